This is an optimization exercise on Yosys and OpenROAD, whose aim is small area and a short achievable clock period, not a production implementation. RTL that was checked went through simulation tests only; none was proved equivalent to the original. Order is by start time. A run may have started before the one above it ended, and the first run may already hold edits. The series may have gaps, and a smaller design here may also do less where the tests do not look. Only the layout flow was run in runs 2, 5 to 8, 11, 13 to 15 and 17; the RTL was not checked for function there. Power and IR drop assume default switching activity.

File: run.sh
#!/bin/bash
# synth_recipe.tcl (not shown) runs the flow's synth.tcl, then flattens the netlist and writes it again
# the make line also repeats each setting of config.mk as NAME=value (left out here)
make -C /OpenROAD-flow-scripts/flow DESIGN_CONFIG=/design/flow/config.mk WORK_HOME=/design/flow/orfs CLKGATE_MAP_FILE= SYNTH_SCRIPT=/design/flow/synth_recipe.tcl finish
File: config.mk
export PLATFORM = sky130hd
export DESIGN_NAME = ks_add
export DESIGN_NICKNAME = ks_add
export VERILOG_FILES = /design/flow/design.v
export SDC_FILE = /design/flow/constraint.sdc
export NUM_CORES = 4
export LEC_CHECK = 0
export CAP_MARGIN = 20
export CORE_MARGIN = 2
export CORE_UTILIZATION = 40
export SLEW_MARGIN = 20
File: constraint.sdc
create_clock -name core_clock -period 2.0 [get_ports {clk}]
set_input_delay 0.4000 -clock core_clock [delete_from_list [all_inputs] [get_ports {clk}]]
set_output_delay 0.4000 -clock core_clock [all_outputs]
set_load 0.01 [all_outputs]
File: design.v
module pg_0 (
    input logic a,
    input logic b,
    output logic p,
    output logic g
);
assign p = a ^ b;
assign g = a & b;
endmodule
module pg_1plus (
    input logic pi_cur,
    input logic gi_cur,
    input logic pi_prev,
    input logic gi_prev,
    output logic pout,
    output logic gout
);
assign pout = pi_cur & pi_prev;
assign gout = gi_cur | (pi_cur & gi_prev);
endmodule
module ks_add #(
    parameter N = 64
)
(
    input  logic         clk,
    input  logic         rstn_,
    input  logic         en,
    input  logic [N-1:0] a,
    input  logic [N-1:0] b,
    output logic [N-1:0] out
);
    localparam int K = 7;                  
    localparam int W = N / K;              
    localparam int R = N - W * K;          
    function automatic int lo_bit(input int k);
        lo_bit = k * W + ((k < R) ? k : R);
    endfunction
    logic [K-2:0] c_reg;                   
    logic [K-2:0] c_nxt;
    logic [N-1:0] s_nxt;
    genvar k;
    generate
        for (k = 0; k < K; k++) begin : chunk
            localparam int LO = lo_bit(k);
            localparam int HI = lo_bit(k + 1) - 1;
            logic [HI-LO+1:0] s;
            if (k == 0) begin : first
                assign s = a[HI:LO] + b[HI:LO];
            end else begin : rest
                assign s = a[HI:LO] + b[HI:LO] + c_reg[k-1];
            end
            assign s_nxt[HI:LO] = s[HI-LO:0];
            if (k < K - 1) begin : carry
                assign c_nxt[k] = s[HI-LO+1];
            end
        end
    endgenerate
    always_ff @(posedge clk) begin
        if (!rstn_) begin
            out <= '0;
        end else if (en) begin
            out <= s_nxt;
        end
    end
    always_ff @(posedge clk) begin
        if (en) begin
            c_reg <= c_nxt;
        end
    end
endmodule
==> results of run 1 <==
per-stage QoR:
stage / instances / worst slack [ns] / setup TNS [ns]
5_1_grt: 1115 / -0.217 / -0.984
6_report: 1115 / -0.129 / -0.315
4_1_cts: 1114 / -0.118 / -0.248
3_5_place_dp: 1089 / -0.703 / -21.55
2_1_floorplan: 655 / -0.0411 / -0.0411
3_3_place_gp: 1089 / -0.612 / -19.85
synth_stat cells (all sizes together), types with 3 or more instances:
library cell and n:
o31ai 4, or3 6, nor3 24, dfxtp 64
a31o 6, nor2b 30, nand3 18, o31a 11
a31oi 15, o2111a 4, and3 10, o21bai 6
a21oi 18, mux2i 3, nand4b 14, nand2 26
o21ai 36, fa 13, o21a 41, nor2 80
a211oi 32, buf 16, a21o 10, ha 57
clkbuf 15, edfxtp 6, and2 4, o211ai 20
inv 32, o2111ai 17
path summary, 6_finish.rpt:
path,cells past startpoint,startpoint,slack [ns],endpoint
min,3,rstn_,0.41,out[63]
min reg2reg,2,out[1],0.47,out[1]
max,6,c_reg[5],-0.13,out[61]
max reg2reg,6,c_reg[5],-0.13,out[61]
critical path, delay by kind of cell, from the launching register on:
family                   cells  cell delay [ns]
adder cells (fa/ha/maj)      2             0.79
AND/OR/NAND/NOR              1             0.07
flip-flops                   1             0.42
AO/OA/AOI/OAI                3             0.80
layer usage:
layer  track usage  up-vias
li1              -     3030
met1         0.337     2877
met3        0.0531       15
met4        0.0647        0
met5             0        -
met2         0.390      196
what timing repair did:
item                                    in CTS  in global routing
endpoints found under the setup margin      25                 29
cloned                                       0                  0
pin swaps                                   36                 32
buffers inserted                             9                  1
resized for setup                           43                 24
logic make-up after synthesis:
| family | count (synthesis) |
|---|---|
| DFF | 70 |
| and+or+nand+nor | 217 |
| xor gates and xnor gates | 2 |
| muxes | 3 |
| adders and majority gates | 70 |
| AOI/OAI and AO/OA | 230 |
| buffers and inverters | 63 |
where the power goes:
part / leakage (uW) / internal, uW / switching (uW)
Combinational: 0.00293 / 1110 / 902
Clock: 0.000155 / 1120 / 621
Sequential: 0.000588 / 1570 / 80.5
layout make-up:
class,count,area (sq um)
Fill cell,1153,4570
Sequential cell,70,1460
Multi-Input combinational cell,522,3920
Clock buffer,11,243
Inverter,32,120
Clock inverter,5,72.6
Timing Repair Buffer,299,2750
Tap cell,176,220
==> reports/metrics.cfg, run 1 <==
[run_status]
status = failed layout checks
check.faults = negative setup slack

[pwr]
leakage_uw = 0.00367
overall_power_uw = 5400
powerDensity_mw_per_mm2 = 615
irDropWorstVdd_v = 0.000449

[yosys]
number_of_enable_type_register_cells_in_the_synthesized_netlist = 6
synth_cells = 655
synth_cell_type_count = 50
synth_largest_area_cell = sky130_fd_sc_hd__dfxtp_1
mux_cell_area_share_after_synthesis = 0.00547
yosys.area_share.xor_xnor = 0.00319
adder_cell_share_of_the_synthesized_area = 0.177
synth.top_cell.area_share = 0.233
postSynthNetCount = 856
synth_async_sr_flop_share = 0
combinational_family_with_the_most_area_after_synthesis = compound AO/OA/AOI/OAI gates
share_of_synthesized_area_occupied_by_flip_flops_and_latches = 0.266
synth_top_flop_cell = sky130_fd_sc_hd__dfxtp_1
cell_types_with_the_largest_area_share_after_synthesis = sky130_fd_sc_hd__dfxtp_1 (23%), sky130_fd_sc_hd__ha_1 (13%), sky130_fd_sc_hd__nor2_1 (5.5%)
yosys_register_bits = 70
warnings_from_yosys = 1
synth-compound-area-share = 0.304
syn_area_per_cell_sq_um = 8.39
synth_area_sq_mm = 0.00549
yosys.area_share.simple = 0.197

[routing]
met2_wirelength_um = 8280
post_route_met1_wirelength_um = 8180
drt_wl_total_um = 17900
detail_route.drc_violations = 0
detail_route.wl_per_cell_um = 16.0
wl_met3_um = 1250
drtAntennaViolNets = 0
routed_via_density = 5.49
top_layer_used = met4
drtIter0Drc = 384
drt-pass1-iter-count = 4
routed-via-count = 6118

[setup_path]
critPathKind = flop to flop
critical_path.most_common_cell = sky130_fd_sc_hd__fa_2
slowest_cell_on_crit_path = sky130_fd_sc_hd__edfxtp_1
cp_data_arrival_time_ns = 2.41
ordered_list_of_cells_on_the_worst_path = fa_2 > fa_2 > a211oi_4 > o21bai_1 > a2111o_1 > nand3_1
setup.worst_path.start_class = flop
path_max_fanout = 3
critical_path_required_ns = 2.29
timing.critical_path.to_type = flop
max_stage_delay_on_crit_path_ns = 0.42

[timing]
period_minus_slack_ns = 2.13
final.setup.worst_slack_ns = -0.129
report.final.hold_viol_count = 0
timing.max_slew.rel_slack = 0.717
timing_worst_slew_pin_value_ns = 0.419
rsz0062_at_grt = yes
hold_ws_ns = 0.409
finalSetupViolCount = 4
drv_slew = 0
max_freq_ghz = 0.470
period_share = 1.06
final_worst_clock_skew_ns = 0.00447

[place]
port_buffer_count = 194
detailedPlacementHpwl_um = 13700
placedInstanceArea_sq_mm = 0.00827
routability_driven_placement_congestion_ratio = 0.852

[layout]
layout.core_utilization = 0.658
layout_cell_share_with_drive_strength_beyond_1 = 0.191
layout_common_cells = sky130_fd_sc_hd__clkdlybuf4s50_1 (174), sky130_fd_sc_hd__buf_4 (101), sky130_fd_sc_hd__nor2_1 (80)
areaGrowthSynthToFinish_pct = 59.8
design_area_sq_mm = 0.00878
antenna-diode-count = 0
layout_commonest_cell = sky130_fd_sc_hd__clkdlybuf4s50_1
largest_register_ffs = 64
final_nets = 1135

[die]
die-height_um = 121
fp.coreArea_sq_mm = 0.0133
num_io_pins = 195
fp.dieW_um = 121
num_rows = 42
dieArea_sq_mm = 0.0147
initial_utilization = 0.412

[clock_network]
cts_sinks = 70
ctsRootBufferMaster = sky130_fd_sc_hd__clkbuf_16
clk_latency_ns = 0.34
cts_inserted_buffers = 9
cts_hold_buf = 0
cts.reportedPaths.clkPinSlew_ns = 0.06
htree_depth = 3
clock_tree.buffer_depth = 2
tritoncts = built

[grt]
global_route.overflow_total = 0
grt_pass1_wl_um = 29000
global_route.usage.total = 0.245
first_global_vias = 5963
grt_start_max_net_pins = 85
number_of_antenna_violations_at_the_first_check_in_global_routing = 0

[hold_path]
timing.hold.worst.class = primary input to flop

[flow_run]
cap_viol_max_count = 0

==> inputs of run 2 (changes only) <==
--- a/design.v
+++ b/design.v
@@ -32,26 +32,51 @@
     localparam int K = 7;                  
     localparam int W = N / K;              
     localparam int R = N - W * K;          
+    localparam int L = 4;                  
     function automatic int lo_bit(input int k);
         lo_bit = k * W + ((k < R) ? k : R);
     endfunction
     logic [K-2:0] c_reg;                   
     logic [K-2:0] c_nxt;
     logic [N-1:0] s_nxt;
-    genvar k;
+    genvar k, l, i;
     generate
         for (k = 0; k < K; k++) begin : chunk
             localparam int LO = lo_bit(k);
-            localparam int HI = lo_bit(k + 1) - 1;
-            logic [HI-LO+1:0] s;
+            localparam int M = lo_bit(k + 1) - LO;    
+            logic [M-1:0] p, g;
+            logic [M-1:0] gp [0:L];                    
+            logic [M-1:0] pp [0:L];                    
+            logic [M-1:0] c;                           
+            logic         cin;
+            assign p = a[LO+M-1:LO] ^ b[LO+M-1:LO];
+            assign g = a[LO+M-1:LO] & b[LO+M-1:LO];
+            assign gp[0] = g;
+            assign pp[0] = p;
+            for (l = 0; l < L; l++) begin : lvl
+                for (i = 0; i < M; i++) begin : bit_
+                    if ((i >> l) & 1) begin : comb
+                        localparam int J = ((i >> l) << l) - 1;    
+                        assign gp[l+1][i] = gp[l][i] | (pp[l][i] & gp[l][J]);
+                        assign pp[l+1][i] = pp[l][i] & pp[l][J];
+                    end else begin : pass
+                        assign gp[l+1][i] = gp[l][i];
+                        assign pp[l+1][i] = pp[l][i];
+                    end
+                end
+            end
             if (k == 0) begin : first
-                assign s = a[HI:LO] + b[HI:LO];
+                assign cin = 1'b0;
             end else begin : rest
-                assign s = a[HI:LO] + b[HI:LO] + c_reg[k-1];
+                assign cin = c_reg[k-1];
             end
-            assign s_nxt[HI:LO] = s[HI-LO:0];
-            if (k < K - 1) begin : carry
-                assign c_nxt[k] = s[HI-LO+1];
+            assign c[0] = cin;
+            for (i = 1; i < M; i++) begin : carry
+                assign c[i] = gp[L][i-1] | (pp[L][i-1] & cin);
+            end
+            assign s_nxt[LO+M-1:LO] = p ^ c;
+            if (k < K - 1) begin : cout
+                assign c_nxt[k] = gp[L][M-1] | (pp[L][M-1] & cin);
             end
         end
     endgenerate
==> run 2 against run 1 <==
Compared with the run above: the layout still fails its checks (negative setup slack); power fell by 4.6%; cell area decreased by 11%; critical path depth increased by 6; synthesized cell count is 23% lower; routed wire length is 21% lower; non-clock buffer count is 18 lower; sequential cell count did not move; first-iteration DRC count shrank 61%.
==> reports/metrics.cfg, run 2 <==
[layout]
layout_cell_share_with_drive_strength_beyond_1 = 0.176  ; -0.0142
multiInputGateArea_sq_mm = 0.00320  ; -18%
largest_register_ffs = 64  ; unchanged
final-seq-area_sq_mm = 0.00146  ; unchanged
final_nets = 986  ; -13%
layout_commonest_cell = sky130_fd_sc_hd__clkdlybuf4s50_1
antenna-diode-count = 0  ; unchanged
filler_cell_count = 947  ; -18%
areaGrowthSynthToFinish_pct = 68.4
layout_common_cells = sky130_fd_sc_hd__clkdlybuf4s50_1 (181), sky130_fd_sc_hd__buf_4 (87), sky130_fd_sc_hd__dfxtp_1 (64)

[setup_path]
path_max_fanout = 2  ; -1
cp_data_arrival_time_ns = 2.40  ; about the same
timing.critical_path.to_type = flop
critical_path_required_ns = 2.27  ; -0.02 ns
timing.critical_path.max_delay_family = adder cells
critPathKind = primary input to flop
setup.worst_path.start_class = primary input
max_stage_delay_on_crit_path_ns = 0.52  ; +0.10 ns
cp.buffers_inverters = 1  ; +1
slowest_cell_on_crit_path = sky130_fd_sc_hd__fa_2
ordered_list_of_cells_on_the_worst_path = buf_6 > ha_4 > fa_2 > a21o_1 > a21o_1 > a21oi_2 > a21oi_2 > nand2_1 > nand2b_1 > fa_2 > mux2i_1 > nor2_1

[routing]
drtAntennaViolNets = 0  ; unchanged
routed-via-count = 4697  ; -23%
drtIter0Drc = 148  ; -61%
drt-pass1-iter-count = 4  ; unchanged
routed_via_density = 5.05  ; -8.1%
drt_wl_total_um = 14100  ; -21%
detail_route.drc_violations = 0  ; unchanged
detail_route.wl_per_cell_um = 15.1  ; -5.6%

[timing]
timing_worst_slew_pin_value_ns = 0.520  ; +0.101 ns
final_worst_clock_skew_ns = 0.00412  ; -0.000347 ns
rsz0062_at_grt = yes
max_freq_ghz = 0.470  ; about the same
period_share = 1.06  ; about the same
report.final.hold_viol_count = 0  ; unchanged
finalSetupViolCount = 2  ; -2
timing.max_slew.rel_slack = 0.653  ; -0.0643
period_minus_slack_ns = 2.13  ; +0.000740 ns
final.setup.worst_slack_ns = -0.130  ; -0.000740 ns
hold_ws_ns = 0.380  ; -0.0292 ns
drv_slew = 0  ; unchanged

[yosys]
synth_cell_type_count = 34  ; -32%
postSynthNetCount = 710  ; -17%
share_of_synthesized_area_occupied_by_flip_flops_and_latches = 0.315  ; +0.0486
warnings_from_yosys = 15  ; +14
synth_most_common_cell = sky130_fd_sc_hd__dfxtp_1
number_of_enable_type_register_cells_in_the_synthesized_netlist = 6  ; unchanged
synth_async_sr_flop_share = 0  ; unchanged
syn_area_per_cell_sq_um = 9.16  ; +9.2%
synth_common_cells = sky130_fd_sc_hd__dfxtp_1 (64), sky130_fd_sc_hd__nor2_1 (63), sky130_fd_sc_hd__ha_1 (62), sky130_fd_sc_hd__a21oi_1 (30), sky130_fd_sc_hd__nand2_1 (29)
synth_largest_area_cell = sky130_fd_sc_hd__dfxtp_1
synth_top_flop_cell = sky130_fd_sc_hd__dfxtp_1
synth_area_sq_mm = 0.00465  ; -15%
synth_cells = 507  ; -23%
yosys_register_bits = 70  ; unchanged
synth.top_cell.area_share = 0.276  ; +0.0426
cell_types_with_the_largest_area_share_after_synthesis = sky130_fd_sc_hd__dfxtp_1 (28%), sky130_fd_sc_hd__ha_1 (17%), sky130_fd_sc_hd__xnor2_1 (5.3%)

[clock_network]
cts_hold_buf = 0  ; unchanged
htree_depth = 3  ; unchanged
clk_latency_ns = 0.34  ; about the same
ctsRootBufferMaster = sky130_fd_sc_hd__clkbuf_16
cts.reportedPaths.clkPinSlew_ns = 0.06  ; about the same
clock_tree.buffer_depth = 2  ; unchanged
cts_sinks = 70  ; unchanged
tritoncts = built
cts_inserted_buffers = 9  ; unchanged

[die]
fp.dieW_um = 112  ; -7.8%
num_rows = 39  ; -7.1%
die-height_um = 112  ; -7.8%
fp.coreArea_sq_mm = 0.0114  ; -15%
initial_utilization = 0.409  ; -0.00300
num_io_pins = 195  ; unchanged
dieArea_sq_mm = 0.0125  ; -15%

[pwr]
overall_power_uw = 5150  ; -4.6%
irDropWorstVdd_v = 0.000478  ; +6.4%
powerDensity_mw_per_mm2 = 659  ; +7.1%
leakage_uw = 0.00348  ; -5.1%

[flow_run]
cap_viol_max_count = 0  ; unchanged

[grt]
global_route.overflow_total = 0  ; unchanged
first_global_vias = 4812  ; -19%
grt_start_max_net_pins = 38  ; -55%
number_of_antenna_violations_at_the_first_check_in_global_routing = 0  ; unchanged
grt_pass1_wl_um = 22200  ; -24%
global_route.usage.total = 0.220  ; -0.0254

[place]
detailedPlacementHpwl_um = 10900  ; -20%
routability_driven_placement_congestion_ratio = 0.837  ; -1.7%
port_buffer_count = 194  ; unchanged

[hold_path]
timing.hold.worst.class = primary input to flop

[run_status]
check.faults = negative setup slack
status = failed layout checks

run 2: logic make-up (layout without fill, tap and decap cells):
family / count (synthesis) / in the layout / synth area share
AO/OA/AOI/OAI: 148 / 148 / 0.213
XOR/XNOR: 41 / 41 / 0.0773
adder cells (fa/ha/maj): 72 / 72 / 0.210
buffers and inverters: 40 / 321 / 0.0337
flip-flops: 70 / 70 / 0.315
multiplexers: 24 / 24 / 0.0517
AND/OR/NAND/NOR: 112 / 112 / 0.0997
run 2: per-stage QoR:
stage               instance area (sq um)  TNS [ns]  cells   util  worst slack, ns
floorplan                            4670    -0.688    507      -           -0.340
global placement                     7310    -13.97    905  0.643           -0.904
detailed placement                   7310    -16.12    905  0.643           -0.955
CTS                                  7650    -0.306    927  0.673           -0.168
global route                         7820    -0.646    931  0.688           -0.260
finish                               7820    -0.237    931  0.688           -0.130
run 2: layout make-up:
| class | count | area share |
|---|---|---|
| timing repair buffer | 281 | 0.333 |
| multi-input combinational | 397 | 0.408 |
| clock buffer | 9 | 0.0288 |
| inverter | 24 | 0.0115 |
| tap | 143 | 0.0229 |
| clock inverter | 7 | 0.00832 |
| sequential | 70 | 0.187 |
run 2: repair_timing:
item                                    CTS  global route
pin swaps                                13            22
resized for setup                        22            32
endpoints found under the hold margin     0             0
endpoints found under the setup margin   13            34
setup buffers                             7             5
run 2: worst paths after layout:
path	slack, ns	cells after the start	from	endpoint
max	-0.13	12	b[0]	out[8]
min	0.38	2	en	out[19]
max reg2reg	0.39	6	c_reg[5]	out[62]
min reg2reg	0.45	2	out[17]	out[17]
run 2: layer usage:
| layer | track usage | up-vias | share of wire |
|---|---|---|---|
| li1 | - | 2351 | - |
| met1 | 0.247 | 2167 | 0.40 |
| met2 | 0.392 | 157 | 0.50 |
| met3 | 0.0659 | 22 | 0.078 |
| met4 | 0.0840 | 0 | 0.019 |
| met5 | 0 | - | 0 |
run 2: power by group:
group          switching, uW  leakage (uW)  internal (uW)
Clock                    623      0.000133            954
Sequential              90.4      0.000588           1570
Combinational            797       0.00276           1110
Total                   1510       0.00348           3640
==> inputs of run 3 (changes only) <==
==> design.v (replaced) <==
module pg_0 (
    input logic a,
    input logic b,
    output logic p,
    output logic g
);
assign p = a ^ b;
assign g = a & b;
endmodule
module pg_1plus (
    input logic pi_cur,
    input logic gi_cur,
    input logic pi_prev,
    input logic gi_prev,
    output logic pout,
    output logic gout
);
assign pout = pi_cur & pi_prev;
assign gout = gi_cur | (pi_cur & gi_prev);
endmodule
module ks_add #(
    parameter N = 64
)
(
    input  logic         clk,
    input  logic         rstn_,
    input  logic         en,
    input  logic [N-1:0] a,
    input  logic [N-1:0] b,
    output logic [N-1:0] out
);
    localparam int K = 7;                  
    localparam int W = N / K;              
    localparam int R = N - W * K;          
    function automatic int lo_bit(input int k);
        lo_bit = k * W + ((k < R) ? k : R);
    endfunction
    logic [K-2:0] c_reg;                   
    logic [K-2:0] c_nxt;
    logic [N-1:0] s_nxt;
    genvar k;
    generate
        for (k = 0; k < K; k++) begin : chunk
            localparam int LO = lo_bit(k);
            localparam int HI = lo_bit(k + 1) - 1;
            logic [HI-LO+1:0] s;
            logic cin;
            logic [HI-LO+2:0] t;
            if (k == 0) begin : first
                assign cin = 1'b0;
            end else begin : rest
                assign cin = c_reg[k-1];
            end
            assign t = {1'b0, a[HI:LO], 1'b1} + {1'b0, b[HI:LO], cin};
            assign s = t[HI-LO+2:1];
            assign s_nxt[HI:LO] = s[HI-LO:0];
            if (k < K - 1) begin : carry
                assign c_nxt[k] = s[HI-LO+1];
            end
        end
    endgenerate
    always_ff @(posedge clk) begin
        if (!rstn_) begin
            out <= '0;
        end else if (en) begin
            out <= s_nxt;
        end
    end
    always_ff @(posedge clk) begin
        if (en) begin
            c_reg <= c_nxt;
        end
    end
endmodule
--- a/config.mk
+++ b/config.mk
@@ -5,7 +5,9 @@
 export SDC_FILE = /design/flow/constraint.sdc
 export NUM_CORES = 4
 export LEC_CHECK = 0
+export ABC_CLOCK_PERIOD_IN_PS = 1400
 export CAP_MARGIN = 20
 export CORE_MARGIN = 2
 export CORE_UTILIZATION = 40
+export SETUP_SLACK_MARGIN = 0.5
 export SLEW_MARGIN = 20
==> run 3 against run 2 <==
Compared with the run above: first-iteration DRC count grew 39%; global-route usage up 1.8 points; sequential cell count stayed put; critical endpoint is now out[15]; sequential power is essentially flat; sequential share of layout area decreased by 2.7 points; utilization rose by 7.0 points; now clean on timing, DRC and antenna; critical path depth fell by 4; synthesized cell count increased by 14%; cell area up 17%; power rose by 15%; largest power group unchanged; largest cell class unchanged; via count is 13% higher; hold slack better by 0.058 ns.
==> reports/metrics.cfg, run 3 <==
[yosys]
synth_area_sq_mm = 0.00497  ; +6.9%
number_of_enable_type_register_cells_in_the_synthesized_netlist = 6  ; unchanged
share_of_synthesized_area_occupied_by_flip_flops_and_latches = 0.294  ; -0.0204
warnings_from_yosys = 1  ; -14
yosys.area_share.xor_xnor = 0.0864  ; +0.00908
synth_async_sr_flop_share = 0  ; unchanged
cell_types_with_the_largest_area_share_after_synthesis = sky130_fd_sc_hd__dfxtp_1 (26%), sky130_fd_sc_hd__ha_1 (16%), sky130_fd_sc_hd__o21ai_0 (7.3%)
synth_common_cells = sky130_fd_sc_hd__o21ai_0 (72), sky130_fd_sc_hd__dfxtp_1 (64), sky130_fd_sc_hd__ha_1 (63), sky130_fd_sc_hd__nor2_1 (63), sky130_fd_sc_hd__a21oi_1 (34)
yosys.area_share.simple = 0.158  ; +0.0582
synth.top_cell.area_share = 0.258  ; -0.0179
adder_cell_share_of_the_synthesized_area = 0.187  ; -0.0232
combinational_family_with_the_most_area_after_synthesis = compound AO/OA/AOI/OAI gates
postSynthNetCount = 778  ; +9.6%
synth_top_flop_cell = sky130_fd_sc_hd__dfxtp_1
synth_cells = 577  ; +14%
synth_largest_area_cell = sky130_fd_sc_hd__dfxtp_1
yosys_register_bits = 70  ; unchanged
synth_most_common_cell = sky130_fd_sc_hd__o21ai_0
synth_cell_type_count = 37  ; +8.8%
syn_area_per_cell_sq_um = 8.61  ; -6.0%
mux_cell_area_share_after_synthesis = 0.0504  ; -0.00135
synth-compound-area-share = 0.192  ; -0.0206

[routing]
drt-pass1-iter-count = 4  ; unchanged
post_route_met1_wirelength_um = 6780  ; +19%
routed-via-count = 5306  ; +13%
wl_met3_um = 883  ; -19%
met2_wirelength_um = 8150  ; +16%
detail_route.wl_per_cell_um = 15.8  ; +4.2%
top_layer_used = met4
routed_via_density = 5.10  ; +1.0%
detail_route.drc_violations = 0  ; unchanged
drtAntennaViolNets = 0  ; unchanged
drtIter0Drc = 206  ; +39%
drt_wl_total_um = 16400  ; +17%

[timing]
finalSetupTns_ns = 0  ; +0.237 ns
final_worst_clock_skew_ns = 0.00822  ; +0.00410 ns
timing_worst_slew_pin_value_ns = 0.400  ; -0.121 ns
drv_slew = 0  ; unchanged
period_share = 0.905  ; -0.159
timing.max_slew.rel_slack = 0.732  ; +0.0789
finalSetupViolCount = 0  ; -2
rsz0062_at_grt = yes
max_freq_ghz = 0.552  ; +18%
period_minus_slack_ns = 1.81  ; -0.319 ns
report.final.hold_viol_count = 0  ; unchanged

[clock_network]
htree_depth = 3  ; unchanged
cts.reportedPaths.clkPinSlew_ns = 0.06  ; about the same
cts_inserted_buffers = 9  ; unchanged
clk_latency_ns = 0.34  ; about the same
cts_sinks = 70  ; unchanged
tritoncts = built
clock_tree.buffer_depth = 2  ; unchanged
cts_hold_buf = 0  ; unchanged
ctsRootBufferMaster = sky130_fd_sc_hd__clkbuf_16

[setup_path]
critPathCapture = out[15]
startpoint = c_reg[0]
critical_path.reg2reg.startpoint = c_reg[0]
worstReg2RegEnd = out[15]
worst-r2r-cell-count = 8  ; +2
critPathKind = flop to flop
cp_data_arrival_time_ns = 2.09  ; -0.31 ns
critical_path_required_ns = 2.27  ; about the same
path_max_fanout = 3  ; +1
setup.worst_path.start_class = flop
timing.critical_path.to_type = flop
slack_of_the_worst_reg_to_reg_path_ns = 0.19  ; -0.20 ns

[layout]
areaGrowthSynthToFinish_pct = 84.2
multiInputGateArea_sq_mm = 0.00437  ; +37%
filler_cell_count = 899  ; -5.1%
design_area_sq_mm = 0.00915  ; +17%
final-seq-area_sq_mm = 0.00146  ; unchanged
layout_commonest_cell = sky130_fd_sc_hd__dlygate4sd2_1
layout_common_cells = sky130_fd_sc_hd__dlygate4sd2_1 (124), sky130_fd_sc_hd__buf_4 (83), sky130_fd_sc_hd__dfxtp_1 (64)
final_nets = 1066  ; +8.1%
layout_cell_share_with_drive_strength_beyond_1 = 0.331  ; +0.155
largest_register_ffs = 64  ; unchanged
final-instance-count-excl-fill = 1041  ; +12%

[grt]
grt_pass1_wl_um = 24900  ; +13%
number_of_antenna_violations_at_the_first_check_in_global_routing = 2  ; +2
grt_start_max_net_pins = 35  ; -7.9%
first_global_vias = 5340  ; +11%
global_route.overflow_total = 0  ; unchanged
global_route.usage.total = 0.238  ; +0.0175

[place]
detailedPlacementHpwl_um = 12000  ; +9.5%
placedInstanceArea_sq_mm = 0.00788  ; +7.7%
port_buffer_count = 194  ; unchanged
routability_driven_placement_congestion_ratio = 0.895  ; +6.9%
dp_cells = 993  ; +9.7%

[die]
fp.coreArea_sq_mm = 0.0121  ; +6.1%
initial_utilization = 0.412  ; +0.00332
fp.dieW_um = 115  ; +3.3%
dieArea_sq_mm = 0.0133  ; +6.7%
die-height_um = 115  ; +3.3%
num_rows = 40  ; +2.6%
num_io_pins = 195  ; unchanged

[pwr]
leakage_uw = 0.00410  ; +18%
irDropWorstVdd_v = 0.000330  ; -31%
overall_power_uw = 5920  ; +15%
powerDensity_mw_per_mm2 = 647  ; -1.7%

[hold_path]
min_path_cells = 4  ; +2
timing.hold.worst.class = primary input to flop

[run_status]
status = complete, no violations

[flow_run]
cap_viol_max_count = 0  ; unchanged

-- run 3: logic make-up after synthesis --
logic type,after synthesis
AOI/OAI and AO/OA,161
xor gates and xnor gates,49
adders and majority gates,70
buffers and inverters,41
DFF,70
muxes,25
and+or+nand+nor,161
-- run 3: worst min path at each step --
stage	endpoint	slack, ns	from
3_5_place_dp	out[54]	0.45	out[54]
4_1_cts	out[0]	0.44	a[0]
3_3_place_gp	out[18]	0.44	out[18]
6_report	out[0]	0.44	a[0]
5_1_grt	out[0]	0.46	a[0]
2_1_floorplan	out[8]	0.47	out[8]
-- run 3: where the power goes --
| part | leakage, uW | internal (uW) | switching, uW |
|---|---|---|---|
| Clock | 0.000179 | 1380 | 609 |
| Combinational | 0.00333 | 1230 | 1040 |
| Sequential | 0.000588 | 1580 | 84.3 |
| Total | 0.00410 | 4180 | 1740 |
-- run 3: cell type report --
class,instances,share of cell area
antenna,3,0.000820
clock buffer,10,0.0261
clock inverter,6,0.0145
inverter,24,0.0103
multi-input combinational,466,0.477
sequential,70,0.160
tap,168,0.0230
timing repair buffer,294,0.288
-- run 3: repair_timing --
action,in CTS,in global routing
gates resized for setup,293,81
endpoints found under the setup margin,127,49
pin swaps,127,84
setup buffers,20,9
-- run 3: metrics by stage --
stage	hold slack, ns	setup WS, ns	util
finish	0.437	0.189	0.759
global route	0.460	0.0938	0.758
CTS	0.437	0.173	0.726
detailed placement	0.446	-0.373	0.653
global placement	0.437	-0.306	0.653
floorplan	0.472	0.303	-
-- run 3: critical path: stages (launching register included) --
cell,delay [ns]
sky130_fd_sc_hd__edfxtp_1,0.45
sky130_fd_sc_hd__inv_2,0.09
sky130_fd_sc_hd__fa_2,0.19
sky130_fd_sc_hd__nor2b_1,0.05
sky130_fd_sc_hd__o21a_1,0.18
sky130_fd_sc_hd__o21ai_2,0.21
sky130_fd_sc_hd__nand2b_1,0.12
sky130_fd_sc_hd__a2111oi_2,0.30
sky130_fd_sc_hd__nand4b_1,0.15
-- run 3: metal layers --
layer | vias up | GRT usage
met3 | 40 | 0.0418
met2 | 156 | 0.419
met5 | - | 0
li1 | 2630 | -
met4 | 0 | 0.119
met1 | 2480 | 0.277
==> inputs of run 4 (changes only) <==
==> flow/run.sh (new file) <==
#!/bin/bash
# The standard layout, except that the input and output ports get the
# smallest buffer cell instead of the one buffer_ports picks by itself.
set -euo pipefail
export BUFFER_PORTS_ARGS="-buffer_cell sky130_fd_sc_hd__buf_1"
bash standard.sh finish > standard_flow.log 2>&1
==> standard.sh (new file) <==
#!/bin/bash
# synth_recipe.tcl (not shown) runs the flow's synth.tcl, then flattens the netlist and writes it again
# the make line also repeats each setting of config.mk as NAME=value (left out here)
make -C /OpenROAD-flow-scripts/flow DESIGN_CONFIG=/design/flow/config.mk WORK_HOME=/design/flow/orfs CLKGATE_MAP_FILE= SYNTH_SCRIPT=/design/flow/synth_recipe.tcl "${@:-finish}"
--- a/config.mk
+++ b/config.mk
@@ -5,9 +5,7 @@
 export SDC_FILE = /design/flow/constraint.sdc
 export NUM_CORES = 4
 export LEC_CHECK = 0
-export ABC_CLOCK_PERIOD_IN_PS = 1400
 export CAP_MARGIN = 20
 export CORE_MARGIN = 2
 export CORE_UTILIZATION = 40
-export SETUP_SLACK_MARGIN = 0.5
 export SLEW_MARGIN = 20
removed: run.sh
==> run 4 against run 3 <==
Compared with the run above: via count fell by 10%; synthesized cell count is the same; register-to-register slack lost 0.04 ns; still clean; critical endpoint is now out[17]; first-iteration DRC count up 13%; utilization decreased by 24 points; sequential cell count unchanged; clock-buffer cell count grew 4.
==> reports/metrics.cfg, run 4 <==
[routing]
detail_route.drc_violations = 0  ; unchanged
drtIter0Drc = 233  ; +13%
drt-pass1-iter-count = 4  ; unchanged
drtAntennaViolNets = 0  ; unchanged
routed-via-count = 4771  ; -10%
routed_via_density = 5.01  ; -1.7%
drt_wl_total_um = 12900  ; -21%
detail_route.wl_per_cell_um = 13.6  ; -14%

[place]
place_worst_setup_slack_ns = -0.112  ; +0.261 ns
placedInstanceArea_sq_mm = 0.00595  ; -24%
routability_driven_placement_congestion_ratio = 0.880  ; -1.6%
port_buffer_count = 194  ; unchanged
detailedPlacementHpwl_um = 9890  ; -17%
dp_cells = 935  ; -5.8%

[yosys]
cell_types_with_the_largest_area_share_after_synthesis = sky130_fd_sc_hd__dfxtp_1 (26%), sky130_fd_sc_hd__ha_1 (16%), sky130_fd_sc_hd__o21ai_0 (7.3%)
postSynthNetCount = 778  ; unchanged
synth_cell_type_count = 37  ; unchanged
number_of_enable_type_register_cells_in_the_synthesized_netlist = 6  ; unchanged
warnings_from_yosys = 1  ; unchanged
share_of_synthesized_area_occupied_by_flip_flops_and_latches = 0.294  ; unchanged
syn_area_per_cell_sq_um = 8.61  ; unchanged
synth_top_flop_cell = sky130_fd_sc_hd__dfxtp_1
synth_most_common_cell = sky130_fd_sc_hd__o21ai_0
synth.top_cell.area_share = 0.258  ; unchanged
synth_async_sr_flop_share = 0  ; unchanged
synth_area_sq_mm = 0.00497  ; unchanged
synth_cells = 577  ; unchanged
synth_largest_area_cell = sky130_fd_sc_hd__dfxtp_1
yosys_register_bits = 70  ; unchanged
synth_common_cells = sky130_fd_sc_hd__o21ai_0 (72), sky130_fd_sc_hd__dfxtp_1 (64), sky130_fd_sc_hd__ha_1 (63), sky130_fd_sc_hd__nor2_1 (63), sky130_fd_sc_hd__a21oi_1 (34)

[clock_network]
htree_depth = 3  ; unchanged
clock_tree.buffer_depth = 2  ; unchanged
ctsRootBufferMaster = sky130_fd_sc_hd__clkbuf_16
cts_inserted_buffers = 9  ; unchanged
clk_latency_ns = 0.33  ; about the same
tritoncts = built
cts.reportedPaths.clkPinSlew_ns = 0.05  ; about the same
cts_sinks = 70  ; unchanged

[setup_path]
timing.critical_path.to_type = flop
slack_of_the_worst_reg_to_reg_path_ns = 0.15  ; -0.04 ns
setup.worst_path.start_class = flop
critPathKind = flop to flop
path_max_fanout = 3  ; unchanged
cp_data_arrival_time_ns = 2.10  ; about the same
critical_path_required_ns = 2.25  ; -0.02 ns
startpoint = c_reg[0]
critical_path.reg2reg.startpoint = c_reg[0]
critPathCapture = out[17]
worstReg2RegEnd = out[17]
worst-r2r-cell-count = 8  ; unchanged

[timing]
period_share = 0.924  ; +0.0186
timing_worst_slew_pin_value_ns = 0.643  ; +0.243 ns
period_minus_slack_ns = 1.85  ; +0.0372 ns
drv_slew = 0  ; unchanged
timing.max_slew.rel_slack = 0.571  ; -0.161
report.final.hold_viol_count = 0  ; unchanged
rsz0062_at_grt = no
final_worst_clock_skew_ns = 0.00509  ; -0.00313 ns
final.setup.worst_slack_ns = 0.152  ; -0.0372 ns
max_freq_ghz = 0.541  ; -2.0%
finalSetupViolCount = 0  ; unchanged

[layout]
layout_cell_share_with_drive_strength_beyond_1 = 0.0446  ; -0.286
layout_commonest_cell = sky130_fd_sc_hd__buf_1
antenna-diode-count = 0  ; -3
final_nets = 980  ; -8.1%
filler_cell_count = 1210  ; +35%
final-instance-count-excl-fill = 952  ; -8.5%
areaGrowthSynthToFinish_pct = 25.5
layout_common_cells = sky130_fd_sc_hd__buf_1 (193), sky130_fd_sc_hd__o21ai_0 (69), sky130_fd_sc_hd__dfxtp_1 (64)
largest_register_ffs = 64  ; unchanged
design_area_sq_mm = 0.00624  ; -32%

[die]
initial_utilization = 0.412  ; unchanged
num_rows = 40  ; unchanged
fp.coreArea_sq_mm = 0.0121  ; unchanged
num_io_pins = 195  ; unchanged
fp.dieW_um = 115  ; unchanged
dieArea_sq_mm = 0.0133  ; unchanged
die-height_um = 115  ; unchanged

[grt]
first_global_vias = 4492  ; -16%
global_route.usage.total = 0.196  ; -0.0414
grt_pass1_wl_um = 20700  ; -17%
grt_start_max_net_pins = 80  ; +130%
global_route.overflow_total = 0  ; unchanged
number_of_antenna_violations_at_the_first_check_in_global_routing = 0  ; -2

[hold_path]
timing.hold.worst.class = primary input to flop
timing.hold.worst.start = b[0]

[flow_run]
cap_viol_max_count = 0  ; unchanged

[pwr]
leakage_uw = 0.00257  ; -37%
powerDensity_mw_per_mm2 = 720  ; +11%
overall_power_uw = 4490  ; -24%
irDropWorstVdd_v = 0.000329  ; -0.44%

[run_status]
status = complete, no violations

## run 4: cell families (layout without fill, tap and decap cells)
group | Yosys count | count (layout) | share of synthesized area
AO/OA/AOI/OAI | 161 | 161 | 0.192
XOR/XNOR | 49 | 49 | 0.0864
adder cells (fa/ha/maj) | 70 | 70 | 0.187
buffers and inverters | 41 | 248 | 0.0320
flip-flops | 70 | 70 | 0.294
multiplexers | 25 | 25 | 0.0504
AND/OR/NAND/NOR | 161 | 161 | 0.158
## run 4: critical path, cell delays in order (launching register included)
cell	delay (ns)
sky130_fd_sc_hd__edfxtp_1	0.45
sky130_fd_sc_hd__inv_2	0.06
sky130_fd_sc_hd__fa_1	0.38
sky130_fd_sc_hd__nor2b_1	0.13
sky130_fd_sc_hd__o21a_1	0.15
sky130_fd_sc_hd__o21ai_2	0.09
sky130_fd_sc_hd__a21oi_1	0.22
sky130_fd_sc_hd__xnor2_1	0.09
sky130_fd_sc_hd__a211oi_1	0.21
## run 4: worst min-delay path by stage
stage,end,slack [ns],cells after the start
3_5_place_dp,out[18],0.44,2
4_1_cts,out[0],0.41,4
5_1_grt,out[0],0.42,4
2_1_floorplan,out[18],0.48,2
6_report,out[0],0.41,4
3_3_place_gp,out[26],0.44,2
## run 4: through the flow
step / TNS (ns) / hold WS, ns / utilization
CTS: 0 / 0.411 / 0.515
global placement: -0.0605 / 0.441 / 0.493
finish: 0 / 0.413 / 0.517
detailed placement: -0.270 / 0.444 / 0.493
global route: 0 / 0.422 / 0.517
floorplan: 0 / 0.483 / -
## run 4: area by class of cell
cell class,count,area [sq um],share of cell area
Multi-Input combinational cell,466,3360,0.539
Sequential cell,70,1460,0.234
Timing Repair Buffer,208,850,0.136
Clock buffer,14,254,0.0407
Tap cell,168,210,0.0337
Inverter,24,90.1,0.0144
Clock inverter,2,10.0,0.00161
## run 4: what timing repair did
action | CTS | global route
gates resized for setup | 0 | 7
hold buffers | 0 | 0
buffers inserted | 0 | 1
setup endpoints to repair | 0 | 6
endpoints found under the hold margin | 0 | 0
## run 4: where the power goes
part,switching [uW],internal (uW)
sequential,86.4,1580
clock,575,870
combinational,757,623
## run 4: routing by layer
metal / track usage / wire [um] / up-vias
met5: 0 / 0 / -
met4: 0.0562 / 180 / 0
met3: 0.0481 / 726 / 10
met2: 0.327 / 6140 / 131
met1: 0.252 / 5880 / 2171
li1: - / - / 2459
==> inputs of run 5 (changes only) <==
==> design.v: back to that of run 2 <==
==> run 5 against run 4 <==
Compared with the run above: sequential cell count stayed put; combinational power hardly changed; first-iteration DRC count is 17% lower; sequential power hardly changed; now fails the layout checks on negative setup slack; critical endpoint is now out[9]; cell count is 7.4% lower; die area is 6.3% lower; critical path depth is 4 higher; largest cell class unchanged; synthesized cell count is 12% lower; clock-buffer cell count is 4 lower; clock power is 7% higher.
==> reports/metrics.cfg, run 5 <==
[run_status]
status = failed layout checks
check.faults = negative setup slack

[grt]
number_of_antenna_violations_at_the_first_check_in_global_routing = 0  ; unchanged
use_met3 = 0.0566  ; +0.00850
global_route.overflow_total = 0  ; unchanged
grt-busiest-layer = met2
grt_start_max_net_pins = 25  ; -69%
first_global_vias = 4370  ; -2.7%
grtUsageMet2 = 0.332  ; +0.00423
grt_pass1_wl_um = 19900  ; -3.8%
global_route.usage.total = 0.197  ; +0.000900
gr-usage-met1 = 0.240  ; -0.0122

[yosys]
share_of_synthesized_area_occupied_by_flip_flops_and_latches = 0.315  ; +0.0204
synth_area_sq_mm = 0.00465  ; -6.5%
warnings_from_yosys = 15  ; +14
synth_async_sr_flop_share = 0  ; unchanged
number_of_enable_type_register_cells_in_the_synthesized_netlist = 6  ; unchanged
synth.top_cell.area_share = 0.276  ; +0.0179
synth_largest_area_cell = sky130_fd_sc_hd__dfxtp_1
synth_most_common_cell = sky130_fd_sc_hd__dfxtp_1
yosys_register_bits = 70  ; unchanged
syn_area_per_cell_sq_um = 9.16  ; +6.4%
synth_top_flop_cell = sky130_fd_sc_hd__dfxtp_1
synth_cell_type_count = 34  ; -8.1%
postSynthNetCount = 710  ; -8.7%
synth_cells = 507  ; -12%
synth_common_cells = sky130_fd_sc_hd__dfxtp_1 (64), sky130_fd_sc_hd__nor2_1 (63), sky130_fd_sc_hd__ha_1 (62), sky130_fd_sc_hd__a21oi_1 (30), sky130_fd_sc_hd__nand2_1 (29)
cell_types_with_the_largest_area_share_after_synthesis = sky130_fd_sc_hd__dfxtp_1 (28%), sky130_fd_sc_hd__ha_1 (17%), sky130_fd_sc_hd__xnor2_1 (5.3%)

[clock_network]
ctsRootBufferMaster = sky130_fd_sc_hd__clkbuf_16
cts_sinks = 70  ; unchanged
cts.reportedPaths.clkPinSlew_ns = 0.05  ; about the same
cts_inserted_buffers = 9  ; unchanged
htree_depth = 3  ; unchanged
cts_hold_buf = 0  ; unchanged
clk_latency_ns = 0.33  ; about the same
clock_tree.buffer_depth = 2  ; unchanged
tritoncts = built

[routing]
drt_wl_total_um = 12200  ; -5.6%
drt-pass1-iter-count = 4  ; unchanged
drtIter0Drc = 194  ; -17%
drtAntennaViolNets = 0  ; unchanged
routed-via-count = 4430  ; -7.1%
detail_route.drc_violations = 0  ; unchanged
routed_via_density = 5.02  ; +0.22%
detail_route.wl_per_cell_um = 13.8  ; +1.9%

[hold_path]
hold-path-endpoint = out[0]
min_path_cells = 4  ; unchanged
timing.hold.worst.class = primary input to flop
timing.hold.worst.start = a[0]

[layout]
design_area_sq_mm = 0.00612  ; -1.9%
filler_cell_count = 1113  ; -8.0%
layout_common_cells = sky130_fd_sc_hd__buf_1 (191), sky130_fd_sc_hd__dfxtp_1 (64), sky130_fd_sc_hd__nor2_1 (63)
layout_commonest_cell = sky130_fd_sc_hd__buf_1
areaGrowthSynthToFinish_pct = 31.6
final_nets = 937  ; -4.4%
final-instance-count-excl-fill = 882  ; -7.4%
layout_cell_share_with_drive_strength_beyond_1 = 0.0920  ; +0.0474
final-seq-area_sq_mm = 0.00146  ; unchanged
antenna-diode-count = 0  ; unchanged
multiInputGateArea_sq_mm = 0.00306  ; -9.0%
largest_register_ffs = 64  ; unchanged

[timing]
report.final.hold_viol_count = 0  ; unchanged
period_share = 1.07  ; +0.146
finalSetupViolCount = 3  ; +3
final.setup.worst_slack_ns = -0.141  ; -0.293 ns
max_freq_ghz = 0.467  ; -14%
period_minus_slack_ns = 2.14  ; +0.293 ns
hold_ws_ns = 0.413  ; +0.000422 ns
rsz0062_at_grt = yes
timing.max_slew.rel_slack = 0.684  ; +0.113
timing_worst_slew_pin_value_ns = 0.473  ; -0.170 ns
final_worst_clock_skew_ns = 0.00705  ; +0.00196 ns
drv_slew = 0  ; unchanged
finalSetupTns_ns = -0.307  ; -0.307 ns

[die]
fp.dieW_um = 112  ; -3.2%
fp.coreArea_sq_mm = 0.0114  ; -5.7%
die-height_um = 112  ; -3.2%
dieArea_sq_mm = 0.0125  ; -6.3%
num_io_pins = 195  ; unchanged
num_rows = 39  ; -2.5%
initial_utilization = 0.409  ; -0.00332

[setup_path]
path_max_fanout = 2  ; -1
critical_path.reg2reg.startpoint = c_reg[5]
setup.worst_path.start_class = primary input
worstReg2RegEnd = out[62]
slack_of_the_worst_reg_to_reg_path_ns = 0.34  ; +0.19 ns
critical_path_required_ns = 2.24  ; about the same
max_stage_delay_on_crit_path_ns = 0.34  ; -0.11 ns
ordered_list_of_cells_on_the_worst_path = buf_6 > ha_4 > fa_2 > a21o_1 > a21o_1 > a21oi_2 > a21oi_2 > nand2_1 > nand2b_1 > fa_2 > xnor2_1 > a211oi_1
worst-r2r-cell-count = 6  ; -2
timing.critical_path.to_type = flop
critPathKind = primary input to flop
slowest_cell_on_crit_path = sky130_fd_sc_hd__fa_2
cp_data_arrival_time_ns = 2.38  ; +0.28 ns

[place]
port_buffer_count = 194  ; unchanged
routability_driven_placement_congestion_ratio = 0.787  ; -11%
dp_cells = 860  ; -8.0%
detailedPlacementHpwl_um = 9720  ; -1.8%
placedInstanceArea_sq_mm = 0.00576  ; -3.3%
place_worst_setup_slack_ns = -0.593  ; -0.481 ns

[pwr]
leakage_uw = 0.00270  ; +5.1%
powerDensity_mw_per_mm2 = 748  ; +3.8%
irDropWorstVdd_v = 0.000439  ; +34%

[flow_run]
cap_viol_max_count = 0  ; unchanged

## run 5: final cells by class
type                    instances  share of cell area
inverters                      24              0.0147
well taps                     143              0.0293
clock buffers                  10              0.0374
clock inverters                 6             0.00859
flip-flops and latches         70               0.239
repair buffers                232               0.171
multi-input cells             397               0.500
## run 5: timing repair
action,in CTS,in global routing
setup endpoints to repair,2,4
buffers inserted,5,1
pin swaps,10,5
gates resized for setup,9,0
## run 5: layer usage
layer | part of all wire | vias to the layer above
met4 | 0.015 | 0
met3 | 0.075 | 13
met2 | 0.46 | 136
met1 | 0.45 | 2015
li1 | - | 2266
met5 | 0 | -
## run 5: worst max-delay path by stage
stage               from  endpoint  slack (ns)
CTS                 b[0]    out[9]       -0.18
detailed placement  a[0]    out[8]       -0.59
finish              b[0]    out[9]       -0.14
floorplan           a[0]    out[9]       -0.34
global route        b[0]    out[9]       -0.26
global placement    a[0]    out[9]       -0.53
## run 5: report_power, final
part           switching (uW)  internal, uW
Sequential               84.5          1570
Combinational             720           650
Clock                     596           950
Total                    1400          3170
## run 5: cells by family (layout without fill, tap and decap cells)
kind of cell    Yosys count  count (layout)  synth area share
xor+xnor                 41              41            0.0773
mux                      24              24            0.0517
compound gates          148             148             0.213
buf+inv                  40             272            0.0337
fa+ha+maj                72              72             0.210
flops                    70              70             0.315
simple gates            112             112            0.0997
## run 5: metrics by stage
step                 util  total power (uW)
floorplan               -              2560
global placement    0.506              2990
finish              0.538              4570
detailed placement  0.506              3020
global route        0.538              4870
CTS                 0.537              4620
## run 5: worst max-delay path: cells and delay by family
| family | cells | cell delay (ns) |
|---|---|---|
| and+or+nand+nor | 2 | 0.16 |
| AOI/OAI and AO/OA | 5 | 0.78 |
| adders and majority gates | 3 | 0.82 |
| buffers and inverters | 1 | 0.10 |
| xor gates and xnor gates | 1 | 0.13 |
==> inputs of run 6 (changes only) <==
--- a/config.mk
+++ b/config.mk
@@ -5,6 +5,7 @@
 export SDC_FILE = /design/flow/constraint.sdc
 export NUM_CORES = 4
 export LEC_CHECK = 0
+export ABC_CLOCK_PERIOD_IN_PS = 1000
 export CAP_MARGIN = 20
 export CORE_MARGIN = 2
 export CORE_UTILIZATION = 40
==> run 6 against run 5 <==
Compared with the run above: the layout still fails its checks (negative setup slack); synthesized area unchanged; maximum frequency unchanged; clock power about the same; register-to-register slack about the same; die area unchanged; setup slack unchanged.
==> reports/metrics.cfg, run 6 <==
[run_status]
status = failed layout checks
check.faults = negative setup slack

[clock_network]
clk_latency_ns = 0.33  ; about the same
cts_inserted_buffers = 9  ; unchanged
ctsRootBufferMaster = sky130_fd_sc_hd__clkbuf_16
htree_depth = 3  ; unchanged
cts_hold_buf = 0  ; unchanged
cts_sinks = 70  ; unchanged
clock_tree.buffer_depth = 2  ; unchanged
tritoncts = built
cts.reportedPaths.clkPinSlew_ns = 0.05  ; about the same

[timing]
final_worst_clock_skew_ns = 0.00705  ; unchanged
period_minus_slack_ns = 2.14  ; unchanged
max_freq_ghz = 0.467  ; unchanged
timing_worst_slew_pin_value_ns = 0.473  ; unchanged
drv_slew = 0  ; unchanged
final.setup.worst_slack_ns = -0.141  ; unchanged
report.final.hold_viol_count = 0  ; unchanged
timing.max_slew.rel_slack = 0.684  ; unchanged
finalSetupViolCount = 3  ; unchanged
finalSetupTns_ns = -0.307  ; unchanged
period_share = 1.07  ; unchanged
rsz0062_at_grt = yes

[yosys]
synth_common_cells = sky130_fd_sc_hd__dfxtp_1 (64), sky130_fd_sc_hd__nor2_1 (63), sky130_fd_sc_hd__ha_1 (62), sky130_fd_sc_hd__a21oi_1 (30), sky130_fd_sc_hd__nand2_1 (29)
synth_area_sq_mm = 0.00465  ; unchanged
synth_largest_area_cell = sky130_fd_sc_hd__dfxtp_1
cell_types_with_the_largest_area_share_after_synthesis = sky130_fd_sc_hd__dfxtp_1 (28%), sky130_fd_sc_hd__ha_1 (17%), sky130_fd_sc_hd__xnor2_1 (5.3%)
warnings_from_yosys = 15  ; unchanged
synth_cell_type_count = 34  ; unchanged
synth_async_sr_flop_share = 0  ; unchanged
synth_most_common_cell = sky130_fd_sc_hd__dfxtp_1
number_of_enable_type_register_cells_in_the_synthesized_netlist = 6  ; unchanged
yosys_register_bits = 70  ; unchanged
synth_cells = 507  ; unchanged
share_of_synthesized_area_occupied_by_flip_flops_and_latches = 0.315  ; unchanged
synth_top_flop_cell = sky130_fd_sc_hd__dfxtp_1
synth.top_cell.area_share = 0.276  ; unchanged
postSynthNetCount = 710  ; unchanged
syn_area_per_cell_sq_um = 9.16  ; unchanged

[die]
num_io_pins = 195  ; unchanged
num_rows = 39  ; unchanged
initial_utilization = 0.409  ; unchanged
dieArea_sq_mm = 0.0125  ; unchanged
fp.coreArea_sq_mm = 0.0114  ; unchanged
fp.dieW_um = 112  ; unchanged
die-height_um = 112  ; unchanged

[place]
routability_driven_placement_congestion_ratio = 0.787  ; unchanged
detailedPlacementHpwl_um = 9720  ; unchanged
placedInstanceArea_sq_mm = 0.00576  ; unchanged
place_worst_setup_slack_ns = -0.593  ; unchanged
port_buffer_count = 194  ; unchanged

[grt]
grt_start_max_net_pins = 25  ; unchanged
grt_pass1_wl_um = 19900  ; unchanged
number_of_antenna_violations_at_the_first_check_in_global_routing = 0  ; unchanged
first_global_vias = 4370  ; unchanged
global_route.usage.total = 0.197  ; unchanged
global_route.overflow_total = 0  ; unchanged

[pwr]
powerDensity_mw_per_mm2 = 748  ; unchanged
leakage_uw = 0.00270  ; unchanged
irDropWorstVdd_v = 0.000439  ; unchanged
overall_power_uw = 4570  ; unchanged

[setup_path]
cp_data_arrival_time_ns = 2.38  ; about the same
setup.worst_path.start_class = primary input
critical_path.reg2reg.startpoint = c_reg[5]
critPathKind = primary input to flop
worst-r2r-cell-count = 6  ; unchanged
path_max_fanout = 2  ; unchanged
critical_path_required_ns = 2.24  ; about the same
worstReg2RegEnd = out[62]
startpoint = b[0]
slack_of_the_worst_reg_to_reg_path_ns = 0.34  ; about the same
timing.critical_path.to_type = flop

[hold_path]
hold-path-endpoint = out[0]
timing.hold.worst.class = primary input to flop
timing.hold.worst.start = a[0]
min_path_cells = 4  ; unchanged

[layout]
areaGrowthSynthToFinish_pct = 31.6  ; unchanged
layout_commonest_cell = sky130_fd_sc_hd__buf_1
layout_common_cells = sky130_fd_sc_hd__buf_1 (191), sky130_fd_sc_hd__dfxtp_1 (64), sky130_fd_sc_hd__nor2_1 (63)
layout_cell_share_with_drive_strength_beyond_1 = 0.0920  ; unchanged
filler_cell_count = 1113  ; unchanged
final_nets = 937  ; unchanged
antenna-diode-count = 0  ; unchanged
layout.core_utilization = 0.538  ; unchanged
design_area_sq_mm = 0.00612  ; unchanged
largest_register_ffs = 64  ; unchanged

[routing]
routed-via-count = 4430  ; unchanged
detail_route.drc_violations = 0  ; unchanged
drtIter0Drc = 194  ; unchanged
drt-pass1-iter-count = 4  ; unchanged
detail_route.wl_per_cell_um = 13.8  ; unchanged
routed_via_density = 5.02  ; unchanged
drtAntennaViolNets = 0  ; unchanged
drt_wl_total_um = 12200  ; unchanged

[flow_run]
cap_viol_max_count = 0  ; unchanged

## run 6: cell counts after synthesis
Identical to the previous run, type by type.
## run 6: worst max-delay path, cell delays in order
cell	delay, ns
sky130_fd_sc_hd__buf_6	0.10
sky130_fd_sc_hd__ha_4	0.15
sky130_fd_sc_hd__fa_2	0.33
sky130_fd_sc_hd__a21o_1	0.16
sky130_fd_sc_hd__a21o_1	0.17
sky130_fd_sc_hd__a21oi_2	0.17
sky130_fd_sc_hd__a21oi_2	0.08
sky130_fd_sc_hd__nand2_1	0.08
sky130_fd_sc_hd__nand2b_1	0.08
sky130_fd_sc_hd__fa_2	0.34
sky130_fd_sc_hd__xnor2_1	0.13
sky130_fd_sc_hd__a211oi_1	0.20
## run 6: routing by layer
layer,vias up,part of all wire,track usage
li1,2266,-,-
met1,2015,0.45,0.240
met2,136,0.46,0.332
met3,13,0.075,0.0566
met4,0,0.015,0.0716
met5,-,0,0
## run 6: worst max-delay path by stage
stage	endpoint	slack, ns	cells after the start
3_3_place_gp	out[9]	-0.53	12
5_1_grt	out[9]	-0.26	12
3_5_place_dp	out[8]	-0.59	12
2_1_floorplan	out[9]	-0.34	11
4_1_cts	out[9]	-0.18	12
6_report	out[9]	-0.14	12
## run 6: through the flow
| step | cells | hold WS (ns) |
|---|---|---|
| 2_1_floorplan | 507 | 0.483 |
| 6_report | 882 | 0.413 |
| 3_5_place_dp | 860 | 0.440 |
| 5_1_grt | 882 | 0.428 |
| 3_3_place_gp | 860 | 0.439 |
| 4_1_cts | 881 | 0.398 |
## run 6: kinds of logic (layout without fill, tap and decap cells)
group,after synthesis,after routing,share of synthesized area
adders and majority gates,72,72,0.210
muxes,24,24,0.0517
and+or+nand+nor,112,112,0.0997
DFF,70,70,0.315
buffers and inverters,40,272,0.0337
xor gates and xnor gates,41,41,0.0773
AOI/OAI and AO/OA,148,148,0.213
## run 6: timing repair
action,4_1_cts,5_1_grt
buffers inserted,5,1
setup endpoints to repair,2,4
gates resized for setup,9,0
pin swaps,10,5
## run 6: power by group
part	internal [uW]	switching [uW]
registers	1570	84.5
logic	650	720
clock network	950	596
total	3170	1400
## run 6: area by class of cell
type	instances	area, sq um	share of cell area
multi-input cells	397	3060	0.500
flip-flops and latches	70	1460	0.239
repair buffers	232	1050	0.171
clock buffers	10	229	0.0374
well taps	143	179	0.0293
inverters	24	90.1	0.0147
clock inverters	6	52.6	0.00859
==> inputs of run 7 (changes only) <==
--- a/config.mk
+++ b/config.mk
@@ -5,7 +5,7 @@
 export SDC_FILE = /design/flow/constraint.sdc
 export NUM_CORES = 4
 export LEC_CHECK = 0
-export ABC_CLOCK_PERIOD_IN_PS = 1000
+export ABC_CLOCK_PERIOD_IN_PS = 700
 export CAP_MARGIN = 20
 export CORE_MARGIN = 2
 export CORE_UTILIZATION = 40
==> run 7 against run 6 <==
Compared with the run above: still fails the layout checks on negative setup slack; synthesized area unchanged; largest cell class unchanged; sequential share of layout area unchanged; die area unchanged; first-iteration DRC count unchanged; utilization unchanged; maximum frequency unchanged.
==> reports/metrics.cfg, run 7 <==
[clock_network]
tritoncts = built
htree_depth = 3  ; unchanged
cts_inserted_buffers = 9  ; unchanged
cts_hold_buf = 0  ; unchanged
cts.reportedPaths.clkPinSlew_ns = 0.05  ; about the same
cts_sinks = 70  ; unchanged
clock_tree.buffer_depth = 2  ; unchanged
clk_latency_ns = 0.33  ; about the same
ctsRootBufferMaster = sky130_fd_sc_hd__clkbuf_16

[timing]
drv_slew = 0  ; unchanged
finalSetupViolCount = 3  ; unchanged
hold_ws_ns = 0.413  ; unchanged
report.final.hold_viol_count = 0  ; unchanged
period_minus_slack_ns = 2.14  ; unchanged
max_freq_ghz = 0.467  ; unchanged
rsz0062_at_grt = yes
timing_worst_slew_pin_value_ns = 0.473  ; unchanged
final_worst_clock_skew_ns = 0.00705  ; unchanged
final.setup.worst_slack_ns = -0.141  ; unchanged
period_share = 1.07  ; unchanged
timing.max_slew.rel_slack = 0.684  ; unchanged

[setup_path]
setup.worst_path.start_class = primary input
worst-r2r-cell-count = 6  ; unchanged
critical_path_required_ns = 2.24  ; about the same
timing.critical_path.to_type = flop
ordered_list_of_cells_on_the_worst_path = buf_6 > ha_4 > fa_2 > a21o_1 > a21o_1 > a21oi_2 > a21oi_2 > nand2_1 > nand2b_1 > fa_2 > xnor2_1 > a211oi_1
slowest_cell_on_crit_path = sky130_fd_sc_hd__fa_2
max_stage_delay_on_crit_path_ns = 0.34  ; about the same
path_max_fanout = 2  ; unchanged
critPathKind = primary input to flop
cp_data_arrival_time_ns = 2.38  ; about the same

[yosys]
yosys_register_bits = 70  ; unchanged
synth.top_cell.area_share = 0.276  ; unchanged
synth_area_sq_mm = 0.00465  ; unchanged
cell_types_with_the_largest_area_share_after_synthesis = sky130_fd_sc_hd__dfxtp_1 (28%), sky130_fd_sc_hd__ha_1 (17%), sky130_fd_sc_hd__xnor2_1 (5.3%)
number_of_enable_type_register_cells_in_the_synthesized_netlist = 6  ; unchanged
synth_async_sr_flop_share = 0  ; unchanged
synth_largest_area_cell = sky130_fd_sc_hd__dfxtp_1
synth_cells = 507  ; unchanged
synth_top_flop_cell = sky130_fd_sc_hd__dfxtp_1
synth_common_cells = sky130_fd_sc_hd__dfxtp_1 (64), sky130_fd_sc_hd__nor2_1 (63), sky130_fd_sc_hd__ha_1 (62), sky130_fd_sc_hd__a21oi_1 (30), sky130_fd_sc_hd__nand2_1 (29)
synth_most_common_cell = sky130_fd_sc_hd__dfxtp_1
syn_area_per_cell_sq_um = 9.16  ; unchanged
share_of_synthesized_area_occupied_by_flip_flops_and_latches = 0.315  ; unchanged
warnings_from_yosys = 15  ; unchanged
synth_cell_type_count = 34  ; unchanged
postSynthNetCount = 710  ; unchanged

[die]
dieArea_sq_mm = 0.0125  ; unchanged
num_rows = 39  ; unchanged
initial_utilization = 0.409  ; unchanged
die-height_um = 112  ; unchanged
num_io_pins = 195  ; unchanged
fp.coreArea_sq_mm = 0.0114  ; unchanged
fp.dieW_um = 112  ; unchanged

[grt]
grt_pass1_wl_um = 19900  ; unchanged
first_global_vias = 4370  ; unchanged
global_route.usage.total = 0.197  ; unchanged
global_route.overflow_total = 0  ; unchanged
number_of_antenna_violations_at_the_first_check_in_global_routing = 0  ; unchanged
grt_start_max_net_pins = 25  ; unchanged

[place]
dp_cells = 860  ; unchanged
placedInstanceArea_sq_mm = 0.00576  ; unchanged
port_buffer_count = 194  ; unchanged
detailedPlacementHpwl_um = 9720  ; unchanged
routability_driven_placement_congestion_ratio = 0.787  ; unchanged

[routing]
detail_route.wl_per_cell_um = 13.8  ; unchanged
drt_wl_total_um = 12200  ; unchanged
drtIter0Drc = 194  ; unchanged
detail_route.drc_violations = 0  ; unchanged
drt-pass1-iter-count = 4  ; unchanged
drtAntennaViolNets = 0  ; unchanged
routed-via-count = 4430  ; unchanged
routed_via_density = 5.02  ; unchanged

[layout]
layout.core_utilization = 0.538  ; unchanged
design_area_sq_mm = 0.00612  ; unchanged
areaGrowthSynthToFinish_pct = 31.6  ; unchanged
final-instance-count-excl-fill = 882  ; unchanged
layout_cell_share_with_drive_strength_beyond_1 = 0.0920  ; unchanged
largest_register_ffs = 64  ; unchanged
layout_commonest_cell = sky130_fd_sc_hd__buf_1
antenna-diode-count = 0  ; unchanged
layout_common_cells = sky130_fd_sc_hd__buf_1 (191), sky130_fd_sc_hd__dfxtp_1 (64), sky130_fd_sc_hd__nor2_1 (63)
final_nets = 937  ; unchanged
filler_cell_count = 1113  ; unchanged

[hold_path]
timing.hold.worst.class = primary input to flop
min_path_cells = 4  ; unchanged

[run_status]
check.faults = negative setup slack
status = failed layout checks

[pwr]
powerDensity_mw_per_mm2 = 748  ; unchanged
irDropWorstVdd_v = 0.000439  ; unchanged
overall_power_uw = 4570  ; unchanged
leakage_uw = 0.00270  ; unchanged

[flow_run]
cap_viol_max_count = 0  ; unchanged

[run 7: cell counts after synthesis]
Identical to the previous run, type by type.
[run 7: power breakdown]
part           total, uW  internal, uW  leakage (uW)  switching, uW
logic               1370           650       0.00197            720
registers           1660          1570      0.000588           84.5
clock network       1550           950      0.000141            596
total               4570          3170       0.00270           1400
[run 7: worst paths after layout]
path,from,slack [ns],end
max,b[0],-0.14,out[9]
min reg2reg,out[18],0.45,out[18]
max reg2reg,c_reg[5],0.34,out[62]
min,a[0],0.41,out[0]
[run 7: through the flow]
| stage | TNS, ns | setup slack [ns] |
|---|---|---|
| global placement | -1.54 | -0.532 |
| floorplan | -0.688 | -0.340 |
| global route | -0.591 | -0.257 |
| CTS | -0.381 | -0.184 |
| detailed placement | -1.90 | -0.593 |
| finish | -0.307 | -0.141 |
[run 7: repair_timing]
item / in CTS / in global routing
setup buffers: 5 / 1
pin swaps: 10 / 5
resized for setup: 9 / 0
endpoints found under the setup margin: 2 / 4
[run 7: cell families after synthesis]
kind of cell / count (synthesis) / share of synthesized area
flops: 70 / 0.315
fa+ha+maj: 72 / 0.210
compound gates: 148 / 0.213
xor+xnor: 41 / 0.0773
buf+inv: 40 / 0.0337
simple gates: 112 / 0.0997
mux: 24 / 0.0517
[run 7: layout make-up]
cell class / instances / area, sq um / share of cell area
clock buffer: 10 / 229 / 0.0374
clock inverter: 6 / 52.6 / 0.00859
inverter: 24 / 90.1 / 0.0147
multi-input combinational: 397 / 3060 / 0.500
sequential: 70 / 1460 / 0.239
tap: 143 / 179 / 0.0293
timing repair buffer: 232 / 1050 / 0.171
[run 7: worst max-delay path: cells and delay by family]
kind | cells | cell delay (ns)
compound gates | 5 | 0.78
xor+xnor | 1 | 0.13
simple gates | 2 | 0.16
fa+ha+maj | 3 | 0.82
buf+inv | 1 | 0.10
[run 7: metal layers]
layer  routed length, um  GRT usage  up-vias
met1                5450      0.240     2015
li1                    -          -     2266
met4                 186     0.0716        0
met2                5650      0.332      136
met5                   0          0        -
met3                 919     0.0566       13
==> inputs of run 8 (changes only) <==
==> design.v (replaced) <==
module pg_0 (
    input logic a,
    input logic b,
    output logic p,
    output logic g
);
assign p = a ^ b;
assign g = a & b;
endmodule
module pg_1plus (
    input logic pi_cur,
    input logic gi_cur,
    input logic pi_prev,
    input logic gi_prev,
    output logic pout,
    output logic gout
);
assign pout = pi_cur & pi_prev;
assign gout = gi_cur | (pi_cur & gi_prev);
endmodule
module ks_add #(
    parameter N = 64
)
(
    input  logic         clk,
    input  logic         rstn_,
    input  logic         en,
    input  logic [N-1:0] a,
    input  logic [N-1:0] b,
    output logic [N-1:0] out
);
    localparam int K = 7;                  
    localparam int W = N / K;              
    localparam int R = N - W * K;          
    function automatic int lo_bit(input int k);
        lo_bit = k * W + ((k < R) ? k : R);
    endfunction
    logic [K-2:0] c_reg;                   
    logic [K-1:0] c_nxt;
    logic [N-1:0] s_nxt;
    logic [N-1:0] p;
    ks_xor #(.W(N)) u_p (.a(a), .b(b), .p(p));
    genvar k;
    generate
        for (k = 0; k < K; k++) begin : chunk
            localparam int LO = lo_bit(k);
            localparam int M = lo_bit(k + 1) - LO;
            ks_chunk #(.W(M), .CIN(k > 0)) u_chunk (
                .a   (a[LO+M-1:LO]),
                .b   (b[LO+M-1:LO]),
                .p   (p[LO+M-1:LO]),
                .cin ((k > 0) ? c_reg[(k > 0) ? k-1 : 0] : 1'b0),
                .s   (s_nxt[LO+M-1:LO]),
                .cout(c_nxt[k])
            );
        end
    endgenerate
    always_ff @(posedge clk) begin
        if (!rstn_) begin
            out <= '0;
        end else if (en) begin
            out <= s_nxt;
        end
    end
    always_ff @(posedge clk) begin
        if (en) begin
            c_reg <= c_nxt[K-2:0];
        end
    end
endmodule
module ks_xor #(
    parameter W = 64
)
(
    input  logic [W-1:0] a,
    input  logic [W-1:0] b,
    output logic [W-1:0] p
);
    assign p = a ^ b;
endmodule
module ks_chunk #(
    parameter W   = 9,
    parameter CIN = 1
)
(
    input  logic [W-1:0] a,
    input  logic [W-1:0] b,
    input  logic [W-1:0] p,                
    input  logic         cin,
    output logic [W-1:0] s,
    output logic         cout
);
    localparam int L = $clog2(W);
    logic [W-1:0] gp [0:L];                
    logic [W-1:0] pp [0:L];                
    logic [W:0]   c;                       
    assign gp[0] = a & b;
    assign pp[0] = p;
    genvar l, i;
    generate
        for (l = 0; l < L; l++) begin : lvl
            for (i = 0; i < W; i++) begin : bit_
                if ((i >> l) & 1) begin : comb
                    localparam int J = ((i >> l) << l) - 1;    
                    assign gp[l+1][i] = gp[l][i] | (pp[l][i] & gp[l][J]);
                    assign pp[l+1][i] = pp[l][i] & pp[l][J];
                end else begin : pass
                    assign gp[l+1][i] = gp[l][i];
                    assign pp[l+1][i] = pp[l][i];
                end
            end
        end
        if (CIN) begin : with_cin
            assign c[0] = cin;
            for (i = 1; i <= W; i++) begin : carry
                assign c[i] = gp[L][i-1] | (pp[L][i-1] & cin);
            end
        end else begin : no_cin
            assign c[0] = 1'b0;
            for (i = 1; i <= W; i++) begin : carry
                assign c[i] = gp[L][i-1];
            end
        end
    endgenerate
    assign s    = p ^ c[W-1:0];
    assign cout = c[W];
endmodule
--- a/config.mk
+++ b/config.mk
@@ -5,8 +5,9 @@
 export SDC_FILE = /design/flow/constraint.sdc
 export NUM_CORES = 4
 export LEC_CHECK = 0
-export ABC_CLOCK_PERIOD_IN_PS = 700
 export CAP_MARGIN = 20
 export CORE_MARGIN = 2
 export CORE_UTILIZATION = 40
 export SLEW_MARGIN = 20
+export SYNTH_HIERARCHICAL = 1
+export SYNTH_MINIMUM_KEEP_SIZE = 0
==> run 8 against run 7 <==
Compared with the run above: the run now finishes clean; synthesized area grew 9.3%; routed wire length increased by 1.5%; via count grew 8.1%; critical path depth did not move; utilization is 0.86 points lower; cell area is 8.3% higher; first-iteration DRC count fell by 32%; critical path type unchanged; cell count increased by 9.9%; sequential power about the same; register-to-register slack worse by 0.09 ns; power increased by 6.0%; non-clock buffer count up 15.
==> reports/metrics.cfg, run 8 <==
[run_status]
status = complete, no violations

[layout]
layout.core_utilization = 0.529  ; -0.00862
areaGrowthSynthToFinish_pct = 30.4
final_nets = 931  ; -0.64%
final-seq-area_sq_mm = 0.00146  ; unchanged
filler_cell_count = 1258  ; +13%
layout_common_cells = sky130_fd_sc_hd__buf_1 (192), sky130_fd_sc_hd__xor2_1 (88), sky130_fd_sc_hd__mux2i_1 (64), sky130_fd_sc_hd__nor2b_1 (64), sky130_fd_sc_hd__dfxtp_1 (64)
multiInputGateArea_sq_mm = 0.00344  ; +12%
largest_register_ffs = 64  ; unchanged
layout_commonest_cell = sky130_fd_sc_hd__buf_1
layout_cell_share_with_drive_strength_beyond_1 = 0.108  ; +0.0162

[yosys]
postSynthNetCount = 688  ; -3.1%
synth_area_sq_mm = 0.00508  ; +9.3%
warnings_from_yosys = 13  ; -2
syn_area_per_cell_sq_um = 9.29  ; +1.3%
synth_cells = 547  ; +7.9%

[clock_network]
htree_depth = 3  ; unchanged
cts_inserted_buffers = 9  ; unchanged
cts_hold_buf = 0  ; unchanged
cts_sinks = 70  ; unchanged
clk_latency_ns = 0.33  ; about the same
ctsRootBufferMaster = sky130_fd_sc_hd__clkbuf_16
cts.reportedPaths.clkPinSlew_ns = 0.06  ; about the same
clock_tree.buffer_depth = 2  ; unchanged
tritoncts = built

[setup_path]
timing.critical_path.to_type = flop
worst-r2r-cell-count = 7  ; +1
critPathKind = primary input to flop
critical_path_required_ns = 2.27  ; +0.03 ns
setup.worst_path.start_class = primary input
cp_data_arrival_time_ns = 2.11  ; -0.27 ns
path_max_fanout = 2  ; unchanged

[grt]
first_global_vias = 4636  ; +6.1%
grt_start_max_net_pins = 71  ; +180%
number_of_antenna_violations_at_the_first_check_in_global_routing = 2  ; +2
grt-busiest-layer = met2
global_route.usage.total = 0.183  ; -0.0142
global_route.overflow_total = 0  ; unchanged
use_met3 = 0.0638  ; +0.00722
grt_pass1_wl_um = 20000  ; +0.45%
grtUsageMet2 = 0.326  ; -0.00609
gr-usage-met1 = 0.199  ; -0.0408

[pwr]
irDropWorstVdd_v = 0.000363  ; -17%
internal_pwr_total_uw = 3350  ; +5.6%
swShare = 0.309  ; +0.00280
power_frac_clock = 0.332  ; -0.006
powerDensity_mw_per_mm2 = 732  ; -2.1%
leakage_uw = 0.00282  ; +4.5%
combinationalPowerShare = 0.322  ; +0.023
power.share.sequential = 0.345  ; -0.018
overall_power_uw = 4850  ; +6.0%
p_sw_uw = 1500  ; +7.0%

[hold_path]
timing.hold.worst.class = primary input to flop
min_path_cells = 2  ; -2

[die]
dieArea_sq_mm = 0.0136  ; +9.0%
initial_utilization = 0.406  ; -0.00277
fp.dieW_um = 117  ; +4.4%
num_rows = 41  ; +5.1%
die-height_um = 117  ; +4.4%
num_io_pins = 195  ; unchanged
fp.coreArea_sq_mm = 0.0125  ; +10%

[routing]
routed-via-count = 4787  ; +8.1%
drtIter0Drc = 131  ; -32%
routed_via_density = 4.94  ; -1.6%
detail_route.wl_per_cell_um = 12.8  ; -7.6%
drtAntennaViolNets = 0  ; unchanged
drt-pass1-iter-count = 4  ; unchanged
detail_route.drc_violations = 0  ; unchanged
drt_wl_total_um = 12400  ; +1.5%

[place]
routability_driven_placement_congestion_ratio = 0.819  ; +4.1%
port_buffer_count = 194  ; unchanged
detailedPlacementHpwl_um = 9700  ; -0.21%

[timing]
report.final.hold_viol_count = 0  ; unchanged
timing_worst_slew_pin_value_ns = 0.529  ; +0.0560 ns
final_worst_clock_skew_ns = 0.00783  ; +0.000780 ns
drv_slew = 0  ; unchanged
period_minus_slack_ns = 1.84  ; -0.297 ns
rsz0062_at_grt = no
timing.max_slew.rel_slack = 0.647  ; -0.0366
period_share = 0.922  ; -0.149
finalSetupViolCount = 0  ; -3
max_freq_ghz = 0.543  ; +16%

[flow_run]
cap_viol_max_count = 0  ; unchanged

run 8: final timing paths:
path / startpoint / endpoint / slack (ns)
setup reg to reg: c_reg[3] / out[45] / 0.25
hold / removal: b[27] / c_reg[2] / 0.42
hold reg to reg: out[20] / out[20] / 0.51
setup / recovery: b[1] / out[9] / 0.16
run 8: metal layers:
layer	routed length (um)	part of all wire	up-vias
met4	198	0.016	0
met3	1110	0.090	18
met1	5130	0.41	2181
met2	5950	0.48	147
li1	-	-	2441
met5	0	0	-
run 8: final cells by class:
cell class                      instances  share of cell area
Antenna cell                            2            0.000755
Clock buffer                           12              0.0387
Clock inverter                          4             0.00680
Inverter                               13             0.00737
Multi-Input combinational cell        449               0.519
Sequential cell                        70               0.221
Tap cell                              172              0.0325
Timing Repair Buffer                  247               0.175
run 8: power groups by stage:
stage	clock network (uW)	logic [uW]	registers [uW]
floorplan	0	930	1760
global placement	0	1530	1700
detailed placement	0	1570	1700
CTS	1680	1580	1680
global route	1730	1750	1690
finish	1610	1560	1670
run 8: metrics by stage:
stage	std cells	setup TNS (ns)	setup slack [ns]	hold slack, ns	instance area [sq um]
after floorplan	547	0	0.00280	0.512	5080
after global placement	951	-0.250	-0.152	0.497	6310
after detailed placement	951	-0.584	-0.211	0.502	6310
after CTS	967	0	0.151	0.406	6620
after global routing	967	0	0.00632	0.437	6620
final	969	0	0.157	0.425	6630
run 8: timing repair:
item	in CTS	in global routing
setup buffers	0	0
gates resized for setup	0	1
endpoints found under the setup margin	0	1
run 8: critical path, cell delays in order:
cell and delay (ns):
sky130_fd_sc_hd__buf_1 0.09, sky130_fd_sc_hd__xor2_1 0.16, sky130_fd_sc_hd__ha_1 0.19, sky130_fd_sc_hd__a21o_1 0.18
sky130_fd_sc_hd__a31o_4 0.25, sky130_fd_sc_hd__a21oi_2 0.14, sky130_fd_sc_hd__inv_1 0.06, sky130_fd_sc_hd__ha_1 0.17
sky130_fd_sc_hd__a21oi_1 0.14, sky130_fd_sc_hd__xnor2_1 0.13, sky130_fd_sc_hd__mux2i_1 0.08, sky130_fd_sc_hd__nor2b_1 0.11
==> inputs of run 9 (changes only) <==
==> design.v (replaced) <==
module pg_0 (
    input logic a,
    input logic b,
    output logic p,
    output logic g
);
assign p = a ^ b;
assign g = a & b;
endmodule
module pg_1plus (
    input logic pi_cur,
    input logic gi_cur,
    input logic pi_prev,
    input logic gi_prev,
    output logic pout,
    output logic gout
);
assign pout = pi_cur & pi_prev;
assign gout = gi_cur | (pi_cur & gi_prev);
endmodule
module ks_add #(
    parameter N = 64
)
(
    input  logic         clk,
    input  logic         rstn_,
    input  logic         en,
    input  logic [N-1:0] a,
    input  logic [N-1:0] b,
    output logic [N-1:0] out
);
    localparam int K = 7;                  
    localparam int W = N / K;              
    localparam int R = N - W * K;          
    function automatic int lo_bit(input int k);
        lo_bit = k * W + ((k < R) ? k : R);
    endfunction
    logic [K-2:0] c_reg;                   
    logic [K-2:0] c_nxt;
    logic [N-1:0] s_nxt;
    genvar k;
    generate
        for (k = 0; k < K; k++) begin : chunk
            localparam int LO = lo_bit(k);
            localparam int HI = lo_bit(k + 1) - 1;
            logic [HI-LO+1:0] s;
            logic cin;
            logic [HI-LO+2:0] t;
            if (k == 0) begin : first
                assign cin = 1'b0;
            end else begin : rest
                assign cin = c_reg[k-1];
            end
            assign t = {1'b0, a[HI:LO], 1'b1} + {1'b0, b[HI:LO], cin};
            assign s = t[HI-LO+2:1];
            assign s_nxt[HI:LO] = s[HI-LO:0];
            if (k < K - 1) begin : carry
                assign c_nxt[k] = s[HI-LO+1];
            end
        end
    endgenerate
    always_ff @(posedge clk) begin
        if (!rstn_) begin
            out <= '0;
        end else if (en) begin
            out <= s_nxt;
        end
    end
    always_ff @(posedge clk) begin
        if (en) begin
            c_reg <= c_nxt;
        end
    end
endmodule
--- a/config.mk
+++ b/config.mk
@@ -7,7 +7,6 @@
 export LEC_CHECK = 0
 export CAP_MARGIN = 20
 export CORE_MARGIN = 2
-export CORE_UTILIZATION = 40
+export CORE_UTILIZATION = 65
+export CTS_BUF_LIST = sky130_fd_sc_hd__clkbuf_4 sky130_fd_sc_hd__clkbuf_8
 export SLEW_MARGIN = 20
-export SYNTH_HIERARCHICAL = 1
-export SYNTH_MINIMUM_KEEP_SIZE = 0
==> run 9 against run 8 <==
Compared with the run above: clock power decreased by 11%; global-route usage is 12 points higher; synthesized area fell by 2.2%; routed wire length is 2.6% higher; power fell by 7.7%; critical path type is now flop to flop; critical endpoint is now out[51]; largest power group unchanged.
==> reports/metrics.cfg, run 9 <==
[yosys]
warnings_from_yosys = 1  ; -12
synth_top_flop_cell = sky130_fd_sc_hd__dfxtp_1
synth_area_sq_mm = 0.00497  ; -2.2%
cell_types_with_the_largest_area_share_after_synthesis = sky130_fd_sc_hd__dfxtp_1 (26%), sky130_fd_sc_hd__ha_1 (16%), sky130_fd_sc_hd__o21ai_0 (7.3%)
synth_most_common_cell = sky130_fd_sc_hd__o21ai_0
synth_cell_type_count = 37
synth.top_cell.area_share = 0.258
syn_area_per_cell_sq_um = 8.61  ; -7.3%
synth_common_cells = sky130_fd_sc_hd__o21ai_0 (72), sky130_fd_sc_hd__dfxtp_1 (64), sky130_fd_sc_hd__ha_1 (63), sky130_fd_sc_hd__nor2_1 (63), sky130_fd_sc_hd__a21oi_1 (34)
synth_cells = 577  ; +5.5%
yosys_register_bits = 70
share_of_synthesized_area_occupied_by_flip_flops_and_latches = 0.294
postSynthNetCount = 778  ; +13%
synth_largest_area_cell = sky130_fd_sc_hd__dfxtp_1
synth_async_sr_flop_share = 0
number_of_enable_type_register_cells_in_the_synthesized_netlist = 6

[setup_path]
max_stage_delay_on_crit_path_ns = 0.39  ; +0.14 ns
critical_path.reg2reg.startpoint = c_reg[4]
ordered_list_of_cells_on_the_worst_path = inv_1 > fa_1 > nor2b_1 > o21a_1 > o21ai_2 > a21oi_1 > nor2_1 > a311o_1
cp_data_arrival_time_ns = 2.10  ; about the same
critical_path_required_ns = 2.22  ; -0.05 ns
worstReg2RegEnd = out[51]
cp.depth = 8  ; -4
critPathCapture = out[51]
timing.critical_path.to_type = flop
setup.worst_path.start_class = flop
cp.buffers_inverters = 1  ; -1
slowest_cell_on_crit_path = sky130_fd_sc_hd__edfxtp_1
startpoint = c_reg[4]
path_max_fanout = 3  ; +1
critPathKind = flop to flop
worst-r2r-cell-count = 8  ; +1
slack_of_the_worst_reg_to_reg_path_ns = 0.12  ; -0.13 ns
timing.critical_path.max_delay_family = compound AO/OA/AOI/OAI gates

[routing]
drt_wl_total_um = 12700  ; +2.6%
drt-pass1-iter-count = 5  ; +1
detail_route.drc_violations = 0  ; unchanged
drtIter0Drc = 272  ; +110%
routed_via_density = 5.68  ; +15%
detail_route.wl_per_cell_um = 14.5  ; +13%
routed-via-count = 4984  ; +4.1%
drtAntennaViolNets = 0  ; unchanged

[timing]
period_minus_slack_ns = 1.88  ; +0.0369 ns
drv_slew = 0  ; unchanged
timing_worst_slew_pin_value_ns = 0.993  ; +0.464 ns
max_freq_ghz = 0.532  ; -2.0%
report.final.hold_viol_count = 0  ; unchanged
timing.max_slew.rel_slack = 0.336  ; -0.312
period_share = 0.940  ; +0.0185
finalSetupViolCount = 0  ; unchanged
rsz0062_at_grt = yes
final_worst_clock_skew_ns = 0.00729  ; -0.000540 ns
hold_ws_ns = 0.423  ; -0.00208 ns

[layout]
layout_cell_share_with_drive_strength_beyond_1 = 0.0386  ; -0.0696
largest_register_ffs = 64  ; unchanged
filler_cell_count = 517  ; -59%
final_nets = 974  ; +4.6%
layout_common_cells = sky130_fd_sc_hd__buf_1 (193), sky130_fd_sc_hd__o21ai_0 (68), sky130_fd_sc_hd__dfxtp_1 (64)
areaGrowthSynthToFinish_pct = 22.3
layout_commonest_cell = sky130_fd_sc_hd__buf_1
final-seq-area_sq_mm = 0.00146  ; unchanged
multiInputGateArea_sq_mm = 0.00335  ; -2.4%
antenna-diode-count = 0  ; -2

[pwr]
leakage_uw = 0.00253  ; -10%
overall_power_uw = 4480  ; -7.7%
irDropWorstVdd_v = 0.000402  ; +11%
powerDensity_mw_per_mm2 = 736  ; +0.59%

[clock_network]
cts_sinks = 70  ; unchanged
clk_latency_ns = 0.33  ; about the same
ctsRootBufferMaster = sky130_fd_sc_hd__clkbuf_8
tritoncts = built
cts.reportedPaths.clkPinSlew_ns = 0.07  ; about the same
htree_depth = 3  ; unchanged
cts_hold_buf = 0  ; unchanged
cts_resized = 0  ; unchanged
clock_tree.buffer_depth = 2  ; unchanged
cts_inserted_buffers = 9  ; unchanged
postCtsSetupRepairBufs = 0  ; unchanged

[die]
num_rows = 31  ; -24%
fp.dieW_um = 91.4  ; -22%
die-height_um = 91.4  ; -22%
initial_utilization = 0.678  ; +0.272
fp.coreArea_sq_mm = 0.00733  ; -41%
num_io_pins = 195  ; unchanged
dieArea_sq_mm = 0.00836  ; -39%

[flow_run]
cap_viol_max_count = 0  ; unchanged

[grt]
global_route.usage.total = 0.299  ; +0.116
grt_start_max_net_pins = 39  ; -45%
global_route.overflow_total = 0  ; unchanged
grt_pass1_wl_um = 20500  ; +2.5%
first_global_vias = 4718  ; +1.8%
number_of_antenna_violations_at_the_first_check_in_global_routing = 0  ; -2

[place]
routability_driven_placement_congestion_ratio = 0.889  ; +8.5%
detailedPlacementHpwl_um = 9870  ; +1.8%
port_buffer_count = 194  ; unchanged

[run_status]
status = complete, no violations

[hold_path]
timing.hold.worst.class = primary input to flop

[run 9: worst min path at each step]
stage                 start       to  slack [ns]  cells after the start
floorplan           out[18]  out[18]        0.48                      2
global placement    out[54]  out[54]        0.44                      2
detailed placement  out[27]  out[27]        0.45                      2
CTS                    b[0]   out[0]        0.42                      4
global route           b[0]   out[0]        0.45                      4
finish                 b[0]   out[0]        0.42                      4
[run 9: layout make-up]
cell class / count / share of cell area
multi-input cells: 466 / 0.552
flip-flops and latches: 70 / 0.240
repair buffers: 202 / 0.130
clock buffers: 13 / 0.0274
well taps: 99 / 0.0204
clock inverters: 3 / 0.0148
inverters: 24 / 0.0148
[run 9: stage by stage]
stage                     std cells  cell area [sq um]  setup WS (ns)  setup TNS [ns]   util
after floorplan                 577               4970          0.190               0      -
after global routing            877               6080        -0.0203         -0.0267  0.829
after detailed placement        861               5820         -0.100          -0.333  0.793
after CTS                       877               6070         0.0600               0  0.828
final                           877               6080          0.120               0  0.829
after global placement          861               5820         0.0311               0  0.793
[run 9: routing by layer]
metal	track usage	vias to the layer above	wire length (um)
li1	-	2444	-
met1	0.353	2326	5170
met2	0.525	186	6280
met3	0.0614	28	949
met4	0.125	0	310
met5	0	-	0
[run 9: kinds of logic after synthesis]
kind of cell,share of synthesized area
AND/OR/NAND/NOR,0.158
multiplexers,0.0504
XOR/XNOR,0.0864
adder cells (fa/ha/maj),0.187
flip-flops,0.294
AO/OA/AOI/OAI,0.192
buffers and inverters,0.0320
[run 9: worst min-delay path, cell delays in order]
cell and delay, ns:
sky130_fd_sc_hd__buf_1 0.07, sky130_fd_sc_hd__ha_1 0.12, sky130_fd_sc_hd__mux2i_1 0.06, sky130_fd_sc_hd__nor2_1 0.07
[run 9: power by group]
group | switching, uW | total, uW | internal (uW)
clock | 505 | 1430 | 926
combinational | 770 | 1380 | 605
sequential | 92.4 | 1670 | 1580
==> inputs of run 10 (changes only) <==
==> design.v (replaced) <==
module pg_0 (
    input logic a,
    input logic b,
    output logic p,
    output logic g
);
assign p = a ^ b;
assign g = a & b;
endmodule
module pg_1plus (
    input logic pi_cur,
    input logic gi_cur,
    input logic pi_prev,
    input logic gi_prev,
    output logic pout,
    output logic gout
);
assign pout = pi_cur & pi_prev;
assign gout = gi_cur | (pi_cur & gi_prev);
endmodule
module ks_add #(
    parameter N = 64
)
(
    input  logic         clk,
    input  logic         rstn_,
    input  logic         en,
    input  logic [N-1:0] a,
    input  logic [N-1:0] b,
    output logic [N-1:0] out
);
    localparam int K = 7;                  
    localparam int W = N / K;              
    localparam int R = N - W * K;          
    function automatic int lo_bit(input int k);
        lo_bit = k * W + ((k < R) ? k : R);
    endfunction
    logic [K-2:0] c_reg;                   
    logic [K-1:0] c_nxt;
    logic [N-1:0] d;                       
    logic [N-1:0] p;
    ks_xor #(.W(N)) u_p (.a(a), .b(b), .p(p));
    genvar k;
    generate
        for (k = 0; k < K; k++) begin : chunk
            localparam int LO = lo_bit(k);
            localparam int M = lo_bit(k + 1) - LO;
            ks_chunk #(.W(M), .CIN(k > 0)) u_chunk (
                .a    (a[LO+M-1:LO]),
                .b    (b[LO+M-1:LO]),
                .p    (p[LO+M-1:LO]),
                .cin  ((k > 0) ? c_reg[(k > 0) ? k-1 : 0] : 1'b0),
                .q    (out[LO+M-1:LO]),
                .en   (en),
                .rstn (rstn_),
                .d    (d[LO+M-1:LO]),
                .cout (c_nxt[k])
            );
        end
    endgenerate
    always_ff @(posedge clk) begin
        out <= d;
    end
    always_ff @(posedge clk) begin
        if (en) begin
            c_reg <= c_nxt[K-2:0];
        end
    end
endmodule
module ks_xor #(
    parameter W = 64
)
(
    input  logic [W-1:0] a,
    input  logic [W-1:0] b,
    output logic [W-1:0] p
);
    assign p = a ^ b;
endmodule
module ks_chunk #(
    parameter W   = 9,
    parameter CIN = 1
)
(
    input  logic [W-1:0] a,
    input  logic [W-1:0] b,
    input  logic [W-1:0] p,                
    input  logic         cin,
    input  logic [W-1:0] q,
    input  logic         en,
    input  logic         rstn,
    output logic [W-1:0] d,
    output logic         cout
);
    localparam int L = $clog2(W);
    logic [W-1:0] gp [0:L];                
    logic [W-1:0] tp [0:L];                
    logic [W:0]   c;                       
    logic [W-1:0] s;
    assign gp[0] = a & b;
    assign tp[0] = a | b;
    genvar l, i;
    generate
        for (l = 0; l < L; l++) begin : lvl
            for (i = 0; i < W; i++) begin : bit_
                if ((i >> l) & 1) begin : comb
                    localparam int J = ((i >> l) << l) - 1;    
                    assign gp[l+1][i] = gp[l][i] | (tp[l][i] & gp[l][J]);
                    assign tp[l+1][i] = tp[l][i] & tp[l][J];
                end else begin : pass
                    assign gp[l+1][i] = gp[l][i];
                    assign tp[l+1][i] = tp[l][i];
                end
            end
        end
        if (CIN) begin : with_cin
            assign c[0] = cin;
            for (i = 1; i <= W; i++) begin : carry
                assign c[i] = gp[L][i-1] | (tp[L][i-1] & cin);
            end
        end else begin : no_cin
            assign c[0] = 1'b0;
            for (i = 1; i <= W; i++) begin : carry
                assign c[i] = gp[L][i-1];
            end
        end
    endgenerate
    assign s    = p ^ c[W-1:0];
    assign cout = c[W];
    assign d    = !rstn ? '0 : (en ? s : q);
endmodule
--- a/config.mk
+++ b/config.mk
@@ -7,6 +7,7 @@
 export LEC_CHECK = 0
 export CAP_MARGIN = 20
 export CORE_MARGIN = 2
-export CORE_UTILIZATION = 65
-export CTS_BUF_LIST = sky130_fd_sc_hd__clkbuf_4 sky130_fd_sc_hd__clkbuf_8
+export CORE_UTILIZATION = 40
 export SLEW_MARGIN = 20
+export SYNTH_HIERARCHICAL = 1
+export SYNTH_MINIMUM_KEEP_SIZE = 0
==> run 10 against run 9 <==
Compared with the run above: setup slack lost 0.076 ns; first-iteration DRC count shrank 14%; combinational power is essentially flat; via count grew 5.7%; hold slack gained 0.020 ns; utilization shrank 29 points; sequential power is essentially flat; synthesized area grew 2.6%; critical path type unchanged; critical endpoint is now out[51]; highest routed layer unchanged.
==> reports/metrics.cfg, run 10 <==
[routing]
drt_wl_total_um = 14000  ; +10%
drt-pass1-iter-count = 4  ; -1
routed-via-count = 5267  ; +5.7%
detail_route.wl_per_cell_um = 14.0  ; -3.4%
routed_via_density = 5.27  ; -7.3%
detail_route.drc_violations = 0  ; unchanged
drtIter0Drc = 235  ; -14%
drtAntennaViolNets = 0  ; unchanged

[setup_path]
cp_data_arrival_time_ns = 2.18  ; +0.08 ns
timing.critical_path.to_type = flop
setup.worst_path.start_class = flop
cp.buffers_inverters = 1  ; unchanged
slowest_cell_on_crit_path = sky130_fd_sc_hd__edfxtp_1
max_stage_delay_on_crit_path_ns = 0.43  ; +0.04 ns
critical_path_required_ns = 2.23  ; about the same
timing.critical_path.max_delay_family = compound AO/OA/AOI/OAI gates
ordered_list_of_cells_on_the_worst_path = maj3_2 > o221a_4 > buf_4 > or3_1 > o221ai_1 > nor3_2
critPathKind = flop to flop
path_max_fanout = 5  ; +2

[die]
num_io_pins = 195  ; unchanged
initial_utilization = 0.407  ; -0.270
fp.coreArea_sq_mm = 0.0125  ; +71%
die-height_um = 117  ; +28%
num_rows = 41  ; +32%
dieArea_sq_mm = 0.0137  ; +64%
fp.dieW_um = 117  ; +28%

[timing]
period_minus_slack_ns = 1.96  ; +0.0757 ns
max_freq_ghz = 0.511  ; -3.9%
report.final.hold_viol_count = 0  ; unchanged
period_share = 0.978  ; +0.0378
final_worst_clock_skew_ns = 0.00522  ; -0.00207 ns
finalSetupViolCount = 0  ; unchanged
hold_ws_ns = 0.443  ; +0.0203 ns
timing_worst_slew_pin_value_ns = 0.483  ; -0.510 ns
timing.max_slew.rel_slack = 0.678  ; +0.342
drv_slew = 0  ; unchanged
rsz0062_at_grt = yes

[clock_network]
htree_depth = 3  ; unchanged
ctsRootBufferMaster = sky130_fd_sc_hd__clkbuf_16
cts_inserted_buffers = 9  ; unchanged
tritoncts = built
cts.reportedPaths.clkPinSlew_ns = 0.05  ; -0.02 ns
cts_sinks = 70  ; unchanged
clk_latency_ns = 0.34  ; about the same
clock_tree.buffer_depth = 2  ; unchanged

[layout]
layout_cell_share_with_drive_strength_beyond_1 = 0.141  ; +0.103
final_nets = 954  ; -2.1%
design_area_sq_mm = 0.00669  ; +10%
areaGrowthSynthToFinish_pct = 31.1
layout_common_cells = sky130_fd_sc_hd__buf_1 (192), sky130_fd_sc_hd__xor2_1 (66), sky130_fd_sc_hd__dfxtp_1 (64)
antenna-diode-count = 0  ; unchanged
filler_cell_count = 1270  ; +150%
largest_register_ffs = 64  ; unchanged
layout_commonest_cell = sky130_fd_sc_hd__buf_1

[pwr]
irDropWorstVdd_v = 0.000301  ; -25%
powerDensity_mw_per_mm2 = 690  ; -6.3%
internal_pwr_total_uw = 3170  ; +2.1%
power_frac_clock = 0.342  ; +0.022
combinationalPowerShare = 0.301  ; -0.006
p_sw_uw = 1440  ; +5.3%
leakage_uw = 0.00255  ; +0.82%
power.share.sequential = 0.357  ; -0.016
swShare = 0.312  ; +0.00657

[grt]
grt_start_max_net_pins = 38  ; -2.6%
first_global_vias = 4895  ; +3.8%
global_route.overflow_total = 0  ; unchanged
number_of_antenna_violations_at_the_first_check_in_global_routing = 0  ; unchanged
grt_pass1_wl_um = 21900  ; +6.8%
global_route.usage.total = 0.200  ; -0.0989

[yosys]
synth_cells = 586  ; +1.6%
warnings_from_yosys = 13  ; +12
syn_area_per_cell_sq_um = 8.70  ; +1.1%
postSynthNetCount = 717  ; -7.8%
synth_area_sq_mm = 0.00510  ; +2.6%

[place]
detailedPlacementHpwl_um = 11200  ; +14%
placedInstanceArea_sq_mm = 0.00632  ; +8.7%
routability_driven_placement_congestion_ratio = 0.847  ; -4.7%
port_buffer_count = 194  ; unchanged

[flow_run]
cap_viol_max_count = 0  ; unchanged

[hold_path]
timing.hold.worst.class = flop to flop

[run_status]
status = complete, no violations

## run 10: changes by cell type in the layout (fill, tap and decap cells not counted), moves of 22 or more
cell / delta
sky130_fd_sc_hd__buf_4: +30
sky130_fd_sc_hd__nor2_1: -29
sky130_fd_sc_hd__o21ai_0: -51
sky130_fd_sc_hd__ha_1: -63
sky130_fd_sc_hd__mux2i_1: -22
sky130_fd_sc_hd__nand2_1: +27
sky130_fd_sc_hd__maj3_2: +23
sky130_fd_sc_hd__xor2_1: +47
## run 10: power by group through the flow
stage | Sequential, uW | Clock [uW] | Combinational, uW
after global routing | 1660 | 1670 | 1540
after global placement | 1670 | 0 | 1320
after detailed placement | 1680 | 0 | 1360
final | 1650 | 1580 | 1390
after CTS | 1650 | 1620 | 1360
after floorplan | 1730 | 0 | 758
## run 10: path summary, 6_finish.rpt
| path | start | end | slack [ns] | depth (start not counted) |
|---|---|---|---|---|
| setup / recovery | c_reg[4] | out[51] | 0.04 | 6 |
| hold / removal | out[40] | out[40] | 0.44 | 2 |
| setup reg to reg | c_reg[4] | out[51] | 0.04 | 6 |
| hold reg to reg | out[40] | out[40] | 0.44 | 2 |
## run 10: metal layers
metal	wire length, um	GRT usage	up-vias
met2	6490	0.341	156
li1	-	-	2671
met4	368	0.0925	0
met3	978	0.0505	20
met1	6170	0.238	2420
met5	0	0	-
## run 10: cell type report
type	count	area, sq um	area share
Clock buffer	16	292	0.0436
Inverter	8	30.0	0.00449
Multi-Input combinational cell	500	3630	0.543
Sequential cell	70	1460	0.219
Tap cell	172	215	0.0322
Timing Repair Buffer	234	1060	0.158
## run 10: tightest hold or removal path: cells and delay by family (launching register included)
| kind | cells | cell delay [ns] |
|---|---|---|
| flops | 1 | 0.31 |
| compound gates | 1 | 0.05 |
| simple gates | 1 | 0.05 |
## run 10: timing repair
| action | in CTS | in global routing |
|---|---|---|
| hold buffers | 0 | 0 |
| buffers inserted | 0 | 3 |
| resized for setup | 0 | 5 |
| endpoints found under the setup margin | 0 | 5 |
## run 10: stage by stage
| stage | setup WS, ns | util | power (uW) | TNS (ns) | std cells |
|---|---|---|---|---|---|
| finish | 0.0441 | 0.534 | 4610 | 0 | 1000 |
| global placement | -0.0152 | 0.505 | 2990 | -0.0152 | 981 |
| CTS | 0.0148 | 0.528 | 4630 | 0 | 997 |
| global route | -0.00543 | 0.534 | 4870 | -0.0117 | 1000 |
| floorplan | 0.125 | - | 2490 | 0 | 586 |
| detailed placement | -0.0150 | 0.505 | 3030 | -0.0305 | 981 |
==> inputs of run 11 (changes only) <==
--- a/design.v
+++ b/design.v
@@ -38,17 +38,25 @@
     logic [K-2:0] c_reg;                   
     logic [K-1:0] c_nxt;
     logic [N-1:0] d;                       
-    logic [N-1:0] p;
+    logic [N-1:0] p;                       
+    logic [N-1:0] gg;                      
+    logic [N-1:0] tt;                      
     ks_xor #(.W(N)) u_p (.a(a), .b(b), .p(p));
     genvar k;
     generate
         for (k = 0; k < K; k++) begin : chunk
             localparam int LO = lo_bit(k);
             localparam int M = lo_bit(k + 1) - LO;
-            ks_chunk #(.W(M), .CIN(k > 0)) u_chunk (
-                .a    (a[LO+M-1:LO]),
-                .b    (b[LO+M-1:LO]),
+            ks_prefix #(.W(M)) u_prefix (
+                .a (a[LO+M-1:LO]),
+                .b (b[LO+M-1:LO]),
+                .g (gg[LO+M-1:LO]),
+                .t (tt[LO+M-1:LO])
+            );
+            ks_sum #(.W(M), .CIN(k > 0)) u_sum (
                 .p    (p[LO+M-1:LO]),
+                .g    (gg[LO+M-1:LO]),
+                .t    (tt[LO+M-1:LO]),
                 .cin  ((k > 0) ? c_reg[(k > 0) ? k-1 : 0] : 1'b0),
                 .q    (out[LO+M-1:LO]),
                 .en   (en),
@@ -77,26 +85,18 @@
 );
     assign p = a ^ b;
 endmodule
-module ks_chunk #(
-    parameter W   = 9,
-    parameter CIN = 1
+module ks_prefix #(
+    parameter W = 9
 )
 (
     input  logic [W-1:0] a,
     input  logic [W-1:0] b,
-    input  logic [W-1:0] p,                
-    input  logic         cin,
-    input  logic [W-1:0] q,
-    input  logic         en,
-    input  logic         rstn,
-    output logic [W-1:0] d,
-    output logic         cout
+    output logic [W-1:0] g,
+    output logic [W-1:0] t
 );
     localparam int L = $clog2(W);
-    logic [W-1:0] gp [0:L];                
-    logic [W-1:0] tp [0:L];                
-    logic [W:0]   c;                       
-    logic [W-1:0] s;
+    logic [W-1:0] gp [0:L];
+    logic [W-1:0] tp [0:L];
     assign gp[0] = a & b;
     assign tp[0] = a | b;
     genvar l, i;
@@ -113,18 +113,29 @@
                 end
             end
         end
-        if (CIN) begin : with_cin
-            assign c[0] = cin;
-            for (i = 1; i <= W; i++) begin : carry
-                assign c[i] = gp[L][i-1] | (tp[L][i-1] & cin);
-            end
-        end else begin : no_cin
-            assign c[0] = 1'b0;
-            for (i = 1; i <= W; i++) begin : carry
-                assign c[i] = gp[L][i-1];
-            end
-        end
     endgenerate
+    assign g = gp[L];
+    assign t = tp[L];
+endmodule
+module ks_sum #(
+    parameter W   = 9,
+    parameter CIN = 1
+)
+(
+    input  logic [W-1:0] p,
+    input  logic [W-1:0] g,
+    input  logic [W-1:0] t,
+    input  logic         cin,
+    input  logic [W-1:0] q,
+    input  logic         en,
+    input  logic         rstn,
+    output logic [W-1:0] d,
+    output logic         cout
+);
+    logic [W:0]   c;                       
+    logic [W-1:0] s;
+    assign c[0] = CIN ? cin : 1'b0;
+    assign c[W:1] = CIN ? (g | (t & {W{cin}})) : g;
     assign s    = p ^ c[W-1:0];
     assign cout = c[W];
     assign d    = !rstn ? '0 : (en ? s : q);
--- a/config.mk
+++ b/config.mk
@@ -5,6 +5,7 @@
 export SDC_FILE = /design/flow/constraint.sdc
 export NUM_CORES = 4
 export LEC_CHECK = 0
+export ABC_AREA = 1
 export CAP_MARGIN = 20
 export CORE_MARGIN = 2
 export CORE_UTILIZATION = 40
==> run 11 against run 10 <==
Compared with the run above: utilization is 6.5 points lower; non-clock buffer count is 37 lower; cell area is 32% higher; sequential power hardly changed; clock-buffer cell count is 3 lower; clock skew is 0.0020 ns higher; sequential cell count stayed put; power is 8.2% higher; critical path depth is 5 lower; cell count is 90% higher; register-to-register slack better by 0.82 ns; via count is 54% higher; critical path type is now flop to output port; highest routed layer unchanged.
==> reports/metrics.cfg, run 11 <==
[setup_path]
worstReg2RegEnd = out[53]
path_max_fanout = 2  ; -3
timing.critical_path.max_delay_family = flip-flops
ordered_list_of_cells_on_the_worst_path = buf_1
critical_path_required_ns = 1.60  ; -0.63 ns
startpoint = out[35]
cp_data_arrival_time_ns = 0.93  ; -1.25 ns
timing.critical_path.to_type = output port
worst-r2r-cell-count = 6  ; unchanged
slowest_cell_on_crit_path = sky130_fd_sc_hd__dfxtp_1
critical_path.reg2reg.startpoint = c_reg[4]
setup.worst_path.start_class = flop
cp.buffers_inverters = 1  ; unchanged
max_stage_delay_on_crit_path_ns = 0.42  ; about the same
slack_of_the_worst_reg_to_reg_path_ns = 0.86  ; +0.82 ns
critPathKind = flop to output port

[die]
die-height_um = 143  ; +22%
num_io_pins = 195  ; unchanged
fp.coreArea_sq_mm = 0.0188  ; +50%
dieArea_sq_mm = 0.0204  ; +49%
initial_utilization = 0.409  ; +0.00187
fp.dieW_um = 143  ; +22%
num_rows = 50  ; +22%

[clock_network]
ctsRootBufferMaster = sky130_fd_sc_hd__clkbuf_16
tritoncts = built
clock_tree.buffer_depth = 2  ; unchanged
clk_latency_ns = 0.34  ; about the same
cts_resized = 0  ; unchanged
htree_depth = 3  ; unchanged
cts_sinks = 70  ; unchanged
cts_hold_buf = 0  ; unchanged
postCtsSetupRepairBufs = 0  ; unchanged
cts_inserted_buffers = 9  ; unchanged
cts.reportedPaths.clkPinSlew_ns = 0.06  ; about the same

[routing]
detail_route.wl_per_cell_um = 9.45  ; -33%
post_route_met1_wirelength_um = 8640  ; +40%
met2_wirelength_um = 8020  ; +24%
drt_wl_total_um = 18000  ; +28%
wl_met3_um = 1130  ; +15%
drtIter0Drc = 287  ; +22%
drtAntennaViolNets = 0  ; unchanged
routed-via-count = 8103  ; +54%
routed_via_density = 4.26  ; -19%
drt-pass1-iter-count = 5  ; +1
top_layer_used = met4
detail_route.drc_violations = 0  ; unchanged

[pwr]
leakage_uw = 0.00544  ; +110%
irDropWorstVdd_v = 0.000387  ; +29%
overall_power_uw = 4990  ; +8.2%
powerDensity_mw_per_mm2 = 565  ; -18%

[layout]
antenna-diode-count = 0  ; unchanged
layout_commonest_cell = sky130_fd_sc_hd__nand2_1
layout_common_cells = sky130_fd_sc_hd__nand2_1 (516), sky130_fd_sc_hd__inv_1 (351), sky130_fd_sc_hd__buf_1 (193)
final_nets = 1769  ; +85%
areaGrowthSynthToFinish_pct = 14.6
layout_cell_share_with_drive_strength_beyond_1 = 0.0931  ; -0.0482
layout.core_utilization = 0.469  ; -0.0651
largest_register_ffs = 64  ; unchanged
filler_cell_count = 2145  ; +69%

[hold_path]
timing.hold.worst.start = a[0]
hold-path-endpoint = out[0]
timing.hold.worst.class = primary input to flop
min_path_cells = 5  ; +3

[timing]
drv_slew = 0  ; unchanged
period_minus_slack_ns = 1.33  ; -0.625 ns
timing_worst_slew_pin_value_ns = 0.436  ; -0.0475 ns
period_share = 0.665  ; -0.313
finalSetupTns_ns = 0  ; unchanged
report.final.hold_viol_count = 0  ; unchanged
final_worst_clock_skew_ns = 0.00718  ; +0.00196 ns
rsz0062_at_grt = no
max_freq_ghz = 0.751  ; +47%
finalSetupViolCount = 0  ; unchanged
timing.max_slew.rel_slack = 0.710  ; +0.0317

[yosys]
syn_area_per_cell_sq_um = 5.31  ; -39%
warnings_from_yosys = 13  ; unchanged
synth_area_sq_mm = 0.00771  ; +51%
postSynthNetCount = 1582  ; +120%
synth_cells = 1451  ; +150%

[run_status]
status = complete, no violations

[grt]
global_route.overflow_total = 0  ; unchanged
first_global_vias = 6742  ; +38%
grt_pass1_wl_um = 29400  ; +34%
global_route.usage.total = 0.175  ; -0.0253
number_of_antenna_violations_at_the_first_check_in_global_routing = 0  ; unchanged
grt_start_max_net_pins = 84  ; +120%

[place]
routability_driven_placement_congestion_ratio = 0.778  ; -8.2%
port_buffer_count = 194  ; unchanged
detailedPlacementHpwl_um = 14300  ; +27%

[flow_run]
cap_viol_max_count = 0  ; unchanged

run 11: cell types whose count changed in the layout (fill, tap and decap cells not counted), moves of 23 or more:
cell	delta
sky130_fd_sc_hd__buf_4	-37
sky130_fd_sc_hd__nor2_2	+41
sky130_fd_sc_hd__inv_1	+343
sky130_fd_sc_hd__nand3_1	+106
sky130_fd_sc_hd__nand2_2	+31
sky130_fd_sc_hd__xor2_1	-66
sky130_fd_sc_hd__maj3_2	-23
sky130_fd_sc_hd__nor2_1	+134
sky130_fd_sc_hd__nand2_1	+460
run 11: worst max path at each step:
stage               depth (start not counted)  slack (ns)       end
floorplan                                   8        0.63  c_reg[1]
global placement                            8        0.37  c_reg[4]
detailed placement                         12        0.35   out[18]
CTS                                         1        0.66   out[35]
global route                               12        0.51   out[27]
finish                                      1        0.67   out[35]
run 11: final cells by class:
class	instances	area, sq um	area share
multi-input cells	1002	4630	0.524
well taps	260	325	0.0368
clock inverters	3	15.0	0.00170
inverters	358	1340	0.152
clock buffers	13	282	0.0319
flip-flops and latches	70	1460	0.165
repair buffers	197	779	0.0882
run 11: per-stage QoR:
step	instances	setup slack (ns)	instance area [sq um]	hold slack, ns
finish	1903	0.669	8830	0.421
global route	1903	0.512	8830	0.449
CTS	1903	0.656	8830	0.411
detailed placement	1887	0.347	8540	0.526
global placement	1887	0.373	8540	0.514
floorplan	1451	0.634	7710	0.512
run 11: per-layer routing:
metal  up-vias  GRT usage
met5         -          0
li1       4589          -
met2       137      0.305
met3        12     0.0469
met1      3365      0.217
met4         0     0.0344
run 11: where the power goes:
part	internal (uW)	total (uW)	switching (uW)	leakage, uW
logic	642	1700	1060	0.00470
registers	1550	1650	106	0.000590
clock network	979	1640	661	0.000151
==> inputs of run 12 (changes only) <==
==> design.v: back to that of run 10 <==
==> run 12 against run 11 <==
Compared with the run above: still clean; sequential power barely moved; sequential share of layout area up 3.1 points; utilization rose by 2.1 points; register-to-register slack worse by 0.23 ns; power fell by 6.8%; hold slack improved by 0.0031 ns; non-clock buffer count increased by 1; critical path type is now flop to flop; clock-buffer cell count is 1 lower; highest routed layer unchanged; sequential cell count unchanged; cell area down 16%.
==> reports/metrics.cfg, run 12 <==
[timing]
max_freq_ghz = 0.731  ; -2.7%
timing.max_slew.rel_slack = 0.786  ; +0.0760
rsz0062_at_grt = no
final_worst_clock_skew_ns = 0.00470  ; -0.00247 ns
report.final.hold_viol_count = 0  ; unchanged
finalSetupTns_ns = 0  ; unchanged
timing_worst_slew_pin_value_ns = 0.322  ; -0.114 ns
drv_slew = 0  ; unchanged
finalSetupViolCount = 0  ; unchanged
period_minus_slack_ns = 1.37  ; +0.0371 ns
period_share = 0.684  ; +0.0185

[layout]
multiInputGateArea_sq_mm = 0.00368  ; -20%
final-seq-area_sq_mm = 0.00146  ; unchanged
layout_cell_share_with_drive_strength_beyond_1 = 0.0590  ; -0.0341
antenna-diode-count = 0  ; unchanged
layout_common_cells = sky130_fd_sc_hd__nand2_1 (398), sky130_fd_sc_hd__inv_1 (260), sky130_fd_sc_hd__buf_1 (193)
design_area_sq_mm = 0.00745  ; -16%
layout_commonest_cell = sky130_fd_sc_hd__nand2_1
filler_cell_count = 1682  ; -22%
final_nets = 1498  ; -15%
largest_register_ffs = 64  ; unchanged
areaGrowthSynthToFinish_pct = 20.0

[yosys]
synth_cells = 1166  ; -20%
syn_area_per_cell_sq_um = 5.33  ; +0.30%
warnings_from_yosys = 13  ; unchanged
postSynthNetCount = 1297  ; -18%
synth_area_sq_mm = 0.00621  ; -19%

[die]
die-height_um = 129  ; -9.9%
num_io_pins = 195  ; unchanged
initial_utilization = 0.409  ; -0.000660
num_rows = 45  ; -10%
fp.coreArea_sq_mm = 0.0152  ; -19%
dieArea_sq_mm = 0.0165  ; -19%
fp.dieW_um = 129  ; -9.9%

[routing]
drt_wl_total_um = 14500  ; -19%
drtAntennaViolNets = 0  ; unchanged
drtIter0Drc = 262  ; -8.7%
detail_route.drc_violations = 0  ; unchanged
routed-via-count = 6669  ; -18%
routed_via_density = 4.28  ; +0.40%
drt-pass1-iter-count = 4  ; -1
detail_route.wl_per_cell_um = 9.31  ; -1.4%

[place]
routability_driven_placement_congestion_ratio = 0.854  ; +9.8%
placedInstanceArea_sq_mm = 0.00714  ; -16%
detailedPlacementHpwl_um = 11800  ; -17%
port_buffer_count = 194  ; unchanged

[clock_network]
cts_sinks = 70  ; unchanged
ctsRootBufferMaster = sky130_fd_sc_hd__clkbuf_16
cts.reportedPaths.clkPinSlew_ns = 0.06  ; about the same
clk_latency_ns = 0.34  ; about the same
clock_tree.buffer_depth = 2  ; unchanged
cts_resized = 0  ; unchanged
postCtsSetupRepairBufs = 0  ; unchanged
htree_depth = 3  ; unchanged
cts_hold_buf = 0  ; unchanged
tritoncts = built
cts_inserted_buffers = 9  ; unchanged

[setup_path]
slack_of_the_worst_reg_to_reg_path_ns = 0.63  ; -0.23 ns
timing.critical_path.to_type = flop
path_max_fanout = 4  ; +2
critical_path_required_ns = 2.10  ; +0.50 ns
setup.worst_path.start_class = flop
critPathKind = flop to flop
cp_data_arrival_time_ns = 1.47  ; +0.54 ns

[grt]
gr-usage-met1 = 0.211  ; -0.00601
global_route.usage.total = 0.179  ; +0.00397
number_of_antenna_violations_at_the_first_check_in_global_routing = 0  ; unchanged
grtUsageMet2 = 0.314  ; +0.00835
grt-busiest-layer = met2
global_route.overflow_total = 0  ; unchanged
grt_start_max_net_pins = 49  ; -42%
grt_pass1_wl_um = 24200  ; -18%
use_met3 = 0.0578  ; +0.0108
first_global_vias = 5712  ; -15%

[pwr]
leakage_uw = 0.00447  ; -18%
internal_pwr_total_uw = 3120  ; -1.7%
p_sw_uw = 1540  ; -16%
combinationalPowerShare = 0.296  ; -0.044
power_frac_clock = 0.356  ; +0.027
power.share.sequential = 0.348  ; +0.017
swShare = 0.330  ; -0.0350
powerDensity_mw_per_mm2 = 624  ; +10%
irDropWorstVdd_v = 0.000379  ; -2.2%

[hold_path]
timing.hold.worst.class = primary input to flop

[flow_run]
cap_viol_max_count = 0  ; unchanged

[run_status]
status = complete, no violations

run 12: critical path: stages (launching register included):
cell,delay [ns]
sky130_fd_sc_hd__edfxtp_1,0.43
sky130_fd_sc_hd__o21ai_1,0.16
sky130_fd_sc_hd__nand2_2,0.10
sky130_fd_sc_hd__nand3_2,0.09
sky130_fd_sc_hd__nand2_2,0.09
sky130_fd_sc_hd__nand2_2,0.08
sky130_fd_sc_hd__nand2_2,0.05
sky130_fd_sc_hd__o21ai_1,0.07
sky130_fd_sc_hd__nand2_1,0.06
run 12: path summary, 6_finish.rpt:
path | start | to | depth (start not counted)
setup / recovery | c_reg[2] | c_reg[3] | 8
hold / removal | b[54] | c_reg[5] | 3
setup reg to reg | c_reg[2] | c_reg[3] | 8
hold reg to reg | out[23] | out[23] | 2
run 12: power by group through the flow:
stage	Sequential [uW]	Combinational [uW]	Clock, uW
final	1620	1380	1660
after global routing	1640	1610	1770
after CTS	1620	1390	1720
after detailed placement	1650	1390	0
after global placement	1650	1370	0
after floorplan	1690	894	0
run 12: layout make-up:
| class | count | area share |
|---|---|---|
| inverter | 261 | 0.131 |
| tap | 188 | 0.0316 |
| clock inverter | 4 | 0.00588 |
| clock buffer | 12 | 0.0358 |
| sequential | 70 | 0.196 |
| timing repair buffer | 198 | 0.106 |
| multi-input combinational | 827 | 0.494 |
run 12: stage by stage:
step                 util  power, uW  hold WS (ns)  setup WS (ns)  std cells
global placement    0.470       3020         0.460          0.468       1544
finish              0.490       4650         0.424          0.632       1560
floorplan               -       2590         0.512          0.705       1166
detailed placement  0.470       3040         0.464          0.467       1544
global route        0.490       5020         0.430          0.524       1560
CTS                 0.490       4730         0.410          0.627       1560
run 12: layer usage:
metal,vias up,part of all wire
li1,3852,-
met1,2680,0.48
met2,126,0.44
met3,11,0.069
met4,0,0.011
met5,-,0
==> inputs of run 13 (changes only) <==
==> design.v (replaced) <==
module pg_0 (
    input logic a,
    input logic b,
    output logic p,
    output logic g
);
assign p = a ^ b;
assign g = a & b;
endmodule
module pg_1plus (
    input logic pi_cur,
    input logic gi_cur,
    input logic pi_prev,
    input logic gi_prev,
    output logic pout,
    output logic gout
);
assign pout = pi_cur & pi_prev;
assign gout = gi_cur | (pi_cur & gi_prev);
endmodule
module ks_add #(
    parameter N = 64
)
(
    input  logic         clk,
    input  logic         rstn_,
    input  logic         en,
    input  logic [N-1:0] a,
    input  logic [N-1:0] b,
    output logic [N-1:0] out
);
    logic [5:0] c_reg;                   
    logic [5:0] c_nxt;                   
    logic [N-1:0] d;                       
    logic [N-1:0] p;                       
    logic [N-1:0] gx, tx;                  
    ks_xor #(.W(N)) u_p (.a(a), .b(b), .p(p));
    ks_gt #(.W(N)) u_gt (.a(a), .b(b), .g(gx), .t(tx));
    ks_chunk10_first u_chunk0 (
        .g(gx[9:0]),
        .t(tx[9:0]),
        .p(p[9:0]),
        .q(out[9:0]),
        .en(en),
        .rstn(rstn_),
        .d(d[9:0]),
        .cd(c_nxt[0])
    );
    ks_chunk9 u_chunk1 (
        .g(gx[18:10]),
        .t(tx[18:10]),
        .p(p[18:10]),
        .cin(c_reg[0]),
        .q(out[18:10]),
        .en(en),
        .rstn(rstn_),
        .d(d[18:10]),
        .cd(c_nxt[1])
    );
    ks_chunk9 u_chunk2 (
        .g(gx[27:19]),
        .t(tx[27:19]),
        .p(p[27:19]),
        .cin(c_reg[1]),
        .q(out[27:19]),
        .en(en),
        .rstn(rstn_),
        .d(d[27:19]),
        .cd(c_nxt[2])
    );
    ks_chunk9 u_chunk3 (
        .g(gx[36:28]),
        .t(tx[36:28]),
        .p(p[36:28]),
        .cin(c_reg[2]),
        .q(out[36:28]),
        .en(en),
        .rstn(rstn_),
        .d(d[36:28]),
        .cd(c_nxt[3])
    );
    ks_chunk9 u_chunk4 (
        .g(gx[45:37]),
        .t(tx[45:37]),
        .p(p[45:37]),
        .cin(c_reg[3]),
        .q(out[45:37]),
        .en(en),
        .rstn(rstn_),
        .d(d[45:37]),
        .cd(c_nxt[4])
    );
    ks_chunk9 u_chunk5 (
        .g(gx[54:46]),
        .t(tx[54:46]),
        .p(p[54:46]),
        .cin(c_reg[4]),
        .q(out[54:46]),
        .en(en),
        .rstn(rstn_),
        .d(d[54:46]),
        .cd(c_nxt[5])
    );
    ks_chunk9_last u_chunk6 (
        .g(gx[63:55]),
        .t(tx[63:55]),
        .p(p[63:55]),
        .cin(c_reg[5]),
        .q(out[63:55]),
        .en(en),
        .rstn(rstn_),
        .d(d[63:55])
    );
    always_ff @(posedge clk) begin
        out <= d;
    end
    always_ff @(posedge clk) begin
        if (en) begin
            c_reg <= c_nxt;
        end
    end
endmodule
module ks_xor #(
    parameter W = 64
)
(
    input  logic [W-1:0] a,
    input  logic [W-1:0] b,
    output logic [W-1:0] p
);
    assign p = a ^ b;
endmodule
module ks_gt #(
    parameter W = 64
)
(
    input  logic [W-1:0] a,
    input  logic [W-1:0] b,
    output logic [W-1:0] g,
    output logic [W-1:0] t
);
    assign g = ~(a & b);
    assign t = ~(a | b);
endmodule
module ks_chunk10_first #(
    parameter W = 10
)
(
    input  logic [W-1:0] g,  
    input  logic [W-1:0] t,  
    input  logic [W-1:0] p,  
    input  logic [W-1:0] q,  
    input  logic         en,
    input  logic         rstn,
    output logic [W-1:0] d,  
    output logic         cd  
);
    logic [W-1:0] g0, t0;
    assign g0 = ~g;
    assign t0 = ~t;
    logic [W-1:0] g1, t1;
    assign g1[0] = g0[0];
    assign t1[0] = t0[0];
    assign g1[1] = g0[1] | (t0[1] & g0[0]);
    assign t1[1] = t0[1] & t0[0];
    assign g1[2] = g0[2];
    assign t1[2] = t0[2];
    assign g1[3] = g0[3] | (t0[3] & g0[2]);
    assign t1[3] = t0[3] & t0[2];
    assign g1[4] = g0[4];
    assign t1[4] = t0[4];
    assign g1[5] = g0[5] | (t0[5] & g0[4]);
    assign t1[5] = t0[5] & t0[4];
    assign g1[6] = g0[6];
    assign t1[6] = t0[6];
    assign g1[7] = g0[7] | (t0[7] & g0[6]);
    assign t1[7] = t0[7] & t0[6];
    assign g1[8] = g0[8];
    assign t1[8] = t0[8];
    assign g1[9] = g0[9] | (t0[9] & g0[8]);
    assign t1[9] = t0[9] & t0[8];
    logic [W-1:0] g2, t2;
    assign g2[0] = g1[0];
    assign t2[0] = t1[0];
    assign g2[1] = g1[1];
    assign t2[1] = t1[1];
    assign g2[2] = g1[2] | (t1[2] & g1[1]);
    assign t2[2] = t1[2] & t1[1];
    assign g2[3] = g1[3] | (t1[3] & g1[1]);
    assign t2[3] = t1[3] & t1[1];
    assign g2[4] = g1[4];
    assign t2[4] = t1[4];
    assign g2[5] = g1[5];
    assign t2[5] = t1[5];
    assign g2[6] = g1[6] | (t1[6] & g1[5]);
    assign t2[6] = t1[6] & t1[5];
    assign g2[7] = g1[7] | (t1[7] & g1[5]);
    assign t2[7] = t1[7] & t1[5];
    assign g2[8] = g1[8];
    assign t2[8] = t1[8];
    assign g2[9] = g1[9];
    assign t2[9] = t1[9];
    logic [W-1:0] g3, t3;
    assign g3[0] = g2[0];
    assign t3[0] = t2[0];
    assign g3[1] = g2[1];
    assign t3[1] = t2[1];
    assign g3[2] = g2[2];
    assign t3[2] = t2[2];
    assign g3[3] = g2[3];
    assign t3[3] = t2[3];
    assign g3[4] = g2[4] | (t2[4] & g2[3]);
    assign t3[4] = t2[4] & t2[3];
    assign g3[5] = g2[5] | (t2[5] & g2[3]);
    assign t3[5] = t2[5] & t2[3];
    assign g3[6] = g2[6] | (t2[6] & g2[3]);
    assign t3[6] = t2[6] & t2[3];
    assign g3[7] = g2[7] | (t2[7] & g2[3]);
    assign t3[7] = t2[7] & t2[3];
    assign g3[8] = g2[8];
    assign t3[8] = t2[8];
    assign g3[9] = g2[9];
    assign t3[9] = t2[9];
    logic [W-1:0] g4, t4;
    assign g4[0] = g3[0];
    assign t4[0] = t3[0];
    assign g4[1] = g3[1];
    assign t4[1] = t3[1];
    assign g4[2] = g3[2];
    assign t4[2] = t3[2];
    assign g4[3] = g3[3];
    assign t4[3] = t3[3];
    assign g4[4] = g3[4];
    assign t4[4] = t3[4];
    assign g4[5] = g3[5];
    assign t4[5] = t3[5];
    assign g4[6] = g3[6];
    assign t4[6] = t3[6];
    assign g4[7] = g3[7];
    assign t4[7] = t3[7];
    assign g4[8] = g3[8] | (t3[8] & g3[7]);
    assign t4[8] = t3[8] & t3[7];
    assign g4[9] = g3[9] | (t3[9] & g3[7]);
    assign t4[9] = t3[9] & t3[7];
    logic [W:0]   c;                       
    logic [W-1:0] s;
    assign c[0] = 1'b0;
    assign c[W:1] = g4;
    assign s = p ^ c[W-1:0];
    assign d = !rstn ? '0 : (en ? s : q);
    assign cd = c[W];
endmodule
module ks_chunk9 #(
    parameter W = 9
)
(
    input  logic [W-1:0] g,  
    input  logic [W-1:0] t,  
    input  logic [W-1:0] p,  
    input  logic         cin,  
    input  logic [W-1:0] q,  
    input  logic         en,
    input  logic         rstn,
    output logic [W-1:0] d,  
    output logic         cd  
);
    logic [W-1:0] g0, t0;
    assign g0 = ~g;
    assign t0 = ~t;
    logic [W-1:0] g1, t1;
    assign g1[0] = g0[0];
    assign t1[0] = t0[0];
    assign g1[1] = g0[1] | (t0[1] & g0[0]);
    assign t1[1] = t0[1] & t0[0];
    assign g1[2] = g0[2];
    assign t1[2] = t0[2];
    assign g1[3] = g0[3] | (t0[3] & g0[2]);
    assign t1[3] = t0[3] & t0[2];
    assign g1[4] = g0[4];
    assign t1[4] = t0[4];
    assign g1[5] = g0[5] | (t0[5] & g0[4]);
    assign t1[5] = t0[5] & t0[4];
    assign g1[6] = g0[6];
    assign t1[6] = t0[6];
    assign g1[7] = g0[7] | (t0[7] & g0[6]);
    assign t1[7] = t0[7] & t0[6];
    assign g1[8] = g0[8];
    assign t1[8] = t0[8];
    logic [W-1:0] g2, t2;
    assign g2[0] = g1[0];
    assign t2[0] = t1[0];
    assign g2[1] = g1[1];
    assign t2[1] = t1[1];
    assign g2[2] = g1[2] | (t1[2] & g1[1]);
    assign t2[2] = t1[2] & t1[1];
    assign g2[3] = g1[3] | (t1[3] & g1[1]);
    assign t2[3] = t1[3] & t1[1];
    assign g2[4] = g1[4];
    assign t2[4] = t1[4];
    assign g2[5] = g1[5];
    assign t2[5] = t1[5];
    assign g2[6] = g1[6] | (t1[6] & g1[5]);
    assign t2[6] = t1[6] & t1[5];
    assign g2[7] = g1[7] | (t1[7] & g1[5]);
    assign t2[7] = t1[7] & t1[5];
    assign g2[8] = g1[8];
    assign t2[8] = t1[8];
    logic [W-1:0] g3, t3;
    assign g3[0] = g2[0];
    assign t3[0] = t2[0];
    assign g3[1] = g2[1];
    assign t3[1] = t2[1];
    assign g3[2] = g2[2];
    assign t3[2] = t2[2];
    assign g3[3] = g2[3];
    assign t3[3] = t2[3];
    assign g3[4] = g2[4] | (t2[4] & g2[3]);
    assign t3[4] = t2[4] & t2[3];
    assign g3[5] = g2[5] | (t2[5] & g2[3]);
    assign t3[5] = t2[5] & t2[3];
    assign g3[6] = g2[6] | (t2[6] & g2[3]);
    assign t3[6] = t2[6] & t2[3];
    assign g3[7] = g2[7] | (t2[7] & g2[3]);
    assign t3[7] = t2[7] & t2[3];
    assign g3[8] = g2[8];
    assign t3[8] = t2[8];
    logic [W-1:0] g4, t4;
    assign g4[0] = g3[0];
    assign t4[0] = t3[0];
    assign g4[1] = g3[1];
    assign t4[1] = t3[1];
    assign g4[2] = g3[2];
    assign t4[2] = t3[2];
    assign g4[3] = g3[3];
    assign t4[3] = t3[3];
    assign g4[4] = g3[4];
    assign t4[4] = t3[4];
    assign g4[5] = g3[5];
    assign t4[5] = t3[5];
    assign g4[6] = g3[6];
    assign t4[6] = t3[6];
    assign g4[7] = g3[7];
    assign t4[7] = t3[7];
    assign g4[8] = g3[8] | (t3[8] & g3[7]);
    assign t4[8] = t3[8] & t3[7];
    logic [W:0]   c;                       
    logic [W-1:0] s;
    assign c[0] = cin;
    assign c[W:1] = g4 | (t4 & {W{cin}});
    assign s = p ^ c[W-1:0];
    assign d = !rstn ? '0 : (en ? s : q);
    assign cd = c[W];
endmodule
module ks_chunk9_last #(
    parameter W = 9
)
(
    input  logic [W-1:0] g,  
    input  logic [W-1:0] t,  
    input  logic [W-1:0] p,  
    input  logic         cin,  
    input  logic [W-1:0] q,  
    input  logic         en,
    input  logic         rstn,
    output logic [W-1:0] d  
);
    logic [W-1:0] g0, t0;
    assign g0 = ~g;
    assign t0 = ~t;
    logic [W-1:0] g1, t1;
    assign g1[0] = g0[0];
    assign t1[0] = t0[0];
    assign g1[1] = g0[1] | (t0[1] & g0[0]);
    assign t1[1] = t0[1] & t0[0];
    assign g1[2] = g0[2];
    assign t1[2] = t0[2];
    assign g1[3] = g0[3] | (t0[3] & g0[2]);
    assign t1[3] = t0[3] & t0[2];
    assign g1[4] = g0[4];
    assign t1[4] = t0[4];
    assign g1[5] = g0[5] | (t0[5] & g0[4]);
    assign t1[5] = t0[5] & t0[4];
    assign g1[6] = g0[6];
    assign t1[6] = t0[6];
    assign g1[7] = g0[7] | (t0[7] & g0[6]);
    assign t1[7] = t0[7] & t0[6];
    assign g1[8] = g0[8];
    assign t1[8] = t0[8];
    logic [W-1:0] g2, t2;
    assign g2[0] = g1[0];
    assign t2[0] = t1[0];
    assign g2[1] = g1[1];
    assign t2[1] = t1[1];
    assign g2[2] = g1[2] | (t1[2] & g1[1]);
    assign t2[2] = t1[2] & t1[1];
    assign g2[3] = g1[3] | (t1[3] & g1[1]);
    assign t2[3] = t1[3] & t1[1];
    assign g2[4] = g1[4];
    assign t2[4] = t1[4];
    assign g2[5] = g1[5];
    assign t2[5] = t1[5];
    assign g2[6] = g1[6] | (t1[6] & g1[5]);
    assign t2[6] = t1[6] & t1[5];
    assign g2[7] = g1[7] | (t1[7] & g1[5]);
    assign t2[7] = t1[7] & t1[5];
    assign g2[8] = g1[8];
    assign t2[8] = t1[8];
    logic [W-1:0] g3, t3;
    assign g3[0] = g2[0];
    assign t3[0] = t2[0];
    assign g3[1] = g2[1];
    assign t3[1] = t2[1];
    assign g3[2] = g2[2];
    assign t3[2] = t2[2];
    assign g3[3] = g2[3];
    assign t3[3] = t2[3];
    assign g3[4] = g2[4] | (t2[4] & g2[3]);
    assign t3[4] = t2[4] & t2[3];
    assign g3[5] = g2[5] | (t2[5] & g2[3]);
    assign t3[5] = t2[5] & t2[3];
    assign g3[6] = g2[6] | (t2[6] & g2[3]);
    assign t3[6] = t2[6] & t2[3];
    assign g3[7] = g2[7] | (t2[7] & g2[3]);
    assign t3[7] = t2[7] & t2[3];
    assign g3[8] = g2[8];
    assign t3[8] = t2[8];
    logic [W-1:0] g4, t4;
    assign g4[0] = g3[0];
    assign t4[0] = t3[0];
    assign g4[1] = g3[1];
    assign t4[1] = t3[1];
    assign g4[2] = g3[2];
    assign t4[2] = t3[2];
    assign g4[3] = g3[3];
    assign t4[3] = t3[3];
    assign g4[4] = g3[4];
    assign t4[4] = t3[4];
    assign g4[5] = g3[5];
    assign t4[5] = t3[5];
    assign g4[6] = g3[6];
    assign t4[6] = t3[6];
    assign g4[7] = g3[7];
    assign t4[7] = t3[7];
    assign g4[8] = g3[8] | (t3[8] & g3[7]);
    assign t4[8] = t3[8] & t3[7];
    logic [W:0]   c;                       
    logic [W-1:0] s;
    assign c[0] = cin;
    assign c[W:1] = g4 | (t4 & {W{cin}});
    assign s = p ^ c[W-1:0];
    assign d = !rstn ? '0 : (en ? s : q);
endmodule
==> run 13 against run 12 <==
Compared with the run above: still clean on timing, DRC and antenna; sequential cell count stayed put; clock skew hardly changed; sequential power hardly changed; first-iteration DRC count is 6.9% lower; power is 1.5% higher; register-to-register slack better by 0.12 ns; combinational power hardly changed; via count is 1.2% higher; hold slack better by 0.0014 ns; non-clock buffer count is 6 higher; maximum frequency is 7.5% higher; highest routed layer unchanged.
==> reports/metrics.cfg, run 13 <==
[run_status]
status = complete, no violations

[die]
num_io_pins = 195  ; unchanged
num_rows = 45  ; unchanged
die-height_um = 128  ; -0.45%
fp.dieW_um = 128  ; -0.45%
initial_utilization = 0.406  ; -0.00228
fp.coreArea_sq_mm = 0.0151  ; -0.37%
dieArea_sq_mm = 0.0164  ; -0.90%

[place]
port_buffer_count = 194  ; unchanged
dp_cells = 1560  ; +1.0%
routability_driven_placement_congestion_ratio = 0.833  ; -2.4%
detailedPlacementHpwl_um = 12400  ; +5.0%
placedInstanceArea_sq_mm = 0.00718  ; +0.58%

[timing]
rsz0062_at_grt = no
period_minus_slack_ns = 1.27  ; -0.0957 ns
final_worst_clock_skew_ns = 0.00445  ; -0.000249 ns
report.final.hold_viol_count = 0  ; unchanged
period_share = 0.636  ; -0.0478
finalSetupViolCount = 0  ; unchanged
timing.max_slew.rel_slack = 0.827  ; +0.0409
max_freq_ghz = 0.786  ; +7.5%
timing_worst_slew_pin_value_ns = 0.260  ; -0.0617 ns
finalSetupTns_ns = 0  ; unchanged
drv_slew = 0  ; unchanged
hold_ws_ns = 0.426  ; +0.00140 ns

[layout]
layout.core_utilization = 0.496  ; +0.00571
layout_common_cells = sky130_fd_sc_hd__nand2_1 (393), sky130_fd_sc_hd__inv_1 (267), sky130_fd_sc_hd__nor2_1 (211)
filler_cell_count = 1709  ; +1.6%
final-instance-count-excl-fill = 1576  ; +1.0%
antenna-diode-count = 0  ; unchanged
layout_commonest_cell = sky130_fd_sc_hd__nand2_1
final_nets = 1514  ; +1.1%
areaGrowthSynthToFinish_pct = 22.1
final-seq-area_sq_mm = 0.00146  ; unchanged
layout_cell_share_with_drive_strength_beyond_1 = 0.0483  ; -0.0108
design_area_sq_mm = 0.00751  ; +0.79%
largest_register_ffs = 64  ; unchanged
multiInputGateArea_sq_mm = 0.00364  ; -1.0%

[grt]
grt_pass1_wl_um = 25100  ; +3.9%
number_of_antenna_violations_at_the_first_check_in_global_routing = 0  ; unchanged
grt_start_max_net_pins = 34  ; -31%
global_route.overflow_total = 0  ; unchanged
global_route.usage.total = 0.186  ; +0.00704
first_global_vias = 5833  ; +2.1%

[yosys]
synth_area_sq_mm = 0.00615  ; -0.93%
synth_cells = 1175  ; +0.77%
warnings_from_yosys = 7  ; -6
postSynthNetCount = 1306  ; +0.69%
syn_area_per_cell_sq_um = 5.24  ; -1.7%

[setup_path]
slowest_cell_on_crit_path = sky130_fd_sc_hd__dfxtp_1
cp.buffers_inverters = 1  ; +1
path_max_fanout = 2  ; -2
cp_data_arrival_time_ns = 0.87  ; -0.60 ns
timing.critical_path.max_delay_family = flip-flops
ordered_list_of_cells_on_the_worst_path = buf_1
setup.worst_path.start_class = flop
critical_path_required_ns = 1.60  ; -0.50 ns
max_stage_delay_on_crit_path_ns = 0.33  ; -0.10 ns
timing.critical_path.to_type = output port
critPathKind = flop to output port

[pwr]
leakage_uw = 0.00453  ; +1.2%
internal_pwr_total_uw = 3170  ; +1.8%
combinationalPowerShare = 0.288  ; -0.008
irDropWorstVdd_v = 0.000339  ; -10%
power.share.sequential = 0.345  ; -0.003
power_frac_clock = 0.367  ; +0.011
swShare = 0.329  ; -0.00183
p_sw_uw = 1550  ; +0.93%
powerDensity_mw_per_mm2 = 629  ; +0.70%

[clock_network]
clk_latency_ns = 0.33  ; about the same
htree_depth = 3  ; unchanged
cts_sinks = 70  ; unchanged
ctsRootBufferMaster = sky130_fd_sc_hd__clkbuf_16
clock_tree.buffer_depth = 2  ; unchanged
cts_inserted_buffers = 9  ; unchanged
cts_hold_buf = 0  ; unchanged
postCtsSetupRepairBufs = 0  ; unchanged
cts_resized = 0  ; unchanged
tritoncts = built
cts.reportedPaths.clkPinSlew_ns = 0.06  ; about the same

[hold_path]
timing.hold.worst.class = primary input to flop

[flow_run]
cap_viol_max_count = 0  ; unchanged

[routing]
drt-pass1-iter-count = 5  ; +1
drtAntennaViolNets = 0  ; unchanged
detail_route.wl_per_cell_um = 9.51  ; +2.1%
routed-via-count = 6752  ; +1.2%
routed_via_density = 4.28  ; +0.22%
detail_route.drc_violations = 0  ; unchanged
drtIter0Drc = 244  ; -6.9%
drt_wl_total_um = 15000  ; +3.2%

run 13: per-stage QoR:
step           setup WS, ns  power [uW]
6_report              0.728        4720
4_1_cts               0.685        4810
3_5_place_dp          0.380        3030
5_1_grt               0.594        5100
3_3_place_gp          0.397        3010
2_1_floorplan         0.672        2570
run 13: worst paths after layout:
check           start  endpoint  slack (ns)  depth (start not counted)
max reg2reg  c_reg[1]  c_reg[2]        0.75                          6
min             b[45]  c_reg[4]        0.43                          3
max           out[32]   out[32]        0.73                          1
min reg2reg    out[0]    out[0]        0.49                          2
run 13: final cells by class:
class	count	share of cell area
inverters	270	0.135
well taps	188	0.0313
multi-input cells	828	0.485
repair buffers	204	0.111
clock inverters	4	0.00666
clock buffers	12	0.0370
flip-flops and latches	70	0.195
run 13: power groups by stage:
stage	Sequential (uW)	Combinational, uW	Clock [uW]
global placement	1660	1360	0
floorplan	1700	867	0
global route	1640	1600	1860
CTS	1630	1380	1800
detailed placement	1660	1370	0
finish	1630	1360	1740
run 13: layer usage:
layer  global-route usage  vias up  share of wire
met5                    0        -              0
met4               0.0485        0          0.014
met3               0.0526       13          0.061
met2                0.321      123           0.45
met1                0.228     2733           0.47
li1                     -     3883              -
==> inputs of run 14 (changes only) <==
--- a/design.v
+++ b/design.v
@@ -184,16 +184,16 @@
     assign t2[0] = t1[0];
     assign g2[1] = g1[1];
     assign t2[1] = t1[1];
-    assign g2[2] = g1[2] | (t1[2] & g1[1]);
-    assign t2[2] = t1[2] & t1[1];
+    assign g2[2] = g1[2];
+    assign t2[2] = t1[2];
     assign g2[3] = g1[3] | (t1[3] & g1[1]);
     assign t2[3] = t1[3] & t1[1];
     assign g2[4] = g1[4];
     assign t2[4] = t1[4];
     assign g2[5] = g1[5];
     assign t2[5] = t1[5];
-    assign g2[6] = g1[6] | (t1[6] & g1[5]);
-    assign t2[6] = t1[6] & t1[5];
+    assign g2[6] = g1[6];
+    assign t2[6] = t1[6];
     assign g2[7] = g1[7] | (t1[7] & g1[5]);
     assign t2[7] = t1[7] & t1[5];
     assign g2[8] = g1[8];
@@ -209,12 +209,12 @@
     assign t3[2] = t2[2];
     assign g3[3] = g2[3];
     assign t3[3] = t2[3];
-    assign g3[4] = g2[4] | (t2[4] & g2[3]);
-    assign t3[4] = t2[4] & t2[3];
-    assign g3[5] = g2[5] | (t2[5] & g2[3]);
-    assign t3[5] = t2[5] & t2[3];
-    assign g3[6] = g2[6] | (t2[6] & g2[3]);
-    assign t3[6] = t2[6] & t2[3];
+    assign g3[4] = g2[4];
+    assign t3[4] = t2[4];
+    assign g3[5] = g2[5];
+    assign t3[5] = t2[5];
+    assign g3[6] = g2[6];
+    assign t3[6] = t2[6];
     assign g3[7] = g2[7] | (t2[7] & g2[3]);
     assign t3[7] = t2[7] & t2[3];
     assign g3[8] = g2[8];
@@ -232,20 +232,41 @@
     assign t4[3] = t3[3];
     assign g4[4] = g3[4];
     assign t4[4] = t3[4];
-    assign g4[5] = g3[5];
-    assign t4[5] = t3[5];
+    assign g4[5] = g3[5] | (t3[5] & g3[3]);
+    assign t4[5] = t3[5] & t3[3];
     assign g4[6] = g3[6];
     assign t4[6] = t3[6];
     assign g4[7] = g3[7];
     assign t4[7] = t3[7];
-    assign g4[8] = g3[8] | (t3[8] & g3[7]);
-    assign t4[8] = t3[8] & t3[7];
+    assign g4[8] = g3[8];
+    assign t4[8] = t3[8];
     assign g4[9] = g3[9] | (t3[9] & g3[7]);
     assign t4[9] = t3[9] & t3[7];
+    logic [W-1:0] g5, t5;
+    assign g5[0] = g4[0];
+    assign t5[0] = t4[0];
+    assign g5[1] = g4[1];
+    assign t5[1] = t4[1];
+    assign g5[2] = g4[2] | (t4[2] & g4[1]);
+    assign t5[2] = t4[2] & t4[1];
+    assign g5[3] = g4[3];
+    assign t5[3] = t4[3];
+    assign g5[4] = g4[4] | (t4[4] & g4[3]);
+    assign t5[4] = t4[4] & t4[3];
+    assign g5[5] = g4[5];
+    assign t5[5] = t4[5];
+    assign g5[6] = g4[6] | (t4[6] & g4[5]);
+    assign t5[6] = t4[6] & t4[5];
+    assign g5[7] = g4[7];
+    assign t5[7] = t4[7];
+    assign g5[8] = g4[8] | (t4[8] & g4[7]);
+    assign t5[8] = t4[8] & t4[7];
+    assign g5[9] = g4[9];
+    assign t5[9] = t4[9];
     logic [W:0]   c;                       
     logic [W-1:0] s;
     assign c[0] = 1'b0;
-    assign c[W:1] = g4;
+    assign c[W:1] = g5;
     assign s = p ^ c[W-1:0];
     assign d = !rstn ? '0 : (en ? s : q);
     assign cd = c[W];
@@ -291,16 +312,16 @@
     assign t2[0] = t1[0];
     assign g2[1] = g1[1];
     assign t2[1] = t1[1];
-    assign g2[2] = g1[2] | (t1[2] & g1[1]);
-    assign t2[2] = t1[2] & t1[1];
+    assign g2[2] = g1[2];
+    assign t2[2] = t1[2];
     assign g2[3] = g1[3] | (t1[3] & g1[1]);
     assign t2[3] = t1[3] & t1[1];
     assign g2[4] = g1[4];
     assign t2[4] = t1[4];
     assign g2[5] = g1[5];
     assign t2[5] = t1[5];
-    assign g2[6] = g1[6] | (t1[6] & g1[5]);
-    assign t2[6] = t1[6] & t1[5];
+    assign g2[6] = g1[6];
+    assign t2[6] = t1[6];
     assign g2[7] = g1[7] | (t1[7] & g1[5]);
     assign t2[7] = t1[7] & t1[5];
     assign g2[8] = g1[8];
@@ -314,12 +335,12 @@
     assign t3[2] = t2[2];
     assign g3[3] = g2[3];
     assign t3[3] = t2[3];
-    assign g3[4] = g2[4] | (t2[4] & g2[3]);
-    assign t3[4] = t2[4] & t2[3];
-    assign g3[5] = g2[5] | (t2[5] & g2[3]);
-    assign t3[5] = t2[5] & t2[3];
-    assign g3[6] = g2[6] | (t2[6] & g2[3]);
-    assign t3[6] = t2[6] & t2[3];
+    assign g3[4] = g2[4];
+    assign t3[4] = t2[4];
+    assign g3[5] = g2[5];
+    assign t3[5] = t2[5];
+    assign g3[6] = g2[6];
+    assign t3[6] = t2[6];
     assign g3[7] = g2[7] | (t2[7] & g2[3]);
     assign t3[7] = t2[7] & t2[3];
     assign g3[8] = g2[8];
@@ -335,18 +356,37 @@
     assign t4[3] = t3[3];
     assign g4[4] = g3[4];
     assign t4[4] = t3[4];
-    assign g4[5] = g3[5];
-    assign t4[5] = t3[5];
+    assign g4[5] = g3[5] | (t3[5] & g3[3]);
+    assign t4[5] = t3[5] & t3[3];
     assign g4[6] = g3[6];
     assign t4[6] = t3[6];
     assign g4[7] = g3[7];
     assign t4[7] = t3[7];
-    assign g4[8] = g3[8] | (t3[8] & g3[7]);
-    assign t4[8] = t3[8] & t3[7];
+    assign g4[8] = g3[8];
+    assign t4[8] = t3[8];
+    logic [W-1:0] g5, t5;
+    assign g5[0] = g4[0];
+    assign t5[0] = t4[0];
+    assign g5[1] = g4[1];
+    assign t5[1] = t4[1];
+    assign g5[2] = g4[2] | (t4[2] & g4[1]);
+    assign t5[2] = t4[2] & t4[1];
+    assign g5[3] = g4[3];
+    assign t5[3] = t4[3];
+    assign g5[4] = g4[4] | (t4[4] & g4[3]);
+    assign t5[4] = t4[4] & t4[3];
+    assign g5[5] = g4[5];
+    assign t5[5] = t4[5];
+    assign g5[6] = g4[6] | (t4[6] & g4[5]);
+    assign t5[6] = t4[6] & t4[5];
+    assign g5[7] = g4[7];
+    assign t5[7] = t4[7];
+    assign g5[8] = g4[8] | (t4[8] & g4[7]);
+    assign t5[8] = t4[8] & t4[7];
     logic [W:0]   c;                       
     logic [W-1:0] s;
     assign c[0] = cin;
-    assign c[W:1] = g4 | (t4 & {W{cin}});
+    assign c[W:1] = g5 | (t5 & {W{cin}});
     assign s = p ^ c[W-1:0];
     assign d = !rstn ? '0 : (en ? s : q);
     assign cd = c[W];
@@ -391,16 +431,16 @@
     assign t2[0] = t1[0];
     assign g2[1] = g1[1];
     assign t2[1] = t1[1];
-    assign g2[2] = g1[2] | (t1[2] & g1[1]);
-    assign t2[2] = t1[2] & t1[1];
+    assign g2[2] = g1[2];
+    assign t2[2] = t1[2];
     assign g2[3] = g1[3] | (t1[3] & g1[1]);
     assign t2[3] = t1[3] & t1[1];
     assign g2[4] = g1[4];
     assign t2[4] = t1[4];
     assign g2[5] = g1[5];
     assign t2[5] = t1[5];
-    assign g2[6] = g1[6] | (t1[6] & g1[5]);
-    assign t2[6] = t1[6] & t1[5];
+    assign g2[6] = g1[6];
+    assign t2[6] = t1[6];
     assign g2[7] = g1[7] | (t1[7] & g1[5]);
     assign t2[7] = t1[7] & t1[5];
     assign g2[8] = g1[8];
@@ -414,12 +454,12 @@
     assign t3[2] = t2[2];
     assign g3[3] = g2[3];
     assign t3[3] = t2[3];
-    assign g3[4] = g2[4] | (t2[4] & g2[3]);
-    assign t3[4] = t2[4] & t2[3];
-    assign g3[5] = g2[5] | (t2[5] & g2[3]);
-    assign t3[5] = t2[5] & t2[3];
-    assign g3[6] = g2[6] | (t2[6] & g2[3]);
-    assign t3[6] = t2[6] & t2[3];
+    assign g3[4] = g2[4];
+    assign t3[4] = t2[4];
+    assign g3[5] = g2[5];
+    assign t3[5] = t2[5];
+    assign g3[6] = g2[6];
+    assign t3[6] = t2[6];
     assign g3[7] = g2[7] | (t2[7] & g2[3]);
     assign t3[7] = t2[7] & t2[3];
     assign g3[8] = g2[8];
@@ -435,18 +475,37 @@
     assign t4[3] = t3[3];
     assign g4[4] = g3[4];
     assign t4[4] = t3[4];
-    assign g4[5] = g3[5];
-    assign t4[5] = t3[5];
+    assign g4[5] = g3[5] | (t3[5] & g3[3]);
+    assign t4[5] = t3[5] & t3[3];
     assign g4[6] = g3[6];
     assign t4[6] = t3[6];
     assign g4[7] = g3[7];
     assign t4[7] = t3[7];
-    assign g4[8] = g3[8] | (t3[8] & g3[7]);
-    assign t4[8] = t3[8] & t3[7];
+    assign g4[8] = g3[8];
+    assign t4[8] = t3[8];
+    logic [W-1:0] g5, t5;
+    assign g5[0] = g4[0];
+    assign t5[0] = t4[0];
+    assign g5[1] = g4[1];
+    assign t5[1] = t4[1];
+    assign g5[2] = g4[2] | (t4[2] & g4[1]);
+    assign t5[2] = t4[2] & t4[1];
+    assign g5[3] = g4[3];
+    assign t5[3] = t4[3];
+    assign g5[4] = g4[4] | (t4[4] & g4[3]);
+    assign t5[4] = t4[4] & t4[3];
+    assign g5[5] = g4[5];
+    assign t5[5] = t4[5];
+    assign g5[6] = g4[6] | (t4[6] & g4[5]);
+    assign t5[6] = t4[6] & t4[5];
+    assign g5[7] = g4[7];
+    assign t5[7] = t4[7];
+    assign g5[8] = g4[8] | (t4[8] & g4[7]);
+    assign t5[8] = t4[8] & t4[7];
     logic [W:0]   c;                       
     logic [W-1:0] s;
     assign c[0] = cin;
-    assign c[W:1] = g4 | (t4 & {W{cin}});
+    assign c[W:1] = g5 | (t5 & {W{cin}});
     assign s = p ^ c[W-1:0];
     assign d = !rstn ? '0 : (en ? s : q);
 endmodule
--- a/config.mk
+++ b/config.mk
@@ -5,7 +5,7 @@
 export SDC_FILE = /design/flow/constraint.sdc
 export NUM_CORES = 4
 export LEC_CHECK = 0
-export ABC_AREA = 1
+export ABC_AREA = 0
 export CAP_MARGIN = 20
 export CORE_MARGIN = 2
 export CORE_UTILIZATION = 40
==> run 14 against run 13 <==
Compared with the run above: largest cell class unchanged; still clean; clock power fell by 7%; setup slack got worse by 0.20 ns; first-iteration DRC count rose by 12%; critical endpoint is now out[63].
==> reports/metrics.cfg, run 14 <==
[pwr]
combinationalPowerShare = 0.294  ; +0.006
p_sw_uw = 1450  ; -6.6%
swShare = 0.312  ; -0.0167
powerDensity_mw_per_mm2 = 708  ; +13%
internal_pwr_total_uw = 3200  ; +0.81%
power_frac_clock = 0.347  ; -0.020
power.share.sequential = 0.359  ; +0.014
leakage_uw = 0.00271  ; -40%
irDropWorstVdd_v = 0.000374  ; +10%

[yosys]
warnings_from_yosys = 7  ; unchanged
synth_area_sq_mm = 0.00529  ; -14%
syn_area_per_cell_sq_um = 7.52  ; +44%
synth_cells = 703  ; -40%
postSynthNetCount = 834  ; -36%

[setup_path]
setup.worst_path.start_class = primary input
timing.critical_path.to_type = flop
critical_path.reg2reg.startpoint = c_reg[5]
slack_of_the_worst_reg_to_reg_path_ns = 0.53  ; -0.22 ns
cp_data_arrival_time_ns = 1.69  ; +0.82 ns
path_max_fanout = 4  ; +2
critical_path_required_ns = 2.22  ; +0.62 ns
worstReg2RegEnd = out[62]
critPathKind = primary input to flop
worst-r2r-cell-count = 5  ; -1

[layout]
areaGrowthSynthToFinish_pct = 24.0
largest_register_ffs = 64  ; unchanged
final-instance-count-excl-fill = 1085  ; -31%
layout_cell_share_with_drive_strength_beyond_1 = 0.0583  ; +0.0100
final-seq-area_sq_mm = 0.00146  ; unchanged
layout_commonest_cell = sky130_fd_sc_hd__buf_1
final_nets = 1035  ; -32%
layout_common_cells = sky130_fd_sc_hd__buf_1 (192), sky130_fd_sc_hd__nand2_1 (134), sky130_fd_sc_hd__nor2_1 (95)
multiInputGateArea_sq_mm = 0.00373  ; +2.3%
filler_cell_count = 1385  ; -19%
antenna-diode-count = 0  ; unchanged

[die]
num_io_pins = 195  ; unchanged
num_rows = 42  ; -6.7%
initial_utilization = 0.404  ; -0.00217
fp.coreArea_sq_mm = 0.0131  ; -14%
dieArea_sq_mm = 0.0142  ; -14%
die-height_um = 119  ; -7.1%
fp.dieW_um = 119  ; -7.1%

[routing]
drt_wl_total_um = 12900  ; -14%
post_route_met1_wirelength_um = 6320  ; -10%
wl_met3_um = 669  ; -27%
top_layer_used = met4
routed-via-count = 5209  ; -23%
drtIter0Drc = 274  ; +12%
routed_via_density = 4.80  ; +12%
drt-pass1-iter-count = 4  ; -1
detail_route.drc_violations = 0  ; unchanged
detail_route.wl_per_cell_um = 11.9  ; +25%
drtAntennaViolNets = 0  ; unchanged
met2_wirelength_um = 5760  ; -15%

[clock_network]
cts_sinks = 70  ; unchanged
htree_depth = 3  ; unchanged
ctsRootBufferMaster = sky130_fd_sc_hd__clkbuf_16
clk_latency_ns = 0.33  ; about the same
tritoncts = built
cts_hold_buf = 0  ; unchanged
cts_inserted_buffers = 9  ; unchanged
clock_tree.buffer_depth = 2  ; unchanged
postCtsSetupRepairBufs = 0  ; unchanged
cts.reportedPaths.clkPinSlew_ns = 0.06  ; about the same
cts_resized = 0  ; unchanged

[timing]
finalSetupViolCount = 0  ; unchanged
finalSetupTns_ns = 0  ; unchanged
drv_slew = 0  ; unchanged
period_minus_slack_ns = 1.47  ; +0.200 ns
max_freq_ghz = 0.679  ; -14%
rsz0062_at_grt = no
timing_worst_slew_pin_value_ns = 0.484  ; +0.224 ns
timing.max_slew.rel_slack = 0.677  ; -0.150
period_share = 0.736  ; +0.0999
report.final.hold_viol_count = 0  ; unchanged
final_worst_clock_skew_ns = 0.00507  ; +0.000616 ns

[place]
port_buffer_count = 194  ; unchanged
dp_cells = 1069  ; -31%
routability_driven_placement_congestion_ratio = 0.845  ; +1.5%
detailedPlacementHpwl_um = 10400  ; -16%

[hold_path]
min_path_cells = 3  ; unchanged
timing.hold.worst.class = primary input to flop
hold-path-endpoint = c_reg[4]
timing.hold.worst.start = b[45]

[flow_run]
cap_viol_max_count = 0  ; unchanged

[grt]
grt_start_max_net_pins = 57  ; +68%
number_of_antenna_violations_at_the_first_check_in_global_routing = 0  ; unchanged
grt_pass1_wl_um = 21900  ; -13%
first_global_vias = 4843  ; -17%
global_route.usage.total = 0.185  ; -0.000581
global_route.overflow_total = 0  ; unchanged

[run_status]
status = complete, no violations

[run 14: how the worst max path moves through the flow]
stage          depth (start not counted)       to  slack, ns      from
3_3_place_gp                           7  out[63]       0.22     a[58]
4_1_cts                                5  out[62]       0.51  c_reg[5]
6_report                               7  out[63]       0.53     b[58]
3_5_place_dp                           7  out[63]       0.20     a[58]
2_1_floorplan                          6  out[63]       0.44     a[58]
5_1_grt                                5  out[62]       0.41  c_reg[5]
[run 14: power by group through the flow]
stage               clock, uW  combinational [uW]  sequential, uW
floorplan                   0                 861            1750
CTS                      1680                1380            1670
detailed placement          0                1370            1700
finish                   1610                1360            1670
global route             1720                1540            1690
global placement            0                1360            1700
[run 14: final cells by class]
cell class,count,area share
Clock buffer,15,0.0408
Tap cell,176,0.0336
Timing Repair Buffer,199,0.121
Sequential cell,70,0.223
Inverter,16,0.00916
Clock inverter,1,0.00458
Multi-Input combinational cell,608,0.568
[run 14: critical path: stages]
cell and delay [ns]:
sky130_fd_sc_hd__buf_1 0.13, sky130_fd_sc_hd__nand2_1 0.12, sky130_fd_sc_hd__a21o_1 0.23, sky130_fd_sc_hd__a2111o_1 0.40, sky130_fd_sc_hd__a21oi_1 0.15, sky130_fd_sc_hd__mux2i_1 0.20
sky130_fd_sc_hd__nand2_1 0.06
[run 14: metrics by stage]
| stage | hold slack, ns | cell area (sq um) | setup WS (ns) | power [uW] | utilization |
|---|---|---|---|---|---|
| 5_1_grt | 0.450 | 6560 | 0.412 | 4940 | 0.501 |
| 3_5_place_dp | 0.436 | 6260 | 0.201 | 3070 | 0.478 |
| 4_1_cts | 0.420 | 6560 | 0.514 | 4720 | 0.501 |
| 3_3_place_gp | 0.432 | 6260 | 0.220 | 3060 | 0.478 |
| 6_report | 0.434 | 6560 | 0.528 | 4640 | 0.501 |
| 2_1_floorplan | 0.470 | 5290 | 0.440 | 2610 | - |
[run 14: layer usage]
| layer | track usage | up-vias |
|---|---|---|
| met5 | 0 | - |
| met1 | 0.246 | 2249 |
| met3 | 0.0354 | 11 |
| met4 | 0.0558 | 0 |
| met2 | 0.305 | 131 |
| li1 | - | 2818 |
==> inputs of run 15 (changes only) <==
--- a/design.v
+++ b/design.v
@@ -32,14 +32,11 @@
     logic [5:0] c_reg;                   
     logic [5:0] c_nxt;                   
     logic [N-1:0] d;                       
-    logic [N-1:0] p;                       
     logic [N-1:0] gx, tx;                  
-    ks_xor #(.W(N)) u_p (.a(a), .b(b), .p(p));
     ks_gt #(.W(N)) u_gt (.a(a), .b(b), .g(gx), .t(tx));
     ks_chunk10_first u_chunk0 (
         .g(gx[9:0]),
         .t(tx[9:0]),
-        .p(p[9:0]),
         .q(out[9:0]),
         .en(en),
         .rstn(rstn_),
@@ -49,7 +46,6 @@
     ks_chunk9 u_chunk1 (
         .g(gx[18:10]),
         .t(tx[18:10]),
-        .p(p[18:10]),
         .cin(c_reg[0]),
         .q(out[18:10]),
         .en(en),
@@ -60,7 +56,6 @@
     ks_chunk9 u_chunk2 (
         .g(gx[27:19]),
         .t(tx[27:19]),
-        .p(p[27:19]),
         .cin(c_reg[1]),
         .q(out[27:19]),
         .en(en),
@@ -71,7 +66,6 @@
     ks_chunk9 u_chunk3 (
         .g(gx[36:28]),
         .t(tx[36:28]),
-        .p(p[36:28]),
         .cin(c_reg[2]),
         .q(out[36:28]),
         .en(en),
@@ -82,7 +76,6 @@
     ks_chunk9 u_chunk4 (
         .g(gx[45:37]),
         .t(tx[45:37]),
-        .p(p[45:37]),
         .cin(c_reg[3]),
         .q(out[45:37]),
         .en(en),
@@ -93,7 +86,6 @@
     ks_chunk9 u_chunk5 (
         .g(gx[54:46]),
         .t(tx[54:46]),
-        .p(p[54:46]),
         .cin(c_reg[4]),
         .q(out[54:46]),
         .en(en),
@@ -104,7 +96,6 @@
     ks_chunk9_last u_chunk6 (
         .g(gx[63:55]),
         .t(tx[63:55]),
-        .p(p[63:55]),
         .cin(c_reg[5]),
         .q(out[63:55]),
         .en(en),
@@ -120,16 +111,6 @@
         end
     end
 endmodule
-module ks_xor #(
-    parameter W = 64
-)
-(
-    input  logic [W-1:0] a,
-    input  logic [W-1:0] b,
-    output logic [W-1:0] p
-);
-    assign p = a ^ b;
-endmodule
 module ks_gt #(
     parameter W = 64
 )
@@ -148,7 +129,6 @@
 (
     input  logic [W-1:0] g,  
     input  logic [W-1:0] t,  
-    input  logic [W-1:0] p,  
     input  logic [W-1:0] q,  
     input  logic         en,
     input  logic         rstn,
@@ -184,16 +164,16 @@
     assign t2[0] = t1[0];
     assign g2[1] = g1[1];
     assign t2[1] = t1[1];
-    assign g2[2] = g1[2];
-    assign t2[2] = t1[2];
+    assign g2[2] = g1[2] | (t1[2] & g1[1]);
+    assign t2[2] = t1[2] & t1[1];
     assign g2[3] = g1[3] | (t1[3] & g1[1]);
     assign t2[3] = t1[3] & t1[1];
     assign g2[4] = g1[4];
     assign t2[4] = t1[4];
     assign g2[5] = g1[5];
     assign t2[5] = t1[5];
-    assign g2[6] = g1[6];
-    assign t2[6] = t1[6];
+    assign g2[6] = g1[6] | (t1[6] & g1[5]);
+    assign t2[6] = t1[6] & t1[5];
     assign g2[7] = g1[7] | (t1[7] & g1[5]);
     assign t2[7] = t1[7] & t1[5];
     assign g2[8] = g1[8];
@@ -209,12 +189,12 @@
     assign t3[2] = t2[2];
     assign g3[3] = g2[3];
     assign t3[3] = t2[3];
-    assign g3[4] = g2[4];
-    assign t3[4] = t2[4];
-    assign g3[5] = g2[5];
-    assign t3[5] = t2[5];
-    assign g3[6] = g2[6];
-    assign t3[6] = t2[6];
+    assign g3[4] = g2[4] | (t2[4] & g2[3]);
+    assign t3[4] = t2[4] & t2[3];
+    assign g3[5] = g2[5] | (t2[5] & g2[3]);
+    assign t3[5] = t2[5] & t2[3];
+    assign g3[6] = g2[6] | (t2[6] & g2[3]);
+    assign t3[6] = t2[6] & t2[3];
     assign g3[7] = g2[7] | (t2[7] & g2[3]);
     assign t3[7] = t2[7] & t2[3];
     assign g3[8] = g2[8];
@@ -232,41 +212,22 @@
     assign t4[3] = t3[3];
     assign g4[4] = g3[4];
     assign t4[4] = t3[4];
-    assign g4[5] = g3[5] | (t3[5] & g3[3]);
-    assign t4[5] = t3[5] & t3[3];
+    assign g4[5] = g3[5];
+    assign t4[5] = t3[5];
     assign g4[6] = g3[6];
     assign t4[6] = t3[6];
     assign g4[7] = g3[7];
     assign t4[7] = t3[7];
-    assign g4[8] = g3[8];
-    assign t4[8] = t3[8];
+    assign g4[8] = g3[8] | (t3[8] & g3[7]);
+    assign t4[8] = t3[8] & t3[7];
     assign g4[9] = g3[9] | (t3[9] & g3[7]);
     assign t4[9] = t3[9] & t3[7];
-    logic [W-1:0] g5, t5;
-    assign g5[0] = g4[0];
-    assign t5[0] = t4[0];
-    assign g5[1] = g4[1];
-    assign t5[1] = t4[1];
-    assign g5[2] = g4[2] | (t4[2] & g4[1]);
-    assign t5[2] = t4[2] & t4[1];
-    assign g5[3] = g4[3];
-    assign t5[3] = t4[3];
-    assign g5[4] = g4[4] | (t4[4] & g4[3]);
-    assign t5[4] = t4[4] & t4[3];
-    assign g5[5] = g4[5];
-    assign t5[5] = t4[5];
-    assign g5[6] = g4[6] | (t4[6] & g4[5]);
-    assign t5[6] = t4[6] & t4[5];
-    assign g5[7] = g4[7];
-    assign t5[7] = t4[7];
-    assign g5[8] = g4[8] | (t4[8] & g4[7]);
-    assign t5[8] = t4[8] & t4[7];
-    assign g5[9] = g4[9];
-    assign t5[9] = t4[9];
+    logic [W-1:0] p;                       
+    assign p = t0 & ~g0;
     logic [W:0]   c;                       
     logic [W-1:0] s;
     assign c[0] = 1'b0;
-    assign c[W:1] = g5;
+    assign c[W:1] = g4;
     assign s = p ^ c[W-1:0];
     assign d = !rstn ? '0 : (en ? s : q);
     assign cd = c[W];
@@ -277,7 +238,6 @@
 (
     input  logic [W-1:0] g,  
     input  logic [W-1:0] t,  
-    input  logic [W-1:0] p,  
     input  logic         cin,  
     input  logic [W-1:0] q,  
     input  logic         en,
@@ -312,16 +272,16 @@
     assign t2[0] = t1[0];
     assign g2[1] = g1[1];
     assign t2[1] = t1[1];
-    assign g2[2] = g1[2];
-    assign t2[2] = t1[2];
+    assign g2[2] = g1[2] | (t1[2] & g1[1]);
+    assign t2[2] = t1[2] & t1[1];
     assign g2[3] = g1[3] | (t1[3] & g1[1]);
     assign t2[3] = t1[3] & t1[1];
     assign g2[4] = g1[4];
     assign t2[4] = t1[4];
     assign g2[5] = g1[5];
     assign t2[5] = t1[5];
-    assign g2[6] = g1[6];
-    assign t2[6] = t1[6];
+    assign g2[6] = g1[6] | (t1[6] & g1[5]);
+    assign t2[6] = t1[6] & t1[5];
     assign g2[7] = g1[7] | (t1[7] & g1[5]);
     assign t2[7] = t1[7] & t1[5];
     assign g2[8] = g1[8];
@@ -335,12 +295,12 @@
     assign t3[2] = t2[2];
     assign g3[3] = g2[3];
     assign t3[3] = t2[3];
-    assign g3[4] = g2[4];
-    assign t3[4] = t2[4];
-    assign g3[5] = g2[5];
-    assign t3[5] = t2[5];
-    assign g3[6] = g2[6];
-    assign t3[6] = t2[6];
+    assign g3[4] = g2[4] | (t2[4] & g2[3]);
+    assign t3[4] = t2[4] & t2[3];
+    assign g3[5] = g2[5] | (t2[5] & g2[3]);
+    assign t3[5] = t2[5] & t2[3];
+    assign g3[6] = g2[6] | (t2[6] & g2[3]);
+    assign t3[6] = t2[6] & t2[3];
     assign g3[7] = g2[7] | (t2[7] & g2[3]);
     assign t3[7] = t2[7] & t2[3];
     assign g3[8] = g2[8];
@@ -356,37 +316,20 @@
     assign t4[3] = t3[3];
     assign g4[4] = g3[4];
     assign t4[4] = t3[4];
-    assign g4[5] = g3[5] | (t3[5] & g3[3]);
-    assign t4[5] = t3[5] & t3[3];
+    assign g4[5] = g3[5];
+    assign t4[5] = t3[5];
     assign g4[6] = g3[6];
     assign t4[6] = t3[6];
     assign g4[7] = g3[7];
     assign t4[7] = t3[7];
-    assign g4[8] = g3[8];
-    assign t4[8] = t3[8];
-    logic [W-1:0] g5, t5;
-    assign g5[0] = g4[0];
-    assign t5[0] = t4[0];
-    assign g5[1] = g4[1];
-    assign t5[1] = t4[1];
-    assign g5[2] = g4[2] | (t4[2] & g4[1]);
-    assign t5[2] = t4[2] & t4[1];
-    assign g5[3] = g4[3];
-    assign t5[3] = t4[3];
-    assign g5[4] = g4[4] | (t4[4] & g4[3]);
-    assign t5[4] = t4[4] & t4[3];
-    assign g5[5] = g4[5];
-    assign t5[5] = t4[5];
-    assign g5[6] = g4[6] | (t4[6] & g4[5]);
-    assign t5[6] = t4[6] & t4[5];
-    assign g5[7] = g4[7];
-    assign t5[7] = t4[7];
-    assign g5[8] = g4[8] | (t4[8] & g4[7]);
-    assign t5[8] = t4[8] & t4[7];
+    assign g4[8] = g3[8] | (t3[8] & g3[7]);
+    assign t4[8] = t3[8] & t3[7];
+    logic [W-1:0] p;                       
+    assign p = t0 & ~g0;
     logic [W:0]   c;                       
     logic [W-1:0] s;
     assign c[0] = cin;
-    assign c[W:1] = g5 | (t5 & {W{cin}});
+    assign c[W:1] = g4 | (t4 & {W{cin}});
     assign s = p ^ c[W-1:0];
     assign d = !rstn ? '0 : (en ? s : q);
     assign cd = c[W];
@@ -397,7 +340,6 @@
 (
     input  logic [W-1:0] g,  
     input  logic [W-1:0] t,  
-    input  logic [W-1:0] p,  
     input  logic         cin,  
     input  logic [W-1:0] q,  
     input  logic         en,
@@ -431,16 +373,16 @@
     assign t2[0] = t1[0];
     assign g2[1] = g1[1];
     assign t2[1] = t1[1];
-    assign g2[2] = g1[2];
-    assign t2[2] = t1[2];
+    assign g2[2] = g1[2] | (t1[2] & g1[1]);
+    assign t2[2] = t1[2] & t1[1];
     assign g2[3] = g1[3] | (t1[3] & g1[1]);
     assign t2[3] = t1[3] & t1[1];
     assign g2[4] = g1[4];
     assign t2[4] = t1[4];
     assign g2[5] = g1[5];
     assign t2[5] = t1[5];
-    assign g2[6] = g1[6];
-    assign t2[6] = t1[6];
+    assign g2[6] = g1[6] | (t1[6] & g1[5]);
+    assign t2[6] = t1[6] & t1[5];
     assign g2[7] = g1[7] | (t1[7] & g1[5]);
     assign t2[7] = t1[7] & t1[5];
     assign g2[8] = g1[8];
@@ -454,12 +396,12 @@
     assign t3[2] = t2[2];
     assign g3[3] = g2[3];
     assign t3[3] = t2[3];
-    assign g3[4] = g2[4];
-    assign t3[4] = t2[4];
-    assign g3[5] = g2[5];
-    assign t3[5] = t2[5];
-    assign g3[6] = g2[6];
-    assign t3[6] = t2[6];
+    assign g3[4] = g2[4] | (t2[4] & g2[3]);
+    assign t3[4] = t2[4] & t2[3];
+    assign g3[5] = g2[5] | (t2[5] & g2[3]);
+    assign t3[5] = t2[5] & t2[3];
+    assign g3[6] = g2[6] | (t2[6] & g2[3]);
+    assign t3[6] = t2[6] & t2[3];
     assign g3[7] = g2[7] | (t2[7] & g2[3]);
     assign t3[7] = t2[7] & t2[3];
     assign g3[8] = g2[8];
@@ -475,37 +417,20 @@
     assign t4[3] = t3[3];
     assign g4[4] = g3[4];
     assign t4[4] = t3[4];
-    assign g4[5] = g3[5] | (t3[5] & g3[3]);
-    assign t4[5] = t3[5] & t3[3];
+    assign g4[5] = g3[5];
+    assign t4[5] = t3[5];
     assign g4[6] = g3[6];
     assign t4[6] = t3[6];
     assign g4[7] = g3[7];
     assign t4[7] = t3[7];
-    assign g4[8] = g3[8];
-    assign t4[8] = t3[8];
-    logic [W-1:0] g5, t5;
-    assign g5[0] = g4[0];
-    assign t5[0] = t4[0];
-    assign g5[1] = g4[1];
-    assign t5[1] = t4[1];
-    assign g5[2] = g4[2] | (t4[2] & g4[1]);
-    assign t5[2] = t4[2] & t4[1];
-    assign g5[3] = g4[3];
-    assign t5[3] = t4[3];
-    assign g5[4] = g4[4] | (t4[4] & g4[3]);
-    assign t5[4] = t4[4] & t4[3];
-    assign g5[5] = g4[5];
-    assign t5[5] = t4[5];
-    assign g5[6] = g4[6] | (t4[6] & g4[5]);
-    assign t5[6] = t4[6] & t4[5];
-    assign g5[7] = g4[7];
-    assign t5[7] = t4[7];
-    assign g5[8] = g4[8] | (t4[8] & g4[7]);
-    assign t5[8] = t4[8] & t4[7];
+    assign g4[8] = g3[8] | (t3[8] & g3[7]);
+    assign t4[8] = t3[8] & t3[7];
+    logic [W-1:0] p;                       
+    assign p = t0 & ~g0;
     logic [W:0]   c;                       
     logic [W-1:0] s;
     assign c[0] = cin;
-    assign c[W:1] = g5 | (t5 & {W{cin}});
+    assign c[W:1] = g4 | (t4 & {W{cin}});
     assign s = p ^ c[W-1:0];
     assign d = !rstn ? '0 : (en ? s : q);
 endmodule
--- a/config.mk
+++ b/config.mk
@@ -5,7 +5,7 @@
 export SDC_FILE = /design/flow/constraint.sdc
 export NUM_CORES = 4
 export LEC_CHECK = 0
-export ABC_AREA = 0
+export ABC_AREA = 1
 export CAP_MARGIN = 20
 export CORE_MARGIN = 2
 export CORE_UTILIZATION = 40
==> run 15 against run 14 <==
Compared with the run above: still clean; synthesized area increased by 2.6%; clock-buffer cell count fell by 1; utilization grew 0.69 points; clock skew fell by 0.0027 ns; power down 0.25%; sequential cell count is the same; die area is 2.6% higher; clock power grew 7%; setup slack better by 0.082 ns; via count grew 14%; largest power group is now clock.
==> reports/metrics.cfg, run 15 <==
[layout]
layout_common_cells = sky130_fd_sc_hd__nor2_1 (247), sky130_fd_sc_hd__nand2_1 (217), sky130_fd_sc_hd__buf_1 (192)
layout_cell_share_with_drive_strength_beyond_1 = 0.0709  ; +0.0126
layout.core_utilization = 0.508  ; +0.00688
areaGrowthSynthToFinish_pct = 23.9  ; about the same
filler_cell_count = 1468  ; +6.0%
largest_register_ffs = 64  ; unchanged
layout_commonest_cell = sky130_fd_sc_hd__nor2_1
final_nets = 1282  ; +24%
antenna-diode-count = 0  ; unchanged
final-instance-count-excl-fill = 1332  ; +23%

[die]
num_rows = 42  ; unchanged
initial_utilization = 0.410  ; +0.00577
dieArea_sq_mm = 0.0145  ; +2.6%
fp.coreArea_sq_mm = 0.0132  ; +1.2%
die-height_um = 121  ; +1.3%
num_io_pins = 195  ; unchanged
fp.dieW_um = 121  ; +1.3%

[pwr]
leakage_uw = 0.00362  ; +34%
powerDensity_mw_per_mm2 = 689  ; -2.8%
irDropWorstVdd_v = 0.000328  ; -12%

[timing]
timing_worst_slew_pin_value_ns = 0.590  ; +0.106 ns
hold_ws_ns = 0.408  ; -0.0258 ns
finalSetupTns_ns = 0  ; unchanged
report.final.hold_viol_count = 0  ; unchanged
timing.max_slew.rel_slack = 0.607  ; -0.0701
period_share = 0.695  ; -0.0408
finalSetupViolCount = 0  ; unchanged
period_minus_slack_ns = 1.39  ; -0.0816 ns
final_worst_clock_skew_ns = 0.00237  ; -0.00271 ns
drv_slew = 0  ; unchanged
rsz0062_at_grt = no
max_freq_ghz = 0.719  ; +5.9%

[clock_network]
clock_tree.buffer_depth = 2  ; unchanged
tritoncts = built
cts_sinks = 70  ; unchanged
htree_depth = 3  ; unchanged
cts_inserted_buffers = 9  ; unchanged
postCtsSetupRepairBufs = 0  ; unchanged
clk_latency_ns = 0.33  ; about the same
cts.reportedPaths.clkPinSlew_ns = 0.06  ; about the same
cts_resized = 0  ; unchanged
cts_hold_buf = 0  ; unchanged
ctsRootBufferMaster = sky130_fd_sc_hd__clkbuf_16

[setup_path]
setup.worst_path.start_class = primary input
critPathKind = primary input to flop
slack_of_the_worst_reg_to_reg_path_ns = 0.66  ; +0.13 ns
critical_path.reg2reg.startpoint = c_reg[3]
timing.critical_path.to_type = flop
worst-r2r-cell-count = 5  ; unchanged
path_max_fanout = 5  ; +1
cp_data_arrival_time_ns = 1.47  ; -0.22 ns
critical_path_required_ns = 2.08  ; -0.14 ns
worstReg2RegEnd = c_reg[4]

[routing]
drt_wl_total_um = 13600  ; +5.1%
drtAntennaViolNets = 0  ; unchanged
detail_route.drc_violations = 0  ; unchanged
drtIter0Drc = 249  ; -9.1%
routed_via_density = 4.47  ; -6.9%
detail_route.wl_per_cell_um = 10.2  ; -14%
drt-pass1-iter-count = 4  ; unchanged
routed-via-count = 5954  ; +14%

[yosys]
synth_cells = 952  ; +35%
syn_area_per_cell_sq_um = 5.70  ; -24%
warnings_from_yosys = 7  ; unchanged
number_of_enable_type_register_cells_in_the_synthesized_netlist = 6
share_of_synthesized_area_occupied_by_flip_flops_and_latches = 0.269
mux_cell_area_share_after_synthesis = 0
synth_area_sq_mm = 0.00543  ; +2.6%
yosys_register_bits = 70
yosys.area_share.simple = 0.437
yosys.area_share.xor_xnor = 0.0274
combinational_family_with_the_most_area_after_synthesis = simple AND/OR/NAND/NOR gates
synth_cell_type_count = 28
synth_largest_area_cell = sky130_fd_sc_hd__dfxtp_1
cell_types_with_the_largest_area_share_after_synthesis = sky130_fd_sc_hd__dfxtp_1 (24%), sky130_fd_sc_hd__nor2_1 (17%), sky130_fd_sc_hd__nand2_1 (15%)
synth_most_common_cell = sky130_fd_sc_hd__nor2_1
synth_common_cells = sky130_fd_sc_hd__nor2_1 (247), sky130_fd_sc_hd__nand2_1 (217), sky130_fd_sc_hd__inv_1 (164), sky130_fd_sc_hd__dfxtp_1 (64), sky130_fd_sc_hd__nand3_1 (60)
postSynthNetCount = 1083  ; +30%
synth-compound-area-share = 0.140
synth_async_sr_flop_share = 0
synth_top_flop_cell = sky130_fd_sc_hd__dfxtp_1
synth.top_cell.area_share = 0.236
adder_cell_share_of_the_synthesized_area = 0

[grt]
use_met3 = 0.0406  ; +0.00513
global_route.usage.total = 0.186  ; +0.000550
number_of_antenna_violations_at_the_first_check_in_global_routing = 0  ; unchanged
grt_pass1_wl_um = 22100  ; +0.95%
grt-busiest-layer = met2
grt_start_max_net_pins = 37  ; -35%
grtUsageMet2 = 0.300  ; -0.00482
first_global_vias = 5068  ; +4.6%
global_route.overflow_total = 0  ; unchanged
gr-usage-met1 = 0.243  ; -0.00338

[hold_path]
timing.hold.worst.start = b[9]
min_path_cells = 3  ; unchanged
hold-path-endpoint = c_reg[0]
timing.hold.worst.class = primary input to flop

[place]
routability_driven_placement_congestion_ratio = 0.917  ; +8.4%
dp_cells = 1316  ; +23%
detailedPlacementHpwl_um = 10900  ; +5.0%
port_buffer_count = 194  ; unchanged

[run_status]
status = complete, no violations

[flow_run]
cap_viol_max_count = 0  ; unchanged

run 15: through the flow:
| stage | area (sq um) | total power, uW | setup slack, ns |
|---|---|---|---|
| after CTS | 6730 | 4710 | 0.620 |
| after detailed placement | 6400 | 2940 | 0.264 |
| final | 6730 | 4630 | 0.610 |
| after global routing | 6730 | 4950 | 0.475 |
| after global placement | 6400 | 2930 | 0.280 |
| after floorplan | 5430 | 2550 | 0.510 |
run 15: worst max path at each step:
stage               startpoint       end  slack, ns  depth (start not counted)
detailed placement       b[20]  c_reg[2]       0.26                          8
finish                   b[20]  c_reg[2]       0.61                          8
floorplan                b[11]  c_reg[1]       0.51                          7
global placement         b[47]  c_reg[5]       0.28                          8
global route             b[11]  c_reg[1]       0.47                          8
CTS                      b[20]  c_reg[2]       0.62                          8
run 15: cell type report:
type,count,area [sq um],share of cell area
sequential,70,1460,0.217
clock buffer,14,295,0.0439
timing repair buffer,202,818,0.122
clock inverter,2,35.0,0.00521
inverter,165,619,0.0920
tap,176,220,0.0327
multi-input combinational,703,3280,0.487
run 15: power by group:
group / internal [uW] / switching [uW]
registers: 1550 / 72.8
logic: 484 / 801
clock network: 1140 / 587
total: 3170 / 1460
run 15: layer usage:
layer / vias up / share of wire
li1: 3326 / -
met1: 2470 / 0.49
met2: 141 / 0.43
met4: 0 / 0.019
met5: - / 0
met3: 17 / 0.060
run 15: modules after synthesis, one instance, submodules excluded, excerpt:
module | times used | flip-flops and latches | cells inside | cell area (sq um)
ks_chunk9_last | 1 | 0 | 107 | 482
ks_chunk9 | 5 | 0 | 109 | 504
ks_chunk10_first | 1 | 0 | 102 | 484
ks_add | 1 | 70 | 70 | 1460
run 15: logic make-up after synthesis:
kind of cell    Yosys count
compound gates          117
xor+xnor                 17
buf+inv                 179
flops                    70
simple gates            569
run 15: worst max-delay path, stage by stage:
cell                      delay [ns]
sky130_fd_sc_hd__buf_1          0.08
sky130_fd_sc_hd__nor2_1         0.28
sky130_fd_sc_hd__nor2_1         0.11
sky130_fd_sc_hd__nand3_2        0.09
sky130_fd_sc_hd__nand3_2        0.14
sky130_fd_sc_hd__nand2_2        0.11
sky130_fd_sc_hd__a21oi_1        0.06
sky130_fd_sc_hd__or2_1          0.20
==> inputs of run 16 (changes only) <==
--- a/design.v
+++ b/design.v
@@ -164,16 +164,16 @@
     assign t2[0] = t1[0];
     assign g2[1] = g1[1];
     assign t2[1] = t1[1];
-    assign g2[2] = g1[2] | (t1[2] & g1[1]);
-    assign t2[2] = t1[2] & t1[1];
+    assign g2[2] = g1[2];
+    assign t2[2] = t1[2];
     assign g2[3] = g1[3] | (t1[3] & g1[1]);
     assign t2[3] = t1[3] & t1[1];
     assign g2[4] = g1[4];
     assign t2[4] = t1[4];
     assign g2[5] = g1[5];
     assign t2[5] = t1[5];
-    assign g2[6] = g1[6] | (t1[6] & g1[5]);
-    assign t2[6] = t1[6] & t1[5];
+    assign g2[6] = g1[6];
+    assign t2[6] = t1[6];
     assign g2[7] = g1[7] | (t1[7] & g1[5]);
     assign t2[7] = t1[7] & t1[5];
     assign g2[8] = g1[8];
@@ -189,12 +189,12 @@
     assign t3[2] = t2[2];
     assign g3[3] = g2[3];
     assign t3[3] = t2[3];
-    assign g3[4] = g2[4] | (t2[4] & g2[3]);
-    assign t3[4] = t2[4] & t2[3];
-    assign g3[5] = g2[5] | (t2[5] & g2[3]);
-    assign t3[5] = t2[5] & t2[3];
-    assign g3[6] = g2[6] | (t2[6] & g2[3]);
-    assign t3[6] = t2[6] & t2[3];
+    assign g3[4] = g2[4];
+    assign t3[4] = t2[4];
+    assign g3[5] = g2[5];
+    assign t3[5] = t2[5];
+    assign g3[6] = g2[6];
+    assign t3[6] = t2[6];
     assign g3[7] = g2[7] | (t2[7] & g2[3]);
     assign t3[7] = t2[7] & t2[3];
     assign g3[8] = g2[8];
@@ -212,22 +212,43 @@
     assign t4[3] = t3[3];
     assign g4[4] = g3[4];
     assign t4[4] = t3[4];
-    assign g4[5] = g3[5];
-    assign t4[5] = t3[5];
+    assign g4[5] = g3[5] | (t3[5] & g3[3]);
+    assign t4[5] = t3[5] & t3[3];
     assign g4[6] = g3[6];
     assign t4[6] = t3[6];
     assign g4[7] = g3[7];
     assign t4[7] = t3[7];
-    assign g4[8] = g3[8] | (t3[8] & g3[7]);
-    assign t4[8] = t3[8] & t3[7];
+    assign g4[8] = g3[8];
+    assign t4[8] = t3[8];
     assign g4[9] = g3[9] | (t3[9] & g3[7]);
     assign t4[9] = t3[9] & t3[7];
+    logic [W-1:0] g5, t5;
+    assign g5[0] = g4[0];
+    assign t5[0] = t4[0];
+    assign g5[1] = g4[1];
+    assign t5[1] = t4[1];
+    assign g5[2] = g4[2] | (t4[2] & g4[1]);
+    assign t5[2] = t4[2] & t4[1];
+    assign g5[3] = g4[3];
+    assign t5[3] = t4[3];
+    assign g5[4] = g4[4] | (t4[4] & g4[3]);
+    assign t5[4] = t4[4] & t4[3];
+    assign g5[5] = g4[5];
+    assign t5[5] = t4[5];
+    assign g5[6] = g4[6] | (t4[6] & g4[5]);
+    assign t5[6] = t4[6] & t4[5];
+    assign g5[7] = g4[7];
+    assign t5[7] = t4[7];
+    assign g5[8] = g4[8] | (t4[8] & g4[7]);
+    assign t5[8] = t4[8] & t4[7];
+    assign g5[9] = g4[9];
+    assign t5[9] = t4[9];
     logic [W-1:0] p;                       
     assign p = t0 & ~g0;
     logic [W:0]   c;                       
     logic [W-1:0] s;
     assign c[0] = 1'b0;
-    assign c[W:1] = g4;
+    assign c[W:1] = g5;
     assign s = p ^ c[W-1:0];
     assign d = !rstn ? '0 : (en ? s : q);
     assign cd = c[W];
@@ -272,16 +293,16 @@
     assign t2[0] = t1[0];
     assign g2[1] = g1[1];
     assign t2[1] = t1[1];
-    assign g2[2] = g1[2] | (t1[2] & g1[1]);
-    assign t2[2] = t1[2] & t1[1];
+    assign g2[2] = g1[2];
+    assign t2[2] = t1[2];
     assign g2[3] = g1[3] | (t1[3] & g1[1]);
     assign t2[3] = t1[3] & t1[1];
     assign g2[4] = g1[4];
     assign t2[4] = t1[4];
     assign g2[5] = g1[5];
     assign t2[5] = t1[5];
-    assign g2[6] = g1[6] | (t1[6] & g1[5]);
-    assign t2[6] = t1[6] & t1[5];
+    assign g2[6] = g1[6];
+    assign t2[6] = t1[6];
     assign g2[7] = g1[7] | (t1[7] & g1[5]);
     assign t2[7] = t1[7] & t1[5];
     assign g2[8] = g1[8];
@@ -295,12 +316,12 @@
     assign t3[2] = t2[2];
     assign g3[3] = g2[3];
     assign t3[3] = t2[3];
-    assign g3[4] = g2[4] | (t2[4] & g2[3]);
-    assign t3[4] = t2[4] & t2[3];
-    assign g3[5] = g2[5] | (t2[5] & g2[3]);
-    assign t3[5] = t2[5] & t2[3];
-    assign g3[6] = g2[6] | (t2[6] & g2[3]);
-    assign t3[6] = t2[6] & t2[3];
+    assign g3[4] = g2[4];
+    assign t3[4] = t2[4];
+    assign g3[5] = g2[5];
+    assign t3[5] = t2[5];
+    assign g3[6] = g2[6];
+    assign t3[6] = t2[6];
     assign g3[7] = g2[7] | (t2[7] & g2[3]);
     assign t3[7] = t2[7] & t2[3];
     assign g3[8] = g2[8];
@@ -316,20 +337,39 @@
     assign t4[3] = t3[3];
     assign g4[4] = g3[4];
     assign t4[4] = t3[4];
-    assign g4[5] = g3[5];
-    assign t4[5] = t3[5];
+    assign g4[5] = g3[5] | (t3[5] & g3[3]);
+    assign t4[5] = t3[5] & t3[3];
     assign g4[6] = g3[6];
     assign t4[6] = t3[6];
     assign g4[7] = g3[7];
     assign t4[7] = t3[7];
-    assign g4[8] = g3[8] | (t3[8] & g3[7]);
-    assign t4[8] = t3[8] & t3[7];
+    assign g4[8] = g3[8];
+    assign t4[8] = t3[8];
+    logic [W-1:0] g5, t5;
+    assign g5[0] = g4[0];
+    assign t5[0] = t4[0];
+    assign g5[1] = g4[1];
+    assign t5[1] = t4[1];
+    assign g5[2] = g4[2] | (t4[2] & g4[1]);
+    assign t5[2] = t4[2] & t4[1];
+    assign g5[3] = g4[3];
+    assign t5[3] = t4[3];
+    assign g5[4] = g4[4] | (t4[4] & g4[3]);
+    assign t5[4] = t4[4] & t4[3];
+    assign g5[5] = g4[5];
+    assign t5[5] = t4[5];
+    assign g5[6] = g4[6] | (t4[6] & g4[5]);
+    assign t5[6] = t4[6] & t4[5];
+    assign g5[7] = g4[7];
+    assign t5[7] = t4[7];
+    assign g5[8] = g4[8] | (t4[8] & g4[7]);
+    assign t5[8] = t4[8] & t4[7];
     logic [W-1:0] p;                       
     assign p = t0 & ~g0;
     logic [W:0]   c;                       
     logic [W-1:0] s;
     assign c[0] = cin;
-    assign c[W:1] = g4 | (t4 & {W{cin}});
+    assign c[W:1] = g5 | (t5 & {W{cin}});
     assign s = p ^ c[W-1:0];
     assign d = !rstn ? '0 : (en ? s : q);
     assign cd = c[W];
@@ -373,16 +413,16 @@
     assign t2[0] = t1[0];
     assign g2[1] = g1[1];
     assign t2[1] = t1[1];
-    assign g2[2] = g1[2] | (t1[2] & g1[1]);
-    assign t2[2] = t1[2] & t1[1];
+    assign g2[2] = g1[2];
+    assign t2[2] = t1[2];
     assign g2[3] = g1[3] | (t1[3] & g1[1]);
     assign t2[3] = t1[3] & t1[1];
     assign g2[4] = g1[4];
     assign t2[4] = t1[4];
     assign g2[5] = g1[5];
     assign t2[5] = t1[5];
-    assign g2[6] = g1[6] | (t1[6] & g1[5]);
-    assign t2[6] = t1[6] & t1[5];
+    assign g2[6] = g1[6];
+    assign t2[6] = t1[6];
     assign g2[7] = g1[7] | (t1[7] & g1[5]);
     assign t2[7] = t1[7] & t1[5];
     assign g2[8] = g1[8];
@@ -396,12 +436,12 @@
     assign t3[2] = t2[2];
     assign g3[3] = g2[3];
     assign t3[3] = t2[3];
-    assign g3[4] = g2[4] | (t2[4] & g2[3]);
-    assign t3[4] = t2[4] & t2[3];
-    assign g3[5] = g2[5] | (t2[5] & g2[3]);
-    assign t3[5] = t2[5] & t2[3];
-    assign g3[6] = g2[6] | (t2[6] & g2[3]);
-    assign t3[6] = t2[6] & t2[3];
+    assign g3[4] = g2[4];
+    assign t3[4] = t2[4];
+    assign g3[5] = g2[5];
+    assign t3[5] = t2[5];
+    assign g3[6] = g2[6];
+    assign t3[6] = t2[6];
     assign g3[7] = g2[7] | (t2[7] & g2[3]);
     assign t3[7] = t2[7] & t2[3];
     assign g3[8] = g2[8];
@@ -417,20 +457,39 @@
     assign t4[3] = t3[3];
     assign g4[4] = g3[4];
     assign t4[4] = t3[4];
-    assign g4[5] = g3[5];
-    assign t4[5] = t3[5];
+    assign g4[5] = g3[5] | (t3[5] & g3[3]);
+    assign t4[5] = t3[5] & t3[3];
     assign g4[6] = g3[6];
     assign t4[6] = t3[6];
     assign g4[7] = g3[7];
     assign t4[7] = t3[7];
-    assign g4[8] = g3[8] | (t3[8] & g3[7]);
-    assign t4[8] = t3[8] & t3[7];
+    assign g4[8] = g3[8];
+    assign t4[8] = t3[8];
+    logic [W-1:0] g5, t5;
+    assign g5[0] = g4[0];
+    assign t5[0] = t4[0];
+    assign g5[1] = g4[1];
+    assign t5[1] = t4[1];
+    assign g5[2] = g4[2] | (t4[2] & g4[1]);
+    assign t5[2] = t4[2] & t4[1];
+    assign g5[3] = g4[3];
+    assign t5[3] = t4[3];
+    assign g5[4] = g4[4] | (t4[4] & g4[3]);
+    assign t5[4] = t4[4] & t4[3];
+    assign g5[5] = g4[5];
+    assign t5[5] = t4[5];
+    assign g5[6] = g4[6] | (t4[6] & g4[5]);
+    assign t5[6] = t4[6] & t4[5];
+    assign g5[7] = g4[7];
+    assign t5[7] = t4[7];
+    assign g5[8] = g4[8] | (t4[8] & g4[7]);
+    assign t5[8] = t4[8] & t4[7];
     logic [W-1:0] p;                       
     assign p = t0 & ~g0;
     logic [W:0]   c;                       
     logic [W-1:0] s;
     assign c[0] = cin;
-    assign c[W:1] = g4 | (t4 & {W{cin}});
+    assign c[W:1] = g5 | (t5 & {W{cin}});
     assign s = p ^ c[W-1:0];
     assign d = !rstn ? '0 : (en ? s : q);
 endmodule
==> run 16 against run 15 <==
Compared with the run above: global-route usage down 0.31 points; register-to-register slack better by 0.05 ns; setup slack better by 0.044 ns; still clean on timing, DRC and antenna.
==> reports/metrics.cfg, run 16 <==
[timing]
hold_ws_ns = 0.387  ; -0.0209 ns
max_freq_ghz = 0.743  ; +3.2%
period_share = 0.673  ; -0.0218
timing.max_slew.rel_slack = 0.786  ; +0.179
drv_slew = 0  ; unchanged
rsz0062_at_grt = no
final_worst_clock_skew_ns = 0.00360  ; +0.00124 ns
finalSetupTns_ns = 0  ; unchanged
timing_worst_slew_pin_value_ns = 0.321  ; -0.269 ns
period_minus_slack_ns = 1.35  ; -0.0436 ns
report.final.hold_viol_count = 0  ; unchanged
finalSetupViolCount = 0  ; unchanged

[clock_network]
cts_hold_buf = 0  ; unchanged
tritoncts = built
cts_sinks = 70  ; unchanged
clock_tree.buffer_depth = 2  ; unchanged
htree_depth = 3  ; unchanged
cts_resized = 0  ; unchanged
ctsRootBufferMaster = sky130_fd_sc_hd__clkbuf_16
clk_latency_ns = 0.33  ; about the same
postCtsSetupRepairBufs = 0  ; unchanged
cts.reportedPaths.clkPinSlew_ns = 0.05  ; about the same
cts_inserted_buffers = 9  ; unchanged

[yosys]
combinational_family_with_the_most_area_after_synthesis = simple AND/OR/NAND/NOR gates
synth_area_sq_mm = 0.00508  ; -6.5%
synth-compound-area-share = 0.135  ; -0.00508
adder_cell_share_of_the_synthesized_area = 0  ; unchanged
synth_common_cells = sky130_fd_sc_hd__nor2_1 (219), sky130_fd_sc_hd__nand2_1 (189), sky130_fd_sc_hd__inv_1 (154), sky130_fd_sc_hd__dfxtp_1 (64), sky130_fd_sc_hd__o21ai_0 (40)
share_of_synthesized_area_occupied_by_flip_flops_and_latches = 0.288  ; +0.0186
synth_largest_area_cell = sky130_fd_sc_hd__dfxtp_1
synth_async_sr_flop_share = 0  ; unchanged
synth_cells = 879  ; -7.7%
number_of_enable_type_register_cells_in_the_synthesized_netlist = 6  ; unchanged
yosys_register_bits = 70  ; unchanged
cell_types_with_the_largest_area_share_after_synthesis = sky130_fd_sc_hd__dfxtp_1 (25%), sky130_fd_sc_hd__nor2_1 (16%), sky130_fd_sc_hd__nand2_1 (14%)
warnings_from_yosys = 7  ; unchanged
synth_most_common_cell = sky130_fd_sc_hd__nor2_1
syn_area_per_cell_sq_um = 5.78  ; +1.3%
synth_top_flop_cell = sky130_fd_sc_hd__dfxtp_1
mux_cell_area_share_after_synthesis = 0  ; unchanged
yosys.area_share.xor_xnor = 0.0586  ; +0.0312
postSynthNetCount = 1010  ; -6.7%
synth.top_cell.area_share = 0.252  ; +0.0163
yosys.area_share.simple = 0.392  ; -0.0447
synth_cell_type_count = 22  ; -21%

[routing]
met2_wirelength_um = 4910  ; -16%
detail_route.wl_per_cell_um = 9.75  ; -4.2%
drt_wl_total_um = 12200  ; -10%
post_route_met1_wirelength_um = 6090  ; -8.0%
routed_via_density = 4.34  ; -3.0%
drtIter0Drc = 272  ; +9.2%
detail_route.drc_violations = 0  ; unchanged
wl_met3_um = 986  ; +20%
routed-via-count = 5430  ; -8.8%
drtAntennaViolNets = 0  ; unchanged
top_layer_used = met4
drt-pass1-iter-count = 6  ; +2

[setup_path]
slack_of_the_worst_reg_to_reg_path_ns = 0.71  ; +0.05 ns
cp_data_arrival_time_ns = 1.58  ; +0.11 ns
path_max_fanout = 4  ; -1
critPathKind = primary input to flop
critical_path_required_ns = 2.23  ; +0.15 ns
setup.worst_path.start_class = primary input
worst-r2r-cell-count = 10  ; +5
timing.critical_path.to_type = flop

[grt]
global_route.usage.total = 0.183  ; -0.00305
global_route.overflow_total = 0  ; unchanged
grt_pass1_wl_um = 19800  ; -10%
grt_start_max_net_pins = 51  ; +38%
number_of_antenna_violations_at_the_first_check_in_global_routing = 0  ; unchanged
first_global_vias = 4649  ; -8.3%

[place]
routability_driven_placement_congestion_ratio = 0.847  ; -7.6%
port_buffer_count = 194  ; unchanged
detailedPlacementHpwl_um = 9670  ; -12%
dp_cells = 1236  ; -6.1%

[layout]
layout_cell_share_with_drive_strength_beyond_1 = 0.0574  ; -0.0135
filler_cell_count = 1410  ; -4.0%
multiInputGateArea_sq_mm = 0.00297  ; -9.3%
antenna-diode-count = 0  ; unchanged
layout_commonest_cell = sky130_fd_sc_hd__nor2_1
final_nets = 1206  ; -5.9%
areaGrowthSynthToFinish_pct = 24.3
final-instance-count-excl-fill = 1252  ; -6.0%
final-seq-area_sq_mm = 0.00146  ; unchanged
largest_register_ffs = 64  ; unchanged
layout_common_cells = sky130_fd_sc_hd__nor2_1 (219), sky130_fd_sc_hd__buf_1 (192), sky130_fd_sc_hd__nand2_1 (189)

[pwr]
internal_pwr_total_uw = 2950  ; -7.0%
p_sw_uw = 1380  ; -5.8%
irDropWorstVdd_v = 0.000354  ; +8.1%
powerDensity_mw_per_mm2 = 686  ; -0.42%
power_frac_clock = 0.351  ; -0.022
power.share.sequential = 0.376  ; +0.026
swShare = 0.318  ; +0.00293
combinationalPowerShare = 0.273  ; -0.004
leakage_uw = 0.00342  ; -5.6%

[die]
fp.dieW_um = 117  ; -3.2%
die-height_um = 117  ; -3.2%
num_rows = 41  ; -2.4%
initial_utilization = 0.406  ; -0.00432
fp.coreArea_sq_mm = 0.0125  ; -5.5%
dieArea_sq_mm = 0.0136  ; -6.3%
num_io_pins = 195  ; unchanged

[hold_path]
timing.hold.worst.class = primary input to flop
min_path_cells = 3  ; unchanged

[flow_run]
cap_viol_max_count = 0  ; unchanged

[run_status]
status = complete, no violations

==> run 16: cell count changes after synthesis, sizes merged, moves of 11 or more <==
cell / before / now
xor2: 8 / 20
nand3: 72 / 37
o21ai: 69 / 81
inv: 165 / 154
nand2: 229 / 215
nor2: 254 / 224
==> run 16: power by group through the flow <==
stage               sequential, uW  clock (uW)  combinational, uW
detailed placement            1660           0               1190
global placement              1660           0               1180
finish                        1630        1520               1180
floorplan                     1700           0                773
global route                  1640        1610               1380
CTS                           1630        1560               1190
==> run 16: layout make-up <==
class	count	area share
Multi-Input combinational cell	642	0.471
Sequential cell	70	0.232
Timing Repair Buffer	198	0.127
Inverter	154	0.0916
Clock buffer	16	0.0446
Tap cell	172	0.0341
==> run 16: layer usage <==
layer / vias to the layer above / track usage
met5: - / 0
met4: 0 / 0.0659
met1: 2196 / 0.237
met2: 141 / 0.286
li1: 3077 / -
met3: 16 / 0.0592
==> run 16: cell families (layout without fill, tap and decap cells) <==
kind of cell / after synthesis / count (layout)
simple gates: 485 / 485
flops: 70 / 70
buf+inv: 167 / 368
compound gates: 123 / 123
xor+xnor: 34 / 34
==> run 16: critical path: stages <==
cell and delay (ns):
sky130_fd_sc_hd__buf_1 0.08, sky130_fd_sc_hd__nor2_1 0.27, sky130_fd_sc_hd__nor2_1 0.11, sky130_fd_sc_hd__nand3_1 0.11
sky130_fd_sc_hd__nand3_2 0.14, sky130_fd_sc_hd__nand2_2 0.09, sky130_fd_sc_hd__nand2_2 0.06, sky130_fd_sc_hd__nand2_2 0.06
sky130_fd_sc_hd__nand2_1 0.05, sky130_fd_sc_hd__nand2_1 0.06, sky130_fd_sc_hd__nand3_1 0.06, sky130_fd_sc_hd__nand2_1 0.06
sky130_fd_sc_hd__inv_1 0.03
==> run 16: Yosys stat by module, one instance, submodules excluded, a selection <==
module	copies in the design	area, sq um	flops+latches	cells
ks_chunk9_last	1	439	0	95
ks_chunk9	5	447	0	97
ks_add	1	1460	70	70
ks_chunk10_first	1	463	0	101
==> run 16: metrics by stage <==
| stage | setup WS (ns) | util | total power (uW) | area (sq um) |
|---|---|---|---|---|
| 6_report | 0.653 | 0.504 | 4330 | 6310 |
| 4_1_cts | 0.665 | 0.504 | 4390 | 6310 |
| 3_5_place_dp | 0.325 | 0.482 | 2850 | 6030 |
| 5_1_grt | 0.440 | 0.504 | 4630 | 6310 |
| 2_1_floorplan | 0.624 | - | 2470 | 5080 |
| 3_3_place_gp | 0.340 | 0.482 | 2840 | 6030 |
==> run 16: worst paths after layout <==
| check | startpoint | end |
|---|---|---|
| hold / removal | b[36] | c_reg[3] |
| setup / recovery | b[29] | out[35] |
| hold reg to reg | out[50] | out[50] |
| setup reg to reg | c_reg[2] | out[35] |
==> inputs of run 17 (changes only) <==
--- a/design.v
+++ b/design.v
@@ -34,73 +34,73 @@
     logic [N-1:0] d;                       
     logic [N-1:0] gx, tx;                  
     ks_gt #(.W(N)) u_gt (.a(a), .b(b), .g(gx), .t(tx));
-    ks_chunk10_first u_chunk0 (
-        .g(gx[9:0]),
-        .t(tx[9:0]),
-        .q(out[9:0]),
+    ks_chunk9_first u_chunk0 (
+        .g(gx[8:0]),
+        .t(tx[8:0]),
+        .q(out[8:0]),
         .en(en),
         .rstn(rstn_),
-        .d(d[9:0]),
+        .d(d[8:0]),
         .cd(c_nxt[0])
     );
     ks_chunk9 u_chunk1 (
-        .g(gx[18:10]),
-        .t(tx[18:10]),
+        .g(gx[17:9]),
+        .t(tx[17:9]),
         .cin(c_reg[0]),
-        .q(out[18:10]),
+        .q(out[17:9]),
         .en(en),
         .rstn(rstn_),
-        .d(d[18:10]),
+        .d(d[17:9]),
         .cd(c_nxt[1])
     );
     ks_chunk9 u_chunk2 (
-        .g(gx[27:19]),
-        .t(tx[27:19]),
+        .g(gx[26:18]),
+        .t(tx[26:18]),
         .cin(c_reg[1]),
-        .q(out[27:19]),
+        .q(out[26:18]),
         .en(en),
         .rstn(rstn_),
-        .d(d[27:19]),
+        .d(d[26:18]),
         .cd(c_nxt[2])
     );
     ks_chunk9 u_chunk3 (
-        .g(gx[36:28]),
-        .t(tx[36:28]),
+        .g(gx[35:27]),
+        .t(tx[35:27]),
         .cin(c_reg[2]),
-        .q(out[36:28]),
+        .q(out[35:27]),
         .en(en),
         .rstn(rstn_),
-        .d(d[36:28]),
+        .d(d[35:27]),
         .cd(c_nxt[3])
     );
     ks_chunk9 u_chunk4 (
-        .g(gx[45:37]),
-        .t(tx[45:37]),
+        .g(gx[44:36]),
+        .t(tx[44:36]),
         .cin(c_reg[3]),
-        .q(out[45:37]),
+        .q(out[44:36]),
         .en(en),
         .rstn(rstn_),
-        .d(d[45:37]),
+        .d(d[44:36]),
         .cd(c_nxt[4])
     );
     ks_chunk9 u_chunk5 (
-        .g(gx[54:46]),
-        .t(tx[54:46]),
+        .g(gx[53:45]),
+        .t(tx[53:45]),
         .cin(c_reg[4]),
-        .q(out[54:46]),
+        .q(out[53:45]),
         .en(en),
         .rstn(rstn_),
-        .d(d[54:46]),
+        .d(d[53:45]),
         .cd(c_nxt[5])
     );
-    ks_chunk9_last u_chunk6 (
-        .g(gx[63:55]),
-        .t(tx[63:55]),
+    ks_chunk10_last u_chunk6 (
+        .g(gx[63:54]),
+        .t(tx[63:54]),
         .cin(c_reg[5]),
-        .q(out[63:55]),
+        .q(out[63:54]),
         .en(en),
         .rstn(rstn_),
-        .d(d[63:55])
+        .d(d[63:54])
     );
     always_ff @(posedge clk) begin
         out <= d;
@@ -123,8 +123,8 @@
     assign g = ~(a & b);
     assign t = ~(a | b);
 endmodule
-module ks_chunk10_first #(
-    parameter W = 10
+module ks_chunk9_first #(
+    parameter W = 9
 )
 (
     input  logic [W-1:0] g,  
@@ -157,8 +157,6 @@
     assign t1[7] = t0[7] & t0[6];
     assign g1[8] = g0[8];
     assign t1[8] = t0[8];
-    assign g1[9] = g0[9] | (t0[9] & g0[8]);
-    assign t1[9] = t0[9] & t0[8];
     logic [W-1:0] g2, t2;
     assign g2[0] = g1[0];
     assign t2[0] = t1[0];
@@ -178,8 +176,6 @@
     assign t2[7] = t1[7] & t1[5];
     assign g2[8] = g1[8];
     assign t2[8] = t1[8];
-    assign g2[9] = g1[9];
-    assign t2[9] = t1[9];
     logic [W-1:0] g3, t3;
     assign g3[0] = g2[0];
     assign t3[0] = t2[0];
@@ -199,8 +195,6 @@
     assign t3[7] = t2[7] & t2[3];
     assign g3[8] = g2[8];
     assign t3[8] = t2[8];
-    assign g3[9] = g2[9];
-    assign t3[9] = t2[9];
     logic [W-1:0] g4, t4;
     assign g4[0] = g3[0];
     assign t4[0] = t3[0];
@@ -220,8 +214,6 @@
     assign t4[7] = t3[7];
     assign g4[8] = g3[8];
     assign t4[8] = t3[8];
-    assign g4[9] = g3[9] | (t3[9] & g3[7]);
-    assign t4[9] = t3[9] & t3[7];
     logic [W-1:0] g5, t5;
     assign g5[0] = g4[0];
     assign t5[0] = t4[0];
@@ -241,8 +233,6 @@
     assign t5[7] = t4[7];
     assign g5[8] = g4[8] | (t4[8] & g4[7]);
     assign t5[8] = t4[8] & t4[7];
-    assign g5[9] = g4[9];
-    assign t5[9] = t4[9];
     logic [W-1:0] p;                       
     assign p = t0 & ~g0;
     logic [W:0]   c;                       
@@ -374,8 +364,8 @@
     assign d = !rstn ? '0 : (en ? s : q);
     assign cd = c[W];
 endmodule
-module ks_chunk9_last #(
-    parameter W = 9
+module ks_chunk10_last #(
+    parameter W = 10
 )
 (
     input  logic [W-1:0] g,  
@@ -408,6 +398,8 @@
     assign t1[7] = t0[7] & t0[6];
     assign g1[8] = g0[8];
     assign t1[8] = t0[8];
+    assign g1[9] = g0[9] | (t0[9] & g0[8]);
+    assign t1[9] = t0[9] & t0[8];
     logic [W-1:0] g2, t2;
     assign g2[0] = g1[0];
     assign t2[0] = t1[0];
@@ -427,6 +419,8 @@
     assign t2[7] = t1[7] & t1[5];
     assign g2[8] = g1[8];
     assign t2[8] = t1[8];
+    assign g2[9] = g1[9];
+    assign t2[9] = t1[9];
     logic [W-1:0] g3, t3;
     assign g3[0] = g2[0];
     assign t3[0] = t2[0];
@@ -446,6 +440,8 @@
     assign t3[7] = t2[7] & t2[3];
     assign g3[8] = g2[8];
     assign t3[8] = t2[8];
+    assign g3[9] = g2[9];
+    assign t3[9] = t2[9];
     logic [W-1:0] g4, t4;
     assign g4[0] = g3[0];
     assign t4[0] = t3[0];
@@ -465,6 +461,8 @@
     assign t4[7] = t3[7];
     assign g4[8] = g3[8];
     assign t4[8] = t3[8];
+    assign g4[9] = g3[9] | (t3[9] & g3[7]);
+    assign t4[9] = t3[9] & t3[7];
     logic [W-1:0] g5, t5;
     assign g5[0] = g4[0];
     assign t5[0] = t4[0];
@@ -484,6 +482,8 @@
     assign t5[7] = t4[7];
     assign g5[8] = g4[8] | (t4[8] & g4[7]);
     assign t5[8] = t4[8] & t4[7];
+    assign g5[9] = g4[9];
+    assign t5[9] = t4[9];
     logic [W-1:0] p;                       
     assign p = t0 & ~g0;
     logic [W:0]   c;                       
==> run 17 against run 16 <==
Compared with the run above: clock skew about the same; routed wire length down 2.0%; sequential cell count unchanged; register-to-register slack worse by 0.02 ns; clock power is 6% lower; synthesized area fell by 0.57%; die area is 0.55% lower; via count increased by 0.48%; cell count down 0.96%; clock-buffer cell count shrank 2; largest power group unchanged.
==> reports/metrics.cfg, run 17 <==
[routing]
routed-via-count = 5456  ; +0.48%
drtAntennaViolNets = 0  ; unchanged
routed_via_density = 4.40  ; +1.5%
drt_wl_total_um = 12000  ; -2.0%
drtIter0Drc = 203  ; -25%
detail_route.wl_per_cell_um = 9.64  ; -1.1%
detail_route.drc_violations = 0  ; unchanged
drt-pass1-iter-count = 5  ; -1

[die]
fp.coreArea_sq_mm = 0.0125  ; -0.41%
num_io_pins = 195  ; unchanged
num_rows = 41  ; unchanged
fp.dieW_um = 116  ; -0.27%
dieArea_sq_mm = 0.0135  ; -0.55%
initial_utilization = 0.405  ; -0.000639
die-height_um = 116  ; -0.27%

[timing]
timing_worst_slew_pin_value_ns = 0.371  ; +0.0499 ns
final_worst_clock_skew_ns = 0.00397  ; +0.000367 ns
period_minus_slack_ns = 1.31  ; -0.0345 ns
timing.max_slew.rel_slack = 0.753  ; -0.0333
finalSetupViolCount = 0  ; unchanged
rsz0062_at_grt = no
period_share = 0.656  ; -0.0173
finalSetupTns_ns = 0  ; unchanged
report.final.hold_viol_count = 0  ; unchanged
hold_ws_ns = 0.400  ; +0.0125 ns
max_freq_ghz = 0.762  ; +2.6%
drv_slew = 0  ; unchanged

[clock_network]
cts_resized = 0  ; unchanged
clock_tree.buffer_depth = 2  ; unchanged
cts_sinks = 70  ; unchanged
cts.reportedPaths.clkPinSlew_ns = 0.05  ; about the same
htree_depth = 3  ; unchanged
clk_latency_ns = 0.33  ; about the same
ctsRootBufferMaster = sky130_fd_sc_hd__clkbuf_16
cts_inserted_buffers = 9  ; unchanged
cts_hold_buf = 0  ; unchanged
postCtsSetupRepairBufs = 0  ; unchanged
tritoncts = built

[layout]
largest_register_ffs = 64  ; unchanged
areaGrowthSynthToFinish_pct = 24.0
filler_cell_count = 1375  ; -2.5%
layout_cell_share_with_drive_strength_beyond_1 = 0.0627  ; +0.00533
layout.core_utilization = 0.502  ; -0.00194
final_nets = 1194  ; -1.0%
design_area_sq_mm = 0.00626  ; -0.79%
layout_common_cells = sky130_fd_sc_hd__nor2_1 (206), sky130_fd_sc_hd__nand2_1 (193), sky130_fd_sc_hd__buf_1 (192)
antenna-diode-count = 0  ; unchanged
layout_commonest_cell = sky130_fd_sc_hd__nor2_1

[grt]
grt_pass1_wl_um = 20000  ; +0.77%
first_global_vias = 4797  ; +3.2%
global_route.overflow_total = 0  ; unchanged
number_of_antenna_violations_at_the_first_check_in_global_routing = 0  ; unchanged
global_route.usage.total = 0.182  ; -0.000631
grt_start_max_net_pins = 48  ; -5.9%

[yosys]
postSynthNetCount = 997  ; -1.3%
synth_async_sr_flop_share = 0  ; unchanged
cell_types_with_the_largest_area_share_after_synthesis = sky130_fd_sc_hd__dfxtp_1 (25%), sky130_fd_sc_hd__nor2_1 (15%), sky130_fd_sc_hd__nand2_1 (14%)
synth_area_sq_mm = 0.00505  ; -0.57%
synth.top_cell.area_share = 0.254  ; +0.00144
synth_cell_type_count = 25  ; +14%
share_of_synthesized_area_occupied_by_flip_flops_and_latches = 0.289  ; +0.00164
synth_top_flop_cell = sky130_fd_sc_hd__dfxtp_1
synth_most_common_cell = sky130_fd_sc_hd__nor2_1
synth_largest_area_cell = sky130_fd_sc_hd__dfxtp_1
yosys_register_bits = 70  ; unchanged
synth_common_cells = sky130_fd_sc_hd__nor2_1 (206), sky130_fd_sc_hd__nand2_1 (193), sky130_fd_sc_hd__inv_1 (146), sky130_fd_sc_hd__dfxtp_1 (64), sky130_fd_sc_hd__o21ai_0 (39)
number_of_enable_type_register_cells_in_the_synthesized_netlist = 6  ; unchanged
warnings_from_yosys = 7  ; unchanged
synth_cells = 866  ; -1.5%
syn_area_per_cell_sq_um = 5.83  ; +0.93%

[setup_path]
slowest_cell_on_crit_path = sky130_fd_sc_hd__edfxtp_1
critical_path_required_ns = 2.23  ; about the same
max_stage_delay_on_crit_path_ns = 0.47  ; +0.20 ns
setup.worst_path.start_class = flop
timing.critical_path.to_type = flop
critPathKind = flop to flop
ordered_list_of_cells_on_the_worst_path = nand3_1 > nand3_2 > nand2_2 > nand2_2 > nand2_2 > nand2_1 > nand2_1 > nand3_1 > nand2_1 > inv_1
worst-r2r-cell-count = 10  ; unchanged
path_max_fanout = 4  ; unchanged
cp_data_arrival_time_ns = 1.55  ; -0.03 ns

[place]
routability_driven_placement_congestion_ratio = 0.798  ; -5.8%
port_buffer_count = 194  ; unchanged
placedInstanceArea_sq_mm = 0.00600  ; -0.54%
detailedPlacementHpwl_um = 9620  ; -0.47%

[run_status]
status = complete, no violations

[hold_path]
min_path_cells = 3  ; unchanged
timing.hold.worst.class = primary input to flop

[pwr]
powerDensity_mw_per_mm2 = 676  ; -1.3%
irDropWorstVdd_v = 0.000350  ; -1.1%
leakage_uw = 0.00335  ; -2.0%

[flow_run]
cap_viol_max_count = 0  ; unchanged

## run 17: cell types whose count changed after synthesis, sizes merged, moves of 3 or more
cell   before  now
nor2      224  213
nand2     215  218
nand3      37   33
a21oi      28   32
xor2       20   24
inv       154  147
## run 17: logic make-up after synthesis
| logic type | synth area share |
|---|---|
| compound gates | 0.138 |
| flops | 0.289 |
| buf+inv | 0.122 |
| xor+xnor | 0.0659 |
| simple gates | 0.384 |
## run 17: worst paths after layout
path                                from       end  slack [ns]
worst max-delay path            c_reg[2]   out[34]        0.69
worst min-delay path               a[26]  c_reg[2]        0.40
worst max register to register  c_reg[2]   out[34]        0.69
worst min register to register    out[0]    out[0]        0.47
## run 17: per-module statistics from Yosys, one instance, submodules excluded, a selection
module,times used,area [sq um],cells,flops+latches
ks_chunk10_last,1,478,98,0
ks_chunk9_first,1,395,85,0
ks_chunk9,5,447,97,0
ks_add,1,1460,70,70
## run 17: critical path: cells and delay by family, from the launching register on
kind,cells,cell delay (ns)
and+or+nand+nor,9,0.71
DFF,1,0.47
buffers and inverters,1,0.03
## run 17: final cells by class
type | count | area (sq um) | area share
multi-input combinational | 636 | 2970 | 0.475
sequential | 70 | 1460 | 0.233
timing repair buffer | 199 | 796 | 0.127
inverter | 147 | 552 | 0.0881
clock buffer | 14 | 254 | 0.0406
tap | 172 | 215 | 0.0344
clock inverter | 2 | 10.0 | 0.00160
## run 17: where the power goes
part / internal (uW) / total, uW / switching [uW] / leakage, uW
clock: 870 / 1430 / 557 / 0.000131
combinational: 454 / 1180 / 722 / 0.00263
sequential: 1550 / 1630 / 79.4 / 0.000590
total: 2880 / 4230 / 1360 / 0.00335
## run 17: metrics by stage
step                setup slack, ns  cells  power (uW)
detailed placement            0.361   1224        2850
global placement              0.380   1224        2840
floorplan                     0.614    866        2470
global route                  0.467   1240        4560
finish                        0.688   1240        4230
CTS                           0.664   1240        4310
## run 17: metal layers
layer,part of all wire,track usage,vias to the layer above
met5,0,0,-
met4,0.024,0.0794,0
met3,0.063,0.0431,20
met2,0.43,0.298,134
met1,0.48,0.229,2250
li1,-,-,3052
==> inputs of run 18 (changes only) <==
==> design.v: back to that of run 16 <==
--- a/config.mk
+++ b/config.mk
@@ -9,6 +9,8 @@
 export CAP_MARGIN = 20
 export CORE_MARGIN = 2
 export CORE_UTILIZATION = 40
+export CTS_CLUSTER_DIAMETER = 200
+export CTS_CLUSTER_SIZE = 50
 export SLEW_MARGIN = 20
 export SYNTH_HIERARCHICAL = 1
 export SYNTH_MINIMUM_KEEP_SIZE = 0
==> run 18 against run 17 <==
Compared with the run above: register-to-register slack better by 0.02 ns; synthesized cell count up 1.5%; critical path type is now primary input to flop; routed wire length up 2.0%; clock skew about the same; critical path depth up 3; first-iteration DRC count up 34%; utilization up 0.19 points; via count down 0.48%; synthesized area up 0.57%; clock power up 6%; setup slack worse by 0.035 ns.
==> reports/metrics.cfg, run 18 <==
[die]
dieArea_sq_mm = 0.0136  ; +0.55%
die-height_um = 117  ; +0.28%
fp.coreArea_sq_mm = 0.0125  ; +0.41%
initial_utilization = 0.406  ; +0.000639
num_rows = 41  ; unchanged
num_io_pins = 195  ; unchanged
fp.dieW_um = 117  ; +0.28%

[yosys]
synth_cells = 879  ; +1.5%
synth_largest_area_cell = sky130_fd_sc_hd__dfxtp_1
adder_cell_share_of_the_synthesized_area = 0  ; unchanged
yosys.area_share.xor_xnor = 0.0586  ; -0.00727
syn_area_per_cell_sq_um = 5.78  ; -0.92%
cell_types_with_the_largest_area_share_after_synthesis = sky130_fd_sc_hd__dfxtp_1 (25%), sky130_fd_sc_hd__nor2_1 (16%), sky130_fd_sc_hd__nand2_1 (14%)
synth_most_common_cell = sky130_fd_sc_hd__nor2_1
combinational_family_with_the_most_area_after_synthesis = simple AND/OR/NAND/NOR gates
warnings_from_yosys = 7  ; unchanged
yosys.area_share.simple = 0.392  ; +0.00743
synth_common_cells = sky130_fd_sc_hd__nor2_1 (219), sky130_fd_sc_hd__nand2_1 (189), sky130_fd_sc_hd__inv_1 (154), sky130_fd_sc_hd__dfxtp_1 (64), sky130_fd_sc_hd__o21ai_0 (40)
synth_area_sq_mm = 0.00508  ; +0.57%
synth.top_cell.area_share = 0.252  ; -0.00144
synth_top_flop_cell = sky130_fd_sc_hd__dfxtp_1
number_of_enable_type_register_cells_in_the_synthesized_netlist = 6  ; unchanged
share_of_synthesized_area_occupied_by_flip_flops_and_latches = 0.288  ; -0.00164
synth_cell_type_count = 22  ; -12%
postSynthNetCount = 1010  ; +1.3%
synth_async_sr_flop_share = 0  ; unchanged
mux_cell_area_share_after_synthesis = 0  ; unchanged
yosys_register_bits = 70  ; unchanged
synth-compound-area-share = 0.135  ; -0.00325

[pwr]
irDropWorstVdd_v = 0.000354  ; +1.1%
leakage_uw = 0.00342  ; +2.0%
powerDensity_mw_per_mm2 = 686  ; +1.4%

[timing]
timing.max_slew.rel_slack = 0.786  ; +0.0333
period_minus_slack_ns = 1.35  ; +0.0345 ns
report.final.hold_viol_count = 0  ; unchanged
final_worst_clock_skew_ns = 0.00360  ; -0.000367 ns
finalSetupViolCount = 0  ; unchanged
rsz0062_at_grt = no
finalSetupTns_ns = 0  ; unchanged
drv_slew = 0  ; unchanged
period_share = 0.673  ; +0.0173
max_freq_ghz = 0.743  ; -2.6%
timing_worst_slew_pin_value_ns = 0.321  ; -0.0499 ns

[place]
routability_driven_placement_congestion_ratio = 0.847  ; +6.2%
port_buffer_count = 194  ; unchanged
detailedPlacementHpwl_um = 9670  ; +0.47%

[setup_path]
cp_data_arrival_time_ns = 1.58  ; +0.03 ns
worst-r2r-cell-count = 10  ; unchanged
timing.critical_path.to_type = flop
slack_of_the_worst_reg_to_reg_path_ns = 0.71  ; +0.02 ns
critical_path_required_ns = 2.23  ; about the same
critPathKind = primary input to flop
max_stage_delay_on_crit_path_ns = 0.27  ; -0.20 ns
path_max_fanout = 4  ; unchanged
cp.buffers_inverters = 2  ; +1
ordered_list_of_cells_on_the_worst_path = buf_1 > nor2_1 > nor2_1 > nand3_1 > nand3_2 > nand2_2 > nand2_2 > nand2_2 > nand2_1 > nand2_1 > nand3_1 > nand2_1 > inv_1
worstReg2RegEnd = out[35]
setup.worst_path.start_class = primary input
critical_path.reg2reg.startpoint = c_reg[2]
slowest_cell_on_crit_path = sky130_fd_sc_hd__nor2_1
timing.critical_path.max_delay_family = simple AND/OR/NAND/NOR gates

[clock_network]
clock_tree.buffer_depth = 2  ; unchanged
cts_inserted_buffers = 9  ; unchanged
postCtsSetupRepairBufs = 0  ; unchanged
clk_latency_ns = 0.33  ; about the same
htree_depth = 3  ; unchanged
cts_hold_buf = 0  ; unchanged
cts_resized = 0  ; unchanged
cts_sinks = 70  ; unchanged
ctsRootBufferMaster = sky130_fd_sc_hd__clkbuf_16
tritoncts = built
cts.reportedPaths.clkPinSlew_ns = 0.05  ; about the same

[routing]
detail_route.wl_per_cell_um = 9.75  ; +1.1%
drtIter0Drc = 272  ; +34%
drt-pass1-iter-count = 6  ; +1
detail_route.drc_violations = 0  ; unchanged
routed_via_density = 4.34  ; -1.4%
drtAntennaViolNets = 0  ; unchanged
routed-via-count = 5430  ; -0.48%
drt_wl_total_um = 12200  ; +2.0%

[layout]
areaGrowthSynthToFinish_pct = 24.3
layout_common_cells = sky130_fd_sc_hd__nor2_1 (219), sky130_fd_sc_hd__buf_1 (192), sky130_fd_sc_hd__nand2_1 (189)
layout_cell_share_with_drive_strength_beyond_1 = 0.0574  ; -0.00533
antenna-diode-count = 0  ; unchanged
layout_commonest_cell = sky130_fd_sc_hd__nor2_1
largest_register_ffs = 64  ; unchanged
layout.core_utilization = 0.504  ; +0.00194
final_nets = 1206  ; +1.0%

[hold_path]
min_path_cells = 3  ; unchanged
hold-path-endpoint = c_reg[3]
timing.hold.worst.class = primary input to flop
timing.hold.worst.start = b[36]

[grt]
first_global_vias = 4649  ; -3.1%
global_route.overflow_total = 0  ; unchanged
grt_pass1_wl_um = 19800  ; -0.76%
number_of_antenna_violations_at_the_first_check_in_global_routing = 0  ; unchanged
grt_start_max_net_pins = 51  ; +6.3%
global_route.usage.total = 0.183  ; +0.000631

[run_status]
status = complete, no violations

[flow_run]
cap_viol_max_count = 0  ; unchanged

==> run 18: cell count changes after synthesis, sizes merged, moves of 3 or more <==
cell,delta
a21oi,-4
inv,+7
nand2,-3
nand3,+4
nor2,+11
xor2,-4
==> run 18: Yosys stat by module, one instance, submodules excluded, a selection <==
module	cells inside	cell area, sq um	copies in the design
ks_chunk9	97	447	5
ks_add	70	1460	1
ks_chunk10_first	101	463	1
ks_chunk9_last	95	439	1
==> run 18: how the worst max path moves through the flow <==
| stage | from | endpoint | slack (ns) | cells past startpoint |
|---|---|---|---|---|
| 4_1_cts | b[29] | out[35] | 0.66 | 13 |
| 6_report | b[29] | out[35] | 0.65 | 13 |
| 3_3_place_gp | b[29] | out[35] | 0.34 | 13 |
| 5_1_grt | b[29] | out[36] | 0.44 | 11 |
| 3_5_place_dp | b[29] | out[35] | 0.32 | 13 |
| 2_1_floorplan | b[13] | out[17] | 0.62 | 12 |
==> run 18: routing by layer <==
metal | vias to the layer above | global-route usage | wire length (um)
met5 | - | 0 | 0
met1 | 2196 | 0.237 | 6090
met3 | 16 | 0.0592 | 986
met2 | 141 | 0.286 | 4910
li1 | 3077 | - | -
met4 | 0 | 0.0659 | 211
==> run 18: per-stage QoR <==
stage	total power (uW)	hold slack [ns]	cell area, sq um	setup WS, ns	std cells
3_3_place_gp	2840	0.464	6030	0.340	1236
2_1_floorplan	2470	0.489	5080	0.624	879
4_1_cts	4390	0.369	6310	0.665	1252
3_5_place_dp	2850	0.465	6030	0.325	1236
5_1_grt	4630	0.405	6310	0.440	1252
6_report	4330	0.387	6310	0.653	1252
==> run 18: kinds of logic (layout without fill, tap and decap cells) <==
| kind of cell | Yosys count | count (layout) |
|---|---|---|
| buffers and inverters | 167 | 368 |
| XOR/XNOR | 34 | 34 |
| AND/OR/NAND/NOR | 485 | 485 |
| AO/OA/AOI/OAI | 123 | 123 |
| flip-flops | 70 | 70 |
==> run 18: final cells by class <==
class / count / area [sq um]
Clock buffer: 16 / 282
Multi-Input combinational cell: 642 / 2970
Inverter: 154 / 578
Tap cell: 172 / 215
Sequential cell: 70 / 1460
Fill cell: 1410 / 6210
Timing Repair Buffer: 198 / 801
==> run 18: power breakdown <==
group          internal, uW  switching, uW
logic                   455            725
registers              1550           77.8
clock network           943            574
total                  2950           1380
==> run 18: worst register-to-register path, cell delays in order, from the launching register on <==
cell and delay [ns]:
sky130_fd_sc_hd__edfxtp_1 0.45, sky130_fd_sc_hd__nand3_1 0.13, sky130_fd_sc_hd__nand3_2 0.14, sky130_fd_sc_hd__nand2_2 0.09
sky130_fd_sc_hd__nand2_2 0.06, sky130_fd_sc_hd__nand2_2 0.06, sky130_fd_sc_hd__nand2_1 0.05, sky130_fd_sc_hd__nand2_1 0.06
sky130_fd_sc_hd__nand3_1 0.06, sky130_fd_sc_hd__nand2_1 0.06, sky130_fd_sc_hd__inv_1 0.03
==> inputs of run 19 (changes only) <==
--- a/config.mk
+++ b/config.mk
@@ -8,9 +8,8 @@
 export ABC_AREA = 1
 export CAP_MARGIN = 20
 export CORE_MARGIN = 2
-export CORE_UTILIZATION = 40
-export CTS_CLUSTER_DIAMETER = 200
-export CTS_CLUSTER_SIZE = 50
+export CORE_UTILIZATION = 60
+export PLACE_DENSITY = 0.75
 export SLEW_MARGIN = 20
 export SYNTH_HIERARCHICAL = 1
 export SYNTH_MINIMUM_KEEP_SIZE = 0
==> run 19 against run 18 <==
Compared with the run above: first-iteration DRC count decreased by 34%; critical endpoint unchanged; synthesized area unchanged; non-clock buffer count increased by 1; critical path type is now flop to flop; via count increased by 4.8%; largest cell class unchanged.
==> reports/metrics.cfg, run 19 <==
[routing]
drtAntennaViolNets = 0  ; unchanged
drt-pass1-iter-count = 6  ; unchanged
routed_via_density = 4.80  ; +11%
routed-via-count = 5689  ; +4.8%
detail_route.wl_per_cell_um = 9.84  ; +0.95%
detail_route.drc_violations = 0  ; unchanged
drtIter0Drc = 180  ; -34%
drt_wl_total_um = 11700  ; -4.4%

[yosys]
synth_cells = 879  ; unchanged
cell_types_with_the_largest_area_share_after_synthesis = sky130_fd_sc_hd__dfxtp_1 (25%), sky130_fd_sc_hd__nor2_1 (16%), sky130_fd_sc_hd__nand2_1 (14%)
synth_most_common_cell = sky130_fd_sc_hd__nor2_1
postSynthNetCount = 1010  ; unchanged
syn_area_per_cell_sq_um = 5.78  ; unchanged
synth_async_sr_flop_share = 0  ; unchanged
synth_largest_area_cell = sky130_fd_sc_hd__dfxtp_1
share_of_synthesized_area_occupied_by_flip_flops_and_latches = 0.288  ; unchanged
yosys_register_bits = 70  ; unchanged
warnings_from_yosys = 7  ; unchanged
synth_area_sq_mm = 0.00508  ; unchanged
synth_cell_type_count = 22  ; unchanged
synth_top_flop_cell = sky130_fd_sc_hd__dfxtp_1
synth_common_cells = sky130_fd_sc_hd__nor2_1 (219), sky130_fd_sc_hd__nand2_1 (189), sky130_fd_sc_hd__inv_1 (154), sky130_fd_sc_hd__dfxtp_1 (64), sky130_fd_sc_hd__o21ai_0 (40)
number_of_enable_type_register_cells_in_the_synthesized_netlist = 6  ; unchanged
synth.top_cell.area_share = 0.252  ; unchanged

[layout]
layout_commonest_cell = sky130_fd_sc_hd__nor2_1
layout_cell_share_with_drive_strength_beyond_1 = 0.0601  ; +0.00272
antenna-diode-count = 0  ; unchanged
layout_common_cells = sky130_fd_sc_hd__nor2_1 (219), sky130_fd_sc_hd__buf_1 (193), sky130_fd_sc_hd__nand2_1 (189)
final_nets = 1207  ; +0.083%
final-instance-count-excl-fill = 1186  ; -5.3%
largest_register_ffs = 64  ; unchanged
areaGrowthSynthToFinish_pct = 21.5

[clock_network]
postCtsSetupRepairBufs = 0  ; unchanged
cts_resized = 0  ; unchanged
cts_hold_buf = 0  ; unchanged
cts_inserted_buffers = 9  ; unchanged
tritoncts = built
cts.reportedPaths.clkPinSlew_ns = 0.08  ; +0.03 ns
ctsRootBufferMaster = sky130_fd_sc_hd__clkbuf_8
clock_tree.buffer_depth = 2  ; unchanged
clk_latency_ns = 0.34  ; about the same
htree_depth = 3  ; unchanged
cts_sinks = 70  ; unchanged

[setup_path]
critical_path_required_ns = 2.24  ; about the same
critPathKind = flop to flop
cp_data_arrival_time_ns = 1.65  ; +0.07 ns
setup.worst_path.start_class = flop
slack_of_the_worst_reg_to_reg_path_ns = 0.60  ; -0.11 ns
timing.critical_path.to_type = flop
path_max_fanout = 4  ; unchanged

[timing]
period_minus_slack_ns = 1.40  ; +0.0570 ns
max_freq_ghz = 0.712  ; -4.1%
drv_slew = 0  ; unchanged
final_worst_clock_skew_ns = 0.00878  ; +0.00518 ns
period_share = 0.702  ; +0.0285
timing.max_slew.rel_slack = 0.818  ; +0.0321
hold_ws_ns = 0.378  ; -0.00959 ns
finalSetupTns_ns = 0  ; unchanged
timing_worst_slew_pin_value_ns = 0.270  ; -0.0509 ns
rsz0062_at_grt = no
report.final.hold_viol_count = 0  ; unchanged
finalSetupViolCount = 0  ; unchanged

[die]
fp.dieW_um = 96.0  ; -18%
num_io_pins = 195  ; unchanged
fp.coreArea_sq_mm = 0.00822  ; -34%
dieArea_sq_mm = 0.00921  ; -32%
num_rows = 33  ; -20%
die-height_um = 96.0  ; -18%
initial_utilization = 0.618  ; +0.212

[hold_path]
timing.hold.worst.class = primary input to flop

[place]
port_buffer_count = 194  ; unchanged
dp_cells = 1170  ; -5.3%
routability_driven_placement_congestion_ratio = 0.907  ; +7.1%
detailedPlacementHpwl_um = 9360  ; -3.2%

[grt]
grt_start_max_net_pins = 55  ; +7.8%
number_of_antenna_violations_at_the_first_check_in_global_routing = 0  ; unchanged
global_route.overflow_total = 0  ; unchanged
global_route.usage.total = 0.252  ; +0.0691
first_global_vias = 4701  ; +1.1%
grt_pass1_wl_um = 18700  ; -5.7%

[pwr]
overall_power_uw = 4130  ; -4.6%
irDropWorstVdd_v = 0.000399  ; +13%
leakage_uw = 0.00339  ; -0.86%
powerDensity_mw_per_mm2 = 669  ; -2.5%

[run_status]
status = complete, no violations

[flow_run]
cap_viol_max_count = 0  ; unchanged

run 19: worst max-delay path: stages, from the launching register on:
cell	delay, ns
sky130_fd_sc_hd__edfxtp_1	0.46
sky130_fd_sc_hd__nand3_1	0.14
sky130_fd_sc_hd__nand3_2	0.16
sky130_fd_sc_hd__nand2_2	0.10
sky130_fd_sc_hd__nand2_2	0.07
sky130_fd_sc_hd__nand2_2	0.07
sky130_fd_sc_hd__nand2_1	0.05
sky130_fd_sc_hd__nand2_1	0.05
sky130_fd_sc_hd__nand3_1	0.06
sky130_fd_sc_hd__nand2_1	0.08
sky130_fd_sc_hd__inv_1	0.05
run 19: report_power, final:
part | switching (uW) | total, uW | internal, uW | leakage (uW)
clock | 541 | 1320 | 776 | 0.000111
sequential | 74.8 | 1620 | 1550 | 0.000590
combinational | 734 | 1190 | 453 | 0.00269
run 19: per-module statistics from Yosys, one instance, submodules excluded, a selection:
module,cell area (sq um),cells
ks_add,1460,70
ks_chunk9_last,439,95
ks_chunk9,447,97
ks_chunk10_first,463,101
run 19: cell type report:
| type | instances | area, sq um |
|---|---|---|
| flip-flops and latches | 70 | 1460 |
| fillers | 765 | 2050 |
| clock buffers | 11 | 153 |
| repair buffers | 199 | 795 |
| inverters | 154 | 578 |
| well taps | 105 | 131 |
| clock inverters | 5 | 80.1 |
| multi-input cells | 642 | 2970 |
run 19: kinds of logic after synthesis:
logic type | share of synthesized area
compound gates | 0.135
xor+xnor | 0.0587
buf+inv | 0.127
flops | 0.288
simple gates | 0.392
run 19: final timing paths:
check	from	endpoint	cells after the start
worst max-delay path	c_reg[2]	out[35]	10
worst min-delay path	b[9]	c_reg[0]	3
worst max register to register	c_reg[2]	out[35]	10
worst min register to register	out[32]	out[32]	2
run 19: per-layer routing:
metal	vias up	wire, um	share of wire	track usage
li1	3081	-	-	-
met1	2425	5170	0.44	0.292
met2	163	5420	0.46	0.444
met3	20	838	0.072	0.0673
met4	0	241	0.021	0.0905
met5	-	0	0	0
run 19: metrics by stage:
step                instance area [sq um]   util  worst slack [ns]
finish                               6170  0.751             0.596
global placement                     5940  0.723             0.406
floorplan                            5080      -             0.624
global route                         6170  0.751             0.491
detailed placement                   5940  0.723             0.338
CTS                                  6170  0.751             0.590
==> inputs of run 20 (changes only) <==
--- a/design.v
+++ b/design.v
@@ -33,13 +33,16 @@
     logic [5:0] c_nxt;                   
     logic [N-1:0] d;                       
     logic [N-1:0] gx, tx;                  
+    logic ld, hd;                          
+    assign ld = rstn_ & en;
+    assign hd = rstn_ & !en;
     ks_gt #(.W(N)) u_gt (.a(a), .b(b), .g(gx), .t(tx));
     ks_chunk10_first u_chunk0 (
         .g(gx[9:0]),
         .t(tx[9:0]),
         .q(out[9:0]),
-        .en(en),
-        .rstn(rstn_),
+        .ld(ld),
+        .hd(hd),
         .d(d[9:0]),
         .cd(c_nxt[0])
     );
@@ -48,8 +51,8 @@
         .t(tx[18:10]),
         .cin(c_reg[0]),
         .q(out[18:10]),
-        .en(en),
-        .rstn(rstn_),
+        .ld(ld),
+        .hd(hd),
         .d(d[18:10]),
         .cd(c_nxt[1])
     );
@@ -58,8 +61,8 @@
         .t(tx[27:19]),
         .cin(c_reg[1]),
         .q(out[27:19]),
-        .en(en),
-        .rstn(rstn_),
+        .ld(ld),
+        .hd(hd),
         .d(d[27:19]),
         .cd(c_nxt[2])
     );
@@ -68,8 +71,8 @@
         .t(tx[36:28]),
         .cin(c_reg[2]),
         .q(out[36:28]),
-        .en(en),
-        .rstn(rstn_),
+        .ld(ld),
+        .hd(hd),
         .d(d[36:28]),
         .cd(c_nxt[3])
     );
@@ -78,8 +81,8 @@
         .t(tx[45:37]),
         .cin(c_reg[3]),
         .q(out[45:37]),
-        .en(en),
-        .rstn(rstn_),
+        .ld(ld),
+        .hd(hd),
         .d(d[45:37]),
         .cd(c_nxt[4])
     );
@@ -88,8 +91,8 @@
         .t(tx[54:46]),
         .cin(c_reg[4]),
         .q(out[54:46]),
-        .en(en),
-        .rstn(rstn_),
+        .ld(ld),
+        .hd(hd),
         .d(d[54:46]),
         .cd(c_nxt[5])
     );
@@ -98,8 +101,8 @@
         .t(tx[63:55]),
         .cin(c_reg[5]),
         .q(out[63:55]),
-        .en(en),
-        .rstn(rstn_),
+        .ld(ld),
+        .hd(hd),
         .d(d[63:55])
     );
     always_ff @(posedge clk) begin
@@ -130,8 +133,8 @@
     input  logic [W-1:0] g,  
     input  logic [W-1:0] t,  
     input  logic [W-1:0] q,  
-    input  logic         en,
-    input  logic         rstn,
+    input  logic         ld,
+    input  logic         hd,
     output logic [W-1:0] d,  
     output logic         cd  
 );
@@ -250,7 +253,7 @@
     assign c[0] = 1'b0;
     assign c[W:1] = g5;
     assign s = p ^ c[W-1:0];
-    assign d = !rstn ? '0 : (en ? s : q);
+    assign d = ({W{ld}} & s) | ({W{hd}} & q);
     assign cd = c[W];
 endmodule
 module ks_chunk9 #(
@@ -261,8 +264,8 @@
     input  logic [W-1:0] t,  
     input  logic         cin,  
     input  logic [W-1:0] q,  
-    input  logic         en,
-    input  logic         rstn,
+    input  logic         ld,
+    input  logic         hd,
     output logic [W-1:0] d,  
     output logic         cd  
 );
@@ -371,7 +374,7 @@
     assign c[0] = cin;
     assign c[W:1] = g5 | (t5 & {W{cin}});
     assign s = p ^ c[W-1:0];
-    assign d = !rstn ? '0 : (en ? s : q);
+    assign d = ({W{ld}} & s) | ({W{hd}} & q);
     assign cd = c[W];
 endmodule
 module ks_chunk9_last #(
@@ -382,8 +385,8 @@
     input  logic [W-1:0] t,  
     input  logic         cin,  
     input  logic [W-1:0] q,  
-    input  logic         en,
-    input  logic         rstn,
+    input  logic         ld,
+    input  logic         hd,
     output logic [W-1:0] d  
 );
     logic [W-1:0] g0, t0;
@@ -491,5 +494,5 @@
     assign c[0] = cin;
     assign c[W:1] = g5 | (t5 & {W{cin}});
     assign s = p ^ c[W-1:0];
-    assign d = !rstn ? '0 : (en ? s : q);
+    assign d = ({W{ld}} & s) | ({W{hd}} & q);
 endmodule
--- a/config.mk
+++ b/config.mk
@@ -8,8 +8,7 @@
 export ABC_AREA = 1
 export CAP_MARGIN = 20
 export CORE_MARGIN = 2
-export CORE_UTILIZATION = 60
-export PLACE_DENSITY = 0.75
+export CORE_UTILIZATION = 35
 export SLEW_MARGIN = 20
 export SYNTH_HIERARCHICAL = 1
 export SYNTH_MINIMUM_KEEP_SIZE = 0
==> run 20 against run 19 <==
Compared with the run above: via count down 4.7%; clock power rose by 19%; routed wire length rose by 7.0%; synthesized area is 6.0% lower; power rose by 3.3%; global-route usage fell by 7.8 points; largest cell class unchanged; largest power group unchanged; highest routed layer unchanged.
==> reports/metrics.cfg, run 20 <==
[clock_network]
clk_latency_ns = 0.33  ; about the same
cts_resized = 0  ; unchanged
ctsRootBufferMaster = sky130_fd_sc_hd__clkbuf_16
cts_sinks = 70  ; unchanged
clock_tree.buffer_depth = 2  ; unchanged
cts_hold_buf = 0  ; unchanged
cts_inserted_buffers = 9  ; unchanged
tritoncts = built
htree_depth = 3  ; unchanged
postCtsSetupRepairBufs = 0  ; unchanged
cts.reportedPaths.clkPinSlew_ns = 0.06  ; -0.02 ns

[layout]
layout_common_cells = sky130_fd_sc_hd__nand2_1 (257), sky130_fd_sc_hd__buf_1 (194), sky130_fd_sc_hd__nor2_1 (101)
layout_commonest_cell = sky130_fd_sc_hd__nand2_1
final_nets = 1127  ; -6.6%
antenna-diode-count = 0  ; unchanged
final-seq-area_sq_mm = 0.00146  ; unchanged
filler_cell_count = 1452  ; +90%
areaGrowthSynthToFinish_pct = 25.6
final-instance-count-excl-fill = 1177  ; -0.76%
largest_register_ffs = 64  ; unchanged
layout_cell_share_with_drive_strength_beyond_1 = 0.0689  ; +0.00880
multiInputGateArea_sq_mm = 0.00290  ; -2.6%

[yosys]
synth_area_sq_mm = 0.00477  ; -6.0%
number_of_enable_type_register_cells_in_the_synthesized_netlist = 6  ; unchanged
synth_most_common_cell = sky130_fd_sc_hd__nand2_1
synth_top_flop_cell = sky130_fd_sc_hd__dfxtp_1
synth_cells = 798  ; -9.2%
share_of_synthesized_area_occupied_by_flip_flops_and_latches = 0.306  ; +0.0185
synth.top_cell.area_share = 0.269  ; +0.0162
cell_types_with_the_largest_area_share_after_synthesis = sky130_fd_sc_hd__dfxtp_1 (27%), sky130_fd_sc_hd__nand2_1 (20%), sky130_fd_sc_hd__nand3_1 (10%)
yosys_register_bits = 70  ; unchanged
postSynthNetCount = 929  ; -8.0%
syn_area_per_cell_sq_um = 5.98  ; +3.5%
synth_largest_area_cell = sky130_fd_sc_hd__dfxtp_1
synth_async_sr_flop_share = 0  ; unchanged
synth_cell_type_count = 28  ; +27%
synth_common_cells = sky130_fd_sc_hd__nand2_1 (257), sky130_fd_sc_hd__nor2_1 (101), sky130_fd_sc_hd__nand3_1 (98), sky130_fd_sc_hd__inv_1 (75), sky130_fd_sc_hd__dfxtp_1 (64)
warnings_from_yosys = 7  ; unchanged

[timing]
period_share = 0.658  ; -0.0442
period_minus_slack_ns = 1.32  ; -0.0884 ns
max_freq_ghz = 0.760  ; +6.7%
rsz0062_at_grt = no
timing.max_slew.rel_slack = 0.790  ; -0.0283
timing_worst_slew_pin_value_ns = 0.315  ; +0.0452 ns
finalSetupViolCount = 0  ; unchanged
drv_slew = 0  ; unchanged
final_worst_clock_skew_ns = 0.00686  ; -0.00191 ns
finalSetupTns_ns = 0  ; unchanged
report.final.hold_viol_count = 0  ; unchanged

[grt]
grt_start_max_net_pins = 38  ; -31%
number_of_antenna_violations_at_the_first_check_in_global_routing = 0  ; unchanged
grt_pass1_wl_um = 20400  ; +9.4%
global_route.usage.total = 0.174  ; -0.0781
global_route.overflow_total = 0  ; unchanged
first_global_vias = 4628  ; -1.6%

[die]
dieArea_sq_mm = 0.0146  ; +58%
fp.coreArea_sq_mm = 0.0133  ; +62%
initial_utilization = 0.359  ; -0.259
num_rows = 42  ; +27%
fp.dieW_um = 121  ; +26%
die-height_um = 121  ; +26%
num_io_pins = 195  ; unchanged

[pwr]
leakage_uw = 0.00276  ; -19%
powerDensity_mw_per_mm2 = 711  ; +6.4%
irDropWorstVdd_v = 0.000365  ; -8.4%
overall_power_uw = 4260  ; +3.3%

[routing]
drt_wl_total_um = 12500  ; +7.0%
routed-via-count = 5422  ; -4.7%
detail_route.drc_violations = 0  ; unchanged
drt-pass1-iter-count = 5  ; -1
detail_route.wl_per_cell_um = 10.6  ; +7.8%
routed_via_density = 4.61  ; -4.0%
drtAntennaViolNets = 0  ; unchanged
drtIter0Drc = 246  ; +37%

[setup_path]
critPathKind = flop to flop
worstReg2RegEnd = c_reg[3]
timing.critical_path.to_type = flop
critical_path.reg2reg.startpoint = c_reg[2]
setup.worst_path.start_class = flop
worst-r2r-cell-count = 6  ; -4
cp_data_arrival_time_ns = 1.40  ; -0.25 ns
slack_of_the_worst_reg_to_reg_path_ns = 0.68  ; +0.09 ns
path_max_fanout = 5  ; +1
critical_path_required_ns = 2.08  ; -0.16 ns

[flow_run]
cap_viol_max_count = 0  ; unchanged

[hold_path]
hold-path-endpoint = out[0]
timing.hold.worst.start = a[0]
timing.hold.worst.class = primary input to flop
min_path_cells = 3  ; unchanged

[place]
routability_driven_placement_congestion_ratio = 0.830  ; -8.5%
detailedPlacementHpwl_um = 9930  ; +6.2%
port_buffer_count = 194  ; unchanged
dp_cells = 1161  ; -0.77%

[run_status]
status = complete, no violations

[run 20: cell types whose count changed after synthesis, sizes merged, moves of 7 or more]
cell	before	now
inv	154	80
o21ai	81	67
o221ai	7	0
nand2	215	284
nor2	224	102
nand3	37	104
xnor2	14	0
o21a	0	7
buf	13	1
xor2	20	0
clkbuf	0	13
a21oi	28	41
a32o	0	7
[run 20: metal layers]
layer  global-route usage  routed length [um]  up-vias
met3               0.0453                 906       13
met1                0.221                5910     2273
met4               0.0654                 182        0
met5                    0                   0        -
met2                0.282                5490      141
li1                     -                   -     2995
[run 20: stage by stage]
step                      setup slack, ns   util  hold slack (ns)  area, sq um
after detailed placement            0.370  0.429            0.437         5700
final                               0.685  0.451            0.349         5990
after floorplan                     0.654      -            0.467         4770
after global routing                0.485  0.451            0.377         5990
after global placement              0.396  0.429            0.431         5700
after CTS                           0.652  0.451            0.335         5990
[run 20: modules after synthesis, one instance, submodules excluded, excerpt]
| module | cells inside | area [sq um] | flops+latches | copies in the design |
|---|---|---|---|---|
| ks_chunk9_last | 83 | 390 | 0 | 1 |
| ks_chunk9 | 85 | 400 | 0 | 5 |
| ks_add | 74 | 1480 | 70 | 1 |
| ks_chunk10_first | 88 | 419 | 0 | 1 |
[run 20: kinds of logic after synthesis]
logic type,Yosys count,share of synthesized area
AOI/OAI and AO/OA,128,0.152
buffers and inverters,95,0.0876
DFF,70,0.306
and+or+nand+nor,505,0.454
[run 20: area by class of cell]
class | count | area share
Clock buffer | 16 | 0.0487
Inverter | 81 | 0.0507
Sequential cell | 70 | 0.244
Multi-Input combinational cell | 633 | 0.483
Timing Repair Buffer | 201 | 0.137
Tap cell | 176 | 0.0368
[run 20: worst max-delay path by stage]
| stage | from | to | depth (start not counted) |
|---|---|---|---|
| floorplan | b[5] | c_reg[0] | 9 |
| global placement | b[38] | c_reg[4] | 9 |
| detailed placement | b[21] | c_reg[2] | 9 |
| CTS | c_reg[2] | c_reg[3] | 6 |
| global route | b[21] | c_reg[2] | 9 |
| finish | c_reg[2] | c_reg[3] | 6 |
[run 20: where the power goes]
group | switching (uW) | internal (uW) | total (uW)
combinational | 668 | 400 | 1070
clock | 590 | 978 | 1570
sequential | 76.1 | 1550 | 1630
[run 20: worst max-delay path, cell delays in order (launching register included)]
cell and delay (ns):
sky130_fd_sc_hd__edfxtp_1 0.48, sky130_fd_sc_hd__nand3_1 0.14, sky130_fd_sc_hd__nand3_2 0.14, sky130_fd_sc_hd__nand3_1 0.12, sky130_fd_sc_hd__nand2_1 0.07, sky130_fd_sc_hd__nand2_1 0.06
sky130_fd_sc_hd__nand2_1 0.05
==> inputs of run 21 (changes only) <==
--- a/config.mk
+++ b/config.mk
@@ -8,7 +8,7 @@
 export ABC_AREA = 1
 export CAP_MARGIN = 20
 export CORE_MARGIN = 2
-export CORE_UTILIZATION = 35
+export CORE_UTILIZATION = 45
 export SLEW_MARGIN = 20
 export SYNTH_HIERARCHICAL = 1
 export SYNTH_MINIMUM_KEEP_SIZE = 0
==> run 21 against run 20 <==
Compared with the run above: cell area fell by 2.5%; hold slack got worse by 0.013 ns; setup slack improved by 0.016 ns; power fell by 6.0%; largest cell class unchanged; via count rose by 3.0%; sequential cell count did not move; die area fell by 22%; non-clock buffer count fell by 1; largest power group unchanged; still clean on timing, DRC and antenna; cell count fell by 3.5%; clock skew rose by 0.0015 ns; combinational power barely moved.
==> reports/metrics.cfg, run 21 <==
[clock_network]
tritoncts = built
cts_resized = 0  ; unchanged
cts_sinks = 70  ; unchanged
clk_latency_ns = 0.35  ; +0.02 ns
clock_tree.buffer_depth = 2  ; unchanged
postCtsSetupRepairBufs = 0  ; unchanged
cts_hold_buf = 0  ; unchanged
ctsRootBufferMaster = sky130_fd_sc_hd__clkbuf_8
htree_depth = 3  ; unchanged
cts.reportedPaths.clkPinSlew_ns = 0.08  ; +0.02 ns
cts_inserted_buffers = 9  ; unchanged

[routing]
drtIter0Drc = 285  ; +16%
detail_route.drc_violations = 0  ; unchanged
drt_wl_total_um = 12300  ; -1.1%
detail_route.wl_per_cell_um = 10.9  ; +2.4%
routed-via-count = 5585  ; +3.0%
drtAntennaViolNets = 0  ; unchanged
routed_via_density = 4.92  ; +6.7%
drt-pass1-iter-count = 6  ; +1

[setup_path]
timing.critical_path.to_type = output port
slowest_cell_on_crit_path = sky130_fd_sc_hd__dfxtp_1
path_max_fanout = 2  ; -3
cp.buffers_inverters = 1  ; +1
critPathKind = flop to output port
ordered_list_of_cells_on_the_worst_path = buf_1
timing.critical_path.max_delay_family = flip-flops
setup.worst_path.start_class = flop
max_stage_delay_on_crit_path_ns = 0.34  ; -0.14 ns
critical_path_required_ns = 1.60  ; -0.48 ns
cp_data_arrival_time_ns = 0.90  ; -0.50 ns

[place]
placedInstanceArea_sq_mm = 0.00562  ; -1.4%
port_buffer_count = 194  ; unchanged
dp_cells = 1120  ; -3.5%
detailedPlacementHpwl_um = 9860  ; -0.71%
routability_driven_placement_congestion_ratio = 0.864  ; +4.0%

[yosys]
cell_types_with_the_largest_area_share_after_synthesis = sky130_fd_sc_hd__dfxtp_1 (27%), sky130_fd_sc_hd__nand2_1 (20%), sky130_fd_sc_hd__nand3_1 (10%)
synth_top_flop_cell = sky130_fd_sc_hd__dfxtp_1
synth_common_cells = sky130_fd_sc_hd__nand2_1 (257), sky130_fd_sc_hd__nor2_1 (101), sky130_fd_sc_hd__nand3_1 (98), sky130_fd_sc_hd__inv_1 (75), sky130_fd_sc_hd__dfxtp_1 (64)
share_of_synthesized_area_occupied_by_flip_flops_and_latches = 0.306  ; unchanged
synth_largest_area_cell = sky130_fd_sc_hd__dfxtp_1
warnings_from_yosys = 7  ; unchanged
postSynthNetCount = 929  ; unchanged
synth_area_sq_mm = 0.00477  ; unchanged
synth.top_cell.area_share = 0.269  ; unchanged
syn_area_per_cell_sq_um = 5.98  ; unchanged
synth_cell_type_count = 28  ; unchanged
synth_async_sr_flop_share = 0  ; unchanged
number_of_enable_type_register_cells_in_the_synthesized_netlist = 6  ; unchanged
synth_cells = 798  ; unchanged
yosys_register_bits = 70  ; unchanged
synth_most_common_cell = sky130_fd_sc_hd__nand2_1

[layout]
layout_cell_share_with_drive_strength_beyond_1 = 0.0690  ; +0.0000689
antenna-diode-count = 0  ; unchanged
layout.core_utilization = 0.566  ; +0.115
filler_cell_count = 1077  ; -26%
final-instance-count-excl-fill = 1136  ; -3.5%
final-seq-area_sq_mm = 0.00146  ; unchanged
multiInputGateArea_sq_mm = 0.00290  ; unchanged
design_area_sq_mm = 0.00584  ; -2.5%
largest_register_ffs = 64  ; unchanged
layout_commonest_cell = sky130_fd_sc_hd__nand2_1
layout_common_cells = sky130_fd_sc_hd__nand2_1 (257), sky130_fd_sc_hd__buf_1 (194), sky130_fd_sc_hd__nor2_1 (101)
areaGrowthSynthToFinish_pct = 22.4
final_nets = 1126  ; -0.089%

[die]
fp.dieW_um = 107  ; -11%
fp.coreArea_sq_mm = 0.0103  ; -22%
die-height_um = 107  ; -11%
num_io_pins = 195  ; unchanged
dieArea_sq_mm = 0.0114  ; -22%
num_rows = 37  ; -12%
initial_utilization = 0.462  ; +0.103

[timing]
finalSetupTns_ns = 0  ; unchanged
report.final.hold_viol_count = 0  ; unchanged
finalSetupViolCount = 0  ; unchanged
timing.max_slew.rel_slack = 0.736  ; -0.0539
hold_ws_ns = 0.336  ; -0.0129 ns
period_share = 0.650  ; -0.00808
drv_slew = 0  ; unchanged
max_freq_ghz = 0.770  ; +1.2%
final_worst_clock_skew_ns = 0.00839  ; +0.00153 ns
timing_worst_slew_pin_value_ns = 0.396  ; +0.0808 ns
rsz0062_at_grt = no
period_minus_slack_ns = 1.30  ; -0.0162 ns

[grt]
number_of_antenna_violations_at_the_first_check_in_global_routing = 0  ; unchanged
first_global_vias = 4885  ; +5.6%
global_route.overflow_total = 0  ; unchanged
global_route.usage.total = 0.220  ; +0.0457
grt_start_max_net_pins = 35  ; -7.9%
grt_pass1_wl_um = 20300  ; -0.61%

[pwr]
irDropWorstVdd_v = 0.000465  ; +27%
leakage_uw = 0.00272  ; -1.5%
powerDensity_mw_per_mm2 = 686  ; -3.6%

[hold_path]
timing.hold.worst.class = primary input to flop

[flow_run]
cap_viol_max_count = 0  ; unchanged

[run_status]
status = complete, no violations

[run 21: Yosys stat by module, one instance, submodules excluded, a selection]
module | flops+latches | area (sq um) | times used | cells
ks_chunk9_last | 0 | 390 | 1 | 83
ks_chunk10_first | 0 | 419 | 1 | 88
ks_add | 70 | 1480 | 1 | 74
ks_chunk9 | 0 | 400 | 5 | 85
[run 21: per-layer routing]
metal,track usage,routed length [um]
met4,0.0900,347
met1,0.250,5140
met3,0.0657,994
met5,0,0
met2,0.383,5870
[run 21: logic make-up (layout without fill, tap and decap cells)]
kind of cell           after synthesis  in the layout  share of synthesized area
buffers and inverters               95            297                     0.0876
AO/OA/AOI/OAI                      128            128                      0.152
AND/OR/NAND/NOR                    505            505                      0.454
flip-flops                          70             70                      0.306
[run 21: power by group]
group          total (uW)  switching [uW]  internal [uW]
Combinational        1060             670            394
Sequential           1620            73.8           1550
Clock                1320             554            766
Total                4010            1300           2710
[run 21: cell type report]
class / count / area share
repair buffers: 200 / 0.135
well taps: 136 / 0.0291
inverters: 81 / 0.0520
clock buffers: 12 / 0.0266
multi-input cells: 633 / 0.496
clock inverters: 4 / 0.0118
flip-flops and latches: 70 / 0.250
[run 21: per-stage QoR]
| step | worst slack (ns) | power (uW) |
|---|---|---|
| floorplan | 0.654 | 2380 |
| global placement | 0.402 | 2690 |
| detailed placement | 0.385 | 2720 |
| CTS | 0.670 | 4060 |
| global route | 0.602 | 4300 |
| finish | 0.701 | 4010 |
[run 21: path summary, 6_finish.rpt]
check	startpoint	end	slack (ns)	cells after the start
worst max-delay path	out[19]	out[19]	0.70	1
worst min-delay path	a[0]	out[0]	0.34	3
worst max register to register	c_reg[3]	c_reg[4]	0.72	6
worst min register to register	out[52]	out[52]	0.44	2
[run 21: worst min-delay path, stage by stage]
cell and delay, ns:
sky130_fd_sc_hd__buf_1 0.08, sky130_fd_sc_hd__nor2_1 0.08, sky130_fd_sc_hd__o21ai_0 0.09
==> inputs of run 22 (changes only) <==
==> flow/run.sh (replaced) <==
#!/bin/bash
# The standard layout, except that the input and output ports get the
# smallest buffer cell instead of the one buffer_ports picks by itself.
set -euo pipefail
export BUFFER_PORTS_ARGS="-buffer_cell sky130_fd_sc_hd__buf_2"
bash standard.sh finish > standard_flow.log 2>&1
==> run 22 against run 21 <==
Compared with the run above: synthesized cell count unchanged; sequential cell count unchanged; synthesized area unchanged; power down 0.79%; sequential power about the same; cell count about the same; critical endpoint is now c_reg[4]; largest power group unchanged.
==> reports/metrics.cfg, run 22 <==
[die]
num_rows = 37  ; unchanged
die-height_um = 107  ; unchanged
fp.dieW_um = 107  ; unchanged
num_io_pins = 195  ; unchanged
fp.coreArea_sq_mm = 0.0103  ; unchanged
dieArea_sq_mm = 0.0114  ; unchanged
initial_utilization = 0.462  ; unchanged

[clock_network]
cts_hold_buf = 0  ; unchanged
ctsRootBufferMaster = sky130_fd_sc_hd__clkbuf_8
tritoncts = built
postCtsSetupRepairBufs = 0  ; unchanged
htree_depth = 3  ; unchanged
cts_resized = 0  ; unchanged
clk_latency_ns = 0.34  ; about the same
clock_tree.buffer_depth = 2  ; unchanged
cts_inserted_buffers = 9  ; unchanged
cts_sinks = 70  ; unchanged
cts.reportedPaths.clkPinSlew_ns = 0.08  ; about the same

[routing]
routed_via_density = 4.86  ; -1.2%
detail_route.drc_violations = 0  ; unchanged
drtIter0Drc = 213  ; -25%
drt_wl_total_um = 12300  ; about the same
met2_wirelength_um = 5780  ; -1.5%
detail_route.wl_per_cell_um = 10.9  ; about the same
wl_met3_um = 885  ; -11%
drtAntennaViolNets = 0  ; unchanged
routed-via-count = 5512  ; -1.3%
drt-pass1-iter-count = 4  ; -2
top_layer_used = met4
post_route_met1_wirelength_um = 5430  ; +5.6%

[timing]
max_freq_ghz = 0.769  ; -0.12%
timing.max_slew.rel_slack = 0.748  ; +0.0120
report.final.hold_viol_count = 0  ; unchanged
finalSetupTns_ns = 0  ; unchanged
final_worst_clock_skew_ns = 0.00455  ; -0.00385 ns
finalSetupViolCount = 0  ; unchanged
period_minus_slack_ns = 1.30  ; +0.00155 ns
drv_slew = 0  ; unchanged
rsz0062_at_grt = no
period_share = 0.650  ; +0.000777
timing_worst_slew_pin_value_ns = 0.377  ; -0.0190 ns

[yosys]
mux_cell_area_share_after_synthesis = 0  ; unchanged
synth.top_cell.area_share = 0.269  ; unchanged
adder_cell_share_of_the_synthesized_area = 0  ; unchanged
synth_top_flop_cell = sky130_fd_sc_hd__dfxtp_1
warnings_from_yosys = 7  ; unchanged
share_of_synthesized_area_occupied_by_flip_flops_and_latches = 0.306  ; unchanged
postSynthNetCount = 929  ; unchanged
yosys.area_share.xor_xnor = 0  ; unchanged
combinational_family_with_the_most_area_after_synthesis = simple AND/OR/NAND/NOR gates
synth_most_common_cell = sky130_fd_sc_hd__nand2_1
yosys_register_bits = 70  ; unchanged
synth_common_cells = sky130_fd_sc_hd__nand2_1 (257), sky130_fd_sc_hd__nor2_1 (101), sky130_fd_sc_hd__nand3_1 (98), sky130_fd_sc_hd__inv_1 (75), sky130_fd_sc_hd__dfxtp_1 (64)
number_of_enable_type_register_cells_in_the_synthesized_netlist = 6  ; unchanged
synth_cell_type_count = 28  ; unchanged
synth_async_sr_flop_share = 0  ; unchanged
syn_area_per_cell_sq_um = 5.98  ; unchanged
synth-compound-area-share = 0.152  ; unchanged
synth_cells = 798  ; unchanged
yosys.area_share.simple = 0.454  ; unchanged
synth_area_sq_mm = 0.00477  ; unchanged
synth_largest_area_cell = sky130_fd_sc_hd__dfxtp_1
cell_types_with_the_largest_area_share_after_synthesis = sky130_fd_sc_hd__dfxtp_1 (27%), sky130_fd_sc_hd__nand2_1 (20%), sky130_fd_sc_hd__nand3_1 (10%)

[layout]
layout.core_utilization = 0.587  ; +0.0210
layout_cell_share_with_drive_strength_beyond_1 = 0.261  ; +0.192
antenna-diode-count = 0  ; unchanged
design_area_sq_mm = 0.00606  ; +3.7%
layout_common_cells = sky130_fd_sc_hd__nand2_1 (257), sky130_fd_sc_hd__buf_2 (194), sky130_fd_sc_hd__nor2_1 (101)
largest_register_ffs = 64  ; unchanged
areaGrowthSynthToFinish_pct = 27.0
final_nets = 1125  ; -0.089%
layout_commonest_cell = sky130_fd_sc_hd__nand2_1

[place]
placedInstanceArea_sq_mm = 0.00585  ; +4.2%
port_buffer_count = 194  ; unchanged
detailedPlacementHpwl_um = 9840  ; -0.28%
routability_driven_placement_congestion_ratio = 0.858  ; -0.59%

[setup_path]
slack_of_the_worst_reg_to_reg_path_ns = 0.70  ; -0.02 ns
startpoint = c_reg[3]
timing.critical_path.to_type = flop
critical_path.reg2reg.startpoint = c_reg[3]
critical_path.most_common_cell = sky130_fd_sc_hd__nand2_1
slowest_cell_on_crit_path = sky130_fd_sc_hd__edfxtp_1
max_stage_delay_on_crit_path_ns = 0.47  ; +0.13 ns
ordered_list_of_cells_on_the_worst_path = nand3_1 > nand3_2 > nand3_1 > nand2_1 > nand2_1 > nand2_1
critPathKind = flop to flop
timing.critical_path.max_delay_family = simple AND/OR/NAND/NOR gates
critical_path_required_ns = 2.10  ; +0.50 ns
path_max_fanout = 5  ; +3
setup.worst_path.start_class = flop
cp_data_arrival_time_ns = 1.40  ; +0.50 ns
cp.buffers_inverters = 0  ; -1

[flow_run]
cap_viol_max_count = 0  ; unchanged

[grt]
global_route.overflow_total = 0  ; unchanged
number_of_antenna_violations_at_the_first_check_in_global_routing = 0  ; unchanged
first_global_vias = 4966  ; +1.7%
grt_start_max_net_pins = 40  ; +14%
grt_pass1_wl_um = 20300  ; -0.14%
global_route.usage.total = 0.215  ; -0.00428

[run_status]
status = complete, no violations

[hold_path]
timing.hold.worst.start = a[0]
timing.hold.worst.class = primary input to flop

[pwr]
leakage_uw = 0.00330  ; +22%
irDropWorstVdd_v = 0.000284  ; -39%
powerDensity_mw_per_mm2 = 656  ; -4.3%

[run 22: cell counts after synthesis]
No cell type changed its count.
[run 22: cell type report]
class	instances	area, sq um
repair buffers	199	1020
multi-input cells	633	2900
flip-flops and latches	70	1460
well taps	136	170
clock inverters	5	73.8
fillers	1050	4270
inverters	81	304
clock buffers	11	131
[run 22: Yosys stat by module (local to each module, per instance), excerpt]
| module | cells | area, sq um | flops+latches |
|---|---|---|---|
| ks_chunk9_last | 83 | 390 | 0 |
| ks_add | 74 | 1480 | 70 |
| ks_chunk9 | 85 | 400 | 0 |
| ks_chunk10_first | 88 | 419 | 0 |
[run 22: final timing paths]
check                                 to  cells after the start
worst min register to register   out[52]                      2
worst min-delay path              out[0]                      3
worst max-delay path            c_reg[4]                      6
worst max register to register  c_reg[4]                      6
[run 22: layer usage]
metal  global-route usage  vias to the layer above
li1                     -                     2981
met1                0.261                     2374
met2                0.371                      141
met3               0.0462                       16
met4               0.0863                        0
met5                    0                        -
[run 22: kinds of logic after synthesis]
logic type | Yosys count
flops | 70
simple gates | 505
buf+inv | 95
compound gates | 128
[run 22: per-stage QoR]
stage | worst slack, ns | total power [uW] | cells | hold slack, ns
2_1_floorplan | 0.654 | 2380 | 798 | 0.467
3_3_place_gp | 0.388 | 2750 | 1119 | 0.429
3_5_place_dp | 0.365 | 2780 | 1119 | 0.430
4_1_cts | 0.698 | 4020 | 1135 | 0.337
5_1_grt | 0.544 | 4250 | 1135 | 0.377
6_report | 0.699 | 3970 | 1135 | 0.351
[run 22: worst register-to-register path, cell delays in order (launching register included)]
cell	delay, ns
sky130_fd_sc_hd__edfxtp_1	0.47
sky130_fd_sc_hd__nand3_1	0.15
sky130_fd_sc_hd__nand3_2	0.14
sky130_fd_sc_hd__nand3_1	0.12
sky130_fd_sc_hd__nand2_1	0.08
sky130_fd_sc_hd__nand2_1	0.06
sky130_fd_sc_hd__nand2_1	0.05
[run 22: report_power, final]
part / internal, uW / leakage [uW] / switching [uW]
sequential: 1550 / 0.000587 / 72.7
combinational: 457 / 0.00261 / 669
clock: 696 / 0.000105 / 530
total: 2700 / 0.00330 / 1270
==> inputs of run 23 (changes only) <==
==> flow/run.sh (replaced) <==
#!/bin/bash
# The standard layout, except that the input and output ports get the
# smallest buffer cell instead of the one buffer_ports picks by itself.
set -euo pipefail
export BUFFER_PORTS_ARGS="-buffer_cell sky130_fd_sc_hd__buf_1"
bash standard.sh finish > standard_flow.log 2>&1
--- a/config.mk
+++ b/config.mk
@@ -9,6 +9,7 @@
 export CAP_MARGIN = 20
 export CORE_MARGIN = 2
 export CORE_UTILIZATION = 45
+export SETUP_SLACK_MARGIN = 0.8
 export SLEW_MARGIN = 20
 export SYNTH_HIERARCHICAL = 1
 export SYNTH_MINIMUM_KEEP_SIZE = 0
==> run 23 against run 22 <==
Compared with the run above: still clean; clock skew grew 0.0023 ns; hold slack improved by 0.038 ns; non-clock buffer count up 23; critical path depth down 2; routed wire length grew 9.0%; clock-buffer cell count up 4; sequential share of layout area fell by 2.7 points; power increased by 6.8%; cell area is 19% higher; sequential cell count stayed put; clock power is 11% lower; maximum frequency grew 5.2%; largest cell class unchanged.
==> reports/metrics.cfg, run 23 <==
[routing]
drt-pass1-iter-count = 6  ; +2
detail_route.drc_violations = 0  ; unchanged
drtIter0Drc = 240  ; +13%
drt_wl_total_um = 13500  ; +9.0%
top_layer_used = met4
met2_wirelength_um = 6590  ; +14%
post_route_met1_wirelength_um = 5780  ; +6.5%
detail_route.wl_per_cell_um = 11.6  ; +6.7%
routed-via-count = 5680  ; +3.0%
routed_via_density = 4.90  ; +0.91%
wl_met3_um = 840  ; -5.1%
drtAntennaViolNets = 0  ; unchanged

[pwr]
swShare = 0.337  ; +0.0169
leakage_uw = 0.00337  ; +2.1%
p_sw_uw = 1430  ; +12%
power.share.sequential = 0.394  ; -0.014
powerDensity_mw_per_mm2 = 588  ; -10%
overall_power_uw = 4240  ; +6.8%
combinationalPowerShare = 0.350  ; +0.066
irDropWorstVdd_v = 0.000318  ; +12%
internal_pwr_total_uw = 2810  ; +4.1%
power_frac_clock = 0.256  ; -0.053

[timing]
timing_worst_slew_pin_value_ns = 0.338  ; -0.0390 ns
timing.max_slew.rel_slack = 0.775  ; +0.0266
finalSetupViolCount = 0  ; unchanged
period_minus_slack_ns = 1.24  ; -0.0639 ns
final.setup.worst_slack_ns = 0.763  ; +0.0639 ns
hold_ws_ns = 0.390  ; +0.0384 ns
period_share = 0.618  ; -0.0319
drv_slew = 0  ; unchanged
final_worst_clock_skew_ns = 0.00688  ; +0.00233 ns
report.final.hold_viol_count = 0  ; unchanged
rsz0062_at_grt = yes
finalSetupTns_ns = 0  ; unchanged
max_freq_ghz = 0.808  ; +5.2%

[yosys]
number_of_enable_type_register_cells_in_the_synthesized_netlist = 6  ; unchanged
syn_area_per_cell_sq_um = 5.98  ; unchanged
synth.top_cell.area_share = 0.269  ; unchanged
synth_cell_type_count = 28  ; unchanged
synth_most_common_cell = sky130_fd_sc_hd__nand2_1
share_of_synthesized_area_occupied_by_flip_flops_and_latches = 0.306  ; unchanged
postSynthNetCount = 929  ; unchanged
yosys_register_bits = 70  ; unchanged
synth_area_sq_mm = 0.00477  ; unchanged
warnings_from_yosys = 7  ; unchanged
cell_types_with_the_largest_area_share_after_synthesis = sky130_fd_sc_hd__dfxtp_1 (27%), sky130_fd_sc_hd__nand2_1 (20%), sky130_fd_sc_hd__nand3_1 (10%)
synth_common_cells = sky130_fd_sc_hd__nand2_1 (257), sky130_fd_sc_hd__nor2_1 (101), sky130_fd_sc_hd__nand3_1 (98), sky130_fd_sc_hd__inv_1 (75), sky130_fd_sc_hd__dfxtp_1 (64)
synth_cells = 798  ; unchanged
synth_largest_area_cell = sky130_fd_sc_hd__dfxtp_1
synth_async_sr_flop_share = 0  ; unchanged
synth_top_flop_cell = sky130_fd_sc_hd__dfxtp_1

[grt]
grt_start_max_net_pins = 41  ; +2.5%
global_route.usage.total = 0.231  ; +0.0155
number_of_antenna_violations_at_the_first_check_in_global_routing = 1  ; +1
first_global_vias = 5327  ; +7.3%
grt_pass1_wl_um = 21700  ; +6.8%
global_route.overflow_total = 0  ; unchanged

[setup_path]
path_max_fanout = 3  ; -2
timing.critical_path.to_type = flop
critical_path_required_ns = 2.23  ; +0.13 ns
cp_data_arrival_time_ns = 1.47  ; +0.07 ns
slack_of_the_worst_reg_to_reg_path_ns = 0.76  ; +0.06 ns
setup.worst_path.start_class = flop
critPathKind = flop to flop

[die]
dieArea_sq_mm = 0.0114  ; unchanged
initial_utilization = 0.462  ; unchanged
num_rows = 37  ; unchanged
die-height_um = 107  ; unchanged
fp.coreArea_sq_mm = 0.0103  ; unchanged
num_io_pins = 195  ; unchanged
fp.dieW_um = 107  ; unchanged

[run_status]
status = complete, no violations

[layout]
layout_common_cells = sky130_fd_sc_hd__nand2_1 (230), sky130_fd_sc_hd__nand3_1 (88), sky130_fd_sc_hd__buf_1 (83)
largest_register_ffs = 64  ; unchanged
filler_cell_count = 901  ; -14%
areaGrowthSynthToFinish_pct = 51.1
layout_cell_share_with_drive_strength_beyond_1 = 0.356  ; +0.0949
final_nets = 1148  ; +2.0%
final-instance-count-excl-fill = 1159  ; +2.1%
layout_commonest_cell = sky130_fd_sc_hd__nand2_1

[clock_network]
clock_tree.buffer_depth = 2  ; unchanged
tritoncts = built
cts_inserted_buffers = 9  ; unchanged
clk_latency_ns = 0.34  ; about the same
cts_sinks = 70  ; unchanged
htree_depth = 3  ; unchanged
cts.reportedPaths.clkPinSlew_ns = 0.07  ; about the same
ctsRootBufferMaster = sky130_fd_sc_hd__clkbuf_8

[place]
detailedPlacementHpwl_um = 10100  ; +2.8%
dp_cells = 1120  ; +0.089%
port_buffer_count = 194  ; unchanged
routability_driven_placement_congestion_ratio = 0.850  ; -0.99%
place_worst_setup_slack_ns = 0.334  ; -0.0308 ns

[hold_path]
timing.hold.worst.class = primary input to flop

[flow_run]
cap_viol_max_count = 0  ; unchanged

==> run 23: kinds of logic (layout without fill, tap and decap cells) <==
group,after synthesis,after routing,share of synthesized area
buffers and inverters,95,319,0.0876
and+or+nand+nor,505,505,0.454
other,0,1,0
DFF,70,70,0.306
AOI/OAI and AO/OA,128,128,0.152
==> run 23: repair_timing <==
action / 4_1_cts / 5_1_grt
hold buffers: 0 / 0
setup buffers: 14 / 8
pin swaps: 2 / 27
setup endpoints to repair: 85 / 102
gates resized for setup: 206 / 102
==> run 23: power by group through the flow <==
stage          Sequential [uW]  Clock [uW]  Combinational, uW
2_1_floorplan             1700           0                721
3_3_place_gp              1650           0               1130
3_5_place_dp              1660           0               1160
4_1_cts                   1670        1120               1370
5_1_grt                   1690        1190               1650
6_report                  1670        1090               1490
==> run 23: routing by layer <==
layer | track usage | vias to the layer above
li1 | - | 3033
met1 | 0.259 | 2485
met2 | 0.423 | 145
met3 | 0.0535 | 17
met4 | 0.0863 | 0
met5 | 0 | -
==> run 23: worst paths after layout <==
| path | endpoint | start | cells past startpoint |
|---|---|---|---|
| setup reg to reg | out[55] | c_reg[5] | 4 |
| setup / recovery | out[55] | c_reg[5] | 4 |
| hold reg to reg | out[16] | out[16] | 2 |
| hold / removal | c_reg[3] | en | 1 |
==> run 23: per-module statistics from Yosys, one instance, submodules excluded, excerpt <==
module | flip-flops and latches | times used | area [sq um] | cells inside
ks_add | 70 | 1 | 1480 | 74
ks_chunk9 | 0 | 5 | 400 | 85
ks_chunk9_last | 0 | 1 | 390 | 83
ks_chunk10_first | 0 | 1 | 419 | 88
==> run 23: cell type report <==
| cell class | instances | area [sq um] | share of cell area |
|---|---|---|---|
| Timing Repair Buffer | 222 | 1530 | 0.212 |
| Clock inverter | 1 | 5.00 | 0.000694 |
| Tap cell | 136 | 170 | 0.0236 |
| Inverter | 81 | 304 | 0.0422 |
| Clock buffer | 15 | 176 | 0.0245 |
| Sequential cell | 70 | 1540 | 0.214 |
| Multi-Input combinational cell | 633 | 3480 | 0.483 |
| Antenna cell | 1 | 2.50 | 0.000347 |
==> run 23: worst max-delay path, stage by stage (launching register included) <==
cell                       delay (ns)
sky130_fd_sc_hd__edfxtp_1        0.45
sky130_fd_sc_hd__buf_4           0.17
sky130_fd_sc_hd__buf_4           0.13
sky130_fd_sc_hd__a21o_2          0.18
sky130_fd_sc_hd__a32o_1          0.21
==> run 23: metrics by stage <==
step                cell area (sq um)  utilization
finish                           7210        0.698
global route                     7210        0.698
CTS                              6850        0.663
detailed placement               5990        0.580
global placement                 5990        0.580
floorplan                        5140            -
==> inputs of run 24 (changes only) <==
--- a/config.mk
+++ b/config.mk
@@ -9,7 +9,7 @@
 export CAP_MARGIN = 20
 export CORE_MARGIN = 2
 export CORE_UTILIZATION = 45
-export SETUP_SLACK_MARGIN = 0.8
+export SETUP_SLACK_MARGIN = 0.6
 export SLEW_MARGIN = 20
 export SYNTH_HIERARCHICAL = 1
 export SYNTH_MINIMUM_KEEP_SIZE = 0
==> run 24 against run 23 <==
Compared with the run above: register-to-register slack got worse by 0.04 ns; sequential cell count did not move; hold slack got worse by 0.054 ns; power fell by 5.6%; sequential share of layout area rose by 3.6 points; cell count fell by 2.0%; die area did not move; via count fell by 1.7%; clock-buffer cell count fell by 3; first-iteration DRC count rose by 19%; non-clock buffer count fell by 22; synthesized area did not move.
==> reports/metrics.cfg, run 24 <==
[pwr]
combinationalPowerShare = 0.266  ; -0.084
powerDensity_mw_per_mm2 = 686  ; +17%
overall_power_uw = 4010  ; -5.6%
irDropWorstVdd_v = 0.000465  ; +46%
leakage_uw = 0.00272  ; -20%
power.share.sequential = 0.405  ; +0.011
internal_pwr_total_uw = 2710  ; -3.7%
power_frac_clock = 0.329  ; +0.073
swShare = 0.324  ; -0.0131
p_sw_uw = 1300  ; -9.3%

[place]
detailedPlacementHpwl_um = 9860  ; -2.5%
routability_driven_placement_congestion_ratio = 0.864  ; +1.6%
port_buffer_count = 194  ; unchanged
place_worst_setup_slack_ns = 0.385  ; +0.0504 ns

[timing]
finalSetupTns_ns = 0  ; unchanged
timing_worst_slew_pin_value_ns = 0.396  ; +0.0580 ns
max_freq_ghz = 0.770  ; -4.8%
final.setup.worst_slack_ns = 0.701  ; -0.0623 ns
hold_ws_ns = 0.336  ; -0.0536 ns
drv_slew = 0  ; unchanged
period_minus_slack_ns = 1.30  ; +0.0623 ns
report.final.hold_viol_count = 0  ; unchanged
final_worst_clock_skew_ns = 0.00839  ; +0.00151 ns
finalSetupViolCount = 0  ; unchanged
period_share = 0.650  ; +0.0311
rsz0062_at_grt = no
timing.max_slew.rel_slack = 0.736  ; -0.0386

[die]
die-height_um = 107  ; unchanged
num_rows = 37  ; unchanged
fp.dieW_um = 107  ; unchanged
fp.coreArea_sq_mm = 0.0103  ; unchanged
initial_utilization = 0.462  ; unchanged
num_io_pins = 195  ; unchanged
dieArea_sq_mm = 0.0114  ; unchanged

[setup_path]
ordered_list_of_cells_on_the_worst_path = buf_1
startpoint = out[19]
critPathKind = flop to output port
cp.buffers_inverters = 1  ; -1
critical_path_required_ns = 1.60  ; -0.63 ns
setup.worst_path.start_class = flop
timing.critical_path.max_delay_family = flip-flops
cp_data_arrival_time_ns = 0.90  ; -0.57 ns
slowest_cell_on_crit_path = sky130_fd_sc_hd__dfxtp_1
timing.critical_path.to_type = output port
path_max_fanout = 2  ; -1
max_stage_delay_on_crit_path_ns = 0.34  ; -0.11 ns
critical_path.reg2reg.startpoint = c_reg[3]

[layout]
final-seq-area_sq_mm = 0.00146  ; -5.2%
layout_cell_share_with_drive_strength_beyond_1 = 0.0690  ; -0.287
filler_cell_count = 1077  ; +20%
multiInputGateArea_sq_mm = 0.00290  ; -17%
antenna-diode-count = 0  ; -1
largest_register_ffs = 64  ; unchanged
final_nets = 1126  ; -1.9%
layout_commonest_cell = sky130_fd_sc_hd__nand2_1
areaGrowthSynthToFinish_pct = 22.4
layout_common_cells = sky130_fd_sc_hd__nand2_1 (257), sky130_fd_sc_hd__buf_1 (194), sky130_fd_sc_hd__nor2_1 (101)

[yosys]
warnings_from_yosys = 7  ; unchanged
synth_cell_type_count = 28  ; unchanged
synth_async_sr_flop_share = 0  ; unchanged
yosys_register_bits = 70  ; unchanged
number_of_enable_type_register_cells_in_the_synthesized_netlist = 6  ; unchanged
cell_types_with_the_largest_area_share_after_synthesis = sky130_fd_sc_hd__dfxtp_1 (27%), sky130_fd_sc_hd__nand2_1 (20%), sky130_fd_sc_hd__nand3_1 (10%)
synth_cells = 798  ; unchanged
synth_top_flop_cell = sky130_fd_sc_hd__dfxtp_1
postSynthNetCount = 929  ; unchanged
synth_largest_area_cell = sky130_fd_sc_hd__dfxtp_1
syn_area_per_cell_sq_um = 5.98  ; unchanged
synth_most_common_cell = sky130_fd_sc_hd__nand2_1
synth_area_sq_mm = 0.00477  ; unchanged
synth.top_cell.area_share = 0.269  ; unchanged
synth_common_cells = sky130_fd_sc_hd__nand2_1 (257), sky130_fd_sc_hd__nor2_1 (101), sky130_fd_sc_hd__nand3_1 (98), sky130_fd_sc_hd__inv_1 (75), sky130_fd_sc_hd__dfxtp_1 (64)
share_of_synthesized_area_occupied_by_flip_flops_and_latches = 0.306  ; unchanged

[hold_path]
timing.hold.worst.class = primary input to flop
timing.hold.worst.start = a[0]

[routing]
drt_wl_total_um = 12300  ; -8.3%
routed_via_density = 4.92  ; +0.32%
drtIter0Drc = 285  ; +19%
routed-via-count = 5585  ; -1.7%
detail_route.drc_violations = 0  ; unchanged
drt-pass1-iter-count = 6  ; unchanged
detail_route.wl_per_cell_um = 10.9  ; -6.4%
drtAntennaViolNets = 0  ; unchanged

[clock_network]
clk_latency_ns = 0.35  ; about the same
cts_sinks = 70  ; unchanged
cts_inserted_buffers = 9  ; unchanged
tritoncts = built
htree_depth = 3  ; unchanged
cts_hold_buf = 0  ; unchanged
clock_tree.buffer_depth = 2  ; unchanged
cts_resized = 0  ; -100%
postCtsSetupRepairBufs = 0  ; -14
ctsRootBufferMaster = sky130_fd_sc_hd__clkbuf_8
cts.reportedPaths.clkPinSlew_ns = 0.08  ; about the same

[grt]
first_global_vias = 4885  ; -8.3%
grt_start_max_net_pins = 35  ; -15%
global_route.usage.total = 0.220  ; -0.0113
number_of_antenna_violations_at_the_first_check_in_global_routing = 0  ; -1
global_route.overflow_total = 0  ; unchanged
grt_pass1_wl_um = 20300  ; -6.3%

[run_status]
status = complete, no violations

[flow_run]
cap_viol_max_count = 0  ; unchanged

==> run 24: cells by family (layout without fill, tap and decap cells) <==
group	Yosys count	after routing	share of synthesized area
compound gates	128	128	0.152
buf+inv	95	297	0.0876
flops	70	70	0.306
simple gates	505	505	0.454
==> run 24: per-module statistics from Yosys, one instance, submodules excluded, a selection <==
module            copies in the design  cell area [sq um]  flip-flops and latches  cells
ks_add                               1               1480                      70     74
ks_chunk10_first                     1                419                       0     88
ks_chunk9_last                       1                390                       0     83
ks_chunk9                            5                400                       0     85
==> run 24: metrics by stage <==
step            util  cell area, sq um  instances
2_1_floorplan      -              4770        798
3_3_place_gp   0.544              5620       1120
3_5_place_dp   0.544              5620       1120
4_1_cts        0.566              5840       1136
5_1_grt        0.566              5840       1136
6_report       0.566              5840       1136
==> run 24: cell type report <==
class                   count  share of cell area
well taps                 136              0.0291
clock inverters             4              0.0118
clock buffers              12              0.0266
repair buffers            200               0.135
inverters                  81              0.0520
flip-flops and latches     70               0.250
multi-input cells         633               0.496
==> run 24: worst paths after layout <==
path / slack, ns / to / cells after the start
worst max register to register: 0.72 / c_reg[4] / 6
worst min register to register: 0.44 / out[52] / 2
worst min-delay path: 0.34 / out[0] / 3
worst max-delay path: 0.70 / out[19] / 1
==> run 24: metal layers <==
metal / wire length [um] / vias to the layer above / track usage
li1: - / 2991 / -
met1: 5140 / 2411 / 0.250
met2: 5870 / 154 / 0.383
met3: 994 / 29 / 0.0657
met4: 347 / 0 / 0.0900
met5: 0 / - / 0
==> run 24: power by group through the flow <==
| stage | logic [uW] | clock network, uW | registers [uW] |
|---|---|---|---|
| global route | 1230 | 1430 | 1640 |
| finish | 1060 | 1320 | 1620 |
| floorplan | 675 | 0 | 1700 |
| global placement | 1040 | 0 | 1650 |
| CTS | 1070 | 1370 | 1620 |
| detailed placement | 1070 | 0 | 1650 |
==> inputs of run 25 (changes only) <==
--- a/config.mk
+++ b/config.mk
@@ -9,7 +9,7 @@
 export CAP_MARGIN = 20
 export CORE_MARGIN = 2
 export CORE_UTILIZATION = 45
-export SETUP_SLACK_MARGIN = 0.6
+export SETUP_SLACK_MARGIN = 0.75
 export SLEW_MARGIN = 20
 export SYNTH_HIERARCHICAL = 1
 export SYNTH_MINIMUM_KEEP_SIZE = 0
==> run 25 against run 24 <==
Compared with the run above: non-clock buffer count grew 14; setup slack improved by 0.066 ns; maximum frequency up 5.4%; via count up 0.84%; critical endpoint is now out[7]; largest cell class unchanged.
==> reports/metrics.cfg, run 25 <==
[flow_run]
cap_viol_max_count = 0  ; unchanged

[die]
die-height_um = 107  ; unchanged
num_io_pins = 195  ; unchanged
fp.coreArea_sq_mm = 0.0103  ; unchanged
num_rows = 37  ; unchanged
fp.dieW_um = 107  ; unchanged
initial_utilization = 0.462  ; unchanged
dieArea_sq_mm = 0.0114  ; unchanged

[run_status]
status = complete, no violations

[clock_network]
cts_inserted_buffers = 9  ; unchanged
ctsRootBufferMaster = sky130_fd_sc_hd__clkbuf_8
cts_hold_buf = 0  ; unchanged
htree_depth = 3  ; unchanged
tritoncts = built
cts.reportedPaths.clkPinSlew_ns = 0.08  ; about the same
cts_sinks = 70  ; unchanged
clock_tree.buffer_depth = 2  ; unchanged
clk_latency_ns = 0.37  ; +0.02 ns

[layout]
design_area_sq_mm = 0.00659  ; +13%
layout_common_cells = sky130_fd_sc_hd__nand2_1 (249), sky130_fd_sc_hd__buf_1 (114), sky130_fd_sc_hd__nand3_1 (91)
final_nets = 1140  ; +1.2%
areaGrowthSynthToFinish_pct = 38.2
layout_commonest_cell = sky130_fd_sc_hd__nand2_1
largest_register_ffs = 64  ; unchanged
layout_cell_share_with_drive_strength_beyond_1 = 0.266  ; +0.197
final-instance-count-excl-fill = 1150  ; +1.2%
antenna-diode-count = 0  ; unchanged

[routing]
drtIter0Drc = 239  ; -16%
routed_via_density = 4.90  ; -0.39%
routed-via-count = 5632  ; +0.84%
drt_wl_total_um = 13100  ; +6.0%
detail_route.wl_per_cell_um = 11.4  ; +4.7%
drt-pass1-iter-count = 4  ; -2
detail_route.drc_violations = 0  ; unchanged
drtAntennaViolNets = 0  ; unchanged

[yosys]
yosys_register_bits = 70  ; unchanged
synth_largest_area_cell = sky130_fd_sc_hd__dfxtp_1
warnings_from_yosys = 7  ; unchanged
synth_cells = 798  ; unchanged
synth_most_common_cell = sky130_fd_sc_hd__nand2_1
cell_types_with_the_largest_area_share_after_synthesis = sky130_fd_sc_hd__dfxtp_1 (27%), sky130_fd_sc_hd__nand2_1 (20%), sky130_fd_sc_hd__nand3_1 (10%)
synth_area_sq_mm = 0.00477  ; unchanged
synth_top_flop_cell = sky130_fd_sc_hd__dfxtp_1
synth.top_cell.area_share = 0.269  ; unchanged
synth_async_sr_flop_share = 0  ; unchanged
postSynthNetCount = 929  ; unchanged
synth_common_cells = sky130_fd_sc_hd__nand2_1 (257), sky130_fd_sc_hd__nor2_1 (101), sky130_fd_sc_hd__nand3_1 (98), sky130_fd_sc_hd__inv_1 (75), sky130_fd_sc_hd__dfxtp_1 (64)
share_of_synthesized_area_occupied_by_flip_flops_and_latches = 0.306  ; unchanged
syn_area_per_cell_sq_um = 5.98  ; unchanged
number_of_enable_type_register_cells_in_the_synthesized_netlist = 6  ; unchanged
synth_cell_type_count = 28  ; unchanged

[timing]
timing.max_slew.rel_slack = 0.739  ; +0.00316
hold_ws_ns = 0.354  ; +0.0176 ns
rsz0062_at_grt = yes
period_share = 0.616  ; -0.0332
timing_worst_slew_pin_value_ns = 0.391  ; -0.00532 ns
final.setup.worst_slack_ns = 0.767  ; +0.0664 ns
final_worst_clock_skew_ns = 0.0106  ; +0.00223 ns
max_freq_ghz = 0.811  ; +5.4%
report.final.hold_viol_count = 0  ; unchanged
drv_slew = 0  ; unchanged
period_minus_slack_ns = 1.23  ; -0.0664 ns
finalSetupTns_ns = 0  ; unchanged
finalSetupViolCount = 0  ; unchanged

[setup_path]
cp_data_arrival_time_ns = 0.83  ; -0.07 ns
timing.critical_path.max_delay_family = flip-flops
max_stage_delay_on_crit_path_ns = 0.34  ; about the same
ordered_list_of_cells_on_the_worst_path = buf_2
critical_path_required_ns = 1.60  ; about the same
timing.critical_path.to_type = output port
slowest_cell_on_crit_path = sky130_fd_sc_hd__dfxtp_1
worstReg2RegEnd = out[14]
critPathKind = flop to output port
path_max_fanout = 2  ; unchanged
setup.worst_path.start_class = flop
cp.buffers_inverters = 1  ; unchanged
slack_of_the_worst_reg_to_reg_path_ns = 0.78  ; +0.06 ns
critical_path.reg2reg.startpoint = c_reg[0]
worst-r2r-cell-count = 6  ; unchanged

[hold_path]
hold-path-endpoint = out[0]
timing.hold.worst.class = primary input to flop
min_path_cells = 3  ; unchanged
timing.hold.worst.start = a[0]

[place]
port_buffer_count = 194  ; unchanged
placedInstanceArea_sq_mm = 0.00595  ; +5.9%
dp_cells = 1120  ; unchanged
routability_driven_placement_congestion_ratio = 0.837  ; -3.0%
place_worst_setup_slack_ns = 0.344  ; -0.0408 ns
detailedPlacementHpwl_um = 10200  ; +3.8%

[pwr]
power_frac_clock = 0.318  ; -0.011
irDropWorstVdd_v = 0.000326  ; -30%
leakage_uw = 0.00317  ; +17%
p_sw_uw = 1410  ; +8.7%
combinationalPowerShare = 0.299  ; +0.033
power.share.sequential = 0.384  ; -0.021
internal_pwr_total_uw = 2870  ; +6.0%
powerDensity_mw_per_mm2 = 649  ; -5.3%
swShare = 0.329  ; +0.00541

[grt]
grt_pass1_wl_um = 21500  ; +5.7%
grt_start_max_net_pins = 35  ; unchanged
global_route.usage.total = 0.230  ; +0.00996
number_of_antenna_violations_at_the_first_check_in_global_routing = 0  ; unchanged
global_route.overflow_total = 0  ; unchanged
first_global_vias = 5171  ; +5.9%

run 25: changes by cell type in the layout (fill, tap and decap cells not counted), moves of 14 or more:
cell,before,now
sky130_fd_sc_hd__dfxtp_1,64,15
sky130_fd_sc_hd__nor2_2,0,14
sky130_fd_sc_hd__buf_2,0,50
sky130_fd_sc_hd__buf_1,194,114
sky130_fd_sc_hd__dfxtp_2,0,49
sky130_fd_sc_hd__nor2_1,101,66
sky130_fd_sc_hd__buf_6,0,17
sky130_fd_sc_hd__nor2_4,1,22
run 25: logic make-up (layout without fill, tap and decap cells):
logic type      after synthesis  after routing  synth area share
compound gates              128            128             0.152
flops                        70             70             0.306
buf+inv                      95            311            0.0876
simple gates                505            505             0.454
run 25: area by class of cell:
type | count | area [sq um]
clock buffers | 11 | 151
clock inverters | 5 | 80.1
fillers | 1025 | 3730
inverters | 81 | 304
multi-input cells | 633 | 3260
flip-flops and latches | 70 | 1520
well taps | 136 | 170
repair buffers | 214 | 1110
run 25: worst max-delay path by stage:
stage,startpoint,endpoint,slack [ns],cells past startpoint
after global routing,c_reg[2],out[35],0.70,9
after floorplan,b[1],c_reg[0],0.73,10
after global placement,a[37],out[44],0.40,12
final,out[7],out[7],0.77,1
after CTS,out[39],out[39],0.73,1
after detailed placement,a[46],out[53],0.34,12
run 25: metal layers:
metal | track usage | up-vias | part of all wire
met5 | 0 | - | 0
met4 | 0.0900 | 0 | 0.024
met2 | 0.417 | 154 | 0.49
met1 | 0.266 | 2443 | 0.42
met3 | 0.0407 | 21 | 0.067
li1 | - | 3014 | -
run 25: modules after synthesis, one instance, submodules excluded, excerpt:
module,flip-flops and latches,cell area (sq um),cells inside
ks_add,70,1480,74
ks_chunk10_first,0,419,88
ks_chunk9,0,400,85
ks_chunk9_last,0,390,83
run 25: power groups by stage:
| stage | logic, uW | registers, uW | clock network, uW |
|---|---|---|---|
| after global placement | 1120 | 1650 | 0 |
| after detailed placement | 1150 | 1660 | 0 |
| after global routing | 1450 | 1660 | 1440 |
| after floorplan | 715 | 1700 | 0 |
| final | 1280 | 1640 | 1360 |
| after CTS | 1200 | 1630 | 1380 |
run 25: timing repair:
item | CTS | global route
setup endpoints to repair | 68 | 69
setup buffers | 2 | 12
pin swaps | 1 | 15
resized for setup | 87 | 75
run 25: through the flow:
step / power, uW / util
after floorplan: 2420 / -
after global placement: 2770 / 0.576
after detailed placement: 2800 / 0.576
after CTS: 4220 / 0.614
after global routing: 4540 / 0.639
final: 4280 / 0.639
==> inputs of run 26 (changes only) <==
--- a/config.mk
+++ b/config.mk
@@ -9,7 +9,7 @@
 export CAP_MARGIN = 20
 export CORE_MARGIN = 2
 export CORE_UTILIZATION = 45
-export SETUP_SLACK_MARGIN = 0.75
+export SETUP_SLACK_MARGIN = 0.7
 export SLEW_MARGIN = 20
 export SYNTH_HIERARCHICAL = 1
 export SYNTH_MINIMUM_KEEP_SIZE = 0
==> run 26 against run 25 <==
Compared with the run above: still clean; power is 13% lower; die area stayed put; critical path depth did not move; clock skew is 0.0020 ns lower.
==> reports/metrics.cfg, run 26 <==
[run_status]
status = complete, no violations

[hold_path]
min_path_cells = 3  ; unchanged
timing.hold.worst.class = primary input to flop
timing.hold.worst.start = a[0]
hold-path-endpoint = out[0]

[setup_path]
ordered_list_of_cells_on_the_worst_path = buf_1
slowest_cell_on_crit_path = sky130_fd_sc_hd__dfxtp_1
cp.buffers_inverters = 1  ; unchanged
critPathKind = flop to output port
worst-r2r-cell-count = 5  ; -1
startpoint = out[54]
timing.critical_path.max_delay_family = flip-flops
cp_data_arrival_time_ns = 0.86  ; +0.03 ns
critical_path.reg2reg.startpoint = c_reg[3]
setup.worst_path.start_class = flop
timing.critical_path.to_type = output port
max_stage_delay_on_crit_path_ns = 0.35  ; about the same
path_max_fanout = 2  ; unchanged
critical_path_required_ns = 1.60  ; about the same
slack_of_the_worst_reg_to_reg_path_ns = 0.76  ; -0.02 ns
worstReg2RegEnd = out[40]

[timing]
period_share = 0.631  ; +0.0143
report.final.hold_viol_count = 0  ; unchanged
drv_slew = 0  ; unchanged
timing.max_slew.rel_slack = 0.782  ; +0.0429
period_minus_slack_ns = 1.26  ; +0.0286 ns
finalSetupTns_ns = 0  ; unchanged
finalSetupViolCount = 0  ; unchanged
timing_worst_slew_pin_value_ns = 0.326  ; -0.0646 ns
final.setup.worst_slack_ns = 0.739  ; -0.0286 ns
final_worst_clock_skew_ns = 0.00863  ; -0.00198 ns
max_freq_ghz = 0.793  ; -2.3%
rsz0062_at_grt = yes
hold_ws_ns = 0.345  ; -0.00912 ns

[yosys]
syn_area_per_cell_sq_um = 5.98  ; unchanged
synth_async_sr_flop_share = 0  ; unchanged
number_of_enable_type_register_cells_in_the_synthesized_netlist = 6  ; unchanged
yosys_register_bits = 70  ; unchanged
synth_largest_area_cell = sky130_fd_sc_hd__dfxtp_1
synth_area_sq_mm = 0.00477  ; unchanged
synth.top_cell.area_share = 0.269  ; unchanged
postSynthNetCount = 929  ; unchanged
share_of_synthesized_area_occupied_by_flip_flops_and_latches = 0.306  ; unchanged
warnings_from_yosys = 7  ; unchanged
synth_cells = 798  ; unchanged
synth_common_cells = sky130_fd_sc_hd__nand2_1 (257), sky130_fd_sc_hd__nor2_1 (101), sky130_fd_sc_hd__nand3_1 (98), sky130_fd_sc_hd__inv_1 (75), sky130_fd_sc_hd__dfxtp_1 (64)
synth_most_common_cell = sky130_fd_sc_hd__nand2_1
synth_cell_type_count = 28  ; unchanged
cell_types_with_the_largest_area_share_after_synthesis = sky130_fd_sc_hd__dfxtp_1 (27%), sky130_fd_sc_hd__nand2_1 (20%), sky130_fd_sc_hd__nand3_1 (10%)
synth_top_flop_cell = sky130_fd_sc_hd__dfxtp_1

[place]
port_buffer_count = 194  ; unchanged
placedInstanceArea_sq_mm = 0.00567  ; -4.7%
place_worst_setup_slack_ns = 0.420  ; +0.0762 ns
routability_driven_placement_congestion_ratio = 0.890  ; +6.3%
detailedPlacementHpwl_um = 10000  ; -2.1%

[routing]
drtAntennaViolNets = 0  ; unchanged
detail_route.wl_per_cell_um = 11.3  ; -1.0%
drt-pass1-iter-count = 5  ; +1
detail_route.drc_violations = 0  ; unchanged
drtIter0Drc = 249  ; +4.2%
drt_wl_total_um = 12900  ; -1.4%
routed_via_density = 4.92  ; +0.53%
routed-via-count = 5642  ; +0.18%

[layout]
areaGrowthSynthToFinish_pct = 25.5
antenna-diode-count = 0  ; unchanged
final_nets = 1137  ; -0.26%
filler_cell_count = 1053  ; +2.7%
layout_commonest_cell = sky130_fd_sc_hd__nand2_1
layout_cell_share_with_drive_strength_beyond_1 = 0.126  ; -0.141
design_area_sq_mm = 0.00599  ; -9.2%
layout_common_cells = sky130_fd_sc_hd__nand2_1 (255), sky130_fd_sc_hd__buf_1 (179), sky130_fd_sc_hd__nand3_1 (93)
largest_register_ffs = 64  ; unchanged

[clock_network]
clk_latency_ns = 0.35  ; -0.02 ns
tritoncts = built
cts_inserted_buffers = 9  ; unchanged
cts.reportedPaths.clkPinSlew_ns = 0.07  ; about the same
clock_tree.buffer_depth = 2  ; unchanged
htree_depth = 3  ; unchanged
ctsRootBufferMaster = sky130_fd_sc_hd__clkbuf_8
cts_sinks = 70  ; unchanged
cts_hold_buf = 0  ; unchanged

[die]
num_io_pins = 195  ; unchanged
dieArea_sq_mm = 0.0114  ; unchanged
fp.coreArea_sq_mm = 0.0103  ; unchanged
die-height_um = 107  ; unchanged
fp.dieW_um = 107  ; unchanged
num_rows = 37  ; unchanged
initial_utilization = 0.462  ; unchanged

[pwr]
irDropWorstVdd_v = 0.000251  ; -23%
overall_power_uw = 3720  ; -13%
leakage_uw = 0.00279  ; -12%
powerDensity_mw_per_mm2 = 621  ; -4.3%

[grt]
grt_pass1_wl_um = 20300  ; -5.3%
grt_start_max_net_pins = 40  ; +14%
global_route.usage.total = 0.219  ; -0.0107
number_of_antenna_violations_at_the_first_check_in_global_routing = 0  ; unchanged
global_route.overflow_total = 0  ; unchanged
first_global_vias = 5017  ; -3.0%

[flow_run]
cap_viol_max_count = 0  ; unchanged

## run 26: changes by cell type in the layout (fill, tap and decap cells not counted), sizes merged
cell | before | now
bufinv | 2 | 0
clkbuf | 24 | 27
inv | 81 | 80
clkinv | 3 | 4
buf | 201 | 196
## run 26: how the worst max path moves through the flow
stage | to | slack [ns] | cells after the start
detailed placement | out[2] | 0.42 | 6
floorplan | c_reg[0] | 0.70 | 9
global route | out[13] | 0.65 | 6
finish | out[54] | 0.74 | 1
CTS | out[19] | 0.70 | 1
global placement | out[2] | 0.45 | 6
## run 26: final cells by class
type	count	area [sq um]	area share
clock buffers	12	135	0.0226
repair buffers	211	887	0.148
flip-flops and latches	70	1460	0.244
clock inverters	3	12.5	0.00209
well taps	136	170	0.0284
multi-input cells	633	3020	0.504
inverters	81	304	0.0508
## run 26: through the flow
| step | instances | util |
|---|---|---|
| final | 1146 | 0.580 |
| after global routing | 1146 | 0.580 |
| after CTS | 1136 | 0.564 |
| after detailed placement | 1120 | 0.549 |
| after global placement | 1120 | 0.549 |
| after floorplan | 798 | - |
## run 26: logic make-up after synthesis
family | Yosys count | synth area share
and+or+nand+nor | 505 | 0.454
buffers and inverters | 95 | 0.0876
DFF | 70 | 0.306
AOI/OAI and AO/OA | 128 | 0.152
## run 26: what timing repair did
action                     4_1_cts  5_1_grt
setup endpoints to repair        1       35
buffers inserted                 1       10
gates resized for setup          0       33
pin swaps                        0        6
## run 26: layer usage
metal	track usage	vias to the layer above	routed length (um)
met5	0	-	0
met4	0.104	0	429
met1	0.249	2447	5520
met3	0.0498	29	912
li1	-	3011	-
met2	0.386	155	6040
## run 26: modules after synthesis (local to each module, per instance), excerpt
module            cells  flip-flops and latches
ks_add               74                      70
ks_chunk10_first     88                       0
ks_chunk9            85                       0
ks_chunk9_last       83                       0
## run 26: report_power, final
part	total [uW]	switching, uW	internal (uW)
Clock	951	517	435
Sequential	1620	73.0	1550
Combinational	1150	709	438
==> inputs of run 27 (changes only) <==
--- a/config.mk
+++ b/config.mk
@@ -8,7 +8,7 @@
 export ABC_AREA = 1
 export CAP_MARGIN = 20
 export CORE_MARGIN = 2
-export CORE_UTILIZATION = 45
+export CORE_UTILIZATION = 50
 export SETUP_SLACK_MARGIN = 0.7
 export SLEW_MARGIN = 20
 export SYNTH_HIERARCHICAL = 1
==> run 27 against run 26 <==
Compared with the run above: cell area is 0.86% higher; utilization is 7.4 points higher; clock power is 24% higher; first-iteration DRC count is 40% lower; setup slack improved by 0.00072 ns; critical endpoint is now out[0]; largest cell class unchanged.
==> reports/metrics.cfg, run 27 <==
[grt]
global_route.usage.total = 0.238  ; +0.0194
grt_start_max_net_pins = 44  ; +10%
global_route.overflow_total = 0  ; unchanged
first_global_vias = 4897  ; -2.4%
number_of_antenna_violations_at_the_first_check_in_global_routing = 1  ; +1
grt_pass1_wl_um = 19900  ; -2.2%

[place]
routability_driven_placement_congestion_ratio = 0.888  ; -0.21%
port_buffer_count = 194  ; unchanged
detailedPlacementHpwl_um = 9710  ; -3.2%

[yosys]
syn_area_per_cell_sq_um = 5.98  ; unchanged
yosys_register_bits = 70  ; unchanged
number_of_enable_type_register_cells_in_the_synthesized_netlist = 6  ; unchanged
synth_most_common_cell = sky130_fd_sc_hd__nand2_1
synth_cells = 798  ; unchanged
postSynthNetCount = 929  ; unchanged
warnings_from_yosys = 7  ; unchanged
synth_async_sr_flop_share = 0  ; unchanged
synth_largest_area_cell = sky130_fd_sc_hd__dfxtp_1
synth_area_sq_mm = 0.00477  ; unchanged
synth_cell_type_count = 28  ; unchanged
synth_common_cells = sky130_fd_sc_hd__nand2_1 (257), sky130_fd_sc_hd__nor2_1 (101), sky130_fd_sc_hd__nand3_1 (98), sky130_fd_sc_hd__inv_1 (75), sky130_fd_sc_hd__dfxtp_1 (64)
share_of_synthesized_area_occupied_by_flip_flops_and_latches = 0.306  ; unchanged
synth.top_cell.area_share = 0.269  ; unchanged
synth_top_flop_cell = sky130_fd_sc_hd__dfxtp_1
cell_types_with_the_largest_area_share_after_synthesis = sky130_fd_sc_hd__dfxtp_1 (27%), sky130_fd_sc_hd__nand2_1 (20%), sky130_fd_sc_hd__nand3_1 (10%)

[layout]
final_nets = 1132  ; -0.44%
filler_cell_count = 893  ; -15%
layout_commonest_cell = sky130_fd_sc_hd__nand2_1
multiInputGateArea_sq_mm = 0.00302  ; +0.17%
layout_common_cells = sky130_fd_sc_hd__nand2_1 (254), sky130_fd_sc_hd__buf_1 (165), sky130_fd_sc_hd__nand3_1 (91)
layout.core_utilization = 0.654  ; +0.0736
largest_register_ffs = 64  ; unchanged
layout_cell_share_with_drive_strength_beyond_1 = 0.143  ; +0.0174
areaGrowthSynthToFinish_pct = 26.6
final-seq-area_sq_mm = 0.00147  ; +0.26%

[setup_path]
worstReg2RegEnd = out[49]
path_max_fanout = 2  ; unchanged
ordered_list_of_cells_on_the_worst_path = clkbuf_2
critical_path_required_ns = 1.60  ; about the same
timing.critical_path.to_type = output port
cp.depth = 1  ; unchanged
cp.buffers_inverters = 1  ; unchanged
slack_of_the_worst_reg_to_reg_path_ns = 0.76  ; about the same
setup.worst_path.start_class = flop
timing.critical_path.max_delay_family = flip-flops
worst-r2r-cell-count = 5  ; unchanged
slowest_cell_on_crit_path = sky130_fd_sc_hd__dfxtp_1
critPathKind = flop to output port
max_stage_delay_on_crit_path_ns = 0.36  ; about the same
cp_data_arrival_time_ns = 0.86  ; about the same
critical_path.reg2reg.startpoint = c_reg[4]

[die]
initial_utilization = 0.516  ; +0.0542
die-height_um = 102  ; -4.9%
num_rows = 35  ; -5.4%
num_io_pins = 195  ; unchanged
dieArea_sq_mm = 0.0103  ; -9.6%
fp.dieW_um = 102  ; -4.9%
fp.coreArea_sq_mm = 0.00924  ; -10%

[clock_network]
htree_depth = 3  ; unchanged
tritoncts = built
ctsRootBufferMaster = sky130_fd_sc_hd__clkbuf_8
cts_inserted_buffers = 9  ; unchanged
cts.reportedPaths.clkPinSlew_ns = 0.08  ; about the same
cts_hold_buf = 0  ; unchanged
clock_tree.buffer_depth = 2  ; unchanged
clk_latency_ns = 0.35  ; about the same
cts_sinks = 70  ; unchanged

[flow_run]
cap_viol_max_count = 0  ; unchanged

[timing]
final_worst_clock_skew_ns = 0.0119  ; +0.00332 ns
finalSetupViolCount = 0  ; unchanged
rsz0062_at_grt = yes
period_share = 0.630  ; about the same
period_minus_slack_ns = 1.26  ; -0.000721 ns
report.final.hold_viol_count = 0  ; unchanged
finalSetupTns_ns = 0  ; unchanged
timing.max_slew.rel_slack = 0.810  ; +0.0275
max_freq_ghz = 0.793  ; about the same
timing_worst_slew_pin_value_ns = 0.285  ; -0.0409 ns
drv_slew = 0  ; unchanged

[hold_path]
hold-path-endpoint = out[0]
timing.hold.worst.class = primary input to flop
min_path_cells = 3  ; unchanged
timing.hold.worst.start = a[0]

[pwr]
irDropWorstVdd_v = 0.000365  ; +46%
leakage_uw = 0.00285  ; +2.0%
powerDensity_mw_per_mm2 = 652  ; +5.0%

[routing]
detail_route.drc_violations = 0  ; unchanged
top_layer_used = met4
drt-pass1-iter-count = 5  ; unchanged
drtIter0Drc = 149  ; -40%
detail_route.wl_per_cell_um = 11.1  ; -1.6%
post_route_met1_wirelength_um = 5270  ; -4.5%
drtAntennaViolNets = 0  ; unchanged
routed-via-count = 5641  ; -0.018%
met2_wirelength_um = 6150  ; +1.8%
drt_wl_total_um = 12600  ; -2.4%
wl_met3_um = 927  ; +1.6%
routed_via_density = 4.97  ; +0.86%

[run_status]
status = complete, no violations

run 27: cell types whose count changed in the layout (fill, tap and decap cells not counted), moves of 2 or more:
cell / previous run / this run
sky130_fd_sc_hd__o21ai_2: 7 / 5
sky130_fd_sc_hd__dfxtp_2: 0 / 3
sky130_fd_sc_hd__dfxtp_1: 64 / 61
sky130_fd_sc_hd__buf_4: 16 / 10
sky130_fd_sc_hd__nand3_1: 93 / 91
sky130_fd_sc_hd__buf_1: 179 / 165
sky130_fd_sc_hd__clkbuf_1: 3 / 1
sky130_fd_sc_hd__clkinv_1: 3 / 1
sky130_fd_sc_hd__clkbuf_16: 0 / 2
sky130_fd_sc_hd__o21ai_1: 35 / 37
sky130_fd_sc_hd__clkbuf_2: 15 / 28
run 27: what timing repair did:
| item | in CTS | in global routing |
|---|---|---|
| pin swaps | 0 | 4 |
| endpoints found under the hold margin | 0 | 0 |
| setup endpoints to repair | 2 | 43 |
| setup buffers | 1 | 5 |
| gates resized for setup | 1 | 49 |
run 27: how the worst max path moves through the flow:
stage               slack, ns  startpoint        to
floorplan                0.70        b[5]  c_reg[0]
global placement         0.48       b[47]  c_reg[5]
detailed placement       0.44       a[10]   out[17]
CTS                      0.71     out[21]   out[21]
global route             0.67    c_reg[1]   out[22]
finish                   0.74      out[0]    out[0]
run 27: routing by layer:
| layer | up-vias | GRT usage |
|---|---|---|
| met5 | - | 0 |
| met4 | 0 | 0.0904 |
| met3 | 22 | 0.0587 |
| met2 | 167 | 0.420 |
| met1 | 2435 | 0.278 |
| li1 | 3017 | - |
run 27: per-stage QoR:
step                      hold slack [ns]  cells  worst slack (ns)  power [uW]  cell area, sq um
after floorplan                     0.467    798             0.695        2380              4820
after global placement              0.430   1113             0.481        2700              5670
after detailed placement            0.436   1113             0.437        2740              5670
after CTS                           0.334   1130             0.709        3920              5880
after global routing                0.339   1135             0.669        4200              6040
final                               0.354   1136             0.739        3940              6040
run 27: cell families after synthesis:
logic type	Yosys count	synth area share
buffers and inverters	95	0.0876
AND/OR/NAND/NOR	505	0.454
AO/OA/AOI/OAI	128	0.152
flip-flops	70	0.306
run 27: power breakdown:
| part | total (uW) | internal [uW] | switching, uW | leakage [uW] |
|---|---|---|---|---|
| sequential | 1620 | 1550 | 75.3 | 0.000588 |
| combinational | 1140 | 435 | 704 | 0.00216 |
| clock | 1180 | 600 | 578 | 0.000103 |
| total | 3940 | 2580 | 1360 | 0.00285 |
run 27: layout make-up:
cell class              instances  share of cell area
clock buffers                  12              0.0294
inverters                      81              0.0503
clock inverters                 4             0.00435
flip-flops and latches         70               0.243
diodes                          1            0.000414
multi-input cells             633               0.501
repair buffers                206               0.146
well taps                     129              0.0267
run 27: Yosys stat by module (local to each module, per instance), excerpt:
module / cell area [sq um] / copies in the design
ks_add: 1480 / 1
ks_chunk10_first: 419 / 1
ks_chunk9: 400 / 5
ks_chunk9_last: 390 / 1
==> inputs of run 28 (changes only) <==
--- a/config.mk
+++ b/config.mk
@@ -8,7 +8,8 @@
 export ABC_AREA = 1
 export CAP_MARGIN = 20
 export CORE_MARGIN = 2
-export CORE_UTILIZATION = 50
+export CORE_UTILIZATION = 45
+export CTS_BUF_LIST = sky130_fd_sc_hd__clkbuf_8
 export SETUP_SLACK_MARGIN = 0.7
 export SLEW_MARGIN = 20
 export SYNTH_HIERARCHICAL = 1
==> run 28 against run 27 <==
Compared with the run above: cell area down 0.85%; synthesized cell count unchanged; hold slack worse by 0.0091 ns; setup slack worse by 0.0016 ns; die area up 11%; maximum frequency down 0.13%; non-clock buffer count up 5; largest cell class unchanged; largest power group unchanged.
==> reports/metrics.cfg, run 28 <==
[pwr]
powerDensity_mw_per_mm2 = 619  ; -5.1%
power_frac_clock = 0.253  ; -0.046
swShare = 0.351  ; +0.00690
internal_pwr_total_uw = 2410  ; -6.9%
irDropWorstVdd_v = 0.000246  ; -33%
combinationalPowerShare = 0.309  ; +0.020
overall_power_uw = 3710  ; -5.9%
power.share.sequential = 0.437  ; +0.025
p_sw_uw = 1300  ; -4.0%
leakage_uw = 0.00281  ; -1.5%

[clock_network]
cts.reportedPaths.clkPinSlew_ns = 0.07  ; about the same
cts_sinks = 70  ; unchanged
cts_inserted_buffers = 9  ; unchanged
clk_latency_ns = 0.35  ; about the same
ctsRootBufferMaster = sky130_fd_sc_hd__clkbuf_8
clock_tree.buffer_depth = 2  ; unchanged
tritoncts = built
htree_depth = 3  ; unchanged

[timing]
period_minus_slack_ns = 1.26  ; +0.00162 ns
timing.max_slew.rel_slack = 0.784  ; -0.0256
rsz0062_at_grt = yes
period_share = 0.631  ; +0.000811
final_worst_clock_skew_ns = 0.00969  ; -0.00226 ns
hold_ws_ns = 0.345  ; -0.00911 ns
drv_slew = 0  ; unchanged
max_freq_ghz = 0.792  ; -0.13%
report.final.hold_viol_count = 0  ; unchanged
timing_worst_slew_pin_value_ns = 0.323  ; +0.0380 ns
finalSetupViolCount = 0  ; unchanged
finalSetupTns_ns = 0  ; unchanged

[flow_run]
cap_viol_max_count = 0  ; unchanged

[die]
die-height_um = 107  ; +5.2%
fp.coreArea_sq_mm = 0.0103  ; +12%
num_io_pins = 195  ; unchanged
dieArea_sq_mm = 0.0114  ; +11%
num_rows = 37  ; +5.7%
fp.dieW_um = 107  ; +5.2%
initial_utilization = 0.462  ; -0.0542

[yosys]
synth_top_flop_cell = sky130_fd_sc_hd__dfxtp_1
synth_common_cells = sky130_fd_sc_hd__nand2_1 (257), sky130_fd_sc_hd__nor2_1 (101), sky130_fd_sc_hd__nand3_1 (98), sky130_fd_sc_hd__inv_1 (75), sky130_fd_sc_hd__dfxtp_1 (64)
postSynthNetCount = 929  ; unchanged
yosys_register_bits = 70  ; unchanged
warnings_from_yosys = 7  ; unchanged
synth_async_sr_flop_share = 0  ; unchanged
share_of_synthesized_area_occupied_by_flip_flops_and_latches = 0.306  ; unchanged
synth_cells = 798  ; unchanged
syn_area_per_cell_sq_um = 5.98  ; unchanged
synth_area_sq_mm = 0.00477  ; unchanged
number_of_enable_type_register_cells_in_the_synthesized_netlist = 6  ; unchanged
synth.top_cell.area_share = 0.269  ; unchanged
cell_types_with_the_largest_area_share_after_synthesis = sky130_fd_sc_hd__dfxtp_1 (27%), sky130_fd_sc_hd__nand2_1 (20%), sky130_fd_sc_hd__nand3_1 (10%)
synth_most_common_cell = sky130_fd_sc_hd__nand2_1
synth_largest_area_cell = sky130_fd_sc_hd__dfxtp_1
synth_cell_type_count = 28  ; unchanged

[layout]
final-instance-count-excl-fill = 1146  ; +0.88%
areaGrowthSynthToFinish_pct = 25.5
largest_register_ffs = 64  ; unchanged
layout_common_cells = sky130_fd_sc_hd__nand2_1 (255), sky130_fd_sc_hd__buf_1 (179), sky130_fd_sc_hd__nand3_1 (93)
layout_commonest_cell = sky130_fd_sc_hd__nand2_1
antenna-diode-count = 0  ; -1
layout_cell_share_with_drive_strength_beyond_1 = 0.126  ; -0.0174
final_nets = 1137  ; +0.44%

[routing]
routed-via-count = 5644  ; +0.053%
drt_wl_total_um = 12900  ; +2.7%
routed_via_density = 4.92  ; -0.82%
detail_route.wl_per_cell_um = 11.3  ; +1.8%
drt-pass1-iter-count = 8  ; +3
detail_route.drc_violations = 0  ; unchanged
drtAntennaViolNets = 0  ; unchanged
drtIter0Drc = 247  ; +66%

[setup_path]
ordered_list_of_cells_on_the_worst_path = buf_1
setup.worst_path.start_class = flop
cp.buffers_inverters = 1  ; unchanged
cp_data_arrival_time_ns = 0.86  ; about the same
path_max_fanout = 2  ; unchanged
max_stage_delay_on_crit_path_ns = 0.35  ; about the same
slowest_cell_on_crit_path = sky130_fd_sc_hd__dfxtp_1
timing.critical_path.max_delay_family = flip-flops
critical_path_required_ns = 1.60  ; about the same
timing.critical_path.to_type = output port
worst-r2r-cell-count = 5  ; unchanged
cp.depth = 1  ; unchanged
critPathKind = flop to output port

[hold_path]
min_path_cells = 3  ; unchanged
timing.hold.worst.class = primary input to flop

[grt]
number_of_antenna_violations_at_the_first_check_in_global_routing = 0  ; -1
first_global_vias = 5017  ; +2.5%
grt_start_max_net_pins = 40  ; -9.1%
grt_pass1_wl_um = 20300  ; +2.3%
global_route.usage.total = 0.219  ; -0.0194
global_route.overflow_total = 0  ; unchanged

[place]
routability_driven_placement_congestion_ratio = 0.890  ; +0.21%
dp_cells = 1120  ; +0.63%
detailedPlacementHpwl_um = 10000  ; +3.3%
port_buffer_count = 194  ; unchanged

[run_status]
status = complete, no violations

run 28: cell counts after synthesis:
No cell type changed its count.
run 28: cell type report:
| class | count | area (sq um) |
|---|---|---|
| clock buffer | 9 | 124 |
| fill | 1053 | 4330 |
| timing repair buffer | 211 | 887 |
| sequential | 70 | 1460 |
| multi-input combinational | 633 | 3020 |
| tap | 136 | 170 |
| clock inverter | 6 | 23.8 |
| inverter | 81 | 304 |
run 28: final timing paths:
| path | slack (ns) | start | endpoint |
|---|---|---|---|
| setup / recovery | 0.74 | out[54] | out[54] |
| hold reg to reg | 0.44 | out[43] | out[43] |
| hold / removal | 0.34 | a[0] | out[0] |
| setup reg to reg | 0.76 | c_reg[0] | out[13] |
run 28: metrics by stage:
stage                     cell area (sq um)  utilization  setup slack (ns)
after global placement                 5670        0.549             0.454
after floorplan                        4820            -             0.695
after detailed placement               5670        0.549             0.420
after global routing                   5990        0.580             0.655
final                                  5990        0.580             0.738
after CTS                              5820        0.564             0.703
run 28: per-module statistics from Yosys (local to each module, per instance), excerpt:
module,flip-flops and latches,cells,area (sq um)
ks_add,70,74,1480
ks_chunk10_first,0,88,419
ks_chunk9,0,85,400
ks_chunk9_last,0,83,390
run 28: per-layer routing:
metal  part of all wire  global-route usage  vias to the layer above
li1                   -                   -                     3012
met2               0.47               0.386                      155
met3              0.071              0.0498                       31
met1               0.43               0.249                     2446
met4              0.033               0.104                        0
met5                  0                   0                        -
run 28: power groups by stage:
stage | logic [uW] | clock network [uW] | registers (uW)
5_1_grt | 1310 | 1010 | 1640
6_report | 1150 | 940 | 1620
3_3_place_gp | 1050 | 0 | 1650
2_1_floorplan | 680 | 0 | 1700
3_5_place_dp | 1080 | 0 | 1660
4_1_cts | 1090 | 970 | 1620
run 28: logic make-up (layout without fill, tap and decap cells):
| logic type | Yosys count | in the layout | synth area share |
|---|---|---|---|
| AND/OR/NAND/NOR | 505 | 505 | 0.454 |
| flip-flops | 70 | 70 | 0.306 |
| buffers and inverters | 95 | 307 | 0.0876 |
| AO/OA/AOI/OAI | 128 | 128 | 0.152 |
run 28: what timing repair did:
item,in CTS,in global routing
hold buffers,0,0
endpoints found under the setup margin,1,35
gates resized for setup,0,33
setup buffers,1,10
pin swaps,0,6
==> inputs of run 29 (changes only) <==
--- a/config.mk
+++ b/config.mk
@@ -9,7 +9,7 @@
 export CAP_MARGIN = 20
 export CORE_MARGIN = 2
 export CORE_UTILIZATION = 45
-export CTS_BUF_LIST = sky130_fd_sc_hd__clkbuf_8
+export CTS_BUF_LIST = sky130_fd_sc_hd__clkbuf_4
 export SETUP_SLACK_MARGIN = 0.7
 export SLEW_MARGIN = 20
 export SYNTH_HIERARCHICAL = 1
==> run 29 against run 28 <==
Compared with the run above: still clean on timing, DRC and antenna; clock power fell by 16%; via count rose by 0.87%; sequential cell count did not move; critical path depth did not move; register-to-register slack improved by 0.02 ns; cell area rose by 9.4%; clock skew rose by 0.0022 ns; clock-buffer cell count rose by 3; non-clock buffer count rose by 8; die area did not move; setup slack got worse by 0.033 ns; power rose by 2.1%; critical path type unchanged.
==> reports/metrics.cfg, run 29 <==
[run_status]
status = complete, no violations

[setup_path]
setup.worst_path.start_class = flop
cp_data_arrival_time_ns = 0.89  ; +0.03 ns
critical_path.reg2reg.startpoint = c_reg[4]
critical_path_required_ns = 1.60  ; about the same
timing.critical_path.max_delay_family = flip-flops
slowest_cell_on_crit_path = sky130_fd_sc_hd__dfxtp_2
cp.buffers_inverters = 1  ; unchanged
ordered_list_of_cells_on_the_worst_path = buf_6
max_stage_delay_on_crit_path_ns = 0.37  ; +0.02 ns
startpoint = out[54]
path_max_fanout = 2  ; unchanged
timing.critical_path.to_type = output port
critPathKind = flop to output port

[timing]
report.final.hold_viol_count = 0  ; unchanged
max_freq_ghz = 0.772  ; -2.5%
period_share = 0.647  ; +0.0163
final_worst_clock_skew_ns = 0.0119  ; +0.00224 ns
rsz0062_at_grt = yes
finalSetupViolCount = 0  ; unchanged
timing.max_slew.rel_slack = 0.751  ; -0.0332
finalSetupTns_ns = 0  ; unchanged
timing_worst_slew_pin_value_ns = 0.374  ; +0.0505 ns
drv_slew = 0  ; unchanged
period_minus_slack_ns = 1.29  ; +0.0326 ns
hold_ws_ns = 0.276  ; -0.0684 ns

[grt]
global_route.overflow_total = 0  ; unchanged
grt_start_max_net_pins = 40  ; unchanged
first_global_vias = 5187  ; +3.4%
number_of_antenna_violations_at_the_first_check_in_global_routing = 0  ; unchanged
global_route.usage.total = 0.228  ; +0.00933
grt_pass1_wl_um = 21200  ; +4.2%

[layout]
layout_commonest_cell = sky130_fd_sc_hd__nand2_1
largest_register_ffs = 64  ; unchanged
layout_common_cells = sky130_fd_sc_hd__nand2_1 (256), sky130_fd_sc_hd__buf_1 (130), sky130_fd_sc_hd__nand3_1 (91)
design_area_sq_mm = 0.00655  ; +9.4%
final_nets = 1145  ; +0.70%
layout.core_utilization = 0.634  ; +0.0543
antenna-diode-count = 0  ; unchanged
layout_cell_share_with_drive_strength_beyond_1 = 0.242  ; +0.116
filler_cell_count = 975  ; -7.4%
areaGrowthSynthToFinish_pct = 37.3

[die]
num_io_pins = 195  ; unchanged
initial_utilization = 0.462  ; unchanged
fp.coreArea_sq_mm = 0.0103  ; unchanged
dieArea_sq_mm = 0.0114  ; unchanged
num_rows = 37  ; unchanged
fp.dieW_um = 107  ; unchanged
die-height_um = 107  ; unchanged

[routing]
drt-pass1-iter-count = 5  ; -3
detail_route.wl_per_cell_um = 11.5  ; +2.4%
wl_met3_um = 874  ; -5.0%
post_route_met1_wirelength_um = 5580  ; +0.76%
top_layer_used = met4
drt_wl_total_um = 13300  ; +3.1%
drtAntennaViolNets = 0  ; unchanged
routed_via_density = 4.93  ; +0.17%
met2_wirelength_um = 6430  ; +6.4%
detail_route.drc_violations = 0  ; unchanged
routed-via-count = 5693  ; +0.87%
drtIter0Drc = 239  ; -3.2%

[pwr]
p_sw_uw = 1320  ; +1.4%
irDropWorstVdd_v = 0.000256  ; +4.0%
power_frac_clock = 0.208  ; -0.045
leakage_uw = 0.00311  ; +11%
internal_pwr_total_uw = 2460  ; +2.4%
swShare = 0.349  ; -0.00214
power.share.sequential = 0.441  ; +0.004
powerDensity_mw_per_mm2 = 578  ; -6.7%
combinationalPowerShare = 0.351  ; +0.042

[clock_network]
cts.reportedPaths.clkPinSlew_ns = 0.12  ; +0.05 ns
cts_inserted_buffers = 9  ; unchanged
clk_latency_ns = 0.42  ; +0.07 ns
clock_tree.buffer_depth = 2  ; unchanged
ctsRootBufferMaster = sky130_fd_sc_hd__clkbuf_4
cts_hold_buf = 0  ; unchanged
tritoncts = built
cts_sinks = 70  ; unchanged
htree_depth = 3  ; unchanged

[hold_path]
timing.hold.worst.class = primary input to flop
timing.hold.worst.start = a[0]

[yosys]
postSynthNetCount = 929  ; unchanged
synth_async_sr_flop_share = 0  ; unchanged
synth_common_cells = sky130_fd_sc_hd__nand2_1 (257), sky130_fd_sc_hd__nor2_1 (101), sky130_fd_sc_hd__nand3_1 (98), sky130_fd_sc_hd__inv_1 (75), sky130_fd_sc_hd__dfxtp_1 (64)
syn_area_per_cell_sq_um = 5.98  ; unchanged
share_of_synthesized_area_occupied_by_flip_flops_and_latches = 0.306  ; unchanged
synth_top_flop_cell = sky130_fd_sc_hd__dfxtp_1
warnings_from_yosys = 7  ; unchanged
synth_area_sq_mm = 0.00477  ; unchanged
yosys_register_bits = 70  ; unchanged
synth_cells = 798  ; unchanged
synth.top_cell.area_share = 0.269  ; unchanged
synth_most_common_cell = sky130_fd_sc_hd__nand2_1
synth_largest_area_cell = sky130_fd_sc_hd__dfxtp_1
number_of_enable_type_register_cells_in_the_synthesized_netlist = 6  ; unchanged
cell_types_with_the_largest_area_share_after_synthesis = sky130_fd_sc_hd__dfxtp_1 (27%), sky130_fd_sc_hd__nand2_1 (20%), sky130_fd_sc_hd__nand3_1 (10%)
synth_cell_type_count = 28  ; unchanged

[place]
port_buffer_count = 194  ; unchanged
placedInstanceArea_sq_mm = 0.00567  ; unchanged
detailedPlacementHpwl_um = 10000  ; unchanged
routability_driven_placement_congestion_ratio = 0.890  ; unchanged

[flow_run]
cap_viol_max_count = 0  ; unchanged

==> run 29: metal layers <==
metal / track usage / vias up
met5: 0 / -
met4: 0.117 / 0
met3: 0.0547 / 30
met2: 0.406 / 149
met1: 0.252 / 2488
li1: - / 3026
==> run 29: modules after synthesis (local to each module, per instance), excerpt <==
module            copies in the design  area (sq um)  cells  flops+latches
ks_chunk9_last                       1           390     83              0
ks_add                               1          1480     74             70
ks_chunk10_first                     1           419     88              0
ks_chunk9                            5           400     85              0
==> run 29: repair_timing <==
| action | 4_1_cts | 5_1_grt |
|---|---|---|
| buffers inserted | 4 | 15 |
| gates resized for setup | 192 | 18 |
| cloned | 0 | 0 |
| pin swaps | 0 | 8 |
| endpoints found under the setup margin | 65 | 81 |
==> run 29: through the flow <==
stage,power (uW),worst slack [ns],instances
after detailed placement,2740,0.420,1120
after global placement,2710,0.454,1120
final,3790,0.705,1154
after global routing,4030,0.659,1154
after CTS,3740,0.676,1139
after floorplan,2380,0.695,798
==> run 29: power groups by stage <==
stage	Sequential [uW]	Clock, uW	Combinational (uW)
global placement	1650	0	1050
detailed placement	1660	0	1080
CTS	1670	814	1250
global route	1680	855	1500
finish	1670	788	1330
floorplan	1700	0	680
==> run 29: cells by family after synthesis <==
kind of cell           synth area share
AOI/OAI and AO/OA                 0.152
buffers and inverters            0.0876
and+or+nand+nor                   0.454
DFF                               0.306
==> run 29: final timing paths <==
kind	endpoint	slack (ns)	cells past startpoint
worst max-delay path	out[54]	0.71	1
worst min register to register	out[43]	0.45	2
worst max register to register	c_reg[5]	0.78	6
worst min-delay path	out[0]	0.28	3
==> run 29: area by class of cell <==
cell class,count,area [sq um],area share
inverter,81,304,0.0464
clock buffer,12,90.1,0.0138
multi-input combinational,633,3020,0.462
timing repair buffer,219,1410,0.215
sequential,70,1540,0.235
clock inverter,3,12.5,0.00191
tap,136,170,0.0260
==> run 29: worst reg2reg max path, stage by stage, from the launching register on <==
cell                       delay (ns)
sky130_fd_sc_hd__edfxtp_1        0.47
sky130_fd_sc_hd__nand3_2         0.13
sky130_fd_sc_hd__nand3_4         0.09
sky130_fd_sc_hd__nand3_1         0.10
sky130_fd_sc_hd__nand2_1         0.08
sky130_fd_sc_hd__nand2_1         0.06
sky130_fd_sc_hd__nand2_1         0.05
==> inputs of run 30 (changes only) <==
--- a/config.mk
+++ b/config.mk
@@ -9,8 +9,7 @@
 export CAP_MARGIN = 20
 export CORE_MARGIN = 2
 export CORE_UTILIZATION = 45
-export CTS_BUF_LIST = sky130_fd_sc_hd__clkbuf_4
-export SETUP_SLACK_MARGIN = 0.7
+export SETUP_SLACK_MARGIN = 0.72
 export SLEW_MARGIN = 20
 export SYNTH_HIERARCHICAL = 1
 export SYNTH_MINIMUM_KEEP_SIZE = 0
==> run 30 against run 29 <==
Compared with the run above: still clean on timing, DRC and antenna; combinational power fell by 11%; sequential share of layout area is 0.26 points higher; non-clock buffer count fell by 3; critical path depth is the same; sequential power decreased by 3%; power increased by 2.4%; clock-buffer cell count rose by 3; maximum frequency up 4.1%; routed wire length down 3.5%; largest cell class unchanged; highest routed layer unchanged.
==> reports/metrics.cfg, run 30 <==
[layout]
layout_common_cells = sky130_fd_sc_hd__nand2_1 (251), sky130_fd_sc_hd__buf_1 (157), sky130_fd_sc_hd__nand3_1 (91)
final_nets = 1142  ; -0.26%
layout_commonest_cell = sky130_fd_sc_hd__nand2_1
multiInputGateArea_sq_mm = 0.00306  ; +1.4%
final-seq-area_sq_mm = 0.00146  ; -5.1%
layout_cell_share_with_drive_strength_beyond_1 = 0.162  ; -0.0792
final-instance-count-excl-fill = 1152  ; -0.17%
filler_cell_count = 1057  ; +8.4%
largest_register_ffs = 64  ; unchanged
design_area_sq_mm = 0.00615  ; -6.2%
antenna-diode-count = 0  ; unchanged
areaGrowthSynthToFinish_pct = 28.8

[grt]
global_route.overflow_total = 0  ; unchanged
first_global_vias = 5022  ; -3.2%
grt_start_max_net_pins = 36  ; -10%
global_route.usage.total = 0.220  ; -0.00780
number_of_antenna_violations_at_the_first_check_in_global_routing = 0  ; unchanged
grt_pass1_wl_um = 20700  ; -2.3%

[routing]
routed-via-count = 5612  ; -1.4%
detail_route.drc_violations = 0  ; unchanged
drt-pass1-iter-count = 7  ; +2
detail_route.wl_per_cell_um = 11.2  ; -3.4%
drtAntennaViolNets = 0  ; unchanged
drt_wl_total_um = 12900  ; -3.5%
drtIter0Drc = 235  ; -1.7%
routed_via_density = 4.87  ; -1.3%

[yosys]
synth_common_cells = sky130_fd_sc_hd__nand2_1 (257), sky130_fd_sc_hd__nor2_1 (101), sky130_fd_sc_hd__nand3_1 (98), sky130_fd_sc_hd__inv_1 (75), sky130_fd_sc_hd__dfxtp_1 (64)
synth_top_flop_cell = sky130_fd_sc_hd__dfxtp_1
warnings_from_yosys = 7  ; unchanged
share_of_synthesized_area_occupied_by_flip_flops_and_latches = 0.306  ; unchanged
number_of_enable_type_register_cells_in_the_synthesized_netlist = 6  ; unchanged
postSynthNetCount = 929  ; unchanged
synth_cells = 798  ; unchanged
synth_area_sq_mm = 0.00477  ; unchanged
yosys_register_bits = 70  ; unchanged
synth_cell_type_count = 28  ; unchanged
cell_types_with_the_largest_area_share_after_synthesis = sky130_fd_sc_hd__dfxtp_1 (27%), sky130_fd_sc_hd__nand2_1 (20%), sky130_fd_sc_hd__nand3_1 (10%)
synth.top_cell.area_share = 0.269  ; unchanged
synth_async_sr_flop_share = 0  ; unchanged
syn_area_per_cell_sq_um = 5.98  ; unchanged
synth_largest_area_cell = sky130_fd_sc_hd__dfxtp_1
synth_most_common_cell = sky130_fd_sc_hd__nand2_1

[timing]
period_minus_slack_ns = 1.24  ; -0.0510 ns
period_share = 0.622  ; -0.0255
final_worst_clock_skew_ns = 0.00764  ; -0.00429 ns
timing_worst_slew_pin_value_ns = 0.400  ; +0.0264 ns
finalSetupViolCount = 0  ; unchanged
drv_slew = 0  ; unchanged
max_freq_ghz = 0.804  ; +4.1%
rsz0062_at_grt = yes
report.final.hold_viol_count = 0  ; unchanged
timing.max_slew.rel_slack = 0.733  ; -0.0176
finalSetupTns_ns = 0  ; unchanged

[die]
die-height_um = 107  ; unchanged
num_io_pins = 195  ; unchanged
num_rows = 37  ; unchanged
dieArea_sq_mm = 0.0114  ; unchanged
fp.coreArea_sq_mm = 0.0103  ; unchanged
initial_utilization = 0.462  ; unchanged
fp.dieW_um = 107  ; unchanged

[clock_network]
cts_sinks = 70  ; unchanged
htree_depth = 3  ; unchanged
cts.reportedPaths.clkPinSlew_ns = 0.08  ; -0.04 ns
ctsRootBufferMaster = sky130_fd_sc_hd__clkbuf_8
clk_latency_ns = 0.34  ; -0.08 ns
cts_inserted_buffers = 9  ; unchanged
tritoncts = built
clock_tree.buffer_depth = 2  ; unchanged

[setup_path]
critPathKind = flop to output port
slowest_cell_on_crit_path = sky130_fd_sc_hd__dfxtp_1
max_stage_delay_on_crit_path_ns = 0.35  ; -0.02 ns
timing.critical_path.to_type = output port
path_max_fanout = 2  ; unchanged
cp_data_arrival_time_ns = 0.84  ; -0.05 ns
critical_path_required_ns = 1.60  ; about the same
setup.worst_path.start_class = flop
cp.buffers_inverters = 1  ; unchanged
ordered_list_of_cells_on_the_worst_path = buf_1
timing.critical_path.max_delay_family = flip-flops

[place]
dp_cells = 1120  ; unchanged
port_buffer_count = 194  ; unchanged
placedInstanceArea_sq_mm = 0.00570  ; +0.53%
detailedPlacementHpwl_um = 9980  ; -0.47%
routability_driven_placement_congestion_ratio = 0.886  ; -0.45%

[pwr]
irDropWorstVdd_v = 0.000305  ; +19%
leakage_uw = 0.00292  ; -6.2%
powerDensity_mw_per_mm2 = 631  ; +9.2%

[hold_path]
timing.hold.worst.class = primary input to flop

[run_status]
status = complete, no violations

[flow_run]
cap_viol_max_count = 0  ; unchanged

## run 30: metal layers
metal,GRT usage,part of all wire
met1,0.259,0.44
met2,0.395,0.48
met3,0.0468,0.062
met4,0.0761,0.015
met5,0,0
## run 30: repair_timing
action	in CTS	in global routing
buffers inserted	1	15
hold buffers	0	0
endpoints found under the setup margin	5	52
gates resized for setup	3	59
pin swaps	0	15
## run 30: layout make-up
cell class / count / share of cell area
multi-input cells: 633 / 0.498
flip-flops and latches: 70 / 0.238
repair buffers: 216 / 0.157
inverters: 81 / 0.0495
clock buffers: 15 / 0.0287
well taps: 136 / 0.0277
clock inverters: 1 / 0.000814
## run 30: kinds of logic after synthesis
kind of cell,Yosys count,synth area share
buf+inv,95,0.0876
compound gates,128,0.152
flops,70,0.306
simple gates,505,0.454
## run 30: per-module statistics from Yosys (local to each module, per instance), a selection
module,cells inside,times used,flops+latches,cell area (sq um)
ks_add,74,1,70,1480
ks_chunk10_first,88,1,0,419
ks_chunk9_last,83,1,0,390
ks_chunk9,85,5,0,400
## run 30: path summary, 6_finish.rpt
check | start | endpoint | slack [ns] | depth (start not counted)
worst max-delay path | out[42] | out[42] | 0.76 | 1
worst min-delay path | a[0] | out[0] | 0.36 | 3
worst max register to register | c_reg[0] | out[13] | 0.77 | 5
worst min register to register | out[52] | out[52] | 0.45 | 2
## run 30: through the flow
| step | utilization | power (uW) | setup slack, ns | hold WS, ns |
|---|---|---|---|---|
| after floorplan | - | 2380 | 0.712 | 0.467 |
| after global placement | 0.552 | 2710 | 0.469 | 0.431 |
| after detailed placement | 0.552 | 2740 | 0.421 | 0.435 |
| after CTS | 0.571 | 3840 | 0.722 | 0.324 |
| after global routing | 0.595 | 4150 | 0.667 | 0.389 |
| final | 0.595 | 3880 | 0.756 | 0.360 |
## run 30: power by group
group | total [uW] | internal (uW) | switching, uW
Combinational | 1180 | 464 | 719
Clock | 1070 | 553 | 521
Sequential | 1620 | 1550 | 71.3
Total | 3880 | 2570 | 1310
==> inputs of run 31 (changes only) <==
--- a/config.mk
+++ b/config.mk
@@ -9,7 +9,8 @@
 export CAP_MARGIN = 20
 export CORE_MARGIN = 2
 export CORE_UTILIZATION = 45
-export SETUP_SLACK_MARGIN = 0.72
+export PLACE_DENSITY = 0.7
+export SETUP_SLACK_MARGIN = 0.7
 export SLEW_MARGIN = 20
 export SYNTH_HIERARCHICAL = 1
 export SYNTH_MINIMUM_KEEP_SIZE = 0
==> run 31 against run 30 <==
Compared with the run above: still clean; clock power about the same; cell count decreased by 0.69%; synthesized cell count unchanged; utilization decreased by 1.5 points; combinational power decreased by 5%; critical path depth unchanged; non-clock buffer count decreased by 8; critical path type unchanged; critical endpoint is now out[9].
==> reports/metrics.cfg, run 31 <==
[layout]
final-seq-area_sq_mm = 0.00146  ; about the same
final_nets = 1134  ; -0.70%
filler_cell_count = 1081  ; +2.3%
layout_commonest_cell = sky130_fd_sc_hd__nand2_1
multiInputGateArea_sq_mm = 0.00299  ; -2.4%
areaGrowthSynthToFinish_pct = 25.6
layout_common_cells = sky130_fd_sc_hd__nand2_1 (255), sky130_fd_sc_hd__buf_1 (181), sky130_fd_sc_hd__nand3_1 (95)
antenna-diode-count = 0  ; unchanged
layout_cell_share_with_drive_strength_beyond_1 = 0.118  ; -0.0443
largest_register_ffs = 64  ; unchanged

[timing]
final_worst_clock_skew_ns = 0.0121  ; +0.00446 ns
finalSetupViolCount = 0  ; unchanged
period_minus_slack_ns = 1.25  ; +0.00790 ns
drv_slew = 0  ; unchanged
report.final.hold_viol_count = 0  ; unchanged
finalSetupTns_ns = 0  ; unchanged
timing.max_slew.rel_slack = 0.794  ; +0.0606
rsz0062_at_grt = yes
period_share = 0.626  ; +0.00395
timing_worst_slew_pin_value_ns = 0.309  ; -0.0909 ns
max_freq_ghz = 0.799  ; -0.63%

[pwr]
powerDensity_mw_per_mm2 = 634  ; +0.55%
power_frac_clock = 0.279  ; +0.002
power.share.sequential = 0.427  ; +0.009
leakage_uw = 0.00279  ; -4.5%
combinationalPowerShare = 0.294  ; -0.011
p_sw_uw = 1300  ; -1.2%
internal_pwr_total_uw = 2500  ; -2.4%
irDropWorstVdd_v = 0.000290  ; -4.8%
overall_power_uw = 3800  ; -2.0%
swShare = 0.341  ; +0.00272

[clock_network]
tritoncts = built
clk_latency_ns = 0.33  ; about the same
cts.reportedPaths.clkPinSlew_ns = 0.09  ; about the same
cts_inserted_buffers = 9  ; unchanged
cts_sinks = 70  ; unchanged
cts_hold_buf = 0  ; unchanged
htree_depth = 3  ; unchanged
ctsRootBufferMaster = sky130_fd_sc_hd__clkbuf_8
clock_tree.buffer_depth = 2  ; unchanged

[routing]
drt_wl_total_um = 11700  ; -9.3%
drt-pass1-iter-count = 4  ; -3
detail_route.wl_per_cell_um = 10.2  ; -8.7%
detail_route.drc_violations = 0  ; unchanged
drtIter0Drc = 223  ; -5.1%
routed_via_density = 4.81  ; -1.3%
drtAntennaViolNets = 0  ; unchanged
routed-via-count = 5499  ; -2.0%

[yosys]
synth_largest_area_cell = sky130_fd_sc_hd__dfxtp_1
synth_common_cells = sky130_fd_sc_hd__nand2_1 (257), sky130_fd_sc_hd__nor2_1 (101), sky130_fd_sc_hd__nand3_1 (98), sky130_fd_sc_hd__inv_1 (75), sky130_fd_sc_hd__dfxtp_1 (64)
yosys_register_bits = 70  ; unchanged
synth_cells = 798  ; unchanged
syn_area_per_cell_sq_um = 5.98  ; unchanged
postSynthNetCount = 929  ; unchanged
number_of_enable_type_register_cells_in_the_synthesized_netlist = 6  ; unchanged
share_of_synthesized_area_occupied_by_flip_flops_and_latches = 0.306  ; unchanged
synth_cell_type_count = 28  ; unchanged
synth_top_flop_cell = sky130_fd_sc_hd__dfxtp_1
cell_types_with_the_largest_area_share_after_synthesis = sky130_fd_sc_hd__dfxtp_1 (27%), sky130_fd_sc_hd__nand2_1 (20%), sky130_fd_sc_hd__nand3_1 (10%)
synth_most_common_cell = sky130_fd_sc_hd__nand2_1
synth_async_sr_flop_share = 0  ; unchanged
synth.top_cell.area_share = 0.269  ; unchanged
warnings_from_yosys = 7  ; unchanged
synth_area_sq_mm = 0.00477  ; unchanged

[place]
detailedPlacementHpwl_um = 9160  ; -8.3%
port_buffer_count = 194  ; unchanged
routability_driven_placement_congestion_ratio = 0.825  ; -6.8%

[setup_path]
timing.critical_path.to_type = output port
cp_data_arrival_time_ns = 0.85  ; about the same
path_max_fanout = 2  ; unchanged
setup.worst_path.start_class = flop
max_stage_delay_on_crit_path_ns = 0.34  ; about the same
ordered_list_of_cells_on_the_worst_path = buf_1
critPathKind = flop to output port
slowest_cell_on_crit_path = sky130_fd_sc_hd__dfxtp_1
timing.critical_path.max_delay_family = flip-flops
critical_path_required_ns = 1.60  ; about the same
cp.buffers_inverters = 1  ; unchanged

[grt]
first_global_vias = 4726  ; -5.9%
grt_pass1_wl_um = 19400  ; -6.1%
global_route.overflow_total = 0  ; unchanged
grt_start_max_net_pins = 37  ; +2.8%
global_route.usage.total = 0.204  ; -0.0163
number_of_antenna_violations_at_the_first_check_in_global_routing = 0  ; unchanged

[die]
fp.dieW_um = 107  ; unchanged
dieArea_sq_mm = 0.0114  ; unchanged
num_io_pins = 195  ; unchanged
num_rows = 37  ; unchanged
initial_utilization = 0.462  ; unchanged
die-height_um = 107  ; unchanged
fp.coreArea_sq_mm = 0.0103  ; unchanged

[hold_path]
timing.hold.worst.class = primary input to flop

[flow_run]
cap_viol_max_count = 0  ; unchanged

[run_status]
status = complete, no violations

run 31: cell counts after synthesis:
Identical to the previous run, type by type.
run 31: area by class of cell:
cell class                 instances  share of cell area
multi-input combinational        633               0.499
sequential                        70               0.244
timing repair buffer             208               0.148
inverter                          81              0.0507
tap                              136              0.0284
clock buffer                      13              0.0267
clock inverter                     3             0.00292
run 31: power groups by stage:
stage	combinational [uW]	clock (uW)	sequential [uW]
after floorplan	680	0	1700
after global placement	1070	0	1660
after detailed placement	1080	0	1660
after CTS	1090	1100	1620
after global routing	1290	1170	1640
final	1120	1060	1620
run 31: logic make-up after synthesis:
family / synth area share
flops: 0.306
compound gates: 0.152
buf+inv: 0.0876
simple gates: 0.454
run 31: per-stage QoR:
| step | utilization | cells | cell area [sq um] | worst slack (ns) | hold WS, ns |
|---|---|---|---|---|---|
| after floorplan | - | 798 | 4820 | 0.695 | 0.467 |
| after global placement | 0.551 | 1120 | 5690 | 0.471 | 0.433 |
| after detailed placement | 0.551 | 1120 | 5690 | 0.455 | 0.435 |
| after CTS | 0.570 | 1138 | 5890 | 0.707 | 0.323 |
| after global routing | 0.580 | 1144 | 5990 | 0.691 | 0.368 |
| final | 0.580 | 1144 | 5990 | 0.748 | 0.335 |
run 31: modules after synthesis, one instance, submodules excluded, excerpt:
module | flops+latches | cell area, sq um | cells | copies in the design
ks_add | 70 | 1480 | 74 | 1
ks_chunk10_first | 0 | 419 | 88 | 1
ks_chunk9 | 0 | 400 | 85 | 5
ks_chunk9_last | 0 | 390 | 83 | 1
run 31: what timing repair did:
item | 4_1_cts | 5_1_grt
endpoints found under the setup margin | 2 | 26
hold endpoints to repair | 0 | 0
gates resized for setup | 0 | 24
pin swaps | 0 | 5
buffers inserted | 2 | 6
run 31: layer usage:
| layer | track usage | wire, um | vias up |
|---|---|---|---|
| li1 | - | - | 3001 |
| met1 | 0.255 | 5340 | 2339 |
| met2 | 0.354 | 5390 | 147 |
| met3 | 0.0486 | 796 | 12 |
| met4 | 0.0519 | 123 | 0 |
| met5 | 0 | 0 | - |
run 31: worst paths after layout:
path | endpoint | cells past startpoint | startpoint | slack (ns)
setup / recovery | out[9] | 1 | out[9] | 0.75
hold / removal | out[0] | 3 | a[0] | 0.34
setup reg to reg | c_reg[5] | 6 | c_reg[4] | 0.77
hold reg to reg | out[52] | 2 | out[52] | 0.44
==> inputs of run 32 (changes only) <==
--- a/config.mk
+++ b/config.mk
@@ -9,7 +9,7 @@
 export CAP_MARGIN = 20
 export CORE_MARGIN = 2
 export CORE_UTILIZATION = 45
-export PLACE_DENSITY = 0.7
+export PLACE_DENSITY = 0.8
 export SETUP_SLACK_MARGIN = 0.7
 export SLEW_MARGIN = 20
 export SYNTH_HIERARCHICAL = 1
==> run 32 against run 31 <==
Compared with the run above: still clean on timing, DRC and antenna; sequential cell count unchanged; sequential power about the same; cell area up 1.2%; critical endpoint is now out[19]; highest routed layer unchanged.
==> reports/metrics.cfg, run 32 <==
[run_status]
status = complete, no violations

[timing]
finalSetupViolCount = 0  ; unchanged
drv_slew = 0  ; unchanged
max_freq_ghz = 0.796  ; -0.39%
finalSetupTns_ns = 0  ; unchanged
period_minus_slack_ns = 1.26  ; +0.00486 ns
report.final.hold_viol_count = 0  ; unchanged
rsz0062_at_grt = yes
timing_worst_slew_pin_value_ns = 0.299  ; -0.00999 ns
period_share = 0.628  ; +0.00243
final_worst_clock_skew_ns = 0.0115  ; -0.000597 ns
timing.max_slew.rel_slack = 0.800  ; +0.00592

[layout]
layout_cell_share_with_drive_strength_beyond_1 = 0.127  ; +0.00880
layout.core_utilization = 0.587  ; +0.00679
layout_commonest_cell = sky130_fd_sc_hd__nand2_1
layout_common_cells = sky130_fd_sc_hd__nand2_1 (254), sky130_fd_sc_hd__buf_1 (181), sky130_fd_sc_hd__nand3_1 (91)
largest_register_ffs = 64  ; unchanged
final_nets = 1135  ; +0.088%
areaGrowthSynthToFinish_pct = 27.1
antenna-diode-count = 0  ; unchanged

[setup_path]
slowest_cell_on_crit_path = sky130_fd_sc_hd__dfxtp_1
ordered_list_of_cells_on_the_worst_path = buf_1
cp_data_arrival_time_ns = 0.86  ; about the same
slack_of_the_worst_reg_to_reg_path_ns = 0.77  ; about the same
path_max_fanout = 2  ; unchanged
critical_path.reg2reg.startpoint = c_reg[1]
worstReg2RegEnd = out[22]
cp.buffers_inverters = 1  ; unchanged
setup.worst_path.start_class = flop
timing.critical_path.to_type = output port
critical_path_required_ns = 1.60  ; about the same
startpoint = out[19]
timing.critical_path.max_delay_family = flip-flops
max_stage_delay_on_crit_path_ns = 0.33  ; about the same
worst-r2r-cell-count = 5  ; -1
critPathKind = flop to output port

[clock_network]
cts_sinks = 70  ; unchanged
cts_inserted_buffers = 9  ; unchanged
cts.reportedPaths.clkPinSlew_ns = 0.08  ; about the same
clock_tree.buffer_depth = 2  ; unchanged
cts_hold_buf = 0  ; unchanged
ctsRootBufferMaster = sky130_fd_sc_hd__clkbuf_8
htree_depth = 3  ; unchanged
clk_latency_ns = 0.34  ; about the same
tritoncts = built

[yosys]
share_of_synthesized_area_occupied_by_flip_flops_and_latches = 0.306  ; unchanged
postSynthNetCount = 929  ; unchanged
synth_cells = 798  ; unchanged
synth_largest_area_cell = sky130_fd_sc_hd__dfxtp_1
synth_most_common_cell = sky130_fd_sc_hd__nand2_1
synth_cell_type_count = 28  ; unchanged
synth_common_cells = sky130_fd_sc_hd__nand2_1 (257), sky130_fd_sc_hd__nor2_1 (101), sky130_fd_sc_hd__nand3_1 (98), sky130_fd_sc_hd__inv_1 (75), sky130_fd_sc_hd__dfxtp_1 (64)
number_of_enable_type_register_cells_in_the_synthesized_netlist = 6  ; unchanged
cell_types_with_the_largest_area_share_after_synthesis = sky130_fd_sc_hd__dfxtp_1 (27%), sky130_fd_sc_hd__nand2_1 (20%), sky130_fd_sc_hd__nand3_1 (10%)
syn_area_per_cell_sq_um = 5.98  ; unchanged
synth_async_sr_flop_share = 0  ; unchanged
synth_area_sq_mm = 0.00477  ; unchanged
yosys_register_bits = 70  ; unchanged
warnings_from_yosys = 7  ; unchanged
synth.top_cell.area_share = 0.269  ; unchanged
synth_top_flop_cell = sky130_fd_sc_hd__dfxtp_1

[die]
num_io_pins = 195  ; unchanged
num_rows = 37  ; unchanged
initial_utilization = 0.462  ; unchanged
fp.coreArea_sq_mm = 0.0103  ; unchanged
fp.dieW_um = 107  ; unchanged
die-height_um = 107  ; unchanged
dieArea_sq_mm = 0.0114  ; unchanged

[routing]
drt-pass1-iter-count = 5  ; +1
drt_wl_total_um = 12100  ; +3.7%
routed-via-count = 5489  ; -0.18%
routed_via_density = 4.79  ; -0.27%
drtAntennaViolNets = 0  ; unchanged
detail_route.wl_per_cell_um = 10.6  ; +3.7%
detail_route.drc_violations = 0  ; unchanged
drtIter0Drc = 241  ; +8.1%

[place]
detailedPlacementHpwl_um = 9480  ; +3.6%
routability_driven_placement_congestion_ratio = 0.832  ; +0.80%
port_buffer_count = 194  ; unchanged

[pwr]
powerDensity_mw_per_mm2 = 662  ; +4.4%
irDropWorstVdd_v = 0.000378  ; +30%
leakage_uw = 0.00282  ; +0.99%

[hold_path]
hold-path-endpoint = out[0]
timing.hold.worst.start = a[0]
min_path_cells = 3  ; unchanged
timing.hold.worst.class = primary input to flop

[grt]
global_route.usage.total = 0.202  ; -0.00185
first_global_vias = 4655  ; -1.5%
global_route.overflow_total = 0  ; unchanged
grt_start_max_net_pins = 46  ; +24%
number_of_antenna_violations_at_the_first_check_in_global_routing = 0  ; unchanged
grt_pass1_wl_um = 19100  ; -1.9%

[flow_run]
cap_viol_max_count = 0  ; unchanged

-- run 32: stage by stage --
step                      power [uW]  area, sq um  hold slack [ns]  setup WS (ns)  cells
after floorplan                 2380         4820            0.467          0.695    798
after global placement          2710         5680            0.433          0.471   1120
after detailed placement        2730         5680            0.435          0.424   1120
after CTS                       4010         5890            0.336          0.702   1136
after global routing            4290         6060            0.399          0.675   1145
final                           4010         6060            0.363          0.743   1145
-- run 32: routing by layer --
metal | global-route usage | routed length (um) | vias up
met5 | 0 | 0 | -
met2 | 0.347 | 5460 | 158
met1 | 0.257 | 5670 | 2323
met4 | 0.0473 | 159 | 0
li1 | - | - | 2994
met3 | 0.0486 | 804 | 14
-- run 32: what timing repair did --
item	CTS	global route
buffers inserted	0	9
endpoints found under the setup margin	1	26
pin swaps	0	8
resized for setup	1	33
-- run 32: per-module statistics from Yosys (local to each module, per instance), excerpt --
module / flip-flops and latches / times used / area (sq um) / cells inside
ks_add: 70 / 1 / 1480 / 74
ks_chunk9_last: 0 / 1 / 390 / 83
ks_chunk10_first: 0 / 1 / 419 / 88
ks_chunk9: 0 / 5 / 400 / 85
-- run 32: layout make-up --
type                            count  area [sq um]
Clock buffer                        9           124
Clock inverter                      7          88.8
Fill cell                        1057          4260
Inverter                           81           304
Multi-Input combinational cell    633          3030
Sequential cell                    70          1460
Tap cell                          136           170
Timing Repair Buffer              209           882
-- run 32: logic make-up (layout without fill, tap and decap cells) --
| family | after synthesis | count (layout) | share of synthesized area |
|---|---|---|---|
| flip-flops | 70 | 70 | 0.306 |
| buffers and inverters | 95 | 306 | 0.0876 |
| AO/OA/AOI/OAI | 128 | 128 | 0.152 |
| AND/OR/NAND/NOR | 505 | 505 | 0.454 |
-- run 32: power breakdown --
group	switching [uW]	internal (uW)
Clock	564	694
Combinational	698	435
Sequential	75.4	1550
Total	1340	2680
-- run 32: worst max path at each step --
| stage | to | depth (start not counted) |
|---|---|---|
| after global placement | c_reg[2] | 9 |
| after CTS | out[44] | 8 |
| after detailed placement | c_reg[2] | 9 |
| after floorplan | c_reg[0] | 9 |
| after global routing | out[22] | 5 |
| final | out[19] | 1 |
==> inputs of run 33 (changes only) <==
--- a/design.v
+++ b/design.v
@@ -44,6 +44,8 @@
         .ld(ld),
         .hd(hd),
         .d(d[9:0]),
+        .en(en),
+        .cq(c_reg[0]),
         .cd(c_nxt[0])
     );
     ks_chunk9 u_chunk1 (
@@ -54,6 +56,8 @@
         .ld(ld),
         .hd(hd),
         .d(d[18:10]),
+        .en(en),
+        .cq(c_reg[1]),
         .cd(c_nxt[1])
     );
     ks_chunk9 u_chunk2 (
@@ -64,6 +68,8 @@
         .ld(ld),
         .hd(hd),
         .d(d[27:19]),
+        .en(en),
+        .cq(c_reg[2]),
         .cd(c_nxt[2])
     );
     ks_chunk9 u_chunk3 (
@@ -74,6 +80,8 @@
         .ld(ld),
         .hd(hd),
         .d(d[36:28]),
+        .en(en),
+        .cq(c_reg[3]),
         .cd(c_nxt[3])
     );
     ks_chunk9 u_chunk4 (
@@ -84,6 +92,8 @@
         .ld(ld),
         .hd(hd),
         .d(d[45:37]),
+        .en(en),
+        .cq(c_reg[4]),
         .cd(c_nxt[4])
     );
     ks_chunk9 u_chunk5 (
@@ -94,6 +104,8 @@
         .ld(ld),
         .hd(hd),
         .d(d[54:46]),
+        .en(en),
+        .cq(c_reg[5]),
         .cd(c_nxt[5])
     );
     ks_chunk9_last u_chunk6 (
@@ -109,9 +121,7 @@
         out <= d;
     end
     always_ff @(posedge clk) begin
-        if (en) begin
-            c_reg <= c_nxt;
-        end
+        c_reg <= c_nxt;
     end
 endmodule
 module ks_gt #(
@@ -135,7 +145,9 @@
     input  logic [W-1:0] q,  
     input  logic         ld,
     input  logic         hd,
+    input  logic         en,
     output logic [W-1:0] d,  
+    input  logic         cq,  
     output logic         cd  
 );
     logic [W-1:0] g0, t0;
@@ -254,7 +266,7 @@
     assign c[W:1] = g5;
     assign s = p ^ c[W-1:0];
     assign d = ({W{ld}} & s) | ({W{hd}} & q);
-    assign cd = c[W];
+    assign cd = en ? c[W] : cq;
 endmodule
 module ks_chunk9 #(
     parameter W = 9
@@ -266,7 +278,9 @@
     input  logic [W-1:0] q,  
     input  logic         ld,
     input  logic         hd,
+    input  logic         en,
     output logic [W-1:0] d,  
+    input  logic         cq,  
     output logic         cd  
 );
     logic [W-1:0] g0, t0;
@@ -375,7 +389,7 @@
     assign c[W:1] = g5 | (t5 & {W{cin}});
     assign s = p ^ c[W-1:0];
     assign d = ({W{ld}} & s) | ({W{hd}} & q);
-    assign cd = c[W];
+    assign cd = en ? c[W] : cq;
 endmodule
 module ks_chunk9_last #(
     parameter W = 9
--- a/config.mk
+++ b/config.mk
@@ -9,7 +9,7 @@
 export CAP_MARGIN = 20
 export CORE_MARGIN = 2
 export CORE_UTILIZATION = 45
-export PLACE_DENSITY = 0.8
+export PLACE_DENSITY = 0.7
 export SETUP_SLACK_MARGIN = 0.7
 export SLEW_MARGIN = 20
 export SYNTH_HIERARCHICAL = 1
==> run 33 against run 32 <==
Compared with the run above: largest power group unchanged; routed wire length down 0.11%; synthesized area up 0.34%; cell count about the same; cell area down 3.1%; synthesized cell count up 1.0%; register-to-register slack better by 0.04 ns; global-route usage up 0.92 points; clock skew up 0.00067 ns; still clean; hold slack worse by 0.026 ns; power down 6.1%; critical path type unchanged; die area up 0.33%; clock-buffer cell count up 5.
==> reports/metrics.cfg, run 33 <==
[run_status]
status = complete, no violations

[layout]
layout_commonest_cell = sky130_fd_sc_hd__nand2_1
multiInputGateArea_sq_mm = 0.00299  ; -1.4%
areaGrowthSynthToFinish_pct = 22.8
final-instance-count-excl-fill = 1144  ; -0.087%
layout_common_cells = sky130_fd_sc_hd__nand2_1 (264), sky130_fd_sc_hd__buf_1 (170), sky130_fd_sc_hd__nor2_1 (89)
final-seq-area_sq_mm = 0.00141  ; -3.8%
layout.core_utilization = 0.569  ; -0.0179
largest_register_ffs = 64  ; unchanged
layout_cell_share_with_drive_strength_beyond_1 = 0.100  ; -0.0267
final_nets = 1135  ; unchanged
filler_cell_count = 1111  ; +5.1%
antenna-diode-count = 0  ; unchanged

[pwr]
p_sw_uw = 1290  ; -3.3%
leakage_uw = 0.00272  ; -3.3%
internal_pwr_total_uw = 2480  ; -7.6%
power_frac_clock = 0.273  ; -0.040
irDropWorstVdd_v = 0.000259  ; -32%
powerDensity_mw_per_mm2 = 641  ; -3.2%
combinationalPowerShare = 0.296  ; +0.014
swShare = 0.343  ; +0.0101
power.share.sequential = 0.431  ; +0.027

[yosys]
postSynthNetCount = 937  ; +0.86%
synth_common_cells = sky130_fd_sc_hd__nand2_1 (266), sky130_fd_sc_hd__nor2_1 (101), sky130_fd_sc_hd__inv_1 (81), sky130_fd_sc_hd__nand3_1 (76), sky130_fd_sc_hd__dfxtp_1 (70)
synth.top_cell.area_share = 0.293  ; +0.0242
yosys_register_bits = 70  ; unchanged
synth_most_common_cell = sky130_fd_sc_hd__nand2_1
synth_largest_area_cell = sky130_fd_sc_hd__dfxtp_1
synth_async_sr_flop_share = 0  ; unchanged
synth_top_flop_cell = sky130_fd_sc_hd__dfxtp_1
share_of_synthesized_area_occupied_by_flip_flops_and_latches = 0.293  ; -0.0136
warnings_from_yosys = 7  ; unchanged
cell_types_with_the_largest_area_share_after_synthesis = sky130_fd_sc_hd__dfxtp_1 (29%), sky130_fd_sc_hd__nand2_1 (21%), sky130_fd_sc_hd__nand3_1 (7.9%)
syn_area_per_cell_sq_um = 5.94  ; -0.66%
number_of_enable_type_register_cells_in_the_synthesized_netlist = 0  ; -6
synth_area_sq_mm = 0.00479  ; +0.34%
synth_cell_type_count = 28  ; unchanged
synth_cells = 806  ; +1.0%

[setup_path]
max_stage_delay_on_crit_path_ns = 0.36  ; +0.03 ns
worst-r2r-cell-count = 9  ; +4
critPathCapture = out[31]
timing.critical_path.to_type = output port
worstReg2RegEnd = out[26]
slowest_cell_on_crit_path = sky130_fd_sc_hd__dfxtp_1
critical_path_required_ns = 1.60  ; about the same
slack_of_the_worst_reg_to_reg_path_ns = 0.81  ; +0.04 ns
ordered_list_of_cells_on_the_worst_path = buf_1
critPathKind = flop to output port
cp_data_arrival_time_ns = 0.85  ; about the same
critical_path.reg2reg.startpoint = c_reg[1]
cp.buffers_inverters = 1  ; unchanged
cp.depth = 1  ; unchanged
setup.worst_path.start_class = flop
startpoint = out[31]
path_max_fanout = 2  ; unchanged
timing.critical_path.max_delay_family = flip-flops

[place]
detailedPlacementHpwl_um = 9450  ; -0.36%
routability_driven_placement_congestion_ratio = 0.869  ; +4.4%
dp_cells = 1127  ; +0.63%
port_buffer_count = 194  ; unchanged
place_worst_setup_slack_ns = 0.398  ; -0.0258 ns

[clock_network]
clock_tree.buffer_depth = 2  ; unchanged
tritoncts = built
clk_latency_ns = 0.34  ; about the same
htree_depth = 3  ; unchanged
cts_sinks = 70  ; unchanged
cts_inserted_buffers = 9  ; unchanged
cts.reportedPaths.clkPinSlew_ns = 0.07  ; about the same
ctsRootBufferMaster = sky130_fd_sc_hd__clkbuf_8

[hold_path]
min_path_cells = 3  ; unchanged
timing.hold.worst.class = primary input to flop

[die]
num_rows = 37  ; unchanged
num_io_pins = 195  ; unchanged
fp.dieW_um = 107  ; +0.16%
dieArea_sq_mm = 0.0115  ; +0.33%
initial_utilization = 0.464  ; +0.00158
die-height_um = 107  ; +0.16%
fp.coreArea_sq_mm = 0.0103  ; unchanged

[grt]
global_route.usage.total = 0.211  ; +0.00920
global_route.overflow_total = 0  ; unchanged
grt_pass1_wl_um = 20000  ; +4.9%
first_global_vias = 4745  ; +1.9%
grt_start_max_net_pins = 45  ; -2.2%
number_of_antenna_violations_at_the_first_check_in_global_routing = 0  ; unchanged

[timing]
final_worst_clock_skew_ns = 0.0122  ; +0.000673 ns
finalSetupTns_ns = 0  ; unchanged
report.final.hold_viol_count = 0  ; unchanged
period_share = 0.626  ; -0.00208
period_minus_slack_ns = 1.25  ; -0.00416 ns
timing_worst_slew_pin_value_ns = 0.295  ; -0.00379 ns
finalSetupViolCount = 0  ; unchanged
final.setup.worst_slack_ns = 0.747  ; +0.00416 ns
rsz0062_at_grt = yes
max_freq_ghz = 0.798  ; +0.33%
timing.max_slew.rel_slack = 0.802  ; +0.00235
drv_slew = 0  ; unchanged

[routing]
detail_route.wl_per_cell_um = 10.6  ; about the same
drt_wl_total_um = 12100  ; -0.11%
routed-via-count = 5508  ; +0.35%
drtIter0Drc = 235  ; -2.5%
routed_via_density = 4.81  ; +0.43%
drt-pass1-iter-count = 4  ; -1
detail_route.drc_violations = 0  ; unchanged
drtAntennaViolNets = 0  ; unchanged

[flow_run]
cap_viol_max_count = 0  ; unchanged

[run 33: cell count changes in the layout (fill, tap and decap cells not counted), sizes merged, moves of 6 or more]
cell,before,now
dfxtp,64,70
nand3,104,82
clkbuf,20,37
a31oi,0,10
a21oi,41,48
buf,198,178
o21ai,67,78
edfxtp,6,0
[run 33: worst register-to-register path, stage by stage, from the launching register on]
cell and delay, ns:
sky130_fd_sc_hd__dfxtp_1 0.44, sky130_fd_sc_hd__nand3_1 0.13, sky130_fd_sc_hd__nand3_2 0.13, sky130_fd_sc_hd__nand2_2 0.07, sky130_fd_sc_hd__nand2_1 0.06, sky130_fd_sc_hd__nand2_1 0.06
sky130_fd_sc_hd__nand2_1 0.06, sky130_fd_sc_hd__nand2_1 0.05, sky130_fd_sc_hd__nand3_1 0.06, sky130_fd_sc_hd__nand2_1 0.05
[run 33: cell families after synthesis]
family                 share of synthesized area
AO/OA/AOI/OAI                              0.187
flip-flops                                 0.293
buffers and inverters                     0.0920
AND/OR/NAND/NOR                            0.428
[run 33: routing by layer]
metal / wire length [um] / track usage
met1: 5780 / 0.270
met2: 5370 / 0.354
met3: 726 / 0.0401
met4: 209 / 0.0761
met5: 0 / 0
[run 33: worst min-delay path by stage]
stage | startpoint | slack [ns] | endpoint
floorplan | out[61] | 0.47 | out[61]
detailed placement | out[62] | 0.44 | out[62]
finish | a[0] | 0.34 | out[0]
global route | b[36] | 0.36 | c_reg[3]
global placement | out[61] | 0.43 | out[61]
CTS | a[0] | 0.32 | out[0]
[run 33: area by class of cell]
type / instances / area share
Inverter: 82 / 0.0524
Timing Repair Buffer: 201 / 0.142
Multi-Input combinational cell: 640 / 0.509
Clock inverter: 1 / 0.000852
Clock buffer: 14 / 0.0277
Tap cell: 136 / 0.0290
Sequential cell: 70 / 0.239
[run 33: power by group through the flow]
stage / Sequential [uW] / Combinational, uW / Clock, uW
6_report: 1630 / 1110 / 1030
5_1_grt: 1640 / 1280 / 1130
4_1_cts: 1620 / 1090 / 1080
3_5_place_dp: 1650 / 1090 / 0
3_3_place_gp: 1650 / 1080 / 0
2_1_floorplan: 1700 / 698 / 0
[run 33: what timing repair did]
action,4_1_cts,5_1_grt
gates resized for setup,1,40
buffers inserted,0,2
hold buffers,0,0
pin swaps,0,5
endpoints found under the setup margin,1,33
hold endpoints to repair,0,0
[run 33: per-stage QoR]
stage / area, sq um / power (uW) / hold slack [ns]
floorplan: 4800 / 2400 / 0.467
detailed placement: 5630 / 2740 / 0.438
global placement: 5630 / 2730 / 0.431
finish: 5880 / 3770 / 0.338
CTS: 5800 / 3790 / 0.324
global route: 5880 / 4060 / 0.355
[run 33: per-module statistics from Yosys (local to each module, per instance), a selection]
module / flip-flops and latches / cells inside / cell area (sq um) / copies in the design
ks_add: 70 / 74 / 1420 / 1
ks_chunk10_first: 0 / 91 / 452 / 1
ks_chunk9: 0 / 86 / 409 / 5
ks_chunk9_last: 0 / 83 / 390 / 1
==> inputs of run 34 (changes only) <==
--- a/config.mk
+++ b/config.mk
@@ -6,11 +6,11 @@
 export NUM_CORES = 4
 export LEC_CHECK = 0
 export ABC_AREA = 1
-export CAP_MARGIN = 20
+export CAP_MARGIN = 5
 export CORE_MARGIN = 2
 export CORE_UTILIZATION = 45
 export PLACE_DENSITY = 0.7
 export SETUP_SLACK_MARGIN = 0.7
-export SLEW_MARGIN = 20
+export SLEW_MARGIN = 5
 export SYNTH_HIERARCHICAL = 1
 export SYNTH_MINIMUM_KEEP_SIZE = 0
==> run 34 against run 33 <==
Compared with the run above: clock power is essentially flat; largest power group unchanged; maximum frequency is the same; die area is the same; largest cell class unchanged.
==> reports/metrics.cfg, run 34 <==
[yosys]
yosys_register_bits = 70  ; unchanged
synth_top_flop_cell = sky130_fd_sc_hd__dfxtp_1
syn_area_per_cell_sq_um = 5.94  ; unchanged
synth_common_cells = sky130_fd_sc_hd__nand2_1 (266), sky130_fd_sc_hd__nor2_1 (101), sky130_fd_sc_hd__inv_1 (81), sky130_fd_sc_hd__nand3_1 (76), sky130_fd_sc_hd__dfxtp_1 (70)
postSynthNetCount = 937  ; unchanged
cell_types_with_the_largest_area_share_after_synthesis = sky130_fd_sc_hd__dfxtp_1 (29%), sky130_fd_sc_hd__nand2_1 (21%), sky130_fd_sc_hd__nand3_1 (7.9%)
warnings_from_yosys = 7  ; unchanged
synth_area_sq_mm = 0.00479  ; unchanged
synth_largest_area_cell = sky130_fd_sc_hd__dfxtp_1
share_of_synthesized_area_occupied_by_flip_flops_and_latches = 0.293  ; unchanged
synth_most_common_cell = sky130_fd_sc_hd__nand2_1
synth_async_sr_flop_share = 0  ; unchanged
synth_cells = 806  ; unchanged
synth.top_cell.area_share = 0.293  ; unchanged
synth_cell_type_count = 28  ; unchanged
number_of_enable_type_register_cells_in_the_synthesized_netlist = 0  ; unchanged

[layout]
layout_common_cells = sky130_fd_sc_hd__nand2_1 (264), sky130_fd_sc_hd__buf_1 (170), sky130_fd_sc_hd__nor2_1 (89)
filler_cell_count = 1111  ; unchanged
areaGrowthSynthToFinish_pct = 22.8  ; unchanged
largest_register_ffs = 64  ; unchanged
antenna-diode-count = 0  ; unchanged
layout_commonest_cell = sky130_fd_sc_hd__nand2_1
final-instance-count-excl-fill = 1144  ; unchanged
layout_cell_share_with_drive_strength_beyond_1 = 0.100  ; unchanged
final_nets = 1135  ; unchanged
layout.core_utilization = 0.569  ; unchanged

[clock_network]
cts_inserted_buffers = 9  ; unchanged
clk_latency_ns = 0.34  ; about the same
cts_sinks = 70  ; unchanged
tritoncts = built
ctsRootBufferMaster = sky130_fd_sc_hd__clkbuf_8
htree_depth = 3  ; unchanged
cts_hold_buf = 0  ; unchanged
cts.reportedPaths.clkPinSlew_ns = 0.07  ; about the same
clock_tree.buffer_depth = 2  ; unchanged

[grt]
global_route.overflow_total = 0  ; unchanged
gr-usage-met1 = 0.270  ; unchanged
grt_pass1_wl_um = 20000  ; unchanged
use_met3 = 0.0401  ; unchanged
grtUsageMet2 = 0.354  ; unchanged
first_global_vias = 4745  ; unchanged
global_route.usage.total = 0.211  ; unchanged
grt-busiest-layer = met2
number_of_antenna_violations_at_the_first_check_in_global_routing = 0  ; unchanged
grt_start_max_net_pins = 45  ; unchanged

[setup_path]
cp.buffers_inverters = 1  ; unchanged
ordered_list_of_cells_on_the_worst_path = buf_1
cp_data_arrival_time_ns = 0.85  ; about the same
timing.critical_path.to_type = output port
setup.worst_path.start_class = flop
max_stage_delay_on_crit_path_ns = 0.36  ; about the same
critPathKind = flop to output port
timing.critical_path.max_delay_family = flip-flops
path_max_fanout = 2  ; unchanged
critical_path_required_ns = 1.60  ; about the same
slowest_cell_on_crit_path = sky130_fd_sc_hd__dfxtp_1

[pwr]
overall_power_uw = 3770  ; unchanged
powerDensity_mw_per_mm2 = 641  ; unchanged
irDropWorstVdd_v = 0.000259  ; unchanged
leakage_uw = 0.00272  ; unchanged

[timing]
drv_slew = 0  ; unchanged
timing.max_slew.rel_slack = 0.802  ; unchanged
finalSetupViolCount = 0  ; unchanged
rsz0062_at_grt = yes
max_freq_ghz = 0.798  ; unchanged
final_worst_clock_skew_ns = 0.0122  ; unchanged
period_share = 0.626  ; unchanged
timing_worst_slew_pin_value_ns = 0.295  ; unchanged
report.final.hold_viol_count = 0  ; unchanged
finalSetupTns_ns = 0  ; unchanged
period_minus_slack_ns = 1.25  ; unchanged

[run_status]
status = complete, no violations

[routing]
routed_via_density = 4.81  ; unchanged
drt_wl_total_um = 12100  ; unchanged
drt-pass1-iter-count = 4  ; unchanged
drtAntennaViolNets = 0  ; unchanged
drtIter0Drc = 235  ; unchanged
detail_route.wl_per_cell_um = 10.6  ; unchanged
routed-via-count = 5508  ; unchanged
detail_route.drc_violations = 0  ; unchanged

[place]
routability_driven_placement_congestion_ratio = 0.869  ; unchanged
port_buffer_count = 194  ; unchanged
detailedPlacementHpwl_um = 9450  ; unchanged
dp_cells = 1127  ; unchanged

[hold_path]
timing.hold.worst.class = primary input to flop

[flow_run]
cap_viol_max_count = 0  ; unchanged

[die]
dieArea_sq_mm = 0.0115  ; unchanged
num_rows = 37  ; unchanged
num_io_pins = 195  ; unchanged
initial_utilization = 0.464  ; unchanged
fp.coreArea_sq_mm = 0.0103  ; unchanged
fp.dieW_um = 107  ; unchanged
die-height_um = 107  ; unchanged

## run 34: cell counts after synthesis
No cell type changed its count.
## run 34: power by group
| group | internal, uW | switching (uW) | total [uW] |
|---|---|---|---|
| logic | 428 | 686 | 1110 |
| registers | 1540 | 90.5 | 1630 |
| clock network | 512 | 517 | 1030 |
## run 34: path summary, 6_finish.rpt
path	end	slack (ns)	startpoint	cells after the start
min	out[0]	0.34	a[0]	3
max	out[31]	0.75	out[31]	1
min reg2reg	out[62]	0.45	out[62]	2
max reg2reg	out[26]	0.81	c_reg[1]	9
## run 34: cell families after synthesis
kind of cell / after synthesis / synth area share
flops: 70 / 0.293
simple gates: 484 / 0.428
buf+inv: 96 / 0.0920
compound gates: 156 / 0.187
## run 34: per-stage QoR
step	setup slack [ns]	hold slack [ns]	area (sq um)
2_1_floorplan	0.702	0.467	4800
3_3_place_gp	0.433	0.431	5630
3_5_place_dp	0.398	0.438	5630
4_1_cts	0.703	0.324	5800
5_1_grt	0.687	0.355	5880
6_report	0.747	0.338	5880
## run 34: final cells by class
cell class / instances / area, sq um / share of cell area
clock buffer: 14 / 163 / 0.0277
clock inverter: 1 / 5.00 / 0.000852
inverter: 82 / 308 / 0.0524
multi-input combinational: 640 / 2990 / 0.509
sequential: 70 / 1410 / 0.239
tap: 136 / 170 / 0.0290
timing repair buffer: 201 / 836 / 0.142
## run 34: what timing repair did
item | 4_1_cts | 5_1_grt
setup endpoints to repair | 1 | 33
pin swaps | 0 | 5
resized for setup | 1 | 40
buffers inserted | 0 | 2
## run 34: per-layer routing
layer  vias to the layer above  part of all wire  wire length (um)
li1                       3023                 -                 -
met1                      2339              0.48              5780
met2                       132              0.44              5370
met3                        14             0.060               726
met4                         0             0.017               209
met5                         -                 0                 0
## run 34: per-module statistics from Yosys, one instance, submodules excluded, a selection
module,flip-flops and latches,cells inside
ks_add,70,74
ks_chunk9,0,86
ks_chunk9_last,0,83
ks_chunk10_first,0,91
==> inputs of run 35 (changes only) <==
--- a/config.mk
+++ b/config.mk
@@ -6,11 +6,10 @@
 export NUM_CORES = 4
 export LEC_CHECK = 0
 export ABC_AREA = 1
-export CAP_MARGIN = 5
+export CAP_MARGIN = 20
 export CORE_MARGIN = 2
 export CORE_UTILIZATION = 45
 export PLACE_DENSITY = 0.7
-export SETUP_SLACK_MARGIN = 0.7
-export SLEW_MARGIN = 5
+export SLEW_MARGIN = 20
 export SYNTH_HIERARCHICAL = 1
 export SYNTH_MINIMUM_KEEP_SIZE = 0
==> run 35 against run 34 <==
Compared with the run above: synthesized cell count stayed put; largest power group unchanged; die area stayed put; cell area is 1.5% lower; critical endpoint is now out[26]; clock-buffer cell count is 2 lower; via count is 0.56% lower; still clean.
==> reports/metrics.cfg, run 35 <==
[yosys]
postSynthNetCount = 937  ; unchanged
synth.top_cell.area_share = 0.293  ; unchanged
synth_common_cells = sky130_fd_sc_hd__nand2_1 (266), sky130_fd_sc_hd__nor2_1 (101), sky130_fd_sc_hd__inv_1 (81), sky130_fd_sc_hd__nand3_1 (76), sky130_fd_sc_hd__dfxtp_1 (70)
synth_largest_area_cell = sky130_fd_sc_hd__dfxtp_1
synth_cell_type_count = 28  ; unchanged
synth_top_flop_cell = sky130_fd_sc_hd__dfxtp_1
warnings_from_yosys = 7  ; unchanged
cell_types_with_the_largest_area_share_after_synthesis = sky130_fd_sc_hd__dfxtp_1 (29%), sky130_fd_sc_hd__nand2_1 (21%), sky130_fd_sc_hd__nand3_1 (7.9%)
share_of_synthesized_area_occupied_by_flip_flops_and_latches = 0.293  ; unchanged
yosys_register_bits = 70  ; unchanged
synth_most_common_cell = sky130_fd_sc_hd__nand2_1
synth_async_sr_flop_share = 0  ; unchanged
synth_area_sq_mm = 0.00479  ; unchanged
number_of_enable_type_register_cells_in_the_synthesized_netlist = 0  ; unchanged
synth_cells = 806  ; unchanged
syn_area_per_cell_sq_um = 5.94  ; unchanged

[die]
initial_utilization = 0.464  ; unchanged
fp.coreArea_sq_mm = 0.0103  ; unchanged
die-height_um = 107  ; unchanged
num_rows = 37  ; unchanged
num_io_pins = 195  ; unchanged
fp.dieW_um = 107  ; unchanged
dieArea_sq_mm = 0.0115  ; unchanged

[grt]
grt_start_max_net_pins = 45  ; unchanged
first_global_vias = 4560  ; -3.9%
global_route.usage.total = 0.207  ; -0.00466
global_route.overflow_total = 0  ; unchanged
grt_pass1_wl_um = 19500  ; -2.7%
number_of_antenna_violations_at_the_first_check_in_global_routing = 0  ; unchanged

[flow_run]
cap_viol_max_count = 0  ; unchanged

[layout]
filler_cell_count = 1093  ; -1.6%
largest_register_ffs = 64  ; unchanged
layout_commonest_cell = sky130_fd_sc_hd__nand2_1
areaGrowthSynthToFinish_pct = 20.9
multiInputGateArea_sq_mm = 0.00295  ; -1.3%
layout.core_utilization = 0.561  ; -0.00848
layout_cell_share_with_drive_strength_beyond_1 = 0.0585  ; -0.0417
layout_common_cells = sky130_fd_sc_hd__nand2_1 (266), sky130_fd_sc_hd__buf_1 (194), sky130_fd_sc_hd__nor2_1 (101)
final_nets = 1135  ; unchanged
antenna-diode-count = 0  ; unchanged
final-seq-area_sq_mm = 0.00140  ; -0.36%

[clock_network]
cts_hold_buf = 0  ; unchanged
htree_depth = 3  ; unchanged
tritoncts = built
ctsRootBufferMaster = sky130_fd_sc_hd__clkbuf_8
cts_resized = 0  ; -1
cts.reportedPaths.clkPinSlew_ns = 0.08  ; about the same
cts_sinks = 70  ; unchanged
cts_inserted_buffers = 9  ; unchanged
clk_latency_ns = 0.33  ; about the same
clock_tree.buffer_depth = 2  ; unchanged
postCtsSetupRepairBufs = 0  ; unchanged

[place]
port_buffer_count = 194  ; unchanged
detailedPlacementHpwl_um = 9460  ; +0.11%
routability_driven_placement_congestion_ratio = 0.869  ; about the same

[pwr]
powerDensity_mw_per_mm2 = 643  ; +0.25%
irDropWorstVdd_v = 0.000360  ; +39%
leakage_uw = 0.00263  ; -3.2%

[setup_path]
timing.critical_path.max_delay_family = simple AND/OR/NAND/NOR gates
max_stage_delay_on_crit_path_ns = 0.26  ; -0.10 ns
timing.critical_path.to_type = flop
ordered_list_of_cells_on_the_worst_path = buf_1 > nor2_1 > nor2_1 > nand3_1 > nand3_2 > nand2_2 > nand2_1 > nand2_1 > nand3_1 > nand3_1 > nand2_1
slowest_cell_on_crit_path = sky130_fd_sc_hd__nor2_1
critPathKind = primary input to flop
cp_data_arrival_time_ns = 1.53  ; +0.68 ns
setup.worst_path.start_class = primary input
critical_path_required_ns = 2.23  ; +0.63 ns
path_max_fanout = 5  ; +3
cp.buffers_inverters = 1  ; unchanged

[routing]
routed_via_density = 4.79  ; -0.56%
detail_route.wl_per_cell_um = 10.5  ; -0.12%
detail_route.drc_violations = 0  ; unchanged
drt-pass1-iter-count = 5  ; +1
routed-via-count = 5477  ; -0.56%
drt_wl_total_um = 12100  ; -0.12%
drtIter0Drc = 312  ; +33%
drtAntennaViolNets = 0  ; unchanged

[timing]
timing.max_slew.rel_slack = 0.753  ; -0.0490
drv_slew = 0  ; unchanged
hold_ws_ns = 0.349  ; +0.0113 ns
final_worst_clock_skew_ns = 0.00879  ; -0.00338 ns
max_freq_ghz = 0.767  ; -4.0%
timing_worst_slew_pin_value_ns = 0.370  ; +0.0748 ns
finalSetupViolCount = 0  ; unchanged
period_share = 0.652  ; +0.0258
period_minus_slack_ns = 1.30  ; +0.0517 ns
report.final.hold_viol_count = 0  ; unchanged
finalSetupTns_ns = 0  ; unchanged
rsz0062_at_grt = no

[hold_path]
timing.hold.worst.class = primary input to flop

[run_status]
status = complete, no violations

[run 35: cells by family after synthesis]
family	share of synthesized area
flip-flops	0.293
AO/OA/AOI/OAI	0.187
buffers and inverters	0.0920
AND/OR/NAND/NOR	0.428
[run 35: metrics by stage]
| stage | cells | setup WS, ns | area [sq um] | total power, uW |
|---|---|---|---|---|
| after CTS | 1144 | 0.700 | 5790 | 3780 |
| after global routing | 1144 | 0.550 | 5790 | 4000 |
| after global placement | 1129 | 0.402 | 5620 | 2720 |
| final | 1144 | 0.696 | 5790 | 3720 |
| after floorplan | 806 | 0.660 | 4790 | 2390 |
| after detailed placement | 1129 | 0.377 | 5620 | 2740 |
[run 35: path summary, 6_finish.rpt]
kind,startpoint,endpoint,slack [ns],depth (start not counted)
max,b[20],out[26],0.70,11
min reg2reg,out[61],out[61],0.45,2
min,b[27],c_reg[2],0.35,3
max reg2reg,c_reg[0],out[18],0.81,5
[run 35: area by class of cell]
class / count / area share
flip-flops and latches: 70 / 0.242
multi-input cells: 640 / 0.510
repair buffers: 201 / 0.137
clock buffers: 12 / 0.0251
inverters: 82 / 0.0532
clock inverters: 3 / 0.00367
well taps: 136 / 0.0294
[run 35: worst reg2reg max path, cell delays in order (launching register included)]
cell and delay (ns):
sky130_fd_sc_hd__dfxtp_1 0.43, sky130_fd_sc_hd__nand3_1 0.12, sky130_fd_sc_hd__nand3_2 0.13, sky130_fd_sc_hd__nand3_1 0.14
sky130_fd_sc_hd__a21oi_1 0.17, sky130_fd_sc_hd__o21ai_1 0.09
[run 35: power breakdown]
group	switching, uW	internal (uW)	total, uW
combinational	681	407	1090
clock	536	480	1020
sequential	86.2	1530	1620
total	1300	2420	3720
[run 35: layer usage]
| metal | global-route usage | part of all wire | up-vias | wire (um) |
|---|---|---|---|---|
| met5 | 0 | 0 | - | 0 |
| met3 | 0.0426 | 0.071 | 15 | 859 |
| li1 | - | - | 3016 | - |
| met1 | 0.267 | 0.48 | 2288 | 5790 |
| met2 | 0.343 | 0.43 | 158 | 5200 |
| met4 | 0.0696 | 0.018 | 0 | 215 |
[run 35: per-module statistics from Yosys (local to each module, per instance), a selection]
module / cell area (sq um) / cells / times used / flops+latches
ks_add: 1420 / 74 / 1 / 70
ks_chunk10_first: 452 / 91 / 1 / 0
ks_chunk9: 409 / 86 / 5 / 0
ks_chunk9_last: 390 / 83 / 1 / 0
==> inputs of run 36 (changes only) <==
--- a/config.mk
+++ b/config.mk
@@ -10,6 +10,7 @@
 export CORE_MARGIN = 2
 export CORE_UTILIZATION = 45
 export PLACE_DENSITY = 0.7
+export SETUP_SLACK_MARGIN = 0.66
 export SLEW_MARGIN = 20
 export SYNTH_HIERARCHICAL = 1
 export SYNTH_MINIMUM_KEEP_SIZE = 0
==> run 36 against run 35 <==
Compared with the run above: clock-buffer cell count did not move; hold slack got worse by 0.00074 ns; clock skew rose by 0.00055 ns; sequential cell count did not move; utilization rose by 0.19 points; via count fell by 0.27%.
==> reports/metrics.cfg, run 36 <==
[yosys]
synth_top_flop_cell = sky130_fd_sc_hd__dfxtp_1
synth_cells = 806  ; unchanged
combinational_family_with_the_most_area_after_synthesis = simple AND/OR/NAND/NOR gates
postSynthNetCount = 937  ; unchanged
synth_largest_area_cell = sky130_fd_sc_hd__dfxtp_1
cell_types_with_the_largest_area_share_after_synthesis = sky130_fd_sc_hd__dfxtp_1 (29%), sky130_fd_sc_hd__nand2_1 (21%), sky130_fd_sc_hd__nand3_1 (7.9%)
syn_area_per_cell_sq_um = 5.94  ; unchanged
synth.top_cell.area_share = 0.293  ; unchanged
warnings_from_yosys = 7  ; unchanged
yosys.area_share.simple = 0.428  ; unchanged
synth-compound-area-share = 0.187  ; unchanged
share_of_synthesized_area_occupied_by_flip_flops_and_latches = 0.293  ; unchanged
synth_area_sq_mm = 0.00479  ; unchanged
synth_common_cells = sky130_fd_sc_hd__nand2_1 (266), sky130_fd_sc_hd__nor2_1 (101), sky130_fd_sc_hd__inv_1 (81), sky130_fd_sc_hd__nand3_1 (76), sky130_fd_sc_hd__dfxtp_1 (70)
mux_cell_area_share_after_synthesis = 0  ; unchanged
adder_cell_share_of_the_synthesized_area = 0  ; unchanged
yosys_register_bits = 70  ; unchanged
yosys.area_share.xor_xnor = 0  ; unchanged
synth_most_common_cell = sky130_fd_sc_hd__nand2_1
number_of_enable_type_register_cells_in_the_synthesized_netlist = 0  ; unchanged
synth_cell_type_count = 28  ; unchanged
synth_async_sr_flop_share = 0  ; unchanged

[place]
placedInstanceArea_sq_mm = 0.00562  ; unchanged
routability_driven_placement_congestion_ratio = 0.869  ; unchanged
port_buffer_count = 194  ; unchanged
detailedPlacementHpwl_um = 9460  ; unchanged
dp_cells = 1129  ; unchanged

[routing]
drt-pass1-iter-count = 5  ; unchanged
drtAntennaViolNets = 0  ; unchanged
drtIter0Drc = 300  ; -3.8%
post_route_met1_wirelength_um = 5850  ; +1.1%
routed_via_density = 4.77  ; -0.27%
met2_wirelength_um = 5250  ; +0.85%
top_layer_used = met4
detail_route.drc_violations = 0  ; unchanged
routed-via-count = 5462  ; -0.27%
drt_wl_total_um = 12100  ; +0.31%
detail_route.wl_per_cell_um = 10.6  ; +0.31%
wl_met3_um = 776  ; -9.7%

[clock_network]
clock_tree.buffer_depth = 2  ; unchanged
tritoncts = built
htree_depth = 3  ; unchanged
cts_sinks = 70  ; unchanged
postCtsSetupRepairBufs = 0  ; unchanged
ctsRootBufferMaster = sky130_fd_sc_hd__clkbuf_8
cts_inserted_buffers = 9  ; unchanged
clk_latency_ns = 0.33  ; about the same
cts_hold_buf = 0  ; unchanged
cts.reportedPaths.clkPinSlew_ns = 0.08  ; about the same

[setup_path]
max_stage_delay_on_crit_path_ns = 0.33  ; +0.07 ns
cp_data_arrival_time_ns = 0.89  ; -0.64 ns
slack_of_the_worst_reg_to_reg_path_ns = 0.83  ; +0.02 ns
ordered_list_of_cells_on_the_worst_path = buf_1
cp.depth = 1  ; -10
timing.critical_path.max_delay_family = flip-flops
worst-r2r-cell-count = 9  ; +4
path_max_fanout = 2  ; -3
setup.worst_path.start_class = flop
critPathKind = flop to output port
timing.critical_path.to_type = output port
slowest_cell_on_crit_path = sky130_fd_sc_hd__dfxtp_1
cp.buffers_inverters = 1  ; unchanged
critical_path_required_ns = 1.60  ; -0.63 ns

[die]
dieArea_sq_mm = 0.0115  ; unchanged
fp.coreArea_sq_mm = 0.0103  ; unchanged
die-height_um = 107  ; unchanged
fp.dieW_um = 107  ; unchanged
initial_utilization = 0.464  ; unchanged
num_io_pins = 195  ; unchanged
num_rows = 37  ; unchanged

[grt]
global_route.usage.total = 0.207  ; unchanged
first_global_vias = 4560  ; unchanged
grt_start_max_net_pins = 45  ; unchanged
grt_pass1_wl_um = 19500  ; unchanged
number_of_antenna_violations_at_the_first_check_in_global_routing = 0  ; unchanged
global_route.overflow_total = 0  ; unchanged

[timing]
finalSetupViolCount = 0  ; unchanged
drv_slew = 0  ; unchanged
report.final.hold_viol_count = 0  ; unchanged
max_freq_ghz = 0.778  ; +1.4%
period_minus_slack_ns = 1.29  ; -0.0183 ns
final_worst_clock_skew_ns = 0.00934  ; +0.000550 ns
period_share = 0.643  ; -0.00916
timing_worst_slew_pin_value_ns = 0.371  ; +0.000419 ns
timing.max_slew.rel_slack = 0.753  ; about the same
rsz0062_at_grt = yes
finalSetupTns_ns = 0  ; unchanged

[layout]
areaGrowthSynthToFinish_pct = 21.4
filler_cell_count = 1092  ; -0.091%
largest_register_ffs = 64  ; unchanged
final_nets = 1135  ; unchanged
layout_common_cells = sky130_fd_sc_hd__nand2_1 (266), sky130_fd_sc_hd__buf_1 (193), sky130_fd_sc_hd__nor2_1 (94)
layout.core_utilization = 0.563  ; +0.00194
final-instance-count-excl-fill = 1144  ; unchanged
antenna-diode-count = 0  ; unchanged
layout_cell_share_with_drive_strength_beyond_1 = 0.0675  ; +0.00893
design_area_sq_mm = 0.00581  ; +0.35%
layout_commonest_cell = sky130_fd_sc_hd__nand2_1

[pwr]
overall_power_uw = 3730  ; +0.20%
powerDensity_mw_per_mm2 = 642  ; -0.15%
irDropWorstVdd_v = 0.000362  ; +0.35%
leakage_uw = 0.00264  ; +0.11%

[hold_path]
timing.hold.worst.class = primary input to flop
min_path_cells = 3  ; unchanged

[run_status]
status = complete, no violations

[flow_run]
cap_viol_max_count = 0  ; unchanged

-- run 36: cell types whose count changed in the layout (fill, tap and decap cells not counted) --
cell | before | now
sky130_fd_sc_hd__clkbuf_2 | 0 | 1
sky130_fd_sc_hd__buf_1 | 194 | 193
sky130_fd_sc_hd__dfxtp_2 | 0 | 1
sky130_fd_sc_hd__dfxtp_1 | 70 | 69
sky130_fd_sc_hd__nor2_1 | 101 | 94
sky130_fd_sc_hd__nor2_2 | 1 | 8
-- run 36: final cells by class --
type                    count  area [sq um]  share of cell area
clock inverters             3          21.3             0.00366
well taps                 136           170              0.0293
clock buffers              12           145              0.0250
flip-flops and latches     70          1400               0.241
inverters                  82           308              0.0530
repair buffers            201           795               0.137
multi-input cells         640          2970               0.511
-- run 36: power by group --
part | total, uW | leakage [uW] | internal [uW] | switching, uW
clock | 1020 | 0.0000824 | 480 | 537
combinational | 1090 | 0.00198 | 409 | 684
sequential | 1620 | 0.000579 | 1530 | 86.7
-- run 36: final timing paths --
check / from / to
max: out[21] / out[21]
min: b[27] / c_reg[2]
max reg2reg: c_reg[4] / out[53]
min reg2reg: out[61] / out[61]
-- run 36: logic make-up after synthesis --
| family | Yosys count |
|---|---|
| simple gates | 484 |
| buf+inv | 96 |
| flops | 70 |
| compound gates | 156 |
-- run 36: layer usage --
layer,track usage,up-vias
met2,0.343,149
met5,0,-
li1,-,3014
met4,0.0696,0
met1,0.267,2283
met3,0.0426,16
-- run 36: modules after synthesis, one instance, submodules excluded, excerpt --
module / cells / times used / cell area, sq um
ks_add: 74 / 1 / 1420
ks_chunk10_first: 91 / 1 / 452
ks_chunk9: 86 / 5 / 409
ks_chunk9_last: 83 / 1 / 390
-- run 36: metrics by stage --
stage	hold slack [ns]	setup slack, ns
after CTS	0.328	0.700
final	0.348	0.714
after detailed placement	0.438	0.377
after global placement	0.435	0.402
after floorplan	0.467	0.660
after global routing	0.346	0.651
-- run 36: timing repair --
item                       4_1_cts  5_1_grt
setup endpoints to repair        0        8
gates resized for setup          0        9
hold endpoints to repair         0        0
-- run 36: worst min-delay path: cells and delay by family --
| kind | cells | cell delay [ns] |
|---|---|---|
| buffers and inverters | 1 | 0.09 |
| AO/OA/AOI/OAI | 1 | 0.07 |
| AND/OR/NAND/NOR | 1 | 0.07 |

what the ideal ports hide:
How much do the figures lean on ideal ports? The routed layouts below were timed once more, with nothing changed but the port constraints.
Step 1, drivers: a clkbuf_16 drives clk and a buf_2 each remaining input, both assumed.
Step 2 adds t to the input delays and takes it off the output delays; t is the mean of the earliest and latest rising clock arrival at the registers after step 1. Input paths then give back, and output paths get back, about the clock's delay inside the block.
a / b / c = ideal / step 1 / step 2; a / b = the first two.
run | shift t [ns] | slack for setup (ns) | worst data-port slew with drivers (ns)
run 1 | 0.380 | -0.129 / -0.129 / -0.429 | 0.07
run 2 | 0.372 | -0.130 / -0.123 / -0.495 | 0.07
run 3 | 0.372 | 0.189 / 0.189 / -0.086 | 0.07
run 4 | 0.369 | 0.152 / 0.152 / -0.087 | 0.06
run 5 | 0.366 | -0.141 / -0.137 / -0.504 | 0.06
run 6 | 0.366 | -0.141 / -0.137 / -0.504 | 0.06
run 7 | 0.366 | -0.141 / -0.137 / -0.504 | 0.06
run 8 | 0.368 | 0.157 / 0.176 / -0.192 | 0.07
run 9 | 0.359 | 0.120 / 0.120 / -0.083 | 0.05
run 10 | 0.375 | 0.044 / 0.044 / -0.027 | 0.05
run 11 | 0.376 | 0.669 / 0.631 / 0.338 | 0.07
run 12 | 0.379 | 0.632 / 0.632 / 0.471 | 0.06
run 13 | 0.368 | 0.728 / 0.689 / 0.393 | 0.07
run 14 | 0.362 | 0.528 / 0.534 / 0.182 | 0.05
run 15 | 0.368 | 0.610 / 0.628 / 0.259 | 0.05
run 16 | 0.372 | 0.653 / 0.672 / 0.300 | 0.05
run 17 | 0.366 | 0.688 / 0.688 / 0.346 | 0.06
run 18 | 0.372 | 0.653 / 0.672 / 0.300 | 0.05
run 19 | 0.370 | 0.596 / 0.596 / 0.275 | 0.05
run 20 | 0.370 | 0.685 / 0.685 / 0.369 | 0.05
run 21 | 0.383 | 0.701 / 0.667 / 0.336 | 0.05
run 22 | 0.365 | 0.699 / 0.699 / 0.352 | 0.05
run 23 | 0.376 | 0.763 / 0.760 / 0.455 | 0.06
run 24 | 0.383 | 0.701 / 0.667 / 0.336 | 0.05
run 25 | 0.394 | 0.767 / 0.735 / 0.411 | 0.06
run 26 | 0.374 | 0.739 / 0.706 / 0.444 | 0.06
run 27 | 0.378 | 0.739 / 0.708 / 0.414 | 0.08
run 28 | 0.374 | 0.738 / 0.705 / 0.443 | 0.06
run 29 | 0.449 | 0.705 / 0.675 / 0.380 | 0.06
run 30 | 0.364 | 0.756 / 0.723 / 0.446 | 0.05
run 31 | 0.356 | 0.748 / 0.716 / 0.459 | 0.04
run 32 | 0.362 | 0.743 / 0.713 / 0.439 | 0.06
run 33 | 0.367 | 0.747 / 0.716 / 0.446 | 0.06
run 34 | 0.367 | 0.747 / 0.716 / 0.446 | 0.06
run 35 | 0.357 | 0.696 / 0.688 / 0.352 | 0.05
run 36 | 0.358 | 0.714 / 0.682 / 0.420 | 0.05
Met with ideal ports but missed after step 2: setup timing in 5 of these runs.
